Source: an optimization exercise on an open RTL-to-GDS flow (aim: small area and a short achievable clock period). Production flows keep margins and buffers that such runs may drop. Where RTL was checked, it was by simulation tests only, not by an equivalence proof against the original. Order is by start time. A run may have started before the one above it ended, and the first run may already hold edits. The series may have gaps, and a smaller design here may also do less where the tests do not look. The RTL of runs 2, 4 to 10, 19 to 21, 23, 24 and 33 was laid out without a check of its function. Power figures rest on the tool's default switching activity, not on a simulated workload.

**design/flow/run.sh**
```bash
#!/bin/bash
# synth_recipe.tcl (not shown) runs the flow's synth.tcl, then flattens the netlist and writes it again
# the make line also repeats each setting of config.mk as NAME=value (left out here)
make -C /OpenROAD-flow-scripts/flow DESIGN_CONFIG=/design/flow/config.mk WORK_HOME=/design/flow/orfs CLKGATE_MAP_FILE= SYNTH_SCRIPT=/design/flow/synth_recipe.tcl finish
```
**design/flow/constraint.sdc**
```tcl
create_clock -name core_clock -period 160.0 [get_ports {CLK100MHZ}]
set_input_delay 32.0000 -clock core_clock [delete_from_list [all_inputs] [get_ports {CLK100MHZ}]]
set_output_delay 32.0000 -clock core_clock [all_outputs]
set_load 0.01 [all_outputs]
```
**design/flow/config.mk**
```make
export PLATFORM = sky130hd
export DESIGN_NAME = calculator
export DESIGN_NICKNAME = calculator
export VERILOG_FILES = /design/flow/design.v
export SDC_FILE = /design/flow/constraint.sdc
export NUM_CORES = 8
export LEC_CHECK = 0
export CAP_MARGIN = 20
export CORE_MARGIN = 2
export CORE_UTILIZATION = 40
export SLEW_MARGIN = 20
```
**design/flow/design.v**
```verilog
`timescale 1ns / 1ps
module clock_divider(
    input logic clk_in,       
    input logic rst,          
    output logic clk_out      
    );
    logic [4:0] counter;
    logic slow_clk;
    always_ff @(posedge clk_in) begin
        if (rst) begin
            counter <= 0;
            slow_clk <= 0;
        end else if (counter == 9) begin
            counter <= 0;
            slow_clk <= ~slow_clk;  
        end else begin
            counter <= counter + 1;
        end
    end
    assign clk_out = (counter == 9) && !slow_clk;
endmodule
`timescale 1ns / 1ps
module bin32_to_bcd(
    input logic [31:0] binary,
    output logic [39:0] bcd  
    );
    logic [71:0] bcd_binary;
    always_comb begin
        bcd_binary = '0;
        bcd_binary[31:0] = binary;
        for(int i=0;i<32;i++) begin
            for(int j=0;j<10;j++) begin
                if(bcd_binary[32 + j*4 +:4] >= 5)
                    bcd_binary[32 + j*4 +:4] += 4'd3;
            end
            bcd_binary = bcd_binary << 1;
        end
        bcd = bcd_binary[71:32];
    end
endmodule
`timescale 1ns / 1ps
module seven_segment(
    input logic [3:0] sw_in,
    output logic [7:0] out
    );
    always_comb begin
        case(sw_in)           
            4'h0: out = 8'b11000000;  
            4'h1: out = 8'b11111001;  
            4'h2: out = 8'b10100100;  
            4'h3: out = 8'b10110000;  
            4'h4: out = 8'b10011001;  
            4'h5: out = 8'b10010010;  
            4'h6: out = 8'b10000010;  
            4'h7: out = 8'b11111000;  
            4'h8: out = 8'b10000000;  
            4'h9: out = 8'b10010000;  
            4'hA: out = 8'b10001000;  
            4'hB: out = 8'b10000011;  
            4'hC: out = 8'b11000110;  
            4'hD: out = 8'b10100001;  
            4'hE: out = 8'b10000110;  
            4'hF: out = 8'b10001110;  
            default: out = 8'b11111111;  
        endcase
    end
endmodule
`timescale 1ns / 1ps
module calculator(
    input logic CLK100MHZ,
    input logic RST,      
    input logic [15:0] SW,
    input logic BTNU,  
    input logic BTND,  
    input logic BTNL,  
    input logic BTNR,  
    input logic BTNC,  
    output logic [7:0] AN,       
    output logic [7:0] out       
    );
    logic CLK5MHZ;
    clock_divider clk_div_inst (
        .clk_in(CLK100MHZ),
        .rst(RST),
        .clk_out(CLK5MHZ)
    );
    typedef enum logic [1:0] {IDLE, BTN_PRESS, RESULT} state_t;
    state_t current_state, next_state;
    typedef enum logic [2:0] {NONE, ADD, SUB, MUL, DIV} op_t;
    op_t current_op;
    logic [2:0] btn_synchronizer;
    logic signed [15:0] a, b;
    logic signed [15:0] sw_s;         
    assign sw_s = SW;
    logic signed [32:0] total;
    logic btn_edge;
    logic is_negative;                
    logic [31:0] val_to_display;      
    logic [39:0] bcd_result;          
    logic [3:0]  current_nibble;      
    logic [19:0] refresh_counter;     
    logic [2:0]  digit_select;        
    logic [7:0]  decoded_segments;    
    always_ff @(posedge CLK100MHZ) begin
        if (RST) begin
            current_state <= IDLE;
            btn_synchronizer <= '0;
        end else if (CLK5MHZ) begin
            current_state <= next_state;
            btn_synchronizer <= ((btn_synchronizer << 1) | BTNU | BTND | BTNL | BTNR | BTNC);  
        end
    end
    always_comb begin
        next_state = current_state;
        btn_edge = (btn_synchronizer[2:1] == 2'b01); 
        case (current_state)
            IDLE:      if(btn_edge && (BTNU | BTND | BTNL | BTNR)) next_state = BTN_PRESS;
            BTN_PRESS: if(btn_edge && BTNC) next_state = RESULT;
            RESULT:    if(btn_edge) next_state = IDLE;
        endcase
    end
    always_ff @(posedge CLK100MHZ) begin
        if (RST) begin
            current_op <= NONE;
            a <= '0;
            b <= '0;
            total <= '0;
        end else if(CLK5MHZ && btn_edge) begin
            if(BTNU) current_op <= ADD;
            else if(BTND) current_op <= SUB;
            else if(BTNL) current_op <= MUL;
            else if(BTNR) current_op <= DIV;
            case(current_state)
                IDLE: if (BTNU | BTND | BTNL | BTNR) a <= SW;
                BTN_PRESS: begin
                    if (BTNC) begin
                        b <= SW;
                        case (current_op)
                            ADD: total <= a + sw_s;
                            SUB: total <= a - sw_s;
                            MUL: total <= a * sw_s;
                            DIV: begin
                                if(SW != 0) total <= a / sw_s;
                                else total <= '0; 
                            end
                            default: total <= '0;
                        endcase
                    end
                end
            endcase
        end
    end
    always_comb begin
        is_negative = 0;  
        val_to_display = 0;
        case(current_state)
            IDLE, BTN_PRESS: begin
                if (SW[15] == 1) begin  
                    val_to_display = {16'b0, ~SW + 16'd1};  
                    is_negative = 1;
                end else begin
                    val_to_display = {16'b0, SW};
                    is_negative = 0;
                end
            end
            RESULT: begin
                if (total < 0) begin
                    val_to_display = -total;
                    is_negative = 1;
                end else begin
                    val_to_display = total[31:0];
                    is_negative = 0;
                end
            end
        endcase
    end
    bin32_to_bcd bcd_conv_inst (
        .binary(val_to_display),
        .bcd(bcd_result)
    );
    always_ff @(posedge CLK100MHZ) begin
        if (RST) refresh_counter <= '0;
        else refresh_counter <= refresh_counter + 1;
    end
    assign digit_select = refresh_counter[19:17]; 
    always_comb begin
        case(digit_select)
            3'd0: current_nibble = bcd_result[3:0];   
            3'd1: current_nibble = bcd_result[7:4];   
            3'd2: current_nibble = bcd_result[11:8];  
            3'd3: current_nibble = bcd_result[15:12]; 
            3'd4: current_nibble = bcd_result[19:16]; 
            3'd5: current_nibble = bcd_result[23:20]; 
            3'd6: current_nibble = bcd_result[27:24]; 
            3'd7: current_nibble = bcd_result[31:28]; 
        endcase
    end
    seven_segment seg_decode_inst (
        .sw_in(current_nibble),
        .out(decoded_segments)  
    );
    always_comb begin
        AN = 8'b11111111; 
        AN[digit_select] = 1'b0; 
        if (digit_select == 3'd7 && is_negative) begin
             out = 8'b10111111; 
        end else begin
             out = decoded_segments;
        end
    end
endmodule
```
==> impl_metrics.tcl, run 1 <==
set metrics [dict create \
    status "timing/DRC/antenna clean" \
    placed_cells 10500 \
    worst-path-buf-inv 31 \
    syn_area_per_cell_sq_um 7.47 \
    maxCapViolCount 0 \
    drt_iter0_drc 4445 \
    die_w_um 401 \
    synth_ff_type "dfxtp_1" \
    yosysMostFrequentCell "ha_1" \
    r2r-start "a[0]" \
    hold_viol_final 0 \
    die_area_sq_mm 0.161 \
    setup_ws_ns 7.97 \
    wire_per_inst_um 18.0 \
    ys_seq_area_share_pct 2.64 \
    crit_cells 634 \
    rr_worst_depth 518 \
    clk_pin_slew_ns 0.07 \
    ys_async_sr_fraction_pct 0 \
    io_pins 39 \
    core_area_sq_mm 0.156 \
    fin_cells 10600 \
    slowest_stage "or4_1" \
    grt_pass1_vias 58200 \
    area_growth_pct 7.29 \
    ant_nets 0 \
    fin_util_pct 43.2 \
    cp_common_cell "o21a_1" \
    synth_edf_count 0 \
    grt_max_degree 61 \
    hold_path.class "flop to flop" \
    synth_common_cells "ha_1, nand2_1, nor2_1, inv_1, nor3_1" \
    crit_fanout 32 \
    hold_path_end "refresh_counter[0]" \
    hold_depth 1 \
    finClkSkew_ns 0.00783 \
    max_freq_mhz 6.58 \
    avgViaCountPerCell 5.85 \
    fin_crit_sh_pct 95.0 \
    rows 145 \
    synth.top_cell.area_share_pct 20.0 \
    synth_cell_types 154 \
    ys_seq_elements 83 \
    drc 0 \
    h-tree-depth 3 \
    fin_crit_ns 152.03 \
    track_usage_pct 22.9 \
    clockBufferDepth 2 \
    critPathRequiredTime_ns 160.26 \
    yosysWarnings 4 \
    antenna_found_initial 4 \
    cp-end-kind "flop" \
    clk_latency_ns 0.39 \
    rrSetupSlack_ns 61.38 \
    dp_hpwl_um 153000 \
    synth.area.top_cells "ha_1, fa_1, o21a_1, nand2_1, mux2_2" \
    holdCritStartpoint "refresh_counter[0]" \
    slew_headroom_pct 26.5 \
    numCtsBuffers 9 \
    worst_slew_pin_slew_ns 1.09 \
    postCtsHoldBufs 0 \
    setup_viol 0 \
    maxSlewViolCount 0 \
    yosysTopAreaCell "ha_1" \
    root_buffer "clkbuf_16" \
    endpoint "total[25]" \
    diodes 0 \
    cp_top_family "compound AO/OA/AOI/OAI gates" \
    start_util_pct 40.3 \
    drive_gt1_share_pct 9.18 \
    wl_um 190000 \
    critical_path_arrival_ns 152.29 \
    tritoncts "yes" \
    gp_congestion 0.920 \
    via_count 62100 \
    dr.pass1.iters 6 \
    max_stage_delay_ns 0.49 \
    netlist_area_sq_mm 0.0630 \
    critPathLaunch "SW[0]" \
    whs_ns 0.440 \
    grt-ovfl-total 0 \
    cts_sinks 83 \
    port_buffers 37 \
    synthCells 8424 \
    cp-start-kind "input port" \
    dp_slack_ns 0.730 \
    critPathKind "input port to flop" \
    grt_pass1_wl_um 306000 \
    r2r-end "total[25]" \
    fin_nets 9837 \
    fp.dieH_um 401 \
]
==> per-layer routing <==
metal,routed length (um),vias up,track usage [%],part of all wire [%]
li1,-,30900,-,-
met1,90700,29400,32.4,48
met2,84700,1501,37.4,44
met3,11000,232,2.42,5.8
met4,3960,6,4.73,2.1
met5,35,-,0,0.018
==> layout make-up <==
type / instances / area [sq um]
clock inverters: 5 / 62.6
well taps: 2058 / 2570
repair inverters: 2 / 10.0
fillers: 15800 / 88700
inverters: 723 / 2730
repair buffers: 170 / 1530
flip-flops and latches: 83 / 1660
clock buffers: 11 / 233
multi-input cells: 7557 / 58700
==> sequential cells by signal (all words and copies together), names as in the netlist <==
name                   count
current_op                 3
clk_div_inst.slow_clk      1
total                     33
btn_synchronizer           3
current_state              2
refresh_counter           20
clk_div_inst.counter       5
a                         16
==> cells in the final DEF (no fill, tap or decap), types with 233 or more instances in the layout <==
| cell | count |
|---|---|
| a21oi_1 | 402 |
| fa_1 | 264 |
| ha_1 | 1002 |
| inv_1 | 672 |
| mux2_2 | 240 |
| nand2_1 | 721 |
| nor2_1 | 689 |
| nor3_1 | 462 |
| o21a_1 | 422 |
| o21ai_0 | 233 |
| o31ai_1 | 244 |
==> logic make-up after synthesis <==
kind of cell	share of synthesized area, %
other	0.0119
AO/OA/AOI/OAI	26.8
flip-flops	2.64
XOR/XNOR	4.85
multiplexers	7.80
adder cells (fa/ha/maj)	28.3
AND/OR/NAND/NOR	23.7
buffers and inverters	5.87
==> through the flow <==
step | instance area (sq um) | setup TNS [ns]
final | 67500 | 0
after global placement | 66400 | 0
after floorplan | 63600 | 0
after global routing | 67500 | -0.676
after detailed placement | 66400 | 0
after CTS | 66700 | 0
==> timing repair <==
action,CTS,global route
endpoints found under the hold margin,0,0
setup buffers,0,39
endpoints found under the setup margin,0,33
resized for setup,0,105
Power of run 1 is not shown: the default activity estimate is doubtful for this run.
==> run 2, diff against run 1 <==
==> design/flow/design.v (replaced) <==
`timescale 1ns / 1ps
module clock_divider(
    input  logic clk_in,
    input  logic rst,       
    output logic clk_out    
    );
    logic [4:0] counter;
    always_ff @(posedge clk_in) begin
        if (rst || counter == 5'd19) counter <= '0;
        else                         counter <= counter + 5'd1;
    end
    assign clk_out = (counter == 5'd9);
endmodule
`timescale 1ns / 1ps
module dd_add3(input logic [3:0] x, output logic [3:0] y);
    assign y[3] = x[3] | (x[2] & (x[1] | x[0]));
    assign y[2] = (x[3] & x[0]) | (x[2] & ~x[1] & ~x[0]);
    assign y[1] = (x[1] & ~x[2]) | (x[1] & x[0]) | (x[3] & ~x[0]);
    assign y[0] = (x[0] & ~x[2] & ~x[3]) | (~x[0] & (x[3] | (x[2] & x[1])));
endmodule
module bin32_to_bcd #(parameter NBITS = 31, parameter NDIG = 8) (
    input  logic [NBITS-1:0] binary,
    output logic [4*NDIG-1:0] bcd
    );
    logic [4*NDIG-1:0] st [0:NBITS];
    assign st[0] = '0;
    genvar k, j;
    generate
        for (k = 0; k < NBITS; k++) begin : g_stage
            logic [4*NDIG-1:0] corr;
            for (j = 0; j < NDIG; j++) begin : g_dig
                if (((64'd1 << k) - 1) >= (64'd5 * (64'd10 ** j)))
                    dd_add3 u (.x(st[k][4*j +: 4]), .y(corr[4*j +: 4]));
                else
                    assign corr[4*j +: 4] = st[k][4*j +: 4];
            end
            assign st[k+1] = {corr[4*NDIG-2:0], binary[NBITS-1-k]};
        end
    endgenerate
    assign bcd = st[NBITS];
endmodule
`timescale 1ns / 1ps
module seven_segment(
    input  logic [3:0] sw_in,
    output logic [7:0] out
    );
    always_comb begin
        case (sw_in)           
            4'h0: out = 8'b11000000;
            4'h1: out = 8'b11111001;
            4'h2: out = 8'b10100100;
            4'h3: out = 8'b10110000;
            4'h4: out = 8'b10011001;
            4'h5: out = 8'b10010010;
            4'h6: out = 8'b10000010;
            4'h7: out = 8'b11111000;
            4'h8: out = 8'b10000000;
            4'h9: out = 8'b10010000;
            default: out = 8'bxxxxxxxx;
        endcase
    end
endmodule
`timescale 1ns / 1ps
module cl_fa(input logic a, b, c, output logic s, co);
    assign s  = a ^ b ^ c;
    assign co = (a & b) | (a & c) | (b & c);
endmodule
module cl_mul16(
    input  logic [15:0] x, y,
    output logic [31:0] p
    );
    logic [15:0] s [0:15];
    logic [15:0] c [0:15];
    genvar i, j;
    generate
        for (j = 0; j < 16; j++) begin : g_r0
            assign s[0][j] = x[j] & y[0];
            assign c[0][j] = 1'b0;
        end
        for (i = 1; i < 16; i++) begin : g_row
            for (j = 0; j < 16; j++) begin : g_col
                logic hi;
                if (j == 15) assign hi = 1'b0; else assign hi = s[i-1][j+1];
                cl_fa f (.a(x[j] & y[i]), .b(hi), .c(c[i-1][j]), .s(s[i][j]), .co(c[i][j]));
            end
        end
        for (i = 0; i < 16; i++) begin : g_lo
            assign p[i] = s[i][0];
        end
    endgenerate
    logic [15:0] rc;
    generate
        for (j = 0; j < 15; j++) begin : g_fin
            logic ci;
            if (j == 0) assign ci = 1'b0; else assign ci = rc[j-1];
            cl_fa f (.a(s[15][j+1]), .b(c[15][j]), .c(ci), .s(p[16+j]), .co(rc[j]));
        end
    endgenerate
    assign p[31] = rc[14] | c[15][15];
endmodule
module cl_div16(
    input  logic [15:0] n, d,
    output logic [15:0] q
    );
    logic [15:0] hz;    
    assign hz[15] = 1'b1;
    genvar k, j;
    generate
        for (k = 14; k >= 0; k--) begin : g_hz
            assign hz[k] = hz[k+1] & ~d[k+1];
        end
    endgenerate
    logic [15:0] r [0:16];   
    assign r[0] = '0;
    generate
        for (k = 0; k < 16; k++) begin : g_row
            logic [k:0] t;       
            logic [k:0] df;
            logic [k+1:0] cy;    
            if (k == 0) assign t = n[15];
            else        assign t = {r[k][k-1:0], n[15-k]};
            assign cy[0] = 1'b1;
            for (j = 0; j <= k; j++) begin : g_b
                cl_fa f (.a(t[j]), .b(~d[j]), .c(cy[j]), .s(df[j]), .co(cy[j+1]));
            end
            assign q[15-k] = cy[k+1] & hz[k];
            assign r[k+1] = q[15-k] ? {{(15-k){1'b0}}, df} : {{(15-k){1'b0}}, t};
        end
    endgenerate
endmodule
module calculator(
    input logic CLK100MHZ,
    input logic RST,      
    input logic [15:0] SW,
    input logic BTNU,  
    input logic BTND,  
    input logic BTNL,  
    input logic BTNR,  
    input logic BTNC,  
    output logic [7:0] AN,       
    output logic [7:0] out       
    );
    logic tick;
    clock_divider clk_div_inst (.clk_in(CLK100MHZ), .rst(RST), .clk_out(tick));
    localparam logic [1:0] IDLE = 2'd0, OPB = 2'd1, RES = 2'd2;
    logic [1:0] state;
    logic [3:0] op;
    logic [2:0] hist;
    logic       a_neg;
    logic [15:0] a_mag;
    logic       r_neg;
    logic [30:0] r_mag;
    logic [19:0] refresh;
    logic any_op, press;
    assign any_op = BTNU | BTND | BTNL | BTNR;
    assign press  = tick & (hist[2:1] == 2'b01);
    logic [15:0] sw_mag;
    assign sw_mag = SW[15] ? (~SW + 16'd1) : SW;
    logic [31:0] prod;
    logic [15:0] quot;
    cl_mul16 u_mul (.x(a_mag), .y(sw_mag), .p(prod));
    cl_div16 u_div (.n(a_mag), .d(sw_mag), .q(quot));
    logic eff_sub, geq;
    logic [16:0] as_sum;
    logic [16:0] as_mag;
    assign eff_sub = a_neg ^ SW[15] ^ op[1];
    assign geq = (a_mag >= sw_mag);
    assign as_sum = eff_sub ? ({1'b0, a_mag} + {1'b1, ~sw_mag} + {16'd0, geq})
                            : ({1'b0, a_mag} + {1'b0, sw_mag});
    assign as_mag = eff_sub ? {1'b0, as_sum[15:0] ^ {16{~geq}}} : as_sum;
    logic sw_nz;
    assign sw_nz = |SW;
    logic [30:0] res_mag;
    logic        res_neg;
    always_comb begin
        res_mag = '0;
        res_neg = 1'b0;
        if (op[0] | op[1]) begin
            res_mag = {14'd0, as_mag};
            res_neg = eff_sub ? (geq ? a_neg : ~a_neg) : a_neg;
        end else if (op[2]) begin
            res_mag = prod[30:0];
            res_neg = a_neg ^ SW[15];
        end else if (op[3]) begin
            res_mag = {15'd0, quot & {16{sw_nz}}};
            res_neg = a_neg ^ SW[15];
        end
    end
    always_ff @(posedge CLK100MHZ) begin
        if (RST) begin
            state <= IDLE;
            hist  <= '0;
            op    <= '0;
        end else if (tick) begin
            hist <= {hist[1:0], any_op | BTNC};
            if (press) begin
                if      (BTNU) op <= 4'b0001;
                else if (BTND) op <= 4'b0010;
                else if (BTNL) op <= 4'b0100;
                else if (BTNR) op <= 4'b1000;
                case (state)
                    IDLE: if (any_op) state <= OPB;
                    OPB:  if (BTNC)   state <= RES;
                    RES:              state <= IDLE;
                    default: ;
                endcase
            end
        end
    end
    always_ff @(posedge CLK100MHZ) begin
        if (!RST && press && state == IDLE && any_op) begin
            a_neg <= SW[15];
            a_mag <= sw_mag;
        end
        if (!RST && press && state == OPB && BTNC) begin
            r_neg <= res_neg;
            r_mag <= res_mag;
        end
    end
    always_ff @(posedge CLK100MHZ) begin
        if (RST) refresh <= '0;
        else     refresh <= refresh + 20'd1;
    end
    logic [2:0] d;
    assign d = refresh[19:17];
    logic is_res;
    assign is_res = (state == RES);
    logic [30:0] val;
    assign val = is_res ? r_mag : {15'd0, sw_mag};
    logic neg;
    assign neg = is_res ? (r_neg & (|r_mag)) : SW[15];
    logic [31:0] bcd;
    bin32_to_bcd #(.NBITS(31), .NDIG(8)) u_bcd (.binary(val), .bcd(bcd));
    logic [3:0] nib;
    assign nib = bcd[4*d +: 4];
    logic [7:0] seg;
    seven_segment u_seg (.sw_in(nib), .out(seg));
    always_comb begin
        AN = 8'hFF;
        AN[d] = 1'b0;
        out = (d == 3'd7 && neg) ? 8'b10111111 : seg;
    end
endmodule
==> impl_metrics.tcl, run 2 <==
set metrics [dict create \
    status "timing/DRC/antenna clean" \
    fillers 8928 \
    port_buffers 37 \
    clk_latency_ns 0.38 \
    avgViaCountPerCell 6.34 \
    synth.area.top_cells "fa_1, nor2_1, nand2_1, edfxtp_1, ha_1" \
    yosysMostFrequentCell "nor2_1" \
    ys_seq_elements 83 \
    synth_edf_count 49 \
    synthCells 4512 \
    cts-resized-gates 0 \
    largest_reg_flops 31 \
    fin_util_pct 41.8 \
    most-common-layout-cells "nor2_1, nand2_1, fa_1" \
    slew_headroom_pct 21.3 \
    wl_um 107000 \
    fin_cells 5515 \
    netlist_area_sq_mm 0.0347 \
    fin_crit_ns 91.49 \
    critPathRequiredTime_ns 160.21 \
    grt_pass1_wl_um 174000 \
    max_freq_mhz 10.9 \
    synth_common_cells "nor2_1, nand2_1, fa_1, a21oi_1, o21ai_0" \
    worst_slew_pin_slew_ns 1.18 \
    ir_drop_mv 0.0340 \
    track_usage_pct 23.3 \
    diodes 0 \
    setup_viol 0 \
    drc 0 \
    endpoint "r_mag[0]" \
    cp_common_cell "fa_1" \
    maxSlewViolCount 0 \
    whs_ns 0.444 \
    numCtsBuffers 9 \
    reg.largest.list "r_mag (31), refresh (20), a_mag (16)" \
    finalSetupTns_ns 0 \
    clk_pin_slew_ns 0.07 \
    synth_ff_type "edfxtp_1" \
    placed_cells 5498 \
    syn_area_per_cell_sq_um 7.69 \
    yosysWarnings 13 \
    wire_per_inst_um 19.3 \
    tritoncts "yes" \
    via_count 35000 \
    rr_worst_depth 163 \
    antenna_found_initial 1 \
    ant_nets 0 \
    root_buffer "clkbuf_16" \
    rows 108 \
    drive_gt1_share_pct 9.61 \
    die_area_sq_mm 0.0891 \
    rsz0062_at_grt "false" \
    multi_input_area_sq_mm 0.0305 \
    grt-ovfl-total 0 \
    critPathKind "input port to flop" \
    fin_area_sq_mm 0.0361 \
    synth_cell_types 153 \
    core_area_sq_mm 0.0863 \
    fin_crit_sh_pct 57.2 \
    grt_pass1_vias 32100 \
    rrSetupSlack_ns 103.72 \
    synth.top_cell.area_share_pct 18.7 \
    h-tree-depth 3 \
    start_util_pct 40.2 \
    cts_sinks 83 \
    max_stage_delay_ns 0.60 \
    r2r-end "r_mag[0]" \
    critical_path_arrival_ns 91.71 \
    ys_async_sr_fraction_pct 0 \
    postCtsHoldBufs 0 \
    maxCapViolCount 0 \
    die_w_um 298 \
    powerDensity_mw_per_mm2 14.3 \
    dr.pass1.iters 6 \
    clockBufferDepth 2 \
    fin_nets 4805 \
    r2r-start "a_mag[15]" \
    cts_setup_buffers 0 \
    cp-end-kind "flop" \
    yosysTopAreaCell "fa_1" \
    regMostFlops "r_mag" \
    drt_iter0_drc 3354 \
    area_growth_pct 4.13 \
    slowest_stage "nand2_1" \
    ys_seq_area_share_pct 6.20 \
    hold_viol_final 0 \
    placed_cell_area_sq_mm 0.0358 \
    finClkSkew_ns 0.0119 \
    fp.dieH_um 298 \
    hold_path.class "flop to flop" \
    gp_congestion 0.954 \
    cp-start-kind "input port" \
    seqCellArea_sq_mm 0.00215 \
    crit_fanout 17 \
    leakagePower_nw 13.9 \
    dp_hpwl_um 80700 \
    final_common_cell "nor2_1" \
    io_pins 39 \
    grt_max_degree 55 \
    critPathLaunch "SW[2]" \
]
run 2: final cells by class:
class                           count  area share, %
Multi-Input combinational cell   3930           84.3
Sequential cell                    83           5.96
Tap cell                         1155           4.00
Timing Repair Buffer              112           2.56
Inverter                          219           2.28
Clock buffer                       11          0.762
Clock inverter                      5          0.104
run 2: critical path, delay by kind of cell:
family | cells | cell delay [ns]
buffers and inverters | 5 | 1.20
AND/OR/NAND/NOR | 30 | 8.60
AO/OA/AOI/OAI | 22 | 4.28
multiplexers | 1 | 0.14
adder cells (fa/ha/maj) | 119 | 45.30
XOR/XNOR | 1 | 0.16
run 2: worst min path at each step:
stage	startpoint	endpoint	slack (ns)	depth (start not counted)
final	refresh[0]	refresh[0]	0.44	1
after CTS	refresh[0]	refresh[0]	0.45	1
after floorplan	refresh[0]	refresh[0]	0.41	1
after global routing	refresh[0]	refresh[0]	0.46	1
after global placement	refresh[0]	refresh[0]	0.43	1
after detailed placement	refresh[0]	refresh[0]	0.44	1
run 2: report_power, final:
| group | total (W) | switching (W) | internal (W) |
|---|---|---|---|
| Combinational | 0.000472 | 0.000266 | 0.000205 |
| Clock | 0.0000228 | 0.0000102 | 0.0000125 |
| Sequential | 0.0000227 | 0.000000103 | 0.0000226 |
| Total | 0.000517 | 0.000277 | 0.000241 |
run 2: logic make-up after synthesis:
group	count (synthesis)	share of synthesized area (%)
AND/OR/NAND/NOR	1702	23.7
AO/OA/AOI/OAI	1458	31.4
buffers and inverters	499	6.17
adder cells (fa/ha/maj)	461	23.4
multiplexers	201	6.37
XOR/XNOR	107	2.72
flip-flops	83	6.20
other	1	0.0108
run 2: per-stage QoR:
step                      setup slack [ns]  power, W
final                                68.51  0.000517
after global routing                 65.25  0.000593
after CTS                            68.61  0.000523
after detailed placement             68.29  0.000492
after global placement               69.37  0.000492
after floorplan                      74.49  0.000368
run 2: per-layer routing:
metal | track usage (%) | share of wire, % | up-vias | routed length (um)
met5 | 0 | 0.012 | - | 13
met4 | 6.31 | 2.6 | 2 | 2760
met3 | 2.28 | 6.0 | 143 | 6400
met2 | 36.1 | 44 | 1241 | 46600
met1 | 34.4 | 48 | 17100 | 50800
li1 | - | - | 16500 | -
==> run 3, diff against run 2 <==
==> design/flow/design.v (replaced) <==
`timescale 1ns / 1ps
module clock_divider(
    input  logic [2:0] cnt,
    output logic [2:0] cnt_next
    );
    assign cnt_next[2] = cnt[1] & cnt[0];
    assign cnt_next[1] = cnt[1] ^ cnt[0];
    assign cnt_next[0] = ~cnt[0] & ~cnt[2];
endmodule
`timescale 1ns / 1ps
module dd_add3(input logic [3:0] x, output logic [3:0] y);
    assign y[3] = x[3] | (x[2] & (x[1] | x[0]));
    assign y[2] = (x[3] & x[0]) | (x[2] & ~x[1] & ~x[0]);
    assign y[1] = (x[1] & ~x[2]) | (x[1] & x[0]) | (x[3] & ~x[0]);
    assign y[0] = (x[0] & ~x[2] & ~x[3]) | (~x[0] & (x[3] | (x[2] & x[1])));
endmodule
module bin32_to_bcd #(parameter NBITS = 31, parameter NDIG = 8) (
    input  logic [NBITS-1:0] binary,
    output logic [4*NDIG-1:0] bcd
    );
    logic [4*NDIG-1:0] st [0:NBITS];
    assign st[0] = '0;
    genvar k, j;
    generate
        for (k = 0; k < NBITS; k++) begin : g_stage
            logic [4*NDIG-1:0] corr;
            for (j = 0; j < NDIG; j++) begin : g_dig
                if (((64'd1 << k) - 1) >= (64'd5 * (64'd10 ** j)))
                    dd_add3 u (.x(st[k][4*j +: 4]), .y(corr[4*j +: 4]));
                else
                    assign corr[4*j +: 4] = st[k][4*j +: 4];
            end
            assign st[k+1] = {corr[4*NDIG-2:0], binary[NBITS-1-k]};
        end
    endgenerate
    assign bcd = st[NBITS];
endmodule
`timescale 1ns / 1ps
module seven_segment(
    input  logic [3:0] sw_in,
    input  logic       inc,
    output logic [7:0] out
    );
    logic [3:0] v;
    always_comb begin
        case ({inc, sw_in})
            5'h00: v = 4'd0;  5'h01: v = 4'd1;  5'h02: v = 4'd2;  5'h03: v = 4'd3;
            5'h04: v = 4'd4;  5'h05: v = 4'd5;  5'h06: v = 4'd6;  5'h07: v = 4'd7;
            5'h08: v = 4'd8;  5'h09: v = 4'd9;
            5'h10: v = 4'd1;  5'h11: v = 4'd2;  5'h12: v = 4'd3;  5'h13: v = 4'd4;
            5'h14: v = 4'd5;  5'h15: v = 4'd6;  5'h16: v = 4'd7;  5'h17: v = 4'd8;
            5'h18: v = 4'd9;  5'h19: v = 4'd0;
            default: v = 4'bxxxx;
        endcase
        case (v)           
            4'h0: out = 8'b11000000;
            4'h1: out = 8'b11111001;
            4'h2: out = 8'b10100100;
            4'h3: out = 8'b10110000;
            4'h4: out = 8'b10011001;
            4'h5: out = 8'b10010010;
            4'h6: out = 8'b10000010;
            4'h7: out = 8'b11111000;
            4'h8: out = 8'b10000000;
            4'h9: out = 8'b10010000;
            default: out = 8'bxxxxxxxx;
        endcase
    end
endmodule
`timescale 1ns / 1ps
module cl_fa(input logic a, b, c, output logic s, co);
    assign s  = a ^ b ^ c;
    assign co = (a & b) | (a & c) | (b & c);
endmodule
module cl_ha(input logic a, b, output logic s, co);
    assign s  = a ^ b;
    assign co = a & b;
endmodule
module cl_mul15(
    input  logic [14:0] x, y,
    output logic [29:0] p
    );
    logic [14:0] s [0:14];
    logic [14:0] c [0:14];
    genvar i, j;
    generate
        for (j = 0; j < 15; j++) begin : g_r0
            assign s[0][j] = x[j] & y[0];
            assign c[0][j] = 1'b0;
        end
        for (i = 1; i < 15; i++) begin : g_row
            for (j = 0; j < 15; j++) begin : g_col
                if (j == 14) begin : g_h
                    cl_ha h (.a(x[j] & y[i]), .b(c[i-1][j]), .s(s[i][j]), .co(c[i][j]));
                end else if (i == 1) begin : g_h1
                    cl_ha h (.a(x[j] & y[i]), .b(s[i-1][j+1]), .s(s[i][j]), .co(c[i][j]));
                end else begin : g_f
                    cl_fa f (.a(x[j] & y[i]), .b(s[i-1][j+1]), .c(c[i-1][j]), .s(s[i][j]), .co(c[i][j]));
                end
            end
        end
        for (i = 0; i < 15; i++) begin : g_lo
            assign p[i] = s[i][0];
        end
    endgenerate
    logic [13:0] rc;
    generate
        for (j = 0; j < 14; j++) begin : g_fin
            if (j == 0) begin : g_h
                cl_ha h (.a(s[14][j+1]), .b(c[14][j]), .s(p[15+j]), .co(rc[j]));
            end else begin : g_f
                cl_fa f (.a(s[14][j+1]), .b(c[14][j]), .c(rc[j-1]), .s(p[15+j]), .co(rc[j]));
            end
        end
    endgenerate
    assign p[29] = rc[13] | c[14][14];
endmodule
module cl_divrow #(parameter W = 1) (
    input  logic [W-1:0] t,
    input  logic [W-1:0] opn,
    input  logic         cin,
    input  logic         hz,
    output logic         q,
    output logic [W-1:0] r
    );
    logic [W:0] cy;
    logic [W-1:0] df;
    assign cy[0] = cin;
    genvar j;
    generate
        for (j = 0; j < W; j++) begin : g_b
            cl_fa f (.a(t[j]), .b(opn[j]), .c(cy[j]), .s(df[j]), .co(cy[j+1]));
        end
    endgenerate
    assign q = cy[W] & hz;
    assign r = q ? df : t;
endmodule
module cl_divlast #(parameter W = 16) (
    input  logic [W-1:0] t,
    input  logic [W-1:0] opn,
    input  logic         cin,
    output logic         q
    );
    logic [W:0] cy;
    assign cy[0] = cin;
    genvar j;
    generate
        for (j = 0; j < W; j++) begin : g_b
            assign cy[j+1] = (t[j] & opn[j]) | (t[j] & cy[j]) | (opn[j] & cy[j]);
        end
    endgenerate
    assign q = cy[W];
endmodule
module calculator(
    input logic CLK100MHZ,
    input logic RST,      
    input logic [15:0] SW,
    input logic BTNU,  
    input logic BTND,  
    input logic BTNL,  
    input logic BTNR,  
    input logic BTNC,  
    output logic [7:0] AN,       
    output logic [7:0] out       
    );
    localparam int CUT = 12;    
    logic [2:0]  cnt5;        
    logic [19:0] refresh;     
    logic [2:0]  hist;        
    logic [1:0]  state;       
    logic [3:0]  op;          
    logic [15:0] a_mag;       
    logic        a_neg;
    logic [30:0] r_mag;       
    logic        r_neg;       
    logic        r_inc;       
    logic        r_div;       
    localparam logic [1:0] IDLE = 2'd0, OPB = 2'd1, RES = 2'd2;
    genvar gi;
    logic [2:0] cnt5_next;
    clock_divider u_cnt (.cnt(cnt5), .cnt_next(cnt5_next));
    logic tick, any_op, press, a_load, calc;
    assign tick   = cnt5[2] & ~refresh[1] & refresh[0];    
    assign any_op = BTNU | BTND | BTNL | BTNR;
    assign press  = tick & ~hist[2] & hist[1];
    assign a_load = press & (state == IDLE) & any_op;
    assign calc   = press & (state == OPB) & BTNC;
    logic [19:0] refresh_next;
    logic [20:0] rfc;
    assign rfc[0] = 1'b1;
    generate
        for (gi = 0; gi < 20; gi++) begin : g_rf
            cl_ha h (.a(refresh[gi]), .b(rfc[gi]), .s(refresh_next[gi]), .co(rfc[gi+1]));
        end
    endgenerate
    logic s;                  
    logic [15:0] u;           
    assign s = SW[15];
    assign u = SW ^ {16{s}};
    logic [15:0] b_mag;       
    logic [16:0] bc;
    assign bc[0] = s;
    generate
        for (gi = 0; gi < 16; gi++) begin : g_inc
            cl_ha h (.a(u[gi]), .b(bc[gi]), .s(b_mag[gi]), .co(bc[gi+1]));
        end
    endgenerate
    logic [29:0] pm;
    cl_mul15 u_mul (.x(a_mag[14:0]), .y(b_mag[14:0]), .p(pm));
    logic [30:0] prod;
    always_comb begin
        prod = {1'b0, pm};
        prod[30:15] = {1'b0, pm[29:15]} | ({16{a_mag[15]}} & b_mag) | ({16{b_mag[15]}} & a_mag);
    end
    logic [15:0] hzu;         
    assign hzu[15] = 1'b1;
    generate
        for (gi = 14; gi >= 0; gi--) begin : g_hzu
            assign hzu[gi] = hzu[gi+1] & ~u[gi+1];
        end
    endgenerate
    logic [15:0] q_pre;
    logic [CUT-1:0] rem_pre [0:CUT];
    assign rem_pre[0] = '0;
    generate
        for (gi = 0; gi < CUT; gi++) begin : g_pre
            logic [gi:0] t, r;
            if (gi == 0) begin : g_t0
                assign t = a_mag[15];
            end else begin : g_t
                assign t = {rem_pre[gi][gi-1:0], a_mag[15-gi]};
            end
            cl_divrow #(.W(gi+1)) row (.t(t), .opn(~u[gi:0]), .cin(~s), .hz(hzu[gi]),
                                       .q(q_pre[15-gi]), .r(r));
            assign rem_pre[gi+1] = {{(CUT-1-gi){1'b0}}, r};
        end
    endgenerate
    assign q_pre[15-CUT:0] = '0;
    localparam int NLO = 16 - CUT;
    logic [30:0] dstate;
    assign dstate = {{(31 - CUT - CUT - NLO){1'b0}}, q_pre[15:16-CUT], rem_pre[CUT], a_mag[NLO-1:0]};
    logic [15:0] hzb;         
    assign hzb[15] = 1'b1;
    generate
        for (gi = 14; gi >= 0; gi--) begin : g_hzb
            assign hzb[gi] = hzb[gi+1] & ~a_mag[gi+1];
        end
    endgenerate
    logic [NLO-1:0] lo_n;
    logic [CUT-1:0] hi_q;
    assign lo_n = r_mag[NLO-1:0];
    assign hi_q = r_mag[NLO+CUT +: CUT];
    logic [15:0] quot;
    logic [15:0] rem_post [CUT:16];
    assign rem_post[CUT] = {{(16-CUT){1'b0}}, r_mag[NLO +: CUT]};
    generate
        for (gi = CUT; gi < 16; gi++) begin : g_post
            logic [gi:0] t;
            assign t = {rem_post[gi][gi-1:0], lo_n[15-gi]};
            if (gi < 15) begin : g_row
                logic [gi:0] r;
                cl_divrow #(.W(gi+1)) row (.t(t), .opn(~a_mag[gi:0]), .cin(1'b1), .hz(hzb[gi]),
                                           .q(quot[15-gi]), .r(r));
                assign rem_post[gi+1] = {{(15-gi){1'b0}}, r};
            end else begin : g_last
                cl_divlast #(.W(16)) row (.t(t), .opn(~a_mag), .cin(1'b1), .q(quot[0]));
            end
        end
    endgenerate
    assign quot[15:16-CUT] = hi_q;
    logic b_nz;               
    assign b_nz = ~hzb[0] | a_mag[0];
    logic eff_sub;
    assign eff_sub = a_neg ^ s ^ op[1];
    logic [16:0] ac;
    logic [15:0] asum;
    assign ac[0] = s ^ eff_sub;
    generate
        for (gi = 0; gi < 16; gi++) begin : g_as
            cl_fa f (.a(a_mag[gi]), .b(u[gi] ^ eff_sub), .c(ac[gi]), .s(asum[gi]), .co(ac[gi+1]));
        end
    endgenerate
    logic as_negd;            
    assign as_negd = eff_sub & ~ac[16];
    logic [16:0] as_m;
    assign as_m = {ac[16] & ~eff_sub, asum ^ {16{as_negd}}};
    logic [30:0] res_m;
    logic        res_neg, res_inc;
    always_comb begin
        res_m = '0;
        res_neg = 1'b0;
        res_inc = 1'b0;
        if (op[0] | op[1]) begin
            res_m = {14'd0, as_m};
            res_neg = a_neg ^ as_negd;
            res_inc = as_negd;
        end else if (op[2]) begin
            res_m = prod;
            res_neg = a_neg ^ s;
        end else if (op[3]) begin
            res_m = dstate;
            res_neg = a_neg ^ s;
        end
    end
    always_ff @(posedge CLK100MHZ) begin
        if (RST) begin
            cnt5    <= '0;
            refresh <= '0;
            state   <= IDLE;
            hist    <= '0;
            op      <= '0;
        end else begin
            cnt5    <= cnt5_next;
            refresh <= refresh_next;
            if (tick) begin
                hist <= {hist[1:0], any_op | BTNC};
                if (press) begin
                    if      (BTNU) op <= 4'b0001;
                    else if (BTND) op <= 4'b0010;
                    else if (BTNL) op <= 4'b0100;
                    else if (BTNR) op <= 4'b1000;
                    case (state)
                        IDLE: if (any_op) state <= OPB;
                        OPB:  if (BTNC)   state <= RES;
                        RES:              state <= IDLE;
                        default: ;
                    endcase
                end
            end
        end
    end
    always_ff @(posedge CLK100MHZ) begin
        if (a_load | calc) a_mag <= b_mag;
        if (a_load) a_neg <= s;
        if (calc) begin
            r_mag <= res_m;
            r_neg <= res_neg;
            r_inc <= res_inc;
            r_div <= op[3];
        end
    end
    logic [2:0] d;
    assign d = refresh[19:17];
    logic is_res;
    assign is_res = (state == RES);
    logic [30:0] val;
    logic        inc, neg;
    always_comb begin
        if (!is_res) begin
            val = {15'd0, u};
            inc = s;
            neg = s;
        end else if (r_div) begin
            val = {15'd0, quot & {16{b_nz}}};
            inc = 1'b0;
            neg = r_neg & (|val);
        end else begin
            val = r_mag;
            inc = r_inc;
            neg = r_neg & ((|val) | inc);
        end
    end
    logic [31:0] bcd;
    bin32_to_bcd #(.NBITS(31), .NDIG(8)) u_bcd (.binary(val), .bcd(bcd));
    logic [3:0] nib;
    assign nib = bcd[4*d +: 4];
    logic [6:0] nine;
    generate
        for (gi = 0; gi < 7; gi++) begin : g_nine
            assign nine[gi] = (bcd[4*gi+3] & bcd[4*gi]) | (3'(gi) >= d);
        end
    endgenerate
    logic cin_d;
    assign cin_d = inc & (&nine);
    logic [7:0] seg;
    seven_segment u_seg (.sw_in(nib), .inc(cin_d), .out(seg));
    always_comb begin
        AN = 8'hFF;
        AN[d] = 1'b0;
        out = (d == 3'd7 && neg) ? 8'b10111111 : seg;
    end
endmodule
--- a/design/flow/config.mk
+++ b/design/flow/config.mk
@@ -10,2 +10,4 @@
 export CORE_UTILIZATION = 40
 export SLEW_MARGIN = 20
+export SYNTH_HIERARCHICAL = 1
+export SYNTH_MINIMUM_KEEP_SIZE = 0
==> impl_metrics.tcl, run 3 <==
set metrics [dict create \
    synthCells 2766 \
    wire_per_inst_um 17.0 \
    area_growth_pct 5.83 \
    critPathKind "input port to output port" \
    most-common-layout-cells "fa_1, a21oi_1, nand2b_1" \
    dr.pass1.iters 7 \
    dr_wl_met2_um 31500 \
    wl_met1_um 26300 \
    tritoncts "yes" \
    fin_util_pct 42.8 \
    fin_cells 3628 \
    cp_top_family "compound AO/OA/AOI/OAI gates" \
    numCtsBuffers 9 \
    grt_max_degree 36 \
    drc 0 \
    fp.dieH_um 254 \
    drive_gt1_share_pct 12.1 \
    port_buffers 37 \
    core_area_sq_mm 0.0616 \
    critPathLaunch "SW[15]" \
    multi_input_area_sq_mm 0.0216 \
    placed_cells 3611 \
    status "timing/DRC/antenna clean" \
    r2r-start "a_mag[15]" \
    antenna_found_initial 0 \
    clk_pin_slew_ns 0.07 \
    gp_congestion 0.898 \
    ant_nets 0 \
    cp-start-kind "input port" \
    root_buffer "clkbuf_16" \
    maxSlewViolCount 0 \
    rows 91 \
    wl_met3_um 2400 \
    maxCapViolCount 0 \
    yosysWarnings 16 \
    hold_path.class "flop to flop" \
    holdCritStartpoint "hist[2]" \
    wl_um 61800 \
    postCtsHoldBufs 0 \
    cts_setup_buffers 0 \
    finalSetupTns_ns 0 \
    start_util_pct 40.4 \
    cp-end-kind "output port" \
    routed.top_layer "met4" \
    seqCellArea_sq_mm 0.00217 \
    die_w_um 254 \
    netlist_area_sq_mm 0.0249 \
    critical_path_arrival_ns 42.38 \
    cp_common_cell "a21oi_1" \
    hold_viol_final 0 \
    h-tree-depth 3 \
    slew_headroom_pct 39.6 \
    fin_crit_sh_pct 46.5 \
    fillers 5918 \
    drt_iter0_drc 1131 \
    finClkSkew_ns 0.0133 \
    slowest_stage "clkdlybuf4s50_1" \
    syn_area_per_cell_sq_um 9.01 \
    grt_pass1_wl_um 104000 \
    max_freq_mhz 13.4 \
    fin_crit_ns 74.38 \
    grt-ovfl-total 0 \
    critPathRequiredTime_ns 128.00 \
    fin_nets 3225 \
    cts_sinks 83 \
    largest_reg_flops 31 \
    cts-resized-gates 0 \
    clk_latency_ns 0.37 \
    dp_hpwl_um 49900 \
    final_common_cell "fa_1" \
    clockBufferDepth 2 \
    track_usage_pct 19.7 \
    grt_pass1_vias 20500 \
    io_pins 39 \
    fin_area_sq_mm 0.0264 \
    avgViaCountPerCell 5.61 \
    rsz0062_at_grt "false" \
    reg.largest.list "r_mag (31), refresh (20), a_mag (16)" \
    via_count 20300 \
    diodes 0 \
    worst_slew_pin_slew_ns 0.903 \
    worst-path-buf-inv 6 \
    die_area_sq_mm 0.0643 \
    placed_cell_area_sq_mm 0.0261 \
    crit_fanout 23 \
    setup_viol 0 \
    regMostFlops "r_mag" \
    max_stage_delay_ns 0.56 \
]
run 3: routing by layer:
| metal | vias to the layer above | global-route usage, % |
|---|---|---|
| met5 | - | 0 |
| met4 | 0 | 5.43 |
| met3 | 84 | 2.23 |
| met2 | 372 | 36.4 |
| met1 | 10100 | 24.2 |
| li1 | 9794 | - |
run 3: final cells by class:
| type | instances | share of cell area, % |
|---|---|---|
| Clock buffer | 10 | 0.949 |
| Sequential cell | 83 | 8.24 |
| Tap cell | 837 | 3.97 |
| Inverter | 190 | 2.71 |
| Multi-Input combinational cell | 2438 | 81.8 |
| Clock inverter | 6 | 0.185 |
| Timing Repair Buffer | 64 | 2.17 |
run 3: final timing paths:
| check | cells past startpoint | to | slack, ns |
|---|---|---|---|
| min reg2reg | 2 | hist[2] | 0.50 |
| max | 44 | out[3] | 85.62 |
| max reg2reg | 94 | r_mag[5] | 124.61 |
| min | 2 | hist[2] | 0.50 |
run 3: stage by stage:
stage | setup WS [ns] | hold slack (ns)
after floorplan | 87.80 | 0.439
after global placement | 86.19 | 0.468
after detailed placement | 85.83 | 0.483
after CTS | 85.78 | 0.498
after global routing | 84.55 | 0.563
final | 85.62 | 0.496
run 3: worst register-to-register path, delay by kind of cell (launching register included):
family	cells	cell delay, ns
AOI/OAI and AO/OA	2	0.27
adders and majority gates	67	27.44
buffers and inverters	1	0.25
DFF	1	0.39
muxes	12	4.34
and+or+nand+nor	12	2.41
Power of run 3 is not shown: default switching activity piles up to over one toggle a cycle in this logic, so the estimate is an artifact.
==> run 4, diff against run 3 <==
==> design/flow/design.v (replaced) <==
`timescale 1ns / 1ps
module clock_divider(
    input  logic [2:0] cnt,
    output logic [2:0] cnt_next
    );
    assign cnt_next[2] = cnt[1] & cnt[0];
    assign cnt_next[1] = cnt[1] ^ cnt[0];
    assign cnt_next[0] = ~cnt[0] & ~cnt[2];
endmodule
`timescale 1ns / 1ps
module dd_add3(input logic [3:0] x, output logic [3:0] y);
    logic n, xn, p;
    g_a221o u_c (.a1(x[2]), .a2(x[1]), .b1(x[2]), .b2(x[0]), .c1(x[3]), .y(y[3]));
    g_xor2  u_0 (.a(x[0]), .b(y[3]), .y(y[0]));
    g_nor2  u_n (.a(x[1]), .b(x[0]), .y(n));
    g_a22o  u_2 (.a1(x[3]), .a2(x[0]), .b1(x[2]), .b2(n), .y(y[2]));
    g_inv   u_i (.a(x[0]), .y(xn));
    g_nand2 u_p (.a(x[2]), .b(xn), .y(p));
    g_a22o  u_1 (.a1(x[1]), .a2(p), .b1(x[3]), .b2(xn), .y(y[1]));
endmodule
module dd_add3_7(input logic [2:0] x, output logic [3:0] y);
    logic n, xn, p;
    g_o21a  u_c (.a1(x[1]), .a2(x[0]), .b1(x[2]), .y(y[3]));
    g_xor2  u_0 (.a(x[0]), .b(y[3]), .y(y[0]));
    g_nor2  u_n (.a(x[1]), .b(x[0]), .y(n));
    g_and2  u_2 (.a(x[2]), .b(n), .y(y[2]));
    g_inv   u_i (.a(x[0]), .y(xn));
    g_nand2 u_p (.a(x[2]), .b(xn), .y(p));
    g_and2  u_1 (.a(x[1]), .b(p), .y(y[1]));
endmodule
module bin32_to_bcd #(parameter int NBITS = 31, parameter int NDIG = 8) (
    input  logic [NBITS-1:0] binary,
    output logic [4*NDIG-1:0] bcd
    );
    function automatic [63:0] dmax(input integer k, input integer j);
        reg [63:0] v, p;
        integer i;
        begin
            v = (64'd1 << k) - 64'd1;
            p = 64'd1;
            for (i = 0; i < j; i = i + 1) p = p * 64'd10;
            v = v / p;
            dmax = (v > 64'd9) ? 64'd9 : v;
        end
    endfunction
    logic [4*NDIG-1:0] st [0:NBITS];
    assign st[0] = '0;
    genvar k, j;
    generate
        for (k = 0; k < NBITS; k++) begin : g_stage
            logic [4*NDIG-1:0] corr;
            for (j = 0; j < NDIG; j++) begin : g_dig
                if (dmax(k, j) >= 8) begin : g_full
                    dd_add3 u (.x(st[k][4*j +: 4]), .y(corr[4*j +: 4]));
                end else if (dmax(k, j) >= 5) begin : g_7
                    dd_add3_7 u (.x(st[k][4*j +: 3]), .y(corr[4*j +: 4]));
                end else begin : g_pass
                    assign corr[4*j +: 4] = st[k][4*j +: 4];
                end
            end
            assign st[k+1] = {corr[4*NDIG-2:0], binary[NBITS-1-k]};
        end
    endgenerate
    assign bcd = st[NBITS];
endmodule
`timescale 1ns / 1ps
module g_inv  (input logic a, output logic y);              assign y = ~a; endmodule
module g_nand2(input logic a, b, output logic y);           assign y = ~(a & b); endmodule
module g_nor2 (input logic a, b, output logic y);           assign y = ~(a | b); endmodule
module g_and2 (input logic a, b, output logic y);           assign y = a & b; endmodule
module g_xor2 (input logic a, b, output logic y);           assign y = a ^ b; endmodule
module g_a22o (input logic a1, a2, b1, b2, output logic y); assign y = (a1 & a2) | (b1 & b2); endmodule
module g_a221o(input logic a1, a2, b1, b2, c1, output logic y);
    assign y = (a1 & a2) | (b1 & b2) | c1;
endmodule
module g_o21a (input logic a1, a2, b1, output logic y);     assign y = (a1 | a2) & b1; endmodule
module g_mux2i(input logic a0, a1, s, output logic y);      assign y = ~(s ? a1 : a0); endmodule
module seg_line #(parameter logic [15:0] TT = 16'h0) (input logic [3:0] v, output logic y);
    assign y = TT[v];
endmodule
module seven_segment(
    input  logic [3:0] sw_in,
    output logic [6:0] out
    );
    seg_line #(.TT(16'b1111000000010010)) u_a (.v(sw_in), .y(out[0]));
    seg_line #(.TT(16'b1110000001100000)) u_b (.v(sw_in), .y(out[1]));
    seg_line #(.TT(16'b1100110000000100)) u_c (.v(sw_in), .y(out[2]));
    seg_line #(.TT(16'b1000000010010010)) u_d (.v(sw_in), .y(out[3]));
    seg_line #(.TT(16'b1010101010111010)) u_e (.v(sw_in), .y(out[4]));
    seg_line #(.TT(16'b1000100010001110)) u_f (.v(sw_in), .y(out[5]));
    seg_line #(.TT(16'b0000000010000011)) u_g (.v(sw_in), .y(out[6]));
endmodule
`timescale 1ns / 1ps
module cl_fa(input logic a, b, c, output logic s, co);
    assign s  = a ^ b ^ c;
    assign co = (a & b) | (a & c) | (b & c);
endmodule
module cl_ha(input logic a, b, output logic s, co);
    assign s  = a ^ b;
    assign co = a & b;
endmodule
module cl_mul15(
    input  logic [14:0] x, y,
    output logic [29:0] p
    );
    logic [14:0] s [0:14];
    logic [14:0] c [0:14];
    genvar i, j;
    generate
        for (j = 0; j < 15; j++) begin : g_r0
            assign s[0][j] = x[j] & y[0];
            assign c[0][j] = 1'b0;
        end
        for (i = 1; i < 15; i++) begin : g_row
            for (j = 0; j < 15; j++) begin : g_col
                if (j == 14) begin : g_h
                    cl_ha h (.a(x[j] & y[i]), .b(c[i-1][j]), .s(s[i][j]), .co(c[i][j]));
                end else if (i == 1) begin : g_h1
                    cl_ha h (.a(x[j] & y[i]), .b(s[i-1][j+1]), .s(s[i][j]), .co(c[i][j]));
                end else begin : g_f
                    cl_fa f (.a(x[j] & y[i]), .b(s[i-1][j+1]), .c(c[i-1][j]), .s(s[i][j]), .co(c[i][j]));
                end
            end
        end
        for (i = 0; i < 15; i++) begin : g_lo
            assign p[i] = s[i][0];
        end
    endgenerate
    logic [13:0] rc;
    generate
        for (j = 0; j < 14; j++) begin : g_fin
            if (j == 0) begin : g_h
                cl_ha h (.a(s[14][j+1]), .b(c[14][j]), .s(p[15+j]), .co(rc[j]));
            end else begin : g_f
                cl_fa f (.a(s[14][j+1]), .b(c[14][j]), .c(rc[j-1]), .s(p[15+j]), .co(rc[j]));
            end
        end
    endgenerate
    assign p[29] = rc[13] | c[14][14];
endmodule
module cl_divrow #(parameter int W = 1, parameter bit P = 0) (
    input  logic [W-1:0] t,
    input  logic [W-1:0] opx,
    input  logic         cinx,
    input  logic         hzx,
    output logic         q,
    output logic [W-1:0] r
    );
    logic [W:0] cy;
    logic [W-1:0] df;
    assign cy[0] = cinx;
    genvar j;
    generate
        for (j = 0; j < W; j++) begin : g_b
            cl_fa f (.a(t[j]), .b(opx[j]), .c(cy[j]), .s(df[j]), .co(cy[j+1]));
        end
        if (P == 0) begin : g_q0
            assign q = cy[W] & hzx;
        end else begin : g_q1
            assign q = ~(cy[W] | hzx);
        end
        for (j = 0; j < W; j++) begin : g_m
            g_mux2i m (.a0(t[j]), .a1(df[j]), .s(q), .y(r[j]));
        end
    endgenerate
endmodule
module cl_divlast #(parameter int W = 16, parameter bit P = 0) (
    input  logic [W-1:0] t,
    input  logic [W-1:0] opx,
    input  logic         cinx,
    output logic         q
    );
    logic [W:0] cy;
    assign cy[0] = cinx;
    genvar j;
    generate
        for (j = 0; j < W; j++) begin : g_b
            assign cy[j+1] = (t[j] & opx[j]) | (t[j] & cy[j]) | (opx[j] & cy[j]);
        end
    endgenerate
    assign q = cy[W] ^ P;
endmodule
module calculator(
    input logic CLK100MHZ,
    input logic RST,      
    input logic [15:0] SW,
    input logic BTNU,  
    input logic BTND,  
    input logic BTNL,  
    input logic BTNR,  
    input logic BTNC,  
    output logic [7:0] AN,       
    output logic [7:0] out       
    );
    localparam int CUT = 11;    
    localparam int NLO = 16 - CUT;
    logic [2:0]  cnt5;        
    logic [19:0] refresh;     
    logic [2:0]  hist;        
    logic [1:0]  state;       
    logic [3:0]  op;          
    logic [15:0] a_mag;       
    logic        a_neg;
    logic [30:0] r_mag;       
    logic        r_neg;       
    logic        r_div;       
    localparam logic [1:0] IDLE = 2'd0, OPB = 2'd1, RES = 2'd2;
    genvar gi;
    logic [2:0] cnt5_next;
    clock_divider u_cnt (.cnt(cnt5), .cnt_next(cnt5_next));
    logic tick, any_op, press, a_load, calc;
    assign tick   = cnt5[2] & ~refresh[1] & refresh[0];    
    assign any_op = BTNU | BTND | BTNL | BTNR;
    assign press  = tick & ~hist[2] & hist[1];
    assign a_load = press & (state == IDLE) & any_op;
    assign calc   = press & (state == OPB) & BTNC;
    logic [19:0] refresh_next;
    logic [20:0] rfc;
    assign rfc[0] = 1'b1;
    generate
        for (gi = 0; gi < 20; gi++) begin : g_rf
            cl_ha h (.a(refresh[gi]), .b(rfc[gi]), .s(refresh_next[gi]), .co(rfc[gi+1]));
        end
    endgenerate
    logic s;
    assign s = SW[15];
    logic [15:0] lo_or;       
    logic [3:0] g4;
    assign g4[0] = |SW[3:0];
    assign g4[1] = |SW[7:4];
    assign g4[2] = |SW[11:8];
    assign g4[3] = |SW[15:12];
    generate
        for (gi = 0; gi < 16; gi++) begin : g_lor
            if (gi == 0) begin : g_z
                assign lo_or[gi] = 1'b0;
            end else begin : g_n
                logic part, grp;
                if (gi % 4 == 0) assign part = 1'b0;
                else             assign part = |SW[gi-1 : gi - gi % 4];
                if (gi < 4)       assign grp = 1'b0;
                else              assign grp = |g4[gi/4 - 1 : 0];
                assign lo_or[gi] = part | grp;
            end
        end
    endgenerate
    logic [15:0] b_mag;
    assign b_mag = SW ^ ({16{s}} & lo_or);
    logic b_nz;
    assign b_nz = |g4;
    logic [29:0] pm;
    cl_mul15 u_mul (.x(a_mag[14:0]), .y(b_mag[14:0]), .p(pm));
    logic [30:0] prod;
    always_comb begin
        prod = {1'b0, pm};
        prod[30:15] = {1'b0, pm[29:15]} | ({16{a_mag[15]}} & b_mag) | ({16{b_mag[15]}} & a_mag);
    end
    logic [15:0] hzs, hzr;    
    assign hzs[15] = 1'b1;
    assign hzr[15] = 1'b1;
    generate
        for (gi = 14; gi >= 0; gi--) begin : g_hz
            assign hzs[gi] = hzs[gi+1] & ~b_mag[gi+1];
            assign hzr[gi] = hzr[gi+1] & ~a_mag[gi+1];
        end
    endgenerate
    logic [15:0] q_pre;
    logic [15:0] rem_pre [0:CUT];
    assign rem_pre[0] = '0;
    generate
        for (gi = 0; gi < CUT; gi++) begin : g_pre
            localparam bit P = gi % 2;
            logic [gi:0] t, r;
            logic nb;
            assign nb = a_mag[15-gi] ^ P;
            if (gi == 0) begin : g_t0
                assign t = nb;
            end else begin : g_t
                assign t = {rem_pre[gi][gi-1:0], nb};
            end
            cl_divrow #(.W(gi+1), .P(P)) row (.t(t), .opx(b_mag[gi:0] ^ {(gi+1){~P}}), .cinx(~P),
                                              .hzx(hzs[gi] ^ P), .q(q_pre[15-gi]), .r(r));
            assign rem_pre[gi+1] = {{(15-gi){1'b0}}, r};
        end
    endgenerate
    logic [30:0] dstate;
    assign dstate = {{(31 - CUT - CUT - NLO){1'b0}}, q_pre[15:16-CUT], rem_pre[CUT][CUT-1:0], a_mag[NLO-1:0]};
    logic [15:0] quot;
    logic [15:0] rem_post [CUT:16];
    assign rem_post[CUT] = {{(16-CUT){1'b0}}, r_mag[NLO +: CUT]};
    generate
        for (gi = CUT; gi < 16; gi++) begin : g_post
            localparam bit P = gi % 2;
            logic [gi:0] t;
            assign t = {rem_post[gi][gi-1:0], r_mag[15-gi] ^ P};
            if (gi < 15) begin : g_row
                logic [gi:0] r;
                cl_divrow #(.W(gi+1), .P(P)) row (.t(t), .opx(a_mag[gi:0] ^ {(gi+1){~P}}), .cinx(~P),
                                                  .hzx(hzr[gi] ^ P), .q(quot[15-gi]), .r(r));
                assign rem_post[gi+1] = {{(15-gi){1'b0}}, r};
            end else begin : g_last
                cl_divlast #(.W(16), .P(P)) row (.t(t), .opx(a_mag ^ {16{~P}}), .cinx(~P), .q(quot[0]));
            end
        end
    endgenerate
    assign quot[15:16-CUT] = r_mag[NLO+CUT +: CUT];
    logic d_nz;               
    assign d_nz = |a_mag;
    logic eff_sub;
    assign eff_sub = a_neg ^ s ^ op[1];
    logic [16:0] gc;          
    assign gc[0] = 1'b1;
    generate
        for (gi = 0; gi < 16; gi++) begin : g_ge
            assign gc[gi+1] = (a_mag[gi] & ~b_mag[gi]) | (a_mag[gi] & gc[gi]) | (~b_mag[gi] & gc[gi]);
        end
    endgenerate
    logic geq, flip;
    assign geq  = gc[16];
    assign flip = eff_sub & ~geq;
    logic [16:0] ac;
    logic [15:0] asum;
    assign ac[0] = eff_sub & geq;
    generate
        for (gi = 0; gi < 16; gi++) begin : g_as
            cl_fa f (.a(a_mag[gi]), .b(b_mag[gi] ^ eff_sub), .c(ac[gi]), .s(asum[gi]), .co(ac[gi+1]));
        end
    endgenerate
    logic [16:0] as_m;
    assign as_m = {ac[16] & ~eff_sub, asum ^ {16{flip}}};
    logic [30:0] res_m;
    logic        res_neg;
    always_comb begin
        res_m = '0;
        res_neg = 1'b0;
        if (op[0] | op[1]) begin
            res_m = {14'd0, as_m};
            res_neg = a_neg ^ flip;
        end else if (op[2]) begin
            res_m = prod;
            res_neg = a_neg ^ s;
        end else if (op[3]) begin
            res_m = dstate;
            res_neg = a_neg ^ s;
        end
    end
    always_ff @(posedge CLK100MHZ) begin
        if (RST) begin
            cnt5    <= '0;
            refresh <= '0;
            state   <= IDLE;
            hist    <= '0;
            op      <= '0;
        end else begin
            cnt5    <= cnt5_next;
            refresh <= refresh_next;
            if (tick) begin
                hist <= {hist[1:0], any_op | BTNC};
                if (press) begin
                    if      (BTNU) op <= 4'b0001;
                    else if (BTND) op <= 4'b0010;
                    else if (BTNL) op <= 4'b0100;
                    else if (BTNR) op <= 4'b1000;
                    case (state)
                        IDLE: if (any_op) state <= OPB;
                        OPB:  if (BTNC)   state <= RES;
                        RES:              state <= IDLE;
                        default: ;
                    endcase
                end
            end
        end
    end
    always_ff @(posedge CLK100MHZ) begin
        if (a_load | calc) a_mag <= b_mag;
        if (a_load) a_neg <= s;
        if (calc) begin
            r_mag <= res_m;
            r_neg <= res_neg;
            r_div <= op[3];
        end
    end
    logic [2:0] d;
    assign d = refresh[19:17];
    logic is_res;
    assign is_res = (state == RES);
    logic [30:0] val;
    logic        neg;
    always_comb begin
        if (!is_res) begin
            val = {15'd0, b_mag};
            neg = s;
        end else if (r_div) begin
            val = {15'd0, quot & {16{d_nz}}};
            neg = r_neg & (|val);
        end else begin
            val = r_mag;
            neg = r_neg & (|val);
        end
    end
    logic [31:0] bcd;
    bin32_to_bcd #(.NBITS(31), .NDIG(8)) u_bcd (.binary(val), .bcd(bcd));
    logic [7:0] dsel;
    always_comb begin
        dsel = '0;
        dsel[d] = 1'b1;
    end
    logic minus;
    assign minus = dsel[7] & neg;
    logic [3:0] nib;
    always_comb begin
        nib = {4{minus}};
        for (int i = 0; i < 8; i++) nib = nib | ({4{dsel[i]}} & bcd[4*i +: 4]);
    end
    logic [6:0] seg;
    seven_segment u_seg (.sw_in(nib), .out(seg));
    assign AN  = ~dsel;
    assign out = {1'b1, seg};
endmodule
==> impl_metrics.tcl, run 4 <==
set metrics [dict create \
    finalSetupTns_ns 0 \
    synth_edf_count 50 \
    synth.area.top_cells "fa_1, a22o_1, and2_1, edfxtp_1, mux2i_1" \
    ys_seq_elements 82 \
    netlist_area_sq_mm 0.0228 \
    fin_crit_sh_pct 48.8 \
    slowest_stage "clkdlybuf4s50_1" \
    grt_pass1_vias 18600 \
    via_count 18600 \
    critPathRequiredTime_ns 128.00 \
    max_freq_mhz 12.8 \
    setup_viol 0 \
    cp_top_family "compound AO/OA/AOI/OAI gates" \
    rsz0062_at_grt "false" \
    maxSlewViolCount 0 \
    whs_ns 0.508 \
    die_w_um 243 \
    wl_met3_um 2730 \
    fin_cells 3250 \
    finClkSkew_ns 0.00764 \
    cts_sinks 82 \
    largest_reg_flops 31 \
    drt_iter0_drc 1040 \
    clockBufferDepth 2 \
    maxCapViolCount 0 \
    clk_latency_ns 0.37 \
    placed_cells 3231 \
    rows 87 \
    area_growth_pct 6.56 \
    tritoncts "yes" \
    hold_viol_final 0 \
    synth_common_cells "fa_1, and2_1, a22o_1, nand2_1, nor2_1" \
    wl_met1_um 25300 \
    die_area_sq_mm 0.0590 \
    grt_pass1_wl_um 96500 \
    synthCells 2474 \
    core_area_sq_mm 0.0564 \
    crit_fanout 20 \
    cts-resized-gates 0 \
    placed_cell_area_sq_mm 0.0240 \
    yosysTopAreaCell "fa_1" \
    port_buffers 37 \
    root_buffer "clkbuf_16" \
    gp_congestion 0.921 \
    fp.dieH_um 243 \
    cp-end-kind "output port" \
    clk_pin_slew_ns 0.06 \
    critical_path_arrival_ns 46.09 \
    max_stage_delay_ns 0.67 \
    synth_ff_type "edfxtp_1" \
    track_usage_pct 20.1 \
    start_util_pct 40.5 \
    reg.largest.list "r_mag (31), refresh (20), a_mag (16)" \
    grt_max_degree 36 \
    yosysWarnings 15 \
    io_pins 39 \
    drc 0 \
    postCtsHoldBufs 0 \
    yosysMostFrequentCell "fa_1" \
    worst-path-buf-inv 3 \
    drive_gt1_share_pct 3.97 \
    hold_path.class "flop to flop" \
    grt-ovfl-total 0 \
    fin_nets 2902 \
    wl_um 58900 \
    final_common_cell "fa_1" \
    fin_crit_ns 78.09 \
    antenna_found_initial 4 \
    slew_headroom_pct 36.5 \
    routed.top_layer "met5" \
    h-tree-depth 3 \
    synth.top_cell.area_share_pct 29.0 \
    ys_seq_area_share_pct 9.39 \
    fin_area_sq_mm 0.0243 \
    ys_async_sr_fraction_pct 0 \
    cp-start-kind "input port" \
    worst_slew_pin_slew_ns 0.952 \
    wire_per_inst_um 18.1 \
    synth_cell_types 82 \
    dp_hpwl_um 47000 \
    cts_setup_buffers 0 \
    fillers 5572 \
    syn_area_per_cell_sq_um 9.23 \
    critPathKind "input port to output port" \
    avgViaCountPerCell 5.72 \
    status "timing/DRC/antenna clean" \
    ant_nets 0 \
    dr.pass1.iters 6 \
    dr_wl_met2_um 28300 \
    most-common-layout-cells "fa_1, and2_1, a22o_1" \
    numCtsBuffers 9 \
    regMostFlops "r_mag" \
    cp_common_cell "a221o_1" \
]
[run 4: per-module statistics from Yosys, one instance, submodules excluded, a selection]
module	cells	copies in the design	flip-flops and latches	cell area (sq um)
calculator	700	1	82	5850
clock_divider	2	1	0	16.3
g_nand2	1	133	0	3.75
g_o21a	1	6	0	7.51
g_a22o	1	254	0	8.76
g_mux2i	1	120	0	10.0
g_inv	1	133	0	3.75
cl_ha	1	49	0	12.5
g_a221o	1	127	0	10.0
g_xor2	1	133	0	8.76
g_and2	1	12	0	6.26
[run 4: kinds of logic (layout without fill, tap and decap cells)]
| family | count (synthesis) | after routing | synth area share, % |
|---|---|---|---|
| buffers and inverters | 273 | 274 | 5.53 |
| xor gates and xnor gates | 167 | 167 | 6.41 |
| and+or+nand+nor | 822 | 822 | 18.0 |
| adders and majority gates | 394 | 394 | 32.5 |
| other | 3 | 22 | 0.0493 |
| AOI/OAI and AO/OA | 602 | 602 | 22.4 |
| DFF | 82 | 82 | 9.39 |
| muxes | 131 | 131 | 5.76 |
[run 4: final cells by class]
type	instances	area, sq um	share of cell area, %
Timing Repair Buffer	83	711	2.92
Tap cell	756	946	3.89
Multi-Input combinational cell	2135	19600	80.4
Sequential cell	82	2140	8.81
Clock buffer	9	225	0.926
Clock inverter	7	76.3	0.314
Inverter	175	657	2.70
Antenna cell	3	7.51	0.0309
[run 4: tightest hold or removal path, stage by stage, from the launching register on]
cell and delay [ns]:
dfxtp_1 0.33, mux2i_1 0.07, nor2_1 0.08
[run 4: stage by stage]
stage / worst slack, ns / util [%]
2_1_floorplan: 83.86 / -
3_3_place_gp: 82.14 / 42.6
3_5_place_dp: 81.91 / 42.6
4_1_cts: 81.88 / 43.1
5_1_grt: 81.09 / 43.1
6_report: 81.91 / 43.1
[run 4: final timing paths]
kind / start / to / slack (ns) / cells past startpoint
setup / recovery: SW[1] / out[3] / 81.91 / 44
hold reg to reg: hist[2] / hist[2] / 0.51 / 2
hold / removal: hist[2] / hist[2] / 0.51 / 2
setup reg to reg: a_mag[15] / r_mag[6] / 130.48 / 84
[run 4: metal layers]
metal  vias up  GRT usage [%]
met5         -              0
met4         4           8.50
met3       115           2.66
met2       456           34.6
met1      9143           25.3
li1       8862              -
Power of run 4 is not shown: the default activity estimate is doubtful for this run.
==> run 5, diff against run 4 <==
--- a/design/flow/design.v
+++ b/design/flow/design.v
@@ -11,6 +11,8 @@
 module dd_add3(input logic [3:0] x, output logic [3:0] y);
     logic n, xn, p;
-    g_a221o u_c (.a1(x[2]), .a2(x[1]), .b1(x[2]), .b2(x[0]), .c1(x[3]), .y(y[3]));
-    g_xor2  u_0 (.a(x[0]), .b(y[3]), .y(y[0]));
+    logic t;
+    g_o21ai  u_t (.a1(x[1]), .a2(x[0]), .b1(x[2]), .y(t));
+    g_nand2b u_c (.an(x[3]), .b(t), .y(y[3]));
+    g_xor2   u_0 (.a(x[0]), .b(y[3]), .y(y[0]));
     g_nor2  u_n (.a(x[1]), .b(x[0]), .y(n));
     g_a22o  u_2 (.a1(x[3]), .a2(x[0]), .b1(x[2]), .b2(n), .y(y[2]));
@@ -29,6 +31,8 @@
     g_and2  u_1 (.a(x[1]), .b(p), .y(y[1]));
 endmodule
-module bin32_to_bcd #(parameter int NBITS = 31, parameter int NDIG = 8) (
+module bin32_to_bcd #(parameter int NBITS = 31, parameter int NDIG = 8, parameter int INJ = 18) (
     input  logic [NBITS-1:0] binary,
+    input  logic             inj,        
+    input  logic [2:0]       inj_val,    
     output logic [4*NDIG-1:0] bcd
     );
@@ -49,12 +53,26 @@
     generate
         for (k = 0; k < NBITS; k++) begin : g_stage
-            logic [4*NDIG-1:0] corr;
+            logic [4*NDIG-1:0] cur, corr;
+            if (k == INJ) begin : g_inj
+                for (j = 0; j < NDIG; j++) begin : g_d
+                    if (dmax(k, j) == 0) begin : g_z
+                        assign cur[4*j +: 4] = st[k][4*j +: 4];
+                    end else if (j == 0) begin : g_0
+                        assign cur[3] = st[k][3] & ~inj;
+                        assign cur[2:0] = inj ? inj_val : st[k][2:0];
+                    end else begin : g_n
+                        assign cur[4*j +: 4] = st[k][4*j +: 4] & {4{~inj}};
+                    end
+                end
+            end else begin : g_pass
+                assign cur = st[k];
+            end
             for (j = 0; j < NDIG; j++) begin : g_dig
                 if (dmax(k, j) >= 8) begin : g_full
-                    dd_add3 u (.x(st[k][4*j +: 4]), .y(corr[4*j +: 4]));
+                    dd_add3 u (.x(cur[4*j +: 4]), .y(corr[4*j +: 4]));
                 end else if (dmax(k, j) >= 5) begin : g_7
-                    dd_add3_7 u (.x(st[k][4*j +: 3]), .y(corr[4*j +: 4]));
+                    dd_add3_7 u (.x(cur[4*j +: 3]), .y(corr[4*j +: 4]));
                 end else begin : g_pass
-                    assign corr[4*j +: 4] = st[k][4*j +: 4];
+                    assign corr[4*j +: 4] = cur[4*j +: 4];
                 end
             end
@@ -76,18 +94,42 @@
 module g_o21a (input logic a1, a2, b1, output logic y);     assign y = (a1 | a2) & b1; endmodule
 module g_mux2i(input logic a0, a1, s, output logic y);      assign y = ~(s ? a1 : a0); endmodule
-module seg_line #(parameter logic [15:0] TT = 16'h0) (input logic [3:0] v, output logic y);
-    assign y = TT[v];
-endmodule
+module g_o21ai(input logic a1, a2, b1, output logic y);     assign y = ~((a1 | a2) & b1); endmodule
+module g_nand2b(input logic an, b, output logic y);         assign y = ~(~an & b); endmodule
+module g_nand3(input logic a, b, c, output logic y);        assign y = ~(a & b & c); endmodule
+module g_xnor2(input logic a, b, output logic y);           assign y = ~(a ^ b); endmodule
+module g_or2  (input logic a, b, output logic y);           assign y = a | b; endmodule
+module g_a21o (input logic a1, a2, b1, output logic y);     assign y = (a1 & a2) | b1; endmodule
+module g_a21oi(input logic a1, a2, b1, output logic y);     assign y = ~((a1 & a2) | b1); endmodule
+module g_o22a (input logic a1, a2, b1, b2, output logic y); assign y = (a1 | a2) & (b1 | b2); endmodule
+module g_a31oi(input logic a1, a2, a3, b1, output logic y); assign y = ~((a1 & a2 & a3) | b1); endmodule
+module g_o31ai(input logic a1, a2, a3, b1, output logic y); assign y = ~((a1 | a2 | a3) & b1); endmodule
+module g_nor4 (input logic a, b, c, d, output logic y);     assign y = ~(a | b | c | d); endmodule
+module g_nor3 (input logic a, b, c, output logic y);        assign y = ~(a | b | c); endmodule
+module g_nand4(input logic a, b, c, d, output logic y);     assign y = ~(a & b & c & d); endmodule
+module g_maj3 (input logic a, b, c, output logic y);        assign y = (a & b) | (a & c) | (b & c); endmodule
 module seven_segment(
     input  logic [3:0] sw_in,
     output logic [6:0] out
     );
-    seg_line #(.TT(16'b1111000000010010)) u_a (.v(sw_in), .y(out[0]));
-    seg_line #(.TT(16'b1110000001100000)) u_b (.v(sw_in), .y(out[1]));
-    seg_line #(.TT(16'b1100110000000100)) u_c (.v(sw_in), .y(out[2]));
-    seg_line #(.TT(16'b1000000010010010)) u_d (.v(sw_in), .y(out[3]));
-    seg_line #(.TT(16'b1010101010111010)) u_e (.v(sw_in), .y(out[4]));
-    seg_line #(.TT(16'b1000100010001110)) u_f (.v(sw_in), .y(out[5]));
-    seg_line #(.TT(16'b0000000010000011)) u_g (.v(sw_in), .y(out[6]));
+    logic [3:0] x;
+    assign x = sw_in;
+    logic a0, a1, b0, b1, c0, d0, d1, e0, f0, g0, g1, x3n;
+    g_nor2  u_a0 (.a(x[3]), .b(~x[0]), .y(a0));
+    g_a21oi u_a1 (.a1(x[0]), .a2(x[2]), .b1(x[1]), .y(a1));
+    g_o22a  u_a  (.a1(x[2]), .a2(a0), .b1(a1), .b2(x[3]), .y(out[0]));
+    g_inv   u_b0 (.a(x[3]), .y(x3n));
+    g_o21ai u_b1 (.a1(x[0]), .a2(x[1]), .b1(x[2]), .y(b1));
+    g_a31oi u_b  (.a1(x[0]), .a2(x[1]), .a3(x3n), .b1(b1), .y(out[1]));
+    g_nor2  u_c0 (.a(x[0]), .b(x[2]), .y(c0));
+    g_o21a  u_c  (.a1(x[3]), .a2(c0), .b1(x[1]), .y(out[2]));
+    g_nand3 u_d0 (.a(x[0]), .b(x[1]), .c(x[2]), .y(d0));
+    g_xnor2 u_d1 (.a(x[0]), .b(x[2]), .y(d1));
+    g_o31ai u_d  (.a1(x[1]), .a2(x[3]), .a3(d1), .b1(d0), .y(out[3]));
+    g_nor2  u_e0 (.a(x[1]), .b(x[3]), .y(e0));
+    g_a21o  u_e  (.a1(x[2]), .a2(e0), .b1(x[0]), .y(out[4]));
+    g_nor2  u_f0 (.a(x[2]), .b(x[3]), .y(f0));
+    g_maj3  u_f  (.a(x[1]), .b(x[0]), .c(f0), .y(out[5]));
+    g_or2   u_g1 (.a(x[1]), .b(x[2]), .y(g1));
+    g_a21oi u_g  (.a1(d0), .a2(g1), .b1(x[3]), .y(out[6]));
 endmodule
 `timescale 1ns / 1ps
@@ -181,4 +223,56 @@
     assign q = cy[W] ^ P;
 endmodule
+module cl_absmag(
+    input  logic [15:0] x,
+    output logic [15:0] m
+    );
+    logic s;
+    assign s = x[15];
+    logic [2:0] ng;           
+    genvar i;
+    generate
+        for (i = 0; i < 3; i++) begin : g_ng
+            g_nor4 u (.a(x[4*i]), .b(x[4*i+1]), .c(x[4*i+2]), .d(x[4*i+3]), .y(ng[i]));
+        end
+    endgenerate
+    logic n12, n13, n14;      
+    g_inv   u_n12 (.a(x[12]), .y(n12));
+    g_nor2  u_n13 (.a(x[12]), .b(x[13]), .y(n13));
+    g_nor3  u_n14 (.a(x[12]), .b(x[13]), .c(x[14]), .y(n14));
+    logic lo13, lo14, lo15;   
+    g_nand4 u_l13 (.a(ng[0]), .b(ng[1]), .c(ng[2]), .d(n12), .y(lo13));
+    g_nand4 u_l14 (.a(ng[0]), .b(ng[1]), .c(ng[2]), .d(n13), .y(lo14));
+    g_nand4 u_l15 (.a(ng[0]), .b(ng[1]), .c(ng[2]), .d(n14), .y(lo15));
+    logic sn;
+    g_inv   u_sn  (.a(s), .y(sn));
+    g_nor2  u_m15 (.a(sn), .b(lo15), .y(m[15]));
+    logic t13, t14;
+    g_and2  u_t13 (.a(s), .b(lo13), .y(t13));
+    g_and2  u_t14 (.a(s), .b(lo14), .y(t14));
+    g_xor2  u_m13 (.a(x[13]), .b(t13), .y(m[13]));
+    g_xor2  u_m14 (.a(x[14]), .b(t14), .y(m[14]));
+    logic [12:0] lo;
+    generate
+        for (i = 0; i < 13; i++) begin : g_lo
+            if (i == 0) begin : g_z
+                assign lo[i] = 1'b0;
+            end else begin : g_n
+                logic part, grp;
+                if (i % 4 == 0) begin : g_p0
+                    assign part = 1'b0;
+                end else begin : g_p
+                    assign part = |x[i-1 : i - i % 4];
+                end
+                if (i < 4) begin : g_g0
+                    assign grp = 1'b0;
+                end else begin : g_g
+                    assign grp = ~&ng[i/4 - 1 : 0];
+                end
+                assign lo[i] = part | grp;
+            end
+        end
+    endgenerate
+    assign m[12:0] = x[12:0] ^ ({13{s}} & lo);
+endmodule
 module calculator(
     input logic CLK100MHZ,
@@ -225,28 +319,6 @@
     logic s;
     assign s = SW[15];
-    logic [15:0] lo_or;       
-    logic [3:0] g4;
-    assign g4[0] = |SW[3:0];
-    assign g4[1] = |SW[7:4];
-    assign g4[2] = |SW[11:8];
-    assign g4[3] = |SW[15:12];
-    generate
-        for (gi = 0; gi < 16; gi++) begin : g_lor
-            if (gi == 0) begin : g_z
-                assign lo_or[gi] = 1'b0;
-            end else begin : g_n
-                logic part, grp;
-                if (gi % 4 == 0) assign part = 1'b0;
-                else             assign part = |SW[gi-1 : gi - gi % 4];
-                if (gi < 4)       assign grp = 1'b0;
-                else              assign grp = |g4[gi/4 - 1 : 0];
-                assign lo_or[gi] = part | grp;
-            end
-        end
-    endgenerate
     logic [15:0] b_mag;
-    assign b_mag = SW ^ ({16{s}} & lo_or);
-    logic b_nz;
-    assign b_nz = |g4;
+    cl_absmag u_abs (.x(SW), .m(b_mag));
     logic [29:0] pm;
     cl_mul15 u_mul (.x(a_mag[14:0]), .y(b_mag[14:0]), .p(pm));
@@ -385,20 +457,15 @@
     logic is_res;
     assign is_res = (state == RES);
+    logic [15:0] rlo;         
+    assign rlo = r_div ? (quot & {16{d_nz}}) : r_mag[15:0];
     logic [30:0] val;
-    logic        neg;
-    always_comb begin
-        if (!is_res) begin
-            val = {15'd0, b_mag};
-            neg = s;
-        end else if (r_div) begin
-            val = {15'd0, quot & {16{d_nz}}};
-            neg = r_neg & (|val);
-        end else begin
-            val = r_mag;
-            neg = r_neg & (|val);
-        end
-    end
+    assign val[30:16] = r_mag[30:16] & {15{~r_div}};
+    assign val[15:13] = rlo[15:13];
+    assign val[12:0]  = is_res ? rlo[12:0] : b_mag[12:0];
+    logic neg;
+    assign neg = is_res ? (r_neg & ((|val[30:16]) | (|rlo))) : s;
     logic [31:0] bcd;
-    bin32_to_bcd #(.NBITS(31), .NDIG(8)) u_bcd (.binary(val), .bcd(bcd));
+    bin32_to_bcd #(.NBITS(31), .NDIG(8), .INJ(18)) u_bcd (.binary(val), .inj(~is_res),
+                                                          .inj_val(b_mag[15:13]), .bcd(bcd));
     logic [7:0] dsel;
     always_comb begin
==> impl_metrics.tcl, run 5 <==
set metrics [dict create \
    status "timing/DRC/antenna clean" \
    ys_async_sr_fraction_pct 0 \
    ant_nets 0 \
    start_util_pct 40.3 \
    synth_edf_count 50 \
    rows 87 \
    synth_ff_type "edfxtp_1" \
    drive_gt1_share_pct 4.58 \
    grt_max_degree 51 \
    track_usage_pct 20.5 \
    regMostFlops "r_mag" \
    rsz0062_at_grt "false" \
    most-common-layout-cells "fa_1, a22o_1, and2_1" \
    synth_common_cells "fa_1, a22o_1, and2_1, nand2_1, inv_1" \
    yosysTopAreaCell "fa_1" \
    critical_path_arrival_ns 43.55 \
    cp-start-kind "input port" \
    yosysMostFrequentCell "fa_1" \
    ys_seq_area_share_pct 9.44 \
    cts_setup_buffers 0 \
    dp_hpwl_um 46900 \
    dr.pass1.iters 7 \
    port_buffers 37 \
    maxSlewViolCount 0 \
    syn_area_per_cell_sq_um 8.99 \
    grt_pass1_wl_um 98000 \
    synthCells 2524 \
    clk_pin_slew_ns 0.06 \
    postCtsHoldBufs 0 \
    finalSetupTns_ns 0 \
    h-tree-depth 3 \
    antenna_found_initial 1 \
    tritoncts "yes" \
    slowest_stage "nor4_2" \
    cts_sinks 82 \
    cp-end-kind "output port" \
    root_buffer "clkbuf_16" \
    largest_reg_flops 31 \
    critPathRequiredTime_ns 128.00 \
    finClkSkew_ns 0.00879 \
    max_freq_mhz 13.2 \
    setup_viol 0 \
    drt_iter0_drc 1217 \
    synth_cell_types 79 \
    numCtsBuffers 9 \
    netlist_area_sq_mm 0.0227 \
    maxCapViolCount 0 \
    ys_seq_elements 82 \
    max_stage_delay_ns 0.70 \
    core_area_sq_mm 0.0563 \
    synth.area.top_cells "fa_1, a22o_1, and2_1, edfxtp_1, mux2i_1" \
    io_pins 39 \
    synth.top_cell.area_share_pct 29.2 \
    grt_pass1_vias 18800 \
    via_count 18500 \
    avgViaCountPerCell 5.59 \
    fin_crit_sh_pct 47.2 \
    final_common_cell "fa_1" \
    diodes 0 \
    cts-resized-gates 0 \
    hold_path.class "flop to flop" \
    clockBufferDepth 2 \
    drc 0 \
    die_area_sq_mm 0.0586 \
    critPathKind "input port to output port" \
    whs_ns 0.492 \
    crit_fanout 28 \
    slew_headroom_pct 26.3 \
    gp_congestion 0.942 \
    area_growth_pct 6.96 \
    reg.largest.list "r_mag (31), refresh (20), a_mag (16)" \
    worst_slew_pin_slew_ns 1.10 \
    grt-ovfl-total 0 \
    hold_viol_final 0 \
    die_w_um 242 \
    wire_per_inst_um 18.1 \
    wl_um 59800 \
    fp.dieH_um 242 \
    fin_crit_ns 75.55 \
    yosysWarnings 14 \
    fin_nets 2960 \
    clk_latency_ns 0.34 \
]
run 5: critical path, delay by kind of cell:
| family | cells | cell delay, ns |
|---|---|---|
| simple gates | 18 | 4.46 |
| xor+xnor | 13 | 3.15 |
| compound gates | 16 | 1.88 |
| buf+inv | 4 | 1.44 |
| mux | 2 | 0.61 |
run 5: Yosys stat by module (local to each module, per instance), a selection:
module | area, sq um | flops+latches
cl_mul15 | 1770 | 0
g_nand3 | 5.00 | 0
g_a21o | 7.51 | 0
cl_fa | 20.0 | 0
calculator | 5090 | 82
g_and2 | 6.26 | 0
g_o31ai | 12.5 | 0
g_maj3 | 11.3 | 0
g_xor2 | 8.76 | 0
cl_absmag | 226 | 0
g_nor2 | 3.75 | 0
seven_segment | 3.75 | 0
run 5: routing by layer:
layer / track usage [%] / vias to the layer above / routed length [um]
met2: 35.3 / 420 / 28500
met5: 0 / - / 13
met3: 2.26 / 95 / 2750
met1: 26.8 / 9252 / 26300
li1: - / 8743 / -
met4: 6.88 / 2 / 2240
run 5: kinds of logic (layout without fill, tap and decap cells):
kind of cell / Yosys count / after routing / synth area share, %
adder cells (fa/ha/maj): 393 / 393 / 32.6
AND/OR/NAND/NOR: 914 / 914 / 21.5
AO/OA/AOI/OAI: 561 / 561 / 18.6
multiplexers: 134 / 134 / 5.98
XOR/XNOR: 167 / 167 / 6.45
buffers and inverters: 270 / 283 / 5.44
other: 3 / 19 / 0.0496
flip-flops: 82 / 82 / 9.44
run 5: area by class of cell:
class | instances | area [sq um]
clock buffers | 11 | 264
flip-flops and latches | 82 | 2140
fillers | 5528 | 32000
repair buffers | 84 | 718
clock inverters | 5 | 38.8
inverters | 183 | 687
well taps | 756 | 946
multi-input cells | 2188 | 19500
run 5: stage by stage:
stage	util [%]	instances	setup WS (ns)	instance area, sq um
finish	43.1	3309	84.45	24300
global route	43.1	3309	83.19	24300
CTS	43.1	3309	84.52	24300
detailed placement	42.6	3293	84.55	24000
global placement	42.6	3293	84.84	24000
floorplan	-	2540	87.08	22700
run 5: path summary, 6_finish.rpt:
path	end	from	cells past startpoint	slack, ns
min	op[0]	op[0]	2	0.49
min reg2reg	op[0]	op[0]	2	0.49
max reg2reg	r_mag[10]	a_mag[15]	84	129.81
max	out[6]	SW[0]	53	84.45
Power of run 5 is not shown: the default activity estimate is doubtful for this run.
==> run 6, diff against run 5 <==
--- a/design/flow/design.v
+++ b/design/flow/design.v
@@ -59,6 +59,11 @@
                         assign cur[4*j +: 4] = st[k][4*j +: 4];
                     end else if (j == 0) begin : g_0
+                        logic [2:0] ta, tb;
                         assign cur[3] = st[k][3] & ~inj;
-                        assign cur[2:0] = inj ? inj_val : st[k][2:0];
+                        for (genvar b = 0; b < 3; b++) begin : g_b
+                            g_nand2 ua (.a(inj), .b(inj_val[b]), .y(ta[b]));
+                            g_nand2 ub (.a(~inj), .b(st[k][b]), .y(tb[b]));
+                            g_nand2 uc (.a(ta[b]), .b(tb[b]), .y(cur[b]));
+                        end
                     end else begin : g_n
                         assign cur[4*j +: 4] = st[k][4*j +: 4] & {4{~inj}};
@@ -107,4 +112,5 @@
 module g_nor3 (input logic a, b, c, output logic y);        assign y = ~(a | b | c); endmodule
 module g_nand4(input logic a, b, c, d, output logic y);     assign y = ~(a & b & c & d); endmodule
+module g_a222oi(input logic a1, a2, b1, b2, c1, c2, output logic y); assign y = ~((a1 & a2) | (b1 & b2) | (c1 & c2)); endmodule
 module g_maj3 (input logic a, b, c, output logic y);        assign y = (a & b) | (a & c) | (b & c); endmodule
 module seven_segment(
@@ -142,29 +148,39 @@
     assign co = a & b;
 endmodule
+module cl_han(input logic an, bn, output logic sn, con);
+    g_xnor2 u_s (.a(an), .b(bn), .y(sn));
+    g_or2   u_c (.a(an), .b(bn), .y(con));
+endmodule
 module cl_mul15(
     input  logic [14:0] x, y,
-    output logic [29:0] p
+    output logic [29:0] pn
     );
-    logic [14:0] s [0:14];
-    logic [14:0] c [0:14];
+    logic [14:0] s [0:14];    
+    logic [14:0] c [0:14];    
+    logic [14:0] pp [0:14];   
     genvar i, j;
     generate
+        for (i = 0; i < 15; i++) begin : g_pp
+            for (j = 0; j < 15; j++) begin : g_c
+                g_nand2 u (.a(x[j]), .b(y[i]), .y(pp[i][j]));
+            end
+        end
         for (j = 0; j < 15; j++) begin : g_r0
-            assign s[0][j] = x[j] & y[0];
-            assign c[0][j] = 1'b0;
+            assign s[0][j] = pp[0][j];
+            assign c[0][j] = 1'b1;
         end
         for (i = 1; i < 15; i++) begin : g_row
             for (j = 0; j < 15; j++) begin : g_col
                 if (j == 14) begin : g_h
-                    cl_ha h (.a(x[j] & y[i]), .b(c[i-1][j]), .s(s[i][j]), .co(c[i][j]));
+                    cl_han h (.an(pp[i][j]), .bn(c[i-1][j]), .sn(s[i][j]), .con(c[i][j]));
                 end else if (i == 1) begin : g_h1
-                    cl_ha h (.a(x[j] & y[i]), .b(s[i-1][j+1]), .s(s[i][j]), .co(c[i][j]));
+                    cl_han h (.an(pp[i][j]), .bn(s[i-1][j+1]), .sn(s[i][j]), .con(c[i][j]));
                 end else begin : g_f
-                    cl_fa f (.a(x[j] & y[i]), .b(s[i-1][j+1]), .c(c[i-1][j]), .s(s[i][j]), .co(c[i][j]));
+                    cl_fa f (.a(pp[i][j]), .b(s[i-1][j+1]), .c(c[i-1][j]), .s(s[i][j]), .co(c[i][j]));
                 end
             end
         end
         for (i = 0; i < 15; i++) begin : g_lo
-            assign p[i] = s[i][0];
+            assign pn[i] = s[i][0];
         end
     endgenerate
@@ -173,11 +189,11 @@
         for (j = 0; j < 14; j++) begin : g_fin
             if (j == 0) begin : g_h
-                cl_ha h (.a(s[14][j+1]), .b(c[14][j]), .s(p[15+j]), .co(rc[j]));
+                cl_han h (.an(s[14][j+1]), .bn(c[14][j]), .sn(pn[15+j]), .con(rc[j]));
             end else begin : g_f
-                cl_fa f (.a(s[14][j+1]), .b(c[14][j]), .c(rc[j-1]), .s(p[15+j]), .co(rc[j]));
+                cl_fa f (.a(s[14][j+1]), .b(c[14][j]), .c(rc[j-1]), .s(pn[15+j]), .co(rc[j]));
             end
         end
     endgenerate
-    assign p[29] = rc[13] | c[14][14];
+    g_and2 u_top (.a(rc[13]), .b(c[14][14]), .y(pn[29]));
 endmodule
 module cl_divrow #(parameter int W = 1, parameter bit P = 0) (
@@ -227,4 +243,21 @@
     output logic [15:0] m
     );
+    logic [15:0] lo;          
+    genvar i;
+    generate
+        for (i = 0; i < 16; i++) begin : g_lo
+            if (i == 0) begin : g_z
+                assign lo[i] = 1'b0;
+            end else begin : g_n
+                assign lo[i] = |x[i-1:0];
+            end
+        end
+    endgenerate
+    assign m = x ^ ({16{x[15]}} & lo);
+endmodule
+module cl_abstop(
+    input  logic [15:0] x,
+    output logic [2:0]  m        
+    );
     logic s;
     assign s = x[15];
@@ -246,32 +279,10 @@
     logic sn;
     g_inv   u_sn  (.a(s), .y(sn));
-    g_nor2  u_m15 (.a(sn), .b(lo15), .y(m[15]));
+    g_nor2  u_m15 (.a(sn), .b(lo15), .y(m[2]));
     logic t13, t14;
     g_and2  u_t13 (.a(s), .b(lo13), .y(t13));
     g_and2  u_t14 (.a(s), .b(lo14), .y(t14));
-    g_xor2  u_m13 (.a(x[13]), .b(t13), .y(m[13]));
-    g_xor2  u_m14 (.a(x[14]), .b(t14), .y(m[14]));
-    logic [12:0] lo;
-    generate
-        for (i = 0; i < 13; i++) begin : g_lo
-            if (i == 0) begin : g_z
-                assign lo[i] = 1'b0;
-            end else begin : g_n
-                logic part, grp;
-                if (i % 4 == 0) begin : g_p0
-                    assign part = 1'b0;
-                end else begin : g_p
-                    assign part = |x[i-1 : i - i % 4];
-                end
-                if (i < 4) begin : g_g0
-                    assign grp = 1'b0;
-                end else begin : g_g
-                    assign grp = ~&ng[i/4 - 1 : 0];
-                end
-                assign lo[i] = part | grp;
-            end
-        end
-    endgenerate
-    assign m[12:0] = x[12:0] ^ ({13{s}} & lo);
+    g_xor2  u_m13 (.a(x[13]), .b(t13), .y(m[0]));
+    g_xor2  u_m14 (.a(x[14]), .b(t14), .y(m[1]));
 endmodule
 module calculator(
@@ -321,10 +332,12 @@
     logic [15:0] b_mag;
     cl_absmag u_abs (.x(SW), .m(b_mag));
-    logic [29:0] pm;
-    cl_mul15 u_mul (.x(a_mag[14:0]), .y(b_mag[14:0]), .p(pm));
-    logic [30:0] prod;
+    logic [2:0] b_top;        
+    cl_abstop u_abst (.x(SW), .m(b_top));
+    logic [29:0] pmn;
+    cl_mul15 u_mul (.x(a_mag[14:0]), .y(b_mag[14:0]), .pn(pmn));
+    logic [30:0] prodn;
     always_comb begin
-        prod = {1'b0, pm};
-        prod[30:15] = {1'b0, pm[29:15]} | ({16{a_mag[15]}} & b_mag) | ({16{b_mag[15]}} & a_mag);
+        prodn = {1'b1, pmn};
+        prodn[30:15] = {1'b1, pmn[29:15]} & ~({16{a_mag[15]}} & b_mag) & ~({16{b_mag[15]}} & a_mag);
     end
     logic [15:0] hzs, hzr;    
@@ -404,11 +417,11 @@
     logic        res_neg;
     always_comb begin
-        res_m = '0;
+        res_m = '1;
         res_neg = 1'b0;
         if (op[0] | op[1]) begin
-            res_m = {14'd0, as_m};
+            res_m = ~{14'd0, as_m};
             res_neg = a_neg ^ flip;
         end else if (op[2]) begin
-            res_m = prod;
+            res_m = prodn;
             res_neg = a_neg ^ s;
         end else if (op[3]) begin
@@ -458,7 +471,7 @@
     assign is_res = (state == RES);
     logic [15:0] rlo;         
-    assign rlo = r_div ? (quot & {16{d_nz}}) : r_mag[15:0];
+    assign rlo = r_div ? (quot & {16{d_nz}}) : ~r_mag[15:0];
     logic [30:0] val;
-    assign val[30:16] = r_mag[30:16] & {15{~r_div}};
+    assign val[30:16] = ~(r_mag[30:16] | {15{r_div}});
     assign val[15:13] = rlo[15:13];
     assign val[12:0]  = is_res ? rlo[12:0] : b_mag[12:0];
@@ -467,5 +480,5 @@
     logic [31:0] bcd;
     bin32_to_bcd #(.NBITS(31), .NDIG(8), .INJ(18)) u_bcd (.binary(val), .inj(~is_res),
-                                                          .inj_val(b_mag[15:13]), .bcd(bcd));
+                                                          .inj_val(b_top), .bcd(bcd));
     logic [7:0] dsel;
     always_comb begin
@@ -476,8 +489,17 @@
     assign minus = dsel[7] & neg;
     logic [3:0] nib;
-    always_comb begin
-        nib = {4{minus}};
-        for (int i = 0; i < 8; i++) nib = nib | ({4{dsel[i]}} & bcd[4*i +: 4]);
-    end
+    genvar gb;
+    generate
+        for (gb = 0; gb < 4; gb++) begin : g_nib
+            logic t0, t1, t2;
+            g_a222oi u0 (.a1(dsel[0]), .a2(bcd[gb]),      .b1(dsel[1]), .b2(bcd[4+gb]),
+                         .c1(dsel[2]), .c2(bcd[8+gb]),    .y(t0));
+            g_a222oi u1 (.a1(dsel[3]), .a2(bcd[12+gb]),   .b1(dsel[4]), .b2(bcd[16+gb]),
+                         .c1(dsel[5]), .c2(bcd[20+gb]),   .y(t1));
+            g_a222oi u2 (.a1(dsel[6]), .a2(bcd[24+gb]),   .b1(dsel[7]), .b2(bcd[28+gb]),
+                         .c1(minus),   .c2(1'b1),         .y(t2));
+            g_nand3  u3 (.a(t0), .b(t1), .c(t2), .y(nib[gb]));
+        end
+    endgenerate
     logic [6:0] seg;
     seven_segment u_seg (.sw_in(nib), .out(seg));
==> impl_metrics.tcl, run 6 <==
set metrics [dict create \
    status "timing/DRC/antenna clean" \
    dr.pass1.iters 7 \
    wl_um 60600 \
    die_area_sq_mm 0.0585 \
    fin_util_pct 43.5 \
    die_w_um 242 \
    synth_compound_area_share_pct 19.7 \
    crit_fanout 30 \
    yosysTopAreaCell "fa_1" \
    cts_sinks 82 \
    track_usage_pct 20.9 \
    ant_nets 0 \
    worst_slew_pin_slew_ns 1.03 \
    dp_slack_ns 85.11 \
    critical_path_arrival_ns 43.07 \
    max_freq_mhz 13.3 \
    rsz0062_at_grt "false" \
    tritoncts "yes" \
    synthXorXnorAreaFrac_pct 7.62 \
    wire_per_inst_um 17.5 \
    yosys.area_share.adder_pct 31.0 \
    grt_pass1_vias 20100 \
    met1_usage_pct 25.4 \
    dp_hpwl_um 47000 \
    cp-start-kind "input port" \
    syn_area_per_cell_sq_um 8.56 \
    r2r-start "a_mag[15]" \
    cp_common_cell "xor2_1" \
    powerDensity_mw_per_mm2 21.0 \
    max_stage_delay_ns 0.55 \
    grt_pass1_wl_um 101000 \
    fin_nets 3080 \
    finalSetupTns_ns 0 \
    root_buffer "clkbuf_16" \
    yosysMostFrequentCell "nand2_1" \
    ys_seq_elements 82 \
    avgViaCountPerCell 5.61 \
    port_buffers 37 \
    synthSimpleGateAreaFrac_pct 21.4 \
    h-tree-depth 3 \
    yosys-mux-area-fraction_pct 5.70 \
    setup_viol 0 \
    synth.area.top_cells "fa_1, a22o_1, nand2_1, edfxtp_1, mux2i_1" \
    setup_ws_ns 84.93 \
    io_pins 39 \
    clk_latency_ns 0.34 \
    fp.dieH_um 242 \
    via_count 19400 \
    netlist_area_sq_mm 0.0226 \
    synth_cell_types 77 \
    hold_path_end "op[1]" \
    grt_max_degree 51 \
    gp_congestion 0.929 \
    drive_gt1_share_pct 5.77 \
    synth_top_family_by_area "adder cells" \
    hold_viol_final 0 \
    synthCells 2644 \
    rrSetupSlack_ns 129.39 \
    maxSlewViolCount 0 \
    regMostFlops "r_mag" \
    drt_iter0_drc 1129 \
    rows 87 \
    largest_reg_flops 31 \
    maxCapViolCount 0 \
    diodes 0 \
    fin_crit_sh_pct 46.9 \
    clk_pin_slew_ns 0.07 \
    hold_path.class "flop to flop" \
    slowest_stage "clkdlybuf4s50_1" \
    yosysWarnings 18 \
    holdCritStartpoint "op[1]" \
    whs_ns 0.511 \
    postCtsHoldBufs 0 \
    cts_setup_buffers 0 \
    reg.largest.list "r_mag (31), refresh (20), a_mag (16)" \
    r2r-end "r_mag[13]" \
    most-common-layout-cells "nand2_1, fa_1, a22o_1" \
    grt_use_met3_pct 1.86 \
    core_area_sq_mm 0.0562 \
    ys_seq_area_share_pct 9.46 \
    leakagePower_nw 9.11 \
    numCtsBuffers 9 \
    synth_ff_type "edfxtp_1" \
    rr_worst_depth 85 \
    clockBufferDepth 2 \
    finClkSkew_ns 0.00939 \
    grt-ovfl-total 0 \
    synth_edf_count 50 \
    synth.top_cell.area_share_pct 29.3 \
    ir_drop_mv 0.0311 \
    area_growth_pct 7.80 \
    power_w 0.000512 \
    antenna_found_initial 0 \
    final_common_cell "nand2_1" \
    slew_headroom_pct 31.0 \
    critPathKind "input port to output port" \
    critPathRequiredTime_ns 128.00 \
    ys_async_sr_fraction_pct 0 \
    synth_common_cells "nand2_1, fa_1, a22o_1, nor2_1, inv_1" \
    drc 0 \
    fin_crit_ns 75.07 \
    grt.met2_usage_pct 38.5 \
    busiest_layer "met2" \
    hold_depth 2 \
    cts-resized-gates 0 \
    start_util_pct 40.3 \
    cp-end-kind "output port" \
]
## run 6: changes by cell type after synthesis, sizes merged, moves of 14 or more
cell	previous run	this run
o21ai	147	172
buf	57	36
nor2	174	212
a21oi	29	67
nor3	23	55
a31oi	17	3
xnor2	31	62
ha	58	29
a22o	275	255
or2	6	37
a221oi	34	11
nand2	192	431
nand3b	16	1
and2	249	24
## run 6: per-module statistics from Yosys (local to each module, per instance), a selection
module,cell area [sq um],times used,cells inside,flip-flops and latches
g_a31oi,6.26,1,1,0
g_and2,6.26,15,1,0
cl_mul15,116,1,16,0
g_nor4,12.5,3,1,0
g_a22o,8.76,254,1,0
g_xor2,8.76,135,1,0
cl_fa,20.0,331,1,0
g_xnor2,8.76,30,1,0
g_nand4,6.26,3,1,0
## run 6: through the flow
step	std cells	instance area (sq um)
3_3_place_gp	3442	24100
4_1_cts	3458	24400
3_5_place_dp	3442	24100
6_report	3458	24400
5_1_grt	3458	24400
2_1_floorplan	2665	22700
## run 6: cells by family after synthesis
| logic type | after synthesis |
|---|---|
| buffers and inverters | 253 |
| AND/OR/NAND/NOR | 1011 |
| XOR/XNOR | 197 |
| flip-flops | 82 |
| adder cells (fa/ha/maj) | 363 |
| other | 3 |
| multiplexers | 129 |
| AO/OA/AOI/OAI | 606 |
## run 6: worst max-delay path: cells and delay by family
family | cells | cell delay [ns]
AO/OA/AOI/OAI | 15 | 1.72
buffers and inverters | 3 | 1.22
AND/OR/NAND/NOR | 20 | 4.39
XOR/XNOR | 14 | 3.74
## run 6: worst max path at each step
stage | start | to | cells past startpoint
finish | SW[0] | out[6] | 52
global route | SW[0] | out[6] | 52
CTS | SW[0] | out[6] | 52
detailed placement | SW[0] | out[6] | 52
global placement | SW[0] | out[6] | 52
floorplan | SW[15] | out[6] | 45
## run 6: cell type report
class                           count  area, sq um
Multi-Input combinational cell   2330        19500
Timing Repair Buffer               89          756
Fill cell                        5596        31800
Inverter                          185          694
Clock inverter                      6         77.6
Sequential cell                    82         2140
Tap cell                          756          946
Clock buffer                       10          250
## run 6: power breakdown
group	leakage (nW)	total, W	switching (W)	internal (W)
clock	0.158	0.0000228	0.00000948	0.0000134
combinational	8.22	0.000467	0.000250	0.000217
sequential	0.726	0.0000225	0.0000000642	0.0000224
total	9.11	0.000512	0.000260	0.000253
## run 6: routing by layer
metal  vias to the layer above  routed length [um]
met3                       108                2410
met2                       413               30900
li1                       9221                   -
met5                         -                   0
met1                      9656               25200
met4                         0                2120
==> run 7, diff against run 6 <==
--- a/design/flow/design.v
+++ b/design/flow/design.v
@@ -21,4 +21,14 @@
     g_a22o  u_1 (.a1(x[1]), .a2(p), .b1(x[3]), .b2(xn), .y(y[1]));
 endmodule
+module dd_add3_s(input logic [3:0] x, output logic [3:0] y);
+    logic n, xn, p;
+    g_a221o u_c (.a1(x[2]), .a2(x[1]), .b1(x[2]), .b2(x[0]), .c1(x[3]), .y(y[3]));
+    g_xor2  u_0 (.a(x[0]), .b(y[3]), .y(y[0]));
+    g_nor2  u_n (.a(x[1]), .b(x[0]), .y(n));
+    g_a22o  u_2 (.a1(x[3]), .a2(x[0]), .b1(x[2]), .b2(n), .y(y[2]));
+    g_inv   u_i (.a(x[0]), .y(xn));
+    g_nand2 u_p (.a(x[2]), .b(xn), .y(p));
+    g_a22o  u_1 (.a1(x[1]), .a2(p), .b1(x[3]), .b2(xn), .y(y[1]));
+endmodule
 module dd_add3_7(input logic [2:0] x, output logic [3:0] y);
     logic n, xn, p;
@@ -74,5 +84,7 @@
             end
             for (j = 0; j < NDIG; j++) begin : g_dig
-                if (dmax(k, j) >= 8) begin : g_full
+                if (dmax(k, j) >= 8 && k < INJ) begin : g_slow
+                    dd_add3_s u (.x(cur[4*j +: 4]), .y(corr[4*j +: 4]));
+                end else if (dmax(k, j) >= 8) begin : g_full
                     dd_add3 u (.x(cur[4*j +: 4]), .y(corr[4*j +: 4]));
                 end else if (dmax(k, j) >= 5) begin : g_7
@@ -173,5 +185,6 @@
             for (j = 0; j < 15; j++) begin : g_col
                 if (j == 14) begin : g_h
-                    cl_han h (.an(pp[i][j]), .bn(c[i-1][j]), .sn(s[i][j]), .con(c[i][j]));
+                    assign s[i][j] = pp[i][j];
+                    assign c[i][j] = 1'b1;
                 end else if (i == 1) begin : g_h1
                     cl_han h (.an(pp[i][j]), .bn(s[i-1][j+1]), .sn(s[i][j]), .con(c[i][j]));
@@ -195,10 +208,9 @@
         end
     endgenerate
-    g_and2 u_top (.a(rc[13]), .b(c[14][14]), .y(pn[29]));
+    assign pn[29] = rc[13];
 endmodule
 module cl_divrow #(parameter int W = 1, parameter bit P = 0) (
     input  logic [W-1:0] t,
     input  logic [W-1:0] opx,
-    input  logic         cinx,
     input  logic         hzx,
     output logic         q,
@@ -207,8 +219,13 @@
     logic [W:0] cy;
     logic [W-1:0] df;
-    assign cy[0] = cinx;
     genvar j;
     generate
-        for (j = 0; j < W; j++) begin : g_b
+        if (P == 0) begin : g_b0
+            g_xnor2 u_s (.a(t[0]), .b(opx[0]), .y(df[0]));
+            g_or2   u_c (.a(t[0]), .b(opx[0]), .y(cy[1]));
+        end else begin : g_b0
+            cl_ha h (.a(t[0]), .b(opx[0]), .s(df[0]), .co(cy[1]));
+        end
+        for (j = 1; j < W; j++) begin : g_b
             cl_fa f (.a(t[j]), .b(opx[j]), .c(cy[j]), .s(df[j]), .co(cy[j+1]));
         end
@@ -310,4 +327,5 @@
     logic        r_neg;       
     logic        r_div;       
+    assign r_div = ~(r_mag[30] | r_mag[29]);
     localparam logic [1:0] IDLE = 2'd0, OPB = 2'd1, RES = 2'd2;
     genvar gi;
@@ -322,7 +340,8 @@
     logic [19:0] refresh_next;
     logic [20:0] rfc;
-    assign rfc[0] = 1'b1;
+    assign refresh_next[0] = ~refresh[0];
+    assign rfc[1] = refresh[0];
     generate
-        for (gi = 0; gi < 20; gi++) begin : g_rf
+        for (gi = 1; gi < 20; gi++) begin : g_rf
             cl_ha h (.a(refresh[gi]), .b(rfc[gi]), .s(refresh_next[gi]), .co(rfc[gi+1]));
         end
@@ -364,6 +383,5 @@
                 assign t = {rem_pre[gi][gi-1:0], nb};
             end
-            cl_divrow #(.W(gi+1), .P(P)) row (.t(t), .opx(b_mag[gi:0] ^ {(gi+1){~P}}), .cinx(~P),
-                                              .hzx(hzs[gi] ^ P), .q(q_pre[15-gi]), .r(r));
+            cl_divrow #(.W(gi+1), .P(P)) row (.t(t), .opx(b_mag[gi:0] ^ {(gi+1){~P}}), .hzx(hzs[gi] ^ P), .q(q_pre[15-gi]), .r(r));
             assign rem_pre[gi+1] = {{(15-gi){1'b0}}, r};
         end
@@ -381,6 +399,5 @@
             if (gi < 15) begin : g_row
                 logic [gi:0] r;
-                cl_divrow #(.W(gi+1), .P(P)) row (.t(t), .opx(a_mag[gi:0] ^ {(gi+1){~P}}), .cinx(~P),
-                                                  .hzx(hzr[gi] ^ P), .q(quot[15-gi]), .r(r));
+                cl_divrow #(.W(gi+1), .P(P)) row (.t(t), .opx(a_mag[gi:0] ^ {(gi+1){~P}}), .hzx(hzr[gi] ^ P), .q(quot[15-gi]), .r(r));
                 assign rem_post[gi+1] = {{(15-gi){1'b0}}, r};
             end else begin : g_last
@@ -463,5 +480,4 @@
             r_mag <= res_m;
             r_neg <= res_neg;
-            r_div <= op[3];
         end
     end
@@ -498,5 +514,5 @@
                          .c1(dsel[5]), .c2(bcd[20+gb]),   .y(t1));
             g_a222oi u2 (.a1(dsel[6]), .a2(bcd[24+gb]),   .b1(dsel[7]), .b2(bcd[28+gb]),
-                         .c1(minus),   .c2(1'b1),         .y(t2));
+                         .c1(minus),   .c2(minus),         .y(t2));
             g_nand3  u3 (.a(t0), .b(t1), .c(t2), .y(nib[gb]));
         end
==> impl_metrics.tcl, run 7 <==
set metrics [dict create \
    status "timing/DRC/antenna clean" \
    critPathKind "input port to output port" \
    critical_path_arrival_ns 43.04 \
    slowest_stage "clkdlybuf4s50_1" \
    setup_ws_ns 84.96 \
    fp.dieH_um 240 \
    largest_reg_flops 31 \
    gp_congestion 0.945 \
    crit_fanout 30 \
    grt-ovfl-total 0 \
    reg.largest.list "r_mag (31), refresh (20), a_mag (16)" \
    synth.area.top_cells "fa_1, a22o_1, nand2_1, edfxtp_1, mux2i_1" \
    placed_cells 3350 \
    grt_pass1_wl_um 98300 \
    cp-start-kind "input port" \
    cts-resized-gates 0 \
    numCtsBuffers 9 \
    cts_setup_buffers 0 \
    seqCellArea_sq_mm 0.00211 \
    clockBufferDepth 2 \
    cp_common_cell "xor2_1" \
    cp-end-kind "output port" \
    rrSetupSlack_ns 129.87 \
    start_util_pct 40.4 \
    track_usage_pct 21.2 \
    fin_nets 2987 \
    postCtsHoldBufs 0 \
    avgViaCountPerCell 5.73 \
    holdCritStartpoint "refresh[0]" \
    hold_path.class "flop to flop" \
    r2r-start "a_mag[15]" \
    ys_seq_elements 81 \
    hold_viol_final 0 \
    clk_pin_slew_ns 0.06 \
    io_pins 39 \
    synth_cell_types 80 \
    clk_latency_ns 0.35 \
    placed_cell_area_sq_mm 0.0236 \
    finalSetupTns_ns 0 \
    fin_crit_ns 75.04 \
    wire_per_inst_um 18.1 \
    rsz0062_at_grt "false" \
    yosysWarnings 18 \
    drive_gt1_share_pct 5.88 \
    grt_pass1_vias 19300 \
    pwr-share-clk_pct 4.3 \
    regMostFlops "r_mag" \
    netlist_area_sq_mm 0.0223 \
    slew_headroom_pct 23.9 \
    antenna_found_initial 0 \
    critPathRequiredTime_ns 128.00 \
    multi_input_area_sq_mm 0.0191 \
    fin_area_sq_mm 0.0239 \
    rows 86 \
    drt_iter0_drc 1361 \
    r2r-end "r_mag[11]" \
    drc 0 \
    switching_share_pct 51.0 \
    ys_async_sr_fraction_pct 0 \
    synth_edf_count 49 \
    dr.pass1.iters 5 \
    port_buffers 37 \
    core_area_sq_mm 0.0551 \
    max_freq_mhz 13.3 \
    root_buffer "clkbuf_16" \
    hold_path_end "refresh[0]" \
    p_switching_w 0.000255 \
    leakagePower_nw 8.85 \
    dp_hpwl_um 46800 \
    ys_seq_area_share_pct 9.49 \
    most-common-layout-cells "nand2_1, fa_1, a22o_1" \
    ir_drop_mv 0.0289 \
    synth_common_cells "nand2_1, fa_1, a22o_1, nor2_1, inv_1" \
    setup_viol 0 \
    synth.top_cell.area_share_pct 28.4 \
    synth_ff_type "edfxtp_1" \
    rr_worst_depth 85 \
    worst_slew_pin_slew_ns 1.14 \
    fin_cells 3366 \
    synthCells 2584 \
    ant_nets 0 \
    diodes 0 \
    via_count 19300 \
    die_w_um 240 \
    yosysMostFrequentCell "nand2_1" \
    grt_max_degree 51 \
    dp_slack_ns 85.10 \
    finClkSkew_ns 0.0106 \
    cts_sinks 81 \
    hold_depth 1 \
    maxSlewViolCount 0 \
    fillers 5432 \
    combinationalPowerShare_pct 91.3 \
    h-tree-depth 3 \
    max_stage_delay_ns 0.55 \
    wl_um 60800 \
    p_seq_share_pct 4.4 \
    fin_crit_sh_pct 46.9 \
    yosysTopAreaCell "fa_1" \
    maxCapViolCount 0 \
    final_common_cell "nand2_1" \
    area_growth_pct 7.33 \
    tritoncts "yes" \
    whs_ns 0.457 \
    powerDensity_mw_per_mm2 20.9 \
    syn_area_per_cell_sq_um 8.62 \
    intPower_w 0.000245 \
    die_area_sq_mm 0.0576 \
]
[run 7: cell count changes after synthesis, sizes merged, moves of 2 or more]
cell,before,now
xnor2,62,56
nand2b,136,97
ha,29,35
o21ai,172,133
buf,36,38
fa,331,316
or2,37,31
a221o,0,40
[run 7: final cells by class]
class | instances | share of cell area [%]
Clock buffer | 11 | 1.10
Clock inverter | 5 | 0.183
Inverter | 186 | 2.92
Multi-Input combinational cell | 2248 | 79.9
Sequential cell | 81 | 8.84
Tap cell | 748 | 3.92
Timing Repair Buffer | 87 | 3.10
[run 7: how the worst max path moves through the flow]
| stage | from | endpoint | depth (start not counted) |
|---|---|---|---|
| 2_1_floorplan | SW[15] | out[6] | 45 |
| 3_3_place_gp | SW[0] | out[6] | 52 |
| 3_5_place_dp | SW[0] | out[6] | 52 |
| 4_1_cts | SW[0] | out[6] | 52 |
| 5_1_grt | SW[0] | out[6] | 52 |
| 6_report | SW[0] | out[6] | 52 |
[run 7: power groups by stage]
stage          clock network (W)  registers (W)  logic (W)
3_3_place_gp                   0      0.0000227   0.000441
4_1_cts                0.0000219      0.0000222   0.000458
5_1_grt                0.0000225      0.0000222   0.000525
2_1_floorplan                  0      0.0000226   0.000382
3_5_place_dp                   0      0.0000227   0.000457
6_report               0.0000214      0.0000222   0.000457
[run 7: modules after synthesis (local to each module, per instance), a selection]
module	cells	area, sq um
g_a22o	1	8.76
g_xnor2	1	8.76
g_xor2	1	8.76
g_a21o	1	7.51
g_and2	1	6.26
g_o22a	1	8.76
g_maj3	1	11.3
g_mux2i	1	10.0
cl_mul15	16	120
g_nand3	1	5.00
g_a221o	1	10.0
g_nor3	1	10.0
g_a21oi	1	8.76
seven_segment	1	3.75
g_a31oi	1	6.26
g_o21a	1	7.51
[run 7: cells by family after synthesis]
logic type	after synthesis	synth area share (%)
fa+ha+maj	354	30.5
buf+inv	255	5.22
flops	81	9.49
simple gates	966	20.5
other cells	2	0.0337
xor+xnor	191	7.51
mux	129	5.80
compound gates	606	20.9
[run 7: critical path, delay by kind of cell]
family | cells | cell delay [ns]
xor+xnor | 14 | 3.70
buf+inv | 3 | 1.22
compound gates | 15 | 1.72
simple gates | 20 | 4.40
[run 7: routing by layer]
metal  part of all wire [%]  vias to the layer above  GRT usage (%)  routed length [um]
met1                     41                     9575           25.4               25200
met4                    3.4                        0           7.36                2070
li1                       -                     9105              -                   -
met5                      0                        -              0                   0
met2                     51                      474           39.1               30700
met3                    4.7                      122           2.64                2840
[run 7: stage by stage]
step	total power, W	utilization [%]
after floorplan	0.000404	-
after global placement	0.000463	42.8
after detailed placement	0.000480	42.8
after CTS	0.000502	43.4
after global routing	0.000569	43.4
final	0.000500	43.4
==> run 8, diff against run 7 <==
--- a/design/flow/config.mk
+++ b/design/flow/config.mk
@@ -9,4 +9,5 @@
 export CORE_MARGIN = 2
 export CORE_UTILIZATION = 40
+export CTS_BUF_LIST = sky130_fd_sc_hd__clkbuf_4 sky130_fd_sc_hd__clkbuf_8
 export SLEW_MARGIN = 20
 export SYNTH_HIERARCHICAL = 1
==> impl_metrics.tcl, run 8 <==
set metrics [dict create \
    status "timing/DRC/antenna clean" \
    most-common-layout-cells "nand2_1, fa_1, a22o_1" \
    avgViaCountPerCell 5.71 \
    slew_headroom_pct 26.1 \
    drive_gt1_share_pct 5.88 \
    finClkSkew_ns 0.0100 \
    ir_drop_mv 0.0290 \
    core_area_sq_mm 0.0551 \
    cp_common_cell "xor2_1" \
    cts_sinks 81 \
    die_area_sq_mm 0.0576 \
    grt-ovfl-total 0 \
    ys_async_sr_fraction_pct 0 \
    wl_um 60700 \
    worst_slew_pin_slew_ns 1.11 \
    grt_max_degree 51 \
    clk_latency_ns 0.37 \
    root_buffer "clkbuf_8" \
    critPathLaunch "SW[0]" \
    maxCapViolCount 0 \
    fin_crit_ns 75.04 \
    rows 86 \
    cp-start-kind "input port" \
    synthCells 2584 \
    critical_path_arrival_ns 43.04 \
    reg.largest.list "r_mag (31), refresh (20), a_mag (16)" \
    track_usage_pct 21.2 \
    hold_path.class "flop to flop" \
    grt_pass1_wl_um 98400 \
    maxSlewViolCount 0 \
    finalSetupTns_ns 0 \
    h-tree-depth 3 \
    netlist_area_sq_mm 0.0223 \
    numCtsBuffers 9 \
    r2r-start "a_mag[15]" \
    clk_pin_slew_ns 0.09 \
    synth_cell_types 80 \
    dr.pass1.iters 8 \
    ys_seq_elements 81 \
    area_growth_pct 6.90 \
    yosysWarnings 18 \
    slowest_stage "clkdlybuf4s50_1" \
    leakagePower_nw 8.81 \
    fin_crit_sh_pct 46.9 \
    drc 0 \
    tritoncts "yes" \
    grt_pass1_vias 19300 \
    whs_ns 0.464 \
    synth_edf_count 49 \
    rrSetupSlack_ns 129.88 \
    r2r-end "r_mag[11]" \
    yosysTopAreaCell "fa_1" \
    max_stage_delay_ns 0.55 \
    max_freq_mhz 13.3 \
    setup_viol 0 \
    seqCellArea_sq_mm 0.00211 \
    final_common_cell "nand2_1" \
    largest_reg_flops 31 \
    hold_viol_final 0 \
    hold_depth 1 \
    cts-resized-gates 0 \
    synth_ff_type "edfxtp_1" \
    cts_setup_buffers 0 \
    diodes 0 \
    synth.top_cell.area_share_pct 28.4 \
    port_buffers 37 \
    crit_fanout 30 \
    rr_worst_depth 85 \
    wire_per_inst_um 18.0 \
    ant_nets 0 \
    gp_congestion 0.945 \
    via_count 19200 \
    start_util_pct 40.4 \
    dp_hpwl_um 46800 \
    powerDensity_mw_per_mm2 20.8 \
    fp.dieH_um 240 \
    io_pins 39 \
    die_w_um 240 \
    antenna_found_initial 1 \
    postCtsHoldBufs 0 \
    fin_nets 2987 \
    yosysMostFrequentCell "nand2_1" \
    drt_iter0_drc 1297 \
    synth_common_cells "nand2_1, fa_1, a22o_1, nor2_1, inv_1" \
    synth.area.top_cells "fa_1, a22o_1, nand2_1, edfxtp_1, mux2i_1" \
    ys_seq_area_share_pct 9.49 \
    fillers 5443 \
    rsz0062_at_grt "false" \
    endpoint "out[6]" \
    regMostFlops "r_mag" \
    critPathKind "input port to output port" \
    clockBufferDepth 2 \
    cp-end-kind "output port" \
    multi_input_area_sq_mm 0.0191 \
    critPathRequiredTime_ns 128.00 \
    syn_area_per_cell_sq_um 8.62 \
]
run 8: cell counts after synthesis:
Identical to the previous run, type by type.
run 8: cell families (layout without fill, tap and decap cells):
group | Yosys count | in the layout | synth area share, %
AND/OR/NAND/NOR | 966 | 966 | 20.5
AO/OA/AOI/OAI | 606 | 606 | 20.9
adder cells (fa/ha/maj) | 354 | 354 | 30.5
buffers and inverters | 255 | 289 | 5.22
XOR/XNOR | 191 | 191 | 7.51
multiplexers | 129 | 129 | 5.80
flip-flops | 81 | 81 | 9.49
other | 2 | 2 | 0.0337
run 8: critical path: cells and delay by family:
family | cells | cell delay, ns
simple gates | 20 | 4.41
xor+xnor | 14 | 3.71
compound gates | 15 | 1.71
buf+inv | 3 | 1.22
run 8: report_power, final:
group | leakage, nW | internal, W | switching, W | total (W)
Combinational | 7.98 | 0.000211 | 0.000245 | 0.000456
Sequential | 0.719 | 0.0000221 | 0.0000000760 | 0.0000222
Clock | 0.109 | 0.00000787 | 0.00000850 | 0.0000164
run 8: worst min-delay path by stage:
stage | start | endpoint
after floorplan | refresh[0] | refresh[0]
after global placement | refresh[0] | refresh[0]
after detailed placement | refresh[0] | refresh[0]
after CTS | refresh[0] | refresh[0]
after global routing | refresh[0] | refresh[0]
final | refresh[0] | refresh[0]
run 8: per-module statistics from Yosys (local to each module, per instance), a selection:
module | cells inside | area [sq um] | times used | flops+latches
g_and2 | 1 | 6.26 | 14 | 0
clock_divider | 2 | 16.3 | 1 | 0
g_or2 | 1 | 6.26 | 24 | 0
cl_fa | 1 | 20.0 | 316 | 0
g_maj3 | 1 | 11.3 | 1 | 0
g_nor3 | 1 | 10.0 | 1 | 0
cl_absmag | 39 | 295 | 1 | 0
g_o21ai | 1 | 5.00 | 89 | 0
g_inv | 1 | 3.75 | 136 | 0
g_nand3 | 1 | 5.00 | 5 | 0
g_a22o | 1 | 8.76 | 254 | 0
g_nand2b | 1 | 6.26 | 88 | 0
g_a31oi | 1 | 6.26 | 1 | 0
g_nor4 | 1 | 12.5 | 3 | 0
run 8: routing by layer:
metal  global-route usage, %  routed length, um
met3                    2.68               2770
met1                    25.5              25200
met5                       0                 11
met2                    39.2              30800
met4                    6.76               1960
run 8: layout make-up:
cell class | count | share of cell area [%]
Timing Repair Buffer | 87 | 3.11
Sequential cell | 81 | 8.87
Tap cell | 748 | 3.93
Inverter | 186 | 2.93
Clock inverter | 6 | 0.310
Multi-Input combinational cell | 2248 | 80.3
Clock buffer | 10 | 0.578
run 8: per-stage QoR:
step | total power, W | instance area, sq um | worst slack, ns | cells | util, %
after CTS | 0.000497 | 23800 | 85.08 | 3366 | 43.2
final | 0.000494 | 23800 | 84.96 | 3366 | 43.2
after global placement | 0.000463 | 23600 | 85.46 | 3350 | 42.8
after floorplan | 0.000404 | 22300 | 87.64 | 2584 | -
after global routing | 0.000564 | 23800 | 83.86 | 3366 | 43.2
after detailed placement | 0.000480 | 23600 | 85.10 | 3350 | 42.8
==> run 9, diff against run 8 <==
--- a/design/flow/config.mk
+++ b/design/flow/config.mk
@@ -9,5 +9,5 @@
 export CORE_MARGIN = 2
 export CORE_UTILIZATION = 40
-export CTS_BUF_LIST = sky130_fd_sc_hd__clkbuf_4 sky130_fd_sc_hd__clkbuf_8
+export CTS_BUF_LIST = sky130_fd_sc_hd__clkbuf_8
 export SLEW_MARGIN = 20
 export SYNTH_HIERARCHICAL = 1
==> impl_metrics.tcl, run 9 <==
set metrics [dict create \
    status "timing/DRC/antenna clean" \
    root_buffer "clkbuf_8" \
    maxCapViolCount 0 \
    fp.dieH_um 240 \
    area_growth_pct 6.90 \
    grt_pass1_wl_um 98400 \
    fin_area_sq_mm 0.0238 \
    placed_cell_area_sq_mm 0.0236 \
    grt_use_met3_pct 2.68 \
    cts_sinks 81 \
    diodes 0 \
    grt_pass1_vias 19300 \
    clk_pin_slew_ns 0.09 \
    core_area_sq_mm 0.0551 \
    cp_common_cell "xor2_1" \
    tritoncts "yes" \
    drc 0 \
    finClkSkew_ns 0.0100 \
    dp_hpwl_um 46800 \
    wl_um 60700 \
    cp-start-kind "input port" \
    dr.pass1.iters 8 \
    wire_per_inst_um 18.0 \
    synth_ff_type "edfxtp_1" \
    clockBufferDepth 2 \
    ys_seq_elements 81 \
    max_stage_delay_ns 0.55 \
    die_area_sq_mm 0.0576 \
    slew_headroom_pct 26.1 \
    synth.area.top_cells "fa_1, a22o_1, nand2_1, edfxtp_1, mux2i_1" \
    ys_async_sr_fraction_pct 0 \
    synth_edf_count 49 \
    critPathKind "input port to output port" \
    postCtsHoldBufs 0 \
    cts-resized-gates 0 \
    fillers 5443 \
    setup_viol 0 \
    powerDensity_mw_per_mm2 20.8 \
    largest_reg_flops 31 \
    max_freq_mhz 13.3 \
    hold_viol_final 0 \
    ir_drop_mv 0.0290 \
    leakagePower_nw 8.81 \
    yosysMostFrequentCell "nand2_1" \
    rows 86 \
    h-tree-depth 3 \
    met1_usage_pct 25.5 \
    fin_nets 2987 \
    syn_area_per_cell_sq_um 8.62 \
    port_buffers 37 \
    grt.met2_usage_pct 39.2 \
    busiest_layer "met2" \
    critPathRequiredTime_ns 128.00 \
    synthCells 2584 \
    hold_path.class "flop to flop" \
    slowest_stage "clkdlybuf4s50_1" \
    finalSetupTns_ns 0 \
    cp-end-kind "output port" \
    rr_worst_depth 85 \
    start_util_pct 40.4 \
    io_pins 39 \
    crit_cells 52 \
    rsz0062_at_grt "false" \
    netlist_area_sq_mm 0.0223 \
    via_count 19200 \
    drive_gt1_share_pct 5.88 \
    reg.largest.list "r_mag (31), refresh (20), a_mag (16)" \
    final_common_cell "nand2_1" \
    drt_iter0_drc 1297 \
    avgViaCountPerCell 5.71 \
    track_usage_pct 21.2 \
    fin_crit_ns 75.04 \
    maxSlewViolCount 0 \
    antenna_found_initial 1 \
    cp_top_family "simple AND/OR/NAND/NOR gates" \
    regMostFlops "r_mag" \
    synth.top_cell.area_share_pct 28.4 \
    hold_depth 1 \
    grt-ovfl-total 0 \
    die_w_um 240 \
    ys_seq_area_share_pct 9.49 \
    numCtsBuffers 9 \
    ant_nets 0 \
    gp_congestion 0.945 \
    worst-path-buf-inv 3 \
    grt_max_degree 51 \
    fin_crit_sh_pct 46.9 \
    most-common-layout-cells "nand2_1, fa_1, a22o_1" \
    synth_cell_types 80 \
    clk_latency_ns 0.37 \
    cts_setup_buffers 0 \
    yosysTopAreaCell "fa_1" \
    critical_path_arrival_ns 43.04 \
    synth_common_cells "nand2_1, fa_1, a22o_1, nor2_1, inv_1" \
    crit_fanout 30 \
    yosysWarnings 18 \
    worst_slew_pin_slew_ns 1.11 \
]
==> run 9: path summary, 6_finish.rpt <==
kind / to / start / slack [ns]
setup / recovery: out[6] / SW[0] / 84.96
hold / removal: refresh[0] / refresh[0] / 0.46
setup reg to reg: r_mag[11] / a_mag[15] / 129.88
hold reg to reg: refresh[0] / refresh[0] / 0.46
==> run 9: cell families (layout without fill, tap and decap cells) <==
family / after synthesis / in the layout / share of synthesized area (%)
xor gates and xnor gates: 191 / 191 / 7.51
adders and majority gates: 354 / 354 / 30.5
buffers and inverters: 255 / 289 / 5.22
AOI/OAI and AO/OA: 606 / 606 / 20.9
other: 2 / 2 / 0.0337
and+or+nand+nor: 966 / 966 / 20.5
DFF: 81 / 81 / 9.49
muxes: 129 / 129 / 5.80
==> run 9: Yosys stat by module (local to each module, per instance), excerpt <==
module | copies in the design | cell area (sq um) | cells
g_a222oi | 12 | 10.0 | 1
g_nand2 | 367 | 3.75 | 1
calculator | 1 | 5490 | 649
cl_absmag | 1 | 295 | 39
cl_mul15 | 1 | 120 | 16
g_a22o | 254 | 8.76 | 1
g_nor3 | 1 | 10.0 | 1
g_nand4 | 3 | 6.26 | 1
g_nor2 | 139 | 3.75 | 1
g_and2 | 14 | 6.26 | 1
g_maj3 | 1 | 11.3 | 1
g_a21oi | 2 | 8.76 | 1
cl_fa | 316 | 20.0 | 1
g_xor2 | 135 | 8.76 | 1
seven_segment | 1 | 3.75 | 1
==> run 9: area by class of cell <==
cell class	count	area, sq um	area share (%)
clock buffers	10	138	0.578
clock inverters	6	73.8	0.310
inverters	186	698	2.93
multi-input cells	2248	19100	80.3
flip-flops and latches	81	2110	8.87
well taps	748	936	3.93
repair buffers	87	741	3.11
==> run 9: layer usage <==
layer  wire (um)  vias to the layer above  part of all wire, %
met4        1960                        2                  3.2
met1       25200                     9540                   41
met5          11                        -                0.018
li1            -                     9101                    -
met2       30800                      457                   51
met3        2770                      134                  4.6
==> run 9: power breakdown <==
| group | internal (W) | switching (W) |
|---|---|---|
| registers | 0.0000221 | 0.0000000760 |
| clock network | 0.00000787 | 0.00000850 |
| logic | 0.000211 | 0.000245 |
| total | 0.000241 | 0.000253 |
==> run 9: per-stage QoR <==
stage / total power [W] / setup slack, ns / hold WS, ns / cells / utilization, %
finish: 0.000494 / 84.96 / 0.464 / 3366 / 43.2
global route: 0.000564 / 83.86 / 0.499 / 3366 / 43.2
CTS: 0.000497 / 85.08 / 0.463 / 3366 / 43.2
detailed placement: 0.000480 / 85.10 / 0.440 / 3350 / 42.8
global placement: 0.000463 / 85.46 / 0.430 / 3350 / 42.8
floorplan: 0.000404 / 87.64 / 0.417 / 2584 / -
==> run 10, diff against run 9 <==
--- a/design/flow/design.v
+++ b/design/flow/design.v
@@ -361,6 +361,10 @@
     end
     logic [15:0] hzs, hzr;    
-    assign hzs[15] = 1'b1;
-    assign hzr[15] = 1'b1;
+    logic b_nz;               
+    assign b_nz = |SW;
+    logic d_nz;               
+    assign d_nz = |a_mag;
+    assign hzs[15] = b_nz;
+    assign hzr[15] = d_nz;
     generate
         for (gi = 14; gi >= 0; gi--) begin : g_hz
@@ -402,11 +406,11 @@
                 assign rem_post[gi+1] = {{(15-gi){1'b0}}, r};
             end else begin : g_last
-                cl_divlast #(.W(16), .P(P)) row (.t(t), .opx(a_mag ^ {16{~P}}), .cinx(~P), .q(quot[0]));
+                logic ql;
+                cl_divlast #(.W(16), .P(P)) row (.t(t), .opx(a_mag ^ {16{~P}}), .cinx(~P), .q(ql));
+                assign quot[0] = ql & d_nz;
             end
         end
     endgenerate
     assign quot[15:16-CUT] = r_mag[NLO+CUT +: CUT];
-    logic d_nz;               
-    assign d_nz = |a_mag;
     logic eff_sub;
     assign eff_sub = a_neg ^ s ^ op[1];
@@ -487,5 +491,5 @@
     assign is_res = (state == RES);
     logic [15:0] rlo;         
-    assign rlo = r_div ? (quot & {16{d_nz}}) : ~r_mag[15:0];
+    assign rlo = r_div ? quot : ~r_mag[15:0];
     logic [30:0] val;
     assign val[30:16] = ~(r_mag[30:16] | {15{r_div}});
--- a/design/flow/config.mk
+++ b/design/flow/config.mk
@@ -8,6 +8,7 @@
 export CAP_MARGIN = 20
 export CORE_MARGIN = 2
-export CORE_UTILIZATION = 40
+export CORE_UTILIZATION = 65
 export CTS_BUF_LIST = sky130_fd_sc_hd__clkbuf_8
+export PLACE_DENSITY = 0.75
 export SLEW_MARGIN = 20
 export SYNTH_HIERARCHICAL = 1
==> impl_metrics.tcl, run 10 <==
set metrics [dict create \
    status "timing/DRC/antenna clean" \
    area_growth_pct 5.61 \
    cts_sinks 81 \
    drc 0 \
    finClkSkew_ns 0.0144 \
    max_freq_mhz 13.4 \
    hold_path.class "flop to flop" \
    dp_slack_ns 85.31 \
    crit_fanout 9 \
    drive_gt1_share_pct 4.95 \
    slowest_stage "clkdlybuf4s50_1" \
    setup_viol 0 \
    postCtsHoldBufs 0 \
    max_stage_delay_ns 0.57 \
    fillers 2754 \
    wire_per_inst_um 18.5 \
    antenna_found_initial 2 \
    ant_nets 0 \
    fin_area_sq_mm 0.0230 \
    start_util_pct 65.5 \
    ir_drop_mv 0.0490 \
    regMostFlops "r_mag" \
    gp_congestion 0.929 \
    yosysTopAreaCell "fa_1" \
    maxCapViolCount 0 \
    cp_common_cell "xor2_1" \
    clk_latency_ns 0.41 \
    hold_depth 1 \
    maxSlewViolCount 0 \
    syn_area_per_cell_sq_um 8.76 \
    slew_headroom_pct 29.2 \
    critical_path_arrival_ns 42.67 \
    tritoncts "yes" \
    rows 67 \
    placed_cell_area_sq_mm 0.0228 \
    largest_reg_flops 31 \
    reg.largest.list "r_mag (31), refresh (20), a_mag (16)" \
    avgViaCountPerCell 6.29 \
    synth_ff_type "edfxtp_1" \
    setup_ws_ns 85.33 \
    seqCellArea_sq_mm 0.00211 \
    clockBufferDepth 2 \
    hold_viol_final 0 \
    fin_crit_ns 74.67 \
    die_w_um 187 \
    wl_um 55100 \
    leakagePower_nw 8.65 \
    die_area_sq_mm 0.0350 \
    numCtsBuffers 9 \
    critPathRequiredTime_ns 128.00 \
    drt_iter0_drc 1487 \
    synth.top_cell.area_share_pct 29.0 \
    cp-end-kind "output port" \
    ys_seq_elements 81 \
    synthCells 2488 \
    grt-ovfl-total 0 \
    yosysWarnings 18 \
    io_pins 39 \
    dp_hpwl_um 42800 \
    ys_seq_area_share_pct 9.70 \
    cp-start-kind "input port" \
    clk_pin_slew_ns 0.10 \
    dr.pass1.iters 6 \
    netlist_area_sq_mm 0.0218 \
    cts_setup_buffers 0 \
    synth.area.top_cells "fa_1, a22o_1, nand2_1, edfxtp_1, mux2i_1" \
    grt_pass1_vias 18200 \
    multi_input_area_sq_mm 0.0187 \
    core_area_sq_mm 0.0333 \
    grt_max_degree 34 \
    synth_edf_count 49 \
    ys_async_sr_fraction_pct 0 \
    fin_crit_sh_pct 46.7 \
    rsz0062_at_grt "false" \
    critPathKind "input port to output port" \
    finalSetupTns_ns 0 \
    port_buffers 37 \
    cts-resized-gates 0 \
    final_common_cell "nand2_1" \
    track_usage_pct 31.8 \
    grt_pass1_wl_um 90400 \
    powerDensity_mw_per_mm2 20.8 \
    via_count 18700 \
    most-common-layout-cells "nand2_1, fa_1, a22o_1" \
    root_buffer "clkbuf_8" \
    fin_nets 2895 \
    yosysMostFrequentCell "nand2_1" \
    h-tree-depth 3 \
    synth_common_cells "nand2_1, fa_1, a22o_1, nor2_1, inv_1" \
    fp.dieH_um 187 \
    synth_cell_types 77 \
    worst_slew_pin_slew_ns 1.06 \
    rr_worst_depth 84 \
]
run 10: cell types whose count changed after synthesis, moves of 10 or more:
| cell | previous run | this run |
|---|---|---|
| a21oi_1 | 55 | 14 |
| and3_1 | 14 | 3 |
| o21ai_0 | 42 | 21 |
| or4_1 | 2 | 19 |
| nor3_1 | 45 | 4 |
| o22a_1 | 2 | 12 |
| a21oi_2 | 12 | 2 |
| a31oi_1 | 3 | 16 |
| o31ai_1 | 3 | 19 |
| nor2_1 | 211 | 197 |
run 10: path summary, 6_finish.rpt:
kind	start	endpoint	slack [ns]
setup reg to reg	a_mag[15]	r_mag[8]	130.00
setup / recovery	SW[8]	out[6]	85.33
hold / removal	refresh[0]	refresh[0]	0.48
hold reg to reg	refresh[0]	refresh[0]	0.48
run 10: per-layer routing:
| layer | track usage [%] | vias to the layer above | routed length [um] |
|---|---|---|---|
| li1 | - | 8816 | - |
| met1 | 42.3 | 9130 | 23300 |
| met2 | 51.7 | 646 | 25300 |
| met3 | 7.02 | 136 | 4610 |
| met4 | 10.6 | 0 | 1830 |
| met5 | 0 | - | 0 |
run 10: logic make-up (layout without fill, tap and decap cells):
logic type	Yosys count	in the layout	share of synthesized area [%]
multiplexers	131	131	6.03
AO/OA/AOI/OAI	581	581	21.0
buffers and inverters	245	283	4.80
flip-flops	81	81	9.70
XOR/XNOR	190	190	7.70
other	2	4	0.0345
adder cells (fa/ha/maj)	353	353	31.1
AND/OR/NAND/NOR	905	905	19.6
run 10: metrics by stage:
stage	instances	utilization [%]	total power [W]	hold WS [ns]
floorplan	2488	-	0.000403	0.417
global placement	2958	68.5	0.000450	0.425
detailed placement	2958	68.5	0.000464	0.463
CTS	2974	69.1	0.000482	0.479
global route	2974	69.1	0.000542	0.496
finish	2976	69.1	0.000477	0.480
run 10: worst max-delay path, delay by kind of cell:
family,cells,cell delay (ns)
AO/OA/AOI/OAI,15,1.64
buffers and inverters,2,1.12
XOR/XNOR,14,3.32
AND/OR/NAND/NOR,20,4.59
run 10: layout make-up:
cell class	instances	share of cell area, %
Antenna cell	2	0.0218
Clock buffer	9	0.538
Clock inverter	7	0.354
Inverter	186	3.03
Multi-Input combinational cell	2162	81.4
Sequential cell	81	9.18
Tap cell	448	2.44
Timing Repair Buffer	81	3.05
run 10: Yosys stat by module, one instance, submodules excluded, excerpt:
module	flip-flops and latches	times used	cells	cell area (sq um)
calculator	81	1	553	5010
cl_mul15	0	1	16	120
cl_fa	0	316	1	20.0
g_nor3	0	1	1	10.0
g_xnor2	0	24	1	8.76
g_o22a	0	1	1	8.76
g_nand2b	0	88	1	6.26
g_a31oi	0	1	1	6.26
g_or2	0	24	1	6.26
g_nand3	0	5	1	5.00
seven_segment	0	1	1	3.75
run 10: where the power goes:
| group | switching [W] | internal (W) | total (W) | leakage [nW] |
|---|---|---|---|---|
| sequential | 0.0000000824 | 0.0000221 | 0.0000222 | 0.679 |
| combinational | 0.000232 | 0.000206 | 0.000438 | 7.87 |
| clock | 0.00000987 | 0.00000751 | 0.0000174 | 0.103 |
| total | 0.000242 | 0.000235 | 0.000477 | 8.65 |
==> run 11, diff against run 10 <==
--- a/design/flow/design.v
+++ b/design/flow/design.v
@@ -65,18 +65,7 @@
             logic [4*NDIG-1:0] cur, corr;
             if (k == INJ) begin : g_inj
-                for (j = 0; j < NDIG; j++) begin : g_d
-                    if (dmax(k, j) == 0) begin : g_z
-                        assign cur[4*j +: 4] = st[k][4*j +: 4];
-                    end else if (j == 0) begin : g_0
-                        logic [2:0] ta, tb;
-                        assign cur[3] = st[k][3] & ~inj;
-                        for (genvar b = 0; b < 3; b++) begin : g_b
-                            g_nand2 ua (.a(inj), .b(inj_val[b]), .y(ta[b]));
-                            g_nand2 ub (.a(~inj), .b(st[k][b]), .y(tb[b]));
-                            g_nand2 uc (.a(ta[b]), .b(tb[b]), .y(cur[b]));
-                        end
-                    end else begin : g_n
-                        assign cur[4*j +: 4] = st[k][4*j +: 4] & {4{~inj}};
-                    end
+                assign cur[4*NDIG-1:3] = st[k][4*NDIG-1:3];
+                for (j = 0; j < 3; j++) begin : g_b
+                    g_a21o u (.a1(inj), .a2(inj_val[j]), .b1(st[k][j]), .y(cur[j]));
                 end
             end else begin : g_pass
@@ -493,9 +482,9 @@
     assign rlo = r_div ? quot : ~r_mag[15:0];
     logic [30:0] val;
-    assign val[30:16] = ~(r_mag[30:16] | {15{r_div}});
-    assign val[15:13] = rlo[15:13];
+    assign val[30:16] = ~(r_mag[30:16] | {15{r_div}} | {15{~is_res}});
+    assign val[15:13] = rlo[15:13] & {3{is_res}};
     assign val[12:0]  = is_res ? rlo[12:0] : b_mag[12:0];
     logic neg;
-    assign neg = is_res ? (r_neg & ((|val[30:16]) | (|rlo))) : s;
+    assign neg = is_res ? (r_neg & (|val)) : s;
     logic [31:0] bcd;
     bin32_to_bcd #(.NBITS(31), .NDIG(8), .INJ(18)) u_bcd (.binary(val), .inj(~is_res),
--- a/design/flow/config.mk
+++ b/design/flow/config.mk
@@ -8,7 +8,7 @@
 export CAP_MARGIN = 20
 export CORE_MARGIN = 2
-export CORE_UTILIZATION = 65
+export CORE_UTILIZATION = 80
 export CTS_BUF_LIST = sky130_fd_sc_hd__clkbuf_8
-export PLACE_DENSITY = 0.75
+export PLACE_DENSITY = 0.88
 export SLEW_MARGIN = 20
 export SYNTH_HIERARCHICAL = 1
==> impl_metrics.tcl, run 11 <==
set metrics [dict create \
    status "timing/DRC/antenna clean" \
    max_freq_mhz 13.3 \
    wl_um 58800 \
    most-common-layout-cells "nand2_1, fa_1, a22o_1" \
    maxSlewViolCount 0 \
    worst_slew_pin_slew_ns 1.20 \
    drt_iter0_drc 2617 \
    via_count 19500 \
    placed_cells 2793 \
    track_usage_pct 42.6 \
    drive_gt1_share_pct 4.37 \
    hold_path.class "flop to flop" \
    drc 0 \
    io_pins 39 \
    max_stage_delay_ns 0.55 \
    dp_hpwl_um 44400 \
    crit_fanout 32 \
    grt-ovfl-total 0 \
    cp-start-kind "input port" \
    synth.top_cell.area_share_pct 29.7 \
    regMostFlops "r_mag" \
    ys_seq_elements 81 \
    synth.area.top_cells "fa_1, a22o_1, nand2_1, edfxtp_1, mux2i_1" \
    h-tree-depth 3 \
    slowest_stage "clkdlybuf4s50_1" \
    rows 59 \
    clockBufferDepth 2 \
    clk_latency_ns 0.40 \
    setup_viol 0 \
    diodes 0 \
    synth_edf_count 49 \
    fin_cells 2809 \
    seqCellArea_sq_mm 0.00211 \
    fillers 1437 \
    grt_max_degree 34 \
    ys_seq_area_share_pct 9.91 \
    die_w_um 167 \
    largest_reg_flops 31 \
    fin_nets 2843 \
    setup_ws_ns 84.84 \
    core_area_sq_mm 0.0261 \
    slew_headroom_pct 19.9 \
    rsz0062_at_grt "false" \
    yosysMostFrequentCell "nand2_1" \
    multi_input_area_sq_mm 0.0183 \
    antenna_found_initial 0 \
    critical_path_arrival_ns 43.16 \
    cp-end-kind "output port" \
    start_util_pct 81.5 \
    syn_area_per_cell_sq_um 8.79 \
    fp.dieH_um 167 \
    gp_congestion 0.977 \
    finClkSkew_ns 0.0173 \
    cts_sinks 81 \
    area_growth_pct 5.56 \
    maxCapViolCount 0 \
    netlist_area_sq_mm 0.0213 \
    dp_slack_ns 85.02 \
    ant_nets 0 \
    final_common_cell "nand2_1" \
    clk_pin_slew_ns 0.09 \
    ys_async_sr_fraction_pct 0 \
    hold_viol_final 0 \
    root_buffer "clkbuf_8" \
    yosysTopAreaCell "fa_1" \
    synth_common_cells "nand2_1, fa_1, a22o_1, nor2_1, inv_1" \
    die_area_sq_mm 0.0280 \
    wire_per_inst_um 20.9 \
    fin_crit_ns 75.16 \
    cts-resized-gates 0 \
    grt_pass1_vias 19600 \
    tritoncts "yes" \
    postCtsHoldBufs 0 \
    synthCells 2425 \
    port_buffers 37 \
    synth_cell_types 76 \
    grt_pass1_wl_um 95500 \
    numCtsBuffers 9 \
    dr.pass1.iters 19 \
    finalSetupTns_ns 0 \
    avgViaCountPerCell 6.96 \
    critPathRequiredTime_ns 128.00 \
    fin_crit_sh_pct 47.0 \
    synth_ff_type "edfxtp_1" \
    reg.largest.list "r_mag (31), refresh (20), a_mag (16)" \
    critPathKind "input port to output port" \
    cts_setup_buffers 0 \
    yosysWarnings 18 \
]
==> run 11: cell count changes in the layout (fill, tap and decap cells not counted), sizes merged, moves of 10 or more <==
cell    delta
nand2     -17
nor2b     -17
o31ai     -17
xnor2     +17
a31oi     -12
o221ai    +12
or4       -12
o22a      -10
==> run 11: cells by family (layout without fill, tap and decap cells) <==
| logic type | Yosys count | after routing | share of synthesized area, % |
|---|---|---|---|
| compound gates | 559 | 559 | 20.6 |
| xor+xnor | 207 | 207 | 8.51 |
| fa+ha+maj | 352 | 352 | 31.8 |
| buf+inv | 237 | 286 | 4.57 |
| flops | 81 | 81 | 9.91 |
| mux | 132 | 132 | 6.20 |
| other cells | 2 | 2 | 0.0352 |
| simple gates | 855 | 855 | 18.4 |
==> run 11: final timing paths <==
path	start	end	slack [ns]	depth (start not counted)
worst min register to register	refresh[0]	refresh[0]	0.47	1
worst max-delay path	SW[0]	out[6]	84.84	50
worst max register to register	a_mag[15]	r_mag[6]	130.29	81
worst min-delay path	refresh[0]	refresh[0]	0.47	1
==> run 11: cell type report <==
cell class,instances,area share [%]
clock buffers,9,0.551
inverters,189,3.15
flip-flops and latches,81,9.39
well taps,335,1.86
repair buffers,81,3.09
clock inverters,7,0.473
multi-input cells,2107,81.5
==> run 11: worst max-delay path: cells and delay by family <==
kind,cells,cell delay (ns)
mux,1,0.41
buf+inv,5,1.69
compound gates,15,2.09
simple gates,16,3.85
xor+xnor,13,3.11
==> run 11: modules after synthesis (local to each module, per instance), a selection <==
| module | area, sq um | cells inside | times used | flip-flops and latches |
|---|---|---|---|---|
| calculator | 4760 | 518 | 1 | 81 |
| clock_divider | 16.3 | 2 | 1 | 0 |
| g_o31ai | 12.5 | 1 | 1 | 0 |
| g_mux2i | 10.0 | 1 | 120 | 0 |
| g_a221o | 10.0 | 1 | 39 | 0 |
| g_o21a | 7.51 | 1 | 7 | 0 |
| g_a21o | 7.51 | 1 | 4 | 0 |
| g_or2 | 6.26 | 1 | 24 | 0 |
| g_and2 | 6.26 | 1 | 14 | 0 |
| g_o21ai | 5.00 | 1 | 89 | 0 |
| g_nand3 | 5.00 | 1 | 5 | 0 |
==> run 11: metal layers <==
layer  vias up  global-route usage [%]  wire (um)
li1       8572                       -          -
met1      9345                    52.6      21200
met2      1241                    69.2      27300
met3       382                    12.1       6750
met4         0                    21.7       3600
met5         -                       0          0
==> run 11: stage by stage <==
| stage | hold slack (ns) | instance area (sq um) | util, % |
|---|---|---|---|
| floorplan | 0.417 | 21300 | - |
| global placement | 0.425 | 22300 | 85.2 |
| detailed placement | 0.439 | 22300 | 85.2 |
| CTS | 0.468 | 22500 | 86.1 |
| global route | 0.482 | 22500 | 86.1 |
| finish | 0.474 | 22500 | 86.1 |
Power of run 11 is not shown: the default activity estimate is doubtful for this run.
==> run 12, diff against run 11 <==
==> design/flow/flow/run.sh (new file) <==
#!/bin/bash
# Layout flow: the standard flow (standard.sh, standard synthesis
# included), with two changes made through ORFS's own hooks:
#  - the port buffers are sky130_fd_sc_hd__buf_2 cells;
#  - just before detailed placement, a timing repair that only resizes gates
#    (no buffers, no cloning) works on the paths with less than SETUP_TARGET
#    ns of setup slack; detailed placement then legalizes as usual.
# Each tool's output goes to a log file in the folder the flow runs in.
set -euo pipefail
W=$(pwd)
export BUFFER_PORTS_ARGS="-buffer_cell sky130_fd_sc_hd__buf_2"
export PRE_DETAIL_PLACE_TCL="$W/flow/pre_detail_place.tcl"
export SETUP_TARGET="${SETUP_TARGET:-87}"
bash "$W/standard.sh" > "$W/standard_flow.log" 2>&1
==> design/flow/flow/pre_detail_place.tcl (new file) <==
# Sourced by ORFS's detail_place.tcl after it loads 3_4_place_resized.odb:
# size up gates on the paths with less than SETUP_TARGET ns of setup slack.
source $::env(PLATFORM_DIR)/setRC.tcl
set_dont_use $::env(DONT_USE_CELLS)
estimate_parasitics -placement
puts "own flow: worst setup slack before sizing [worst_slack -max]"
repair_timing -setup -setup_margin $::env(SETUP_TARGET) -skip_buffering \
  -skip_gate_cloning -skip_buffer_removal
puts "own flow: worst setup slack after sizing [worst_slack -max]"
==> design/flow/standard.sh (new file) <==
#!/bin/bash
# synth_recipe.tcl (not shown) runs the flow's synth.tcl, then flattens the netlist and writes it again
# the make line also repeats each setting of config.mk as NAME=value (left out here)
make -C /OpenROAD-flow-scripts/flow DESIGN_CONFIG=/design/flow/config.mk WORK_HOME=/design/flow/orfs CLKGATE_MAP_FILE= SYNTH_SCRIPT=/design/flow/synth_recipe.tcl "${@:-finish}"
--- a/design/flow/config.mk
+++ b/design/flow/config.mk
@@ -8,7 +8,7 @@
 export CAP_MARGIN = 20
 export CORE_MARGIN = 2
-export CORE_UTILIZATION = 80
+export CORE_UTILIZATION = 65
 export CTS_BUF_LIST = sky130_fd_sc_hd__clkbuf_8
-export PLACE_DENSITY = 0.88
+export PLACE_DENSITY = 0.75
 export SLEW_MARGIN = 20
 export SYNTH_HIERARCHICAL = 1
removed: design/flow/run.sh
==> impl_metrics.tcl, run 12 <==
set metrics [dict create \
    diodes 0 \
    status "timing/DRC/antenna clean" \
    endpoint "out[6]" \
    critPathKind "input port to output port" \
    rsz0062_at_grt "false" \
    synth_common_cells "nand2_1, fa_1, a22o_1, nor2_1, inv_1" \
    area_growth_pct 5.98 \
    critPathRequiredTime_ns 128.00 \
    synthXorXnorAreaFrac_pct 8.51 \
    antenna_found_initial 0 \
    postCtsHoldBufs 0 \
    synth_ff_type "edfxtp_1" \
    worst_slew_pin_slew_ns 1.16 \
    synthCells 2425 \
    numCtsBuffers 9 \
    clockBufferDepth 2 \
    final_common_cell "nand2_1" \
    dp_hpwl_um 41200 \
    clk_latency_ns 0.42 \
    tritoncts "yes" \
    critPathLaunch "SW[0]" \
    cts_setup_buffers 0 \
    drt_iter0_drc 1283 \
    critical_path_arrival_ns 41.74 \
    slowest_stage "a222oi_1" \
    grt_pass1_wl_um 84300 \
    r2r-end "r_mag[15]" \
    h-tree-depth 3 \
    ant_nets 0 \
    largest_reg_flops 31 \
    max_freq_mhz 13.6 \
    synth_top_family_by_area "adder cells" \
    rows 66 \
    wire_per_inst_um 17.9 \
    dr.pass1.iters 8 \
    fp.dieH_um 185 \
    whs_ns 0.457 \
    fin_area_sq_mm 0.0226 \
    grt-ovfl-total 0 \
    synth_edf_count 49 \
    slew_headroom_pct 22.4 \
    finalSetupTns_ns 0 \
    io_pins 39 \
    yosys.area_share.adder_pct 31.8 \
    reg.largest.list "r_mag (31), refresh (20), a_mag (16)" \
    grt_pass1_vias 17000 \
    cp-end-kind "output port" \
    die_area_sq_mm 0.0342 \
    rrSetupSlack_ns 130.22 \
    fin_crit_ns 73.74 \
    ys_async_sr_fraction_pct 0 \
    met1_usage_pct 41.4 \
    via_count 18100 \
    clk_pin_slew_ns 0.10 \
    yosys-mux-area-fraction_pct 6.20 \
    cts_sinks 81 \
    grt_use_met3_pct 7.16 \
    netlist_area_sq_mm 0.0213 \
    synthSimpleGateAreaFrac_pct 18.4 \
    grt.met2_usage_pct 50.4 \
    ys_seq_elements 81 \
    syn_area_per_cell_sq_um 8.79 \
    port_buffers 37 \
    regMostFlops "r_mag" \
    max_stage_delay_ns 0.45 \
    drc 0 \
    track_usage_pct 31.1 \
    drive_gt1_share_pct 6.14 \
    synth_compound_area_share_pct 20.6 \
    hold_viol_final 0 \
    busiest_layer "met2" \
    wl_um 52100 \
    fin_nets 2845 \
    core_area_sq_mm 0.0324 \
    maxCapViolCount 0 \
    r2r-start "a_mag[15]" \
    root_buffer "clkbuf_8" \
    avgViaCountPerCell 6.20 \
    maxSlewViolCount 0 \
    cts-resized-gates 0 \
    most-common-layout-cells "nand2_1, fa_1, a22o_1" \
    synth_cell_types 76 \
    cp-start-kind "input port" \
    finClkSkew_ns 0.0244 \
    start_util_pct 65.8 \
    yosysMostFrequentCell "nand2_1" \
    fin_crit_sh_pct 46.1 \
    synth.area.top_cells "fa_1, a22o_1, nand2_1, edfxtp_1, mux2i_1" \
    ys_seq_area_share_pct 9.91 \
    die_w_um 185 \
    grt_max_degree 34 \
    hold_path.class "flop to flop" \
    placed_cell_area_sq_mm 0.0223 \
    rr_worst_depth 83 \
    synth.top_cell.area_share_pct 29.7 \
    yosysWarnings 18 \
    gp_congestion 0.972 \
    yosysTopAreaCell "fa_1" \
    setup_viol 0 \
    crit_fanout 32 \
]
[run 12: layout make-up]
cell class / count / area (sq um)
fill: 2650 / 9790
timing repair buffer: 83 / 583
tap: 442 / 553
clock buffer: 9 / 124
inverter: 189 / 709
multi-input combinational: 2107 / 18400
sequential: 81 / 2110
clock inverter: 7 / 106
[run 12: logic make-up (layout without fill, tap and decap cells)]
group	after synthesis	after routing
AND/OR/NAND/NOR	855	855
AO/OA/AOI/OAI	559	559
adder cells (fa/ha/maj)	352	352
buffers and inverters	237	288
XOR/XNOR	207	207
multiplexers	132	132
flip-flops	81	81
other	2	2
[run 12: modules after synthesis (local to each module, per instance), a selection]
module / cell area (sq um) / cells inside / flops+latches
cl_absmag: 295 / 39 / 0
g_nand2: 3.75 / 1 / 0
cl_fa: 20.0 / 1 / 0
g_nor4: 12.5 / 1 / 0
g_mux2i: 10.0 / 1 / 0
g_a222oi: 10.0 / 1 / 0
g_and2: 6.26 / 1 / 0
g_nand2b: 6.26 / 1 / 0
g_a22o: 8.76 / 1 / 0
[run 12: worst max-delay path, delay by kind of cell]
| family | cells | cell delay [ns] |
|---|---|---|
| AND/OR/NAND/NOR | 18 | 3.85 |
| XOR/XNOR | 14 | 3.34 |
| AO/OA/AOI/OAI | 16 | 2.11 |
| buffers and inverters | 3 | 0.41 |
[run 12: stage by stage]
stage	instances	utilization, %	setup slack (ns)
after floorplan	2425	-	87.38
after global placement	2902	68.7	86.41
after detailed placement	2902	69.0	86.36
after CTS	2918	69.7	86.33
after global routing	2918	69.8	85.37
final	2918	69.8	86.26
[run 12: worst min path at each step]
stage          slack [ns]         end       start  cells after the start
4_1_cts              0.47  refresh[0]  refresh[0]                      1
5_1_grt              0.50  refresh[0]  refresh[0]                      1
2_1_floorplan        0.42  refresh[0]  refresh[0]                      1
3_5_place_dp         0.45  refresh[0]  refresh[0]                      1
3_3_place_gp         0.43  refresh[0]  refresh[0]                      1
6_report             0.46  refresh[0]  refresh[0]                      1
[run 12: per-layer routing]
metal  part of all wire (%)  wire (um)
met1                     43      22200
met2                     46      24100
met3                    8.0       4190
met4                    3.0       1540
met5                   0.10         54
Power of run 12 is not shown: the default activity estimate is doubtful for this run.
==> run 13, diff against run 12 <==
==> design/flow/run.sh (new file) <==
#!/bin/bash
# synth_recipe.tcl (not shown) runs the flow's synth.tcl, then flattens the netlist and writes it again
# the make line also repeats each setting of config.mk as NAME=value (left out here)
make -C /OpenROAD-flow-scripts/flow DESIGN_CONFIG=/design/flow/config.mk WORK_HOME=/design/flow/orfs CLKGATE_MAP_FILE= SYNTH_SCRIPT=/design/flow/synth_recipe.tcl finish
removed: design/flow/flow/run.sh
removed: design/flow/flow/pre_detail_place.tcl
removed: design/flow/standard.sh
==> impl_metrics.tcl, run 13 <==
set metrics [dict create \
    io_pins 39 \
    status "timing/DRC/antenna clean" \
    r2r-end "r_mag[15]" \
    worst_slew_pin_slew_ns 1.13 \
    synth_cell_types 76 \
    seqCellArea_sq_mm 0.00211 \
    syn_area_per_cell_sq_um 8.79 \
    ys_seq_area_share_pct 9.91 \
    grt.met2_usage_pct 49.8 \
    synth_ff_type "edfxtp_1" \
    rsz0062_at_grt "false" \
    dr.pass1.iters 8 \
    largest_reg_flops 31 \
    rr_worst_depth 81 \
    die_w_um 185 \
    critPathRequiredTime_ns 128.00 \
    postCtsHoldBufs 0 \
    crit_fanout 32 \
    tritoncts "yes" \
    critical_path_arrival_ns 42.82 \
    cp_common_cell "xor2_1" \
    finalSetupTns_ns 0 \
    synth_common_cells "nand2_1, fa_1, a22o_1, nor2_1, inv_1" \
    via_count 18200 \
    slew_headroom_pct 24.5 \
    hold_path.class "flop to flop" \
    cp-start-kind "input port" \
    core_area_sq_mm 0.0324 \
    cts-resized-gates 0 \
    final_common_cell "nand2_1" \
    setup_viol 0 \
    synth.top_cell.area_share_pct 29.7 \
    ant_nets 0 \
    yosysTopAreaCell "fa_1" \
    fin_crit_ns 74.82 \
    netlist_area_sq_mm 0.0213 \
    most-common-layout-cells "nand2_1, fa_1, a22o_1" \
    yosysMostFrequentCell "nand2_1" \
    clk_pin_slew_ns 0.10 \
    root_buffer "clkbuf_8" \
    gp_congestion 0.909 \
    numCtsBuffers 9 \
    cts_setup_buffers 0 \
    fin_nets 2844 \
    ys_async_sr_fraction_pct 0 \
    clockBufferDepth 2 \
    grt-ovfl-total 0 \
    grt_max_degree 34 \
    critPathLaunch "SW[0]" \
    ys_seq_elements 81 \
    start_util_pct 65.8 \
    rrSetupSlack_ns 130.23 \
    multi_input_area_sq_mm 0.0183 \
    drive_gt1_share_pct 4.36 \
    busiest_layer "met2" \
    maxCapViolCount 0 \
    max_stage_delay_ns 0.55 \
    grt_pass1_vias 17100 \
    fillers 2629 \
    h-tree-depth 3 \
    avgViaCountPerCell 6.25 \
    yosysWarnings 18 \
    cts_sinks 81 \
    slowest_stage "clkdlybuf4s50_1" \
    cp-end-kind "output port" \
    fp.dieH_um 185 \
    drt_iter0_drc 1464 \
    antenna_found_initial 0 \
    r2r-start "a_mag[15]" \
    synth_edf_count 49 \
    wire_per_inst_um 17.8 \
    regMostFlops "r_mag" \
    reg.largest.list "r_mag (31), refresh (20), a_mag (16)" \
    grt_use_met3_pct 5.72 \
    area_growth_pct 6.23 \
    fin_crit_sh_pct 46.8 \
    critPathKind "input port to output port" \
    synth.area.top_cells "fa_1, a22o_1, nand2_1, edfxtp_1, mux2i_1" \
    clk_latency_ns 0.39 \
    hold_depth 1 \
    maxSlewViolCount 0 \
    finClkSkew_ns 0.0163 \
    diodes 0 \
    wl_um 51800 \
    synthCells 2425 \
    met1_usage_pct 42.5 \
    holdCritStartpoint "refresh[0]" \
    rows 66 \
    max_freq_mhz 13.4 \
    hold_path_end "refresh[0]" \
    grt_pass1_wl_um 84200 \
    hold_viol_final 0 \
    die_area_sq_mm 0.0342 \
    port_buffers 37 \
    drc 0 \
    dp_hpwl_um 41100 \
    track_usage_pct 30.7 \
]
run 13: cell counts after synthesis:
Identical to the previous run, type by type.
run 13: stage by stage:
stage / setup slack [ns] / area (sq um) / hold WS [ns] / instances / util [%]
3_5_place_dp: 85.22 / 22400 / 0.441 / 2901 / 69.2
2_1_floorplan: 87.38 / 21300 / 0.417 / 2425 / -
3_3_place_gp: 85.66 / 22400 / 0.427 / 2901 / 69.2
5_1_grt: 84.07 / 22600 / 0.484 / 2917 / 69.9
4_1_cts: 85.21 / 22600 / 0.457 / 2917 / 69.9
6_report: 85.18 / 22600 / 0.450 / 2917 / 69.9
run 13: final cells by class:
cell class / count / area share, %
Clock buffer: 9 / 0.547
Timing Repair Buffer: 82 / 3.11
Clock inverter: 7 / 0.492
Sequential cell: 81 / 9.33
Tap cell: 442 / 2.44
Multi-Input combinational cell: 2107 / 80.9
Inverter: 189 / 3.13
run 13: critical path, delay by kind of cell:
| kind | cells | cell delay [ns] |
|---|---|---|
| XOR/XNOR | 14 | 3.35 |
| AO/OA/AOI/OAI | 16 | 2.05 |
| buffers and inverters | 3 | 1.23 |
| AND/OR/NAND/NOR | 18 | 4.19 |
run 13: how the worst max path moves through the flow:
stage / to
after floorplan: out[6]
after global placement: out[6]
after global routing: out[6]
after CTS: out[6]
after detailed placement: out[6]
final: out[6]
run 13: kinds of logic (layout without fill, tap and decap cells):
kind of cell             Yosys count  after routing  synth area share (%)
AO/OA/AOI/OAI                    559            559                  20.6
XOR/XNOR                         207            207                  8.51
adder cells (fa/ha/maj)          352            352                  31.8
buffers and inverters            237            287                  4.57
flip-flops                        81             81                  9.91
multiplexers                     132            132                  6.20
other                              2              2                0.0352
AND/OR/NAND/NOR                  855            855                  18.4
run 13: per-layer routing:
metal / share of wire [%] / routed length, um
met5: 0 / 0
met4: 2.7 / 1390
met1: 43 / 22100
met2: 46 / 23700
met3: 8.9 / 4610
run 13: modules after synthesis, one instance, submodules excluded, excerpt:
| module | cell area [sq um] | flops+latches |
|---|---|---|
| cl_absmag | 295 | 0 |
| cl_ha | 12.5 | 0 |
| g_o22a | 8.76 | 0 |
| g_a21o | 7.51 | 0 |
| g_o21ai | 5.00 | 0 |
| g_nor2 | 3.75 | 0 |
Power of run 13 is not shown: the default activity estimate is doubtful for this run.
==> run 14, diff against run 13 <==
==> design/flow/flow/run.sh (new file) <==
#!/bin/bash
# Layout flow: the standard flow (standard.sh, standard synthesis
# included), with two changes made through ORFS's own hooks:
#  - the port buffers are sky130_fd_sc_hd__buf_2 cells;
#  - just before detailed placement, a timing repair that only resizes gates
#    (no buffers, no cloning) works on the paths with less than SETUP_TARGET
#    ns of setup slack; detailed placement then legalizes as usual.
# Each tool's output goes to a log file in the folder the flow runs in.
set -euo pipefail
W=$(pwd)
export BUFFER_PORTS_ARGS="-buffer_cell sky130_fd_sc_hd__buf_2"
export PRE_DETAIL_PLACE_TCL="$W/flow/pre_detail_place.tcl"
export SETUP_TARGET="${SETUP_TARGET:-89}"
bash "$W/standard.sh" > "$W/standard_flow.log" 2>&1
==> design/flow/flow/pre_detail_place.tcl (new file) <==
# Sourced by ORFS's detail_place.tcl after it loads 3_4_place_resized.odb:
# size up gates on the paths with less than SETUP_TARGET ns of setup slack.
source $::env(PLATFORM_DIR)/setRC.tcl
set_dont_use $::env(DONT_USE_CELLS)
estimate_parasitics -placement
puts "own flow: worst setup slack before sizing [worst_slack -max]"
repair_timing -setup -setup_margin $::env(SETUP_TARGET) -skip_buffering \
  -skip_gate_cloning -skip_buffer_removal
puts "own flow: worst setup slack after sizing [worst_slack -max]"
==> design/flow/standard.sh (new file) <==
#!/bin/bash
# synth_recipe.tcl (not shown) runs the flow's synth.tcl, then flattens the netlist and writes it again
# the make line also repeats each setting of config.mk as NAME=value (left out here)
make -C /OpenROAD-flow-scripts/flow DESIGN_CONFIG=/design/flow/config.mk WORK_HOME=/design/flow/orfs CLKGATE_MAP_FILE= SYNTH_SCRIPT=/design/flow/synth_recipe.tcl "${@:-finish}"
removed: design/flow/run.sh
==> impl_metrics.tcl, run 14 <==
set metrics [dict create \
    placed_cell_area_sq_mm 0.0223 \
    clk_pin_slew_ns 0.10 \
    ant_nets 0 \
    fin_area_sq_mm 0.0226 \
    fin_nets 2845 \
    critPathKind "input port to output port" \
    critPathLaunch "SW[0]" \
    finClkSkew_ns 0.0229 \
    cp-start-kind "input port" \
    grt_max_degree 34 \
    final_common_cell "nand2_1" \
    start_util_pct 65.8 \
    wl_um 52100 \
    port_buffers 37 \
    setup_viol 0 \
    yosys.area_share.adder_pct 31.8 \
    fin_crit_ns 73.74 \
    synth.area.top_cells "fa_1, a22o_1, nand2_1, edfxtp_1, mux2i_1" \
    rsz0062_at_grt "false" \
    fin_crit_sh_pct 46.1 \
    holdCritStartpoint "refresh[0]" \
    yosysTopAreaCell "fa_1" \
    regMostFlops "r_mag" \
    synthXorXnorAreaFrac_pct 8.51 \
    grt-ovfl-total 0 \
    synthCells 2425 \
    antenna_found_initial 0 \
    clockBufferDepth 2 \
    crit_fanout 32 \
    dp_hpwl_um 41200 \
    gp_congestion 0.972 \
    endpoint "out[6]" \
    yosysWarnings 18 \
    track_usage_pct 31.1 \
    critPathRequiredTime_ns 128.00 \
    avgViaCountPerCell 6.20 \
    synth_ff_type "edfxtp_1" \
    netlist_area_sq_mm 0.0213 \
    cp-end-kind "output port" \
    worst_slew_pin_slew_ns 1.15 \
    io_pins 39 \
    area_growth_pct 5.98 \
    synth_common_cells "nand2_1, fa_1, a22o_1, nor2_1, inv_1" \
    hold_viol_final 0 \
    synth_edf_count 49 \
    drive_gt1_share_pct 6.14 \
    drc 0 \
    reg.largest.list "r_mag (31), refresh (20), a_mag (16)" \
    synth.top_cell.area_share_pct 29.7 \
    fin_util_pct 69.8 \
    synthSimpleGateAreaFrac_pct 18.4 \
    synth_top_family_by_area "adder cells" \
    rr_worst_depth 83 \
    die_w_um 185 \
    root_buffer "clkbuf_8" \
    diodes 0 \
    cts_sinks 81 \
    r2r-end "r_mag[15]" \
    drt_iter0_drc 1293 \
    tritoncts "yes" \
    hold_depth 1 \
    cts_setup_buffers 0 \
    fp.dieH_um 185 \
    syn_area_per_cell_sq_um 8.79 \
    most-common-layout-cells "nand2_1, fa_1, a22o_1" \
    yosys-mux-area-fraction_pct 6.20 \
    numCtsBuffers 9 \
    via_count 18100 \
    r2r-start "a_mag[15]" \
    grt_pass1_wl_um 84300 \
    rrSetupSlack_ns 130.20 \
    finalSetupTns_ns 0 \
    yosysMostFrequentCell "nand2_1" \
    grt_pass1_vias 17000 \
    cts-resized-gates 0 \
    maxSlewViolCount 0 \
    wire_per_inst_um 17.9 \
    dr.pass1.iters 6 \
    clk_latency_ns 0.42 \
    ys_async_sr_fraction_pct 0 \
    postCtsHoldBufs 0 \
    slew_headroom_pct 23.3 \
    ys_seq_elements 81 \
    die_area_sq_mm 0.0342 \
    core_area_sq_mm 0.0324 \
    slowest_stage "a222oi_1" \
    synth_cell_types 76 \
    largest_reg_flops 31 \
    critical_path_arrival_ns 41.74 \
    max_stage_delay_ns 0.45 \
    ys_seq_area_share_pct 9.91 \
    h-tree-depth 3 \
    maxCapViolCount 0 \
    status "timing/DRC/antenna clean" \
    max_freq_mhz 13.6 \
    rows 66 \
    hold_path.class "flop to flop" \
    synth_compound_area_share_pct 20.6 \
]
==> run 14: cell counts after synthesis <==
No cell type changed its count.
==> run 14: layout make-up <==
| cell class | count | area, sq um |
|---|---|---|
| Timing Repair Buffer | 83 | 583 |
| Tap cell | 442 | 553 |
| Multi-Input combinational cell | 2107 | 18400 |
| Fill cell | 2650 | 9790 |
| Sequential cell | 81 | 2110 |
| Clock buffer | 9 | 124 |
| Clock inverter | 7 | 106 |
| Inverter | 189 | 709 |
==> run 14: Yosys stat by module, one instance, submodules excluded, excerpt <==
module / cells inside / flops+latches / area, sq um / copies in the design
g_nor2: 1 / 0 / 3.75 / 139
g_o31ai: 1 / 0 / 12.5 / 1
g_a222oi: 1 / 0 / 10.0 / 12
calculator: 518 / 81 / 4760 / 1
clock_divider: 2 / 0 / 16.3 / 1
g_xor2: 1 / 0 / 8.76 / 135
g_a221o: 1 / 0 / 10.0 / 39
g_inv: 1 / 0 / 3.75 / 136
g_o22a: 1 / 0 / 8.76 / 1
==> run 14: cells by family after synthesis <==
family / after synthesis
other: 2
adder cells (fa/ha/maj): 352
flip-flops: 81
buffers and inverters: 237
AO/OA/AOI/OAI: 559
XOR/XNOR: 207
AND/OR/NAND/NOR: 855
multiplexers: 132
==> run 14: worst min path at each step <==
stage	to	slack, ns
finish	refresh[0]	0.46
detailed placement	refresh[0]	0.45
CTS	refresh[0]	0.47
global route	refresh[0]	0.50
global placement	refresh[0]	0.43
floorplan	refresh[0]	0.42
==> run 14: worst max-delay path: cells and delay by family <==
kind                      cells  cell delay (ns)
buffers and inverters         3             0.41
AOI/OAI and AO/OA            16             2.11
and+or+nand+nor              18             3.86
xor gates and xnor gates     14             3.34
==> run 14: per-stage QoR <==
step	setup WS, ns	hold slack, ns	instances
finish	86.26	0.457	2918
global route	85.37	0.502	2918
CTS	86.33	0.465	2918
detailed placement	86.36	0.448	2902
global placement	86.41	0.428	2902
floorplan	87.38	0.417	2425
==> run 14: metal layers <==
metal | up-vias | share of wire (%) | GRT usage (%)
li1 | 8600 | - | -
met1 | 8800 | 43 | 41.4
met2 | 564 | 46 | 50.4
met3 | 119 | 8.1 | 7.16
met4 | 2 | 3.1 | 9.27
met5 | - | 0.10 | 2.52
Power of run 14 is not shown: the default activity estimate is doubtful for this run.
==> run 15, diff against run 14 <==
--- a/design/flow/flow/run.sh
+++ b/design/flow/flow/run.sh
@@ -11,4 +11,4 @@
 export BUFFER_PORTS_ARGS="-buffer_cell sky130_fd_sc_hd__buf_2"
 export PRE_DETAIL_PLACE_TCL="$W/flow/pre_detail_place.tcl"
-export SETUP_TARGET="${SETUP_TARGET:-89}"
+export SETUP_TARGET="${SETUP_TARGET:-0}"
 bash "$W/standard.sh" > "$W/standard_flow.log" 2>&1
==> impl_metrics.tcl, run 15 <==
set metrics [dict create \
    slowest_stage "mux2i_1" \
    cts_sinks 81 \
    fin_crit_ns 74.16 \
    ys_seq_elements 81 \
    h-tree-depth 3 \
    critPathKind "input port to output port" \
    seqCellArea_sq_mm 0.00211 \
    die_area_sq_mm 0.0342 \
    hold_viol_final 0 \
    numCtsBuffers 9 \
    synth_common_cells "nand2_1, fa_1, a22o_1, nor2_1, inv_1" \
    diodes 0 \
    clk_latency_ns 0.41 \
    multi_input_area_sq_mm 0.0183 \
    grt_max_degree 34 \
    avgViaCountPerCell 6.19 \
    slew_headroom_pct 22.7 \
    postCtsHoldBufs 0 \
    ys_async_sr_fraction_pct 0 \
    yosysTopAreaCell "fa_1" \
    core_area_sq_mm 0.0324 \
    gp_congestion 0.972 \
    finClkSkew_ns 0.0262 \
    fp.dieH_um 185 \
    cts_setup_buffers 0 \
    clockBufferDepth 2 \
    antenna_found_initial 0 \
    synth.top_cell.area_share_pct 29.7 \
    synth.area.top_cells "fa_1, a22o_1, nand2_1, edfxtp_1, mux2i_1" \
    fin_cells 2918 \
    dr.pass1.iters 6 \
    critical_path_arrival_ns 42.16 \
    root_buffer "clkbuf_8" \
    drive_gt1_share_pct 5.90 \
    cp_top_family "simple AND/OR/NAND/NOR gates" \
    io_pins 39 \
    status "timing/DRC/antenna clean" \
    cts-resized-gates 0 \
    yosysMostFrequentCell "nand2_1" \
    fin_crit_sh_pct 46.3 \
    wire_per_inst_um 17.8 \
    max_freq_mhz 13.5 \
    ant_nets 0 \
    regMostFlops "r_mag" \
    grt-ovfl-total 0 \
    placed_cells 2902 \
    rsz0062_at_grt "false" \
    die_w_um 185 \
    cp-end-kind "output port" \
    synth_ff_type "edfxtp_1" \
    cp-start-kind "input port" \
    clk_pin_slew_ns 0.10 \
    rrSetupSlack_ns 130.18 \
    critPathRequiredTime_ns 128.00 \
    via_count 18100 \
    maxSlewViolCount 0 \
    netlist_area_sq_mm 0.0213 \
    wl_um 52100 \
    grt_pass1_vias 17000 \
    ys_seq_area_share_pct 9.91 \
    drt_iter0_drc 1314 \
    start_util_pct 65.8 \
    synthCells 2425 \
    largest_reg_flops 31 \
    grt_pass1_wl_um 84200 \
    synth_cell_types 76 \
    reg.largest.list "r_mag (31), refresh (20), a_mag (16)" \
    most-common-layout-cells "nand2_1, fa_1, a22o_1" \
    synth_edf_count 49 \
    worst_slew_pin_slew_ns 1.16 \
    finalSetupTns_ns 0 \
    setup_viol 0 \
    worst-path-buf-inv 5 \
    dp_hpwl_um 41200 \
    fillers 2669 \
    hold_path.class "flop to flop" \
    fin_nets 2845 \
    rows 66 \
    crit_fanout 32 \
    tritoncts "yes" \
    yosysWarnings 18 \
    placed_cell_area_sq_mm 0.0222 \
    drc 0 \
    final_common_cell "nand2_1" \
    whs_ns 0.466 \
    maxCapViolCount 0 \
    max_stage_delay_ns 0.41 \
    syn_area_per_cell_sq_um 8.79 \
    track_usage_pct 31.1 \
    fin_area_sq_mm 0.0225 \
    port_buffers 37 \
    area_growth_pct 5.41 \
]
run 15: cell counts after synthesis:
Identical to the previous run, type by type.
run 15: cell type report:
cell class / instances / share of cell area, %
multi-input combinational: 2107 / 81.6
sequential: 81 / 9.40
inverter: 189 / 3.16
tap: 442 / 2.46
timing repair buffer: 83 / 2.36
clock buffer: 9 / 0.552
clock inverter: 7 / 0.474
run 15: worst paths after layout:
kind	cells after the start	start	end
worst max-delay path	50	SW[0]	out[6]
worst min-delay path	1	refresh[0]	refresh[0]
worst max register to register	83	a_mag[15]	r_mag[15]
worst min register to register	1	refresh[0]	refresh[0]
run 15: worst reg2reg max path: cells and delay by family, from the launching register on:
kind	cells	cell delay [ns]
fa+ha+maj	55	22.10
simple gates	12	3.59
mux	11	2.24
buf+inv	3	0.74
flops	1	0.42
compound gates	2	0.41
run 15: per-layer routing:
metal / share of wire [%] / track usage [%] / vias up
met3: 8.1 / 7.85 / 103
met5: 0 / 0 / -
li1: - / - / 8581
met4: 2.7 / 8.35 / 0
met2: 46 / 50.3 / 548
met1: 43 / 41.6 / 8823
run 15: cell families (layout without fill, tap and decap cells):
| group | count (synthesis) | after routing | synth area share, % |
|---|---|---|---|
| muxes | 132 | 132 | 6.20 |
| DFF | 81 | 81 | 9.91 |
| and+or+nand+nor | 855 | 855 | 18.4 |
| other | 2 | 2 | 0.0352 |
| adders and majority gates | 352 | 352 | 31.8 |
| buffers and inverters | 237 | 288 | 4.57 |
| AOI/OAI and AO/OA | 559 | 559 | 20.6 |
| xor gates and xnor gates | 207 | 207 | 8.51 |
run 15: metrics by stage:
step                utilization, %  setup WS, ns
floorplan                        -         87.38
global placement              68.7         86.41
detailed placement            68.7         85.90
CTS                           69.4         85.88
global route                  69.4         84.78
finish                        69.4         85.84
run 15: modules after synthesis (local to each module, per instance), a selection:
module | flops+latches | times used | area, sq um | cells inside
g_a21oi | 0 | 2 | 8.76 | 1
g_a222oi | 0 | 12 | 10.0 | 1
g_nor4 | 0 | 3 | 12.5 | 1
g_mux2i | 0 | 120 | 10.0 | 1
cl_ha | 0 | 26 | 12.5 | 1
g_maj3 | 0 | 1 | 11.3 | 1
g_o31ai | 0 | 1 | 12.5 | 1
g_nor3 | 0 | 1 | 10.0 | 1
g_nand4 | 0 | 3 | 6.26 | 1
g_inv | 0 | 136 | 3.75 | 1
g_o21a | 0 | 7 | 7.51 | 1
g_and2 | 0 | 14 | 6.26 | 1
g_nor2 | 0 | 139 | 3.75 | 1
g_xor2 | 0 | 135 | 8.76 | 1
Power of run 15 is not shown: the default activity estimate is doubtful for this run.
==> run 16, diff against run 15 <==
==> design/flow/run.sh (new file) <==
#!/bin/bash
# synth_recipe.tcl (not shown) runs the flow's synth.tcl, then flattens the netlist and writes it again
# the make line also repeats each setting of config.mk as NAME=value (left out here)
make -C /OpenROAD-flow-scripts/flow DESIGN_CONFIG=/design/flow/config.mk WORK_HOME=/design/flow/orfs CLKGATE_MAP_FILE= SYNTH_SCRIPT=/design/flow/synth_recipe.tcl finish
--- a/design/flow/config.mk
+++ b/design/flow/config.mk
@@ -6,10 +6,11 @@
 export NUM_CORES = 8
 export LEC_CHECK = 0
-export CAP_MARGIN = 20
+export CAP_MARGIN = 0
 export CORE_MARGIN = 2
 export CORE_UTILIZATION = 65
 export CTS_BUF_LIST = sky130_fd_sc_hd__clkbuf_8
+export GPL_TIMING_DRIVEN = 0
 export PLACE_DENSITY = 0.75
-export SLEW_MARGIN = 20
+export SLEW_MARGIN = 0
 export SYNTH_HIERARCHICAL = 1
 export SYNTH_MINIMUM_KEEP_SIZE = 0
removed: design/flow/flow/run.sh
removed: design/flow/flow/pre_detail_place.tcl
removed: design/flow/standard.sh
==> impl_metrics.tcl, run 16 <==
set metrics [dict create \
    wire_per_inst_um 17.9 \
    gp_congestion 0.938 \
    fp.dieH_um 185 \
    rr_worst_depth 79 \
    fin_area_sq_mm 0.0229 \
    wl_um 52700 \
    rows 66 \
    critPathKind "input port to output port" \
    placed_cell_area_sq_mm 0.0226 \
    critical_path_arrival_ns 43.21 \
    yosysMostFrequentCell "nand2_1" \
    largest_reg_flops 31 \
    slew_headroom_pct 10.1 \
    ant_nets 0 \
    most-common-layout-cells "nand2_1, fa_1, a22o_1" \
    netlist_area_sq_mm 0.0213 \
    crit_fanout 15 \
    rrSetupSlack_ns 128.57 \
    port_buffers 37 \
    grt_pass1_vias 17400 \
    drt_iter0_drc 1212 \
    start_util_pct 65.8 \
    clk_latency_ns 0.41 \
    dp_hpwl_um 43000 \
    tritoncts "yes" \
    dr.pass1.iters 5 \
    synthCells 2425 \
    synth.area.top_cells "fa_1, a22o_1, nand2_1, edfxtp_1, mux2i_1" \
    synth.top_cell.area_share_pct 29.7 \
    synth_cell_types 76 \
    fillers 2631 \
    rsz0062_at_grt "false" \
    setup_viol 0 \
    fin_crit_sh_pct 47.0 \
    worst_slew_pin_slew_ns 1.35 \
    clk_pin_slew_ns 0.10 \
    core_area_sq_mm 0.0324 \
    clockBufferDepth 2 \
    synth_common_cells "nand2_1, fa_1, a22o_1, nor2_1, inv_1" \
    finClkSkew_ns 0.0175 \
    maxSlewViolCount 0 \
    synth_edf_count 49 \
    final_common_cell "nand2_1" \
    die_w_um 185 \
    fin_crit_ns 75.21 \
    hold_depth 1 \
    finalSetupTns_ns 0 \
    maxCapViolCount 0 \
    reg.largest.list "r_mag (31), refresh (20), a_mag (16)" \
    syn_area_per_cell_sq_um 8.79 \
    seqCellArea_sq_mm 0.00211 \
    ys_async_sr_fraction_pct 0 \
    drc 0 \
    io_pins 39 \
    track_usage_pct 31.5 \
    status "timing/DRC/antenna clean" \
    critPathRequiredTime_ns 128.00 \
    cts_sinks 81 \
    via_count 18200 \
    hold_path.class "flop to flop" \
    regMostFlops "r_mag" \
    grt_max_degree 34 \
    avgViaCountPerCell 6.17 \
    root_buffer "clkbuf_8" \
    max_stage_delay_ns 0.98 \
    multi_input_area_sq_mm 0.0183 \
    fin_cells 2942 \
    h-tree-depth 3 \
    numCtsBuffers 9 \
    fin_nets 2866 \
    die_area_sq_mm 0.0342 \
    postCtsHoldBufs 0 \
    cts_setup_buffers 0 \
    grt-ovfl-total 0 \
    cts-resized-gates 0 \
    cp-end-kind "output port" \
    ys_seq_elements 81 \
    grt_pass1_wl_um 84900 \
    yosysTopAreaCell "fa_1" \
    synth_ff_type "edfxtp_1" \
    placed_cells 2922 \
    yosysWarnings 18 \
    area_growth_pct 7.25 \
    hold_viol_final 0 \
    cp-start-kind "input port" \
    drive_gt1_share_pct 4.25 \
    max_freq_mhz 13.3 \
    whs_ns 0.456 \
    slowest_stage "clkdlybuf4s50_1" \
    ys_seq_area_share_pct 9.91 \
    antenna_found_initial 6 \
]
run 16: cell counts after synthesis:
No cell type changed its count.
run 16: routing by layer:
metal | global-route usage, % | part of all wire [%] | wire length [um]
met4 | 8.98 | 2.8 | 1460
met1 | 40.3 | 42 | 22200
met2 | 52.0 | 47 | 24600
met3 | 9.04 | 8.4 | 4400
met5 | 0 | 0.057 | 30
run 16: final cells by class:
cell class                      count  share of cell area (%)
Timing Repair Buffer               56                    2.83
Inverter                          189                    3.10
Clock buffer                        9                   0.542
Tap cell                          442                    2.42
Clock inverter                      7                   0.465
Buffer                             48                    1.16
Antenna cell                        3                  0.0329
Multi-Input combinational cell   2107                    80.2
Sequential cell                    81                    9.24
run 16: cell families after synthesis:
kind of cell,Yosys count,share of synthesized area [%]
simple gates,855,18.4
compound gates,559,20.6
fa+ha+maj,352,31.8
buf+inv,237,4.57
xor+xnor,207,8.51
mux,132,6.20
flops,81,9.91
other cells,2,0.0352
run 16: critical path, delay by kind of cell:
family,cells,cell delay [ns]
simple gates,14,3.22
compound gates,15,1.94
mux,1,0.40
buf+inv,5,2.31
xor+xnor,13,3.30
run 16: metrics by stage:
step	utilization, %	setup slack (ns)
6_report	70.6	84.79
5_1_grt	70.6	83.63
4_1_cts	70.5	84.84
3_5_place_dp	69.8	84.84
3_3_place_gp	68.7	83.91
2_1_floorplan	-	87.38
run 16: per-module statistics from Yosys (local to each module, per instance), excerpt:
module,cells,flops+latches,copies in the design,cell area [sq um]
cl_absmag,39,0,1,295
cl_fa,1,0,316,20.0
g_maj3,1,0,1,11.3
g_nor3,1,0,1,10.0
g_mux2i,1,0,120,10.0
g_o22a,1,0,1,8.76
g_xnor2,1,0,24,8.76
g_a21o,1,0,4,7.51
g_nand4,1,0,3,6.26
g_nand2b,1,0,88,6.26
g_and2,1,0,14,6.26
g_nand3,1,0,5,5.00
g_inv,1,0,136,3.75
g_nand2,1,0,358,3.75
run 16: final timing paths:
kind	from	to
setup / recovery	SW[15]	out[6]
hold / removal	refresh[0]	refresh[0]
setup reg to reg	a_mag[14]	r_mag[13]
hold reg to reg	refresh[0]	refresh[0]
Power of run 16 is not shown: the default activity estimate is doubtful for this run.
==> run 17, diff against run 16 <==
--- a/design/flow/config.mk
+++ b/design/flow/config.mk
@@ -10,5 +10,4 @@
 export CORE_UTILIZATION = 65
 export CTS_BUF_LIST = sky130_fd_sc_hd__clkbuf_8
-export GPL_TIMING_DRIVEN = 0
 export PLACE_DENSITY = 0.75
 export SLEW_MARGIN = 0
==> impl_metrics.tcl, run 17 <==
set metrics [dict create \
    yosysTopAreaCell "fa_1" \
    synth.top_cell.area_share_pct 29.7 \
    critical_path_arrival_ns 42.82 \
    rows 66 \
    ys_async_sr_fraction_pct 0 \
    drive_gt1_share_pct 4.32 \
    postCtsHoldBufs 0 \
    syn_area_per_cell_sq_um 8.79 \
    placed_cell_area_sq_mm 0.0224 \
    worst-path-buf-inv 3 \
    slew_headroom_pct 19.3 \
    cp-end-kind "output port" \
    via_count 18200 \
    diodes 0 \
    wire_per_inst_um 17.8 \
    finalSetupTns_ns 0 \
    fp.dieH_um 185 \
    critPathKind "input port to output port" \
    whs_ns 0.450 \
    dp_hpwl_um 41100 \
    grt_pass1_wl_um 84200 \
    worst_slew_pin_slew_ns 1.21 \
    synth_edf_count 49 \
    grt_pass1_vias 17100 \
    fin_crit_sh_pct 46.8 \
    fin_cells 2917 \
    placed_cells 2901 \
    ant_nets 0 \
    hold_depth 1 \
    final_common_cell "nand2_1" \
    cp-start-kind "input port" \
    reg.largest.list "r_mag (31), refresh (20), a_mag (16)" \
    port_buffers 37 \
    maxCapViolCount 0 \
    start_util_pct 65.8 \
    holdCritStartpoint "refresh[0]" \
    antenna_found_initial 0 \
    most-common-layout-cells "nand2_1, fa_1, a22o_1" \
    ys_seq_elements 81 \
    hold_path_end "refresh[0]" \
    die_w_um 185 \
    fin_crit_ns 74.82 \
    clockBufferDepth 2 \
    die_area_sq_mm 0.0342 \
    fillers 2628 \
    regMostFlops "r_mag" \
    finClkSkew_ns 0.0156 \
    h-tree-depth 3 \
    maxSlewViolCount 0 \
    core_area_sq_mm 0.0324 \
    critPathRequiredTime_ns 128.00 \
    gp_congestion 0.909 \
    yosysMostFrequentCell "nand2_1" \
    cts-resized-gates 0 \
    cts_setup_buffers 0 \
    yosysWarnings 18 \
    area_growth_pct 6.25 \
    grt-ovfl-total 0 \
    fin_area_sq_mm 0.0226 \
    fin_nets 2844 \
    netlist_area_sq_mm 0.0213 \
    ys_seq_area_share_pct 9.91 \
    track_usage_pct 30.7 \
    drc 0 \
    root_buffer "clkbuf_8" \
    grt_max_degree 34 \
    setup_viol 0 \
    rsz0062_at_grt "false" \
    synth_cell_types 76 \
    tritoncts "yes" \
    r2r-end "r_mag[15]" \
    dr.pass1.iters 6 \
    hold_path.class "flop to flop" \
    r2r-start "a_mag[15]" \
    max_freq_mhz 13.4 \
    synthCells 2425 \
    io_pins 39 \
    avgViaCountPerCell 6.25 \
    rrSetupSlack_ns 130.22 \
    seqCellArea_sq_mm 0.00211 \
    crit_fanout 32 \
    clk_pin_slew_ns 0.10 \
    cts_sinks 81 \
    cp_common_cell "xor2_1" \
    synth.area.top_cells "fa_1, a22o_1, nand2_1, edfxtp_1, mux2i_1" \
    multi_input_area_sq_mm 0.0183 \
    clk_latency_ns 0.39 \
    hold_viol_final 0 \
    largest_reg_flops 31 \
    synth_ff_type "edfxtp_1" \
    max_stage_delay_ns 0.55 \
    drt_iter0_drc 1464 \
    status "timing/DRC/antenna clean" \
    wl_um 51800 \
    cp_top_family "simple AND/OR/NAND/NOR gates" \
    numCtsBuffers 9 \
    slowest_stage "clkdlybuf4s50_1" \
    synth_common_cells "nand2_1, fa_1, a22o_1, nor2_1, inv_1" \
    rr_worst_depth 81 \
]
run 17: per-stage QoR:
step | util [%] | worst slack (ns)
detailed placement | 69.2 | 85.22
global route | 69.9 | 84.07
floorplan | - | 87.38
finish | 69.9 | 85.18
global placement | 69.2 | 85.66
CTS | 69.9 | 85.21
run 17: how the worst max path moves through the flow:
stage / startpoint / end / slack, ns / depth (start not counted)
6_report: SW[0] / out[6] / 85.18 / 51
4_1_cts: SW[0] / out[6] / 85.21 / 51
3_5_place_dp: SW[0] / out[6] / 85.22 / 51
5_1_grt: SW[0] / out[6] / 84.07 / 51
3_3_place_gp: SW[0] / out[6] / 85.66 / 51
2_1_floorplan: SW[15] / out[6] / 87.38 / 45
run 17: layer usage:
| metal | global-route usage, % | part of all wire [%] | up-vias |
|---|---|---|---|
| met3 | 5.72 | 8.9 | 123 |
| met1 | 42.5 | 43 | 8854 |
| met2 | 49.8 | 46 | 652 |
| met4 | 8.38 | 2.7 | 0 |
| met5 | 0 | 0 | - |
| li1 | - | - | 8590 |
run 17: area by class of cell:
type	instances	area share (%)
clock inverters	7	0.492
multi-input cells	2107	80.9
inverters	189	3.13
well taps	442	2.44
flip-flops and latches	81	9.33
clock buffers	9	0.547
repair buffers	82	3.13
run 17: logic make-up after synthesis:
family	Yosys count	synth area share, %
compound gates	559	20.6
simple gates	855	18.4
fa+ha+maj	352	31.8
mux	132	6.20
flops	81	9.91
xor+xnor	207	8.51
other cells	2	0.0352
buf+inv	237	4.57
run 17: modules after synthesis (local to each module, per instance), excerpt:
module | area (sq um) | flip-flops and latches
calculator | 4760 | 81
cl_absmag | 295 | 0
clock_divider | 16.3 | 0
g_a21oi | 8.76 | 0
g_a222oi | 10.0 | 0
g_a22o | 8.76 | 0
g_and2 | 6.26 | 0
g_mux2i | 10.0 | 0
g_nand3 | 5.00 | 0
g_nor4 | 12.5 | 0
g_o31ai | 12.5 | 0
g_or2 | 6.26 | 0
g_xor2 | 8.76 | 0
seven_segment | 3.75 | 0
Power of run 17 is not shown: the default activity estimate is doubtful for this run.
==> run 18, diff against run 17 <==
==> design/flow/flow/run.sh (new file) <==
#!/bin/bash
# Layout flow: the standard flow (standard.sh, standard synthesis
# included), with one change made through ORFS's own setting for it: the
# buffers placed on the input and output ports are sky130_fd_sc_hd__buf_2
# cells. The tools' output goes to standard_flow.log in the folder the flow
# runs in (ORFS also keeps each step's log under orfs/logs).
set -euo pipefail
W=$(pwd)
export BUFFER_PORTS_ARGS="-buffer_cell sky130_fd_sc_hd__buf_2"
bash "$W/standard.sh" > "$W/standard_flow.log" 2>&1
==> design/flow/standard.sh (new file) <==
#!/bin/bash
# synth_recipe.tcl (not shown) runs the flow's synth.tcl, then flattens the netlist and writes it again
# the make line also repeats each setting of config.mk as NAME=value (left out here)
make -C /OpenROAD-flow-scripts/flow DESIGN_CONFIG=/design/flow/config.mk WORK_HOME=/design/flow/orfs CLKGATE_MAP_FILE= SYNTH_SCRIPT=/design/flow/synth_recipe.tcl "${@:-finish}"
--- a/design/flow/config.mk
+++ b/design/flow/config.mk
@@ -6,10 +6,10 @@
 export NUM_CORES = 8
 export LEC_CHECK = 0
-export CAP_MARGIN = 0
+export CAP_MARGIN = 20
 export CORE_MARGIN = 2
 export CORE_UTILIZATION = 65
 export CTS_BUF_LIST = sky130_fd_sc_hd__clkbuf_8
 export PLACE_DENSITY = 0.75
-export SLEW_MARGIN = 0
+export SLEW_MARGIN = 20
 export SYNTH_HIERARCHICAL = 1
 export SYNTH_MINIMUM_KEEP_SIZE = 0
removed: design/flow/run.sh
==> impl_metrics.tcl, run 18 <==
set metrics [dict create \
    critical_path_arrival_ns 42.16 \
    reg.largest.list "r_mag (31), refresh (20), a_mag (16)" \
    area_growth_pct 5.41 \
    r2r-start "a_mag[15]" \
    yosysTopAreaCell "fa_1" \
    grt_pass1_vias 17000 \
    cts_sinks 81 \
    numCtsBuffers 9 \
    syn_area_per_cell_sq_um 8.79 \
    maxCapViolCount 0 \
    tritoncts "yes" \
    cts-resized-gates 0 \
    wire_per_inst_um 17.8 \
    track_usage_pct 31.1 \
    fp.dieH_um 185 \
    yosysWarnings 18 \
    rsz0062_at_grt "false" \
    io_pins 39 \
    via_count 18100 \
    gp_congestion 0.972 \
    synth.area.top_cells "fa_1, a22o_1, nand2_1, edfxtp_1, mux2i_1" \
    placed_cell_area_sq_mm 0.0222 \
    drc 0 \
    rr_worst_depth 83 \
    avgViaCountPerCell 6.19 \
    r2r-end "r_mag[15]" \
    fin_crit_ns 74.16 \
    synth_common_cells "nand2_1, fa_1, a22o_1, nor2_1, inv_1" \
    clk_latency_ns 0.41 \
    rows 66 \
    seqCellArea_sq_mm 0.00211 \
    synthCells 2425 \
    postCtsHoldBufs 0 \
    wl_um 52100 \
    drive_gt1_share_pct 5.90 \
    clockBufferDepth 2 \
    dp_hpwl_um 41200 \
    ys_async_sr_fraction_pct 0 \
    grt_max_degree 34 \
    synth_edf_count 49 \
    fillers 2669 \
    setup_viol 0 \
    diodes 0 \
    worst_slew_pin_slew_ns 1.16 \
    cp-end-kind "output port" \
    finClkSkew_ns 0.0262 \
    yosysMostFrequentCell "nand2_1" \
    regMostFlops "r_mag" \
    slew_headroom_pct 22.7 \
    finalSetupTns_ns 0 \
    fin_crit_sh_pct 46.3 \
    multi_input_area_sq_mm 0.0183 \
    synth_cell_types 76 \
    cp-start-kind "input port" \
    die_area_sq_mm 0.0342 \
    grt-ovfl-total 0 \
    ant_nets 0 \
    ys_seq_elements 81 \
    hold_depth 1 \
    dr.pass1.iters 6 \
    holdCritStartpoint "refresh[0]" \
    cts_setup_buffers 0 \
    ys_seq_area_share_pct 9.91 \
    critPathKind "input port to output port" \
    crit_fanout 32 \
    grt_pass1_wl_um 84200 \
    status "timing/DRC/antenna clean" \
    fin_area_sq_mm 0.0225 \
    fin_nets 2845 \
    most-common-layout-cells "nand2_1, fa_1, a22o_1" \
    largest_reg_flops 31 \
    core_area_sq_mm 0.0324 \
    h-tree-depth 3 \
    critPathRequiredTime_ns 128.00 \
    fin_cells 2918 \
    max_stage_delay_ns 0.41 \
    hold_path.class "flop to flop" \
    rrSetupSlack_ns 130.18 \
    root_buffer "clkbuf_8" \
    drt_iter0_drc 1314 \
    hold_viol_final 0 \
    antenna_found_initial 0 \
    synth.top_cell.area_share_pct 29.7 \
    max_freq_mhz 13.5 \
    slowest_stage "mux2i_1" \
    die_w_um 185 \
    placed_cells 2902 \
    start_util_pct 65.8 \
    final_common_cell "nand2_1" \
    netlist_area_sq_mm 0.0213 \
    maxSlewViolCount 0 \
    hold_path_end "refresh[0]" \
    fin_util_pct 69.4 \
    clk_pin_slew_ns 0.10 \
    synth_ff_type "edfxtp_1" \
    port_buffers 37 \
]
## run 18: kinds of logic (layout without fill, tap and decap cells)
group,count (synthesis),after routing,synth area share (%)
other,2,2,0.0352
AOI/OAI and AO/OA,559,559,20.6
DFF,81,81,9.91
xor gates and xnor gates,207,207,8.51
adders and majority gates,352,352,31.8
and+or+nand+nor,855,855,18.4
buffers and inverters,237,288,4.57
muxes,132,132,6.20
## run 18: Yosys stat by module (local to each module, per instance), a selection
module	cells inside	flops+latches
g_a222oi	1	0
calculator	518	81
g_a221o	1	0
g_a21o	1	0
g_nand4	1	0
g_o21a	1	0
cl_absmag	39	0
g_a21oi	1	0
cl_mul15	16	0
cl_fa	1	0
g_maj3	1	0
g_a22o	1	0
g_or2	1	0
## run 18: area by class of cell
| class | instances | share of cell area, % |
|---|---|---|
| multi-input combinational | 2107 | 81.6 |
| sequential | 81 | 9.40 |
| inverter | 189 | 3.16 |
| tap | 442 | 2.46 |
| timing repair buffer | 83 | 2.36 |
| clock buffer | 9 | 0.552 |
| clock inverter | 7 | 0.474 |
## run 18: worst max-delay path: cells and delay by family
family	cells	cell delay [ns]
xor+xnor	13	3.02
buf+inv	5	0.96
simple gates	16	3.75
compound gates	15	1.99
mux	1	0.41
## run 18: metrics by stage
stage | hold slack [ns] | setup slack (ns)
floorplan | 0.417 | 87.38
global placement | 0.428 | 86.41
detailed placement | 0.448 | 85.90
CTS | 0.477 | 85.88
global route | 0.512 | 84.78
finish | 0.466 | 85.84
## run 18: routing by layer
metal,GRT usage (%),part of all wire (%),vias to the layer above
met5,0,0,-
met4,8.35,2.7,0
met3,7.85,8.1,103
met2,50.3,46,548
met1,41.6,43,8823
li1,-,-,8581
## run 18: worst max-delay path by stage
stage	startpoint	cells past startpoint	slack (ns)	to
floorplan	SW[15]	45	87.38	out[6]
global placement	SW[0]	50	86.41	out[6]
detailed placement	SW[0]	50	85.90	out[6]
CTS	SW[0]	50	85.88	out[6]
global route	SW[0]	50	84.78	out[6]
finish	SW[0]	50	85.84	out[6]
Power of run 18 is not shown: the default activity estimate is doubtful for this run.
==> run 19, diff against run 18 <==
--- a/design/flow/design.v
+++ b/design/flow/design.v
@@ -260,9 +260,12 @@
         end
     endgenerate
-    assign m = x ^ ({16{x[15]}} & lo);
+    logic x0n;
+    g_inv u_x0a (.a(x[0]), .y(x0n));
+    g_inv u_x0b (.a(x0n), .y(m[0]));
+    assign m[15:1] = x[15:1] ^ ({15{x[15]}} & lo[15:1]);
 endmodule
 module cl_abstop(
     input  logic [15:0] x,
-    output logic [2:0]  m        
+    output logic [5:0]  m        
     );
     logic s;
@@ -275,20 +278,27 @@
         end
     endgenerate
-    logic n12, n13, n14;      
-    g_inv   u_n12 (.a(x[12]), .y(n12));
-    g_nor2  u_n13 (.a(x[12]), .b(x[13]), .y(n13));
-    g_nor3  u_n14 (.a(x[12]), .b(x[13]), .c(x[14]), .y(n14));
-    logic lo13, lo14, lo15;   
-    g_nand4 u_l13 (.a(ng[0]), .b(ng[1]), .c(ng[2]), .d(n12), .y(lo13));
-    g_nand4 u_l14 (.a(ng[0]), .b(ng[1]), .c(ng[2]), .d(n13), .y(lo14));
-    g_nand4 u_l15 (.a(ng[0]), .b(ng[1]), .c(ng[2]), .d(n14), .y(lo15));
+    logic z9, z10, z12, z13, z14;    
+    g_nor2  u_z9  (.a(x[8]), .b(x[9]), .y(z9));
+    g_nor3  u_z10 (.a(x[8]), .b(x[9]), .c(x[10]), .y(z10));
+    g_inv   u_z12 (.a(x[12]), .y(z12));
+    g_nor2  u_z13 (.a(x[12]), .b(x[13]), .y(z13));
+    g_nor3  u_z14 (.a(x[12]), .b(x[13]), .c(x[14]), .y(z14));
+    logic [15:10] lo;         
+    g_nand3 u_l10 (.a(ng[0]), .b(ng[1]), .c(z9),  .y(lo[10]));
+    g_nand3 u_l11 (.a(ng[0]), .b(ng[1]), .c(z10), .y(lo[11]));
+    g_nand3 u_l12 (.a(ng[0]), .b(ng[1]), .c(ng[2]), .y(lo[12]));
+    g_nand4 u_l13 (.a(ng[0]), .b(ng[1]), .c(ng[2]), .d(z12), .y(lo[13]));
+    g_nand4 u_l14 (.a(ng[0]), .b(ng[1]), .c(ng[2]), .d(z13), .y(lo[14]));
+    g_nand4 u_l15 (.a(ng[0]), .b(ng[1]), .c(ng[2]), .d(z14), .y(lo[15]));
     logic sn;
     g_inv   u_sn  (.a(s), .y(sn));
-    g_nor2  u_m15 (.a(sn), .b(lo15), .y(m[2]));
-    logic t13, t14;
-    g_and2  u_t13 (.a(s), .b(lo13), .y(t13));
-    g_and2  u_t14 (.a(s), .b(lo14), .y(t14));
-    g_xor2  u_m13 (.a(x[13]), .b(t13), .y(m[0]));
-    g_xor2  u_m14 (.a(x[14]), .b(t14), .y(m[1]));
+    g_nor2  u_m15 (.a(sn), .b(lo[15]), .y(m[5]));
+    generate
+        for (i = 10; i < 15; i++) begin : g_m
+            logic t;
+            g_and2 u_t (.a(s), .b(lo[i]), .y(t));
+            g_xor2 u_m (.a(x[i]), .b(t), .y(m[i-10]));
+        end
+    endgenerate
 endmodule
 module calculator(
@@ -340,5 +350,5 @@
     logic [15:0] b_mag;
     cl_absmag u_abs (.x(SW), .m(b_mag));
-    logic [2:0] b_top;        
+    logic [5:0] b_top;        
     cl_abstop u_abst (.x(SW), .m(b_top));
     logic [29:0] pmn;
@@ -484,10 +494,17 @@
     assign val[30:16] = ~(r_mag[30:16] | {15{r_div}} | {15{~is_res}});
     assign val[15:13] = rlo[15:13] & {3{is_res}};
-    assign val[12:0]  = is_res ? rlo[12:0] : b_mag[12:0];
+    logic [12:0] b_disp;
+    assign b_disp = {b_top[2:0], b_mag[9:0]};
+    genvar gv;
+    generate
+        for (gv = 0; gv < 13; gv++) begin : g_val
+            g_a22o u (.a1(is_res), .a2(rlo[gv]), .b1(~is_res), .b2(b_disp[gv]), .y(val[gv]));
+        end
+    endgenerate
     logic neg;
     assign neg = is_res ? (r_neg & (|val)) : s;
     logic [31:0] bcd;
     bin32_to_bcd #(.NBITS(31), .NDIG(8), .INJ(18)) u_bcd (.binary(val), .inj(~is_res),
-                                                          .inj_val(b_top), .bcd(bcd));
+                                                          .inj_val(b_top[5:3]), .bcd(bcd));
     logic [7:0] dsel;
     always_comb begin
==> impl_metrics.tcl, run 19 <==
set metrics [dict create \
    status "timing/DRC/antenna clean" \
    yosysTopAreaCell "fa_1" \
    grt-ovfl-total 0 \
    grt_max_degree 35 \
    maxCapViolCount 0 \
    multi_input_area_sq_mm 0.0184 \
    diodes 0 \
    regMostFlops "r_mag" \
    critPathKind "input port to output port" \
    antenna_found_initial 0 \
    cts_sinks 81 \
    max_freq_mhz 13.5 \
    rows 66 \
    crit_fanout 9 \
    yosysWarnings 18 \
    critical_path_arrival_ns 41.97 \
    h-tree-depth 3 \
    cts-resized-gates 0 \
    cp_common_cell "xor2_1" \
    gp_congestion 0.940 \
    clk_pin_slew_ns 0.12 \
    core_area_sq_mm 0.0325 \
    ant_nets 0 \
    finClkSkew_ns 0.0273 \
    postCtsHoldBufs 0 \
    hold_path.class "flop to flop" \
    wire_per_inst_um 17.7 \
    root_buffer "clkbuf_8" \
    wl_um 51800 \
    syn_area_per_cell_sq_um 8.81 \
    dr.pass1.iters 5 \
    clockBufferDepth 2 \
    drive_gt1_share_pct 5.73 \
    fillers 2654 \
    grt_pass1_wl_um 83200 \
    finalSetupTns_ns 0 \
    final_common_cell "nand2_1" \
    rsz0062_at_grt "false" \
    track_usage_pct 30.7 \
    ys_seq_elements 81 \
    die_area_sq_mm 0.0343 \
    setup_viol 0 \
    port_buffers 37 \
    area_growth_pct 5.14 \
    hold_viol_final 0 \
    netlist_area_sq_mm 0.0214 \
    fp.dieH_um 185 \
    fin_crit_sh_pct 46.2 \
    slew_headroom_pct 21.7 \
    most-common-layout-cells "nand2_1, fa_1, a22o_1" \
    synth.area.top_cells "fa_1, a22o_1, nand2_1, edfxtp_1, mux2i_1" \
    synthCells 2426 \
    max_stage_delay_ns 0.58 \
    synth_ff_type "edfxtp_1" \
    cp-end-kind "output port" \
    slowest_stage "nor4_2" \
    ys_async_sr_fraction_pct 0 \
    via_count 18000 \
    synth.top_cell.area_share_pct 29.6 \
    grt_pass1_vias 16800 \
    worst_slew_pin_slew_ns 1.17 \
    cts_setup_buffers 0 \
    clk_latency_ns 0.44 \
    critPathRequiredTime_ns 128.00 \
    yosysMostFrequentCell "nand2_1" \
    tritoncts "yes" \
    die_w_um 185 \
    maxSlewViolCount 0 \
    avgViaCountPerCell 6.16 \
    cp-start-kind "input port" \
    largest_reg_flops 31 \
    drt_iter0_drc 1277 \
    fin_crit_ns 73.97 \
    io_pins 39 \
    reg.largest.list "r_mag (31), refresh (20), a_mag (16)" \
    synth_cell_types 73 \
    dp_hpwl_um 40600 \
    numCtsBuffers 9 \
    synth_common_cells "nand2_1, fa_1, a22o_1, nor2_1, inv_1" \
    synth_edf_count 49 \
    drc 0 \
    start_util_pct 65.8 \
    seqCellArea_sq_mm 0.00211 \
    ys_seq_area_share_pct 9.89 \
    fin_nets 2848 \
]
run 19: logic make-up after synthesis:
group / synth area share [%]
other: 0.0352
muxes: 6.04
AOI/OAI and AO/OA: 20.6
xor gates and xnor gates: 8.65
and+or+nand+nor: 18.5
DFF: 9.89
adders and majority gates: 31.8
buffers and inverters: 4.41
run 19: layer usage:
| metal | vias up | share of wire (%) | GRT usage (%) |
|---|---|---|---|
| li1 | 8585 | - | - |
| met1 | 8817 | 45 | 41.9 |
| met2 | 517 | 46 | 50.8 |
| met3 | 82 | 6.5 | 4.44 |
| met4 | 0 | 2.5 | 9.30 |
| met5 | - | 0 | 0 |
run 19: per-stage QoR:
stage               hold slack, ns  setup slack (ns)  instances  area [sq um]  util (%)
global route                 0.491             85.01       2921         22500      69.2
global placement             0.425             86.72       2905         22300      68.6
CTS                          0.477             86.20       2921         22500      69.2
detailed placement           0.460             86.22       2905         22300      68.6
floorplan                    0.417             87.86       2426         21400         -
finish                       0.466             86.03       2921         22500      69.2
run 19: path summary, 6_finish.rpt:
| path | cells past startpoint | slack [ns] | start | to |
|---|---|---|---|---|
| min | 1 | 0.47 | refresh[0] | refresh[0] |
| max | 50 | 86.03 | SW[1] | out[6] |
| min reg2reg | 1 | 0.47 | refresh[0] | refresh[0] |
| max reg2reg | 83 | 130.26 | a_mag[15] | r_mag[8] |
run 19: layout make-up:
class,instances,area share (%)
Multi-Input combinational cell,2117,82.0
Sequential cell,81,9.40
Inverter,185,3.09
Tap cell,442,2.46
Timing Repair Buffer,80,2.26
Clock buffer,9,0.552
Clock inverter,7,0.240
run 19: critical path: cells and delay by family:
family	cells	cell delay, ns
compound gates	16	1.92
xor+xnor	14	3.61
buf+inv	2	0.30
simple gates	18	4.14
run 19: Yosys stat by module (local to each module, per instance), excerpt:
module         flops+latches  cells inside  area (sq um)  times used
clock_divider              0             2          16.3           1
g_inv                      0             1          3.75         138
g_maj3                     0             1          11.3           1
g_nand2b                   0             1          6.26          88
g_nand3                    0             1          5.00           8
g_o21a                     0             1          7.51           7
g_o21ai                    0             1          5.00          89
Power of run 19 is not shown: the default activity estimate is doubtful for this run.
==> run 20, diff against run 19 <==
--- a/design/flow/design.v
+++ b/design/flow/design.v
@@ -116,9 +116,11 @@
 module g_maj3 (input logic a, b, c, output logic y);        assign y = (a & b) | (a & c) | (b & c); endmodule
 module seven_segment(
-    input  logic [3:0] sw_in,
+    input  logic [3:0] sw_in,     
+    input  logic [3:0] sw_in2,
     output logic [6:0] out
     );
-    logic [3:0] x;
+    logic [3:0] x, w;
     assign x = sw_in;
+    assign w = sw_in2;
     logic a0, a1, b0, b1, c0, d0, d1, e0, f0, g0, g1, x3n;
     g_nor2  u_a0 (.a(x[3]), .b(~x[0]), .y(a0));
@@ -130,13 +132,15 @@
     g_nor2  u_c0 (.a(x[0]), .b(x[2]), .y(c0));
     g_o21a  u_c  (.a1(x[3]), .a2(c0), .b1(x[1]), .y(out[2]));
-    g_nand3 u_d0 (.a(x[0]), .b(x[1]), .c(x[2]), .y(d0));
-    g_xnor2 u_d1 (.a(x[0]), .b(x[2]), .y(d1));
-    g_o31ai u_d  (.a1(x[1]), .a2(x[3]), .a3(d1), .b1(d0), .y(out[3]));
-    g_nor2  u_e0 (.a(x[1]), .b(x[3]), .y(e0));
-    g_a21o  u_e  (.a1(x[2]), .a2(e0), .b1(x[0]), .y(out[4]));
-    g_nor2  u_f0 (.a(x[2]), .b(x[3]), .y(f0));
-    g_maj3  u_f  (.a(x[1]), .b(x[0]), .c(f0), .y(out[5]));
-    g_or2   u_g1 (.a(x[1]), .b(x[2]), .y(g1));
-    g_a21oi u_g  (.a1(d0), .a2(g1), .b1(x[3]), .y(out[6]));
+    g_nand3 u_d0 (.a(w[0]), .b(w[1]), .c(w[2]), .y(d0));
+    g_xnor2 u_d1 (.a(w[0]), .b(w[2]), .y(d1));
+    g_o31ai u_d  (.a1(w[1]), .a2(w[3]), .a3(d1), .b1(d0), .y(out[3]));
+    g_nor2  u_e0 (.a(w[1]), .b(w[3]), .y(e0));
+    g_a21o  u_e  (.a1(w[2]), .a2(e0), .b1(w[0]), .y(out[4]));
+    g_nor2  u_f0 (.a(w[2]), .b(w[3]), .y(f0));
+    g_maj3  u_f  (.a(w[1]), .b(w[0]), .c(f0), .y(out[5]));
+    logic g2;
+    g_nor2  u_g1 (.a(w[1]), .b(w[2]), .y(g1));
+    g_a31oi u_g2 (.a1(w[2]), .a2(w[1]), .a3(w[0]), .b1(g1), .y(g2));
+    g_nor2  u_g  (.a(w[3]), .b(g2), .y(out[6]));
 endmodule
 `timescale 1ns / 1ps
@@ -271,9 +275,10 @@
     logic s;
     assign s = x[15];
-    logic [2:0] ng;           
+    logic [2:0] ng, nh;       
     genvar i;
     generate
         for (i = 0; i < 3; i++) begin : g_ng
             g_nor4 u (.a(x[4*i]), .b(x[4*i+1]), .c(x[4*i+2]), .d(x[4*i+3]), .y(ng[i]));
+            g_nor4 v (.a(x[4*i]), .b(x[4*i+1]), .c(x[4*i+2]), .d(x[4*i+3]), .y(nh[i]));
         end
     endgenerate
@@ -288,7 +293,7 @@
     g_nand3 u_l11 (.a(ng[0]), .b(ng[1]), .c(z10), .y(lo[11]));
     g_nand3 u_l12 (.a(ng[0]), .b(ng[1]), .c(ng[2]), .y(lo[12]));
-    g_nand4 u_l13 (.a(ng[0]), .b(ng[1]), .c(ng[2]), .d(z12), .y(lo[13]));
-    g_nand4 u_l14 (.a(ng[0]), .b(ng[1]), .c(ng[2]), .d(z13), .y(lo[14]));
-    g_nand4 u_l15 (.a(ng[0]), .b(ng[1]), .c(ng[2]), .d(z14), .y(lo[15]));
+    g_nand4 u_l13 (.a(nh[0]), .b(nh[1]), .c(nh[2]), .d(z12), .y(lo[13]));
+    g_nand4 u_l14 (.a(nh[0]), .b(nh[1]), .c(nh[2]), .d(z13), .y(lo[14]));
+    g_nand4 u_l15 (.a(nh[0]), .b(nh[1]), .c(nh[2]), .d(z14), .y(lo[15]));
     logic sn;
     g_inv   u_sn  (.a(s), .y(sn));
@@ -514,5 +519,5 @@
     logic minus;
     assign minus = dsel[7] & neg;
-    logic [3:0] nib;
+    logic [3:0] nib, nib2;    
     genvar gb;
     generate
@@ -526,8 +531,9 @@
                          .c1(minus),   .c2(minus),         .y(t2));
             g_nand3  u3 (.a(t0), .b(t1), .c(t2), .y(nib[gb]));
+            g_nand3  u4 (.a(t0), .b(t1), .c(t2), .y(nib2[gb]));
         end
     endgenerate
     logic [6:0] seg;
-    seven_segment u_seg (.sw_in(nib), .out(seg));
+    seven_segment u_seg (.sw_in(nib), .sw_in2(nib2), .out(seg));
     assign AN  = ~dsel;
     assign out = {1'b1, seg};
==> impl_metrics.tcl, run 20 <==
set metrics [dict create \
    port_buffers 37 \
    ys_seq_elements 81 \
    synth.area.top_cells "fa_1, a22o_1, nand2_1, edfxtp_1, mux2i_1" \
    tritoncts "yes" \
    hold_path_end "refresh[0]" \
    hold_depth 1 \
    synth_edf_count 49 \
    cts_setup_buffers 0 \
    cts_sinks 81 \
    critPathKind "input port to output port" \
    final_common_cell "nand2_1" \
    critical_path_arrival_ns 41.79 \
    syn_area_per_cell_sq_um 8.80 \
    yosysTopAreaCell "fa_1" \
    area_growth_pct 5.10 \
    grt_pass1_vias 17200 \
    r2r-end "r_mag[13]" \
    rsz0062_at_grt "false" \
    maxSlewViolCount 0 \
    status "timing/DRC/antenna clean" \
    netlist_area_sq_mm 0.0214 \
    yosysMostFrequentCell "nand2_1" \
    synthCells 2434 \
    most-common-layout-cells "nand2_1, fa_1, a22o_1" \
    placed_cells 2911 \
    postCtsHoldBufs 0 \
    slew_headroom_pct 37.8 \
    avgViaCountPerCell 6.26 \
    regMostFlops "r_mag" \
    largest_reg_flops 31 \
    slowest_stage "a222oi_1" \
    crit_fanout 7 \
    rrSetupSlack_ns 130.31 \
    cp-start-kind "input port" \
    core_area_sq_mm 0.0325 \
    max_freq_mhz 13.6 \
    dr.pass1.iters 6 \
    fin_cells 2928 \
    r2r-start "a_mag[15]" \
    worst_slew_pin_slew_ns 0.933 \
    drt_iter0_drc 1367 \
    wl_um 53200 \
    via_count 18300 \
    cp_common_cell "xor2_1" \
    rr_worst_depth 83 \
    die_area_sq_mm 0.0344 \
    cts-resized-gates 0 \
    critPathRequiredTime_ns 128.00 \
    grt_pass1_wl_um 85100 \
    finalSetupTns_ns 0 \
    clockBufferDepth 2 \
    worst-path-buf-inv 2 \
    grt-ovfl-total 0 \
    fin_crit_sh_pct 46.1 \
    synth.top_cell.area_share_pct 29.5 \
    start_util_pct 66.0 \
    h-tree-depth 3 \
    wire_per_inst_um 18.2 \
    holdCritStartpoint "refresh[0]" \
    grt_max_degree 35 \
    ys_seq_area_share_pct 9.86 \
    synth_ff_type "edfxtp_1" \
    maxCapViolCount 0 \
    cp-end-kind "output port" \
    io_pins 39 \
    setup_viol 0 \
    fin_nets 2854 \
    die_w_um 186 \
    yosysWarnings 18 \
    gp_congestion 0.948 \
    ys_async_sr_fraction_pct 0 \
    fin_crit_ns 73.79 \
    rows 66 \
    track_usage_pct 31.5 \
    drive_gt1_share_pct 5.79 \
    dp_hpwl_um 41200 \
    numCtsBuffers 9 \
    ant_nets 0 \
    hold_path.class "flop to flop" \
    reg.largest.list "r_mag (31), refresh (20), a_mag (16)" \
    drc 0 \
    root_buffer "clkbuf_8" \
    clk_latency_ns 0.43 \
    cp_top_family "simple AND/OR/NAND/NOR gates" \
    fp.dieH_um 186 \
    finClkSkew_ns 0.0249 \
    clk_pin_slew_ns 0.09 \
    max_stage_delay_ns 0.48 \
    antenna_found_initial 1 \
    hold_viol_final 0 \
    synth_cell_types 73 \
    synth_common_cells "nand2_1, fa_1, a22o_1, nor2_1, inv_1" \
]
[run 20: area by class of cell]
type	count	area, sq um
diodes	1	2.50
clock buffers	9	124
clock inverters	7	58.8
fillers	2672	9940
inverters	185	694
multi-input cells	2125	18500
flip-flops and latches	81	2110
well taps	442	553
repair buffers	78	493
[run 20: worst reg2reg max path, delay by kind of cell, from the launching register on]
family,cells,cell delay [ns]
AOI/OAI and AO/OA,2,0.34
muxes,11,2.28
DFF,1,0.41
adders and majority gates,55,22.14
and+or+nand+nor,12,3.54
buffers and inverters,3,0.70
[run 20: worst max path at each step]
stage	from	endpoint	slack, ns	depth (start not counted)
global placement	SW[1]	out[5]	86.88	49
CTS	SW[1]	out[5]	86.31	49
finish	SW[1]	out[5]	86.21	49
detailed placement	SW[1]	out[5]	86.34	49
global route	SW[9]	out[5]	85.27	49
floorplan	SW[9]	out[5]	88.06	47
[run 20: metal layers]
metal  global-route usage (%)  wire, um  up-vias
li1                         -         -     8632
met1                     42.5     22800     8988
met2                     51.1     24400      600
met3                     5.89      4300       98
met4                     11.1      1700        0
met5                        0         0        -
[run 20: kinds of logic after synthesis]
kind of cell / Yosys count / share of synthesized area (%)
buffers and inverters: 228 / 4.40
adder cells (fa/ha/maj): 354 / 31.7
XOR/XNOR: 210 / 8.62
AND/OR/NAND/NOR: 875 / 18.7
flip-flops: 81 / 9.86
multiplexers: 129 / 6.03
AO/OA/AOI/OAI: 555 / 20.6
other: 2 / 0.0351
[run 20: Yosys stat by module, one instance, submodules excluded, a selection]
module   flops+latches  times used  area (sq um)
g_o31ai              0           1          12.5
cl_fa                0         316          20.0
g_o22a               0           1          8.76
g_and2               0          17          6.26
g_mux2i              0         120          10.0
g_a21o               0           4          7.51
g_inv                0         138          3.75
g_a221o              0          39          10.0
[run 20: per-stage QoR]
stage	util (%)	area (sq um)	hold slack [ns]	setup WS, ns
final	69.4	22500	0.456	86.21
after floorplan	-	21400	0.417	88.06
after detailed placement	68.8	22300	0.447	86.34
after global routing	69.4	22500	0.490	85.27
after global placement	68.8	22300	0.427	86.88
after CTS	69.3	22500	0.460	86.31
Power of run 20 is not shown: the default activity estimate is doubtful for this run.
==> run 21, diff against run 20 <==
--- a/design/flow/config.mk
+++ b/design/flow/config.mk
@@ -9,5 +9,5 @@
 export CORE_MARGIN = 2
 export CORE_UTILIZATION = 65
-export CTS_BUF_LIST = sky130_fd_sc_hd__clkbuf_8
+export CTS_BUF_LIST = sky130_fd_sc_hd__clkbuf_8 sky130_fd_sc_hd__clkbuf_16
 export PLACE_DENSITY = 0.75
 export SLEW_MARGIN = 20
==> impl_metrics.tcl, run 21 <==
set metrics [dict create \
    cts_setup_buffers 0 \
    drive_gt1_share_pct 5.79 \
    critPathKind "input port to output port" \
    largest_reg_flops 31 \
    hold_viol_final 0 \
    grt_max_degree 35 \
    wire_per_inst_um 18.3 \
    wl_um 53500 \
    fin_crit_ns 73.83 \
    slew_headroom_pct 36.8 \
    slowest_stage "a222oi_1" \
    yosys.area_share.adder_pct 31.7 \
    core_area_sq_mm 0.0325 \
    root_buffer "clkbuf_16" \
    clk_pin_slew_ns 0.06 \
    finalSetupTns_ns 0 \
    crit_fanout 9 \
    synth.top_cell.area_share_pct 29.5 \
    hold_depth 1 \
    yosys-mux-area-fraction_pct 6.03 \
    maxSlewViolCount 0 \
    cp-start-kind "input port" \
    rr_worst_depth 83 \
    cp_common_cell "xor2_1" \
    regMostFlops "r_mag" \
    drt_iter0_drc 1361 \
    clk_latency_ns 0.38 \
    grt_pass1_vias 17300 \
    fillers 2658 \
    maxCapViolCount 0 \
    synth.area.top_cells "fa_1, a22o_1, nand2_1, edfxtp_1, mux2i_1" \
    tritoncts "yes" \
    yosysWarnings 18 \
    die_area_sq_mm 0.0344 \
    status "timing/DRC/antenna clean" \
    clockBufferDepth 2 \
    endpoint "out[5]" \
    rows 66 \
    setup_viol 0 \
    reg.largest.list "r_mag (31), refresh (20), a_mag (16)" \
    gp_congestion 0.948 \
    synth_ff_type "edfxtp_1" \
    fin_nets 2854 \
    fp.dieH_um 186 \
    synth_compound_area_share_pct 20.6 \
    netlist_area_sq_mm 0.0214 \
    fin_crit_sh_pct 46.1 \
    hold_path.class "flop to flop" \
    cp-end-kind "output port" \
    rsz0062_at_grt "false" \
    grt-ovfl-total 0 \
    final_common_cell "nand2_1" \
    avgViaCountPerCell 6.28 \
    ys_async_sr_fraction_pct 0 \
    ys_seq_area_share_pct 9.86 \
    dr.pass1.iters 7 \
    start_util_pct 66.0 \
    max_stage_delay_ns 0.48 \
    cts-resized-gates 0 \
    cts_sinks 81 \
    synth_common_cells "nand2_1, fa_1, a22o_1, nor2_1, inv_1" \
    ys_seq_elements 81 \
    most-common-layout-cells "nand2_1, fa_1, a22o_1" \
    grt_pass1_wl_um 85400 \
    holdCritStartpoint "refresh[0]" \
    track_usage_pct 31.7 \
    critPathLaunch "SW[9]" \
    yosysTopAreaCell "fa_1" \
    synthCells 2434 \
    drc 0 \
    r2r-start "a_mag[15]" \
    critPathRequiredTime_ns 128.00 \
    numCtsBuffers 9 \
    critical_path_arrival_ns 41.83 \
    rrSetupSlack_ns 130.31 \
    area_growth_pct 5.57 \
    r2r-end "r_mag[10]" \
    synth_top_family_by_area "adder cells" \
    synthXorXnorAreaFrac_pct 8.62 \
    ant_nets 0 \
    postCtsHoldBufs 0 \
    io_pins 39 \
    dp_hpwl_um 41200 \
    h-tree-depth 3 \
    port_buffers 37 \
    finClkSkew_ns 0.0114 \
    worst_slew_pin_slew_ns 0.948 \
    synthSimpleGateAreaFrac_pct 18.7 \
    syn_area_per_cell_sq_um 8.80 \
    die_w_um 186 \
    yosysMostFrequentCell "nand2_1" \
    via_count 18400 \
    max_freq_mhz 13.5 \
    synth_edf_count 49 \
    antenna_found_initial 1 \
    synth_cell_types 73 \
]
==> run 21: changes by cell type in the layout (fill, tap and decap cells not counted) <==
cell / delta
clkbuf_16: +9
clkbuf_8: -9
==> run 21: routing by layer <==
metal / GRT usage, % / share of wire [%]
met1: 42.3 / 43
met5: 0 / 0
met2: 51.3 / 46
met4: 10.8 / 3.0
met3: 7.02 / 8.3
==> run 21: modules after synthesis, one instance, submodules excluded, a selection <==
module    cells inside  area (sq um)  flops+latches  times used
cl_mul15            16           120              0           1
g_inv                1          3.75              0         138
g_nand2b             1          6.26              0          88
g_a221o              1          10.0              0          39
g_mux2i              1          10.0              0         120
g_a31oi              1          6.26              0           2
g_xor2               1          8.76              0         138
g_nand2              1          3.75              0         358
==> run 21: worst min path at each step <==
stage	endpoint	slack [ns]
final	refresh[0]	0.45
after global routing	refresh[0]	0.49
after CTS	refresh[0]	0.46
after detailed placement	refresh[0]	0.45
after global placement	refresh[0]	0.43
after floorplan	refresh[0]	0.42
==> run 21: logic make-up after synthesis <==
group                    count (synthesis)
AND/OR/NAND/NOR                        875
flip-flops                              81
XOR/XNOR                               210
buffers and inverters                  228
adder cells (fa/ha/maj)                354
multiplexers                           129
AO/OA/AOI/OAI                          555
other                                    2
==> run 21: per-stage QoR <==
step           hold WS, ns  setup WS (ns)  cells  util, %  instance area, sq um
6_report             0.452          86.17   2928     69.7                 22600
5_1_grt              0.486          85.27   2928     69.7                 22600
4_1_cts              0.456          86.31   2927     69.7                 22600
3_5_place_dp         0.447          86.34   2911     68.8                 22300
3_3_place_gp         0.427          86.88   2911     68.8                 22300
2_1_floorplan        0.417          88.06   2434        -                 21400
==> run 21: cell type report <==
cell class | count | area, sq um | area share (%)
clock inverter | 7 | 58.8 | 0.260
tap | 442 | 553 | 2.45
sequential | 81 | 2110 | 9.34
clock buffer | 9 | 225 | 0.996
antenna | 1 | 2.50 | 0.0111
timing repair buffer | 78 | 493 | 2.18
multi-input combinational | 2125 | 18500 | 81.7
inverter | 185 | 694 | 3.07
==> run 21: worst max-delay path: cells and delay by family <==
family,cells,cell delay (ns)
simple gates,17,3.61
compound gates,15,1.93
fa+ha+maj,1,0.39
buf+inv,2,0.32
xor+xnor,14,3.53
Power of run 21 is not shown: the default activity estimate is doubtful for this run.
==> run 22, diff against run 21 <==
--- a/design/flow/design.v
+++ b/design/flow/design.v
@@ -496,6 +496,8 @@
     logic [15:0] rlo;         
     assign rlo = r_div ? quot : ~r_mag[15:0];
-    logic [30:0] val;
-    assign val[30:16] = ~(r_mag[30:16] | {15{r_div}} | {15{~is_res}});
+    logic big;                
+    assign big = is_res & ~r_mag[30] & r_mag[29];
+    logic [29:0] val;
+    assign val[29:16] = ~(r_mag[29:16] | {14{r_div}} | {14{~is_res}});
     assign val[15:13] = rlo[15:13] & {3{is_res}};
     logic [12:0] b_disp;
@@ -510,5 +512,5 @@
     assign neg = is_res ? (r_neg & (|val)) : s;
     logic [31:0] bcd;
-    bin32_to_bcd #(.NBITS(31), .NDIG(8), .INJ(18)) u_bcd (.binary(val), .inj(~is_res),
+    bin32_to_bcd #(.NBITS(30), .NDIG(8), .INJ(17)) u_bcd (.binary(val), .inj(~is_res),
                                                           .inj_val(b_top[5:3]), .bcd(bcd));
     logic [7:0] dsel;
@@ -519,9 +521,15 @@
     logic minus;
     assign minus = dsel[7] & neg;
+    logic [3:0] kd;
+    assign kd[0] = big & (dsel[3] | dsel[5] | dsel[6] | dsel[7]);
+    assign kd[1] = big & (dsel[1] | dsel[5] | dsel[6] | dsel[7]);
+    assign kd[2] = big & (dsel[0] | dsel[4] | dsel[5] | dsel[7]);
+    assign kd[3] = big & dsel[2];
     logic [3:0] nib, nib2;    
     genvar gb;
     generate
         for (gb = 0; gb < 4; gb++) begin : g_nib
-            logic t0, t1, t2;
+            logic t0, t1, t2, t3;
+            g_inv    uk (.a(kd[gb]), .y(t3));
             g_a222oi u0 (.a1(dsel[0]), .a2(bcd[gb]),      .b1(dsel[1]), .b2(bcd[4+gb]),
                          .c1(dsel[2]), .c2(bcd[8+gb]),    .y(t0));
@@ -530,6 +538,6 @@
             g_a222oi u2 (.a1(dsel[6]), .a2(bcd[24+gb]),   .b1(dsel[7]), .b2(bcd[28+gb]),
                          .c1(minus),   .c2(minus),         .y(t2));
-            g_nand3  u3 (.a(t0), .b(t1), .c(t2), .y(nib[gb]));
-            g_nand3  u4 (.a(t0), .b(t1), .c(t2), .y(nib2[gb]));
+            g_nand4  u3 (.a(t0), .b(t1), .c(t2), .d(t3), .y(nib[gb]));
+            g_nand4  u4 (.a(t0), .b(t1), .c(t2), .d(t3), .y(nib2[gb]));
         end
     endgenerate
--- a/design/flow/config.mk
+++ b/design/flow/config.mk
@@ -9,5 +9,5 @@
 export CORE_MARGIN = 2
 export CORE_UTILIZATION = 65
-export CTS_BUF_LIST = sky130_fd_sc_hd__clkbuf_8 sky130_fd_sc_hd__clkbuf_16
+export CTS_BUF_LIST = sky130_fd_sc_hd__clkbuf_8
 export PLACE_DENSITY = 0.75
 export SLEW_MARGIN = 20
==> impl_metrics.tcl, run 22 <==
set metrics [dict create \
    fin_crit_sh_pct 46.2 \
    maxSlewViolCount 0 \
    worst-path-buf-inv 2 \
    rr_worst_depth 82 \
    r2r-end "r_mag[9]" \
    yosysTopAreaCell "fa_1" \
    synthSimpleGateAreaFrac_pct 18.8 \
    holdCritStartpoint "refresh[0]" \
    cts-resized-gates 0 \
    cp-start-kind "input port" \
    whs_ns 0.471 \
    numCtsBuffers 9 \
    regMostFlops "r_mag" \
    yosys-mux-area-fraction_pct 6.17 \
    critPathRequiredTime_ns 128.00 \
    max_stage_delay_ns 0.48 \
    hold_path.class "flop to flop" \
    track_usage_pct 32.0 \
    port_buffers 37 \
    reg.largest.list "r_mag (31), refresh (20), a_mag (16)" \
    root_buffer "clkbuf_8" \
    grt.met2_usage_pct 52.5 \
    dp_hpwl_um 41800 \
    postCtsHoldBufs 0 \
    finClkSkew_ns 0.0224 \
    grt_pass1_wl_um 85300 \
    start_util_pct 66.5 \
    yosysWarnings 18 \
    clockBufferDepth 2 \
    max_freq_mhz 13.5 \
    hold_depth 1 \
    grt_max_degree 34 \
    multi_input_area_sq_mm 0.0182 \
    drive_gt1_share_pct 5.86 \
    wire_per_inst_um 18.6 \
    crit_fanout 9 \
    maxCapViolCount 0 \
    hold_path_end "refresh[0]" \
    hold_viol_final 0 \
    synth_compound_area_share_pct 19.9 \
    area_growth_pct 5.02 \
    syn_area_per_cell_sq_um 8.83 \
    slew_headroom_pct 38.1 \
    finalSetupTns_ns 0 \
    gp_congestion 0.940 \
    rrSetupSlack_ns 129.79 \
    grt_pass1_vias 17200 \
    ys_seq_area_share_pct 10.0 \
    synth_cell_types 72 \
    core_area_sq_mm 0.0317 \
    ys_seq_elements 81 \
    netlist_area_sq_mm 0.0211 \
    yosys.area_share.adder_pct 32.2 \
    cp_common_cell "xor2_1" \
    grt-ovfl-total 0 \
    die_area_sq_mm 0.0339 \
    cts_sinks 81 \
    synth_ff_type "edfxtp_1" \
    fin_nets 2808 \
    tritoncts "yes" \
    avgViaCountPerCell 6.27 \
    yosysMostFrequentCell "nand2_1" \
    r2r-start "a_mag[15]" \
    cp_top_family "simple AND/OR/NAND/NOR gates" \
    die_w_um 184 \
    ys_async_sr_fraction_pct 0 \
    h-tree-depth 3 \
    met1_usage_pct 42.5 \
    critical_path_arrival_ns 41.87 \
    final_common_cell "nand2_1" \
    busiest_layer "met2" \
    synth_top_family_by_area "adder cells" \
    synthCells 2387 \
    rows 65 \
    ant_nets 0 \
    clk_pin_slew_ns 0.11 \
    cts_setup_buffers 0 \
    synth_edf_count 49 \
    io_pins 39 \
    clk_latency_ns 0.42 \
    synthXorXnorAreaFrac_pct 8.43 \
    antenna_found_initial 0 \
    wl_um 52900 \
    setup_viol 0 \
    rsz0062_at_grt "false" \
    synth.top_cell.area_share_pct 30.0 \
    seqCellArea_sq_mm 0.00211 \
    worst_slew_pin_slew_ns 0.929 \
    fp.dieH_um 184 \
    diodes 0 \
    most-common-layout-cells "nand2_1, fa_1, a22o_1" \
    fillers 2596 \
    dr.pass1.iters 6 \
    synth.area.top_cells "fa_1, a22o_1, nand2_1, edfxtp_1, mux2i_1" \
    status "timing/DRC/antenna clean" \
    synth_common_cells "nand2_1, fa_1, a22o_1, nor2_1, inv_1" \
    drc 0 \
    critPathKind "input port to output port" \
    fin_crit_ns 73.87 \
    grt_use_met3_pct 6.68 \
    drt_iter0_drc 1228 \
    largest_reg_flops 31 \
    via_count 17800 \
    slowest_stage "a222oi_1" \
    cp-end-kind "output port" \
]
-- run 22: worst max-delay path by stage --
stage	start	end	slack, ns	cells after the start
detailed placement	SW[9]	out[6]	86.22	51
finish	SW[9]	out[6]	86.13	51
global route	SW[9]	out[6]	85.17	51
floorplan	SW[9]	out[5]	88.02	47
CTS	SW[9]	out[6]	86.20	51
global placement	SW[9]	out[5]	86.80	49
-- run 22: cells by family after synthesis --
family,Yosys count
simple gates,861
compound gates,533
fa+ha+maj,354
buf+inv,224
xor+xnor,202
mux,130
flops,81
other cells,2
-- run 22: per-module statistics from Yosys (local to each module, per instance), a selection --
module / cell area [sq um] / flops+latches / times used
g_mux2i: 10.0 / 0 / 120
g_o31ai: 12.5 / 0 / 1
g_nand2: 3.75 / 0 / 350
seven_segment: 3.75 / 0 / 1
g_or2: 6.26 / 0 / 23
g_a31oi: 6.26 / 0 / 2
cl_ha: 12.5 / 0 / 26
cl_fa: 20.0 / 0 / 316
g_and2: 6.26 / 0 / 17
g_nand3: 5.00 / 0 / 4
cl_mul15: 120 / 0 / 1
-- run 22: final cells by class --
class                      count  area share (%)
timing repair buffer          79            2.26
multi-input combinational   2082            82.0
clock inverter                 7           0.316
inverter                     181            3.07
clock buffer                   9           0.559
sequential                    81            9.54
tap                          402            2.27
-- run 22: routing by layer --
| layer | routed length [um] | part of all wire, % |
|---|---|---|
| met3 | 4180 | 7.9 |
| met4 | 1540 | 2.9 |
| met2 | 24300 | 46 |
| met1 | 22800 | 43 |
| met5 | 0 | 0 |
-- run 22: metrics by stage --
| stage | instances | cell area [sq um] | setup WS (ns) | util (%) |
|---|---|---|---|---|
| after floorplan | 2387 | 21100 | 88.02 | - |
| after global placement | 2825 | 21900 | 86.80 | 69.2 |
| after detailed placement | 2825 | 21900 | 86.22 | 69.2 |
| after global routing | 2841 | 22100 | 85.17 | 69.8 |
| after CTS | 2841 | 22100 | 86.20 | 69.8 |
| final | 2841 | 22100 | 86.13 | 69.8 |
Power of run 22 is not shown: the default activity estimate is doubtful for this run.
==> run 23, diff against run 22 <==
--- a/design/flow/design.v
+++ b/design/flow/design.v
@@ -44,5 +44,5 @@
     input  logic [NBITS-1:0] binary,
     input  logic             inj,        
-    input  logic [2:0]       inj_val,    
+    input  logic [5:0]       inj_val,    
     output logic [4*NDIG-1:0] bcd
     );
@@ -65,6 +65,6 @@
             logic [4*NDIG-1:0] cur, corr;
             if (k == INJ) begin : g_inj
-                assign cur[4*NDIG-1:3] = st[k][4*NDIG-1:3];
-                for (j = 0; j < 3; j++) begin : g_b
+                assign cur[4*NDIG-1:6] = st[k][4*NDIG-1:6];
+                for (j = 0; j < 6; j++) begin : g_b
                     g_a21o u (.a1(inj), .a2(inj_val[j]), .b1(st[k][j]), .y(cur[j]));
                 end
@@ -273,38 +273,59 @@
     output logic [5:0]  m        
     );
-    logic s;
+    logic s, sn;
     assign s = x[15];
-    logic [2:0] ng, nh;       
+    g_inv u_sn (.a(s), .y(sn));
+    logic [6:0] p;
     genvar i;
     generate
-        for (i = 0; i < 3; i++) begin : g_ng
-            g_nor4 u (.a(x[4*i]), .b(x[4*i+1]), .c(x[4*i+2]), .d(x[4*i+3]), .y(ng[i]));
-            g_nor4 v (.a(x[4*i]), .b(x[4*i+1]), .c(x[4*i+2]), .d(x[4*i+3]), .y(nh[i]));
-        end
-    endgenerate
-    logic z9, z10, z12, z13, z14;    
-    g_nor2  u_z9  (.a(x[8]), .b(x[9]), .y(z9));
-    g_nor3  u_z10 (.a(x[8]), .b(x[9]), .c(x[10]), .y(z10));
-    g_inv   u_z12 (.a(x[12]), .y(z12));
-    g_nor2  u_z13 (.a(x[12]), .b(x[13]), .y(z13));
-    g_nor3  u_z14 (.a(x[12]), .b(x[13]), .c(x[14]), .y(z14));
-    logic [15:10] lo;         
-    g_nand3 u_l10 (.a(ng[0]), .b(ng[1]), .c(z9),  .y(lo[10]));
-    g_nand3 u_l11 (.a(ng[0]), .b(ng[1]), .c(z10), .y(lo[11]));
-    g_nand3 u_l12 (.a(ng[0]), .b(ng[1]), .c(ng[2]), .y(lo[12]));
-    g_nand4 u_l13 (.a(nh[0]), .b(nh[1]), .c(nh[2]), .d(z12), .y(lo[13]));
-    g_nand4 u_l14 (.a(nh[0]), .b(nh[1]), .c(nh[2]), .d(z13), .y(lo[14]));
-    g_nand4 u_l15 (.a(nh[0]), .b(nh[1]), .c(nh[2]), .d(z14), .y(lo[15]));
-    logic sn;
-    g_inv   u_sn  (.a(s), .y(sn));
-    g_nor2  u_m15 (.a(sn), .b(lo[15]), .y(m[5]));
-    generate
-        for (i = 10; i < 15; i++) begin : g_m
-            logic t;
-            g_and2 u_t (.a(s), .b(lo[i]), .y(t));
-            g_xor2 u_m (.a(x[i]), .b(t), .y(m[i-10]));
+        for (i = 0; i < 7; i++) begin : g_p
+            g_nor2 u (.a(x[2*i]), .b(x[2*i+1]), .y(p[i]));
+        end
+    endgenerate
+    logic na, nb;
+    g_nand4 u_na (.a(p[0]), .b(p[1]), .c(p[2]), .d(p[3]), .y(na));
+    g_nand4 u_nb (.a(p[0]), .b(p[1]), .c(p[2]), .d(p[3]), .y(nb));
+    logic x10n, x12n, x14n, o89, h10, h11, h12, h13, h14, h15;
+    g_inv   u_i10 (.a(x[10]), .y(x10n));
+    g_inv   u_i12 (.a(x[12]), .y(x12n));
+    g_inv   u_i14 (.a(x[14]), .y(x14n));
+    g_or2   u_h10 (.a(x[8]), .b(x[9]), .y(h10));                                
+    g_nand2 u_h11 (.a(p[4]), .b(x10n), .y(h11));                                
+    g_nand2 u_h12 (.a(p[4]), .b(p[5]), .y(h12));                                
+    g_nand3 u_h13 (.a(p[4]), .b(p[5]), .c(x12n), .y(h13));                      
+    g_nand3 u_h14 (.a(p[4]), .b(p[5]), .c(p[6]), .y(h14));                      
+    g_nand4 u_h15 (.a(p[4]), .b(p[5]), .c(p[6]), .d(x14n), .y(h15));            
+    g_nor3  u_m15 (.a(nb), .b(h15), .c(sn), .y(m[5]));
+    logic [4:0] tn;
+    g_o21ai u_t10 (.a1(na), .a2(h10), .b1(s), .y(tn[0]));
+    g_o21ai u_t11 (.a1(na), .a2(h11), .b1(s), .y(tn[1]));
+    g_o21ai u_t12 (.a1(na), .a2(h12), .b1(s), .y(tn[2]));
+    g_o21ai u_t13 (.a1(nb), .a2(h13), .b1(s), .y(tn[3]));
+    g_o21ai u_t14 (.a1(nb), .a2(h14), .b1(s), .y(tn[4]));
+    generate
+        for (i = 0; i < 5; i++) begin : g_m
+            g_xnor2 u (.a(x[10+i]), .b(tn[i]), .y(m[i]));
         end
     endgenerate
 endmodule
+module cl_bcd6(
+    input  logic [5:0] v,
+    output logic [5:0] y
+    );
+    always_comb begin
+        case (v)
+            6'd0:  y = 6'h00; 6'd1:  y = 6'h01; 6'd2:  y = 6'h02; 6'd3:  y = 6'h03;
+            6'd4:  y = 6'h04; 6'd5:  y = 6'h05; 6'd6:  y = 6'h06; 6'd7:  y = 6'h07;
+            6'd8:  y = 6'h08; 6'd9:  y = 6'h09; 6'd10: y = 6'h10; 6'd11: y = 6'h11;
+            6'd12: y = 6'h12; 6'd13: y = 6'h13; 6'd14: y = 6'h14; 6'd15: y = 6'h15;
+            6'd16: y = 6'h16; 6'd17: y = 6'h17; 6'd18: y = 6'h18; 6'd19: y = 6'h19;
+            6'd20: y = 6'h20; 6'd21: y = 6'h21; 6'd22: y = 6'h22; 6'd23: y = 6'h23;
+            6'd24: y = 6'h24; 6'd25: y = 6'h25; 6'd26: y = 6'h26; 6'd27: y = 6'h27;
+            6'd28: y = 6'h28; 6'd29: y = 6'h29; 6'd30: y = 6'h30; 6'd31: y = 6'h31;
+            6'd32: y = 6'h32;
+            default: y = 6'h00;    
+        endcase
+    end
+endmodule
 module calculator(
     input logic CLK100MHZ,
@@ -500,18 +521,18 @@
     logic [29:0] val;
     assign val[29:16] = ~(r_mag[29:16] | {14{r_div}} | {14{~is_res}});
-    assign val[15:13] = rlo[15:13] & {3{is_res}};
-    logic [12:0] b_disp;
-    assign b_disp = {b_top[2:0], b_mag[9:0]};
+    assign val[15:10] = rlo[15:10] & {6{is_res}};
     genvar gv;
     generate
-        for (gv = 0; gv < 13; gv++) begin : g_val
-            g_a22o u (.a1(is_res), .a2(rlo[gv]), .b1(~is_res), .b2(b_disp[gv]), .y(val[gv]));
+        for (gv = 0; gv < 10; gv++) begin : g_val
+            g_a22o u (.a1(is_res), .a2(rlo[gv]), .b1(~is_res), .b2(b_mag[gv]), .y(val[gv]));
         end
     endgenerate
+    logic [5:0] b_top_bcd;    
+    cl_bcd6 u_b6 (.v(b_top), .y(b_top_bcd));
     logic neg;
     assign neg = is_res ? (r_neg & (|val)) : s;
     logic [31:0] bcd;
-    bin32_to_bcd #(.NBITS(30), .NDIG(8), .INJ(17)) u_bcd (.binary(val), .inj(~is_res),
-                                                          .inj_val(b_top[5:3]), .bcd(bcd));
+    bin32_to_bcd #(.NBITS(30), .NDIG(8), .INJ(20)) u_bcd (.binary(val), .inj(~is_res),
+                                                          .inj_val(b_top_bcd), .bcd(bcd));
     logic [7:0] dsel;
     always_comb begin
==> impl_metrics.tcl, run 23 <==
set metrics [dict create \
    gp_congestion 0.941 \
    synth_ff_type "edfxtp_1" \
    p_switching_w 0.000240 \
    grt.met2_usage_pct 61.4 \
    slowest_stage "a222oi_1" \
    cts_setup_buffers 0 \
    tritoncts "yes" \
    clockBufferDepth 2 \
    clk_pin_slew_ns 0.09 \
    finalSetupTns_ns 0 \
    fin_crit_ns 73.05 \
    critPathRequiredTime_ns 128.00 \
    numCtsBuffers 9 \
    fp.dieH_um 185 \
    busiest_layer "met2" \
    area_growth_pct 5.12 \
    rows 66 \
    rr_worst_depth 83 \
    avgViaCountPerCell 6.32 \
    cts-resized-gates 0 \
    powerDensity_mw_per_mm2 20.8 \
    crit_fanout 26 \
    fin_nets 2833 \
    die_area_sq_mm 0.0342 \
    start_util_pct 65.7 \
    finClkSkew_ns 0.0250 \
    cp-end-kind "output port" \
    dp_hpwl_um 43300 \
    root_buffer "clkbuf_8" \
    drc 0 \
    syn_area_per_cell_sq_um 8.84 \
    rsz0062_at_grt "false" \
    hold_path.class "flop to flop" \
    synth_edf_count 49 \
    port_buffers 37 \
    postCtsHoldBufs 0 \
    ir_drop_mv 0.0358 \
    holdCritStartpoint "refresh[0]" \
    r2r-start "a_mag[15]" \
    critical_path_arrival_ns 41.05 \
    regMostFlops "r_mag" \
    wl_um 56200 \
    max_freq_mhz 13.7 \
    via_count 18300 \
    synth.area.top_cells "fa_1, a22o_1, nand2_1, edfxtp_1, mux2i_1" \
    setup_viol 0 \
    status "timing/DRC/antenna clean" \
    p_seq_share_pct 4.8 \
    synth_common_cells "nand2_1, fa_1, a22o_1, nor2_1, inv_1" \
    ys_async_sr_fraction_pct 0 \
    h-tree-depth 3 \
    critPathLaunch "SW[15]" \
    ys_seq_area_share_pct 9.92 \
    fin_crit_sh_pct 45.7 \
    diodes 0 \
    r2r-end "r_mag[10]" \
    slew_headroom_pct 31.4 \
    synth_cell_types 78 \
    most-common-layout-cells "nand2_1, fa_1, a22o_1" \
    hold_depth 1 \
    ys_seq_elements 81 \
    worst-path-buf-inv 3 \
    pwr-share-clk_pct 3.3 \
    grt_use_met3_pct 4.72 \
    synth.top_cell.area_share_pct 29.7 \
    io_pins 39 \
    cp_top_family "XOR/XNOR gates" \
    grt-ovfl-total 0 \
    hold_viol_final 0 \
    core_area_sq_mm 0.0324 \
    leakagePower_nw 8.48 \
    cp_common_cell "o21ai_1" \
    intPower_w 0.000225 \
    crit_cells 42 \
    worst_slew_pin_slew_ns 1.03 \
    wire_per_inst_um 19.4 \
    clk_latency_ns 0.40 \
    maxSlewViolCount 0 \
    critPathKind "input port to output port" \
    maxCapViolCount 0 \
    cp-start-kind "input port" \
    antenna_found_initial 1 \
    largest_reg_flops 31 \
    final_common_cell "nand2_1" \
    dr.pass1.iters 6 \
    drive_gt1_share_pct 5.70 \
    combinationalPowerShare_pct 91.9 \
    max_stage_delay_ns 0.50 \
    hold_path_end "refresh[0]" \
    reg.largest.list "r_mag (31), refresh (20), a_mag (16)" \
    rrSetupSlack_ns 130.21 \
    whs_ns 0.461 \
    switching_share_pct 51.5 \
    synthCells 2407 \
    netlist_area_sq_mm 0.0213 \
    cts_sinks 81 \
    grt_max_degree 34 \
    grt_pass1_wl_um 90700 \
    yosysTopAreaCell "fa_1" \
    yosysWarnings 19 \
    met1_usage_pct 39.6 \
    ant_nets 0 \
    drt_iter0_drc 1190 \
    die_w_um 185 \
    track_usage_pct 33.8 \
    grt_pass1_vias 18200 \
    yosysMostFrequentCell "nand2_1" \
]
[run 23: changes by cell type in the layout (fill, tap and decap cells not counted), moves of 7 or more]
cell | before | now
nor2_1 | 199 | 206
nand2b_1 | 96 | 81
a221o_1 | 34 | 49
o21ai_1 | 93 | 83
[run 23: logic make-up after synthesis]
| kind of cell | share of synthesized area (%) |
|---|---|
| compound gates | 20.5 |
| xor+xnor | 8.35 |
| simple gates | 17.9 |
| flops | 9.92 |
| mux | 6.37 |
| fa+ha+maj | 32.3 |
| other cells | 0.0353 |
| buf+inv | 4.55 |
[run 23: area by class of cell]
| class | count | area [sq um] |
|---|---|---|
| repair buffers | 79 | 500 |
| well taps | 442 | 553 |
| clock buffers | 9 | 124 |
| multi-input cells | 2093 | 18300 |
| fillers | 2696 | 10000 |
| flip-flops and latches | 81 | 2110 |
| clock inverters | 7 | 58.8 |
| inverters | 189 | 709 |
[run 23: Yosys stat by module (local to each module, per instance), excerpt]
module | copies in the design | cells inside | flip-flops and latches
g_a31oi | 2 | 1 | 0
clock_divider | 1 | 2 | 0
g_inv | 136 | 1 | 0
g_nand4 | 11 | 1 | 0
g_a222oi | 12 | 1 | 0
cl_mul15 | 1 | 16 | 0
cl_ha | 26 | 1 | 0
[run 23: routing by layer]
metal,vias to the layer above,share of wire [%]
met3,150,5.2
met2,537,51
met5,-,0.023
met4,2,4.9
met1,9082,39
li1,8546,-
[run 23: worst max path at each step]
stage	slack, ns	end
floorplan	88.57	out[5]
global placement	87.62	out[5]
detailed placement	87.01	out[5]
CTS	87.01	out[5]
global route	85.86	out[6]
finish	86.95	out[5]
[run 23: power groups by stage]
stage	clock network, W	registers, W	logic, W
floorplan	0	0.0000226	0.000368
global placement	0	0.0000227	0.000405
detailed placement	0	0.0000227	0.000427
CTS	0.0000159	0.0000222	0.000427
global route	0.0000166	0.0000222	0.000492
finish	0.0000155	0.0000222	0.000427
[run 23: metrics by stage]
step           total power (W)  utilization (%)  instance area, sq um  setup WS, ns  cells
2_1_floorplan         0.000390                -                 21300         88.57   2407
3_3_place_gp          0.000428             68.5                 22200         87.62   2884
3_5_place_dp          0.000450             68.5                 22200         87.01   2884
4_1_cts               0.000465             69.1                 22400         87.01   2900
5_1_grt               0.000530             69.1                 22400         85.86   2900
6_report              0.000465             69.1                 22400         86.95   2900
[run 23: worst reg2reg max path, delay by kind of cell (launching register included)]
kind,cells,cell delay (ns)
buf+inv,3,0.70
flops,1,0.38
compound gates,2,0.37
mux,11,2.27
fa+ha+maj,55,22.32
simple gates,12,3.52
==> run 24, diff against run 23 <==
--- a/design/flow/design.v
+++ b/design/flow/design.v
@@ -309,22 +309,22 @@
     endgenerate
 endmodule
+module bcd6_line #(parameter logic [15:0] TT = 16'h0) (input logic [3:0] u, output logic y);
+    assign y = TT[u];
+endmodule
 module cl_bcd6(
     input  logic [5:0] v,
-    output logic [5:0] y
+    output logic [5:1] y      
     );
-    always_comb begin
-        case (v)
-            6'd0:  y = 6'h00; 6'd1:  y = 6'h01; 6'd2:  y = 6'h02; 6'd3:  y = 6'h03;
-            6'd4:  y = 6'h04; 6'd5:  y = 6'h05; 6'd6:  y = 6'h06; 6'd7:  y = 6'h07;
-            6'd8:  y = 6'h08; 6'd9:  y = 6'h09; 6'd10: y = 6'h10; 6'd11: y = 6'h11;
-            6'd12: y = 6'h12; 6'd13: y = 6'h13; 6'd14: y = 6'h14; 6'd15: y = 6'h15;
-            6'd16: y = 6'h16; 6'd17: y = 6'h17; 6'd18: y = 6'h18; 6'd19: y = 6'h19;
-            6'd20: y = 6'h20; 6'd21: y = 6'h21; 6'd22: y = 6'h22; 6'd23: y = 6'h23;
-            6'd24: y = 6'h24; 6'd25: y = 6'h25; 6'd26: y = 6'h26; 6'd27: y = 6'h27;
-            6'd28: y = 6'h28; 6'd29: y = 6'h29; 6'd30: y = 6'h30; 6'd31: y = 6'h31;
-            6'd32: y = 6'h32;
-            default: y = 6'h00;    
-        endcase
-    end
+    logic [3:0] u;
+    assign u = v[4:1];
+    logic q1, q0, r0;
+    bcd6_line #(.TT(16'hfc00)) u_q1 (.u(u), .y(q1));
+    bcd6_line #(.TT(16'h83e0)) u_q0 (.u(u), .y(q0));
+    bcd6_line #(.TT(16'h4210)) u_r2 (.u(u), .y(y[3]));
+    bcd6_line #(.TT(16'h318c)) u_r1 (.u(u), .y(y[2]));
+    bcd6_line #(.TT(16'h294a)) u_r0 (.u(u), .y(r0));
+    g_or2 u_t1 (.a(q1), .b(v[5]), .y(y[5]));
+    g_or2 u_t0 (.a(q0), .b(v[5]), .y(y[4]));
+    g_or2 u_u1 (.a(r0), .b(v[5]), .y(y[1]));
 endmodule
 module calculator(
@@ -529,5 +529,6 @@
     endgenerate
     logic [5:0] b_top_bcd;    
-    cl_bcd6 u_b6 (.v(b_top), .y(b_top_bcd));
+    cl_bcd6 u_b6 (.v(b_top), .y(b_top_bcd[5:1]));
+    assign b_top_bcd[0] = b_top[0];
     logic neg;
     assign neg = is_res ? (r_neg & (|val)) : s;
==> impl_metrics.tcl, run 24 <==
set metrics [dict create \
    finalSetupTns_ns 0 \
    ys_seq_elements 81 \
    grt_pass1_vias 18300 \
    critPathKind "input port to output port" \
    worst_slew_pin_slew_ns 0.971 \
    grt_pass1_wl_um 90000 \
    critical_path_arrival_ns 41.14 \
    max_stage_delay_ns 0.64 \
    status "timing/DRC/antenna clean" \
    power_w 0.000458 \
    grt-ovfl-total 0 \
    ys_async_sr_fraction_pct 0 \
    yosysTopAreaCell "fa_1" \
    slowest_stage "xnor2_1" \
    synth_ff_type "edfxtp_1" \
    powerDensity_mw_per_mm2 20.5 \
    io_pins 39 \
    grt_max_degree 34 \
    crit_fanout 26 \
    wire_per_inst_um 19.2 \
    dr.pass1.iters 8 \
    synth_common_cells "nand2_1, fa_1, a22o_1, nor2_1, inv_1" \
    cp-start-kind "input port" \
    setup_viol 0 \
    antenna_found_initial 0 \
    clockBufferDepth 2 \
    ir_drop_mv 0.0419 \
    syn_area_per_cell_sq_um 8.85 \
    largest_reg_flops 31 \
    ant_nets 0 \
    port_buffers 37 \
    fin_util_pct 69.1 \
    start_util_pct 65.6 \
    rows 66 \
    root_buffer "clkbuf_8" \
    synth.top_cell.area_share_pct 29.8 \
    maxSlewViolCount 0 \
    maxCapViolCount 0 \
    h-tree-depth 3 \
    yosysMostFrequentCell "nand2_1" \
    drc 0 \
    tritoncts "yes" \
    dp_hpwl_um 42700 \
    diodes 0 \
    synth_edf_count 49 \
    fp.dieH_um 185 \
    clk_pin_slew_ns 0.10 \
    rsz0062_at_grt "false" \
    max_freq_mhz 13.7 \
    cts-resized-gates 0 \
    wl_um 55400 \
    hold_path.class "flop to flop" \
    drt_iter0_drc 1152 \
    regMostFlops "r_mag" \
    fin_nets 2822 \
    avgViaCountPerCell 6.35 \
    gp_congestion 0.985 \
    cts_sinks 81 \
    area_growth_pct 5.45 \
    yosysWarnings 18 \
    hold_viol_final 0 \
    clk_latency_ns 0.38 \
    critPathRequiredTime_ns 128.00 \
    slew_headroom_pct 35.2 \
    fillers 2688 \
    fin_crit_sh_pct 45.7 \
    synth.area.top_cells "fa_1, a22o_1, nand2_1, edfxtp_1, mux2i_1" \
    synthCells 2398 \
    numCtsBuffers 9 \
    cp_common_cell "o21ai_1" \
    leakagePower_nw 8.48 \
    postCtsHoldBufs 0 \
    ys_seq_area_share_pct 9.95 \
    cts_setup_buffers 0 \
    final_common_cell "nand2_1" \
    netlist_area_sq_mm 0.0212 \
    most-common-layout-cells "nand2_1, fa_1, a22o_1" \
    reg.largest.list "r_mag (31), refresh (20), a_mag (16)" \
    fin_crit_ns 73.14 \
    finClkSkew_ns 0.0203 \
    via_count 18400 \
    cp-end-kind "output port" \
    die_area_sq_mm 0.0341 \
    synth_cell_types 79 \
    core_area_sq_mm 0.0324 \
    die_w_um 185 \
    drive_gt1_share_pct 5.71 \
    track_usage_pct 33.5 \
]
-- run 24: area by class of cell --
class	count	area [sq um]	share of cell area [%]
Clock buffer	9	124	0.554
Clock inverter	7	109	0.486
Inverter	185	694	3.10
Multi-Input combinational cell	2089	18300	81.7
Sequential cell	81	2110	9.44
Tap cell	442	553	2.47
Timing Repair Buffer	80	508	2.27
-- run 24: per-module statistics from Yosys, one instance, submodules excluded, a selection --
module / flip-flops and latches / copies in the design / area (sq um) / cells
g_a21o: 0 / 7 / 7.51 / 1
g_a221o: 0 / 49 / 10.0 / 1
cl_mul15: 0 / 1 / 120 / 16
g_xnor2: 0 / 29 / 8.76 / 1
g_maj3: 0 / 1 / 11.3 / 1
g_a22o: 0 / 248 / 8.76 / 1
-- run 24: cells by family after synthesis --
family / after synthesis / share of synthesized area (%)
xor gates and xnor gates: 203 / 8.41
DFF: 81 / 9.95
and+or+nand+nor: 854 / 18.2
AOI/OAI and AO/OA: 542 / 20.5
buffers and inverters: 228 / 4.44
muxes: 132 / 6.29
other: 2 / 0.0354
adders and majority gates: 356 / 32.1
-- run 24: path summary, 6_finish.rpt --
check	endpoint	startpoint	slack, ns	cells past startpoint
hold reg to reg	refresh[0]	refresh[0]	0.47	1
setup reg to reg	r_mag[7]	a_mag[15]	130.51	84
setup / recovery	out[6]	SW[15]	86.86	43
hold / removal	refresh[0]	refresh[0]	0.47	1
-- run 24: stage by stage --
stage               hold slack [ns]  instance area [sq um]  instances  setup WS [ns]
floorplan                     0.417                  21200       2398          88.53
global placement              0.432                  22100       2877          87.47
detailed placement            0.452                  22100       2877          87.01
CTS                           0.476                  22400       2893          86.99
global route                  0.524                  22400       2893          85.98
finish                        0.471                  22400       2893          86.86
-- run 24: power by group --
| group | switching, W | leakage [nW] | internal (W) |
|---|---|---|---|
| Combinational | 0.000224 | 7.68 | 0.000193 |
| Clock | 0.00000912 | 0.118 | 0.00000915 |
| Sequential | 0.0000000749 | 0.685 | 0.0000221 |
-- run 24: worst max-delay path, delay by kind of cell --
kind / cells / cell delay [ns]
xor+xnor: 11 / 3.11
simple gates: 14 / 2.78
compound gates: 14 / 1.88
buf+inv: 2 / 0.55
mux: 1 / 0.45
fa+ha+maj: 1 / 0.37
-- run 24: layer usage --
layer	track usage (%)	part of all wire (%)
met1	37.2	38
met2	62.5	52
met3	4.07	5.2
met4	17.8	5.7
met5	0	0
==> run 25, diff against run 24 <==
--- a/design/flow/design.v
+++ b/design/flow/design.v
@@ -44,5 +44,5 @@
     input  logic [NBITS-1:0] binary,
     input  logic             inj,        
-    input  logic [5:0]       inj_val,    
+    input  logic [2:0]       inj_val,    
     output logic [4*NDIG-1:0] bcd
     );
@@ -65,6 +65,6 @@
             logic [4*NDIG-1:0] cur, corr;
             if (k == INJ) begin : g_inj
-                assign cur[4*NDIG-1:6] = st[k][4*NDIG-1:6];
-                for (j = 0; j < 6; j++) begin : g_b
+                assign cur[4*NDIG-1:3] = st[k][4*NDIG-1:3];
+                for (j = 0; j < 3; j++) begin : g_b
                     g_a21o u (.a1(inj), .a2(inj_val[j]), .b1(st[k][j]), .y(cur[j]));
                 end
@@ -309,23 +309,4 @@
     endgenerate
 endmodule
-module bcd6_line #(parameter logic [15:0] TT = 16'h0) (input logic [3:0] u, output logic y);
-    assign y = TT[u];
-endmodule
-module cl_bcd6(
-    input  logic [5:0] v,
-    output logic [5:1] y      
-    );
-    logic [3:0] u;
-    assign u = v[4:1];
-    logic q1, q0, r0;
-    bcd6_line #(.TT(16'hfc00)) u_q1 (.u(u), .y(q1));
-    bcd6_line #(.TT(16'h83e0)) u_q0 (.u(u), .y(q0));
-    bcd6_line #(.TT(16'h4210)) u_r2 (.u(u), .y(y[3]));
-    bcd6_line #(.TT(16'h318c)) u_r1 (.u(u), .y(y[2]));
-    bcd6_line #(.TT(16'h294a)) u_r0 (.u(u), .y(r0));
-    g_or2 u_t1 (.a(q1), .b(v[5]), .y(y[5]));
-    g_or2 u_t0 (.a(q0), .b(v[5]), .y(y[4]));
-    g_or2 u_u1 (.a(r0), .b(v[5]), .y(y[1]));
-endmodule
 module calculator(
     input logic CLK100MHZ,
@@ -521,19 +502,18 @@
     logic [29:0] val;
     assign val[29:16] = ~(r_mag[29:16] | {14{r_div}} | {14{~is_res}});
-    assign val[15:10] = rlo[15:10] & {6{is_res}};
+    assign val[15:13] = rlo[15:13] & {3{is_res}};
+    logic [12:0] b_disp;
+    assign b_disp = {b_top[2:0], b_mag[9:0]};
     genvar gv;
     generate
-        for (gv = 0; gv < 10; gv++) begin : g_val
-            g_a22o u (.a1(is_res), .a2(rlo[gv]), .b1(~is_res), .b2(b_mag[gv]), .y(val[gv]));
+        for (gv = 0; gv < 13; gv++) begin : g_val
+            g_a22o u (.a1(is_res), .a2(rlo[gv]), .b1(~is_res), .b2(b_disp[gv]), .y(val[gv]));
         end
     endgenerate
-    logic [5:0] b_top_bcd;    
-    cl_bcd6 u_b6 (.v(b_top), .y(b_top_bcd[5:1]));
-    assign b_top_bcd[0] = b_top[0];
     logic neg;
     assign neg = is_res ? (r_neg & (|val)) : s;
     logic [31:0] bcd;
-    bin32_to_bcd #(.NBITS(30), .NDIG(8), .INJ(20)) u_bcd (.binary(val), .inj(~is_res),
-                                                          .inj_val(b_top_bcd), .bcd(bcd));
+    bin32_to_bcd #(.NBITS(30), .NDIG(8), .INJ(17)) u_bcd (.binary(val), .inj(~is_res),
+                                                          .inj_val(b_top[5:3]), .bcd(bcd));
     logic [7:0] dsel;
     always_comb begin
==> impl_metrics.tcl, run 25 <==
set metrics [dict create \
    track_usage_pct 32.1 \
    regMostFlops "r_mag" \
    tritoncts "yes" \
    synth.area.top_cells "fa_1, a22o_1, nand2_1, edfxtp_1, mux2i_1" \
    setup_viol 0 \
    hold_path.class "flop to flop" \
    root_buffer "clkbuf_8" \
    gp_congestion 0.952 \
    diodes 0 \
    max_stage_delay_ns 0.46 \
    grt-ovfl-total 0 \
    maxSlewViolCount 0 \
    placed_cells 2827 \
    netlist_area_sq_mm 0.0210 \
    dr.pass1.iters 7 \
    fp.dieH_um 184 \
    clk_latency_ns 0.43 \
    avgViaCountPerCell 6.30 \
    synthCells 2388 \
    ys_seq_elements 81 \
    die_w_um 184 \
    reg.largest.list "r_mag (31), refresh (20), a_mag (16)" \
    largest_reg_flops 31 \
    ys_async_sr_fraction_pct 0 \
    port_buffers 37 \
    finClkSkew_ns 0.0217 \
    clk_pin_slew_ns 0.10 \
    most-common-layout-cells "nand2_1, fa_1, a22o_1" \
    core_area_sq_mm 0.0317 \
    ant_nets 0 \
    yosysMostFrequentCell "nand2_1" \
    synth_ff_type "edfxtp_1" \
    cp-start-kind "input port" \
    fin_cells 2843 \
    max_freq_mhz 13.6 \
    cp_common_cell "o21ai_1" \
    critical_path_arrival_ns 41.57 \
    cts-resized-gates 0 \
    drc 0 \
    fin_crit_sh_pct 46.0 \
    grt_pass1_vias 17300 \
    wire_per_inst_um 18.5 \
    critPathRequiredTime_ns 128.00 \
    syn_area_per_cell_sq_um 8.81 \
    rsz0062_at_grt "false" \
    grt_pass1_wl_um 86000 \
    maxCapViolCount 0 \
    rows 65 \
    finalSetupTns_ns 0 \
    io_pins 39 \
    clockBufferDepth 2 \
    yosysTopAreaCell "fa_1" \
    status "timing/DRC/antenna clean" \
    start_util_pct 66.3 \
    cp_top_family "XOR/XNOR gates" \
    drt_iter0_drc 1358 \
    slowest_stage "a222oi_1" \
    critPathKind "input port to output port" \
    postCtsHoldBufs 0 \
    dp_hpwl_um 41400 \
    worst_slew_pin_slew_ns 0.924 \
    via_count 17900 \
    cp-end-kind "output port" \
    slew_headroom_pct 38.4 \
    seqCellArea_sq_mm 0.00211 \
    antenna_found_initial 0 \
    multi_input_area_sq_mm 0.0181 \
    fin_crit_ns 73.57 \
    drive_gt1_share_pct 5.69 \
    area_growth_pct 5.11 \
    cts_sinks 81 \
    hold_viol_final 0 \
    numCtsBuffers 9 \
    grt_max_degree 34 \
    synth_edf_count 49 \
    fin_nets 2810 \
    ys_seq_area_share_pct 10.0 \
    cts_setup_buffers 0 \
    yosysWarnings 18 \
    h-tree-depth 3 \
    final_common_cell "nand2_1" \
    worst-path-buf-inv 2 \
    crit_fanout 7 \
    wl_um 52500 \
    fillers 2609 \
    synth_common_cells "nand2_1, fa_1, a22o_1, nor2_1, inv_1" \
    synth_cell_types 72 \
    synth.top_cell.area_share_pct 30.1 \
    die_area_sq_mm 0.0338 \
]
## run 25: cell types whose count changed after synthesis, moves of 4 or more
cell | previous run | this run
a211oi_1 | 10 | 6
a21oi_1 | 23 | 27
nor4_1 | 18 | 14
a221o_1 | 49 | 34
o21ai_1 | 84 | 98
nand2b_1 | 85 | 96
## run 25: layer usage
| metal | track usage, % | routed length (um) | vias to the layer above |
|---|---|---|---|
| met3 | 5.82 | 4100 | 105 |
| met4 | 10.3 | 1600 | 0 |
| li1 | - | - | 8442 |
| met2 | 52.3 | 24200 | 602 |
| met5 | 0 | 0 | - |
| met1 | 43.7 | 22600 | 8762 |
## run 25: worst reg2reg max path, delay by kind of cell (launching register included)
| family | cells | cell delay [ns] |
|---|---|---|
| fa+ha+maj | 55 | 22.21 |
| flops | 1 | 0.39 |
| buf+inv | 3 | 0.69 |
| simple gates | 12 | 3.42 |
| compound gates | 2 | 0.37 |
| mux | 11 | 2.25 |
## run 25: stage by stage
step	hold WS [ns]	instance area, sq um	worst slack (ns)	util, %
floorplan	0.417	21000	88.20	-
global placement	0.429	21900	87.07	69.0
detailed placement	0.444	21900	86.52	69.0
CTS	0.468	22100	86.49	69.7
global route	0.490	22100	85.27	69.7
finish	0.464	22100	86.43	69.7
## run 25: layout make-up
cell class | instances | share of cell area (%)
Clock buffer | 10 | 0.623
Multi-Input combinational cell | 2081 | 81.8
Timing Repair Buffer | 80 | 2.30
Clock inverter | 6 | 0.294
Sequential cell | 81 | 9.56
Inverter | 183 | 3.11
Tap cell | 402 | 2.28
## run 25: modules after synthesis, one instance, submodules excluded, a selection
module         cells inside  flip-flops and latches  copies in the design
g_a22o                    1                       0                   251
g_xnor2                   1                       0                    29
g_nand4                   1                       0                    11
g_a221o                   1                       0                    34
g_nor3                    1                       0                     1
g_mux2i                   1                       0                   120
seven_segment             1                       0                     1
g_o21ai                   1                       0                    91
g_a21oi                   1                       0                     1
g_nand2                   1                       0                   352
cl_fa                     1                       0                   316
## run 25: worst paths after layout
| path | from | endpoint | slack [ns] | depth (start not counted) |
|---|---|---|---|---|
| min reg2reg | refresh[0] | refresh[0] | 0.46 | 1 |
| max | SW[9] | out[5] | 86.43 | 49 |
| min | refresh[0] | refresh[0] | 0.46 | 1 |
| max reg2reg | a_mag[15] | r_mag[7] | 130.39 | 83 |
## run 25: kinds of logic (layout without fill, tap and decap cells)
logic type / after synthesis / count (layout) / synth area share, %
adder cells (fa/ha/maj): 354 / 354 / 32.3
XOR/XNOR: 202 / 202 / 8.45
flip-flops: 81 / 81 / 10.0
buffers and inverters: 226 / 279 / 4.44
AND/OR/NAND/NOR: 855 / 855 / 18.4
AO/OA/AOI/OAI: 538 / 538 / 20.1
other: 2 / 2 / 0.0357
multiplexers: 130 / 130 / 6.19
Power of run 25 is not shown: the default activity estimate is doubtful for this run.
==> run 26, diff against run 25 <==
--- a/design/flow/config.mk
+++ b/design/flow/config.mk
@@ -8,7 +8,7 @@
 export CAP_MARGIN = 20
 export CORE_MARGIN = 2
-export CORE_UTILIZATION = 65
+export CORE_UTILIZATION = 55
 export CTS_BUF_LIST = sky130_fd_sc_hd__clkbuf_8
-export PLACE_DENSITY = 0.75
+export PLACE_DENSITY = 0.65
 export SLEW_MARGIN = 20
 export SYNTH_HIERARCHICAL = 1
==> impl_metrics.tcl, run 26 <==
set metrics [dict create \
    status "timing/DRC/antenna clean" \
    grt_pass1_vias 16500 \
    via_count 17600 \
    worst_slew_pin_slew_ns 0.947 \
    fin_area_sq_mm 0.0223 \
    core_area_sq_mm 0.0377 \
    cts_setup_buffers 0 \
    die_area_sq_mm 0.0398 \
    avgViaCountPerCell 5.95 \
    cp_common_cell "o21ai_1" \
    cp-end-kind "output port" \
    clockBufferDepth 2 \
    critPathKind "input port to output port" \
    synth_compound_area_share_pct 20.1 \
    track_usage_pct 27.0 \
    yosys-mux-area-fraction_pct 6.19 \
    whs_ns 0.448 \
    yosysWarnings 18 \
    die_w_um 200 \
    yosys.area_share.adder_pct 32.3 \
    finalSetupTns_ns 0 \
    syn_area_per_cell_sq_um 8.81 \
    wire_per_inst_um 17.5 \
    synth_edf_count 49 \
    rsz0062_at_grt "false" \
    start_util_pct 55.8 \
    largest_reg_flops 31 \
    tritoncts "yes" \
    h-tree-depth 3 \
    slew_headroom_pct 36.9 \
    reg.largest.list "r_mag (31), refresh (20), a_mag (16)" \
    grt-ovfl-total 0 \
    synth_ff_type "edfxtp_1" \
    maxSlewViolCount 0 \
    fin_crit_sh_pct 45.9 \
    yosysMostFrequentCell "nand2_1" \
    rows 71 \
    dp_hpwl_um 41100 \
    max_freq_mhz 13.6 \
    ys_seq_elements 81 \
    synth_common_cells "nand2_1, fa_1, a22o_1, nor2_1, inv_1" \
    max_stage_delay_ns 0.48 \
    maxCapViolCount 0 \
    critical_path_arrival_ns 41.48 \
    placed_cell_area_sq_mm 0.0220 \
    clk_latency_ns 0.43 \
    drive_gt1_share_pct 5.57 \
    fin_crit_ns 73.48 \
    synthXorXnorAreaFrac_pct 8.45 \
    port_buffers 37 \
    drt_iter0_drc 1128 \
    fillers 3421 \
    fin_nets 2810 \
    most-common-layout-cells "nand2_1, fa_1, a22o_1" \
    clk_pin_slew_ns 0.10 \
    numCtsBuffers 9 \
    hold_viol_final 0 \
    ant_nets 0 \
    netlist_area_sq_mm 0.0210 \
    regMostFlops "r_mag" \
    postCtsHoldBufs 0 \
    drc 0 \
    synthCells 2388 \
    fp.dieH_um 200 \
    setup_viol 0 \
    synth_cell_types 72 \
    gp_congestion 0.938 \
    finClkSkew_ns 0.0190 \
    cts_sinks 81 \
    synth_top_family_by_area "adder cells" \
    hold_path.class "flop to flop" \
    synth.area.top_cells "fa_1, a22o_1, nand2_1, edfxtp_1, mux2i_1" \
    root_buffer "clkbuf_8" \
    slowest_stage "a222oi_1" \
    synthSimpleGateAreaFrac_pct 18.4 \
    critPathRequiredTime_ns 128.00 \
    final_common_cell "nand2_1" \
    cp-start-kind "input port" \
    area_growth_pct 5.82 \
    io_pins 39 \
    grt_max_degree 34 \
    antenna_found_initial 2 \
    yosysTopAreaCell "fa_1" \
    cts-resized-gates 0 \
    synth.top_cell.area_share_pct 30.1 \
    crit_fanout 7 \
    wl_um 51700 \
    ys_async_sr_fraction_pct 0 \
    ys_seq_area_share_pct 10.0 \
    grt_pass1_wl_um 84100 \
    dr.pass1.iters 5 \
]
-- run 26: cell counts after synthesis --
Identical to the previous run, type by type.
-- run 26: final timing paths --
path	depth (start not counted)	to	start	slack (ns)
setup / recovery	49	out[5]	SW[9]	86.52
hold / removal	1	refresh[0]	refresh[0]	0.45
setup reg to reg	83	r_mag[6]	a_mag[15]	130.47
hold reg to reg	1	refresh[0]	refresh[0]	0.45
-- run 26: kinds of logic (layout without fill, tap and decap cells) --
group	Yosys count	in the layout
XOR/XNOR	202	202
flip-flops	81	81
multiplexers	130	130
AO/OA/AOI/OAI	538	538
buffers and inverters	226	279
adder cells (fa/ha/maj)	354	354
AND/OR/NAND/NOR	855	855
other	2	3
-- run 26: cell type report --
type	count	area (sq um)	area share, %
Tap cell	511	639	2.87
Clock buffer	9	124	0.557
Sequential cell	81	2110	9.49
Inverter	183	687	3.09
Multi-Input combinational cell	2081	18100	81.3
Timing Repair Buffer	80	508	2.28
Clock inverter	7	91.3	0.410
Antenna cell	1	2.50	0.0112
-- run 26: layer usage --
| metal | up-vias | global-route usage (%) | share of wire, % |
|---|---|---|---|
| li1 | 8434 | - | - |
| met1 | 8663 | 36.3 | 44 |
| met2 | 405 | 44.1 | 47 |
| met3 | 69 | 5.86 | 7.2 |
| met4 | 2 | 7.22 | 2.4 |
| met5 | - | 0 | 0.025 |
-- run 26: per-stage QoR --
stage / worst slack [ns] / instances / utilization, %
after floorplan: 88.20 / 2388 / -
after global placement: 87.08 / 2936 / 58.5
after detailed placement: 86.60 / 2936 / 58.5
after CTS: 86.58 / 2952 / 59.1
after global routing: 85.54 / 2953 / 59.1
final: 86.52 / 2953 / 59.1
-- run 26: Yosys stat by module, one instance, submodules excluded, excerpt --
module         area (sq um)  flip-flops and latches
g_maj3                 11.3                       0
g_a22o                 8.76                       0
cl_absmag               288                       0
g_o21ai                5.00                       0
g_nor3                 10.0                       0
g_inv                  3.75                       0
clock_divider          16.3                       0
g_nand3                5.00                       0
-- run 26: worst max-delay path, delay by kind of cell --
kind	cells	cell delay [ns]
fa+ha+maj	1	0.37
compound gates	16	2.10
buf+inv	2	0.30
simple gates	16	3.31
xor+xnor	14	3.42
Power of run 26 is not shown: the default activity estimate is doubtful for this run.
==> run 27, diff against run 26 <==
--- a/design/flow/config.mk
+++ b/design/flow/config.mk
@@ -8,7 +8,7 @@
 export CAP_MARGIN = 20
 export CORE_MARGIN = 2
-export CORE_UTILIZATION = 55
+export CORE_UTILIZATION = 72
 export CTS_BUF_LIST = sky130_fd_sc_hd__clkbuf_8
-export PLACE_DENSITY = 0.65
+export PLACE_DENSITY = 0.82
 export SLEW_MARGIN = 20
 export SYNTH_HIERARCHICAL = 1
==> impl_metrics.tcl, run 27 <==
set metrics [dict create \
    wire_per_inst_um 18.8 \
    cp-start-kind "input port" \
    drc 0 \
    setup_viol 0 \
    max_freq_mhz 13.6 \
    ys_seq_area_share_pct 10.0 \
    clockBufferDepth 2 \
    finClkSkew_ns 0.0232 \
    io_pins 39 \
    start_util_pct 73.3 \
    maxCapViolCount 0 \
    synth.top_cell.area_share_pct 30.1 \
    placed_cell_area_sq_mm 0.0219 \
    clk_latency_ns 0.41 \
    yosysWarnings 18 \
    dp_hpwl_um 41100 \
    whs_ns 0.474 \
    core_area_sq_mm 0.0287 \
    cts_sinks 81 \
    antenna_found_initial 0 \
    grt-ovfl-total 0 \
    status "timing/DRC/antenna clean" \
    port_buffers 37 \
    postCtsHoldBufs 0 \
    ys_async_sr_fraction_pct 0 \
    die_w_um 175 \
    fp.dieH_um 175 \
    fin_crit_ns 73.63 \
    die_area_sq_mm 0.0306 \
    largest_reg_flops 31 \
    synth_cell_types 72 \
    cp-end-kind "output port" \
    maxSlewViolCount 0 \
    synth.area.top_cells "fa_1, a22o_1, nand2_1, edfxtp_1, mux2i_1" \
    area_growth_pct 5.03 \
    placed_cells 2807 \
    netlist_area_sq_mm 0.0210 \
    fin_cells 2824 \
    syn_area_per_cell_sq_um 8.81 \
    hold_path.class "flop to flop" \
    fin_nets 2808 \
    fillers 2080 \
    track_usage_pct 35.3 \
    root_buffer "clkbuf_8" \
    clk_pin_slew_ns 0.10 \
    h-tree-depth 3 \
    critPathRequiredTime_ns 128.00 \
    slowest_stage "a222oi_1" \
    max_stage_delay_ns 0.51 \
    critPathKind "input port to output port" \
    grt_pass1_vias 17400 \
    crit_fanout 8 \
    cp_common_cell "o21ai_1" \
    synth_ff_type "edfxtp_1" \
    rsz0062_at_grt "false" \
    rows 62 \
    finalSetupTns_ns 0 \
    dr.pass1.iters 6 \
    yosysMostFrequentCell "nand2_1" \
    hold_viol_final 0 \
    via_count 18300 \
    worst_slew_pin_slew_ns 1.02 \
    drt_iter0_drc 1526 \
    ant_nets 0 \
    tritoncts "yes" \
    critical_path_arrival_ns 41.63 \
    cts_setup_buffers 0 \
    ys_seq_elements 81 \
    synthCells 2388 \
    avgViaCountPerCell 6.46 \
    grt_pass1_wl_um 86400 \
    fin_crit_sh_pct 46.0 \
    grt_max_degree 34 \
    slew_headroom_pct 31.6 \
    synth_edf_count 49 \
    final_common_cell "nand2_1" \
    reg.largest.list "r_mag (31), refresh (20), a_mag (16)" \
    synth_common_cells "nand2_1, fa_1, a22o_1, nor2_1, inv_1" \
    yosysTopAreaCell "fa_1" \
    numCtsBuffers 9 \
    cts-resized-gates 0 \
    wl_um 53000 \
    fin_area_sq_mm 0.0221 \
    gp_congestion 0.965 \
    most-common-layout-cells "nand2_1, fa_1, a22o_1" \
    drive_gt1_share_pct 5.58 \
    regMostFlops "r_mag" \
]
-- run 27: changes by cell type in the layout (fill, tap and decap cells not counted) --
cell,previous run,this run
clkinv_1,1,0
nor2_2,1,2
clkinv_4,0,3
inv_6,2,0
nor2_1,204,203
buf_4,43,41
-- run 27: path summary, 6_finish.rpt --
path / to / slack [ns] / startpoint / cells past startpoint
worst max-delay path: out[5] / 86.37 / SW[7] / 49
worst min-delay path: refresh[0] / 0.47 / refresh[0] / 1
worst max register to register: r_mag[5] / 129.91 / a_mag[15] / 82
worst min register to register: refresh[0] / 0.47 / refresh[0] / 1
-- run 27: kinds of logic (layout without fill, tap and decap cells) --
kind of cell | count (synthesis) | in the layout | synth area share [%]
AND/OR/NAND/NOR | 855 | 855 | 18.4
AO/OA/AOI/OAI | 538 | 538 | 20.1
adder cells (fa/ha/maj) | 354 | 354 | 32.3
buffers and inverters | 226 | 277 | 4.44
XOR/XNOR | 202 | 202 | 8.45
multiplexers | 130 | 130 | 6.19
flip-flops | 81 | 81 | 10.0
other | 2 | 3 | 0.0357
-- run 27: area by class of cell --
type / instances / area (sq um) / area share (%)
Antenna cell: 1 / 2.50 / 0.0113
Clock buffer: 9 / 124 / 0.561
Clock inverter: 7 / 96.3 / 0.436
Inverter: 183 / 687 / 3.11
Multi-Input combinational cell: 2081 / 18100 / 81.9
Sequential cell: 81 / 2110 / 9.56
Tap cell: 384 / 480 / 2.18
Timing Repair Buffer: 78 / 493 / 2.23
-- run 27: per-layer routing --
metal	track usage [%]	share of wire, %	vias up
met3	7.42	8.9	140
met1	47.1	41	9003
met2	57.5	47	681
li1	-	-	8428
met5	0	0	-
met4	12.2	3.4	0
-- run 27: Yosys stat by module (local to each module, per instance), a selection --
module / flip-flops and latches / times used / cells inside / cell area (sq um)
cl_fa: 0 / 316 / 1 / 20.0
g_maj3: 0 / 1 / 1 / 11.3
g_nor3: 0 / 1 / 1 / 10.0
g_o21a: 0 / 7 / 1 / 7.51
g_nand3: 0 / 3 / 1 / 5.00
g_nor2: 0 / 138 / 1 / 3.75
-- run 27: through the flow --
step / worst slack, ns / util, %
final: 86.37 / 76.9
after global routing: 85.14 / 76.9
after CTS: 86.50 / 76.9
after detailed placement: 86.53 / 76.2
after global placement: 87.11 / 76.2
after floorplan: 88.20 / -
-- run 27: worst max-delay path, delay by kind of cell --
| family | cells | cell delay, ns |
|---|---|---|
| compound gates | 16 | 2.18 |
| xor+xnor | 14 | 3.53 |
| fa+ha+maj | 1 | 0.37 |
| simple gates | 16 | 3.27 |
| buf+inv | 2 | 0.30 |
Power of run 27 is not shown: the default activity estimate is doubtful for this run.
==> run 28, diff against run 27 <==
--- a/design/flow/design.v
+++ b/design/flow/design.v
@@ -44,5 +44,5 @@
     input  logic [NBITS-1:0] binary,
     input  logic             inj,        
-    input  logic [2:0]       inj_val,    
+    input  logic [3:0]       inj_val,    
     output logic [4*NDIG-1:0] bcd
     );
@@ -65,6 +65,6 @@
             logic [4*NDIG-1:0] cur, corr;
             if (k == INJ) begin : g_inj
-                assign cur[4*NDIG-1:3] = st[k][4*NDIG-1:3];
-                for (j = 0; j < 3; j++) begin : g_b
+                assign cur[4*NDIG-1:4] = st[k][4*NDIG-1:4];
+                for (j = 0; j < 4; j++) begin : g_b
                     g_a21o u (.a1(inj), .a2(inj_val[j]), .b1(st[k][j]), .y(cur[j]));
                 end
@@ -502,10 +502,10 @@
     logic [29:0] val;
     assign val[29:16] = ~(r_mag[29:16] | {14{r_div}} | {14{~is_res}});
-    assign val[15:13] = rlo[15:13] & {3{is_res}};
-    logic [12:0] b_disp;
-    assign b_disp = {b_top[2:0], b_mag[9:0]};
+    assign val[15:12] = rlo[15:12] & {4{is_res}};
+    logic [11:0] b_disp;
+    assign b_disp = {b_top[1:0], b_mag[9:0]};
     genvar gv;
     generate
-        for (gv = 0; gv < 13; gv++) begin : g_val
+        for (gv = 0; gv < 12; gv++) begin : g_val
             g_a22o u (.a1(is_res), .a2(rlo[gv]), .b1(~is_res), .b2(b_disp[gv]), .y(val[gv]));
         end
@@ -514,6 +514,6 @@
     assign neg = is_res ? (r_neg & (|val)) : s;
     logic [31:0] bcd;
-    bin32_to_bcd #(.NBITS(30), .NDIG(8), .INJ(17)) u_bcd (.binary(val), .inj(~is_res),
-                                                          .inj_val(b_top[5:3]), .bcd(bcd));
+    bin32_to_bcd #(.NBITS(30), .NDIG(8), .INJ(18)) u_bcd (.binary(val), .inj(~is_res),
+                                                          .inj_val(b_top[5:2]), .bcd(bcd));
     logic [7:0] dsel;
     always_comb begin
--- a/design/flow/config.mk
+++ b/design/flow/config.mk
@@ -8,7 +8,7 @@
 export CAP_MARGIN = 20
 export CORE_MARGIN = 2
-export CORE_UTILIZATION = 72
+export CORE_UTILIZATION = 65
 export CTS_BUF_LIST = sky130_fd_sc_hd__clkbuf_8
-export PLACE_DENSITY = 0.82
+export PLACE_DENSITY = 0.75
 export SLEW_MARGIN = 20
 export SYNTH_HIERARCHICAL = 1
==> impl_metrics.tcl, run 28 <==
set metrics [dict create \
    synth.area.top_cells "fa_1, a22o_1, nand2_1, edfxtp_1, mux2i_1" \
    worst_slew_pin_slew_ns 0.887 \
    yosysWarnings 18 \
    crit_fanout 8 \
    cp_common_cell "o21ai_1" \
    holdCritStartpoint "refresh[0]" \
    ys_async_sr_fraction_pct 0 \
    max_stage_delay_ns 0.54 \
    rsz0062_at_grt "false" \
    cts-resized-gates 0 \
    slew_headroom_pct 40.8 \
    clk_latency_ns 0.43 \
    synth_cell_types 72 \
    drc 0 \
    avgViaCountPerCell 6.27 \
    seqCellArea_sq_mm 0.00211 \
    routed.top_layer "met4" \
    r2r-end "r_mag[7]" \
    drt_iter0_drc 1082 \
    syn_area_per_cell_sq_um 8.82 \
    rows 65 \
    root_buffer "clkbuf_8" \
    antenna_found_initial 0 \
    start_util_pct 66.3 \
    max_freq_mhz 13.7 \
    critPathRequiredTime_ns 128.00 \
    finClkSkew_ns 0.0218 \
    grt-ovfl-total 0 \
    cp-start-kind "input port" \
    wl_met1_um 22300 \
    synth_ff_type "edfxtp_1" \
    multi_input_area_sq_mm 0.0181 \
    reg.largest.list "r_mag (31), refresh (20), a_mag (16)" \
    postCtsHoldBufs 0 \
    fin_nets 2808 \
    gp_congestion 1.00 \
    status "timing/DRC/antenna clean" \
    grt_max_degree 34 \
    clk_pin_slew_ns 0.10 \
    fin_crit_ns 73.15 \
    maxCapViolCount 0 \
    wl_met3_um 3920 \
    finalSetupTns_ns 0 \
    clockBufferDepth 2 \
    wire_per_inst_um 18.6 \
    hold_path.class "flop to flop" \
    synth_edf_count 49 \
    synth_common_cells "nand2_1, fa_1, a22o_1, nor2_1, inv_1" \
    tritoncts "yes" \
    maxSlewViolCount 0 \
    grt_pass1_vias 17200 \
    diodes 0 \
    fin_crit_sh_pct 45.7 \
    die_w_um 184 \
    track_usage_pct 32.2 \
    core_area_sq_mm 0.0317 \
    yosysMostFrequentCell "nand2_1" \
    area_growth_pct 5.16 \
    rrSetupSlack_ns 130.24 \
    fin_util_pct 69.7 \
    via_count 17800 \
    synthCells 2385 \
    ys_seq_area_share_pct 10.0 \
    cts_sinks 81 \
    drive_gt1_share_pct 5.70 \
    ys_seq_elements 81 \
    fp.dieH_um 184 \
    largest_reg_flops 31 \
    final_common_cell "nand2_1" \
    h-tree-depth 3 \
    port_buffers 37 \
    dr.pass1.iters 5 \
    setup_viol 0 \
    dp_hpwl_um 41400 \
    most-common-layout-cells "nand2_1, fa_1, a22o_1" \
    hold_viol_final 0 \
    hold_path_end "refresh[0]" \
    hold_depth 1 \
    yosysTopAreaCell "fa_1" \
    cts_setup_buffers 0 \
    grt_pass1_wl_um 85900 \
    cp-end-kind "output port" \
    wl_um 52700 \
    ant_nets 0 \
    die_area_sq_mm 0.0338 \
    slowest_stage "xor2_1" \
    synth.top_cell.area_share_pct 30.1 \
    r2r-start "a_mag[15]" \
    io_pins 39 \
    regMostFlops "r_mag" \
    numCtsBuffers 9 \
    fillers 2538 \
    netlist_area_sq_mm 0.0210 \
    rr_worst_depth 83 \
    dr_wl_met2_um 24400 \
    critPathKind "input port to output port" \
    critical_path_arrival_ns 41.15 \
]
## run 28: worst max-delay path: cells and delay by family
kind	cells	cell delay [ns]
compound gates	15	1.99
xor+xnor	13	3.35
fa+ha+maj	1	0.37
buf+inv	2	0.30
simple gates	15	3.12
## run 28: final cells by class
type | count | area share [%]
multi-input cells | 2078 | 81.8
flip-flops and latches | 81 | 9.55
inverters | 183 | 3.11
repair buffers | 81 | 2.33
well taps | 402 | 2.27
clock buffers | 9 | 0.560
clock inverters | 7 | 0.379
## run 28: stage by stage
| stage | hold slack [ns] | cell area, sq um | setup slack [ns] | instances |
|---|---|---|---|---|
| after global routing | 0.507 | 22100 | 85.97 | 2841 |
| after CTS | 0.475 | 22100 | 87.10 | 2841 |
| after floorplan | 0.417 | 21000 | 88.70 | 2385 |
| after global placement | 0.444 | 21900 | 87.56 | 2825 |
| final | 0.466 | 22100 | 86.85 | 2841 |
| after detailed placement | 0.450 | 21900 | 87.10 | 2825 |
## run 28: kinds of logic (layout without fill, tap and decap cells)
group	Yosys count	count (layout)	synth area share (%)
AO/OA/AOI/OAI	539	539	20.3
other	2	2	0.0357
buffers and inverters	226	280	4.44
XOR/XNOR	202	202	8.45
flip-flops	81	81	10.0
AND/OR/NAND/NOR	851	851	18.3
multiplexers	130	130	6.19
adder cells (fa/ha/maj)	354	354	32.3
## run 28: per-module statistics from Yosys (local to each module, per instance), a selection
module         cells inside  flip-flops and latches
cl_ha                     1                       0
g_a21o                    1                       0
g_a21oi                   1                       0
g_a222oi                  1                       0
g_and2                    1                       0
g_maj3                    1                       0
g_nand3                   1                       0
g_nand4                   1                       0
g_o21ai                   1                       0
g_o22a                    1                       0
seven_segment             1                       0
## run 28: worst max path at each step
stage,from,to,depth (start not counted)
finish,SW[7],out[5],46
global route,SW[1],out[5],46
CTS,SW[9],out[5],46
detailed placement,SW[9],out[5],46
global placement,SW[9],out[5],46
floorplan,SW[9],out[5],44
## run 28: metal layers
metal / global-route usage [%] / vias up
met5: 0 / -
met4: 12.6 / 0
met3: 6.79 / 122
met2: 52.3 / 513
met1: 42.3 / 8732
li1: - / 8441
Power of run 28 is not shown: the default activity estimate is doubtful for this run.
==> run 29, diff against run 28 <==
==> design/flow/flow/run.sh (replaced) <==
#!/bin/bash
set -euo pipefail
W=$(pwd)
export BUFFER_PORTS_ARGS="-buffer_cell sky130_fd_sc_hd__buf_2"
export CTS_ARGS="-sink_clustering_enable -repair_clock_nets -buf_list sky130_fd_sc_hd__clkbuf_8 -dont_use_dummy_load"
bash "$W/standard.sh" > "$W/standard_flow.log" 2>&1
==> impl_metrics.tcl, run 29 <==
set metrics [dict create \
    hold_path.class "flop to flop" \
    fin_nets 2808 \
    grt_max_degree 34 \
    die_w_um 184 \
    fin_area_sq_mm 0.0220 \
    syn_area_per_cell_sq_um 8.82 \
    critPathRequiredTime_ns 128.00 \
    crit_fanout 8 \
    dr.pass1.iters 7 \
    hold_viol_final 0 \
    dp_hpwl_um 41400 \
    placed_cell_area_sq_mm 0.0219 \
    fp.dieH_um 184 \
    drive_gt1_share_pct 5.43 \
    max_freq_mhz 13.7 \
    clk_latency_ns 0.43 \
    root_buffer "clkbuf_8" \
    ys_seq_elements 81 \
    grt-ovfl-total 0 \
    worst-path-buf-inv 2 \
    wl_um 52700 \
    slew_headroom_pct 40.9 \
    cts_sinks 81 \
    worst_slew_pin_slew_ns 0.885 \
    yosysWarnings 18 \
    cts-resized-gates 0 \
    regMostFlops "r_mag" \
    start_util_pct 66.3 \
    synth_cell_types 72 \
    cts_setup_buffers 0 \
    critPathKind "input port to output port" \
    ant_nets 0 \
    ys_async_sr_fraction_pct 0 \
    maxSlewViolCount 0 \
    core_area_sq_mm 0.0317 \
    fin_crit_sh_pct 45.7 \
    synth.top_cell.area_share_pct 30.1 \
    gp_congestion 1.00 \
    tritoncts "yes" \
    yosysTopAreaCell "fa_1" \
    via_count 17800 \
    drt_iter0_drc 1092 \
    final_common_cell "nand2_1" \
    cp-start-kind "input port" \
    whs_ns 0.466 \
    area_growth_pct 4.76 \
    slowest_stage "xor2_1" \
    avgViaCountPerCell 6.28 \
    critical_path_arrival_ns 41.10 \
    maxCapViolCount 0 \
    synth_ff_type "edfxtp_1" \
    finalSetupTns_ns 0 \
    antenna_found_initial 0 \
    synthCells 2385 \
    synth.area.top_cells "fa_1, a22o_1, nand2_1, edfxtp_1, mux2i_1" \
    rows 65 \
    setup_viol 0 \
    finClkSkew_ns 0.0265 \
    drc 0 \
    cp_top_family "XOR/XNOR gates" \
    h-tree-depth 3 \
    track_usage_pct 32.3 \
    rsz0062_at_grt "false" \
    max_stage_delay_ns 0.57 \
    netlist_area_sq_mm 0.0210 \
    clk_pin_slew_ns 0.10 \
    yosysMostFrequentCell "nand2_1" \
    io_pins 39 \
    ys_seq_area_share_pct 10.0 \
    wire_per_inst_um 18.6 \
    grt_pass1_vias 17200 \
    port_buffers 37 \
    reg.largest.list "r_mag (31), refresh (20), a_mag (16)" \
    largest_reg_flops 31 \
    diodes 0 \
    cp_common_cell "o21ai_1" \
    status "timing/DRC/antenna clean" \
    most-common-layout-cells "nand2_1, fa_1, a22o_1" \
    cp-end-kind "output port" \
    grt_pass1_wl_um 85900 \
    synth_common_cells "nand2_1, fa_1, a22o_1, nor2_1, inv_1" \
    die_area_sq_mm 0.0338 \
    postCtsHoldBufs 0 \
    numCtsBuffers 9 \
    clockBufferDepth 2 \
    synth_edf_count 49 \
    fin_crit_ns 73.10 \
]
[run 29: cells by family (layout without fill, tap and decap cells)]
logic type	count (synthesis)	count (layout)	share of synthesized area, %
fa+ha+maj	354	354	32.3
simple gates	851	851	18.3
mux	130	130	6.19
compound gates	539	539	20.3
other cells	2	2	0.0357
buf+inv	226	273	4.44
flops	81	81	10.0
xor+xnor	202	202	8.45
[run 29: per-module statistics from Yosys (local to each module, per instance), a selection]
module         area, sq um  flops+latches
g_xnor2               8.76              0
cl_mul15               120              0
g_nand2b              6.26              0
g_o31ai               12.5              0
g_o21a                7.51              0
g_a31oi               6.26              0
g_a21oi               8.76              0
seven_segment         3.75              0
g_o21ai               5.00              0
g_nand2               3.75              0
g_nand3               5.00              0
clock_divider         16.3              0
g_or2                 6.26              0
g_a221o               10.0              0
g_maj3                11.3              0
g_a222oi              10.0              0
[run 29: worst register-to-register path: cells and delay by family (launching register included)]
family | cells | cell delay, ns
multiplexers | 11 | 2.46
AND/OR/NAND/NOR | 12 | 3.49
adder cells (fa/ha/maj) | 55 | 22.23
buffers and inverters | 3 | 0.70
AO/OA/AOI/OAI | 2 | 0.33
flip-flops | 1 | 0.39
[run 29: final cells by class]
cell class / count / area [sq um]
inverters: 183 / 687
well taps: 402 / 503
repair buffers: 81 / 515
clock buffers: 9 / 124
fillers: 2546 / 9680
flip-flops and latches: 81 / 2110
multi-input cells: 2078 / 18100
[run 29: per-layer routing]
layer  vias up  GRT usage (%)  share of wire, %
li1       8436              -                 -
met5         -              0                 0
met4         0           13.1               3.8
met2       496           52.1                46
met3       112           7.07               7.0
met1      8764           42.3                43
[run 29: final timing paths]
path | from | end | slack [ns] | cells past startpoint
worst max-delay path | SW[7] | out[5] | 86.90 | 46
worst min-delay path | refresh[0] | refresh[0] | 0.47 | 1
worst max register to register | a_mag[15] | r_mag[7] | 130.21 | 83
worst min register to register | refresh[0] | refresh[0] | 0.47 | 1
[run 29: per-stage QoR]
step	utilization (%)	std cells	setup slack [ns]
after detailed placement	69.1	2825	87.10
after CTS	69.5	2834	87.10
final	69.5	2834	86.90
after floorplan	-	2385	88.70
after global placement	69.1	2825	87.56
after global routing	69.5	2834	85.97
Power of run 29 is not shown: the default activity estimate is doubtful for this run.
==> run 30, diff against run 29 <==
--- a/design/flow/design.v
+++ b/design/flow/design.v
@@ -45,5 +45,5 @@
     input  logic             inj,        
     input  logic [3:0]       inj_val,    
-    output logic [4*NDIG-1:0] bcd
+    output logic [4*NDIG-1:0] pre        
     );
     function automatic [63:0] dmax(input integer k, input integer j);
@@ -62,5 +62,5 @@
     genvar k, j;
     generate
-        for (k = 0; k < NBITS; k++) begin : g_stage
+        for (k = 0; k < NBITS - 1; k++) begin : g_stage
             logic [4*NDIG-1:0] cur, corr;
             if (k == INJ) begin : g_inj
@@ -86,5 +86,5 @@
         end
     endgenerate
-    assign bcd = st[NBITS];
+    assign pre = st[NBITS-1];
 endmodule
 `timescale 1ns / 1ps
@@ -114,4 +114,5 @@
 module g_nand4(input logic a, b, c, d, output logic y);     assign y = ~(a & b & c & d); endmodule
 module g_a222oi(input logic a1, a2, b1, b2, c1, c2, output logic y); assign y = ~((a1 & a2) | (b1 & b2) | (c1 & c2)); endmodule
+module g_a22oi(input logic a1, a2, b1, b2, output logic y); assign y = ~((a1 & a2) | (b1 & b2)); endmodule
 module g_maj3 (input logic a, b, c, output logic y);        assign y = (a & b) | (a & c) | (b & c); endmodule
 module seven_segment(
@@ -513,7 +514,7 @@
     logic neg;
     assign neg = is_res ? (r_neg & (|val)) : s;
-    logic [31:0] bcd;
+    logic [31:0] pre;
     bin32_to_bcd #(.NBITS(30), .NDIG(8), .INJ(18)) u_bcd (.binary(val), .inj(~is_res),
-                                                          .inj_val(b_top[5:2]), .bcd(bcd));
+                                                          .inj_val(b_top[5:2]), .pre(pre));
     logic [7:0] dsel;
     always_comb begin
@@ -521,27 +522,54 @@
         dsel[d] = 1'b1;
     end
-    logic minus;
-    assign minus = dsel[7] & neg;
-    logic [3:0] kd;
-    assign kd[0] = big & (dsel[3] | dsel[5] | dsel[6] | dsel[7]);
-    assign kd[1] = big & (dsel[1] | dsel[5] | dsel[6] | dsel[7]);
-    assign kd[2] = big & (dsel[0] | dsel[4] | dsel[5] | dsel[7]);
-    assign kd[3] = big & dsel[2];
-    logic [3:0] nib, nib2;    
+    logic d7n, d7m;           
+    assign d7m = dsel[7] & neg;
+    assign d7n = dsel[7] & ~neg;
+    logic [3:0] ks;           
+    assign ks[0] = big & (dsel[1] | dsel[5] | dsel[6] | dsel[7]);
+    assign ks[1] = big & (dsel[0] | dsel[4] | dsel[5] | dsel[7]);
+    assign ks[2] = big & dsel[2];
+    assign ks[3] = 1'b0;
+    logic kc;                 
+    assign kc = big & (dsel[3] | dsel[5] | dsel[6] | dsel[7]);
+    logic [3:0] sm;           
+    assign sm = ks | {d7m, d7m, 1'b0, 1'b0};
+    logic cm;                 
+    assign cm = kc | d7m;
+    logic [6:0] cy;
     genvar gb;
     generate
-        for (gb = 0; gb < 4; gb++) begin : g_nib
-            logic t0, t1, t2, t3;
-            g_inv    uk (.a(kd[gb]), .y(t3));
-            g_a222oi u0 (.a1(dsel[0]), .a2(bcd[gb]),      .b1(dsel[1]), .b2(bcd[4+gb]),
-                         .c1(dsel[2]), .c2(bcd[8+gb]),    .y(t0));
-            g_a222oi u1 (.a1(dsel[3]), .a2(bcd[12+gb]),   .b1(dsel[4]), .b2(bcd[16+gb]),
-                         .c1(dsel[5]), .c2(bcd[20+gb]),   .y(t1));
-            g_a222oi u2 (.a1(dsel[6]), .a2(bcd[24+gb]),   .b1(dsel[7]), .b2(bcd[28+gb]),
-                         .c1(minus),   .c2(minus),         .y(t2));
-            g_nand4  u3 (.a(t0), .b(t1), .c(t2), .d(t3), .y(nib[gb]));
-            g_nand4  u4 (.a(t0), .b(t1), .c(t2), .d(t3), .y(nib2[gb]));
+        for (gb = 0; gb < 7; gb++) begin : g_cy
+            logic t;
+            g_o21ai  u_t (.a1(pre[4*gb+1]), .a2(pre[4*gb]), .b1(pre[4*gb+2]), .y(t));
+            g_nand2b u_c (.an(pre[4*gb+3]), .b(t), .y(cy[gb]));
         end
     endgenerate
+    logic [3:0] sel;
+    logic cin, cin2;
+    generate
+        for (gb = 0; gb < 4; gb++) begin : g_sel
+            logic t0, t1, t2, t3;
+            g_a222oi u0 (.a1(dsel[0]), .a2(pre[gb]),      .b1(dsel[1]), .b2(pre[4+gb]),
+                         .c1(dsel[2]), .c2(pre[8+gb]),    .y(t0));
+            g_a222oi u1 (.a1(dsel[3]), .a2(pre[12+gb]),   .b1(dsel[4]), .b2(pre[16+gb]),
+                         .c1(dsel[5]), .c2(pre[20+gb]),   .y(t1));
+            g_a22oi  u2 (.a1(dsel[6]), .a2(pre[24+gb]),   .b1(d7n),     .b2(pre[28+gb]), .y(t2));
+            g_inv    u3 (.a(sm[gb]), .y(t3));
+            g_nand4  u4 (.a(t0), .b(t1), .c(t2), .d(t3), .y(sel[gb]));
+        end
+    endgenerate
+    logic c0, c1, c2, c3;
+    g_a222oi u_c0 (.a1(dsel[0]), .a2(val[0]), .b1(dsel[1]), .b2(cy[0]), .c1(dsel[2]), .c2(cy[1]), .y(c0));
+    g_a222oi u_c1 (.a1(dsel[3]), .a2(cy[2]),  .b1(dsel[4]), .b2(cy[3]), .c1(dsel[5]), .c2(cy[4]), .y(c1));
+    g_a22oi  u_c2 (.a1(dsel[6]), .a2(cy[5]),  .b1(d7n),     .b2(cy[6]), .y(c2));
+    g_inv    u_c3 (.a(cm), .y(c3));
+    g_nand4  u_c4 (.a(c0), .b(c1), .c(c2), .d(c3), .y(cin));
+    g_nand4  u_c5 (.a(c0), .b(c1), .c(c2), .d(c3), .y(cin2));
+    logic [3:0] ya, yb;
+    dd_add3 u_la (.x(sel), .y(ya));
+    dd_add3 u_lb (.x(sel), .y(yb));
+    logic [3:0] nib, nib2;
+    assign nib  = {ya[2:0], cin};
+    assign nib2 = {yb[2:0], cin2};
     logic [6:0] seg;
     seven_segment u_seg (.sw_in(nib), .sw_in2(nib2), .out(seg));
==> impl_metrics.tcl, run 30 <==
set metrics [dict create \
    status "timing/DRC/antenna clean" \
    antenna_found_initial 0 \
    yosysTopAreaCell "fa_1" \
    io_pins 39 \
    critPathRequiredTime_ns 128.00 \
    wl_um 56000 \
    h-tree-depth 3 \
    worst-path-buf-inv 2 \
    cts_setup_buffers 0 \
    grt_pass1_vias 18300 \
    clk_pin_slew_ns 0.11 \
    critPathLaunch "SW[9]" \
    gp_congestion 0.951 \
    drive_gt1_share_pct 5.51 \
    worst_slew_pin_slew_ns 0.857 \
    cp_top_family "XOR/XNOR gates" \
    cts-resized-gates 0 \
    track_usage_pct 34.2 \
    fin_nets 2772 \
    most-common-layout-cells "nand2_1, fa_1, a22o_1" \
    rr_worst_depth 83 \
    via_count 18000 \
    hold_path.class "flop to flop" \
    diodes 0 \
    ys_seq_area_share_pct 10.1 \
    regMostFlops "r_mag" \
    critical_path_arrival_ns 41.12 \
    cp_common_cell "o21ai_1" \
    tritoncts "yes" \
    drc 0 \
    wire_per_inst_um 20.0 \
    maxCapViolCount 0 \
    synth_cell_types 74 \
    netlist_area_sq_mm 0.0208 \
    postCtsHoldBufs 0 \
    start_util_pct 66.0 \
    synth.top_cell.area_share_pct 30.4 \
    setup_viol 0 \
    grt_pass1_wl_um 91700 \
    rows 65 \
    crit_fanout 7 \
    final_common_cell "nand2_1" \
    critPathKind "input port to output port" \
    dr.pass1.iters 6 \
    synthCells 2348 \
    area_growth_pct 4.86 \
    cp-end-kind "output port" \
    numCtsBuffers 9 \
    syn_area_per_cell_sq_um 8.87 \
    grt_max_degree 34 \
    grt-ovfl-total 0 \
    seqCellArea_sq_mm 0.00211 \
    max_freq_mhz 13.7 \
    synth_common_cells "nand2_1, fa_1, a22o_1, nor2_1, inv_1" \
    die_w_um 183 \
    die_area_sq_mm 0.0335 \
    clk_latency_ns 0.38 \
    avgViaCountPerCell 6.44 \
    yosysWarnings 18 \
    ys_async_sr_fraction_pct 0 \
    rsz0062_at_grt "false" \
    max_stage_delay_ns 0.39 \
    root_buffer "clkbuf_8" \
    port_buffers 37 \
    ant_nets 0 \
    endpoint "out[6]" \
    fin_crit_sh_pct 45.7 \
    finalSetupTns_ns 0 \
    cp-start-kind "input port" \
    maxSlewViolCount 0 \
    synth_edf_count 49 \
    core_area_sq_mm 0.0316 \
    synth_ff_type "edfxtp_1" \
    fp.dieH_um 183 \
    dp_hpwl_um 43000 \
    r2r-start "a_mag[15]" \
    ys_seq_elements 81 \
    rrSetupSlack_ns 129.92 \
    holdCritStartpoint "refresh[0]" \
    yosysMostFrequentCell "nand2_1" \
    clockBufferDepth 2 \
    slowest_stage "xor2_1" \
    fillers 2620 \
    finClkSkew_ns 0.0481 \
    reg.largest.list "r_mag (31), refresh (20), a_mag (16)" \
    drt_iter0_drc 1273 \
    cts_sinks 81 \
    fin_crit_ns 73.12 \
    synth.area.top_cells "fa_1, a22o_1, edfxtp_1, nand2_1, mux2i_1" \
    largest_reg_flops 31 \
    crit_cells 48 \
    r2r-end "r_mag[9]" \
    slew_headroom_pct 42.7 \
    multi_input_area_sq_mm 0.0179 \
    hold_viol_final 0 \
]
==> run 30: changes by cell type in the layout (fill, tap and decap cells not counted), sizes merged, moves of 3 or more <==
cell   change
o21ai      +3
nor2b      +3
nor2      -10
a22oi      +5
nand2     -12
xor2       -6
inv        -5
a22o      -12
==> run 30: metrics by stage <==
| stage | setup WS (ns) | hold slack, ns | util (%) | cells | cell area, sq um |
|---|---|---|---|---|---|
| floorplan | 88.71 | 0.417 | - | 2348 | 20800 |
| global placement | 87.69 | 0.428 | 68.8 | 2789 | 21700 |
| detailed placement | 87.06 | 0.441 | 68.8 | 2789 | 21700 |
| CTS | 87.04 | 0.465 | 69.2 | 2798 | 21800 |
| global route | 85.82 | 0.479 | 69.2 | 2798 | 21800 |
| finish | 86.88 | 0.462 | 69.2 | 2798 | 21800 |
==> run 30: worst min-delay path by stage <==
stage,endpoint,cells after the start
2_1_floorplan,refresh[0],1
3_3_place_gp,refresh[0],1
3_5_place_dp,refresh[0],1
4_1_cts,refresh[0],1
5_1_grt,refresh[0],1
6_report,refresh[0],1
==> run 30: per-module statistics from Yosys, one instance, submodules excluded, excerpt <==
module	copies in the design	cell area, sq um
g_maj3	1	11.3
g_xnor2	29	8.76
g_nand2	346	3.75
g_a21oi	1	8.76
g_a222oi	10	10.0
g_nand3	3	5.00
g_a22oi	5	12.5
g_or2	24	6.26
calculator	1	4640
g_nand2b	81	6.26
g_inv	131	3.75
g_o22a	1	8.76
g_o31ai	1	12.5
g_a221o	39	10.0
g_nor3	1	10.0
==> run 30: area by class of cell <==
cell class              instances  area share (%)
multi-input cells            2048            82.1
repair buffers                 81            2.36
well taps                     402            2.30
flip-flops and latches         81            9.67
clock buffers                   9           0.567
inverters                     177            3.04
==> run 30: cell families after synthesis <==
| group | after synthesis | synth area share [%] |
|---|---|---|
| compound gates | 536 | 20.3 |
| buf+inv | 219 | 4.31 |
| other cells | 2 | 0.0361 |
| flops | 81 | 10.1 |
| simple gates | 829 | 18.0 |
| mux | 130 | 6.25 |
| fa+ha+maj | 354 | 32.6 |
| xor+xnor | 197 | 8.32 |
==> run 30: metal layers <==
layer	part of all wire (%)	global-route usage, %	wire length [um]	up-vias
li1	-	-	-	8316
met1	39	40.7	22000	8965
met2	50	61.5	28200	563
met3	4.9	3.57	2730	169
met4	5.4	17.3	3040	0
met5	0	0	0	-
Power of run 30 is not shown: the default activity estimate is doubtful for this run.
==> run 31, diff against run 30 <==
==> design/flow/flow/run.sh (replaced) <==
#!/bin/bash
set -euo pipefail
W=$(pwd)
export BUFFER_PORTS_ARGS="-buffer_cell sky130_fd_sc_hd__buf_2"
export CTS_ARGS="-sink_clustering_enable -repair_clock_nets -buf_list sky130_fd_sc_hd__clkbuf_8 -dont_use_dummy_load -sink_clustering_size 20"
bash "$W/standard.sh" > "$W/standard_flow.log" 2>&1
==> impl_metrics.tcl, run 31 <==
set metrics [dict create \
    most-common-layout-cells "nand2_1, fa_1, a22o_1" \
    root_buffer "clkbuf_8" \
    rows 65 \
    max_stage_delay_ns 0.39 \
    track_usage_pct 34.2 \
    synth_edf_count 49 \
    diodes 0 \
    rrSetupSlack_ns 129.92 \
    drive_gt1_share_pct 5.51 \
    wire_per_inst_um 20.0 \
    hold_path.class "flop to flop" \
    critPathKind "input port to output port" \
    maxSlewViolCount 0 \
    r2r-end "r_mag[9]" \
    status "timing/DRC/antenna clean" \
    slew_headroom_pct 42.7 \
    finalSetupTns_ns 0 \
    die_w_um 183 \
    critical_path_arrival_ns 41.12 \
    wl_um 56000 \
    clockBufferDepth 2 \
    via_count 18000 \
    synth_common_cells "nand2_1, fa_1, a22o_1, nor2_1, inv_1" \
    cp-start-kind "input port" \
    setup_viol 0 \
    numCtsBuffers 9 \
    drt_iter0_drc 1273 \
    hold_path_end "refresh[0]" \
    port_buffers 37 \
    synth_cell_types 74 \
    grt_pass1_vias 18300 \
    crit_fanout 7 \
    clk_latency_ns 0.38 \
    dp_slack_ns 87.06 \
    fin_nets 2772 \
    netlist_area_sq_mm 0.0208 \
    dr.pass1.iters 6 \
    r2r-start "a_mag[15]" \
    ant_nets 0 \
    synthCells 2348 \
    synth_ff_type "edfxtp_1" \
    hold_viol_final 0 \
    yosysMostFrequentCell "nand2_1" \
    ys_async_sr_fraction_pct 0 \
    dp_hpwl_um 43000 \
    synth.area.top_cells "fa_1, a22o_1, edfxtp_1, nand2_1, mux2i_1" \
    reg.largest.list "r_mag (31), refresh (20), a_mag (16)" \
    yosysWarnings 18 \
    fin_crit_ns 73.12 \
    cp_top_family "XOR/XNOR gates" \
    cts_sinks 81 \
    rr_worst_depth 83 \
    regMostFlops "r_mag" \
    ys_seq_area_share_pct 10.1 \
    drc 0 \
    h-tree-depth 3 \
    finClkSkew_ns 0.0481 \
    area_growth_pct 4.86 \
    max_freq_mhz 13.7 \
    rsz0062_at_grt "false" \
    gp_congestion 0.951 \
    slowest_stage "xor2_1" \
    worst-path-buf-inv 2 \
    core_area_sq_mm 0.0316 \
    cp-end-kind "output port" \
    grt-ovfl-total 0 \
    largest_reg_flops 31 \
    cp_common_cell "o21ai_1" \
    start_util_pct 66.0 \
    antenna_found_initial 0 \
    postCtsHoldBufs 0 \
    hold_depth 1 \
    avgViaCountPerCell 6.44 \
    maxCapViolCount 0 \
    setup_ws_ns 86.88 \
    worst_slew_pin_slew_ns 0.857 \
    grt_pass1_wl_um 91700 \
    whs_ns 0.462 \
    clk_pin_slew_ns 0.11 \
    ys_seq_elements 81 \
    fin_crit_sh_pct 45.7 \
    critPathRequiredTime_ns 128.00 \
    holdCritStartpoint "refresh[0]" \
    fin_util_pct 69.2 \
    synth.top_cell.area_share_pct 30.4 \
    cts_setup_buffers 0 \
    grt_max_degree 34 \
    final_common_cell "nand2_1" \
    die_area_sq_mm 0.0335 \
    fp.dieH_um 183 \
    cts-resized-gates 0 \
    io_pins 39 \
    tritoncts "yes" \
    syn_area_per_cell_sq_um 8.87 \
    yosysTopAreaCell "fa_1" \
]
-- run 31: cell counts after synthesis --
Identical to the previous run, type by type.
-- run 31: layout make-up --
cell class | instances | area [sq um]
repair buffers | 81 | 515
multi-input cells | 2048 | 17900
inverters | 177 | 664
fillers | 2620 | 9720
flip-flops and latches | 81 | 2110
clock buffers | 9 | 124
well taps | 402 | 503
-- run 31: worst register-to-register path: cells and delay by family (launching register included) --
family	cells	cell delay, ns
AOI/OAI and AO/OA	2	0.43
and+or+nand+nor	12	3.82
adders and majority gates	55	22.03
muxes	11	2.32
DFF	1	0.44
buffers and inverters	3	0.73
-- run 31: kinds of logic after synthesis --
logic type / count (synthesis) / share of synthesized area (%)
other cells: 2 / 0.0361
mux: 130 / 6.25
simple gates: 829 / 18.0
compound gates: 536 / 20.3
fa+ha+maj: 354 / 32.6
xor+xnor: 197 / 8.32
buf+inv: 219 / 4.31
flops: 81 / 10.1
-- run 31: stage by stage --
stage / instances / cell area, sq um
3_5_place_dp: 2789 / 21700
2_1_floorplan: 2348 / 20800
5_1_grt: 2798 / 21800
6_report: 2798 / 21800
3_3_place_gp: 2789 / 21700
4_1_cts: 2798 / 21800
-- run 31: per-module statistics from Yosys (local to each module, per instance), a selection --
module | cell area, sq um | cells inside
g_a22o | 8.76 | 1
g_nand3 | 5.00 | 1
g_a31oi | 6.26 | 1
g_nor3 | 10.0 | 1
g_a22oi | 12.5 | 1
g_nand4 | 6.26 | 1
calculator | 4640 | 499
g_o22a | 8.76 | 1
cl_absmag | 288 | 38
cl_ha | 12.5 | 1
g_inv | 3.75 | 1
-- run 31: metal layers --
metal	global-route usage, %	up-vias	wire [um]
met2	61.5	563	28200
met1	40.7	8965	22000
met5	0	-	0
met4	17.3	0	3040
met3	3.57	169	2730
li1	-	8316	-
-- run 31: worst max-delay path by stage --
stage	from	end	slack [ns]	depth (start not counted)
global placement	SW[7]	out[6]	87.69	48
finish	SW[9]	out[6]	86.88	48
floorplan	SW[9]	out[6]	88.71	45
global route	SW[9]	out[6]	85.82	48
CTS	SW[1]	out[6]	87.04	48
detailed placement	SW[7]	out[6]	87.06	48
Power of run 31 is not shown: the default activity estimate is doubtful for this run.
==> run 32, diff against run 31 <==
--- a/design/flow/design.v
+++ b/design/flow/design.v
@@ -41,5 +41,6 @@
     g_and2  u_1 (.a(x[1]), .b(p), .y(y[1]));
 endmodule
-module bin32_to_bcd #(parameter int NBITS = 31, parameter int NDIG = 8, parameter int INJ = 18) (
+module bin32_to_bcd #(parameter int NBITS = 31, parameter int NDIG = 8, parameter int INJ = 18,
+                      parameter int NLAST = 1) (
     input  logic [NBITS-1:0] binary,
     input  logic             inj,        
@@ -62,5 +63,5 @@
     genvar k, j;
     generate
-        for (k = 0; k < NBITS - 1; k++) begin : g_stage
+        for (k = 0; k < NBITS - NLAST; k++) begin : g_stage
             logic [4*NDIG-1:0] cur, corr;
             if (k == INJ) begin : g_inj
@@ -86,5 +87,5 @@
         end
     endgenerate
-    assign pre = st[NBITS-1];
+    assign pre = st[NBITS-NLAST];
 endmodule
 `timescale 1ns / 1ps
@@ -515,5 +516,5 @@
     assign neg = is_res ? (r_neg & (|val)) : s;
     logic [31:0] pre;
-    bin32_to_bcd #(.NBITS(30), .NDIG(8), .INJ(18)) u_bcd (.binary(val), .inj(~is_res),
+    bin32_to_bcd #(.NBITS(30), .NDIG(8), .INJ(18), .NLAST(2)) u_bcd (.binary(val), .inj(~is_res),
                                                           .inj_val(b_top[5:2]), .pre(pre));
     logic [7:0] dsel;
@@ -525,51 +526,69 @@
     assign d7m = dsel[7] & neg;
     assign d7n = dsel[7] & ~neg;
-    logic [3:0] ks;           
-    assign ks[0] = big & (dsel[1] | dsel[5] | dsel[6] | dsel[7]);
-    assign ks[1] = big & (dsel[0] | dsel[4] | dsel[5] | dsel[7]);
-    assign ks[2] = big & dsel[2];
-    assign ks[3] = 1'b0;
-    logic kc;                 
-    assign kc = big & (dsel[3] | dsel[5] | dsel[6] | dsel[7]);
-    logic [3:0] sm;           
-    assign sm = ks | {d7m, d7m, 1'b0, 1'b0};
-    logic cm;                 
-    assign cm = kc | d7m;
-    logic [6:0] cy;
+    logic [3:0] sa;           
+    assign sa[0] = (big & (dsel[0] | dsel[4] | dsel[5] | dsel[7])) | d7m;
+    assign sa[1] = (big & dsel[2]) | d7m;
+    assign sa[2] = 1'b0;
+    assign sa[3] = d7m;
+    logic se;                 
+    assign se = big & (dsel[1] | dsel[5] | dsel[6] | dsel[7]);
+    logic sf;                 
+    assign sf = (big & (dsel[3] | dsel[5] | dsel[6] | dsel[7])) | d7m;
+    logic [6:0] cp;
     genvar gb;
     generate
-        for (gb = 0; gb < 7; gb++) begin : g_cy
+        for (gb = 0; gb < 7; gb++) begin : g_cp
             logic t;
             g_o21ai  u_t (.a1(pre[4*gb+1]), .a2(pre[4*gb]), .b1(pre[4*gb+2]), .y(t));
-            g_nand2b u_c (.an(pre[4*gb+3]), .b(t), .y(cy[gb]));
+            g_nand2b u_c (.an(pre[4*gb+3]), .b(t), .y(cp[gb]));
         end
     endgenerate
-    logic [3:0] sel;
-    logic cin, cin2;
+    logic [3:0] pa, pb;
     generate
         for (gb = 0; gb < 4; gb++) begin : g_sel
-            logic t0, t1, t2, t3;
-            g_a222oi u0 (.a1(dsel[0]), .a2(pre[gb]),      .b1(dsel[1]), .b2(pre[4+gb]),
-                         .c1(dsel[2]), .c2(pre[8+gb]),    .y(t0));
-            g_a222oi u1 (.a1(dsel[3]), .a2(pre[12+gb]),   .b1(dsel[4]), .b2(pre[16+gb]),
-                         .c1(dsel[5]), .c2(pre[20+gb]),   .y(t1));
-            g_a22oi  u2 (.a1(dsel[6]), .a2(pre[24+gb]),   .b1(d7n),     .b2(pre[28+gb]), .y(t2));
-            g_inv    u3 (.a(sm[gb]), .y(t3));
-            g_nand4  u4 (.a(t0), .b(t1), .c(t2), .d(t3), .y(sel[gb]));
-        end
-    endgenerate
-    logic c0, c1, c2, c3;
-    g_a222oi u_c0 (.a1(dsel[0]), .a2(val[0]), .b1(dsel[1]), .b2(cy[0]), .c1(dsel[2]), .c2(cy[1]), .y(c0));
-    g_a222oi u_c1 (.a1(dsel[3]), .a2(cy[2]),  .b1(dsel[4]), .b2(cy[3]), .c1(dsel[5]), .c2(cy[4]), .y(c1));
-    g_a22oi  u_c2 (.a1(dsel[6]), .a2(cy[5]),  .b1(d7n),     .b2(cy[6]), .y(c2));
-    g_inv    u_c3 (.a(cm), .y(c3));
-    g_nand4  u_c4 (.a(c0), .b(c1), .c(c2), .d(c3), .y(cin));
-    g_nand4  u_c5 (.a(c0), .b(c1), .c(c2), .d(c3), .y(cin2));
+            logic a0, a1, a2, a3, b0, b1, b2;
+            g_a222oi ua0 (.a1(dsel[0]), .a2(pre[gb]),      .b1(dsel[1]), .b2(pre[4+gb]),
+                          .c1(dsel[2]), .c2(pre[8+gb]),    .y(a0));
+            g_a222oi ua1 (.a1(dsel[3]), .a2(pre[12+gb]),   .b1(dsel[4]), .b2(pre[16+gb]),
+                          .c1(dsel[5]), .c2(pre[20+gb]),   .y(a1));
+            g_a22oi  ua2 (.a1(dsel[6]), .a2(pre[24+gb]),   .b1(d7n),     .b2(pre[28+gb]), .y(a2));
+            g_inv    ua3 (.a(sa[gb]), .y(a3));
+            g_nand4  ua4 (.a(a0), .b(a1), .c(a2), .d(a3), .y(pa[gb]));
+            g_a222oi ub0 (.a1(dsel[1]), .a2(pre[gb]),      .b1(dsel[2]), .b2(pre[4+gb]),
+                          .c1(dsel[3]), .c2(pre[8+gb]),    .y(b0));
+            g_a222oi ub1 (.a1(dsel[4]), .a2(pre[12+gb]),   .b1(dsel[5]), .b2(pre[16+gb]),
+                          .c1(dsel[6]), .c2(pre[20+gb]),   .y(b1));
+            g_nand2  ub2 (.a(d7n), .b(pre[24+gb]), .y(b2));
+            g_nand3  ub3 (.a(b0), .b(b1), .c(b2), .y(pb[gb]));
+        end
+    endgenerate
+    logic ed, edm1;
+    logic e0, e1, e2, e3, g0, g1, g2;
+    g_a222oi ue0 (.a1(dsel[0]), .a2(val[1]), .b1(dsel[1]), .b2(cp[0]), .c1(dsel[2]), .c2(cp[1]), .y(e0));
+    g_a222oi ue1 (.a1(dsel[3]), .a2(cp[2]),  .b1(dsel[4]), .b2(cp[3]), .c1(dsel[5]), .c2(cp[4]), .y(e1));
+    g_a22oi  ue2 (.a1(dsel[6]), .a2(cp[5]),  .b1(d7n),     .b2(cp[6]), .y(e2));
+    g_inv    ue3 (.a(se), .y(e3));
+    g_nand4  ue4 (.a(e0), .b(e1), .c(e2), .d(e3), .y(ed));
+    g_a222oi ug0 (.a1(dsel[1]), .a2(val[1]), .b1(dsel[2]), .b2(cp[0]), .c1(dsel[3]), .c2(cp[1]), .y(g0));
+    g_a222oi ug1 (.a1(dsel[4]), .a2(cp[2]),  .b1(dsel[5]), .b2(cp[3]), .c1(dsel[6]), .c2(cp[4]), .y(g1));
+    g_nand2  ug2 (.a(d7n), .b(cp[5]), .y(g2));
+    g_nand3  ug3 (.a(g0), .b(g1), .c(g2), .y(edm1));
     logic [3:0] ya, yb;
-    dd_add3 u_la (.x(sel), .y(ya));
-    dd_add3 u_lb (.x(sel), .y(yb));
+    dd_add3 u_ya (.x(pa), .y(ya));
+    dd_add3 u_yb (.x(pb), .y(yb));
+    logic cb, tb_;
+    g_o21ai  u_cbt (.a1(yb[0]), .a2(edm1), .b1(yb[1]), .y(tb_));
+    g_nand2b u_cb  (.an(yb[2]), .b(tb_), .y(cb));
+    logic f, f2, fn0, fn1, fs;
+    g_inv    u_fs  (.a(sf), .y(fs));
+    g_a22oi  u_fa  (.a1(dsel[0]), .a2(val[0]), .b1(~dsel[0]), .b2(cb), .y(fn0));
+    g_nand2  u_f   (.a(fn0), .b(fs), .y(f));
+    g_nand2  u_f2  (.a(fn0), .b(fs), .y(f2));
+    logic [3:0] za, zb;
+    dd_add3 u_za (.x({ya[2:0], ed}), .y(za));
+    dd_add3 u_zb (.x({ya[2:0], ed}), .y(zb));
     logic [3:0] nib, nib2;
-    assign nib  = {ya[2:0], cin};
-    assign nib2 = {yb[2:0], cin2};
+    assign nib  = {za[2:0], f};
+    assign nib2 = {zb[2:0], f2};
     logic [6:0] seg;
     seven_segment u_seg (.sw_in(nib), .sw_in2(nib2), .out(seg));
==> design/flow/flow/run.sh (replaced) <==
#!/bin/bash
set -euo pipefail
W=$(pwd)
export BUFFER_PORTS_ARGS="-buffer_cell sky130_fd_sc_hd__buf_2"
export CTS_ARGS="-sink_clustering_enable -repair_clock_nets -buf_list sky130_fd_sc_hd__clkbuf_8 -dont_use_dummy_load"
bash "$W/standard.sh" > "$W/standard_flow.log" 2>&1
==> impl_metrics.tcl, run 32 <==
set metrics [dict create \
    tritoncts "yes" \
    cts_sinks 81 \
    wire_per_inst_um 20.0 \
    most-common-layout-cells "nand2_1, fa_1, a22o_1" \
    status "timing/DRC/antenna clean" \
    fin_crit_ns 72.92 \
    ys_seq_elements 81 \
    reg.largest.list "r_mag (31), refresh (20), a_mag (16)" \
    ir_drop_mv 0.0309 \
    track_usage_pct 34.6 \
    dr.pass1.iters 8 \
    leakagePower_nw 8.14 \
    port_buffers 37 \
    avgViaCountPerCell 6.46 \
    fin_util_pct 69.0 \
    core_area_sq_mm 0.0315 \
    crit_fanout 6 \
    drt_iter0_drc 1642 \
    maxSlewViolCount 0 \
    drc 0 \
    hold_path.class "flop to flop" \
    gp_congestion 0.921 \
    ys_seq_area_share_pct 10.2 \
    io_pins 39 \
    syn_area_per_cell_sq_um 8.89 \
    ant_nets 0 \
    drive_gt1_share_pct 5.51 \
    synth_edf_count 49 \
    synth_ff_type "edfxtp_1" \
    synth_common_cells "nand2_1, fa_1, a22o_1, nor2_1, inv_1" \
    netlist_area_sq_mm 0.0207 \
    grt-ovfl-total 0 \
    finalSetupTns_ns 0 \
    finClkSkew_ns 0.0372 \
    fin_nets 2754 \
    powerDensity_mw_per_mm2 19.1 \
    max_freq_mhz 13.7 \
    synth.area.top_cells "fa_1, a22o_1, nand2_1, edfxtp_1, mux2i_1" \
    power_w 0.000414 \
    numCtsBuffers 9 \
    h-tree-depth 3 \
    yosysMostFrequentCell "nand2_1" \
    hold_viol_final 0 \
    rows 65 \
    critical_path_arrival_ns 40.92 \
    cts-resized-gates 0 \
    postCtsHoldBufs 0 \
    slowest_stage "xor2_1" \
    synthCells 2330 \
    clk_pin_slew_ns 0.10 \
    area_growth_pct 4.83 \
    yosysWarnings 19 \
    final_common_cell "nand2_1" \
    ys_async_sr_fraction_pct 0 \
    rsz0062_at_grt "false" \
    clk_latency_ns 0.36 \
    grt_pass1_vias 18100 \
    grt_pass1_wl_um 91900 \
    worst_slew_pin_slew_ns 0.958 \
    grt_max_degree 34 \
    max_stage_delay_ns 0.41 \
    slew_headroom_pct 35.9 \
    setup_viol 0 \
    largest_reg_flops 31 \
    root_buffer "clkbuf_8" \
    whs_ns 0.455 \
    regMostFlops "r_mag" \
    dp_hpwl_um 43200 \
    critPathRequiredTime_ns 128.00 \
    start_util_pct 65.8 \
    cts_setup_buffers 0 \
    maxCapViolCount 0 \
    clockBufferDepth 2 \
    die_w_um 183 \
    yosysTopAreaCell "fa_1" \
    die_area_sq_mm 0.0333 \
    fp.dieH_um 183 \
    synth_cell_types 73 \
    fin_crit_sh_pct 45.6 \
    cp_common_cell "o21ai_1" \
    cp-start-kind "input port" \
    antenna_found_initial 3 \
    wl_um 55700 \
    critPathKind "input port to output port" \
    synth.top_cell.area_share_pct 30.5 \
    via_count 18000 \
    cp-end-kind "output port" \
]
run 32: power by group:
group	internal, W	switching [W]	total [W]
registers	0.0000221	0.0000000825	0.0000222
clock network	0.00000504	0.00000679	0.0000118
logic	0.000175	0.000205	0.000380
total	0.000202	0.000212	0.000414
run 32: worst max-delay path: cells and delay by family:
| kind | cells | cell delay [ns] |
|---|---|---|
| compound gates | 16 | 2.10 |
| simple gates | 17 | 3.06 |
| buf+inv | 2 | 0.29 |
| xor+xnor | 13 | 3.45 |
run 32: cell families (layout without fill, tap and decap cells):
logic type | after synthesis | after routing | synth area share (%)
other | 2 | 6 | 0.0363
buffers and inverters | 217 | 264 | 4.31
adders and majority gates | 354 | 354 | 32.8
muxes | 130 | 130 | 6.28
AOI/OAI and AO/OA | 529 | 529 | 20.2
DFF | 81 | 81 | 10.2
xor gates and xnor gates | 192 | 192 | 8.16
and+or+nand+nor | 825 | 825 | 18.0
run 32: final timing paths:
| path | cells past startpoint | start | to | slack, ns |
|---|---|---|---|---|
| setup / recovery | 48 | SW[1] | out[6] | 87.08 |
| hold / removal | 1 | refresh[0] | refresh[0] | 0.46 |
| setup reg to reg | 83 | a_mag[15] | r_mag[7] | 130.17 |
| hold reg to reg | 1 | refresh[0] | refresh[0] | 0.46 |
run 32: area by class of cell:
class                      count  area, sq um
multi-input combinational   2033        17800
fill                        2544         9760
sequential                    81         2110
inverter                     173          649
timing repair buffer          82          523
tap                          402          503
clock buffer                   9          124
antenna                        3         7.51
run 32: layer usage:
metal	track usage (%)	wire (um)	up-vias
met1	44.6	22500	8868
met3	4.77	3830	165
li1	-	-	8281
met5	0	26	-
met2	59.6	27100	671
met4	13.1	2220	4
run 32: modules after synthesis (local to each module, per instance), excerpt:
module / flops+latches / cell area, sq um
cl_fa: 0 / 20.0
g_xor2: 0 / 8.76
g_nand2b: 0 / 6.26
g_nand2: 0 / 3.75
cl_ha: 0 / 12.5
cl_mul15: 0 / 120
g_inv: 0 / 3.75
g_a21oi: 0 / 8.76
clock_divider: 0 / 16.3
g_a222oi: 0 / 10.0
g_o21ai: 0 / 5.00
run 32: stage by stage:
stage	cell area [sq um]	setup WS, ns	instances
floorplan	20700	88.76	2331
global placement	21600	87.64	2771
detailed placement	21600	87.36	2771
CTS	21700	87.32	2780
global route	21700	86.11	2781
finish	21700	87.08	2783
==> run 33, diff against run 32 <==
--- a/design/flow/design.v
+++ b/design/flow/design.v
@@ -574,6 +574,7 @@
     g_nand2  ug2 (.a(d7n), .b(cp[5]), .y(g2));
     g_nand3  ug3 (.a(g0), .b(g1), .c(g2), .y(edm1));
-    logic [3:0] ya, yb;
+    logic [3:0] ya, ya2, yb;
     dd_add3 u_ya (.x(pa), .y(ya));
+    dd_add3 u_ya2 (.x(pa), .y(ya2));
     dd_add3 u_yb (.x(pb), .y(yb));
     logic cb, tb_;
@@ -587,5 +588,5 @@
     logic [3:0] za, zb;
     dd_add3 u_za (.x({ya[2:0], ed}), .y(za));
-    dd_add3 u_zb (.x({ya[2:0], ed}), .y(zb));
+    dd_add3 u_zb (.x({ya2[2:0], ed}), .y(zb));
     logic [3:0] nib, nib2;
     assign nib  = {za[2:0], f};
==> impl_metrics.tcl, run 33 <==
set metrics [dict create \
    cts_sinks 81 \
    via_count 17900 \
    avgViaCountPerCell 6.41 \
    drive_gt1_share_pct 5.58 \
    regMostFlops "r_mag" \
    setup_viol 0 \
    crit_fanout 8 \
    tritoncts "yes" \
    root_buffer "clkbuf_8" \
    clk_latency_ns 0.37 \
    yosysTopAreaCell "fa_1" \
    fp.dieH_um 183 \
    max_freq_mhz 13.8 \
    finClkSkew_ns 0.0238 \
    fin_crit_sh_pct 45.4 \
    worst_slew_pin_slew_ns 1.01 \
    h-tree-depth 3 \
    final_common_cell "nand2_1" \
    yosysWarnings 19 \
    dr.pass1.iters 6 \
    leakagePower_nw 8.18 \
    dp_slack_ns 87.43 \
    die_w_um 183 \
    rsz0062_at_grt "false" \
    grt-ovfl-total 0 \
    gp_congestion 0.960 \
    synthCells 2338 \
    diodes 0 \
    status "timing/DRC/antenna clean" \
    grt_pass1_vias 17900 \
    r2r-end "r_mag[6]" \
    hold_viol_final 0 \
    synth_cell_types 73 \
    critPathLaunch "SW[7]" \
    drc 0 \
    ys_seq_area_share_pct 10.2 \
    rows 65 \
    track_usage_pct 33.8 \
    postCtsHoldBufs 0 \
    fin_cells 2787 \
    synth.area.top_cells "fa_1, a22o_1, nand2_1, edfxtp_1, mux2i_1" \
    maxCapViolCount 0 \
    cp-end-kind "output port" \
    cts-resized-gates 0 \
    powerDensity_mw_per_mm2 19.4 \
    antenna_found_initial 0 \
    syn_area_per_cell_sq_um 8.88 \
    clk_pin_slew_ns 0.07 \
    slew_headroom_pct 32.9 \
    ys_seq_elements 81 \
    cts_setup_buffers 0 \
    start_util_pct 66.0 \
    core_area_sq_mm 0.0315 \
    clockBufferDepth 2 \
    die_area_sq_mm 0.0334 \
    ir_drop_mv 0.0387 \
    max_stage_delay_ns 0.41 \
    drt_iter0_drc 1412 \
    area_growth_pct 4.85 \
    netlist_area_sq_mm 0.0208 \
    ant_nets 0 \
    yosysMostFrequentCell "nand2_1" \
    slowest_stage "xor2_1" \
    cp_common_cell "o21ai_1" \
    critPathKind "input port to output port" \
    rrSetupSlack_ns 130.09 \
    finalSetupTns_ns 0 \
    wl_um 54800 \
    critPathRequiredTime_ns 128.00 \
    hold_path.class "flop to flop" \
    critical_path_arrival_ns 40.72 \
    io_pins 39 \
    most-common-layout-cells "nand2_1, fa_1, a22o_1" \
    synth.top_cell.area_share_pct 30.5 \
    maxSlewViolCount 0 \
    grt_max_degree 34 \
    largest_reg_flops 31 \
    setup_ws_ns 87.28 \
    grt_pass1_wl_um 90000 \
    rr_worst_depth 83 \
    reg.largest.list "r_mag (31), refresh (20), a_mag (16)" \
    synth_common_cells "nand2_1, fa_1, a22o_1, nor2_1, inv_1" \
    fin_nets 2761 \
    port_buffers 37 \
    placed_cells 2778 \
    wire_per_inst_um 19.7 \
    synth_ff_type "edfxtp_1" \
    dp_hpwl_um 41600 \
    fin_crit_ns 72.72 \
    endpoint "out[3]" \
    synth_edf_count 49 \
    numCtsBuffers 9 \
    r2r-start "a_mag[15]" \
    ys_async_sr_fraction_pct 0 \
    cp-start-kind "input port" \
]
-- run 33: cell count changes after synthesis --
cell and delta:
nand2_1 +1, nand2b_1 +1, o21ai_1 +1, inv_1 +1
nor2_1 +1, a22o_1 +2, xor2_1 +1
-- run 33: worst min path at each step --
| stage | startpoint | to | slack [ns] | cells after the start |
|---|---|---|---|---|
| 4_1_cts | refresh[0] | refresh[0] | 0.47 | 1 |
| 5_1_grt | refresh[0] | refresh[0] | 0.49 | 1 |
| 6_report | refresh[0] | refresh[0] | 0.46 | 1 |
| 3_3_place_gp | refresh[0] | refresh[0] | 0.43 | 1 |
| 2_1_floorplan | refresh[0] | refresh[0] | 0.42 | 1 |
| 3_5_place_dp | refresh[0] | refresh[0] | 0.45 | 1 |
-- run 33: area by class of cell --
type                       instances  area (sq um)
multi-input combinational       2040         17900
fill                            2525          9710
sequential                        81          2110
inverter                         174           653
timing repair buffer              81           515
tap                              402           503
clock buffer                       9           124
-- run 33: critical path, delay by kind of cell --
| family | cells | cell delay (ns) |
|---|---|---|
| buffers and inverters | 2 | 0.32 |
| AOI/OAI and AO/OA | 16 | 2.12 |
| xor gates and xnor gates | 13 | 3.24 |
| and+or+nand+nor | 16 | 3.02 |
-- run 33: metrics by stage --
| stage | total power [W] | area [sq um] | hold WS [ns] | utilization, % |
|---|---|---|---|---|
| 2_1_floorplan | 0.000339 | 20800 | 0.417 | - |
| 3_3_place_gp | 0.000387 | 21600 | 0.428 | 68.8 |
| 3_5_place_dp | 0.000403 | 21600 | 0.448 | 68.8 |
| 4_1_cts | 0.000415 | 21800 | 0.473 | 69.2 |
| 5_1_grt | 0.000477 | 21800 | 0.489 | 69.2 |
| 6_report | 0.000421 | 21800 | 0.464 | 69.2 |
-- run 33: kinds of logic after synthesis --
| kind of cell | share of synthesized area (%) |
|---|---|
| muxes | 6.27 |
| xor gates and xnor gates | 8.18 |
| adders and majority gates | 32.7 |
| DFF | 10.2 |
| buffers and inverters | 4.32 |
| AOI/OAI and AO/OA | 20.3 |
| other | 0.0362 |
| and+or+nand+nor | 18.0 |
-- run 33: per-layer routing --
metal / vias to the layer above / GRT usage [%] / share of wire, %
li1: 8287 / - / -
met1: 8808 / 42.6 / 40
met2: 627 / 59.9 / 50
met3: 129 / 3.71 / 5.7
met4: 0 / 13.0 / 4.0
met5: - / 0 / 0
-- run 33: modules after synthesis, one instance, submodules excluded, excerpt --
module         cells inside  copies in the design  area, sq um
clock_divider             2                     1         16.3
g_a22oi                   1                     6         12.5
cl_ha                     1                    26         12.5
g_a222oi                  1                    20         10.0
g_a22o                    1                   228         8.76
g_o21a                    1                     7         7.51
g_nand2b                  1                    77         6.26
-- run 33: power by group --
part           internal (W)  switching, W
clock network    0.00000503    0.00000681
registers         0.0000221  0.0000000785
logic              0.000178      0.000210
total              0.000205      0.000216

==> afterwards: timing with drivers on the ports <==
The results above use ideal ports. As a check the final layouts listed here were re-extracted and re-timed, cells and wires unchanged. Step 1 assumes that a clkbuf_16 drives the clock port and a buf_2 every other input. Step 2 also shifts input and output timing later by t, the mid clock arrival at the registers, as if the neighbouring blocks saw the same clock. Three values: ideal ports, drivers, drivers and shift; two values: the first two.
| run | shift t [ns] | setup WS [ns] | worst hold slack (ns) | latest minus earliest clock arrival (ns) |
|---|---|---|---|---|
| run 1 | 0.463 | 7.968 / 8.019 / 7.556 | 0.440 / 0.440 / 0.440 | 0.009 / 0.009 |
| run 2 | 0.441 | 68.506 / 68.549 / 68.108 | 0.444 / 0.444 / 0.444 | 0.016 / 0.016 |
| run 3 | 0.400 | 85.618 / 85.594 / 85.594 | 0.496 / 0.496 / 0.496 | 0.013 / 0.013 |
| run 4 | 0.414 | 81.905 / 81.864 / 81.864 | 0.508 / 0.508 / 0.508 | 0.010 / 0.010 |
| run 5 | 0.385 | 84.450 / 84.428 / 84.428 | 0.492 / 0.492 / 0.492 | 0.010 / 0.009 |
| run 6 | 0.386 | 84.926 / 84.904 / 84.904 | 0.511 / 0.511 / 0.511 | 0.009 / 0.010 |
| run 7 | 0.389 | 84.962 / 84.941 / 84.941 | 0.457 / 0.457 / 0.457 | 0.010 / 0.011 |
| run 8 | 0.402 | 84.960 / 84.939 / 84.939 | 0.464 / 0.464 / 0.464 | 0.010 / 0.010 |
| run 9 | 0.402 | 84.960 / 84.939 / 84.939 | 0.464 / 0.464 / 0.464 | 0.010 / 0.010 |
| run 10 | 0.454 | 85.334 / 85.307 / 85.307 | 0.480 / 0.480 / 0.480 | 0.014 / 0.014 |
| run 11 | 0.442 | 84.841 / 84.819 / 84.819 | 0.474 / 0.474 / 0.474 | 0.017 / 0.017 |
| run 12 | 0.451 | 86.264 / 86.233 / 86.233 | 0.457 / 0.457 / 0.457 | 0.024 / 0.025 |
| run 13 | 0.427 | 85.181 / 85.160 / 85.160 | 0.450 / 0.450 / 0.450 | 0.016 / 0.016 |
| run 14 | 0.453 | 86.264 / 86.233 / 86.233 | 0.457 / 0.457 / 0.457 | 0.023 / 0.023 |
| run 15 | 0.444 | 85.842 / 85.822 / 85.822 | 0.466 / 0.466 / 0.466 | 0.027 / 0.027 |
| run 16 | 0.454 | 84.794 / 84.772 / 84.772 | 0.456 / 0.456 / 0.456 | 0.018 / 0.018 |
| run 17 | 0.427 | 85.179 / 85.159 / 85.159 | 0.450 / 0.450 / 0.450 | 0.016 / 0.015 |
| run 18 | 0.444 | 85.842 / 85.822 / 85.822 | 0.466 / 0.466 / 0.466 | 0.027 / 0.027 |
| run 19 | 0.476 | 86.028 / 86.006 / 86.006 | 0.466 / 0.466 / 0.466 | 0.028 / 0.027 |
| run 20 | 0.464 | 86.208 / 86.190 / 86.190 | 0.456 / 0.456 / 0.456 | 0.026 / 0.026 |
| run 21 | 0.430 | 86.172 / 86.153 / 86.153 | 0.452 / 0.452 / 0.452 | 0.011 / 0.012 |
| run 22 | 0.463 | 86.133 / 86.113 / 86.113 | 0.471 / 0.471 / 0.471 | 0.023 / 0.022 |
| run 23 | 0.429 | 86.947 / 86.924 / 86.924 | 0.461 / 0.461 / 0.461 | 0.025 / 0.025 |
| run 24 | 0.418 | 86.856 / 86.836 / 86.836 | 0.471 / 0.471 / 0.471 | 0.021 / 0.020 |
| run 25 | 0.464 | 86.434 / 86.415 / 86.415 | 0.464 / 0.464 / 0.464 | 0.023 / 0.022 |
| run 26 | 0.474 | 86.521 / 86.491 / 86.491 | 0.448 / 0.448 / 0.448 | 0.019 / 0.019 |
| run 27 | 0.454 | 86.370 / 86.349 / 86.349 | 0.474 / 0.474 / 0.474 | 0.023 / 0.023 |
| run 28 | 0.471 | 86.854 / 86.833 / 86.833 | 0.466 / 0.466 / 0.466 | 0.022 / 0.022 |
| run 29 | 0.466 | 86.904 / 86.883 / 86.883 | 0.466 / 0.466 / 0.466 | 0.027 / 0.027 |
| run 30 | 0.394 | 86.876 / 86.855 / 86.855 | 0.462 / 0.462 / 0.462 | 0.049 / 0.048 |
| run 31 | 0.394 | 86.876 / 86.855 / 86.855 | 0.462 / 0.462 / 0.462 | 0.049 / 0.048 |
| run 32 | 0.379 | 87.083 / 87.061 / 87.061 | 0.455 / 0.455 / 0.455 | 0.038 / 0.038 |
| run 33 | 0.399 | 87.281 / 87.256 / 87.256 | 0.464 / 0.464 / 0.464 | 0.024 / 0.025 |
After both steps setup and hold are still met in every run listed. For run 1, which loses most, drivers alone change the setup slack by +0.051 ns; drivers and shift together by -0.412 ns.
